What follows belongs to an exercise in optimizing a design on an open flow for small area and a short achievable clock period; a production flow would make more cautious choices.
At most, simulation tests tie the RTL to the original design; equivalence was not proved.
The runs stand in the order in which they began. Some may have run side by side, so a run need not build on the results above it, and the first need not be the original design.
Some runs may be left out. An edit can pass the tests and still lose a function that they never use.
No functional check of the RTL was part of runs 1, 3, 4, 9, 10, 15 to 18, 29 and 30.
No activity file was given, so power comes from the tool's default toggle rates.

==> flow/design.v <==
`timescale 1ns/10ps
module CannyEdge(dAddrRegRow, dAddrRegCol, bWE, bCE, InData, OutData,
	OPMode, bOPEnable, dReadReg, dWriteReg,	clk, rst_b);
input 	[2:0]			dAddrRegRow, dAddrRegCol;
input				bWE, bCE;
input 	[8-1:0] 	InData;
output 	[8-1:0] 	OutData;
reg     [8-1:0] 	OutData;
input 	[2:0]			OPMode;
input 				bOPEnable;
input 	[3:0]			dReadReg, dWriteReg;
input				clk, rst_b;
reg 	[8-1:0]	regX[0:24];	 
reg 	[8-1:0]	regY[0:24];	 
reg 	[8-1:0]	regZ[0:24];	 
reg 	[8-1:0]	Out_gf, Out_gradient, Out_direction, Out_bThres;
reg 	[8-1:0]	Out_nms;
parameter 			dThresHigh = 15;
parameter			dThresLow = 10;
reg 		[31:0]		tpSum;
integer tempX;
integer	tempY;
integer tempGx;
integer	tempGy;
reg		[1:0]		IntSignal;
reg signed 	[31:0] 		Gx, Gy, fGx, fGy;
reg signed	[1:0]		dx, dy;
integer i,k,j,l;
function integer gf;
	input integer idx;
	begin
		case (idx)
			0, 4, 20, 24:		gf = 1;
			1, 3, 5, 9, 15, 19, 21, 23:	gf = 3;
			2, 10, 14, 22:		gf = 4;
			6, 8, 16, 18:		gf = 7;
			7, 11, 13, 17:		gf = 10;
			default:		gf = 16;	 
		endcase
	end
endfunction
function integer sobelx;
	input integer idx;
	begin
		case (idx)
			0, 6:		sobelx = -1;
			2, 8:		sobelx = 1;
			3:		sobelx = -2;
			5:		sobelx = 2;
			default:	sobelx = 0;
		endcase
	end
endfunction
function integer sobely;
	input integer idx;
	begin
		case (idx)
			0, 2:		sobely = 1;
			1:		sobely = 2;
			6, 8:		sobely = -1;
			7:		sobely = -2;
			default:	sobely = 0;
		endcase
	end
endfunction
always @(posedge clk or negedge rst_b)
begin
	if(!rst_b) begin
		IntSignal <= 2'b00;
	end
	else if(bCE==1'b0 && bWE==1'b0) 
	begin
		if(dWriteReg == 0)
			regX[dAddrRegRow*5+dAddrRegCol] <= InData;
        else if(dWriteReg == 1)
            regY[dAddrRegRow*5+dAddrRegCol] <= InData;
        else if(dWriteReg == 2)
            regZ[dAddrRegRow*5+dAddrRegCol] <= InData;
	end
	else if(bCE==1'b0 && bWE==1'b1)
	begin
		if(dReadReg == 0)
			OutData <= Out_gf;
        else if (dReadReg == 1)
            OutData <= Out_gradient;
        else if (dReadReg == 2)
            OutData <= Out_direction; 
        else if (dReadReg == 3)
            OutData <= Out_nms;
        else if (dReadReg == 4)
            OutData <= Out_bThres;
        else OutData <= 0;
	end
	else
	begin
	if(bOPEnable==1'b0)
	begin
		if(OPMode == 0)
		begin
			if(IntSignal == 2'b00)	begin
                tpSum=0;
                for (i =0; i< 5 ; i = i+1) 
                    for  (j =0; j< 5 ; j = j+1) begin
                         tpSum = tpSum + regX[i*5+j]*gf(i*5+j);
                    end
				IntSignal <= 2'b01;
			end
			else if(IntSignal == 2'b01) begin
                 Out_gf <= tpSum/128;
                 IntSignal <= 2'b10;
			end
			else begin
				Out_gf <= Out_gf;
				IntSignal <= IntSignal;
			end
		end
		else if(OPMode == 1)
		begin
			if(IntSignal == 2'b00)	begin
                tempX =0;
                tempY =0;
                for (i =0; i< 3 ; i = i+1) 
        		for  (j =0; j< 3 ; j = j+1) begin 
                         tempX = tempX+regX[i*5+j]*sobelx(i*3+j);
                         tempY = tempY+regX[i*5+j]*sobely(i*3+j);
                    end
				Gx <= tempX;
				Gy <= tempY;
				IntSignal <= 2'b01;
			end
			else if(IntSignal == 2'b01) begin
				if (Gx[31] == 1) tempGx =-Gx; else tempGx = Gx;
				if (Gy[31] == 1 ) tempGy =-Gy; else tempGy = Gy;
                		Out_gradient <= (tempGx + tempGy) >> 3;
				IntSignal <= 2'b10;
			end	
			else if(IntSignal == 2'b10) begin
				if(Gy < 0)
				begin
					fGx <= -Gx;
					fGy <= -Gy;
				end
				else
				begin
					fGx <= Gx;
					fGy <= Gy;
				end
				IntSignal <= 2'b11;
			end
			else if(IntSignal == 2'b11) begin
				if(fGx >=0)
				begin
                    if (5*fGy <= 2*fGx) Out_direction <= 0;
                    else if (5*fGy > 2*fGx && 5*fGy <= 12*fGx) Out_direction <= 45; 
                    else 
			    Out_direction <= 90;
				    end
				else  
				begin
                    if (5*fGy <= -2*fGx) Out_direction <= 0;
                    else if (5*fGy > -2*fGx && 5*fGy <= -12*fGx) Out_direction <= 135; 
                    else 
			    Out_direction <= 90;
				    end
				IntSignal <= IntSignal;
			end
		end
		else if(OPMode == 2)
		begin
			if(IntSignal == 2'b00) begin
                    if (regY[6] == 0) 
                        begin 
                            dx<=1;
                            dy<=0;
                        end
                    else if (regY[6] == 90) 
                        begin 
                            dx<=0;
                            dy<=-1;
                        end    
                    else if (regY[6] == 45) 
                        begin 
                            dx<=1;
                            dy<=-1;
                        end
					else if (regY[6] ==135) begin
						dx <=-1;
						dy<=-1;
					end	
				IntSignal <= 2'b01;
			end
			else if(IntSignal == 2'b01) begin
				if (regX[6] >= regX[6+dx+(5*dy)] &&  regX[6] >= regX[6-dx-5*dy]) begin 
						regX[6+dx+(5*dy)] <=0;
						regX[6-dx-(5*dy)] <=0;
					Out_nms <= regX[dAddrRegRow*5+dAddrRegCol];
					end
				else  
					Out_nms <= 0 ;  
				IntSignal = 2'b00;
			end
		end
		else if(OPMode == 3)
		begin
			if(IntSignal == 2'b00) begin
                    if (regY[6] == 0) 
                        begin 
                            dx<=0;
                            dy<=1;
                        end
                    else if (regY[6] == 90) 
                        begin 
                            dx<=1;
                            dy<=0;
                        end    
                    else if (regY[6] == 45) 
                        begin 
                            dx<=-1;
                            dy<=-1;
                        end
					else if (regY[6] ==135) begin
						dx <=1;
						dy<=-1;
					end	
				IntSignal <= 2'b01;
			end	
			else if(IntSignal == 2'b01) begin
				if(regX[6] >= dThresHigh)		 
					Out_bThres <= 1;
				else if(regX[6] <= dThresLow)		 
					Out_bThres <= 0;
				else					 
				begin
					if(regX[6-5*dy-dx] >= dThresHigh || regX[6+5*dy+dx] >= dThresHigh)
						Out_bThres <= 1;
					else if(regZ[6-5*dy-dx] == 1 || regZ[6+5*dy+dx] == 1)
						Out_bThres <= 1;
					else
						Out_bThres <= 0;
				end
				IntSignal <= IntSignal;
			end
		end
	end	
	else
		IntSignal <= 2'b00;
	end  
end
endmodule
==> flow/run.sh <==
#!/bin/bash
# synth_recipe.tcl (not shown) runs the flow's synth.tcl, then flattens the netlist and writes it again
# the make line also repeats each setting of config.mk as NAME=value (left out here)
make -C /OpenROAD-flow-scripts/flow DESIGN_CONFIG=/design/flow/config.mk WORK_HOME=/design/flow/orfs CLKGATE_MAP_FILE= SYNTH_SCRIPT=/design/flow/synth_recipe.tcl finish
==> flow/config.mk <==
export PLATFORM = sky130hd
export DESIGN_NAME = CannyEdge
export DESIGN_NICKNAME = CannyEdge
export VERILOG_FILES = /design/flow/design.v
export SDC_FILE = /design/flow/constraint.sdc
export NUM_CORES = 4
export LEC_CHECK = 0
export CAP_MARGIN = 20
export CORE_MARGIN = 2
export CORE_UTILIZATION = 40
export PLACE_DENSITY = 0.6
export SLEW_MARGIN = 20
==> flow/constraint.sdc <==
create_clock -name core_clock -period 10.0 [get_ports {clk}]
set_input_delay 2.0000 -clock core_clock [delete_from_list [all_inputs] [get_ports {clk}]]
set_output_delay 2.0000 -clock core_clock [all_outputs]
set_load 0.01 [all_outputs]
==> results of run 1 <==
==> through the flow <==
| stage | total power, mW | hold WS, ns | utilization | setup slack, ns |
|---|---|---|---|---|
| 2_1_floorplan | 3.39 | 0.400 | - | 0.300 |
| 3_3_place_gp | 3.79 | 0.403 | 0.432 | 0.340 |
| 3_5_place_dp | 3.79 | 0.405 | 0.432 | 0.203 |
| 4_1_cts | 6.54 | 0.414 | 0.448 | 0.194 |
| 5_1_grt | 6.73 | 0.416 | 0.448 | 0.00483 |
| 6_report | 6.54 | 0.412 | 0.448 | 0.453 |
==> layer usage <==
layer | global-route usage | share of wire | vias up
met5 | 0 | 0.00070 | -
met4 | 0.128 | 0.049 | 10
met3 | 0.109 | 0.12 | 635
met2 | 0.443 | 0.40 | 2619
met1 | 0.452 | 0.43 | 24400
li1 | - | - | 20400
==> final cells by class <==
class                      instances  area [um^2]
fill                           14400        85000
multi-input combinational       3945        40300
sequential                       589        17700
inverter                        1118         4200
tap                             2044         2560
timing repair buffer             243         1920
clock buffer                      76         1770
clock inverter                    52          678
antenna                            5         12.5
==> where the power goes <==
part	internal (mW)	switching (mW)	total [mW]
Combinational	0.351	0.682	1.03
Sequential	2.74	0.00560	2.75
Clock	1.58	1.18	2.76
==> state kept, by name (all words and copies together), names as in the netlist <==
register,count
fGx,32
dy,2
regX,200
Gy,32
Gx,32
dx,2
Out_gf,8
Out_bThres,1
Out_nms,8
IntSignal,2
Out_direction,6
Out_gradient,8
fGy,32
tpSum,8
regY,8
OutData,8
regZ,200
==> cells by family (layout without fill, tap and decap cells) <==
family                     Yosys count  after routing  synth area share
AOI/OAI and AO/OA                 1113           1113             0.123
xor gates and xnor gates           307            307            0.0433
adders and majority gates         1441           1441             0.378
buffers and inverters             1237           1489            0.0749
DFF                                589            589             0.285
muxes                               52             52            0.0103
other                                0              5                 0
and+or+nand+nor                   1032           1032            0.0854
==> worst paths after layout <==
kind                                                  to  slack (ns)
worst max-delay path                    Gx[29]$_DFFE_PP_        0.45
worst min-delay path                 Out_gf[2]$_DFFE_PP_        0.41
worst min register to register       Out_gf[2]$_DFFE_PP_        0.41
min in group asynchronous       IntSignal[1]$_DFFE_PN0P_        1.52
worst max register to register          Gx[29]$_DFFE_PP_        0.45
max in group asynchronous       IntSignal[0]$_DFFE_PN0P_        8.30
==> what timing repair did <==
item,in CTS,in global routing
endpoints found under the setup margin,0,11
hold buffers,0,0
gates resized for setup,0,20
setup buffers,0,2
==> placed cells by master (no fill, tap or decap), types with 31 or more instances in the layout <==
cell             Yosys  layout
a21o_1             115     115
a22oi_1            124     123
xnor2_1            242     236
nor3_1              83      69
ha_1               716     712
xor2_1              65      63
a221oi_1            46      46
a31oi_1             42      38
and3_1              33      31
o21a_1              57      57
o31ai_1             32      31
nand2b_1            40      40
nor2_1             223     213
nor2b_1             50      50
o21ai_0            182     179
or4_1               31      31
buf_4                0     206
nand2_1            227     227
fa_1               725     722
o21bai_1            37      37
nand3_1            110     110
a21oi_1            219     212
inv_1             1118    1117
clkbuf_16            0      70
clkdlybuf4s50_1      0      37
mux2i_1             36      35
nand4_1             61      61
edfxtp_1           587     587
a222oi_1            35      35
==> results.toml, run 1 <==
[cells_and_area]
drive_gt1_frac = 0.0767
instances_no_fill = 8072
design_area_mm2 = 0.0691
syn_to_final_growth_pct = 11.3
final_nets = 7438

[sta]
skew_ns = 0.0841
max_slew.worst_pin.slew_ns = 1.27
finalHoldViolations = 0
finalCriticalPeriod_ns = 9.55
fmax_ghz = 0.105
setup_viol = 0
rsz0062_at_grt = "false"
slew_headroom = 0.154
finalCritPeriodShare = 0.955
fin_setup_tns_ns = 0
finalMaxSlewViolations = 0

[placement]
portBuffers = 37
dp.cells = 7936
dp_hpwl_um = 202000
placedInstanceArea_mm2 = 0.0665
routabilityCongestion = 1.11

[setup_path]
reg2reg_depth = 36
path_common_cell = "fa_1"
critPathBufInv = 7
cpMaxStageDelayCell = "fa_1"
setup.worst_path.class = "flop to flop"
timing.rr.start = "regX[5][2]$_DFFE_PP_"
crit_cells = 36
critPathTopFamily = "adder cells"
cp-startpoint = "regX[5][2]$_DFFE_PP_"
max_stage_delay_ns = 0.57
cp_max_fo = 6
crit_path_end_kind = "flop"
required_ns = 10.46
critical_path_arrival_ns = 10.01
crit_path_start_kind = "flop"

[synth]
synthArstFlopShare = 0.00340
yosysMostFrequentCell = "inv_1"
synth_top_area_cell = "edfxtp_1"
yosys-top-cells-count = "1118 x inv_1, 725 x fa_1, 716 x ha_1, 587 x edfxtp_1, 242 x xnor2_1"
ys_ff_latch = 589
synth.avg_cell_area_um2 = 10.8
synth_area_leaders = "edfxtp_1 28%, fa_1 23%, ha_1 14%, inv_1 6.8%, xnor2_1 3.4%"
synth_top_area_frac = 0.284
syn_inst = 5771
seq_area_frac_synth = 0.285
synth_cell_types = 81
synth_area_mm2 = 0.0621
ys_warn_count = 4
synthFlopType = "edfxtp_1"
synth_nets = 7242
synth_edf_count = 587

[clock_network]
cts_buffers = 70
htreeDepth = 3
cts_max_path_buffers = 3
clkTransAtPathRegs_ns = 0.06
cts-root-buf = "clkbuf_16"
cts.sink_count = 589
cts_tree = "done"
clock_latency_ns = 0.73

[worst_hold_path]
hold_class = "flop to flop"
hold_start = "tpSum[9]$_DFFE_PP_"
min_delay_path_depth = 0

[die]
num_rows = 144
initial_core_util = 0.403
die_area_mm2 = 0.158
ios = 38
die_w_um = 398
die_h_um = 398
coreArea_mm2 = 0.154

[drt]
drtAntennaViolNets = 0
drtIter0Drc = 6118
vias = 48100
via_per_inst = 5.95
route.detailed.drc = 0
firstDrtPassIters = 9
drt_wl_total_um = 254000
wl_per_cell_um = 31.4

[power_and_ir_drop]
p_per_area_mw_per_mm2 = 94.6
p_leak_nw = 29.9
vdd_drop_max_v = 0.000136

[grt]
track_usage = 0.319
grt_pass1_wl_um = 356000
gr-total-overflow = 0
grt_max_degree = 65
antenna_found_initial = 18
grt_pass1_vias = 48000

[run_status]
status = "timing/DRC/antenna clean"

[flow_run]
drv_cap = 0
==> run 2: changes to the inputs <==
==> flow/design.v (replaced) <==
`timescale 1ns/10ps
module CannyEdge(dAddrRegRow, dAddrRegCol, bWE, bCE, InData, OutData,
	OPMode, bOPEnable, dReadReg, dWriteReg, clk, rst_b);
input  [2:0] dAddrRegRow, dAddrRegCol;
input        bWE, bCE;
input  [7:0] InData;
output [7:0] OutData;
reg    [7:0] OutData;
input  [2:0] OPMode;
input        bOPEnable;
input  [3:0] dReadReg, dWriteReg;
input        clk, rst_b;
reg [7:0] x [0:24];
reg [1:0] S;
reg       y6v;           
reg [1:0] y6c;           
reg [1:0] pd;            
reg [7:0] z1;            
reg [7:0] gsum;          
reg [7:0] out_gf, out_grad, gpre, out_nms;
reg [1:0] dpre, out_dir;  
reg       out_bt;
wire wr = !bCE && !bWE;
wire rd = !bCE && bWE;
wire op = bCE && !bOPEnable;
wire op0 = op && S == 2'd0;
wire op1 = op && S == 2'd1;
wire op3 = op && S == 2'd3;
wire [4:0] rdec, cdec;
genvar gi;
generate for (gi = 0; gi < 5; gi = gi + 1) begin : g_dec
	assign rdec[gi] = dAddrRegRow == gi;
	assign cdec[gi] = dAddrRegCol == gi;
end endgenerate
wire [24:0] sel;
generate for (gi = 0; gi < 25; gi = gi + 1) begin : g_sel
	assign sel[gi] = rdec[gi/5] & cdec[gi%5];
end endgenerate
wire [14:0] gs =
	  {7'd0, x[0]} + x[4] + x[20] + x[24]
	+ 3 * ({7'd0, x[1]} + x[3] + x[5] + x[9] + x[15] + x[19] + x[21] + x[23])
	+ 4 * ({7'd0, x[2]} + x[10] + x[14] + x[22])
	+ 7 * ({7'd0, x[6]} + x[8] + x[16] + x[18])
	+ 10 * ({7'd0, x[7]} + x[11] + x[13] + x[17])
	+ 16 * {7'd0, x[12]};
wire [11:0] gx = {4'd0, x[2]} - {4'd0, x[0]} + {3'd0, x[7], 1'b0} - {3'd0, x[5], 1'b0}
	+ {4'd0, x[12]} - {4'd0, x[10]};
wire [11:0] gy = {4'd0, x[0]} + {3'd0, x[1], 1'b0} + {4'd0, x[2]}
	- {4'd0, x[10]} - {3'd0, x[11], 1'b0} - {4'd0, x[12]};
wire [10:0] ax = gx[11] ? -gx : gx;
wire [10:0] ay = gy[11] ? -gy : gy;
wire [10:0] gsumxy = ax + ay;
wire [13:0] b5 = ay * 5;
wire [13:0] a2 = ax * 2;
wire [13:0] a12 = ax * 12;
wire [1:0] dcls = (b5 <= a2) ? 2'd0 :
	(b5 <= a12) ? ((gx[11] == gy[11]) ? 2'd1 : 2'd3) : 2'd2;
reg [7:0] xa, xb;
reg       za, zb;
always @* begin
	case (pd)
	2'd0: begin xa = x[5];  xb = x[7];  za = z1[3]; zb = z1[4]; end
	2'd1: begin xa = x[1];  xb = x[11]; za = z1[1]; zb = z1[6]; end
	2'd2: begin xa = x[2];  xb = x[10]; za = z1[2]; zb = z1[5]; end
	default: begin xa = x[0]; xb = x[12]; za = z1[0]; zb = z1[7]; end
	endcase
end
wire nms_max = x[6] >= xa && x[6] >= xb;
wire nms_zero = op1 && OPMode == 3'd2 && nms_max;
wire [3:0] pdz;    
assign pdz[0] = nms_zero && pd == 2'd0;
assign pdz[1] = nms_zero && pd == 2'd1;
assign pdz[2] = nms_zero && pd == 2'd2;
assign pdz[3] = nms_zero && pd == 2'd3;
reg [7:0] xsel;
integer k;
always @* begin
	xsel = 8'd0;
	for (k = 0; k < 25; k = k + 1)
		xsel = xsel | ({8{sel[k]}} & x[k]);
end
wire hi6 = x[6] >= 8'd15;
wire lo6 = x[6] <= 8'd10;
wire bt = hi6 || (!lo6 && (xa >= 8'd15 || xb >= 8'd15 || za || zb));
always @(posedge clk or negedge rst_b) begin
	if (!rst_b)
		S <= 2'd0;
	else if (bCE) begin
		if (bOPEnable)
			S <= 2'd0;
		else case (OPMode)
			3'd0: if (S[1] == 1'b0) S <= S + 2'd1;
			3'd1: if (S != 2'd3) S <= S + 2'd1;
			3'd2: if (S == 2'd0) S <= 2'd1; else if (S == 2'd1) S <= 2'd0;
			3'd3: if (S == 2'd0) S <= 2'd1;
			default: ;
		endcase
	end
end
wire xw = rst_b && wr && dWriteReg == 4'd0;
wire yw = rst_b && wr && dWriteReg == 4'd1;
wire zw = rst_b && wr && dWriteReg == 4'd2;
generate for (gi = 0; gi < 25; gi = gi + 1) begin : g_x
	wire clr;
	if (gi == 5 || gi == 7) assign clr = pdz[0];
	else if (gi == 1 || gi == 11) assign clr = pdz[1];
	else if (gi == 2 || gi == 10) assign clr = pdz[2];
	else if (gi == 0 || gi == 12) assign clr = pdz[3];
	else assign clr = 1'b0;
	always @(posedge clk)
		if (xw && sel[gi])
			x[gi] <= InData;
		else if (rst_b && clr)
			x[gi] <= 8'd0;
end endgenerate
wire in_is1 = InData == 8'd1;
always @(posedge clk) begin
	if (yw && sel[6]) begin
		y6v <= InData == 8'd0 || InData == 8'd90 || InData == 8'd45 || InData == 8'd135;
		y6c <= {InData == 8'd45 || InData == 8'd135, InData == 8'd90 || InData == 8'd135};
	end
	if (zw && sel[0])  z1[0] <= in_is1;
	if (zw && sel[1])  z1[1] <= in_is1;
	if (zw && sel[2])  z1[2] <= in_is1;
	if (zw && sel[5])  z1[3] <= in_is1;
	if (zw && sel[7])  z1[4] <= in_is1;
	if (zw && sel[10]) z1[5] <= in_is1;
	if (zw && sel[11]) z1[6] <= in_is1;
	if (zw && sel[12]) z1[7] <= in_is1;
end
reg [7:0] dir8;
always @* case (out_dir)
	2'd0: dir8 = 8'd0;
	2'd1: dir8 = 8'd45;
	2'd2: dir8 = 8'd90;
	default: dir8 = 8'd135;
endcase
always @(posedge clk) begin
	if (rst_b) begin
		if (rd) case (dReadReg)
			4'd0: OutData <= out_gf;
			4'd1: OutData <= out_grad;
			4'd2: OutData <= dir8;
			4'd3: OutData <= out_nms;
			4'd4: OutData <= {7'd0, out_bt};
			default: OutData <= 8'd0;
		endcase
		if (op0 && OPMode == 3'd0) gsum <= gs[14:7];
		if (op1 && OPMode == 3'd0) out_gf <= gsum;
		if (op0 && OPMode == 3'd1) begin gpre <= gsumxy[10:3]; dpre <= dcls; end
		if (op1 && OPMode == 3'd1) out_grad <= gpre;
		if (op3 && OPMode == 3'd1) out_dir <= dpre;
		if (op0 && OPMode == 3'd2 && y6v) pd <= y6c;
		if (op0 && OPMode == 3'd3 && y6v) pd <= y6c ^ 2'd1;
		if (op1 && OPMode == 3'd2) out_nms <= nms_max ? xsel : 8'd0;
		if (op1 && OPMode == 3'd3) out_bt <= bt;
	end
end
endmodule
==> results.toml, run 2 <==
[synth]
synth_top_area_cell = "edfxtp_1"
syn_inst = 2031
synth_area_leaders = "edfxtp_1 35%, fa_1 21%, ha_1 11%, inv_1 6.8%, a22oi_1 2.3%"
synth_nets = 2507
ys_ff_latch = 268
synthFlopType = "edfxtp_1"
synth_area_mm2 = 0.0229
synth.avg_cell_area_um2 = 11.3
ys_warn_count = 2
yosys-top-cells-count = "418 x inv_1, 266 x edfxtp_1, 240 x fa_1, 206 x ha_1, 106 x nor2_1"
synth_edf_count = 266
synthArstFlopShare = 0.00746
synth_top_area_frac = 0.348
synth_cell_types = 72
seq_area_frac_synth = 0.350
yosysMostFrequentCell = "inv_1"

[clock_network]
cts_max_path_buffers = 3
cts_buffers = 30
postCtsHoldBufs = 0
clkTransAtPathRegs_ns = 0.07
clock_latency_ns = 0.58
cts.sink_count = 268
htreeDepth = 1
cts-root-buf = "clkbuf_16"
cts_tree = "done"
post_cts_resized = 0
post_cts_buffers = 0

[setup_path]
reg2reg_depth = 31
crit_path_start_kind = "flop"
timing.rr.start = "x[1][3]$_SDFFCE_PN0P_"
path_common_cell = "fa_1"
required_ns = 10.32
cp_max_fo = 5
ff2ff_setup_slack_ns = 1.15
max_stage_delay_ns = 0.56
r2r_end = "gsum[6]$_DFFE_PP_"
cp-startpoint = "x[1][3]$_SDFFCE_PN0P_"
critical_path_arrival_ns = 9.17
crit_path_end_kind = "flop"
crit_end = "gsum[6]$_DFFE_PP_"
cpMaxStageDelayCell = "fa_1"
setup.worst_path.class = "flop to flop"

[worst_hold_path]
hold_class = "flop to flop"

[grt]
antenna_found_initial = 1
grt_max_degree = 86
track_usage = 0.238
grt_pass1_vias = 16800
grt_pass1_wl_um = 105000
gr-total-overflow = 0

[drt]
route.detailed.drc = 0
wl_per_cell_um = 24.4
drtAntennaViolNets = 0
drtIter0Drc = 1657
via_per_inst = 5.61
firstDrtPassIters = 5
drt_wl_total_um = 70100
vias = 16100

[run_status]
status = "timing/DRC/antenna clean"

[cells_and_area]
nFillCells = 5284
final_nets = 2574
largest_reg_flops = 200
mostFrequentLayoutCells = "418 x inv_1, 266 x edfxtp_1, 240 x fa_1, 206 x ha_1, 98 x nor2_1"
final_common_cell = "inv_1"
top_register = "x"
syn_to_final_growth_pct = 11.1
drive_gt1_frac = 0.0646
num_antenna_cells = 0

[sta]
finalMaxSlewViolations = 0
finalHoldViolations = 0
finalCritPeriodShare = 0.885
slew_headroom = 0.177
finalCriticalPeriod_ns = 8.85
rsz0062_at_grt = "false"
skew_ns = 0.0135
max_slew.worst_pin.slew_ns = 1.23
fmax_ghz = 0.113
fin_setup_tns_ns = 0
hold_slack_ns = 0.421
setup_viol = 0

[power_and_ir_drop]
switchingPower_mw = 0.620
comb_power_share = 0.088
vdd_drop_max_v = 0.000124
pwr-share-clk = 0.438
p_int_mw = 2.00
p_per_area_mw_per_mm2 = 103
p_leak_nw = 11.1
seq_power_share = 0.474
switching_share = 0.237

[die]
coreArea_mm2 = 0.0566
die_h_um = 244
die_area_mm2 = 0.0593
die_w_um = 244
num_rows = 87
ios = 38
initial_core_util = 0.405

[flow_run]
drv_cap = 0

[placement]
dp_hpwl_um = 55400
routabilityCongestion = 0.947
portBuffers = 37
[run 2: cell count changes in the layout (fill, tap and decap cells not counted), sizes merged, moves of 138 or more]
cell    change
nand2     -188
edfxtp    -321
a21oi     -158
o21ai     -138
ha        -510
inv       -706
buf       -166
xnor2     -181
fa        -485
[run 2: cells by family (layout without fill, tap and decap cells)]
logic type | count (synthesis) | count (layout) | synth area share
buffers and inverters | 460 | 551 | 0.0753
adders and majority gates | 446 | 446 | 0.322
and+or+nand+nor | 390 | 390 | 0.0904
AOI/OAI and AO/OA | 359 | 359 | 0.109
DFF | 268 | 268 | 0.350
xor gates and xnor gates | 87 | 87 | 0.0341
muxes | 21 | 21 | 0.0196
[run 2: worst min-delay path by stage]
stage          slack, ns  cells past startpoint                     to                   from
2_1_floorplan       0.40                      0   out_dir[0]$_DFFE_PP_  dpre[0]$_SDFFCE_PP0P_
3_3_place_gp        0.40                      0        pd[1]$_DFFE_PP_       y6c[1]$_DFFE_PP_
3_5_place_dp        0.41                      0  out_grad[1]$_DFFE_PP_      gpre[1]$_DFFE_PP_
4_1_cts             0.42                      0  out_grad[1]$_DFFE_PP_      gpre[1]$_DFFE_PP_
5_1_grt             0.43                      0  out_grad[3]$_DFFE_PP_      gpre[3]$_DFFE_PP_
6_report            0.42                      0  out_grad[1]$_DFFE_PP_      gpre[1]$_DFFE_PP_
[run 2: area by class of cell]
type                       instances  area [um^2]  share of cell area
multi-input combinational       1303        13300               0.520
sequential                       268         8040               0.315
inverter                         418         1570              0.0616
tap                              756          946              0.0371
clock buffer                      34          787              0.0309
timing repair buffer              77          674              0.0265
clock inverter                    22          219             0.00859
[run 2: critical path: cells and delay by family (launching register included)]
| family | cells | cell delay [ns] |
|---|---|---|
| XOR/XNOR | 1 | 0.22 |
| AO/OA/AOI/OAI | 8 | 1.57 |
| flip-flops | 1 | 0.40 |
| buffers and inverters | 8 | 0.57 |
| adder cells (fa/ha/maj) | 11 | 5.43 |
| AND/OR/NAND/NOR | 3 | 0.39 |
[run 2: power by group through the flow]
stage          clock [mW]  combinational (mW)  sequential, mW
6_report             1.15               0.230            1.24
5_1_grt              1.20               0.256            1.24
4_1_cts              1.16               0.229            1.24
3_5_place_dp            0               0.227            1.26
3_3_place_gp            0               0.219            1.26
2_1_floorplan           0               0.146            1.26
[run 2: routing by layer]
metal / part of all wire / GRT usage / up-vias
met4: 0.040 / 0.0827 / 0
met3: 0.077 / 0.0361 / 143
met1: 0.43 / 0.332 / 8112
li1: - / - / 7154
met5: 0 / 0 / -
met2: 0.46 / 0.378 / 725
[run 2: per-stage QoR]
| stage | util | area, um^2 | setup slack [ns] | cells | total power, mW |
|---|---|---|---|---|---|
| floorplan | - | 22900 | 1.84 | 2031 | 1.41 |
| global placement | 0.432 | 24400 | 1.31 | 2819 | 1.48 |
| detailed placement | 0.432 | 24500 | 1.17 | 2819 | 1.49 |
| CTS | 0.450 | 25500 | 1.16 | 2875 | 2.62 |
| global route | 0.450 | 25500 | 0.757 | 2878 | 2.70 |
| finish | 0.450 | 25500 | 1.15 | 2878 | 2.62 |
==> run 3: changes to the inputs <==
--- a/flow/design.v
+++ b/flow/design.v
@@ -16,9 +16,8 @@
 reg [1:0] y6c;           
 reg [1:0] pd;            
 reg [7:0] z1;            
-reg [7:0] gsum;          
-reg [7:0] out_gf, out_grad, gpre, out_nms;
-reg [1:0] dpre, out_dir;  
+reg [7:0] out_gf, out_grad, out_nms;
+reg [1:0] out_dir;       
 reg       out_bt;
 wire wr = !bCE && !bWE;
 wire rd = !bCE && bWE;
@@ -36,25 +35,650 @@
 generate for (gi = 0; gi < 25; gi = gi + 1) begin : g_sel
 	assign sel[gi] = rdec[gi/5] & cdec[gi%5];
 end endgenerate
-wire [14:0] gs =
-	  {7'd0, x[0]} + x[4] + x[20] + x[24]
-	+ 3 * ({7'd0, x[1]} + x[3] + x[5] + x[9] + x[15] + x[19] + x[21] + x[23])
-	+ 4 * ({7'd0, x[2]} + x[10] + x[14] + x[22])
-	+ 7 * ({7'd0, x[6]} + x[8] + x[16] + x[18])
-	+ 10 * ({7'd0, x[7]} + x[11] + x[13] + x[17])
-	+ 16 * {7'd0, x[12]};
-wire [11:0] gx = {4'd0, x[2]} - {4'd0, x[0]} + {3'd0, x[7], 1'b0} - {3'd0, x[5], 1'b0}
-	+ {4'd0, x[12]} - {4'd0, x[10]};
-wire [11:0] gy = {4'd0, x[0]} + {3'd0, x[1], 1'b0} + {4'd0, x[2]}
-	- {4'd0, x[10]} - {3'd0, x[11], 1'b0} - {4'd0, x[12]};
-wire [10:0] ax = gx[11] ? -gx : gx;
-wire [10:0] ay = gy[11] ? -gy : gy;
-wire [10:0] gsumxy = ax + ay;
+wire g1_1 = x[0][0] ^ x[1][0] ^ x[3][0];
+wire g1_2 = (x[0][0] & x[1][0]) | (x[0][0] & x[3][0]) | (x[1][0] & x[3][0]);
+wire g1_3 = x[4][0] ^ x[5][0] ^ ~x[6][0];
+wire g1_4 = (x[4][0] & x[5][0]) | (x[4][0] & ~x[6][0]) | (x[5][0] & ~x[6][0]);
+wire g1_5 = ~x[8][0] ^ x[9][0] ^ x[15][0];
+wire g1_6 = (~x[8][0] & x[9][0]) | (~x[8][0] & x[15][0]) | (x[9][0] & x[15][0]);
+wire g1_7 = ~x[16][0] ^ ~x[18][0] ^ x[19][0];
+wire g1_8 = (~x[16][0] & ~x[18][0]) | (~x[16][0] & x[19][0]) | (~x[18][0] & x[19][0]);
+wire g1_9 = x[20][0] ^ x[21][0] ^ x[23][0];
+wire g1_10 = (x[20][0] & x[21][0]) | (x[20][0] & x[23][0]) | (x[21][0] & x[23][0]);
+wire g1_11 = x[0][1] ^ x[1][1] ^ x[1][0];
+wire g1_12 = (x[0][1] & x[1][1]) | (x[0][1] & x[1][0]) | (x[1][1] & x[1][0]);
+wire g1_13 = x[3][1] ^ x[3][0] ^ x[4][1];
+wire g1_14 = (x[3][1] & x[3][0]) | (x[3][1] & x[4][1]) | (x[3][0] & x[4][1]);
+wire g1_15 = x[5][1] ^ x[5][0] ^ ~x[6][1];
+wire g1_16 = (x[5][1] & x[5][0]) | (x[5][1] & ~x[6][1]) | (x[5][0] & ~x[6][1]);
+wire g1_17 = x[7][0] ^ ~x[8][1] ^ x[9][1];
+wire g1_18 = (x[7][0] & ~x[8][1]) | (x[7][0] & x[9][1]) | (~x[8][1] & x[9][1]);
+wire g1_19 = x[9][0] ^ x[11][0] ^ x[13][0];
+wire g1_20 = (x[9][0] & x[11][0]) | (x[9][0] & x[13][0]) | (x[11][0] & x[13][0]);
+wire g1_21 = x[15][1] ^ x[15][0] ^ ~x[16][1];
+wire g1_22 = (x[15][1] & x[15][0]) | (x[15][1] & ~x[16][1]) | (x[15][0] & ~x[16][1]);
+wire g1_23 = x[17][0] ^ ~x[18][1] ^ x[19][1];
+wire g1_24 = (x[17][0] & ~x[18][1]) | (x[17][0] & x[19][1]) | (~x[18][1] & x[19][1]);
+wire g1_25 = x[19][0] ^ x[20][1] ^ x[21][1];
+wire g1_26 = (x[19][0] & x[20][1]) | (x[19][0] & x[21][1]) | (x[20][1] & x[21][1]);
+wire g1_27 = x[21][0] ^ x[23][1] ^ x[23][0];
+wire g1_28 = (x[21][0] & x[23][1]) | (x[21][0] & x[23][0]) | (x[23][1] & x[23][0]);
+wire g1_29 = x[0][2] ^ x[1][2] ^ x[1][1];
+wire g1_30 = (x[0][2] & x[1][2]) | (x[0][2] & x[1][1]) | (x[1][2] & x[1][1]);
+wire g1_31 = x[2][0] ^ x[3][2] ^ x[3][1];
+wire g1_32 = (x[2][0] & x[3][2]) | (x[2][0] & x[3][1]) | (x[3][2] & x[3][1]);
+wire g1_33 = x[4][2] ^ x[5][2] ^ x[5][1];
+wire g1_34 = (x[4][2] & x[5][2]) | (x[4][2] & x[5][1]) | (x[5][2] & x[5][1]);
+wire g1_35 = ~x[6][2] ^ x[7][1] ^ ~x[8][2];
+wire g1_36 = (~x[6][2] & x[7][1]) | (~x[6][2] & ~x[8][2]) | (x[7][1] & ~x[8][2]);
+wire g1_37 = x[9][2] ^ x[9][1] ^ x[10][0];
+wire g1_38 = (x[9][2] & x[9][1]) | (x[9][2] & x[10][0]) | (x[9][1] & x[10][0]);
+wire g1_39 = x[11][1] ^ x[13][1] ^ x[14][0];
+wire g1_40 = (x[11][1] & x[13][1]) | (x[11][1] & x[14][0]) | (x[13][1] & x[14][0]);
+wire g1_41 = x[15][2] ^ x[15][1] ^ ~x[16][2];
+wire g1_42 = (x[15][2] & x[15][1]) | (x[15][2] & ~x[16][2]) | (x[15][1] & ~x[16][2]);
+wire g1_43 = x[17][1] ^ ~x[18][2] ^ x[19][2];
+wire g1_44 = (x[17][1] & ~x[18][2]) | (x[17][1] & x[19][2]) | (~x[18][2] & x[19][2]);
+wire g1_45 = x[19][1] ^ x[20][2] ^ x[21][2];
+wire g1_46 = (x[19][1] & x[20][2]) | (x[19][1] & x[21][2]) | (x[20][2] & x[21][2]);
+wire g1_47 = x[21][1] ^ x[22][0] ^ x[23][2];
+wire g1_48 = (x[21][1] & x[22][0]) | (x[21][1] & x[23][2]) | (x[22][0] & x[23][2]);
+wire g1_49 = x[0][3] ^ x[1][3] ^ x[1][2];
+wire g1_50 = (x[0][3] & x[1][3]) | (x[0][3] & x[1][2]) | (x[1][3] & x[1][2]);
+wire g1_51 = x[2][1] ^ x[3][3] ^ x[3][2];
+wire g1_52 = (x[2][1] & x[3][3]) | (x[2][1] & x[3][2]) | (x[3][3] & x[3][2]);
+wire g1_53 = x[4][3] ^ x[5][3] ^ x[5][2];
+wire g1_54 = (x[4][3] & x[5][3]) | (x[4][3] & x[5][2]) | (x[5][3] & x[5][2]);
+wire g1_55 = x[6][0] ^ ~x[6][3] ^ x[7][2];
+wire g1_56 = (x[6][0] & ~x[6][3]) | (x[6][0] & x[7][2]) | (~x[6][3] & x[7][2]);
+wire g1_57 = x[7][0] ^ x[8][0] ^ ~x[8][3];
+wire g1_58 = (x[7][0] & x[8][0]) | (x[7][0] & ~x[8][3]) | (x[8][0] & ~x[8][3]);
+wire g1_59 = x[9][3] ^ x[9][2] ^ x[10][1];
+wire g1_60 = (x[9][3] & x[9][2]) | (x[9][3] & x[10][1]) | (x[9][2] & x[10][1]);
+wire g1_61 = x[11][2] ^ x[11][0] ^ x[13][2];
+wire g1_62 = (x[11][2] & x[11][0]) | (x[11][2] & x[13][2]) | (x[11][0] & x[13][2]);
+wire g1_63 = x[13][0] ^ x[14][1] ^ x[15][3];
+wire g1_64 = (x[13][0] & x[14][1]) | (x[13][0] & x[15][3]) | (x[14][1] & x[15][3]);
+wire g1_65 = x[15][2] ^ x[16][0] ^ ~x[16][3];
+wire g1_66 = (x[15][2] & x[16][0]) | (x[15][2] & ~x[16][3]) | (x[16][0] & ~x[16][3]);
+wire g1_67 = x[17][2] ^ x[17][0] ^ x[18][0];
+wire g1_68 = (x[17][2] & x[17][0]) | (x[17][2] & x[18][0]) | (x[17][0] & x[18][0]);
+wire g1_69 = ~x[18][3] ^ x[19][3] ^ x[19][2];
+wire g1_70 = (~x[18][3] & x[19][3]) | (~x[18][3] & x[19][2]) | (x[19][3] & x[19][2]);
+wire g1_71 = x[20][3] ^ x[21][3] ^ x[21][2];
+wire g1_72 = (x[20][3] & x[21][3]) | (x[20][3] & x[21][2]) | (x[21][3] & x[21][2]);
+wire g1_73 = x[22][1] ^ x[23][3] ^ x[23][2];
+wire g1_74 = (x[22][1] & x[23][3]) | (x[22][1] & x[23][2]) | (x[23][3] & x[23][2]);
+wire g1_75 = x[0][4] ^ x[1][4] ^ x[1][3];
+wire g1_76 = (x[0][4] & x[1][4]) | (x[0][4] & x[1][3]) | (x[1][4] & x[1][3]);
+wire g1_77 = x[2][2] ^ x[3][4] ^ x[3][3];
+wire g1_78 = (x[2][2] & x[3][4]) | (x[2][2] & x[3][3]) | (x[3][4] & x[3][3]);
+wire g1_79 = x[4][4] ^ x[5][4] ^ x[5][3];
+wire g1_80 = (x[4][4] & x[5][4]) | (x[4][4] & x[5][3]) | (x[5][4] & x[5][3]);
+wire g1_81 = x[6][1] ^ ~x[6][4] ^ x[7][3];
+wire g1_82 = (x[6][1] & ~x[6][4]) | (x[6][1] & x[7][3]) | (~x[6][4] & x[7][3]);
+wire g1_83 = x[7][1] ^ x[8][1] ^ ~x[8][4];
+wire g1_84 = (x[7][1] & x[8][1]) | (x[7][1] & ~x[8][4]) | (x[8][1] & ~x[8][4]);
+wire g1_85 = x[9][4] ^ x[9][3] ^ x[10][2];
+wire g1_86 = (x[9][4] & x[9][3]) | (x[9][4] & x[10][2]) | (x[9][3] & x[10][2]);
+wire g1_87 = x[11][3] ^ x[11][1] ^ x[12][0];
+wire g1_88 = (x[11][3] & x[11][1]) | (x[11][3] & x[12][0]) | (x[11][1] & x[12][0]);
+wire g1_89 = x[13][3] ^ x[13][1] ^ x[14][2];
+wire g1_90 = (x[13][3] & x[13][1]) | (x[13][3] & x[14][2]) | (x[13][1] & x[14][2]);
+wire g1_91 = x[15][4] ^ x[15][3] ^ x[16][1];
+wire g1_92 = (x[15][4] & x[15][3]) | (x[15][4] & x[16][1]) | (x[15][3] & x[16][1]);
+wire g1_93 = ~x[16][4] ^ x[17][3] ^ x[17][1];
+wire g1_94 = (~x[16][4] & x[17][3]) | (~x[16][4] & x[17][1]) | (x[17][3] & x[17][1]);
+wire g1_95 = x[18][1] ^ ~x[18][4] ^ x[19][4];
+wire g1_96 = (x[18][1] & ~x[18][4]) | (x[18][1] & x[19][4]) | (~x[18][4] & x[19][4]);
+wire g1_97 = x[19][3] ^ x[20][4] ^ x[21][4];
+wire g1_98 = (x[19][3] & x[20][4]) | (x[19][3] & x[21][4]) | (x[20][4] & x[21][4]);
+wire g1_99 = x[21][3] ^ x[22][2] ^ x[23][4];
+wire g1_100 = (x[21][3] & x[22][2]) | (x[21][3] & x[23][4]) | (x[22][2] & x[23][4]);
+wire g1_101 = x[0][5] ^ x[1][5] ^ x[1][4];
+wire g1_102 = (x[0][5] & x[1][5]) | (x[0][5] & x[1][4]) | (x[1][5] & x[1][4]);
+wire g1_103 = x[2][3] ^ x[3][5] ^ x[3][4];
+wire g1_104 = (x[2][3] & x[3][5]) | (x[2][3] & x[3][4]) | (x[3][5] & x[3][4]);
+wire g1_105 = x[4][5] ^ x[5][5] ^ x[5][4];
+wire g1_106 = (x[4][5] & x[5][5]) | (x[4][5] & x[5][4]) | (x[5][5] & x[5][4]);
+wire g1_107 = x[6][2] ^ ~x[6][5] ^ x[7][4];
+wire g1_108 = (x[6][2] & ~x[6][5]) | (x[6][2] & x[7][4]) | (~x[6][5] & x[7][4]);
+wire g1_109 = x[7][2] ^ x[8][2] ^ ~x[8][5];
+wire g1_110 = (x[7][2] & x[8][2]) | (x[7][2] & ~x[8][5]) | (x[8][2] & ~x[8][5]);
+wire g1_111 = x[9][5] ^ x[9][4] ^ x[10][3];
+wire g1_112 = (x[9][5] & x[9][4]) | (x[9][5] & x[10][3]) | (x[9][4] & x[10][3]);
+wire g1_113 = x[11][4] ^ x[11][2] ^ x[12][1];
+wire g1_114 = (x[11][4] & x[11][2]) | (x[11][4] & x[12][1]) | (x[11][2] & x[12][1]);
+wire g1_115 = x[13][4] ^ x[13][2] ^ x[14][3];
+wire g1_116 = (x[13][4] & x[13][2]) | (x[13][4] & x[14][3]) | (x[13][2] & x[14][3]);
+wire g1_117 = x[15][5] ^ x[15][4] ^ x[16][2];
+wire g1_118 = (x[15][5] & x[15][4]) | (x[15][5] & x[16][2]) | (x[15][4] & x[16][2]);
+wire g1_119 = ~x[16][5] ^ x[17][4] ^ x[17][2];
+wire g1_120 = (~x[16][5] & x[17][4]) | (~x[16][5] & x[17][2]) | (x[17][4] & x[17][2]);
+wire g1_121 = x[18][2] ^ ~x[18][5] ^ x[19][5];
+wire g1_122 = (x[18][2] & ~x[18][5]) | (x[18][2] & x[19][5]) | (~x[18][5] & x[19][5]);
+wire g1_123 = x[19][4] ^ x[20][5] ^ x[21][5];
+wire g1_124 = (x[19][4] & x[20][5]) | (x[19][4] & x[21][5]) | (x[20][5] & x[21][5]);
+wire g1_125 = x[21][4] ^ x[22][3] ^ x[23][5];
+wire g1_126 = (x[21][4] & x[22][3]) | (x[21][4] & x[23][5]) | (x[22][3] & x[23][5]);
+wire g1_127 = x[0][6] ^ x[1][6] ^ x[1][5];
+wire g1_128 = (x[0][6] & x[1][6]) | (x[0][6] & x[1][5]) | (x[1][6] & x[1][5]);
+wire g1_129 = x[2][4] ^ x[3][6] ^ x[3][5];
+wire g1_130 = (x[2][4] & x[3][6]) | (x[2][4] & x[3][5]) | (x[3][6] & x[3][5]);
+wire g1_131 = x[4][6] ^ x[5][6] ^ x[5][5];
+wire g1_132 = (x[4][6] & x[5][6]) | (x[4][6] & x[5][5]) | (x[5][6] & x[5][5]);
+wire g1_133 = x[6][3] ^ ~x[6][6] ^ x[7][5];
+wire g1_134 = (x[6][3] & ~x[6][6]) | (x[6][3] & x[7][5]) | (~x[6][6] & x[7][5]);
+wire g1_135 = x[7][3] ^ x[8][3] ^ ~x[8][6];
+wire g1_136 = (x[7][3] & x[8][3]) | (x[7][3] & ~x[8][6]) | (x[8][3] & ~x[8][6]);
+wire g1_137 = x[9][6] ^ x[9][5] ^ x[10][4];
+wire g1_138 = (x[9][6] & x[9][5]) | (x[9][6] & x[10][4]) | (x[9][5] & x[10][4]);
+wire g1_139 = x[11][5] ^ x[11][3] ^ x[12][2];
+wire g1_140 = (x[11][5] & x[11][3]) | (x[11][5] & x[12][2]) | (x[11][3] & x[12][2]);
+wire g1_141 = x[13][5] ^ x[13][3] ^ x[14][4];
+wire g1_142 = (x[13][5] & x[13][3]) | (x[13][5] & x[14][4]) | (x[13][3] & x[14][4]);
+wire g1_143 = x[15][6] ^ x[15][5] ^ x[16][3];
+wire g1_144 = (x[15][6] & x[15][5]) | (x[15][6] & x[16][3]) | (x[15][5] & x[16][3]);
+wire g1_145 = ~x[16][6] ^ x[17][5] ^ x[17][3];
+wire g1_146 = (~x[16][6] & x[17][5]) | (~x[16][6] & x[17][3]) | (x[17][5] & x[17][3]);
+wire g1_147 = x[18][3] ^ ~x[18][6] ^ x[19][6];
+wire g1_148 = (x[18][3] & ~x[18][6]) | (x[18][3] & x[19][6]) | (~x[18][6] & x[19][6]);
+wire g1_149 = x[19][5] ^ x[20][6] ^ x[21][6];
+wire g1_150 = (x[19][5] & x[20][6]) | (x[19][5] & x[21][6]) | (x[20][6] & x[21][6]);
+wire g1_151 = x[21][5] ^ x[22][4] ^ x[23][6];
+wire g1_152 = (x[21][5] & x[22][4]) | (x[21][5] & x[23][6]) | (x[22][4] & x[23][6]);
+wire g1_153 = x[0][7] ^ x[1][7] ^ x[1][6];
+wire g1_154 = (x[0][7] & x[1][7]) | (x[0][7] & x[1][6]) | (x[1][7] & x[1][6]);
+wire g1_155 = x[2][5] ^ x[3][7] ^ x[3][6];
+wire g1_156 = (x[2][5] & x[3][7]) | (x[2][5] & x[3][6]) | (x[3][7] & x[3][6]);
+wire g1_157 = x[4][7] ^ x[5][7] ^ x[5][6];
+wire g1_158 = (x[4][7] & x[5][7]) | (x[4][7] & x[5][6]) | (x[5][7] & x[5][6]);
+wire g1_159 = x[6][4] ^ ~x[6][7] ^ x[7][6];
+wire g1_160 = (x[6][4] & ~x[6][7]) | (x[6][4] & x[7][6]) | (~x[6][7] & x[7][6]);
+wire g1_161 = x[7][4] ^ x[8][4] ^ ~x[8][7];
+wire g1_162 = (x[7][4] & x[8][4]) | (x[7][4] & ~x[8][7]) | (x[8][4] & ~x[8][7]);
+wire g1_163 = x[9][7] ^ x[9][6] ^ x[10][5];
+wire g1_164 = (x[9][7] & x[9][6]) | (x[9][7] & x[10][5]) | (x[9][6] & x[10][5]);
+wire g1_165 = x[11][6] ^ x[11][4] ^ x[12][3];
+wire g1_166 = (x[11][6] & x[11][4]) | (x[11][6] & x[12][3]) | (x[11][4] & x[12][3]);
+wire g1_167 = x[13][6] ^ x[13][4] ^ x[14][5];
+wire g1_168 = (x[13][6] & x[13][4]) | (x[13][6] & x[14][5]) | (x[13][4] & x[14][5]);
+wire g1_169 = x[15][7] ^ x[15][6] ^ x[16][4];
+wire g1_170 = (x[15][7] & x[15][6]) | (x[15][7] & x[16][4]) | (x[15][6] & x[16][4]);
+wire g1_171 = ~x[16][7] ^ x[17][6] ^ x[17][4];
+wire g1_172 = (~x[16][7] & x[17][6]) | (~x[16][7] & x[17][4]) | (x[17][6] & x[17][4]);
+wire g1_173 = x[18][4] ^ ~x[18][7] ^ x[19][7];
+wire g1_174 = (x[18][4] & ~x[18][7]) | (x[18][4] & x[19][7]) | (~x[18][7] & x[19][7]);
+wire g1_175 = x[19][6] ^ x[20][7] ^ x[21][7];
+wire g1_176 = (x[19][6] & x[20][7]) | (x[19][6] & x[21][7]) | (x[20][7] & x[21][7]);
+wire g1_177 = x[21][6] ^ x[22][5] ^ x[23][7];
+wire g1_178 = (x[21][6] & x[22][5]) | (x[21][6] & x[23][7]) | (x[22][5] & x[23][7]);
+wire g1_179 = x[1][7] ^ x[2][6] ^ x[3][7];
+wire g1_180 = (x[1][7] & x[2][6]) | (x[1][7] & x[3][7]) | (x[2][6] & x[3][7]);
+wire g1_181 = x[5][7] ^ x[6][5] ^ x[7][7];
+wire g1_182 = (x[5][7] & x[6][5]) | (x[5][7] & x[7][7]) | (x[6][5] & x[7][7]);
+wire g1_183 = x[7][5] ^ x[8][5] ^ x[9][7];
+wire g1_184 = (x[7][5] & x[8][5]) | (x[7][5] & x[9][7]) | (x[8][5] & x[9][7]);
+wire g1_185 = x[10][6] ^ x[11][7] ^ x[11][5];
+wire g1_186 = (x[10][6] & x[11][7]) | (x[10][6] & x[11][5]) | (x[11][7] & x[11][5]);
+wire g1_187 = x[12][4] ^ x[13][7] ^ x[13][5];
+wire g1_188 = (x[12][4] & x[13][7]) | (x[12][4] & x[13][5]) | (x[13][7] & x[13][5]);
+wire g1_189 = x[14][6] ^ x[15][7] ^ x[16][5];
+wire g1_190 = (x[14][6] & x[15][7]) | (x[14][6] & x[16][5]) | (x[15][7] & x[16][5]);
+wire g1_191 = x[17][7] ^ x[17][5] ^ x[18][5];
+wire g1_192 = (x[17][7] & x[17][5]) | (x[17][7] & x[18][5]) | (x[17][5] & x[18][5]);
+wire g1_193 = x[19][7] ^ x[21][7] ^ x[22][6];
+wire g1_194 = (x[19][7] & x[21][7]) | (x[19][7] & x[22][6]) | (x[21][7] & x[22][6]);
+wire g1_195 = x[2][7] ^ x[6][6] ^ x[7][6];
+wire g1_196 = (x[2][7] & x[6][6]) | (x[2][7] & x[7][6]) | (x[6][6] & x[7][6]);
+wire g1_197 = x[8][6] ^ x[10][7] ^ x[11][6];
+wire g1_198 = (x[8][6] & x[10][7]) | (x[8][6] & x[11][6]) | (x[10][7] & x[11][6]);
+wire g1_199 = x[12][5] ^ x[13][6] ^ x[14][7];
+wire g1_200 = (x[12][5] & x[13][6]) | (x[12][5] & x[14][7]) | (x[13][6] & x[14][7]);
+wire g1_201 = x[16][6] ^ x[17][6] ^ x[18][6];
+wire g1_202 = (x[16][6] & x[17][6]) | (x[16][6] & x[18][6]) | (x[17][6] & x[18][6]);
+wire g1_203 = x[6][7] ^ x[7][7] ^ x[8][7];
+wire g1_204 = (x[6][7] & x[7][7]) | (x[6][7] & x[8][7]) | (x[7][7] & x[8][7]);
+wire g1_205 = x[11][7] ^ x[12][6] ^ x[13][7];
+wire g1_206 = (x[11][7] & x[12][6]) | (x[11][7] & x[13][7]) | (x[12][6] & x[13][7]);
+wire g1_207 = x[16][7] ^ x[17][7] ^ x[18][7];
+wire g1_208 = (x[16][7] & x[17][7]) | (x[16][7] & x[18][7]) | (x[17][7] & x[18][7]);
+wire g1_209 = g1_1 ^ g1_3 ^ g1_5;
+wire g1_210 = (g1_1 & g1_3) | (g1_1 & g1_5) | (g1_3 & g1_5);
+wire g1_211 = g1_7 ^ g1_9 ^ x[24][0];
+wire g1_212 = (g1_7 & g1_9) | (g1_7 & x[24][0]) | (g1_9 & x[24][0]);
+wire g1_213 = g1_11 ^ g1_13 ^ g1_15;
+wire g1_214 = (g1_11 & g1_13) | (g1_11 & g1_15) | (g1_13 & g1_15);
+wire g1_215 = g1_17 ^ g1_19 ^ g1_21;
+wire g1_216 = (g1_17 & g1_19) | (g1_17 & g1_21) | (g1_19 & g1_21);
+wire g1_217 = g1_23 ^ g1_25 ^ g1_27;
+wire g1_218 = (g1_23 & g1_25) | (g1_23 & g1_27) | (g1_25 & g1_27);
+wire g1_219 = x[24][1] ^ g1_2 ^ g1_4;
+wire g1_220 = (x[24][1] & g1_2) | (x[24][1] & g1_4) | (g1_2 & g1_4);
+wire g1_221 = g1_6 ^ g1_8 ^ g1_10;
+wire g1_222 = (g1_6 & g1_8) | (g1_6 & g1_10) | (g1_8 & g1_10);
+wire g1_223 = g1_29 ^ g1_31 ^ g1_33;
+wire g1_224 = (g1_29 & g1_31) | (g1_29 & g1_33) | (g1_31 & g1_33);
+wire g1_225 = g1_35 ^ g1_37 ^ g1_39;
+wire g1_226 = (g1_35 & g1_37) | (g1_35 & g1_39) | (g1_37 & g1_39);
+wire g1_227 = g1_41 ^ g1_43 ^ g1_45;
+wire g1_228 = (g1_41 & g1_43) | (g1_41 & g1_45) | (g1_43 & g1_45);
+wire g1_229 = g1_47 ^ x[23][1] ^ x[24][2];
+wire g1_230 = (g1_47 & x[23][1]) | (g1_47 & x[24][2]) | (x[23][1] & x[24][2]);
+wire g1_231 = g1_12 ^ g1_14 ^ g1_16;
+wire g1_232 = (g1_12 & g1_14) | (g1_12 & g1_16) | (g1_14 & g1_16);
+wire g1_233 = g1_18 ^ g1_20 ^ g1_22;
+wire g1_234 = (g1_18 & g1_20) | (g1_18 & g1_22) | (g1_20 & g1_22);
+wire g1_235 = g1_24 ^ g1_26 ^ g1_28;
+wire g1_236 = (g1_24 & g1_26) | (g1_24 & g1_28) | (g1_26 & g1_28);
+wire g1_237 = g1_49 ^ g1_51 ^ g1_53;
+wire g1_238 = (g1_49 & g1_51) | (g1_49 & g1_53) | (g1_51 & g1_53);
+wire g1_239 = g1_55 ^ g1_57 ^ g1_59;
+wire g1_240 = (g1_55 & g1_57) | (g1_55 & g1_59) | (g1_57 & g1_59);
+wire g1_241 = g1_61 ^ g1_63 ^ g1_65;
+wire g1_242 = (g1_61 & g1_63) | (g1_61 & g1_65) | (g1_63 & g1_65);
+wire g1_243 = g1_67 ^ g1_69 ^ g1_71;
+wire g1_244 = (g1_67 & g1_69) | (g1_67 & g1_71) | (g1_69 & g1_71);
+wire g1_245 = g1_73 ^ x[24][3] ^ g1_30;
+wire g1_246 = (g1_73 & x[24][3]) | (g1_73 & g1_30) | (x[24][3] & g1_30);
+wire g1_247 = g1_32 ^ g1_34 ^ g1_36;
+wire g1_248 = (g1_32 & g1_34) | (g1_32 & g1_36) | (g1_34 & g1_36);
+wire g1_249 = g1_38 ^ g1_40 ^ g1_42;
+wire g1_250 = (g1_38 & g1_40) | (g1_38 & g1_42) | (g1_40 & g1_42);
+wire g1_251 = g1_44 ^ g1_46 ^ g1_48;
+wire g1_252 = (g1_44 & g1_46) | (g1_44 & g1_48) | (g1_46 & g1_48);
+wire g1_253 = g1_75 ^ g1_77 ^ g1_79;
+wire g1_254 = (g1_75 & g1_77) | (g1_75 & g1_79) | (g1_77 & g1_79);
+wire g1_255 = g1_81 ^ g1_83 ^ g1_85;
+wire g1_256 = (g1_81 & g1_83) | (g1_81 & g1_85) | (g1_83 & g1_85);
+wire g1_257 = g1_87 ^ g1_89 ^ g1_91;
+wire g1_258 = (g1_87 & g1_89) | (g1_87 & g1_91) | (g1_89 & g1_91);
+wire g1_259 = g1_93 ^ g1_95 ^ g1_97;
+wire g1_260 = (g1_93 & g1_95) | (g1_93 & g1_97) | (g1_95 & g1_97);
+wire g1_261 = g1_99 ^ x[23][3] ^ x[24][4];
+wire g1_262 = (g1_99 & x[23][3]) | (g1_99 & x[24][4]) | (x[23][3] & x[24][4]);
+wire g1_263 = g1_50 ^ g1_52 ^ g1_54;
+wire g1_264 = (g1_50 & g1_52) | (g1_50 & g1_54) | (g1_52 & g1_54);
+wire g1_265 = g1_56 ^ g1_58 ^ g1_60;
+wire g1_266 = (g1_56 & g1_58) | (g1_56 & g1_60) | (g1_58 & g1_60);
+wire g1_267 = g1_62 ^ g1_64 ^ g1_66;
+wire g1_268 = (g1_62 & g1_64) | (g1_62 & g1_66) | (g1_64 & g1_66);
+wire g1_269 = g1_68 ^ g1_70 ^ g1_72;
+wire g1_270 = (g1_68 & g1_70) | (g1_68 & g1_72) | (g1_70 & g1_72);
+wire g1_271 = g1_101 ^ g1_103 ^ g1_105;
+wire g1_272 = (g1_101 & g1_103) | (g1_101 & g1_105) | (g1_103 & g1_105);
+wire g1_273 = g1_107 ^ g1_109 ^ g1_111;
+wire g1_274 = (g1_107 & g1_109) | (g1_107 & g1_111) | (g1_109 & g1_111);
+wire g1_275 = g1_113 ^ g1_115 ^ g1_117;
+wire g1_276 = (g1_113 & g1_115) | (g1_113 & g1_117) | (g1_115 & g1_117);
+wire g1_277 = g1_119 ^ g1_121 ^ g1_123;
+wire g1_278 = (g1_119 & g1_121) | (g1_119 & g1_123) | (g1_121 & g1_123);
+wire g1_279 = g1_125 ^ x[23][4] ^ x[24][5];
+wire g1_280 = (g1_125 & x[23][4]) | (g1_125 & x[24][5]) | (x[23][4] & x[24][5]);
+wire g1_281 = g1_76 ^ g1_78 ^ g1_80;
+wire g1_282 = (g1_76 & g1_78) | (g1_76 & g1_80) | (g1_78 & g1_80);
+wire g1_283 = g1_82 ^ g1_84 ^ g1_86;
+wire g1_284 = (g1_82 & g1_84) | (g1_82 & g1_86) | (g1_84 & g1_86);
+wire g1_285 = g1_88 ^ g1_90 ^ g1_92;
+wire g1_286 = (g1_88 & g1_90) | (g1_88 & g1_92) | (g1_90 & g1_92);
+wire g1_287 = g1_94 ^ g1_96 ^ g1_98;
+wire g1_288 = (g1_94 & g1_96) | (g1_94 & g1_98) | (g1_96 & g1_98);
+wire g1_289 = g1_127 ^ g1_129 ^ g1_131;
+wire g1_290 = (g1_127 & g1_129) | (g1_127 & g1_131) | (g1_129 & g1_131);
+wire g1_291 = g1_133 ^ g1_135 ^ g1_137;
+wire g1_292 = (g1_133 & g1_135) | (g1_133 & g1_137) | (g1_135 & g1_137);
+wire g1_293 = g1_139 ^ g1_141 ^ g1_143;
+wire g1_294 = (g1_139 & g1_141) | (g1_139 & g1_143) | (g1_141 & g1_143);
+wire g1_295 = g1_145 ^ g1_147 ^ g1_149;
+wire g1_296 = (g1_145 & g1_147) | (g1_145 & g1_149) | (g1_147 & g1_149);
+wire g1_297 = g1_151 ^ x[23][5] ^ x[24][6];
+wire g1_298 = (g1_151 & x[23][5]) | (g1_151 & x[24][6]) | (x[23][5] & x[24][6]);
+wire g1_299 = g1_102 ^ g1_104 ^ g1_106;
+wire g1_300 = (g1_102 & g1_104) | (g1_102 & g1_106) | (g1_104 & g1_106);
+wire g1_301 = g1_108 ^ g1_110 ^ g1_112;
+wire g1_302 = (g1_108 & g1_110) | (g1_108 & g1_112) | (g1_110 & g1_112);
+wire g1_303 = g1_114 ^ g1_116 ^ g1_118;
+wire g1_304 = (g1_114 & g1_116) | (g1_114 & g1_118) | (g1_116 & g1_118);
+wire g1_305 = g1_120 ^ g1_122 ^ g1_124;
+wire g1_306 = (g1_120 & g1_122) | (g1_120 & g1_124) | (g1_122 & g1_124);
+wire g1_307 = g1_153 ^ g1_155 ^ g1_157;
+wire g1_308 = (g1_153 & g1_155) | (g1_153 & g1_157) | (g1_155 & g1_157);
+wire g1_309 = g1_159 ^ g1_161 ^ g1_163;
+wire g1_310 = (g1_159 & g1_161) | (g1_159 & g1_163) | (g1_161 & g1_163);
+wire g1_311 = g1_165 ^ g1_167 ^ g1_169;
+wire g1_312 = (g1_165 & g1_167) | (g1_165 & g1_169) | (g1_167 & g1_169);
+wire g1_313 = g1_171 ^ g1_173 ^ g1_175;
+wire g1_314 = (g1_171 & g1_173) | (g1_171 & g1_175) | (g1_173 & g1_175);
+wire g1_315 = g1_177 ^ x[23][6] ^ x[24][7];
+wire g1_316 = (g1_177 & x[23][6]) | (g1_177 & x[24][7]) | (x[23][6] & x[24][7]);
+wire g1_317 = g1_128 ^ g1_130 ^ g1_132;
+wire g1_318 = (g1_128 & g1_130) | (g1_128 & g1_132) | (g1_130 & g1_132);
+wire g1_319 = g1_134 ^ g1_136 ^ g1_138;
+wire g1_320 = (g1_134 & g1_136) | (g1_134 & g1_138) | (g1_136 & g1_138);
+wire g1_321 = g1_140 ^ g1_142 ^ g1_144;
+wire g1_322 = (g1_140 & g1_142) | (g1_140 & g1_144) | (g1_142 & g1_144);
+wire g1_323 = g1_146 ^ g1_148 ^ g1_150;
+wire g1_324 = (g1_146 & g1_148) | (g1_146 & g1_150) | (g1_148 & g1_150);
+wire g1_325 = g1_179 ^ g1_181 ^ g1_183;
+wire g1_326 = (g1_179 & g1_181) | (g1_179 & g1_183) | (g1_181 & g1_183);
+wire g1_327 = g1_185 ^ g1_187 ^ g1_189;
+wire g1_328 = (g1_185 & g1_187) | (g1_185 & g1_189) | (g1_187 & g1_189);
+wire g1_329 = g1_191 ^ g1_193 ^ x[23][7];
+wire g1_330 = (g1_191 & g1_193) | (g1_191 & x[23][7]) | (g1_193 & x[23][7]);
+wire g1_331 = g1_154 ^ g1_156 ^ g1_158;
+wire g1_332 = (g1_154 & g1_156) | (g1_154 & g1_158) | (g1_156 & g1_158);
+wire g1_333 = g1_160 ^ g1_162 ^ g1_164;
+wire g1_334 = (g1_160 & g1_162) | (g1_160 & g1_164) | (g1_162 & g1_164);
+wire g1_335 = g1_166 ^ g1_168 ^ g1_170;
+wire g1_336 = (g1_166 & g1_168) | (g1_166 & g1_170) | (g1_168 & g1_170);
+wire g1_337 = g1_172 ^ g1_174 ^ g1_176;
+wire g1_338 = (g1_172 & g1_174) | (g1_172 & g1_176) | (g1_174 & g1_176);
+wire g1_339 = g1_195 ^ g1_197 ^ g1_199;
+wire g1_340 = (g1_195 & g1_197) | (g1_195 & g1_199) | (g1_197 & g1_199);
+wire g1_341 = g1_201 ^ x[22][7] ^ g1_180;
+wire g1_342 = (g1_201 & x[22][7]) | (g1_201 & g1_180) | (x[22][7] & g1_180);
+wire g1_343 = g1_182 ^ g1_184 ^ g1_186;
+wire g1_344 = (g1_182 & g1_184) | (g1_182 & g1_186) | (g1_184 & g1_186);
+wire g1_345 = g1_188 ^ g1_190 ^ g1_192;
+wire g1_346 = (g1_188 & g1_190) | (g1_188 & g1_192) | (g1_190 & g1_192);
+wire g1_347 = g1_203 ^ g1_205 ^ g1_207;
+wire g1_348 = (g1_203 & g1_205) | (g1_203 & g1_207) | (g1_205 & g1_207);
+wire g1_349 = g1_196 ^ g1_198 ^ g1_200;
+wire g1_350 = (g1_196 & g1_198) | (g1_196 & g1_200) | (g1_198 & g1_200);
+wire g1_351 = x[12][7] ^ g1_204 ^ g1_206;
+wire g1_352 = (x[12][7] & g1_204) | (x[12][7] & g1_206) | (g1_204 & g1_206);
+wire g1_353 = g1_213 ^ g1_215 ^ g1_217;
+wire g1_354 = (g1_213 & g1_215) | (g1_213 & g1_217) | (g1_215 & g1_217);
+wire g1_355 = g1_219 ^ g1_221 ^ g1_210;
+wire g1_356 = (g1_219 & g1_221) | (g1_219 & g1_210) | (g1_221 & g1_210);
+wire g1_357 = g1_223 ^ g1_225 ^ g1_227;
+wire g1_358 = (g1_223 & g1_225) | (g1_223 & g1_227) | (g1_225 & g1_227);
+wire g1_359 = g1_229 ^ g1_231 ^ g1_233;
+wire g1_360 = (g1_229 & g1_231) | (g1_229 & g1_233) | (g1_231 & g1_233);
+wire g1_361 = g1_235 ^ g1_214 ^ g1_216;
+wire g1_362 = (g1_235 & g1_214) | (g1_235 & g1_216) | (g1_214 & g1_216);
+wire g1_363 = g1_218 ^ g1_220 ^ g1_222;
+wire g1_364 = (g1_218 & g1_220) | (g1_218 & g1_222) | (g1_220 & g1_222);
+wire g1_365 = g1_237 ^ g1_239 ^ g1_241;
+wire g1_366 = (g1_237 & g1_239) | (g1_237 & g1_241) | (g1_239 & g1_241);
+wire g1_367 = g1_243 ^ g1_245 ^ g1_247;
+wire g1_368 = (g1_243 & g1_245) | (g1_243 & g1_247) | (g1_245 & g1_247);
+wire g1_369 = g1_249 ^ g1_251 ^ g1_224;
+wire g1_370 = (g1_249 & g1_251) | (g1_249 & g1_224) | (g1_251 & g1_224);
+wire g1_371 = g1_226 ^ g1_228 ^ g1_230;
+wire g1_372 = (g1_226 & g1_228) | (g1_226 & g1_230) | (g1_228 & g1_230);
+wire g1_373 = g1_232 ^ g1_234 ^ g1_236;
+wire g1_374 = (g1_232 & g1_234) | (g1_232 & g1_236) | (g1_234 & g1_236);
+wire g1_375 = g1_253 ^ g1_255 ^ g1_257;
+wire g1_376 = (g1_253 & g1_255) | (g1_253 & g1_257) | (g1_255 & g1_257);
+wire g1_377 = g1_259 ^ g1_261 ^ g1_263;
+wire g1_378 = (g1_259 & g1_261) | (g1_259 & g1_263) | (g1_261 & g1_263);
+wire g1_379 = g1_265 ^ g1_267 ^ g1_269;
+wire g1_380 = (g1_265 & g1_267) | (g1_265 & g1_269) | (g1_267 & g1_269);
+wire g1_381 = g1_74 ^ g1_238 ^ g1_240;
+wire g1_382 = (g1_74 & g1_238) | (g1_74 & g1_240) | (g1_238 & g1_240);
+wire g1_383 = g1_242 ^ g1_244 ^ g1_246;
+wire g1_384 = (g1_242 & g1_244) | (g1_242 & g1_246) | (g1_244 & g1_246);
+wire g1_385 = g1_248 ^ g1_250 ^ g1_252;
+wire g1_386 = (g1_248 & g1_250) | (g1_248 & g1_252) | (g1_250 & g1_252);
+wire g1_387 = g1_271 ^ g1_273 ^ g1_275;
+wire g1_388 = (g1_271 & g1_273) | (g1_271 & g1_275) | (g1_273 & g1_275);
+wire g1_389 = g1_277 ^ g1_279 ^ g1_281;
+wire g1_390 = (g1_277 & g1_279) | (g1_277 & g1_281) | (g1_279 & g1_281);
+wire g1_391 = g1_283 ^ g1_285 ^ g1_287;
+wire g1_392 = (g1_283 & g1_285) | (g1_283 & g1_287) | (g1_285 & g1_287);
+wire g1_393 = g1_100 ^ g1_254 ^ g1_256;
+wire g1_394 = (g1_100 & g1_254) | (g1_100 & g1_256) | (g1_254 & g1_256);
+wire g1_395 = g1_258 ^ g1_260 ^ g1_262;
+wire g1_396 = (g1_258 & g1_260) | (g1_258 & g1_262) | (g1_260 & g1_262);
+wire g1_397 = g1_264 ^ g1_266 ^ g1_268;
+wire g1_398 = (g1_264 & g1_266) | (g1_264 & g1_268) | (g1_266 & g1_268);
+wire g1_399 = g1_289 ^ g1_291 ^ g1_293;
+wire g1_400 = (g1_289 & g1_291) | (g1_289 & g1_293) | (g1_291 & g1_293);
+wire g1_401 = g1_295 ^ g1_297 ^ g1_299;
+wire g1_402 = (g1_295 & g1_297) | (g1_295 & g1_299) | (g1_297 & g1_299);
+wire g1_403 = g1_301 ^ g1_303 ^ g1_305;
+wire g1_404 = (g1_301 & g1_303) | (g1_301 & g1_305) | (g1_303 & g1_305);
+wire g1_405 = g1_126 ^ g1_272 ^ g1_274;
+wire g1_406 = (g1_126 & g1_272) | (g1_126 & g1_274) | (g1_272 & g1_274);
+wire g1_407 = g1_276 ^ g1_278 ^ g1_280;
+wire g1_408 = (g1_276 & g1_278) | (g1_276 & g1_280) | (g1_278 & g1_280);
+wire g1_409 = g1_282 ^ g1_284 ^ g1_286;
+wire g1_410 = (g1_282 & g1_284) | (g1_282 & g1_286) | (g1_284 & g1_286);
+wire g1_411 = g1_307 ^ g1_309 ^ g1_311;
+wire g1_412 = (g1_307 & g1_309) | (g1_307 & g1_311) | (g1_309 & g1_311);
+wire g1_413 = g1_313 ^ g1_315 ^ g1_317;
+wire g1_414 = (g1_313 & g1_315) | (g1_313 & g1_317) | (g1_315 & g1_317);
+wire g1_415 = g1_319 ^ g1_321 ^ g1_323;
+wire g1_416 = (g1_319 & g1_321) | (g1_319 & g1_323) | (g1_321 & g1_323);
+wire g1_417 = g1_152 ^ g1_290 ^ g1_292;
+wire g1_418 = (g1_152 & g1_290) | (g1_152 & g1_292) | (g1_290 & g1_292);
+wire g1_419 = g1_294 ^ g1_296 ^ g1_298;
+wire g1_420 = (g1_294 & g1_296) | (g1_294 & g1_298) | (g1_296 & g1_298);
+wire g1_421 = g1_300 ^ g1_302 ^ g1_304;
+wire g1_422 = (g1_300 & g1_302) | (g1_300 & g1_304) | (g1_302 & g1_304);
+wire g1_423 = g1_325 ^ g1_327 ^ g1_329;
+wire g1_424 = (g1_325 & g1_327) | (g1_325 & g1_329) | (g1_327 & g1_329);
+wire g1_425 = g1_331 ^ g1_333 ^ g1_335;
+wire g1_426 = (g1_331 & g1_333) | (g1_331 & g1_335) | (g1_333 & g1_335);
+wire g1_427 = g1_337 ^ g1_178 ^ g1_308;
+wire g1_428 = (g1_337 & g1_178) | (g1_337 & g1_308) | (g1_178 & g1_308);
+wire g1_429 = g1_310 ^ g1_312 ^ g1_314;
+wire g1_430 = (g1_310 & g1_312) | (g1_310 & g1_314) | (g1_312 & g1_314);
+wire g1_431 = g1_316 ^ g1_318 ^ g1_320;
+wire g1_432 = (g1_316 & g1_318) | (g1_316 & g1_320) | (g1_318 & g1_320);
+wire g1_433 = g1_339 ^ g1_341 ^ g1_343;
+wire g1_434 = (g1_339 & g1_341) | (g1_339 & g1_343) | (g1_341 & g1_343);
+wire g1_435 = g1_345 ^ g1_194 ^ g1_326;
+wire g1_436 = (g1_345 & g1_194) | (g1_345 & g1_326) | (g1_194 & g1_326);
+wire g1_437 = g1_328 ^ g1_330 ^ g1_332;
+wire g1_438 = (g1_328 & g1_330) | (g1_328 & g1_332) | (g1_330 & g1_332);
+wire g1_439 = g1_334 ^ g1_336 ^ g1_338;
+wire g1_440 = (g1_334 & g1_336) | (g1_334 & g1_338) | (g1_336 & g1_338);
+wire g1_441 = g1_347 ^ g1_349 ^ g1_202;
+wire g1_442 = (g1_347 & g1_349) | (g1_347 & g1_202) | (g1_349 & g1_202);
+wire g1_443 = g1_340 ^ g1_342 ^ g1_344;
+wire g1_444 = (g1_340 & g1_342) | (g1_340 & g1_344) | (g1_342 & g1_344);
+wire g1_445 = g1_351 ^ g1_208 ^ g1_348;
+wire g1_446 = (g1_351 & g1_208) | (g1_351 & g1_348) | (g1_208 & g1_348);
+wire g1_447 = g1_353 ^ g1_355 ^ g1_212;
+wire g1_448 = (g1_353 & g1_355) | (g1_353 & g1_212) | (g1_355 & g1_212);
+wire g1_449 = g1_357 ^ g1_359 ^ g1_361;
+wire g1_450 = (g1_357 & g1_359) | (g1_357 & g1_361) | (g1_359 & g1_361);
+wire g1_451 = g1_363 ^ g1_354 ^ g1_356;
+wire g1_452 = (g1_363 & g1_354) | (g1_363 & g1_356) | (g1_354 & g1_356);
+wire g1_453 = g1_365 ^ g1_367 ^ g1_369;
+wire g1_454 = (g1_365 & g1_367) | (g1_365 & g1_369) | (g1_367 & g1_369);
+wire g1_455 = g1_371 ^ g1_373 ^ g1_358;
+wire g1_456 = (g1_371 & g1_373) | (g1_371 & g1_358) | (g1_373 & g1_358);
+wire g1_457 = g1_360 ^ g1_362 ^ g1_364;
+wire g1_458 = (g1_360 & g1_362) | (g1_360 & g1_364) | (g1_362 & g1_364);
+wire g1_459 = g1_375 ^ g1_377 ^ g1_379;
+wire g1_460 = (g1_375 & g1_377) | (g1_375 & g1_379) | (g1_377 & g1_379);
+wire g1_461 = g1_381 ^ g1_383 ^ g1_385;
+wire g1_462 = (g1_381 & g1_383) | (g1_381 & g1_385) | (g1_383 & g1_385);
+wire g1_463 = g1_366 ^ g1_368 ^ g1_370;
+wire g1_464 = (g1_366 & g1_368) | (g1_366 & g1_370) | (g1_368 & g1_370);
+wire g1_465 = g1_387 ^ g1_389 ^ g1_391;
+wire g1_466 = (g1_387 & g1_389) | (g1_387 & g1_391) | (g1_389 & g1_391);
+wire g1_467 = g1_393 ^ g1_395 ^ g1_397;
+wire g1_468 = (g1_393 & g1_395) | (g1_393 & g1_397) | (g1_395 & g1_397);
+wire g1_469 = g1_270 ^ g1_376 ^ g1_378;
+wire g1_470 = (g1_270 & g1_376) | (g1_270 & g1_378) | (g1_376 & g1_378);
+wire g1_471 = g1_380 ^ g1_382 ^ g1_384;
+wire g1_472 = (g1_380 & g1_382) | (g1_380 & g1_384) | (g1_382 & g1_384);
+wire g1_473 = g1_399 ^ g1_401 ^ g1_403;
+wire g1_474 = (g1_399 & g1_401) | (g1_399 & g1_403) | (g1_401 & g1_403);
+wire g1_475 = g1_405 ^ g1_407 ^ g1_409;
+wire g1_476 = (g1_405 & g1_407) | (g1_405 & g1_409) | (g1_407 & g1_409);
+wire g1_477 = g1_288 ^ g1_388 ^ g1_390;
+wire g1_478 = (g1_288 & g1_388) | (g1_288 & g1_390) | (g1_388 & g1_390);
+wire g1_479 = g1_392 ^ g1_394 ^ g1_396;
+wire g1_480 = (g1_392 & g1_394) | (g1_392 & g1_396) | (g1_394 & g1_396);
+wire g1_481 = g1_411 ^ g1_413 ^ g1_415;
+wire g1_482 = (g1_411 & g1_413) | (g1_411 & g1_415) | (g1_413 & g1_415);
+wire g1_483 = g1_417 ^ g1_419 ^ g1_421;
+wire g1_484 = (g1_417 & g1_419) | (g1_417 & g1_421) | (g1_419 & g1_421);
+wire g1_485 = g1_306 ^ g1_400 ^ g1_402;
+wire g1_486 = (g1_306 & g1_400) | (g1_306 & g1_402) | (g1_400 & g1_402);
+wire g1_487 = g1_404 ^ g1_406 ^ g1_408;
+wire g1_488 = (g1_404 & g1_406) | (g1_404 & g1_408) | (g1_406 & g1_408);
+wire g1_489 = g1_423 ^ g1_425 ^ g1_427;
+wire g1_490 = (g1_423 & g1_425) | (g1_423 & g1_427) | (g1_425 & g1_427);
+wire g1_491 = g1_429 ^ g1_431 ^ g1_322;
+wire g1_492 = (g1_429 & g1_431) | (g1_429 & g1_322) | (g1_431 & g1_322);
+wire g1_493 = g1_324 ^ g1_412 ^ g1_414;
+wire g1_494 = (g1_324 & g1_412) | (g1_324 & g1_414) | (g1_412 & g1_414);
+wire g1_495 = g1_416 ^ g1_418 ^ g1_420;
+wire g1_496 = (g1_416 & g1_418) | (g1_416 & g1_420) | (g1_418 & g1_420);
+wire g1_497 = g1_433 ^ g1_435 ^ g1_437;
+wire g1_498 = (g1_433 & g1_435) | (g1_433 & g1_437) | (g1_435 & g1_437);
+wire g1_499 = g1_439 ^ g1_424 ^ g1_426;
+wire g1_500 = (g1_439 & g1_424) | (g1_439 & g1_426) | (g1_424 & g1_426);
+wire g1_501 = g1_428 ^ g1_430 ^ g1_432;
+wire g1_502 = (g1_428 & g1_430) | (g1_428 & g1_432) | (g1_430 & g1_432);
+wire g1_503 = g1_441 ^ g1_443 ^ g1_346;
+wire g1_504 = (g1_441 & g1_443) | (g1_441 & g1_346) | (g1_443 & g1_346);
+wire g1_505 = g1_434 ^ g1_436 ^ g1_438;
+wire g1_506 = (g1_434 & g1_436) | (g1_434 & g1_438) | (g1_436 & g1_438);
+wire g1_507 = g1_445 ^ g1_350 ^ g1_442;
+wire g1_508 = (g1_445 & g1_350) | (g1_445 & g1_442) | (g1_350 & g1_442);
+wire g1_509 = g1_449 ^ g1_451 ^ g1_448;
+wire g1_510 = (g1_449 & g1_451) | (g1_449 & g1_448) | (g1_451 & g1_448);
+wire g1_511 = g1_453 ^ g1_455 ^ g1_457;
+wire g1_512 = (g1_453 & g1_455) | (g1_453 & g1_457) | (g1_455 & g1_457);
+wire g1_513 = g1_459 ^ g1_461 ^ g1_463;
+wire g1_514 = (g1_459 & g1_461) | (g1_459 & g1_463) | (g1_461 & g1_463);
+wire g1_515 = g1_372 ^ g1_374 ^ g1_454;
+wire g1_516 = (g1_372 & g1_374) | (g1_372 & g1_454) | (g1_374 & g1_454);
+wire g1_517 = g1_465 ^ g1_467 ^ g1_469;
+wire g1_518 = (g1_465 & g1_467) | (g1_465 & g1_469) | (g1_467 & g1_469);
+wire g1_519 = g1_471 ^ g1_386 ^ g1_460;
+wire g1_520 = (g1_471 & g1_386) | (g1_471 & g1_460) | (g1_386 & g1_460);
+wire g1_521 = g1_473 ^ g1_475 ^ g1_477;
+wire g1_522 = (g1_473 & g1_475) | (g1_473 & g1_477) | (g1_475 & g1_477);
+wire g1_523 = g1_479 ^ g1_398 ^ g1_466;
+wire g1_524 = (g1_479 & g1_398) | (g1_479 & g1_466) | (g1_398 & g1_466);
+wire g1_525 = g1_468 ^ g1_470 ^ g1_472;
+wire g1_526 = (g1_468 & g1_470) | (g1_468 & g1_472) | (g1_470 & g1_472);
+wire g1_527 = g1_481 ^ g1_483 ^ g1_485;
+wire g1_528 = (g1_481 & g1_483) | (g1_481 & g1_485) | (g1_483 & g1_485);
+wire g1_529 = g1_487 ^ g1_410 ^ g1_474;
+wire g1_530 = (g1_487 & g1_410) | (g1_487 & g1_474) | (g1_410 & g1_474);
+wire g1_531 = g1_476 ^ g1_478 ^ g1_480;
+wire g1_532 = (g1_476 & g1_478) | (g1_476 & g1_480) | (g1_478 & g1_480);
+wire g1_533 = g1_489 ^ g1_491 ^ g1_493;
+wire g1_534 = (g1_489 & g1_491) | (g1_489 & g1_493) | (g1_491 & g1_493);
+wire g1_535 = g1_495 ^ g1_422 ^ g1_482;
+wire g1_536 = (g1_495 & g1_422) | (g1_495 & g1_482) | (g1_422 & g1_482);
+wire g1_537 = g1_484 ^ g1_486 ^ g1_488;
+wire g1_538 = (g1_484 & g1_486) | (g1_484 & g1_488) | (g1_486 & g1_488);
+wire g1_539 = g1_497 ^ g1_499 ^ g1_501;
+wire g1_540 = (g1_497 & g1_499) | (g1_497 & g1_501) | (g1_499 & g1_501);
+wire g1_541 = g1_490 ^ g1_492 ^ g1_494;
+wire g1_542 = (g1_490 & g1_492) | (g1_490 & g1_494) | (g1_492 & g1_494);
+wire g1_543 = g1_503 ^ g1_505 ^ g1_440;
+wire g1_544 = (g1_503 & g1_505) | (g1_503 & g1_440) | (g1_505 & g1_440);
+wire g1_545 = g1_498 ^ g1_500 ^ g1_502;
+wire g1_546 = (g1_498 & g1_500) | (g1_498 & g1_502) | (g1_500 & g1_502);
+wire g1_547 = g1_507 ^ g1_444 ^ g1_504;
+wire g1_548 = (g1_507 & g1_444) | (g1_507 & g1_504) | (g1_444 & g1_504);
+wire g1_549 = g1_352 ^ g1_446 ^ g1_508;
+wire g1_550 = (g1_352 & g1_446) | (g1_352 & g1_508) | (g1_446 & g1_508);
+reg [52:0] gq;
+wire [52:0] gq_d = {g1_550, g1_548, g1_549, g1_546, g1_544, g1_506, g1_547, g1_542, g1_540, g1_545, g1_543, g1_538, g1_536, g1_534, g1_496, g1_541, g1_539, g1_532, g1_530, g1_528, g1_537, g1_535, g1_533, g1_526, g1_524, g1_522, g1_531, g1_529, g1_527, g1_520, g1_518, g1_525, g1_523, g1_521, g1_516, g1_514, g1_464, g1_462, g1_519, g1_517, g1_512, g1_458, g1_456, g1_515, g1_513, g1_510, g1_452, g1_450, g1_511, g1_509, g1_447, g1_211, g1_209};
+wire g2_1 = gq[8] ^ gq[9];
+wire g2_2 = gq[8] & gq[9];
+wire g2_3 = gq[13] ^ gq[14] ^ gq[15];
+wire g2_4 = (gq[13] & gq[14]) | (gq[13] & gq[15]) | (gq[14] & gq[15]);
+wire g2_5 = gq[16] ^ gq[17];
+wire g2_6 = gq[16] & gq[17];
+wire g2_7 = gq[19] ^ gq[20] ^ gq[21];
+wire g2_8 = (gq[19] & gq[20]) | (gq[19] & gq[21]) | (gq[20] & gq[21]);
+wire g2_9 = gq[22] ^ gq[23];
+wire g2_10 = gq[22] & gq[23];
+wire g2_11 = gq[24] ^ gq[25] ^ gq[26];
+wire g2_12 = (gq[24] & gq[25]) | (gq[24] & gq[26]) | (gq[25] & gq[26]);
+wire g2_13 = gq[27] ^ gq[28] ^ gq[29];
+wire g2_14 = (gq[27] & gq[28]) | (gq[27] & gq[29]) | (gq[28] & gq[29]);
+wire g2_15 = gq[30] ^ gq[31] ^ gq[32];
+wire g2_16 = (gq[30] & gq[31]) | (gq[30] & gq[32]) | (gq[31] & gq[32]);
+wire g2_17 = gq[33] ^ gq[34] ^ gq[35];
+wire g2_18 = (gq[33] & gq[34]) | (gq[33] & gq[35]) | (gq[34] & gq[35]);
+wire g2_19 = gq[36] ^ gq[37] ^ gq[38];
+wire g2_20 = (gq[36] & gq[37]) | (gq[36] & gq[38]) | (gq[37] & gq[38]);
+wire g2_21 = gq[39] ^ gq[40] ^ gq[41];
+wire g2_22 = (gq[39] & gq[40]) | (gq[39] & gq[41]) | (gq[40] & gq[41]);
+wire g2_23 = gq[42] ^ gq[43] ^ gq[44];
+wire g2_24 = (gq[42] & gq[43]) | (gq[42] & gq[44]) | (gq[43] & gq[44]);
+wire g2_25 = gq[45] ^ 1'b1;
+wire g2_26 = gq[45] & 1'b1;
+wire g2_27 = gq[46] ^ gq[47] ^ gq[48];
+wire g2_28 = (gq[46] & gq[47]) | (gq[46] & gq[48]) | (gq[47] & gq[48]);
+wire g2_29 = gq[49] ^ 1'b1;
+wire g2_30 = gq[49] & 1'b1;
+wire g2_31 = gq[50] ^ gq[51];
+wire g2_32 = gq[50] & gq[51];
+wire g2_33 = gq[4] ^ gq[5];
+wire g2_34 = gq[4] & gq[5];
+wire g2_35 = g2_1 ^ gq[10] ^ gq[11];
+wire g2_36 = (g2_1 & gq[10]) | (g2_1 & gq[11]) | (gq[10] & gq[11]);
+wire g2_37 = g2_2 ^ g2_3 ^ g2_5;
+wire g2_38 = (g2_2 & g2_3) | (g2_2 & g2_5) | (g2_3 & g2_5);
+wire g2_39 = g2_4 ^ g2_6 ^ g2_7;
+wire g2_40 = (g2_4 & g2_6) | (g2_4 & g2_7) | (g2_6 & g2_7);
+wire g2_41 = g2_8 ^ g2_10 ^ g2_11;
+wire g2_42 = (g2_8 & g2_10) | (g2_8 & g2_11) | (g2_10 & g2_11);
+wire g2_43 = g2_12 ^ g2_14 ^ g2_15;
+wire g2_44 = (g2_12 & g2_14) | (g2_12 & g2_15) | (g2_14 & g2_15);
+wire g2_45 = g2_16 ^ g2_18 ^ g2_19;
+wire g2_46 = (g2_16 & g2_18) | (g2_16 & g2_19) | (g2_18 & g2_19);
+wire g2_47 = g2_20 ^ g2_22 ^ g2_23;
+wire g2_48 = (g2_20 & g2_22) | (g2_20 & g2_23) | (g2_22 & g2_23);
+wire g2_49 = g2_24 ^ g2_26 ^ g2_27;
+wire g2_50 = (g2_24 & g2_26) | (g2_24 & g2_27) | (g2_26 & g2_27);
+wire g2_51 = g2_28 ^ g2_30 ^ g2_31;
+wire g2_52 = (g2_28 & g2_30) | (g2_28 & g2_31) | (g2_30 & g2_31);
+wire g2_53 = g2_32 ^ gq[52];
+wire g2_54 = g2_32 & gq[52];
+wire g2_55 = g2_33 ^ gq[6];
+wire g2_56 = g2_33 & gq[6];
+wire g2_57 = g2_34 ^ g2_35 ^ gq[12];
+wire g2_58 = (g2_34 & g2_35) | (g2_34 & gq[12]) | (g2_35 & gq[12]);
+wire g2_59 = g2_36 ^ g2_37 ^ gq[18];
+wire g2_60 = (g2_36 & g2_37) | (g2_36 & gq[18]) | (g2_37 & gq[18]);
+wire g2_61 = g2_38 ^ g2_39 ^ g2_9;
+wire g2_62 = (g2_38 & g2_39) | (g2_38 & g2_9) | (g2_39 & g2_9);
+wire g2_63 = g2_40 ^ g2_41 ^ g2_13;
+wire g2_64 = (g2_40 & g2_41) | (g2_40 & g2_13) | (g2_41 & g2_13);
+wire g2_65 = g2_42 ^ g2_43 ^ g2_17;
+wire g2_66 = (g2_42 & g2_43) | (g2_42 & g2_17) | (g2_43 & g2_17);
+wire g2_67 = g2_44 ^ g2_45 ^ g2_21;
+wire g2_68 = (g2_44 & g2_45) | (g2_44 & g2_21) | (g2_45 & g2_21);
+wire g2_69 = g2_46 ^ g2_47 ^ g2_25;
+wire g2_70 = (g2_46 & g2_47) | (g2_46 & g2_25) | (g2_47 & g2_25);
+wire g2_71 = g2_48 ^ g2_49 ^ g2_29;
+wire g2_72 = (g2_48 & g2_49) | (g2_48 & g2_29) | (g2_49 & g2_29);
+wire g2_73 = g2_50 ^ g2_51 ^ 1'b1;
+wire g2_74 = (g2_50 & g2_51) | (g2_50 & 1'b1) | (g2_51 & 1'b1);
+wire g2_75 = g2_52 ^ g2_53 ^ 1'b1;
+wire g2_76 = (g2_52 & g2_53) | (g2_52 & 1'b1) | (g2_53 & 1'b1);
+wire g2_77 = g2_54 ^ 1'b1;
+wire g2_78 = g2_54 & 1'b1;
+wire [14:0] gfsum = {g2_76, g2_74, g2_72, g2_70, g2_68, g2_66, g2_64, g2_62, g2_60, g2_58, g2_56, g2_55, gq[3], gq[2], gq[0]} + {g2_77, g2_75, g2_73, g2_71, g2_69, g2_67, g2_65, g2_63, g2_61, g2_59, g2_57, gq[7], 1'b1, 1'b0, gq[1]};
+wire [10:0] gx = {3'd0, x[2]} - {3'd0, x[0]} + {2'd0, x[7], 1'b0} - {2'd0, x[5], 1'b0}
+	+ {3'd0, x[12]} - {3'd0, x[10]};
+wire [10:0] gy = {3'd0, x[0]} + {2'd0, x[1], 1'b0} + {3'd0, x[2]}
+	- {3'd0, x[10]} - {2'd0, x[11], 1'b0} - {3'd0, x[12]};
+reg [10:0] Gx, Gy;
+wire sx = Gx[10], sy = Gy[10];
+wire [9:0] ax = (Gx[9:0] ^ {10{sx}}) + sx;    
+wire [9:0] ay = (Gy[9:0] ^ {10{sy}}) + sy;    
+wire [10:0] gsumxy = {1'b0, Gx[9:0] ^ {10{sx}}} + {1'b0, Gy[9:0] ^ {10{sy}}} + sx + sy;
 wire [13:0] b5 = ay * 5;
 wire [13:0] a2 = ax * 2;
 wire [13:0] a12 = ax * 12;
-wire [1:0] dcls = (b5 <= a2) ? 2'd0 :
-	(b5 <= a12) ? ((gx[11] == gy[11]) ? 2'd1 : 2'd3) : 2'd2;
+wire [1:0] dcls = (b5 <= a2) ? 2'd0 : (b5 <= a12) ? ((sx == sy) ? 2'd1 : 2'd3) : 2'd2;
 reg [7:0] xa, xb;
 reg       za, zb;
 always @* begin
@@ -145,11 +769,11 @@
 			4'd4: OutData <= {7'd0, out_bt};
 			default: OutData <= 8'd0;
 		endcase
-		if (op0 && OPMode == 3'd0) gsum <= gs[14:7];
-		if (op1 && OPMode == 3'd0) out_gf <= gsum;
-		if (op0 && OPMode == 3'd1) begin gpre <= gsumxy[10:3]; dpre <= dcls; end
-		if (op1 && OPMode == 3'd1) out_grad <= gpre;
-		if (op3 && OPMode == 3'd1) out_dir <= dpre;
+		if (op0 && OPMode == 3'd0) gq <= gq_d;
+		if (op1 && OPMode == 3'd0) out_gf <= gfsum[14:7];
+		if (op0 && OPMode == 3'd1) begin Gx <= gx; Gy <= gy; end
+		if (op1 && OPMode == 3'd1) out_grad <= gsumxy[10:3];
+		if (op3 && OPMode == 3'd1) out_dir <= dcls;
 		if (op0 && OPMode == 3'd2 && y6v) pd <= y6c;
 		if (op0 && OPMode == 3'd3 && y6v) pd <= y6c ^ 2'd1;
 		if (op1 && OPMode == 3'd2) out_nms <= nms_max ? xsel : 8'd0;
--- a/flow/config.mk
+++ b/flow/config.mk
@@ -7,6 +7,7 @@
 export LEC_CHECK = 0
 export CAP_MARGIN = 20
 export CORE_MARGIN = 2
-export CORE_UTILIZATION = 40
-export PLACE_DENSITY = 0.6
+export CORE_UTILIZATION = 55
+export PLACE_DENSITY = 0.7
+export SETUP_SLACK_MARGIN = 5
 export SLEW_MARGIN = 20
==> results.toml, run 3 <==
[sta]
setup_viol = 0
fmax_ghz = 0.210
slew_headroom = 0.316
finalCritPeriodShare = 0.475
finalCriticalPeriod_ns = 4.75
finalHoldViolations = 0
max_slew.worst_pin.slew_ns = 1.02
fin_setup_tns_ns = 0
skew_ns = 0.0333
finalMaxSlewViolations = 0
rsz0062_at_grt = "false"

[setup_path]
cp-startpoint = "x[5][1]$_SDFFCE_PN0P_"
critPathTopFamily = "adder cells"
reg2reg_depth = 14
crit_path_end_kind = "flop"
crit_cells = 14
critPathBufInv = 3
cp_max_fo = 4
required_ns = 10.32
max_stage_delay_ns = 0.71
cpMaxStageDelayCell = "edfxtp_1"
path_cells = "inv_1 -> fa_1 -> fa_1 -> inv_1 -> fa_1 -> inv_1 -> ha_1 -> a21o_1 -> a21oi_1 -> o21ai_1 -> or4_1 -> a31o_1 -> a21oi_1 -> xnor2_1"
r2r_end = "Gx[10]$_DFFE_PP_"
crit_end = "Gx[10]$_DFFE_PP_"
setup.worst_path.class = "flop to flop"
timing.rr.start = "x[5][1]$_SDFFCE_PN0P_"
crit_path_start_kind = "flop"
ff2ff_setup_slack_ns = 5.25
critical_path_arrival_ns = 5.07

[synth]
synth_top_area_cell = "edfxtp_1"
ys_warn_count = 2
yosysMostFrequentCell = "inv_1"
syn_inst = 2139
synth-xor-area-share = 0.0310
synth.avg_cell_area_um2 = 12.2
synth-compound-area-share = 0.0702
synth_top_area_frac = 0.372
synth_area_leaders = "edfxtp_1 37%, fa_1 28%, inv_1 7.7%, ha_1 7.1%, and3_1 1.9%"
synth_cell_types = 75
ys_ff_latch = 325
synth_nets = 2676
yosys.area_share.simple = 0.0762
synthArstFlopShare = 0.00615
synth_edf_count = 323
synth_mux_area_frac = 0.0180
synthFlopType = "edfxtp_1"
synth_top_family_by_area = "adder cells"
yosys-top-cells-count = "536 x inv_1, 359 x fa_1, 323 x edfxtp_1, 148 x ha_1, 81 x and3_1"
yosys.area_share.adder = 0.347
synth_area_mm2 = 0.0261
seq_area_frac_synth = 0.373

[cells_and_area]
post-route-util = 0.613
syn_to_final_growth_pct = 9.61
top_register = "x"
drive_gt1_frac = 0.0710
instances_no_fill = 2849
final_nets = 2751
largest_reg_flops = 200
mostFrequentLayoutCells = "536 x inv_1, 359 x fa_1, 323 x edfxtp_1, 148 x ha_1, 81 x and3_1"
reg.largest.list = "x (200), gq (53)"
design_area_mm2 = 0.0286
final_common_cell = "inv_1"

[grt]
antenna_found_initial = 3
grt_max_degree = 87
track_usage = 0.377
grt_pass1_wl_um = 128000
gr-total-overflow = 0
grt_pass1_vias = 17800

[power_and_ir_drop]
p_int_mw = 2.31
switchingPower_mw = 0.676
seq_power_share = 0.501
p_per_area_mw_per_mm2 = 104
comb_power_share = 0.046
vdd_drop_max_v = 0.000151
switching_share = 0.226
pwr-share-clk = 0.453
p_leak_nw = 12.5

[die]
coreArea_mm2 = 0.0467
die_area_mm2 = 0.0492
ios = 38
initial_core_util = 0.560
die_w_um = 222
die_h_um = 222
num_rows = 79

[drt]
vias = 17600
drt_wl_total_um = 90600
wl_per_cell_um = 31.8
via_per_inst = 6.17
firstDrtPassIters = 8
route.detailed.drc = 0
drtAntennaViolNets = 0
drtIter0Drc = 2157

[clock_network]
cts-root-buf = "clkbuf_16"
cts.sink_count = 325
cts_buffers = 38
postCtsHoldBufs = 0
clock_latency_ns = 0.57
clkTransAtPathRegs_ns = 0.06
cts_max_path_buffers = 3
htreeDepth = 2
cts_tree = "done"

[worst_hold_path]
hold_class = "flop to flop"
min_delay_path_depth = 0

[placement]
routabilityCongestion = 1.06
dp_hpwl_um = 70100
placedInstanceArea_mm2 = 0.0273
dp.cells = 2774
portBuffers = 37

[flow_run]
drv_cap = 0

[run_status]
status = "timing/DRC/antenna clean"
[run 3: cell count changes after synthesis, moves of 16 or more]
cell / change
a21o_1: -16
ha_1: -58
nand3_1: -18
a221oi_1: +21
a21oi_1: -21
nor2_1: -34
edfxtp_1: +57
inv_1: +118
fa_1: +119
a22oi_1: -36
o21bai_1: -21
[run 3: metrics by stage]
step / hold WS (ns) / setup slack [ns] / total power [mW]
global placement: 0.404 / 4.95 / 1.66
finish: 0.420 / 5.25 / 2.99
floorplan: 0.400 / 5.52 / 1.60
CTS: 0.421 / 5.25 / 2.99
global route: 0.438 / 5.05 / 3.06
detailed placement: 0.421 / 4.80 / 1.66
[run 3: how the worst min path moves through the flow]
stage,from,endpoint,slack (ns)
2_1_floorplan,y6c[1]$_DFFE_PP_,pd[1]$_DFFE_PP_,0.40
3_3_place_gp,y6c[1]$_DFFE_PP_,pd[1]$_DFFE_PP_,0.40
3_5_place_dp,y6c[1]$_DFFE_PP_,pd[1]$_DFFE_PP_,0.42
4_1_cts,y6c[1]$_DFFE_PP_,pd[1]$_DFFE_PP_,0.42
5_1_grt,y6c[1]$_DFFE_PP_,pd[1]$_DFFE_PP_,0.44
6_report,y6c[1]$_DFFE_PP_,pd[1]$_DFFE_PP_,0.42
[run 3: cell type report]
cell class	count	area, um^2
well taps	607	759
multi-input cells	1233	14200
clock inverters	23	188
repair buffers	80	681
diodes	1	2.50
inverters	536	2010
flip-flops and latches	325	9750
clock buffers	44	995
fillers	3784	18000
[run 3: repair_timing]
item	CTS	global route
setup buffers	4	3
resized for setup	0	4
setup endpoints to repair	2	2
[run 3: power by group through the flow]
stage,Sequential [mW],Clock [mW],Combinational [mW]
3_5_place_dp,1.53,0,0.135
3_3_place_gp,1.53,0,0.135
6_report,1.50,1.35,0.138
4_1_cts,1.50,1.36,0.136
5_1_grt,1.50,1.41,0.150
2_1_floorplan,1.52,0,0.0753
[run 3: cells by family after synthesis]
kind of cell / count (synthesis)
buffers and inverters: 581
adder cells (fa/ha/maj): 508
AND/OR/NAND/NOR: 359
flip-flops: 325
AO/OA/AOI/OAI: 255
XOR/XNOR: 88
multiplexers: 23
[run 3: layer usage]
layer | up-vias | global-route usage | part of all wire
li1 | 7245 | - | -
met1 | 8876 | 0.507 | 0.38
met2 | 1208 | 0.534 | 0.41
met3 | 241 | 0.140 | 0.14
met4 | 2 | 0.204 | 0.066
met5 | - | 0 | 0.00014
==> run 4: changes to the inputs <==
--- a/flow/config.mk
+++ b/flow/config.mk
@@ -7,7 +7,6 @@
 export LEC_CHECK = 0
 export CAP_MARGIN = 20
 export CORE_MARGIN = 2
-export CORE_UTILIZATION = 55
-export PLACE_DENSITY = 0.7
-export SETUP_SLACK_MARGIN = 5
+export CORE_UTILIZATION = 40
+export PLACE_DENSITY = 0.6
 export SLEW_MARGIN = 20
==> results.toml, run 4 <==
[clock_network]
cts-root-buf = "clkbuf_16"
cts_max_path_buffers = 3
clock_latency_ns = 0.58
cts.sink_count = 325
clkTransAtPathRegs_ns = 0.06
post_cts_buffers = 0
cts_buffers = 38
cts_tree = "done"
post_cts_resized = 0
htreeDepth = 2
postCtsHoldBufs = 0

[die]
ios = 38
die_h_um = 259
initial_core_util = 0.405
num_rows = 93
coreArea_mm2 = 0.0645
die_w_um = 259
die_area_mm2 = 0.0673

[placement]
dp.cells = 3014
dp_hpwl_um = 69500
portBuffers = 37
placedInstanceArea_mm2 = 0.0276
routabilityCongestion = 1.03

[power_and_ir_drop]
totalPowerFinal_mw = 3.02
p_leak_nw = 12.5
p_per_area_mw_per_mm2 = 105
vdd_drop_max_v = 0.0000877

[sta]
fin_setup_tns_ns = 0
setup_viol = 0
fmax_ghz = 0.195
slew_headroom = 0.246
finalCriticalPeriod_ns = 5.14
rsz0062_at_grt = "false"
finalHoldViolations = 0
finalMaxSlewViolations = 0
finalCritPeriodShare = 0.514
max_slew.worst_pin.slew_ns = 1.13
skew_ns = 0.0313

[cells_and_area]
nFillCells = 5971
design_area_mm2 = 0.0288
largest_reg_flops = 200
syn_to_final_growth_pct = 10.3
final_nets = 2736
mostFrequentLayoutCells = "536 x inv_1, 359 x fa_1, 323 x edfxtp_1, 148 x ha_1, 81 x and3_1"
reg.largest.list = "x (200), gq (53)"
top_register = "x"
final_common_cell = "inv_1"
num_antenna_cells = 0
instances_no_fill = 3081
drive_gt1_frac = 0.0615
post-route-util = 0.447

[synth]
yosysMostFrequentCell = "inv_1"
synth_area_mm2 = 0.0261
ys_warn_count = 2
synthArstFlopShare = 0.00615
synth_top_area_frac = 0.372
seq_area_frac_synth = 0.373
synth_nets = 2676
synth.avg_cell_area_um2 = 12.2
synthFlopType = "edfxtp_1"
ys_ff_latch = 325
yosys-top-cells-count = "536 x inv_1, 359 x fa_1, 323 x edfxtp_1, 148 x ha_1, 81 x and3_1"
synth_top_area_cell = "edfxtp_1"
synth_edf_count = 323
synth_area_leaders = "edfxtp_1 37%, fa_1 28%, inv_1 7.7%, ha_1 7.1%, and3_1 1.9%"
synth_cell_types = 75
syn_inst = 2139

[drt]
drt_wl_total_um = 88900
via_per_inst = 5.62
vias = 17300
route.detailed.drc = 0
drtAntennaViolNets = 0
wl_per_cell_um = 28.8
firstDrtPassIters = 5
drtIter0Drc = 2267

[setup_path]
cp_max_fo = 18
required_ns = 10.29
crit_path_start_kind = "flop"
setup.worst_path.class = "flop to flop"
critical_path_arrival_ns = 5.43
crit_path_end_kind = "flop"

[grt]
grt_pass1_wl_um = 127000
gr-total-overflow = 0
track_usage = 0.269
antenna_found_initial = 4
grt_max_degree = 87
grt_pass1_vias = 18000

[worst_hold_path]
hold_class = "flop to flop"

[run_status]
status = "timing/DRC/antenna clean"

[flow_run]
drv_cap = 0
[run 4: worst paths after layout]
check / start / to / slack [ns] / depth (start not counted)
min in group asynchronous: rst_b / S[0]$_DFFE_PN0P_ / 1.65 / 1
hold / removal: y6c[1]$_DFFE_PP_ / pd[1]$_DFFE_PP_ / 0.43 / 0
setup reg to reg: Gy[10]$_DFFE_PP_ / out_dir[1]$_SDFFCE_PP0P_ / 4.86 / 17
setup / recovery: Gy[10]$_DFFE_PP_ / out_dir[1]$_SDFFCE_PP0P_ / 4.86 / 17
hold reg to reg: y6c[1]$_DFFE_PP_ / pd[1]$_DFFE_PP_ / 0.43 / 0
max in group asynchronous: rst_b / S[1]$_DFFE_PN0P_ / 8.17 / 1
[run 4: per-layer routing]
layer / share of wire / routed length, um / track usage
met5: 0.00017 / 15 / 0
met1: 0.41 / 36300 / 0.365
met3: 0.11 / 9830 / 0.0766
met2: 0.43 / 37900 / 0.401
met4: 0.055 / 4870 / 0.122
[run 4: cell type report]
| type | count | area (um^2) | area share |
|---|---|---|---|
| Clock buffer | 44 | 973 | 0.0338 |
| Clock inverter | 23 | 245 | 0.00851 |
| Inverter | 536 | 2010 | 0.0698 |
| Multi-Input combinational cell | 1233 | 14200 | 0.493 |
| Sequential cell | 325 | 9750 | 0.338 |
| Tap cell | 855 | 1070 | 0.0371 |
| Timing Repair Buffer | 65 | 564 | 0.0196 |
[run 4: power by group]
group / switching (mW) / total (mW) / internal [mW]
registers: 0.00417 / 1.50 / 1.49
logic: 0.0849 / 0.136 / 0.0513
clock network: 0.577 / 1.38 / 0.806
[run 4: through the flow]
step | setup slack [ns] | hold slack, ns
2_1_floorplan | 2.09 | 0.400
3_3_place_gp | 5.02 | 0.401
3_5_place_dp | 4.78 | 0.406
4_1_cts | 4.84 | 0.423
5_1_grt | 4.30 | 0.426
6_report | 4.86 | 0.427
[run 4: critical path, cell delays in order (launching register included)]
cell and delay (ns):
edfxtp_1 0.80, xor2_1 0.33, ha_1 0.25, nand3_1 0.11, nor3b_1 0.35, xnor2_1 0.20
ha_1 0.28, ha_1 0.35, a21oi_1 0.16, nor2b_1 0.06, a311oi_1 0.46, xnor2_1 0.19
ha_1 0.34, a21o_1 0.18, a211oi_1 0.31, nand3b_1 0.13, a31oi_1 0.24, a22oi_1 0.13
[run 4: cells by family after synthesis]
| kind of cell | Yosys count | synth area share |
|---|---|---|
| multiplexers | 23 | 0.0180 |
| adder cells (fa/ha/maj) | 508 | 0.347 |
| AO/OA/AOI/OAI | 255 | 0.0702 |
| flip-flops | 325 | 0.373 |
| AND/OR/NAND/NOR | 359 | 0.0762 |
| XOR/XNOR | 88 | 0.0310 |
| buffers and inverters | 581 | 0.0846 |
## Run 5: large edit since run 4, in outline
flow/design.v: 783 -> 1067 lines; modules unchanged: 0
  CannyEdge: edited, 782 -> 1066 lines, shown in part
==> module CannyEdge as of run 5, first 48 of 1066 lines <==
module CannyEdge(dAddrRegRow, dAddrRegCol, bWE, bCE, InData, OutData,
	OPMode, bOPEnable, dReadReg, dWriteReg, clk, rst_b);
input  [2:0] dAddrRegRow, dAddrRegCol;
input        bWE, bCE;
input  [7:0] InData;
output [7:0] OutData;
reg    [7:0] OutData;
input  [2:0] OPMode;
input        bOPEnable;
input  [3:0] dReadReg, dWriteReg;
input        clk, rst_b;
reg [7:0] x [0:24];
reg [1:0] S;
reg       y6v;           
reg [1:0] y6c;           
reg [1:0] pd;            
reg [7:0] z1;            
reg [7:0] out_gf, out_grad, out_nms;
reg [1:0] out_dir;       
reg       out_bt;
wire wr = !bCE && !bWE;
wire rd = !bCE && bWE;
wire op = bCE && !bOPEnable;
wire op0 = op && S == 2'd0;
wire op1 = op && S == 2'd1;
wire op3 = op && S == 2'd3;
wire [4:0] rdec, cdec;
genvar gi;
generate for (gi = 0; gi < 5; gi = gi + 1) begin : g_dec
	assign rdec[gi] = dAddrRegRow == gi;
	assign cdec[gi] = dAddrRegCol == gi;
end endgenerate
wire [24:0] sel;
generate for (gi = 0; gi < 25; gi = gi + 1) begin : g_sel
	assign sel[gi] = rdec[gi/5] & cdec[gi%5];
end endgenerate
wire g1_1 = ~(~x[0][0] ^ x[1][0] ^ x[3][0]);
wire g1_2 = ~((~x[0][0] & ~x[1][0]) | (~x[3][0] & (~x[0][0] | ~x[1][0])));
wire g1_3 = ~(~x[4][0] ^ x[5][0] ^ ~x[6][0]);
wire g1_4 = ~((~x[4][0] & ~x[5][0]) | (x[6][0] & (~x[4][0] | ~x[5][0])));
wire g1_5 = ~(x[8][0] ^ x[9][0] ^ x[15][0]);
wire g1_6 = ~((x[8][0] & ~x[9][0]) | (~x[15][0] & (x[8][0] | ~x[9][0])));
wire g1_7 = ~(x[16][0] ^ ~x[18][0] ^ x[19][0]);
wire g1_8 = ~((x[16][0] & x[18][0]) | (~x[19][0] & (x[16][0] | x[18][0])));
wire g1_9 = ~(~x[20][0] ^ x[21][0] ^ x[23][0]);
wire g1_10 = ~((~x[20][0] & ~x[21][0]) | (~x[23][0] & (~x[20][0] | ~x[21][0])));
wire g1_11 = ~(~x[0][1] ^ x[1][1] ^ x[1][0]);
wire g1_12 = ~((~x[0][1] & ~x[1][1]) | (~x[1][0] & (~x[0][1] | ~x[1][1])));
--- a/flow/config.mk
+++ b/flow/config.mk
@@ -7,6 +7,7 @@
 export LEC_CHECK = 0
 export CAP_MARGIN = 20
 export CORE_MARGIN = 2
-export CORE_UTILIZATION = 40
-export PLACE_DENSITY = 0.6
+export CORE_UTILIZATION = 55
+export PLACE_DENSITY = 0.7
+export SETUP_SLACK_MARGIN = 5
 export SLEW_MARGIN = 20
==> results.toml, run 5 <==
[clock_network]
cts-root-buf = "clkbuf_16"
clkTransAtPathRegs_ns = 0.06
post_cts_resized = 0
clock_latency_ns = 0.55
cts_max_path_buffers = 3
cts_tree = "done"
htreeDepth = 2
postCtsHoldBufs = 0
post_cts_buffers = 0
cts.sink_count = 325
cts_buffers = 36

[flow_run]
drv_cap = 0

[sta]
worst_slack_ns = 5.38
finalCriticalPeriod_ns = 4.62
finalHoldViolations = 0
fin_setup_tns_ns = 0
skew_ns = 0.0154
fmax_ghz = 0.217
hold_slack_ns = 0.425
setup_viol = 0
finalCritPeriodShare = 0.462
max_slew.worst_pin.slew_ns = 1.02
finalMaxSlewViolations = 0
slew_headroom = 0.320
rsz0062_at_grt = "false"

[worst_hold_path]
hold_start = "y6c[1]$_DFFE_PP_"
holdPathEnd = "pd[1]$_DFFE_PP_"
hold_class = "flop to flop"
min_delay_path_depth = 0

[placement]
routabilityCongestion = 1.05
portBuffers = 37
dp.cells = 2663
dp_hpwl_um = 55800
placedInstanceArea_mm2 = 0.0273
dpl_worst_slack_ns = 4.91

[power_and_ir_drop]
totalPowerFinal_mw = 3.02
p_leak_nw = 12.1
p_per_area_mw_per_mm2 = 106
vdd_drop_max_v = 0.000102

[grt]
antenna_found_initial = 2
track_usage = 0.300
grt_pass1_wl_um = 107000
grt_max_degree = 54
gr-total-overflow = 0
grt_pass1_vias = 17300

[cells_and_area]
final_common_cell = "inv_1"
largest_reg_flops = 200
drive_gt1_frac = 0.0746
instances_no_fill = 2725
post-route-util = 0.608
design_area_mm2 = 0.0284
mostFrequentLayoutCells = "527 x inv_1, 382 x fa_1, 323 x edfxtp_1, 150 x ha_1, 106 x nor2_1"
reg.largest.list = "x (200), gq (53)"
syn_to_final_growth_pct = 8.65
top_register = "x"
final_nets = 2656
num_antenna_cells = 0

[synth]
synth.avg_cell_area_um2 = 12.8
synth_nets = 2608
yosys-top-cells-count = "527 x inv_1, 382 x fa_1, 323 x edfxtp_1, 150 x ha_1, 106 x nor2_1"
synth_top_area_frac = 0.371
synthArstFlopShare = 0.00615
synth_area_leaders = "edfxtp_1 37%, fa_1 29%, inv_1 7.6%, ha_1 7.2%, mux4_2 4.6%"
synth_edf_count = 323
seq_area_frac_synth = 0.372
synth_area_mm2 = 0.0262
synthFlopType = "edfxtp_1"
synth_cell_types = 66
ys_warn_count = 3
syn_inst = 2046
synth_top_area_cell = "edfxtp_1"
ys_ff_latch = 325
yosysMostFrequentCell = "inv_1"

[drt]
route.detailed.drc = 0
vias = 16100
drt_wl_total_um = 70800
drtIter0Drc = 1879
via_per_inst = 5.92
wl_per_cell_um = 26.0
drtAntennaViolNets = 0
firstDrtPassIters = 5

[die]
die_h_um = 222
die_area_mm2 = 0.0494
ios = 38
initial_core_util = 0.560
die_w_um = 222
num_rows = 79
coreArea_mm2 = 0.0468

[setup_path]
r2r_end = "Gx[10]$_DFFE_PP_"
required_ns = 10.17
critical_path_arrival_ns = 4.79
cpMaxStageDelayCell = "nor3b_2"
cp_max_fo = 9
path_cells = "clkdlybuf4s50_1 -> nor3b_2 -> nand3_1 -> nor2_1 -> inv_1 -> o31ai_2"
reg2reg_depth = 13
setup.worst_path.class = "input pin to flop"
crit_path_end_kind = "flop"
ff2ff_setup_slack_ns = 5.51
timing.rr.start = "x[12][4]$_SDFFCE_PN0P_"
crit_path_start_kind = "input pin"
max_stage_delay_ns = 0.86

[run_status]
status = "timing/DRC/antenna clean"
run 5: cell count changes after synthesis, sizes merged, moves of 12 or more:
cell    change
a21oi      -15
a221oi     -12
a22o       -21
a22oi      -14
and2       +48
and3       -79
fa         +23
mux4       +40
nor2       +29
nor2b      -16
o21ai      -12
xnor2      -22
run 5: critical path: cells and delay by family:
| family | cells | cell delay (ns) |
|---|---|---|
| AOI/OAI and AO/OA | 1 | 0.21 |
| buffers and inverters | 2 | 0.69 |
| and+or+nand+nor | 3 | 1.88 |
run 5: worst max path at each step:
stage	start	endpoint	slack [ns]
after global placement	bCE	x[12][7]$_SDFFCE_PN0P_	5.03
after floorplan	bCE	gq[0]$_DFFE_PP_	5.27
after global routing	rst_b	x[12][7]$_SDFFCE_PN0P_	5.21
after detailed placement	bCE	x[2][3]$_SDFFCE_PN0P_	4.91
after CTS	bCE	x[0][4]$_SDFFCE_PN0P_	5.46
final	rst_b	x[12][7]$_SDFFCE_PN0P_	5.38
run 5: kinds of logic (layout without fill, tap and decap cells):
family,after synthesis,after routing,synth area share
mux,60,60,0.0519
xor+xnor,61,61,0.0204
buf+inv,589,661,0.0858
compound gates,170,170,0.0458
simple gates,308,308,0.0595
fa+ha+maj,533,533,0.364
flops,325,325,0.372
run 5: where the power goes:
part           internal (mW)  switching (mW)
Combinational         0.0732           0.118
Sequential              1.49         0.00391
Clock                  0.780           0.547
run 5: final cells by class:
type                    instances  area, um^2
fillers                      3609       18300
multi-input cells            1132       14200
flip-flops and latches        325        9750
inverters                     545        2050
clock buffers                  44         952
well taps                     607         759
repair buffers                 54         488
clock inverters                18         198
run 5: per-layer routing:
metal / vias to the layer above / track usage / share of wire
li1: 6765 / - / -
met5: - / 0 / 0.00037
met2: 972 / 0.447 / 0.44
met3: 240 / 0.102 / 0.12
met1: 8143 / 0.394 / 0.37
met4: 4 / 0.154 / 0.061
==> run 6: changes to the inputs <==
==> flow/flow/run.sh (new file) <==
#!/bin/bash
# Standard layout with two changes:
#  - after the standard synthesis, flow/polarity.py removes inverters between
#    full adders (a full adder is self-dual, so an adder can be implemented in
#    its inverted form); registers and all other cells are untouched;
#  - timing repair aims at a setup slack margin of MARGIN ns, and the port
#    buffers are plain buffers instead of the delay cell buffer_ports picks.
set -euo pipefail
MARGIN=5
R=orfs/results/sky130hd/CannyEdge/base
bash standard.sh synth > log_synth.txt 2>&1
cp $R/1_2_yosys.v $R/1_2_yosys_std.v
python3 flow/polarity.py $R/1_2_yosys_std.v $R/1_2_yosys.v > log_polarity.txt 2>&1
rm -f $R/1_synth.odb $R/1_synth.sdc
bash standard.sh SETUP_SLACK_MARGIN=$MARGIN "BUFFER_PORTS_ARGS=-buffer_cell sky130_fd_sc_hd__buf_2" finish > log_finish.txt 2>&1
==> flow/flow/polarity.py (new file) <==
#!/usr/bin/env python3
# Full-adder polarity clean-up on a Yosys netlist of sky130 cells.
# A full adder is self-dual: FA(~a,~b,~c) = (~cout, ~sum). Yosys's extract_fa
# picks input/output inversions freely, which leaves many inverters between
# adders. This pass chooses, for each fa cell, whether to implement it in the
# inverted form, so that as few signals as possible need an inverter, and then
# rebuilds the inverters (one per signal that needs the inverted polarity).
# Registers and all other cells are left as they are.
# usage: polarity.py in.v out.v
import re, sys, random

OUTPINS = {"X", "Y", "Q", "Q_N", "SUM", "COUT", "HI", "LO"}
src = open(sys.argv[1]).read()
cell_re = re.compile(r"^  (sky130_fd_sc_hd__\w+) (\S+)\s+\((.*?)\n  \);\n", re.S | re.M)
pin_re = re.compile(r"\.(\w+)\(([^()]*)\)")

cells = []
for m in cell_re.finditer(src):
    pins = [(p, n.strip()) for p, n in pin_re.findall(m.group(3))]
    cells.append([m.group(1), m.group(2), pins, m.start(), m.end()])

def is_inv(t):
    return t in ("sky130_fd_sc_hd__inv_1", "sky130_fd_sc_hd__clkinv_1")
def is_fa(t):
    return t.startswith("sky130_fd_sc_hd__fa_")

inv_of = {}       # inverter output net -> input net
for c in cells:
    if is_inv(c[0]):
        d = dict(c[2])
        inv_of[d["Y"]] = d["A"]
drv = {}          # net -> cell index (non-inverter drivers)
for i, c in enumerate(cells):
    if is_inv(c[0]):
        continue
    for p, n in c[2]:
        if p in OUTPINS:
            drv[n] = i

def root(n):
    par = 0
    seen = 0
    while n in inv_of:
        n = inv_of[n]; par ^= 1; seen += 1
        if seen > 100:
            raise SystemExit("inverter loop")
    return n, par

# consumers of each root: list of (cell index, pin, parity)
cons = {}
ext_inv_roots = set()
for i, c in enumerate(cells):
    if is_inv(c[0]):
        continue
    for p, n in c[2]:
        if p in OUTPINS:
            continue
        r, par = root(n)
        cons.setdefault(r, []).append((i, p, par))
# inverter outputs that are not consumed by any cell (e.g. ports) keep their inverters
consumed = set()
for c in cells:
    for p, n in c[2]:
        if p not in OUTPINS:
            consumed.add(n)
port_nets = set()
for m in re.finditer(r"^\s*output\s+(?:\[(\d+):(\d+)\]\s+)?(\S+);", src, re.M):
    if m.group(1):
        for b in range(int(m.group(2)), int(m.group(1)) + 1):
            port_nets.add("%s[%d]" % (m.group(3), b))
    else:
        port_nets.add(m.group(3))
for n in inv_of:
    if n in port_nets:
        raise SystemExit("inverter drives a port; not handled")

fa_idx = [i for i, c in enumerate(cells) if is_fa(c[0])]
f = {i: 0 for i in fa_idx}
def fl(i):
    return f.get(i, 0)
def root_cost(r):
    fd = fl(drv[r]) if r in drv else 0
    return 1 if any(par ^ fl(ci) ^ fd for ci, p, par in cons.get(r, [])) else 0

# roots touched by each fa: its outputs and its inputs
touch = {}
for i in fa_idx:
    rs = set()
    for p, n in cells[i][2]:
        if p in OUTPINS:
            rs.add(n)
        else:
            rs.add(root(n)[0])
    touch[i] = rs
before = sum(root_cost(r) for r in cons)
improved = True
it = 0
while improved and it < 50:
    improved = False
    it += 1
    order = fa_idx[:]
    random.Random(it).shuffle(order)
    for i in order:
        rs = touch[i]
        c0 = sum(root_cost(r) for r in rs)
        f[i] ^= 1
        c1 = sum(root_cost(r) for r in rs)
        if c1 < c0:
            improved = True
        else:
            f[i] ^= 1
after = sum(root_cost(r) for r in cons)
sys.stderr.write("polarity: %d fa cells, %d flipped, inverted signals %d -> %d, old inverter cells %d\n"
                 % (len(fa_idx), sum(f.values()), before, after, len(inv_of)))

# rebuild connections
newconn = {}   # (cell index, pin) -> net
newinv = []
k = 0
for r, lst in cons.items():
    fd = fl(drv[r]) if r in drv else 0
    need = [(ci, p) for ci, p, par in lst if par ^ fl(ci) ^ fd]
    keep = [(ci, p) for ci, p, par in lst if not (par ^ fl(ci) ^ fd)]
    for ci, p in keep:
        newconn[(ci, p)] = r
    if need:
        k += 1
        nn = "_pol%d_" % k
        newinv.append((nn, r))
        for ci, p in need:
            newconn[(ci, p)] = nn

out = []
pos = 0
wire_decl = "".join("  wire %s;\n" % nn for nn, r in newinv)
for i, c in enumerate(cells):
    out.append(src[pos:c[3]])
    pos = c[4]
    if is_inv(c[0]):
        continue
    pins = []
    for p, n in c[2]:
        if p not in OUTPINS:
            n = newconn[(i, p)]
        pins.append("    .%s(%s)" % (p, n if not n.startswith("\\") else n + " "))
    nm = c[1] + " " if c[1].startswith("\\") else c[1]
    out.append("  %s %s (\n%s\n  );\n" % (c[0], nm, ",\n".join(pins)))
tail = src[pos:]
for j, (nn, r) in enumerate(newinv):
    tail_cell = "  sky130_fd_sc_hd__inv_1 _polinv%d_ (\n    .A(%s),\n    .Y(%s)\n  );\n" % (
        j + 1, r if not r.startswith("\\") else r + " ", nn)
    out.append(tail_cell)
out.append(tail)
res = "".join(out)
# declare the new wires after the module header
mh = re.search(r"^module [^;]*;\n", res, re.M | re.S)
res = res[:mh.end()] + wire_decl + res[mh.end():]
n_in = len(re.findall(r"^  sky130_fd_sc_hd__", src, re.M))
if n_in != len(cells):
    raise SystemExit("parsed %d of %d cells" % (len(cells), n_in))
open(sys.argv[2], "w").write(res)
==> flow/standard.sh (new file) <==
#!/bin/bash
# synth_recipe.tcl (not shown) runs the flow's synth.tcl, then flattens the netlist and writes it again
# the make line also repeats each setting of config.mk as NAME=value (left out here)
make -C /OpenROAD-flow-scripts/flow DESIGN_CONFIG=/design/flow/config.mk WORK_HOME=/design/flow/orfs CLKGATE_MAP_FILE= SYNTH_SCRIPT=/design/flow/synth_recipe.tcl "${@:-finish}"
--- a/flow/config.mk
+++ b/flow/config.mk
@@ -9,5 +9,4 @@
 export CORE_MARGIN = 2
 export CORE_UTILIZATION = 55
 export PLACE_DENSITY = 0.7
-export SETUP_SLACK_MARGIN = 5
 export SLEW_MARGIN = 20
removed: flow/run.sh
==> results.toml, run 6 <==
[power_and_ir_drop]
p_leak_nw = 9.90
p_per_area_mw_per_mm2 = 115
totalPowerFinal_mw = 3.10
vdd_drop_max_v = 0.000127

[cells_and_area]
post-route-util = 0.607
drive_gt1_frac = 0.113
largest_reg_flops = 200
final_nets = 2276
syn_to_final_growth_pct = 8.65
nFillCells = 3343
final_common_cell = "fa_1"
design_area_mm2 = 0.0269
mostFrequentLayoutCells = "382 x fa_1, 323 x edfxtp_1, 150 x ha_1, 149 x inv_1, 106 x nor2_1"
reg.largest.list = "x (200), gq (53)"
top_register = "x"

[clock_network]
htreeDepth = 2
clock_latency_ns = 0.57
post_cts_resized = 0
postCtsHoldBufs = 0
cts_buffers = 37
cts_max_path_buffers = 3
cts.sink_count = 325
cts_tree = "done"
post_cts_buffers = 0
cts-root-buf = "clkbuf_16"
clkTransAtPathRegs_ns = 0.07

[setup_path]
critical_path_arrival_ns = 4.52
required_ns = 10.18
critPathTopFamily = "compound AO/OA/AOI/OAI gates"
path_cells = "buf_4 -> mux4_1 -> ha_1 -> nand2b_1 -> a21o_1 -> a21o_1 -> a21oi_1 -> o21ai_1 -> nand2_1 -> o41ai_2"
max_stage_delay_ns = 0.99
path_common_cell = "a21o_1"
cpMaxStageDelayCell = "o41ai_2"
crit_path_end_kind = "flop"
crit_path_start_kind = "flop"
critPathBufInv = 1
setup.worst_path.class = "flop to flop"
cp_max_fo = 24

[die]
coreArea_mm2 = 0.0443
die_w_um = 216
initial_core_util = 0.559
ios = 38
die_area_mm2 = 0.0467
num_rows = 77
die_h_um = 216

[drt]
firstDrtPassIters = 5
drtIter0Drc = 1428
route.detailed.drc = 0
wl_per_cell_um = 29.3
via_per_inst = 6.29
drtAntennaViolNets = 0
vias = 14700
drt_wl_total_um = 68500

[flow_run]
drv_cap = 0

[placement]
routabilityCongestion = 0.987
portBuffers = 37
dp_hpwl_um = 53500
placedInstanceArea_mm2 = 0.0256

[run_status]
status = "timing/DRC/antenna clean"

[sta]
rsz0062_at_grt = "false"
fin_setup_tns_ns = 0
finalCriticalPeriod_ns = 4.34
slew_headroom = 0.250
max_slew.worst_pin.slew_ns = 1.12
setup_viol = 0
finalCritPeriodShare = 0.434
finalHoldViolations = 0
skew_ns = 0.0187
finalMaxSlewViolations = 0
fmax_ghz = 0.230

[worst_hold_path]
hold_class = "flop to flop"

[grt]
track_usage = 0.309
gr-total-overflow = 0
grt_pass1_wl_um = 103000
grt_max_degree = 54
grt_pass1_vias = 15900
antenna_found_initial = 1

[synth]
syn_inst = 1668
ys_warn_count = 3
synth_nets = 2230
synth.avg_cell_area_um2 = 14.8
synth_area_mm2 = 0.0248
## run 6: changes by cell type in the layout (fill, tap and decap cells not counted), moves of 3 or more
cell and change:
clkinv_2 +4, buf_4 -4, clkbuf_1 -3, clkinvlp_4 -3, clkdlybuf4s50_1 -35, inv_1 -378, buf_2 +35
## run 6: through the flow
stage | instances | hold WS [ns] | setup WS (ns)
after floorplan | 1668 | 0.400 | 5.27
after global placement | 2266 | 0.431 | 5.41
after detailed placement | 2266 | 0.428 | 5.34
after CTS | 2333 | 0.452 | 5.58
after global routing | 2334 | 0.459 | 5.46
final | 2336 | 0.455 | 5.66
## run 6: area by class of cell
| cell class | count | area (um^2) | share of cell area |
|---|---|---|---|
| multi-input cells | 1132 | 14200 | 0.529 |
| flip-flops and latches | 325 | 9750 | 0.362 |
| clock buffers | 41 | 941 | 0.0350 |
| well taps | 592 | 741 | 0.0275 |
| inverters | 167 | 627 | 0.0233 |
| clock inverters | 26 | 314 | 0.0117 |
| repair buffers | 51 | 288 | 0.0107 |
| diodes | 2 | 5.00 | 0.000186 |
## run 6: power by group
group          switching [mW]  internal, mW
combinational           0.115        0.0658
clock                   0.578         0.840
sequential            0.00411          1.49
## run 6: per-layer routing
| metal | GRT usage | part of all wire | up-vias | routed length [um] |
|---|---|---|---|---|
| li1 | - | - | 6001 | - |
| met1 | 0.427 | 0.38 | 7601 | 26000 |
| met2 | 0.466 | 0.45 | 926 | 31100 |
| met3 | 0.0874 | 0.12 | 166 | 8010 |
| met4 | 0.129 | 0.049 | 0 | 3350 |
| met5 | 0 | 0 | - | 0 |
## run 6: path summary, 6_finish.rpt
path | from | to | slack (ns) | cells after the start
worst max-delay path | pd[1]$_DFFE_PP_ | x[11][7]$_SDFFCE_PN0P_ | 5.66 | 10
worst min-delay path | y6c[1]$_DFFE_PP_ | pd[1]$_DFFE_PP_ | 0.46 | 0
worst max register to register | pd[1]$_DFFE_PP_ | x[11][7]$_SDFFCE_PN0P_ | 5.66 | 10
worst min register to register | y6c[1]$_DFFE_PP_ | pd[1]$_DFFE_PP_ | 0.46 | 0
max in group asynchronous | rst_b | S[1]$_DFFE_PN0P_ | 8.66 | 1
min in group asynchronous | rst_b | S[0]$_DFFE_PN0P_ | 1.23 | 1
==> run 7: changes to the inputs <==
--- a/flow/flow/run.sh
+++ b/flow/flow/run.sh
@@ -6,7 +6,7 @@
 #  - timing repair aims at a setup slack margin of MARGIN ns, and the port
 #    buffers are plain buffers instead of the delay cell buffer_ports picks.
 set -euo pipefail
-MARGIN=5
+MARGIN=6
 R=orfs/results/sky130hd/CannyEdge/base
 bash standard.sh synth > log_synth.txt 2>&1
 cp $R/1_2_yosys.v $R/1_2_yosys_std.v
==> results.toml, run 7 <==
[run_status]
status = "timing/DRC/antenna clean"

[drt]
drtIter0Drc = 1645
drt_wl_total_um = 70500
firstDrtPassIters = 5
route.detailed.drc = 0
vias = 14900
wl_per_cell_um = 29.6
drtAntennaViolNets = 0
via_per_inst = 6.24

[die]
die_area_mm2 = 0.0467
die_h_um = 216
num_rows = 77
die_w_um = 216
coreArea_mm2 = 0.0443
initial_core_util = 0.559
ios = 38

[grt]
grt_pass1_vias = 15700
grt_max_degree = 54
gr-total-overflow = 0
grt_pass1_wl_um = 104000
track_usage = 0.316
antenna_found_initial = 0

[cells_and_area]
nFillCells = 3349
regArea_mm2 = 0.00975
drive_gt1_frac = 0.159
largest_reg_flops = 200
final_common_cell = "fa_1"
syn_to_final_growth_pct = 11.6
design_area_mm2 = 0.0276
post-route-util = 0.623
instances_no_fill = 2379
multiInputGateArea_mm2 = 0.0145
final_nets = 2319
top_register = "x"
mostFrequentLayoutCells = "379 x fa_1, 323 x edfxtp_1, 149 x inv_1, 147 x ha_1, 100 x nor2_1"
reg.largest.list = "x (200), gq (53)"

[setup_path]
timing.rr.start = "x[0][1]$_SDFFCE_PN0P_"
critPathBufInv = 0
cpMaxStageDelayCell = "fa_1"
setup.worst_path.class = "flop to flop"
cp_max_fo = 2
crit_path_start_kind = "flop"
r2r_end = "Gy[9]$_DFFE_PP_"
path_cells = "fa_1 -> fa_1 -> fa_1 -> ha_1 -> a21o_1 -> a21oi_2 -> o21ai_1 -> or4_1 -> a31oi_2 -> o21ai_1 -> xor2_1"
crit_path_end_kind = "flop"
ff2ff_setup_slack_ns = 5.99
critPathTopFamily = "adder cells"
critical_path_arrival_ns = 4.30
path_common_cell = "fa_1"
required_ns = 10.30
max_stage_delay_ns = 0.59
reg2reg_depth = 11

[clock_network]
postCtsHoldBufs = 0
clkTransAtPathRegs_ns = 0.06
cts_tree = "done"
htreeDepth = 2
cts_buffers = 37
clock_latency_ns = 0.57
cts-root-buf = "clkbuf_16"
cts_max_path_buffers = 3
cts.sink_count = 325

[sta]
worst_slack_ns = 5.99
skew_ns = 0.0287
fmax_ghz = 0.250
finalHoldViolations = 0
finalCritPeriodShare = 0.401
finalMaxSlewViolations = 0
setup_viol = 0
hold_slack_ns = 0.424
slew_headroom = 0.260
fin_setup_tns_ns = 0
rsz0062_at_grt = "true"
finalCriticalPeriod_ns = 4.01
max_slew.worst_pin.slew_ns = 1.10

[placement]
dp_hpwl_um = 54200
portBuffers = 37
placedInstanceArea_mm2 = 0.0257
routabilityCongestion = 1.01
dpl_worst_slack_ns = 5.43
dp.cells = 2267

[worst_hold_path]
min_delay_path_depth = 0
hold_class = "flop to flop"
hold_start = "y6c[1]$_DFFE_PP_"
holdPathEnd = "pd[1]$_DFFE_PP_"

[power_and_ir_drop]
p_per_area_mw_per_mm2 = 116
vdd_drop_max_v = 0.000124
totalPowerFinal_mw = 3.20
p_leak_nw = 10.2

[synth]
ys_warn_count = 3
syn_inst = 1668
synth_nets = 2230
synth_area_mm2 = 0.0248
synth.avg_cell_area_um2 = 14.8

[flow_run]
drv_cap = 0
run 7: worst max-delay path by stage:
stage | endpoint | startpoint | depth (start not counted) | slack, ns
global route | out_dir[1]$_SDFFCE_PP0P_ | Gx[10]$_DFFE_PP_ | 14 | 5.90
detailed placement | out_nms[4]$_SDFFCE_PN0P_ | dAddrRegCol[1] | 8 | 5.43
floorplan | gq[0]$_DFFE_PP_ | bCE | 5 | 5.38
global placement | out_nms[4]$_SDFFCE_PN0P_ | dAddrRegCol[1] | 8 | 5.52
CTS | x[11][4]$_SDFFCE_PN0P_ | pd[1]$_DFFE_PP_ | 10 | 5.91
finish | Gy[9]$_DFFE_PP_ | x[0][1]$_SDFFCE_PN0P_ | 11 | 5.99
run 7: report_power, final:
group          total, mW  switching [mW]  internal (mW)  leakage (nW)
Combinational      0.188           0.120         0.0680          6.80
Sequential          1.50         0.00381           1.49          2.79
Clock               1.51           0.588          0.925         0.654
Total               3.20           0.712           2.49          10.2
run 7: layout make-up:
cell class / instances / share of cell area
clock buffers: 42 / 0.0357
inverters: 167 / 0.0227
well taps: 592 / 0.0268
clock inverters: 25 / 0.0130
flip-flops and latches: 325 / 0.353
diodes: 2 / 0.000181
repair buffers: 94 / 0.0223
multi-input cells: 1132 / 0.526
run 7: repair_timing:
action	4_1_cts	5_1_grt
pin swaps	0	12
resized for setup	5	38
setup buffers	23	20
endpoints found under the setup margin	31	179
run 7: routing by layer:
| layer | share of wire | vias up | wire [um] | GRT usage |
|---|---|---|---|---|
| met1 | 0.37 | 7608 | 26300 | 0.430 |
| met4 | 0.044 | 0 | 3100 | 0.126 |
| met3 | 0.13 | 178 | 9300 | 0.107 |
| met5 | 0 | - | 0 | 0 |
| li1 | - | 6089 | - | - |
| met2 | 0.45 | 979 | 31800 | 0.473 |
==> run 8: changes to the inputs <==
--- a/flow/flow/run.sh
+++ b/flow/flow/run.sh
@@ -6,7 +6,7 @@
 #  - timing repair aims at a setup slack margin of MARGIN ns, and the port
 #    buffers are plain buffers instead of the delay cell buffer_ports picks.
 set -euo pipefail
-MARGIN=6
+MARGIN=7
 R=orfs/results/sky130hd/CannyEdge/base
 bash standard.sh synth > log_synth.txt 2>&1
 cp $R/1_2_yosys.v $R/1_2_yosys_std.v
==> results.toml, run 8 <==
[run_status]
status = "timing/DRC/antenna clean"

[placement]
dp_hpwl_um = 53800
dpl_worst_slack_ns = 5.34
routabilityCongestion = 0.964
portBuffers = 37

[sta]
finalCritPeriodShare = 0.394
worst_slack_ns = 6.06
fmax_ghz = 0.254
finalHoldViolations = 0
max_slew.worst_pin.slew_ns = 0.816
rsz0062_at_grt = "true"
setup_viol = 0
slew_headroom = 0.454
hold_slack_ns = 0.438
fin_setup_tns_ns = 0
finalMaxSlewViolations = 0
finalCriticalPeriod_ns = 3.94
skew_ns = 0.0195

[grt]
grt_max_degree = 54
antenna_found_initial = 1
grt_pass1_vias = 17300
gr-total-overflow = 0
track_usage = 0.340
grt_pass1_wl_um = 113000

[setup_path]
required_ns = 10.29
critPathBufInv = 0
cp_max_fo = 2
max_stage_delay_ns = 0.64
critPathTopFamily = "adder cells"
setup.worst_path.class = "flop to flop"
cpMaxStageDelayCell = "fa_2"
path_cells = "fa_1 -> fa_1 -> fa_2 -> ha_4 -> a21o_1 -> a21oi_2 -> o21ai_2 -> or4_4 -> a31oi_1 -> o21ai_1 -> xor2_1"
crit_path_start_kind = "flop"
critical_path_arrival_ns = 4.23
path_common_cell = "fa_1"
crit_path_end_kind = "flop"

[die]
die_w_um = 216
ios = 38
coreArea_mm2 = 0.0443
die_h_um = 216
die_area_mm2 = 0.0467
initial_core_util = 0.559
num_rows = 77

[drt]
wl_per_cell_um = 30.0
drt_wl_total_um = 77000
drtAntennaViolNets = 0
via_per_inst = 6.28
drtIter0Drc = 2085
vias = 16100
route.detailed.drc = 0
firstDrtPassIters = 7

[power_and_ir_drop]
p_leak_nw = 11.7
vdd_drop_max_v = 0.000105
p_per_area_mw_per_mm2 = 100
totalPowerFinal_mw = 3.17

[cells_and_area]
num_antenna_cells = 0
mostFrequentLayoutCells = "323 x edfxtp_1, 255 x fa_1, 136 x inv_1, 134 x buf_4, 127 x fa_2"
syn_to_final_growth_pct = 27.6
reg.largest.list = "x (200), gq (53)"
largest_reg_flops = 200
final_nets = 2511
drive_gt1_frac = 0.388
top_register = "x"
final_common_cell = "edfxtp_1"

[clock_network]
cts-root-buf = "clkbuf_16"
cts_tree = "done"
cts_max_path_buffers = 3
postCtsHoldBufs = 0
clkTransAtPathRegs_ns = 0.06
clock_latency_ns = 0.56
cts.sink_count = 325
cts_buffers = 39
htreeDepth = 2

[synth]
syn_inst = 1668
synth_nets = 2230
synth.avg_cell_area_um2 = 14.8
ys_warn_count = 3
synth_area_mm2 = 0.0248

[worst_hold_path]
hold_class = "flop to flop"

[flow_run]
drv_cap = 0
run 8: changes by cell type in the layout (fill, tap and decap cells not counted), sizes merged:
cell / previous run / this run
diode: 2 / 0
clkbuf: 42 / 53
inv: 170 / 168
bufinv: 8 / 2
buf: 94 / 278
bufbuf: 0 / 4
clkinvlp: 2 / 4
clkinv: 12 / 13
run 8: path summary, 6_finish.rpt:
path                            slack, ns  cells after the start                to             startpoint
worst max-delay path                 6.06                     11   Gy[9]$_DFFE_PP_  x[0][1]$_SDFFCE_PN0P_
worst min-delay path                 0.44                      0   pd[1]$_DFFE_PP_       y6c[1]$_DFFE_PP_
worst max register to register       6.06                     11   Gy[9]$_DFFE_PP_  x[0][1]$_SDFFCE_PN0P_
worst min register to register       0.44                      0   pd[1]$_DFFE_PP_       y6c[1]$_DFFE_PP_
max in group asynchronous            8.59                      2  S[1]$_DFFE_PN0P_                  rst_b
min in group asynchronous            1.32                      2  S[0]$_DFFE_PN0P_                  rst_b
run 8: layout make-up:
cell class | instances | area, um^2
multi-input cells | 1132 | 16200
fillers | 2762 | 12700
flip-flops and latches | 325 | 9750
repair buffers | 284 | 3020
clock buffers | 51 | 1080
well taps | 592 | 741
inverters | 167 | 644
clock inverters | 20 | 164
run 8: report_power, final:
group,leakage [nW],total (mW),switching (mW),internal (mW)
combinational,8.26,0.263,0.150,0.113
sequential,2.79,1.50,0.00380,1.50
clock,0.600,1.41,0.588,0.818
total,11.7,3.17,0.742,2.43
run 8: through the flow:
| step | area (um^2) | utilization | std cells |
|---|---|---|---|
| floorplan | 26000 | - | 1668 |
| global placement | 26600 | 0.600 | 2262 |
| detailed placement | 26600 | 0.600 | 2262 |
| CTS | 30900 | 0.697 | 2540 |
| global route | 31600 | 0.713 | 2571 |
| finish | 31600 | 0.713 | 2571 |
run 8: repair_timing:
item,CTS,global route
pin swaps,131,59
setup endpoints to repair,434,354
resized for setup,245,99
cloned,13,0
endpoints found under the hold margin,0,0
setup buffers,194,31
run 8: per-layer routing:
layer / up-vias / part of all wire / GRT usage / wire, um
li1: 6494 / - / - / -
met2: 1073 / 0.47 / 0.529 / 35900
met3: 245 / 0.11 / 0.0860 / 8720
met5: - / 0 / 0 / 0
met4: 0 / 0.053 / 0.149 / 4100
met1: 8332 / 0.37 / 0.459 / 28400
==> run 9: changes to the inputs <==
--- a/flow/design.v
+++ b/flow/design.v
@@ -587,375 +587,329 @@
 wire g1_550 = ~((~g1_352 & ~g1_446) | (~g1_508 & (~g1_352 | ~g1_446)));
 reg [52:0] gq;
 wire [52:0] gq_d = {g1_550, g1_548, g1_549, g1_546, g1_544, g1_506, g1_547, g1_542, g1_540, g1_545, g1_543, g1_538, g1_536, g1_534, g1_496, g1_541, g1_539, g1_532, g1_530, g1_528, g1_537, g1_535, g1_533, g1_526, g1_524, g1_522, g1_531, g1_529, g1_527, g1_520, g1_518, g1_525, g1_523, g1_521, g1_516, g1_514, g1_464, g1_462, g1_519, g1_517, g1_512, g1_458, g1_456, g1_515, g1_513, g1_510, g1_452, g1_450, g1_511, g1_509, g1_447, g1_211, g1_209};
-wire g2_1 = gq[8] ^ gq[9];
-wire g2_2 = gq[8] & gq[9];
-wire g2_3 = ~(~gq[13] ^ gq[14] ^ gq[15]);
-wire g2_4 = ~((~gq[13] & ~gq[14]) | (~gq[15] & (~gq[13] | ~gq[14])));
-wire g2_5 = gq[16] ^ gq[17];
-wire g2_6 = gq[16] & gq[17];
-wire g2_7 = ~(~gq[19] ^ gq[20] ^ gq[21]);
-wire g2_8 = ~((~gq[19] & ~gq[20]) | (~gq[21] & (~gq[19] | ~gq[20])));
-wire g2_9 = gq[22] ^ gq[23];
-wire g2_10 = gq[22] & gq[23];
-wire g2_11 = ~(~gq[24] ^ gq[25] ^ gq[26]);
-wire g2_12 = ~((~gq[24] & ~gq[25]) | (~gq[26] & (~gq[24] | ~gq[25])));
-wire g2_13 = ~(~gq[27] ^ gq[28] ^ gq[29]);
-wire g2_14 = ~((~gq[27] & ~gq[28]) | (~gq[29] & (~gq[27] | ~gq[28])));
-wire g2_15 = ~(~gq[30] ^ gq[31] ^ gq[32]);
-wire g2_16 = ~((~gq[30] & ~gq[31]) | (~gq[32] & (~gq[30] | ~gq[31])));
-wire g2_17 = ~(~gq[33] ^ gq[34] ^ gq[35]);
-wire g2_18 = ~((~gq[33] & ~gq[34]) | (~gq[35] & (~gq[33] | ~gq[34])));
-wire g2_19 = ~(~gq[36] ^ gq[37] ^ gq[38]);
-wire g2_20 = ~((~gq[36] & ~gq[37]) | (~gq[38] & (~gq[36] | ~gq[37])));
-wire g2_21 = ~(~gq[39] ^ gq[40] ^ gq[41]);
-wire g2_22 = ~((~gq[39] & ~gq[40]) | (~gq[41] & (~gq[39] | ~gq[40])));
-wire g2_23 = ~(~gq[42] ^ gq[43] ^ gq[44]);
-wire g2_24 = ~((~gq[42] & ~gq[43]) | (~gq[44] & (~gq[42] | ~gq[43])));
-wire g2_25 = gq[45] ^ 1'b1;
-wire g2_26 = gq[45] & 1'b1;
-wire g2_27 = ~(~gq[46] ^ gq[47] ^ gq[48]);
-wire g2_28 = ~((~gq[46] & ~gq[47]) | (~gq[48] & (~gq[46] | ~gq[47])));
-wire g2_29 = gq[49] ^ 1'b1;
-wire g2_30 = gq[49] & 1'b1;
-wire g2_31 = gq[50] ^ gq[51];
-wire g2_32 = gq[50] & gq[51];
-wire g2_33 = gq[4] ^ gq[5];
-wire g2_34 = gq[4] & gq[5];
-wire g2_35 = ~(~g2_1 ^ gq[10] ^ gq[11]);
-wire g2_36 = ~((~g2_1 & ~gq[10]) | (~gq[11] & (~g2_1 | ~gq[10])));
-wire g2_37 = ~(~g2_2 ^ g2_3 ^ g2_5);
-wire g2_38 = ~((~g2_2 & ~g2_3) | (~g2_5 & (~g2_2 | ~g2_3)));
-wire g2_39 = ~(~g2_4 ^ g2_6 ^ g2_7);
-wire g2_40 = ~((~g2_4 & ~g2_6) | (~g2_7 & (~g2_4 | ~g2_6)));
-wire g2_41 = ~(~g2_8 ^ g2_10 ^ g2_11);
-wire g2_42 = ~((~g2_8 & ~g2_10) | (~g2_11 & (~g2_8 | ~g2_10)));
-wire g2_43 = ~(~g2_12 ^ g2_14 ^ g2_15);
-wire g2_44 = ~((~g2_12 & ~g2_14) | (~g2_15 & (~g2_12 | ~g2_14)));
-wire g2_45 = ~(~g2_16 ^ g2_18 ^ g2_19);
-wire g2_46 = ~((~g2_16 & ~g2_18) | (~g2_19 & (~g2_16 | ~g2_18)));
-wire g2_47 = ~(~g2_20 ^ g2_22 ^ g2_23);
-wire g2_48 = ~((~g2_20 & ~g2_22) | (~g2_23 & (~g2_20 | ~g2_22)));
-wire g2_49 = ~(~g2_24 ^ g2_26 ^ g2_27);
-wire g2_50 = ~((~g2_24 & ~g2_26) | (~g2_27 & (~g2_24 | ~g2_26)));
-wire g2_51 = ~(~g2_28 ^ g2_30 ^ g2_31);
-wire g2_52 = ~((~g2_28 & ~g2_30) | (~g2_31 & (~g2_28 | ~g2_30)));
-wire g2_53 = g2_32 ^ gq[52];
-wire g2_54 = g2_32 & gq[52];
-wire g2_55 = g2_33 ^ gq[6];
-wire g2_56 = g2_33 & gq[6];
-wire g2_57 = ~(~g2_34 ^ g2_35 ^ gq[12]);
-wire g2_58 = ~((~g2_34 & ~g2_35) | (~gq[12] & (~g2_34 | ~g2_35)));
-wire g2_59 = ~(~g2_36 ^ g2_37 ^ gq[18]);
-wire g2_60 = ~((~g2_36 & ~g2_37) | (~gq[18] & (~g2_36 | ~g2_37)));
-wire g2_61 = ~(~g2_38 ^ g2_39 ^ g2_9);
-wire g2_62 = ~((~g2_38 & ~g2_39) | (~g2_9 & (~g2_38 | ~g2_39)));
-wire g2_63 = ~(~g2_40 ^ g2_41 ^ g2_13);
-wire g2_64 = ~((~g2_40 & ~g2_41) | (~g2_13 & (~g2_40 | ~g2_41)));
-wire g2_65 = ~(~g2_42 ^ g2_43 ^ g2_17);
-wire g2_66 = ~((~g2_42 & ~g2_43) | (~g2_17 & (~g2_42 | ~g2_43)));
-wire g2_67 = ~(~g2_44 ^ g2_45 ^ g2_21);
-wire g2_68 = ~((~g2_44 & ~g2_45) | (~g2_21 & (~g2_44 | ~g2_45)));
-wire g2_69 = ~(~g2_46 ^ g2_47 ^ g2_25);
-wire g2_70 = ~((~g2_46 & ~g2_47) | (~g2_25 & (~g2_46 | ~g2_47)));
-wire g2_71 = ~(~g2_48 ^ g2_49 ^ g2_29);
-wire g2_72 = ~((~g2_48 & ~g2_49) | (~g2_29 & (~g2_48 | ~g2_49)));
-wire g2_73 = ~(~g2_50 ^ g2_51 ^ 1'b1);
-wire g2_74 = ~((~g2_50 & ~g2_51) | (~1'b1 & (~g2_50 | ~g2_51)));
-wire g2_75 = ~(~g2_52 ^ g2_53 ^ 1'b1);
-wire g2_76 = ~((~g2_52 & ~g2_53) | (~1'b1 & (~g2_52 | ~g2_53)));
-wire g2_77 = g2_54 ^ 1'b1;
-wire g2_78 = g2_54 & 1'b1;
-wire [14:0] gfsum = {g2_76, g2_74, g2_72, g2_70, g2_68, g2_66, g2_64, g2_62, g2_60, g2_58, g2_56, g2_55, gq[3], gq[2], gq[0]} + {g2_77, g2_75, g2_73, g2_71, g2_69, g2_67, g2_65, g2_63, g2_61, g2_59, g2_57, gq[7], 1'b1, 1'b0, gq[1]};
-wire sx_1 = x[2][2] ^ x[12][2];
-wire sx_2 = x[2][2] & x[12][2];
-wire sx_3 = x[2][3] ^ x[12][3];
-wire sx_4 = x[2][3] & x[12][3];
-wire sx_5 = x[2][4] ^ x[12][4];
-wire sx_6 = x[2][4] & x[12][4];
-wire sx_7 = x[2][5] ^ x[12][5];
-wire sx_8 = x[2][5] & x[12][5];
-wire sx_9 = x[2][6] ^ x[12][6];
-wire sx_10 = x[2][6] & x[12][6];
-wire sx_11 = x[2][7] ^ x[12][7];
-wire sx_12 = x[2][7] & x[12][7];
-wire sx_13 = ~(~x[2][1] ^ x[12][1] ^ x[7][0]);
-wire sx_14 = ~((~x[2][1] & ~x[12][1]) | (~x[7][0] & (~x[2][1] | ~x[12][1])));
-wire sx_15 = ~(~sx_1 ^ x[7][1] ^ ~x[0][2]);
-wire sx_16 = ~((~sx_1 & ~x[7][1]) | (x[0][2] & (~sx_1 | ~x[7][1])));
-wire sx_17 = ~x[10][2] ^ ~x[5][1];
-wire sx_18 = ~x[10][2] & ~x[5][1];
-wire sx_19 = ~(~sx_2 ^ sx_3 ^ x[7][2]);
-wire sx_20 = ~((~sx_2 & ~sx_3) | (~x[7][2] & (~sx_2 | ~sx_3)));
-wire sx_21 = ~(x[0][3] ^ ~x[10][3] ^ ~x[5][2]);
-wire sx_22 = ~((x[0][3] & x[10][3]) | (x[5][2] & (x[0][3] | x[10][3])));
-wire sx_23 = ~(~sx_4 ^ sx_5 ^ x[7][3]);
-wire sx_24 = ~((~sx_4 & ~sx_5) | (~x[7][3] & (~sx_4 | ~sx_5)));
-wire sx_25 = ~(x[0][4] ^ ~x[10][4] ^ ~x[5][3]);
-wire sx_26 = ~((x[0][4] & x[10][4]) | (x[5][3] & (x[0][4] | x[10][4])));
-wire sx_27 = ~(~sx_6 ^ sx_7 ^ x[7][4]);
-wire sx_28 = ~((~sx_6 & ~sx_7) | (~x[7][4] & (~sx_6 | ~sx_7)));
-wire sx_29 = ~(x[0][5] ^ ~x[10][5] ^ ~x[5][4]);
-wire sx_30 = ~((x[0][5] & x[10][5]) | (x[5][4] & (x[0][5] | x[10][5])));
-wire sx_31 = ~(~sx_8 ^ sx_9 ^ x[7][5]);
-wire sx_32 = ~((~sx_8 & ~sx_9) | (~x[7][5] & (~sx_8 | ~sx_9)));
-wire sx_33 = ~(x[0][6] ^ ~x[10][6] ^ ~x[5][5]);
-wire sx_34 = ~((x[0][6] & x[10][6]) | (x[5][5] & (x[0][6] | x[10][6])));
-wire sx_35 = ~(~sx_10 ^ sx_11 ^ x[7][6]);
-wire sx_36 = ~((~sx_10 & ~sx_11) | (~x[7][6] & (~sx_10 | ~sx_11)));
-wire sx_37 = ~(x[0][7] ^ ~x[10][7] ^ ~x[5][6]);
-wire sx_38 = ~((x[0][7] & x[10][7]) | (x[5][6] & (x[0][7] | x[10][7])));
-wire sx_39 = sx_12 ^ x[7][7];
-wire sx_40 = sx_12 & x[7][7];
-wire sx_41 = x[2][0] ^ x[12][0];
-wire sx_42 = x[2][0] & x[12][0];
-wire sx_43 = ~(~sx_13 ^ ~x[0][1] ^ ~x[10][1]);
-wire sx_44 = ~((~sx_13 & x[0][1]) | (x[10][1] & (~sx_13 | x[0][1])));
-wire sx_45 = ~(~sx_14 ^ sx_15 ^ sx_17);
-wire sx_46 = ~((~sx_14 & ~sx_15) | (~sx_17 & (~sx_14 | ~sx_15)));
-wire sx_47 = ~(~sx_16 ^ sx_18 ^ sx_19);
-wire sx_48 = ~((~sx_16 & ~sx_18) | (~sx_19 & (~sx_16 | ~sx_18)));
-wire sx_49 = ~(~sx_20 ^ sx_22 ^ sx_23);
-wire sx_50 = ~((~sx_20 & ~sx_22) | (~sx_23 & (~sx_20 | ~sx_22)));
-wire sx_51 = ~(~sx_24 ^ sx_26 ^ sx_27);
-wire sx_52 = ~((~sx_24 & ~sx_26) | (~sx_27 & (~sx_24 | ~sx_26)));
-wire sx_53 = ~(~sx_28 ^ sx_30 ^ sx_31);
-wire sx_54 = ~((~sx_28 & ~sx_30) | (~sx_31 & (~sx_28 | ~sx_30)));
-wire sx_55 = ~(~sx_32 ^ sx_34 ^ sx_35);
-wire sx_56 = ~((~sx_32 & ~sx_34) | (~sx_35 & (~sx_32 | ~sx_34)));
-wire sx_57 = ~(~sx_36 ^ sx_38 ^ sx_39);
-wire sx_58 = ~((~sx_36 & ~sx_38) | (~sx_39 & (~sx_36 | ~sx_38)));
-wire sx_59 = sx_41 ^ ~x[0][0];
-wire sx_60 = sx_41 & ~x[0][0];
-wire sx_61 = ~(~sx_42 ^ sx_43 ^ ~x[5][0]);
-wire sx_62 = ~((~sx_42 & ~sx_43) | (x[5][0] & (~sx_42 | ~sx_43)));
-wire sx_63 = ~(~sx_44 ^ sx_45 ^ 1'b1);
-wire sx_64 = ~((~sx_44 & ~sx_45) | (~1'b1 & (~sx_44 | ~sx_45)));
-wire sx_65 = ~(~sx_46 ^ sx_47 ^ sx_21);
-wire sx_66 = ~((~sx_46 & ~sx_47) | (~sx_21 & (~sx_46 | ~sx_47)));
-wire sx_67 = ~(~sx_48 ^ sx_49 ^ sx_25);
-wire sx_68 = ~((~sx_48 & ~sx_49) | (~sx_25 & (~sx_48 | ~sx_49)));
-wire sx_69 = ~(~sx_50 ^ sx_51 ^ sx_29);
-wire sx_70 = ~((~sx_50 & ~sx_51) | (~sx_29 & (~sx_50 | ~sx_51)));
-wire sx_71 = ~(~sx_52 ^ sx_53 ^ sx_33);
-wire sx_72 = ~((~sx_52 & ~sx_53) | (~sx_33 & (~sx_52 | ~sx_53)));
-wire sx_73 = ~(~sx_54 ^ sx_55 ^ sx_37);
-wire sx_74 = ~((~sx_54 & ~sx_55) | (~sx_37 & (~sx_54 | ~sx_55)));
-wire sx_75 = ~(~sx_56 ^ sx_57 ^ ~x[5][7]);
-wire sx_76 = ~((~sx_56 & ~sx_57) | (x[5][7] & (~sx_56 | ~sx_57)));
-wire sx_77 = sx_58 ^ sx_40;
-wire sx_78 = sx_58 & sx_40;
-wire [10:0] gx = {sx_78, sx_76, sx_74, sx_72, sx_70, sx_68, sx_66, sx_64, sx_62, sx_60, sx_59} + {1'b1, sx_77, sx_75, sx_73, sx_71, sx_69, sx_67, sx_65, sx_63, sx_61, ~x[10][0]};
-wire sy_1 = x[0][2] ^ x[1][1];
-wire sy_2 = x[0][2] & x[1][1];
-wire sy_3 = x[0][3] ^ x[1][2];
-wire sy_4 = x[0][3] & x[1][2];
-wire sy_5 = x[0][4] ^ x[1][3];
-wire sy_6 = x[0][4] & x[1][3];
-wire sy_7 = x[0][5] ^ x[1][4];
-wire sy_8 = x[0][5] & x[1][4];
-wire sy_9 = x[0][6] ^ x[1][5];
-wire sy_10 = x[0][6] & x[1][5];
-wire sy_11 = x[0][7] ^ x[1][6];
-wire sy_12 = x[0][7] & x[1][6];
-wire sy_13 = ~(~x[0][1] ^ x[1][0] ^ x[2][1]);
-wire sy_14 = ~((~x[0][1] & ~x[1][0]) | (~x[2][1] & (~x[0][1] | ~x[1][0])));
-wire sy_15 = ~(~sy_1 ^ x[2][2] ^ ~x[10][2]);
-wire sy_16 = ~((~sy_1 & ~x[2][2]) | (x[10][2] & (~sy_1 | ~x[2][2])));
-wire sy_17 = ~x[11][1] ^ ~x[12][2];
-wire sy_18 = ~x[11][1] & ~x[12][2];
-wire sy_19 = ~(~sy_2 ^ sy_3 ^ x[2][3]);
-wire sy_20 = ~((~sy_2 & ~sy_3) | (~x[2][3] & (~sy_2 | ~sy_3)));
-wire sy_21 = ~(x[10][3] ^ ~x[11][2] ^ ~x[12][3]);
-wire sy_22 = ~((x[10][3] & x[11][2]) | (x[12][3] & (x[10][3] | x[11][2])));
-wire sy_23 = ~(~sy_4 ^ sy_5 ^ x[2][4]);
-wire sy_24 = ~((~sy_4 & ~sy_5) | (~x[2][4] & (~sy_4 | ~sy_5)));
-wire sy_25 = ~(x[10][4] ^ ~x[11][3] ^ ~x[12][4]);
-wire sy_26 = ~((x[10][4] & x[11][3]) | (x[12][4] & (x[10][4] | x[11][3])));
-wire sy_27 = ~(~sy_6 ^ sy_7 ^ x[2][5]);
-wire sy_28 = ~((~sy_6 & ~sy_7) | (~x[2][5] & (~sy_6 | ~sy_7)));
-wire sy_29 = ~(x[10][5] ^ ~x[11][4] ^ ~x[12][5]);
-wire sy_30 = ~((x[10][5] & x[11][4]) | (x[12][5] & (x[10][5] | x[11][4])));
-wire sy_31 = ~(~sy_8 ^ sy_9 ^ x[2][6]);
-wire sy_32 = ~((~sy_8 & ~sy_9) | (~x[2][6] & (~sy_8 | ~sy_9)));
-wire sy_33 = ~(x[10][6] ^ ~x[11][5] ^ ~x[12][6]);
-wire sy_34 = ~((x[10][6] & x[11][5]) | (x[12][6] & (x[10][6] | x[11][5])));
-wire sy_35 = ~(~sy_10 ^ sy_11 ^ x[2][7]);
-wire sy_36 = ~((~sy_10 & ~sy_11) | (~x[2][7] & (~sy_10 | ~sy_11)));
-wire sy_37 = ~(x[10][7] ^ ~x[11][6] ^ ~x[12][7]);
-wire sy_38 = ~((x[10][7] & x[11][6]) | (x[12][7] & (x[10][7] | x[11][6])));
-wire sy_39 = sy_12 ^ x[1][7];
-wire sy_40 = sy_12 & x[1][7];
-wire sy_41 = x[0][0] ^ x[2][0];
-wire sy_42 = x[0][0] & x[2][0];
-wire sy_43 = ~(~sy_13 ^ ~x[10][1] ^ ~x[11][0]);
-wire sy_44 = ~((~sy_13 & x[10][1]) | (x[11][0] & (~sy_13 | x[10][1])));
-wire sy_45 = ~(~sy_14 ^ sy_15 ^ sy_17);
-wire sy_46 = ~((~sy_14 & ~sy_15) | (~sy_17 & (~sy_14 | ~sy_15)));
-wire sy_47 = ~(~sy_16 ^ sy_18 ^ sy_19);
-wire sy_48 = ~((~sy_16 & ~sy_18) | (~sy_19 & (~sy_16 | ~sy_18)));
-wire sy_49 = ~(~sy_20 ^ sy_22 ^ sy_23);
-wire sy_50 = ~((~sy_20 & ~sy_22) | (~sy_23 & (~sy_20 | ~sy_22)));
-wire sy_51 = ~(~sy_24 ^ sy_26 ^ sy_27);
-wire sy_52 = ~((~sy_24 & ~sy_26) | (~sy_27 & (~sy_24 | ~sy_26)));
-wire sy_53 = ~(~sy_28 ^ sy_30 ^ sy_31);
-wire sy_54 = ~((~sy_28 & ~sy_30) | (~sy_31 & (~sy_28 | ~sy_30)));
-wire sy_55 = ~(~sy_32 ^ sy_34 ^ sy_35);
-wire sy_56 = ~((~sy_32 & ~sy_34) | (~sy_35 & (~sy_32 | ~sy_34)));
-wire sy_57 = ~(~sy_36 ^ sy_38 ^ sy_39);
-wire sy_58 = ~((~sy_36 & ~sy_38) | (~sy_39 & (~sy_36 | ~sy_38)));
-wire sy_59 = sy_41 ^ ~x[10][0];
-wire sy_60 = sy_41 & ~x[10][0];
-wire sy_61 = ~(~sy_42 ^ sy_43 ^ ~x[12][1]);
-wire sy_62 = ~((~sy_42 & ~sy_43) | (x[12][1] & (~sy_42 | ~sy_43)));
-wire sy_63 = ~(~sy_44 ^ sy_45 ^ 1'b1);
-wire sy_64 = ~((~sy_44 & ~sy_45) | (~1'b1 & (~sy_44 | ~sy_45)));
-wire sy_65 = ~(~sy_46 ^ sy_47 ^ sy_21);
-wire sy_66 = ~((~sy_46 & ~sy_47) | (~sy_21 & (~sy_46 | ~sy_47)));
-wire sy_67 = ~(~sy_48 ^ sy_49 ^ sy_25);
-wire sy_68 = ~((~sy_48 & ~sy_49) | (~sy_25 & (~sy_48 | ~sy_49)));
-wire sy_69 = ~(~sy_50 ^ sy_51 ^ sy_29);
-wire sy_70 = ~((~sy_50 & ~sy_51) | (~sy_29 & (~sy_50 | ~sy_51)));
-wire sy_71 = ~(~sy_52 ^ sy_53 ^ sy_33);
-wire sy_72 = ~((~sy_52 & ~sy_53) | (~sy_33 & (~sy_52 | ~sy_53)));
-wire sy_73 = ~(~sy_54 ^ sy_55 ^ sy_37);
-wire sy_74 = ~((~sy_54 & ~sy_55) | (~sy_37 & (~sy_54 | ~sy_55)));
-wire sy_75 = ~(~sy_56 ^ sy_57 ^ ~x[11][7]);
-wire sy_76 = ~((~sy_56 & ~sy_57) | (x[11][7] & (~sy_56 | ~sy_57)));
-wire sy_77 = sy_58 ^ sy_40;
-wire sy_78 = sy_58 & sy_40;
-wire [10:0] gy = {sy_78, sy_76, sy_74, sy_72, sy_70, sy_68, sy_66, sy_64, sy_62, sy_60, sy_59} + {1'b1, sy_77, sy_75, sy_73, sy_71, sy_69, sy_67, sy_65, sy_63, sy_61, ~x[12][0]};
+wire g2_1 = ~(~gq[4] ^ gq[5] ^ gq[6]);
+wire g2_2 = ~((~gq[4] & ~gq[5]) | (~gq[6] & (~gq[4] | ~gq[5])));
+wire g2_3 = ~(~gq[8] ^ gq[9] ^ gq[10]);
+wire g2_4 = ~((~gq[8] & ~gq[9]) | (~gq[10] & (~gq[8] | ~gq[9])));
+wire g2_5 = ~(~gq[11] ^ gq[12] ^ g2_2);
+wire g2_6 = ~((~gq[11] & ~gq[12]) | (~g2_2 & (~gq[11] | ~gq[12])));
+wire g2_7 = ~(~gq[13] ^ gq[14] ^ gq[15]);
+wire g2_8 = ~((~gq[13] & ~gq[14]) | (~gq[15] & (~gq[13] | ~gq[14])));
+wire g2_9 = ~(~gq[16] ^ gq[17] ^ gq[18]);
+wire g2_10 = ~((~gq[16] & ~gq[17]) | (~gq[18] & (~gq[16] | ~gq[17])));
+wire g2_11 = ~(~g2_4 ^ g2_7 ^ g2_9);
+wire g2_12 = ~((~g2_4 & ~g2_7) | (~g2_9 & (~g2_4 | ~g2_7)));
+wire g2_13 = ~(~gq[19] ^ gq[20] ^ gq[21]);
+wire g2_14 = ~((~gq[19] & ~gq[20]) | (~gq[21] & (~gq[19] | ~gq[20])));
+wire g2_15 = ~(~gq[22] ^ gq[23] ^ g2_8);
+wire g2_16 = ~((~gq[22] & ~gq[23]) | (~g2_8 & (~gq[22] | ~gq[23])));
+wire g2_17 = ~(~g2_10 ^ g2_13 ^ g2_12);
+wire g2_18 = ~((~g2_10 & ~g2_13) | (~g2_12 & (~g2_10 | ~g2_13)));
+wire g2_19 = ~(~gq[24] ^ gq[25] ^ gq[26]);
+wire g2_20 = ~((~gq[24] & ~gq[25]) | (~gq[26] & (~gq[24] | ~gq[25])));
+wire g2_21 = ~(~gq[27] ^ gq[28] ^ gq[29]);
+wire g2_22 = ~((~gq[27] & ~gq[28]) | (~gq[29] & (~gq[27] | ~gq[28])));
+wire g2_23 = ~(~g2_14 ^ g2_19 ^ g2_21);
+wire g2_24 = ~((~g2_14 & ~g2_19) | (~g2_21 & (~g2_14 | ~g2_19)));
+wire g2_25 = g2_16 ^ g2_23;
+wire g2_26 = g2_16 & g2_23;
+wire g2_27 = ~(~gq[30] ^ gq[31] ^ gq[32]);
+wire g2_28 = ~((~gq[30] & ~gq[31]) | (~gq[32] & (~gq[30] | ~gq[31])));
+wire g2_29 = ~(~gq[33] ^ gq[34] ^ gq[35]);
+wire g2_30 = ~((~gq[33] & ~gq[34]) | (~gq[35] & (~gq[33] | ~gq[34])));
+wire g2_31 = ~(~g2_20 ^ g2_22 ^ g2_27);
+wire g2_32 = ~((~g2_20 & ~g2_22) | (~g2_27 & (~g2_20 | ~g2_22)));
+wire g2_33 = ~(~g2_29 ^ g2_24 ^ g2_31);
+wire g2_34 = ~((~g2_29 & ~g2_24) | (~g2_31 & (~g2_29 | ~g2_24)));
+wire g2_35 = ~(~gq[36] ^ gq[37] ^ gq[38]);
+wire g2_36 = ~((~gq[36] & ~gq[37]) | (~gq[38] & (~gq[36] | ~gq[37])));
+wire g2_37 = ~(~gq[39] ^ gq[40] ^ gq[41]);
+wire g2_38 = ~((~gq[39] & ~gq[40]) | (~gq[41] & (~gq[39] | ~gq[40])));
+wire g2_39 = ~(~g2_28 ^ g2_30 ^ g2_35);
+wire g2_40 = ~((~g2_28 & ~g2_30) | (~g2_35 & (~g2_28 | ~g2_30)));
+wire g2_41 = ~(~g2_37 ^ g2_32 ^ g2_39);
+wire g2_42 = ~((~g2_37 & ~g2_32) | (~g2_39 & (~g2_37 | ~g2_32)));
+wire g2_43 = ~(~1'b1 ^ gq[42] ^ gq[43]);
+wire g2_44 = ~((~1'b1 & ~gq[42]) | (~gq[43] & (~1'b1 | ~gq[42])));
+wire g2_45 = ~(~gq[44] ^ gq[45] ^ g2_36);
+wire g2_46 = ~((~gq[44] & ~gq[45]) | (~g2_36 & (~gq[44] | ~gq[45])));
+wire g2_47 = ~(~g2_38 ^ g2_43 ^ g2_40);
+wire g2_48 = ~((~g2_38 & ~g2_43) | (~g2_40 & (~g2_38 | ~g2_43)));
+wire g2_49 = g2_45 ^ g2_42;
+wire g2_50 = g2_45 & g2_42;
+wire g2_51 = ~(~1'b1 ^ gq[46] ^ gq[47]);
+wire g2_52 = ~((~1'b1 & ~gq[46]) | (~gq[47] & (~1'b1 | ~gq[46])));
+wire g2_53 = ~(~gq[48] ^ gq[49] ^ g2_44);
+wire g2_54 = ~((~gq[48] & ~gq[49]) | (~g2_44 & (~gq[48] | ~gq[49])));
+wire g2_55 = ~(~g2_51 ^ g2_46 ^ g2_53);
+wire g2_56 = ~((~g2_51 & ~g2_46) | (~g2_53 & (~g2_51 | ~g2_46)));
+wire g2_57 = g2_48 ^ g2_55;
+wire g2_58 = g2_48 & g2_55;
+wire g2_59 = ~(~1'b1 ^ gq[50] ^ gq[51]);
+wire g2_60 = ~((~1'b1 & ~gq[50]) | (~gq[51] & (~1'b1 | ~gq[50])));
+wire g2_61 = ~(~g2_52 ^ g2_59 ^ g2_54);
+wire g2_62 = ~((~g2_52 & ~g2_59) | (~g2_54 & (~g2_52 | ~g2_59)));
+wire g2_63 = g2_56 ^ g2_61;
+wire g2_64 = g2_56 & g2_61;
+wire g2_65 = ~(~1'b1 ^ gq[52] ^ g2_60);
+wire g2_66 = ~((~1'b1 & ~gq[52]) | (~g2_60 & (~1'b1 | ~gq[52])));
+wire g2_67 = g2_65 ^ g2_62;
+wire g2_68 = g2_65 & g2_62;
+wire g2_69 = 1'b1 ^ g2_66;
+wire g2_70 = 1'b1 & g2_66;
+wire [14:0] gfsum = {g2_68, g2_64, g2_58, g2_50, g2_47, g2_34, g2_26, g2_18, g2_15, g2_6, g2_3, gq[7], gq[3], gq[2], gq[0]} + {g2_69, g2_67, g2_63, g2_57, g2_49, g2_41, g2_33, g2_25, g2_17, g2_11, g2_5, g2_1, 1'b1, 1'b0, gq[1]};
+wire sx_1 = ~(~x[2][0] ^ x[12][0] ^ ~x[0][0]);
+wire sx_2 = ~((~x[2][0] & ~x[12][0]) | (x[0][0] & (~x[2][0] | ~x[12][0])));
+wire sx_3 = ~(~x[2][1] ^ x[12][1] ^ x[7][0]);
+wire sx_4 = ~((~x[2][1] & ~x[12][1]) | (~x[7][0] & (~x[2][1] | ~x[12][1])));
+wire sx_5 = ~(x[0][1] ^ ~x[10][1] ^ ~x[5][0]);
+wire sx_6 = ~((x[0][1] & x[10][1]) | (x[5][0] & (x[0][1] | x[10][1])));
+wire sx_7 = sx_2 ^ sx_3;
+wire sx_8 = sx_2 & sx_3;
+wire sx_9 = ~(~1'b1 ^ x[2][2] ^ x[12][2]);
+wire sx_10 = ~((~1'b1 & ~x[2][2]) | (~x[12][2] & (~1'b1 | ~x[2][2])));
+wire sx_11 = ~(~x[7][1] ^ ~x[0][2] ^ ~x[10][2]);
+wire sx_12 = ~((~x[7][1] & x[0][2]) | (x[10][2] & (~x[7][1] | x[0][2])));
+wire sx_13 = ~(x[5][1] ^ sx_4 ^ sx_6);
+wire sx_14 = ~((x[5][1] & ~sx_4) | (~sx_6 & (x[5][1] | ~sx_4)));
+wire sx_15 = ~(~sx_9 ^ sx_11 ^ sx_8);
+wire sx_16 = ~((~sx_9 & ~sx_11) | (~sx_8 & (~sx_9 | ~sx_11)));
+wire sx_17 = ~(~x[2][3] ^ x[12][3] ^ x[7][2]);
+wire sx_18 = ~((~x[2][3] & ~x[12][3]) | (~x[7][2] & (~x[2][3] | ~x[12][3])));
+wire sx_19 = ~(x[0][3] ^ ~x[10][3] ^ ~x[5][2]);
+wire sx_20 = ~((x[0][3] & x[10][3]) | (x[5][2] & (x[0][3] | x[10][3])));
+wire sx_21 = ~(~sx_10 ^ sx_12 ^ sx_17);
+wire sx_22 = ~((~sx_10 & ~sx_12) | (~sx_17 & (~sx_10 | ~sx_12)));
+wire sx_23 = ~(~sx_19 ^ sx_14 ^ sx_21);
+wire sx_24 = ~((~sx_19 & ~sx_14) | (~sx_21 & (~sx_19 | ~sx_14)));
+wire sx_25 = ~(~x[2][4] ^ x[12][4] ^ x[7][3]);
+wire sx_26 = ~((~x[2][4] & ~x[12][4]) | (~x[7][3] & (~x[2][4] | ~x[12][4])));
+wire sx_27 = ~(x[0][4] ^ ~x[10][4] ^ ~x[5][3]);
+wire sx_28 = ~((x[0][4] & x[10][4]) | (x[5][3] & (x[0][4] | x[10][4])));
+wire sx_29 = ~(~sx_18 ^ sx_20 ^ sx_25);
+wire sx_30 = ~((~sx_18 & ~sx_20) | (~sx_25 & (~sx_18 | ~sx_20)));
+wire sx_31 = ~(~sx_27 ^ sx_22 ^ sx_29);
+wire sx_32 = ~((~sx_27 & ~sx_22) | (~sx_29 & (~sx_27 | ~sx_22)));
+wire sx_33 = ~(~x[2][5] ^ x[12][5] ^ x[7][4]);
+wire sx_34 = ~((~x[2][5] & ~x[12][5]) | (~x[7][4] & (~x[2][5] | ~x[12][5])));
+wire sx_35 = ~(x[0][5] ^ ~x[10][5] ^ ~x[5][4]);
+wire sx_36 = ~((x[0][5] & x[10][5]) | (x[5][4] & (x[0][5] | x[10][5])));
+wire sx_37 = ~(~sx_26 ^ sx_28 ^ sx_33);
+wire sx_38 = ~((~sx_26 & ~sx_28) | (~sx_33 & (~sx_26 | ~sx_28)));
+wire sx_39 = ~(~sx_35 ^ sx_30 ^ sx_37);
+wire sx_40 = ~((~sx_35 & ~sx_30) | (~sx_37 & (~sx_35 | ~sx_30)));
+wire sx_41 = ~(~x[2][6] ^ x[12][6] ^ x[7][5]);
+wire sx_42 = ~((~x[2][6] & ~x[12][6]) | (~x[7][5] & (~x[2][6] | ~x[12][6])));
+wire sx_43 = ~(x[0][6] ^ ~x[10][6] ^ ~x[5][5]);
+wire sx_44 = ~((x[0][6] & x[10][6]) | (x[5][5] & (x[0][6] | x[10][6])));
+wire sx_45 = ~(~sx_34 ^ sx_36 ^ sx_41);
+wire sx_46 = ~((~sx_34 & ~sx_36) | (~sx_41 & (~sx_34 | ~sx_36)));
+wire sx_47 = ~(~sx_43 ^ sx_38 ^ sx_45);
+wire sx_48 = ~((~sx_43 & ~sx_38) | (~sx_45 & (~sx_43 | ~sx_38)));
+wire sx_49 = ~(~x[2][7] ^ x[12][7] ^ x[7][6]);
+wire sx_50 = ~((~x[2][7] & ~x[12][7]) | (~x[7][6] & (~x[2][7] | ~x[12][7])));
+wire sx_51 = ~(x[0][7] ^ ~x[10][7] ^ ~x[5][6]);
+wire sx_52 = ~((x[0][7] & x[10][7]) | (x[5][6] & (x[0][7] | x[10][7])));
+wire sx_53 = ~(~sx_42 ^ sx_44 ^ sx_49);
+wire sx_54 = ~((~sx_42 & ~sx_44) | (~sx_49 & (~sx_42 | ~sx_44)));
+wire sx_55 = ~(~sx_51 ^ sx_46 ^ sx_53);
+wire sx_56 = ~((~sx_51 & ~sx_46) | (~sx_53 & (~sx_51 | ~sx_46)));
+wire sx_57 = ~(~x[7][7] ^ ~x[5][7] ^ sx_50);
+wire sx_58 = ~((~x[7][7] & x[5][7]) | (~sx_50 & (~x[7][7] | x[5][7])));
+wire sx_59 = ~(~sx_52 ^ sx_54 ^ sx_57);
+wire sx_60 = ~((~sx_52 & ~sx_54) | (~sx_57 & (~sx_52 | ~sx_54)));
+wire [10:0] gx = {1'b1, sx_58, sx_56, sx_48, sx_40, sx_32, sx_24, sx_16, sx_13, sx_5, ~x[10][0]} + {1'b0, sx_60, sx_59, sx_55, sx_47, sx_39, sx_31, sx_23, sx_15, sx_7, sx_1};
+wire sy_1 = ~(~x[0][0] ^ x[2][0] ^ ~x[10][0]);
+wire sy_2 = ~((~x[0][0] & ~x[2][0]) | (x[10][0] & (~x[0][0] | ~x[2][0])));
+wire sy_3 = ~(~x[0][1] ^ x[1][0] ^ x[2][1]);
+wire sy_4 = ~((~x[0][1] & ~x[1][0]) | (~x[2][1] & (~x[0][1] | ~x[1][0])));
+wire sy_5 = ~(x[10][1] ^ ~x[11][0] ^ ~x[12][1]);
+wire sy_6 = ~((x[10][1] & x[11][0]) | (x[12][1] & (x[10][1] | x[11][0])));
+wire sy_7 = sy_2 ^ sy_3;
+wire sy_8 = sy_2 & sy_3;
+wire sy_9 = ~(~1'b1 ^ x[0][2] ^ x[1][1]);
+wire sy_10 = ~((~1'b1 & ~x[0][2]) | (~x[1][1] & (~1'b1 | ~x[0][2])));
+wire sy_11 = ~(~x[2][2] ^ ~x[10][2] ^ ~x[11][1]);
+wire sy_12 = ~((~x[2][2] & x[10][2]) | (x[11][1] & (~x[2][2] | x[10][2])));
+wire sy_13 = ~(x[12][2] ^ sy_4 ^ sy_6);
+wire sy_14 = ~((x[12][2] & ~sy_4) | (~sy_6 & (x[12][2] | ~sy_4)));
+wire sy_15 = ~(~sy_9 ^ sy_11 ^ sy_8);
+wire sy_16 = ~((~sy_9 & ~sy_11) | (~sy_8 & (~sy_9 | ~sy_11)));
+wire sy_17 = ~(~x[0][3] ^ x[1][2] ^ x[2][3]);
+wire sy_18 = ~((~x[0][3] & ~x[1][2]) | (~x[2][3] & (~x[0][3] | ~x[1][2])));
+wire sy_19 = ~(x[10][3] ^ ~x[11][2] ^ ~x[12][3]);
+wire sy_20 = ~((x[10][3] & x[11][2]) | (x[12][3] & (x[10][3] | x[11][2])));
+wire sy_21 = ~(~sy_10 ^ sy_12 ^ sy_17);
+wire sy_22 = ~((~sy_10 & ~sy_12) | (~sy_17 & (~sy_10 | ~sy_12)));
+wire sy_23 = ~(~sy_19 ^ sy_14 ^ sy_21);
+wire sy_24 = ~((~sy_19 & ~sy_14) | (~sy_21 & (~sy_19 | ~sy_14)));
+wire sy_25 = ~(~x[0][4] ^ x[1][3] ^ x[2][4]);
+wire sy_26 = ~((~x[0][4] & ~x[1][3]) | (~x[2][4] & (~x[0][4] | ~x[1][3])));
+wire sy_27 = ~(x[10][4] ^ ~x[11][3] ^ ~x[12][4]);
+wire sy_28 = ~((x[10][4] & x[11][3]) | (x[12][4] & (x[10][4] | x[11][3])));
+wire sy_29 = ~(~sy_18 ^ sy_20 ^ sy_25);
+wire sy_30 = ~((~sy_18 & ~sy_20) | (~sy_25 & (~sy_18 | ~sy_20)));
+wire sy_31 = ~(~sy_27 ^ sy_22 ^ sy_29);
+wire sy_32 = ~((~sy_27 & ~sy_22) | (~sy_29 & (~sy_27 | ~sy_22)));
+wire sy_33 = ~(~x[0][5] ^ x[1][4] ^ x[2][5]);
+wire sy_34 = ~((~x[0][5] & ~x[1][4]) | (~x[2][5] & (~x[0][5] | ~x[1][4])));
+wire sy_35 = ~(x[10][5] ^ ~x[11][4] ^ ~x[12][5]);
+wire sy_36 = ~((x[10][5] & x[11][4]) | (x[12][5] & (x[10][5] | x[11][4])));
+wire sy_37 = ~(~sy_26 ^ sy_28 ^ sy_33);
+wire sy_38 = ~((~sy_26 & ~sy_28) | (~sy_33 & (~sy_26 | ~sy_28)));
+wire sy_39 = ~(~sy_35 ^ sy_30 ^ sy_37);
+wire sy_40 = ~((~sy_35 & ~sy_30) | (~sy_37 & (~sy_35 | ~sy_30)));
+wire sy_41 = ~(~x[0][6] ^ x[1][5] ^ x[2][6]);
+wire sy_42 = ~((~x[0][6] & ~x[1][5]) | (~x[2][6] & (~x[0][6] | ~x[1][5])));
+wire sy_43 = ~(x[10][6] ^ ~x[11][5] ^ ~x[12][6]);
+wire sy_44 = ~((x[10][6] & x[11][5]) | (x[12][6] & (x[10][6] | x[11][5])));
+wire sy_45 = ~(~sy_34 ^ sy_36 ^ sy_41);
+wire sy_46 = ~((~sy_34 & ~sy_36) | (~sy_41 & (~sy_34 | ~sy_36)));
+wire sy_47 = ~(~sy_43 ^ sy_38 ^ sy_45);
+wire sy_48 = ~((~sy_43 & ~sy_38) | (~sy_45 & (~sy_43 | ~sy_38)));
+wire sy_49 = ~(~x[0][7] ^ x[1][6] ^ x[2][7]);
+wire sy_50 = ~((~x[0][7] & ~x[1][6]) | (~x[2][7] & (~x[0][7] | ~x[1][6])));
+wire sy_51 = ~(x[10][7] ^ ~x[11][6] ^ ~x[12][7]);
+wire sy_52 = ~((x[10][7] & x[11][6]) | (x[12][7] & (x[10][7] | x[11][6])));
+wire sy_53 = ~(~sy_42 ^ sy_44 ^ sy_49);
+wire sy_54 = ~((~sy_42 & ~sy_44) | (~sy_49 & (~sy_42 | ~sy_44)));
+wire sy_55 = ~(~sy_51 ^ sy_46 ^ sy_53);
+wire sy_56 = ~((~sy_51 & ~sy_46) | (~sy_53 & (~sy_51 | ~sy_46)));
+wire sy_57 = ~(~x[1][7] ^ ~x[11][7] ^ sy_50);
+wire sy_58 = ~((~x[1][7] & x[11][7]) | (~sy_50 & (~x[1][7] | x[11][7])));
+wire sy_59 = ~(~sy_52 ^ sy_54 ^ sy_57);
+wire sy_60 = ~((~sy_52 & ~sy_54) | (~sy_57 & (~sy_52 | ~sy_54)));
+wire [10:0] gy = {1'b1, sy_58, sy_56, sy_48, sy_40, sy_32, sy_24, sy_16, sy_13, sy_5, ~x[12][0]} + {1'b0, sy_60, sy_59, sy_55, sy_47, sy_39, sy_31, sy_23, sy_15, sy_7, sy_1};
 reg [10:0] Gx, Gy;
 wire sx = Gx[10], sy = Gy[10];
 wire [9:0] ga = Gx[9:0] ^ {10{sx}};    
 wire [9:0] gb = Gy[9:0] ^ {10{sy}};    
-wire sm_1 = ga[0] ^ gb[0];
-wire sm_2 = ga[0] & gb[0];
-wire sm_3 = sm_1 ^ sx;
-wire sm_4 = sm_1 & sx;
-wire sm_5 = ~(~sm_2 ^ ga[1] ^ gb[1]);
-wire sm_6 = ~((~sm_2 & ~ga[1]) | (~gb[1] & (~sm_2 | ~ga[1])));
-wire sm_7 = ga[2] ^ gb[2];
-wire sm_8 = ga[2] & gb[2];
-wire sm_9 = ga[3] ^ gb[3];
-wire sm_10 = ga[3] & gb[3];
-wire sm_11 = ga[4] ^ gb[4];
-wire sm_12 = ga[4] & gb[4];
-wire sm_13 = ga[5] ^ gb[5];
-wire sm_14 = ga[5] & gb[5];
-wire sm_15 = ga[6] ^ gb[6];
-wire sm_16 = ga[6] & gb[6];
-wire sm_17 = ga[7] ^ gb[7];
-wire sm_18 = ga[7] & gb[7];
-wire sm_19 = ga[8] ^ gb[8];
-wire sm_20 = ga[8] & gb[8];
-wire sm_21 = ga[9] ^ gb[9];
-wire sm_22 = ga[9] & gb[9];
-wire [10:0] gsumxy = {sm_22, sm_20, sm_18, sm_16, sm_14, sm_12, sm_10, sm_8, sm_6, sm_4, sm_3} + {1'b0, sm_21, sm_19, sm_17, sm_15, sm_13, sm_11, sm_9, sm_7, sm_5, sy};
-wire d1_1 = ga[1] ^ ~gb[0];
-wire d1_2 = ga[1] & ~gb[0];
-wire d1_3 = ga[2] ^ ~gb[1];
-wire d1_4 = ga[2] & ~gb[1];
-wire d1_5 = ga[3] ^ ~gb[2];
-wire d1_6 = ga[3] & ~gb[2];
-wire d1_7 = ga[4] ^ ~gb[3];
-wire d1_8 = ga[4] & ~gb[3];
-wire d1_9 = ga[5] ^ ~gb[4];
-wire d1_10 = ga[5] & ~gb[4];
-wire d1_11 = ga[6] ^ ~gb[5];
-wire d1_12 = ga[6] & ~gb[5];
-wire d1_13 = ga[7] ^ ~gb[6];
-wire d1_14 = ga[7] & ~gb[6];
-wire d1_15 = ga[8] ^ ~gb[7];
-wire d1_16 = ga[8] & ~gb[7];
-wire d1_17 = ga[9] ^ ~gb[8];
-wire d1_18 = ga[9] & ~gb[8];
-wire d1_19 = ga[0] ^ sx;
-wire d1_20 = ga[0] & sx;
-wire d1_21 = ~(~d1_1 ^ ~gb[2] ^ ~sy);
-wire d1_22 = ~((~d1_1 & gb[2]) | (sy & (~d1_1 | gb[2])));
-wire d1_23 = ~(~d1_2 ^ d1_3 ^ ~gb[3]);
-wire d1_24 = ~((~d1_2 & ~d1_3) | (gb[3] & (~d1_2 | ~d1_3)));
-wire d1_25 = ~(~d1_4 ^ d1_5 ^ ~gb[4]);
-wire d1_26 = ~((~d1_4 & ~d1_5) | (gb[4] & (~d1_4 | ~d1_5)));
-wire d1_27 = ~(~d1_6 ^ d1_7 ^ ~gb[5]);
-wire d1_28 = ~((~d1_6 & ~d1_7) | (gb[5] & (~d1_6 | ~d1_7)));
-wire d1_29 = ~(~d1_8 ^ d1_9 ^ ~gb[6]);
-wire d1_30 = ~((~d1_8 & ~d1_9) | (gb[6] & (~d1_8 | ~d1_9)));
-wire d1_31 = ~(~d1_10 ^ d1_11 ^ ~gb[7]);
-wire d1_32 = ~((~d1_10 & ~d1_11) | (gb[7] & (~d1_10 | ~d1_11)));
-wire d1_33 = ~(~d1_12 ^ d1_13 ^ ~gb[8]);
-wire d1_34 = ~((~d1_12 & ~d1_13) | (gb[8] & (~d1_12 | ~d1_13)));
-wire d1_35 = ~(~d1_14 ^ d1_15 ^ ~gb[9]);
-wire d1_36 = ~((~d1_14 & ~d1_15) | (gb[9] & (~d1_14 | ~d1_15)));
-wire d1_37 = ~(~d1_16 ^ d1_17 ^ 1'b1);
-wire d1_38 = ~((~d1_16 & ~d1_17) | (~1'b1 & (~d1_16 | ~d1_17)));
-wire d1_39 = ~(~d1_18 ^ ~gb[9] ^ 1'b1);
-wire d1_40 = ~((~d1_18 & gb[9]) | (~1'b1 & (~d1_18 | gb[9])));
-wire [13:0] d1 = {1'b1, d1_40, d1_38, d1_36, d1_34, d1_32, d1_30, d1_28, d1_26, d1_24, d1_22, d1_20, d1_19, ~gb[0]} + {1'b0, 1'b0, d1_39, d1_37, d1_35, d1_33, d1_31, d1_29, d1_27, d1_25, d1_23, d1_21, ~gb[1], ~sy};
-wire d2_1 = ga[0] ^ sx;
-wire d2_2 = ga[0] & sx;
-wire d2_3 = ~(~ga[0] ^ ga[1] ^ sx);
-wire d2_4 = ~((~ga[0] & ~ga[1]) | (~sx & (~ga[0] | ~ga[1])));
-wire d2_5 = ga[1] ^ ga[2];
-wire d2_6 = ga[1] & ga[2];
-wire d2_7 = ga[2] ^ ga[3];
-wire d2_8 = ga[2] & ga[3];
-wire d2_9 = ga[3] ^ ga[4];
-wire d2_10 = ga[3] & ga[4];
-wire d2_11 = ga[4] ^ ga[5];
-wire d2_12 = ga[4] & ga[5];
-wire d2_13 = ga[5] ^ ga[6];
-wire d2_14 = ga[5] & ga[6];
-wire d2_15 = ga[6] ^ ga[7];
-wire d2_16 = ga[6] & ga[7];
-wire d2_17 = ga[7] ^ ga[8];
-wire d2_18 = ga[7] & ga[8];
-wire d2_19 = ga[8] ^ ga[9];
-wire d2_20 = ga[8] & ga[9];
-wire d2_21 = d2_1 ^ ~gb[0];
-wire d2_22 = d2_1 & ~gb[0];
-wire d2_23 = ~(~d2_2 ^ d2_3 ^ ~gb[1]);
-wire d2_24 = ~((~d2_2 & ~d2_3) | (gb[1] & (~d2_2 | ~d2_3)));
-wire d2_25 = ~(~d2_4 ^ d2_5 ^ ~gb[2]);
-wire d2_26 = ~((~d2_4 & ~d2_5) | (gb[2] & (~d2_4 | ~d2_5)));
-wire d2_27 = ~(~d2_6 ^ d2_7 ^ ~gb[3]);
-wire d2_28 = ~((~d2_6 & ~d2_7) | (gb[3] & (~d2_6 | ~d2_7)));
-wire d2_29 = ~(~d2_8 ^ d2_9 ^ ~gb[4]);
-wire d2_30 = ~((~d2_8 & ~d2_9) | (gb[4] & (~d2_8 | ~d2_9)));
-wire d2_31 = ~(~d2_10 ^ d2_11 ^ ~gb[5]);
-wire d2_32 = ~((~d2_10 & ~d2_11) | (gb[5] & (~d2_10 | ~d2_11)));
-wire d2_33 = ~(~d2_12 ^ d2_13 ^ ~gb[6]);
-wire d2_34 = ~((~d2_12 & ~d2_13) | (gb[6] & (~d2_12 | ~d2_13)));
-wire d2_35 = ~(~d2_14 ^ d2_15 ^ ~gb[7]);
-wire d2_36 = ~((~d2_14 & ~d2_15) | (gb[7] & (~d2_14 | ~d2_15)));
-wire d2_37 = ~(~d2_16 ^ d2_17 ^ ~gb[8]);
-wire d2_38 = ~((~d2_16 & ~d2_17) | (gb[8] & (~d2_16 | ~d2_17)));
-wire d2_39 = ~(~d2_18 ^ d2_19 ^ ~gb[9]);
-wire d2_40 = ~((~d2_18 & ~d2_19) | (gb[9] & (~d2_18 | ~d2_19)));
-wire d2_41 = d2_21 ^ ~gb[2];
-wire d2_42 = d2_21 & ~gb[2];
-wire d2_43 = ~(~d2_22 ^ d2_23 ^ ~gb[3]);
-wire d2_44 = ~((~d2_22 & ~d2_23) | (gb[3] & (~d2_22 | ~d2_23)));
-wire d2_45 = ~(~d2_24 ^ d2_25 ^ ~gb[4]);
-wire d2_46 = ~((~d2_24 & ~d2_25) | (gb[4] & (~d2_24 | ~d2_25)));
-wire d2_47 = ~(~d2_26 ^ d2_27 ^ ~gb[5]);
-wire d2_48 = ~((~d2_26 & ~d2_27) | (gb[5] & (~d2_26 | ~d2_27)));
-wire d2_49 = ~(~d2_28 ^ d2_29 ^ ~gb[6]);
-wire d2_50 = ~((~d2_28 & ~d2_29) | (gb[6] & (~d2_28 | ~d2_29)));
-wire d2_51 = ~(~d2_30 ^ d2_31 ^ ~gb[7]);
-wire d2_52 = ~((~d2_30 & ~d2_31) | (gb[7] & (~d2_30 | ~d2_31)));
-wire d2_53 = ~(~d2_32 ^ d2_33 ^ ~gb[8]);
-wire d2_54 = ~((~d2_32 & ~d2_33) | (gb[8] & (~d2_32 | ~d2_33)));
-wire d2_55 = ~(~d2_34 ^ d2_35 ^ ~gb[9]);
-wire d2_56 = ~((~d2_34 & ~d2_35) | (gb[9] & (~d2_34 | ~d2_35)));
-wire d2_57 = ~(~d2_36 ^ d2_37 ^ 1'b1);
-wire d2_58 = ~((~d2_36 & ~d2_37) | (~1'b1 & (~d2_36 | ~d2_37)));
-wire d2_59 = ~(~d2_38 ^ d2_39 ^ 1'b1);
-wire d2_60 = ~((~d2_38 & ~d2_39) | (~1'b1 & (~d2_38 | ~d2_39)));
-wire d2_61 = ~(~d2_40 ^ d2_20 ^ ga[9]);
-wire d2_62 = ~((~d2_40 & ~d2_20) | (~ga[9] & (~d2_40 | ~d2_20)));
-wire [14:0] d2 = {1'b1, d2_62, d2_60, d2_58, d2_56, d2_54, d2_52, d2_50, d2_48, d2_46, d2_44, d2_42, d2_41, ~gb[1], ~gb[0]} + {1'b0, 1'b1, d2_61, d2_59, d2_57, d2_55, d2_53, d2_51, d2_49, d2_47, d2_45, d2_43, ~sy, 1'b0, ~sy};
+wire sm_1 = ~(~ga[0] ^ gb[0] ^ sx);
+wire sm_2 = ~((~ga[0] & ~gb[0]) | (~sx & (~ga[0] | ~gb[0])));
+wire sm_3 = ga[1] ^ gb[1];
+wire sm_4 = ga[1] & gb[1];
+wire sm_5 = ga[2] ^ gb[2];
+wire sm_6 = ga[2] & gb[2];
+wire sm_7 = ga[3] ^ gb[3];
+wire sm_8 = ga[3] & gb[3];
+wire sm_9 = ga[4] ^ gb[4];
+wire sm_10 = ga[4] & gb[4];
+wire sm_11 = ga[5] ^ gb[5];
+wire sm_12 = ga[5] & gb[5];
+wire sm_13 = ga[6] ^ gb[6];
+wire sm_14 = ga[6] & gb[6];
+wire sm_15 = ga[7] ^ gb[7];
+wire sm_16 = ga[7] & gb[7];
+wire sm_17 = ga[8] ^ gb[8];
+wire sm_18 = ga[8] & gb[8];
+wire sm_19 = ga[9] ^ gb[9];
+wire sm_20 = ga[9] & gb[9];
+wire [10:0] gsumxy = {sm_20, sm_18, sm_16, sm_14, sm_12, sm_10, sm_8, sm_6, sm_4, sm_2, sy} + {1'b0, sm_19, sm_17, sm_15, sm_13, sm_11, sm_9, sm_7, sm_5, sm_3, sm_1};
+wire d1_1 = ga[0] ^ sx;
+wire d1_2 = ga[0] & sx;
+wire d1_3 = ~(~ga[1] ^ ~gb[0] ^ ~gb[2]);
+wire d1_4 = ~((~ga[1] & gb[0]) | (gb[2] & (~ga[1] | gb[0])));
+wire d1_5 = ~sy ^ d1_2;
+wire d1_6 = ~sy & d1_2;
+wire d1_7 = ~(~ga[2] ^ ~gb[1] ^ ~gb[3]);
+wire d1_8 = ~((~ga[2] & gb[1]) | (gb[3] & (~ga[2] | gb[1])));
+wire d1_9 = d1_4 ^ d1_7;
+wire d1_10 = d1_4 & d1_7;
+wire d1_11 = ~(~ga[3] ^ ~gb[2] ^ ~gb[4]);
+wire d1_12 = ~((~ga[3] & gb[2]) | (gb[4] & (~ga[3] | gb[2])));
+wire d1_13 = d1_8 ^ d1_11;
+wire d1_14 = d1_8 & d1_11;
+wire d1_15 = ~(~ga[4] ^ ~gb[3] ^ ~gb[5]);
+wire d1_16 = ~((~ga[4] & gb[3]) | (gb[5] & (~ga[4] | gb[3])));
+wire d1_17 = d1_12 ^ d1_15;
+wire d1_18 = d1_12 & d1_15;
+wire d1_19 = ~(~ga[5] ^ ~gb[4] ^ ~gb[6]);
+wire d1_20 = ~((~ga[5] & gb[4]) | (gb[6] & (~ga[5] | gb[4])));
+wire d1_21 = d1_16 ^ d1_19;
+wire d1_22 = d1_16 & d1_19;
+wire d1_23 = ~(~ga[6] ^ ~gb[5] ^ ~gb[7]);
+wire d1_24 = ~((~ga[6] & gb[5]) | (gb[7] & (~ga[6] | gb[5])));
+wire d1_25 = d1_20 ^ d1_23;
+wire d1_26 = d1_20 & d1_23;
+wire d1_27 = ~(~ga[7] ^ ~gb[6] ^ ~gb[8]);
+wire d1_28 = ~((~ga[7] & gb[6]) | (gb[8] & (~ga[7] | gb[6])));
+wire d1_29 = d1_24 ^ d1_27;
+wire d1_30 = d1_24 & d1_27;
+wire d1_31 = ~(~ga[8] ^ ~gb[7] ^ ~gb[9]);
+wire d1_32 = ~((~ga[8] & gb[7]) | (gb[9] & (~ga[8] | gb[7])));
+wire d1_33 = d1_28 ^ d1_31;
+wire d1_34 = d1_28 & d1_31;
+wire d1_35 = ~(~1'b1 ^ ga[9] ^ ~gb[8]);
+wire d1_36 = ~((~1'b1 & ~ga[9]) | (gb[8] & (~1'b1 | ~ga[9])));
+wire d1_37 = d1_32 ^ d1_35;
+wire d1_38 = d1_32 & d1_35;
+wire d1_39 = ~(~1'b1 ^ ~gb[9] ^ d1_36);
+wire d1_40 = ~((~1'b1 & gb[9]) | (~d1_36 & (~1'b1 | gb[9])));
+wire [13:0] d1 = {1'b1, d1_40, d1_38, d1_34, d1_30, d1_26, d1_22, d1_18, d1_14, d1_10, d1_6, d1_3, ~gb[1], ~gb[0]} + {1'b0, 1'b0, d1_39, d1_37, d1_33, d1_29, d1_25, d1_21, d1_17, d1_13, d1_9, d1_5, d1_1, ~sy};
+wire d2_1 = ~(~ga[0] ^ sx ^ ~gb[0]);
+wire d2_2 = ~((~ga[0] & ~sx) | (gb[0] & (~ga[0] | ~sx)));
+wire d2_3 = ~gb[2] ^ ~sy;
+wire d2_4 = ~gb[2] & ~sy;
+wire d2_5 = ~(~ga[0] ^ ga[1] ^ sx);
+wire d2_6 = ~((~ga[0] & ~ga[1]) | (~sx & (~ga[0] | ~ga[1])));
+wire d2_7 = ~(gb[1] ^ ~gb[3] ^ d2_2);
+wire d2_8 = ~((gb[1] & gb[3]) | (~d2_2 & (gb[1] | gb[3])));
+wire d2_9 = d2_4 ^ d2_5;
+wire d2_10 = d2_4 & d2_5;
+wire d2_11 = ~(~ga[1] ^ ga[2] ^ ~gb[2]);
+wire d2_12 = ~((~ga[1] & ~ga[2]) | (gb[2] & (~ga[1] | ~ga[2])));
+wire d2_13 = ~(gb[4] ^ d2_6 ^ d2_11);
+wire d2_14 = ~((gb[4] & ~d2_6) | (~d2_11 & (gb[4] | ~d2_6)));
+wire d2_15 = d2_8 ^ d2_10;
+wire d2_16 = d2_8 & d2_10;
+wire d2_17 = ~(~ga[2] ^ ga[3] ^ ~gb[3]);
+wire d2_18 = ~((~ga[2] & ~ga[3]) | (gb[3] & (~ga[2] | ~ga[3])));
+wire d2_19 = ~(gb[5] ^ d2_12 ^ d2_17);
+wire d2_20 = ~((gb[5] & ~d2_12) | (~d2_17 & (gb[5] | ~d2_12)));
+wire d2_21 = d2_14 ^ d2_19;
+wire d2_22 = d2_14 & d2_19;
+wire d2_23 = ~(~ga[3] ^ ga[4] ^ ~gb[4]);
+wire d2_24 = ~((~ga[3] & ~ga[4]) | (gb[4] & (~ga[3] | ~ga[4])));
+wire d2_25 = ~(gb[6] ^ d2_18 ^ d2_23);
+wire d2_26 = ~((gb[6] & ~d2_18) | (~d2_23 & (gb[6] | ~d2_18)));
+wire d2_27 = d2_20 ^ d2_25;
+wire d2_28 = d2_20 & d2_25;
+wire d2_29 = ~(~ga[4] ^ ga[5] ^ ~gb[5]);
+wire d2_30 = ~((~ga[4] & ~ga[5]) | (gb[5] & (~ga[4] | ~ga[5])));
+wire d2_31 = ~(gb[7] ^ d2_24 ^ d2_29);
+wire d2_32 = ~((gb[7] & ~d2_24) | (~d2_29 & (gb[7] | ~d2_24)));
+wire d2_33 = d2_26 ^ d2_31;
+wire d2_34 = d2_26 & d2_31;
+wire d2_35 = ~(~ga[5] ^ ga[6] ^ ~gb[6]);
+wire d2_36 = ~((~ga[5] & ~ga[6]) | (gb[6] & (~ga[5] | ~ga[6])));
+wire d2_37 = ~(gb[8] ^ d2_30 ^ d2_35);
+wire d2_38 = ~((gb[8] & ~d2_30) | (~d2_35 & (gb[8] | ~d2_30)));
+wire d2_39 = d2_32 ^ d2_37;
+wire d2_40 = d2_32 & d2_37;
+wire d2_41 = ~(~ga[6] ^ ga[7] ^ ~gb[7]);
+wire d2_42 = ~((~ga[6] & ~ga[7]) | (gb[7] & (~ga[6] | ~ga[7])));
+wire d2_43 = ~(gb[9] ^ d2_36 ^ d2_41);
+wire d2_44 = ~((gb[9] & ~d2_36) | (~d2_41 & (gb[9] | ~d2_36)));
+wire d2_45 = d2_38 ^ d2_43;
+wire d2_46 = d2_38 & d2_43;
+wire d2_47 = ~(~1'b1 ^ ga[7] ^ ga[8]);
+wire d2_48 = ~((~1'b1 & ~ga[7]) | (~ga[8] & (~1'b1 | ~ga[7])));
+wire d2_49 = ~(gb[8] ^ d2_42 ^ d2_47);
+wire d2_50 = ~((gb[8] & ~d2_42) | (~d2_47 & (gb[8] | ~d2_42)));
+wire d2_51 = d2_44 ^ d2_49;
+wire d2_52 = d2_44 & d2_49;
+wire d2_53 = ~(~1'b1 ^ ga[8] ^ ga[9]);
+wire d2_54 = ~((~1'b1 & ~ga[8]) | (~ga[9] & (~1'b1 | ~ga[8])));
+wire d2_55 = ~(gb[9] ^ d2_48 ^ d2_53);
+wire d2_56 = ~((gb[9] & ~d2_48) | (~d2_53 & (gb[9] | ~d2_48)));
+wire d2_57 = d2_50 ^ d2_55;
+wire d2_58 = d2_50 & d2_55;
+wire d2_59 = ~(~ga[9] ^ d2_54 ^ d2_56);
+wire d2_60 = ~((~ga[9] & ~d2_54) | (~d2_56 & (~ga[9] | ~d2_54)));
+wire [14:0] d2 = {1'b1, 1'b1, d2_58, d2_52, d2_46, d2_40, d2_34, d2_28, d2_22, d2_16, d2_13, d2_7, d2_1, ~gb[1], ~gb[0]} + {1'b0, d2_60, d2_59, d2_57, d2_51, d2_45, d2_39, d2_33, d2_27, d2_21, d2_15, d2_9, d2_3, 1'b0, ~sy};
 wire [1:0] dcls = !d1[13] ? 2'd0 : !d2[14] ? ((sx == sy) ? 2'd1 : 2'd3) : 2'd2;
+reg [1:0] dpre;
+always @(posedge clk) dpre <= dcls;
 reg [7:0] xa, xb;
 reg       za, zb;
 always @* begin
@@ -1057,7 +1011,7 @@
 		if (op1 && OPMode == 3'd0) out_gf <= gfsum[14:7];
 		if (op0 && OPMode == 3'd1) begin Gx <= gx; Gy <= gy; end
 		if (op1 && OPMode == 3'd1) out_grad <= gsumxy[10:3];
-		if (op3 && OPMode == 3'd1) out_dir <= dcls;
+		if (op3 && OPMode == 3'd1) out_dir <= dpre;
 		if (op0 && OPMode == 3'd2 && y6v) pd <= y6c;
 		if (op0 && OPMode == 3'd3 && y6v) pd <= y6c ^ 2'd1;
 		if (op1 && OPMode == 3'd2) out_nms <= nms_max ? xsel : 8'd0;
--- a/flow/flow/run.sh
+++ b/flow/flow/run.sh
@@ -6,7 +6,7 @@
 #  - timing repair aims at a setup slack margin of MARGIN ns, and the port
 #    buffers are plain buffers instead of the delay cell buffer_ports picks.
 set -euo pipefail
-MARGIN=7
+MARGIN=6.5
 R=orfs/results/sky130hd/CannyEdge/base
 bash standard.sh synth > log_synth.txt 2>&1
 cp $R/1_2_yosys.v $R/1_2_yosys_std.v
--- a/flow/flow/polarity.py
+++ b/flow/flow/polarity.py
@@ -93,22 +93,37 @@
             rs.add(root(n)[0])
     touch[i] = rs
 before = sum(root_cost(r) for r in cons)
-improved = True
-it = 0
-while improved and it < 50:
-    improved = False
-    it += 1
-    order = fa_idx[:]
-    random.Random(it).shuffle(order)
-    for i in order:
-        rs = touch[i]
-        c0 = sum(root_cost(r) for r in rs)
+def local_search(seed):
+    improved = True
+    it = 0
+    while improved and it < 50:
+        improved = False
+        it += 1
+        order = fa_idx[:]
+        random.Random(seed * 1000 + it).shuffle(order)
+        for i in order:
+            rs = touch[i]
+            c0 = sum(root_cost(r) for r in rs)
+            f[i] ^= 1
+            c1 = sum(root_cost(r) for r in rs)
+            if c1 < c0 or (c1 == c0 and random.Random(seed * 7 + i + it).random() < 0.3):
+                improved = improved or c1 < c0
+            else:
+                f[i] ^= 1
+local_search(0)
+best = dict(f); bestc = sum(root_cost(r) for r in cons)
+# perturb and re-optimise a few times; keep the best assignment
+rng = random.Random(12345)
+for rnd in range(1, 200):
+    for i in rng.sample(fa_idx, max(1, len(fa_idx) // 20)):
         f[i] ^= 1
-        c1 = sum(root_cost(r) for r in rs)
-        if c1 < c0:
-            improved = True
-        else:
-            f[i] ^= 1
+    local_search(rnd)
+    c = sum(root_cost(r) for r in cons)
+    if c < bestc:
+        best = dict(f); bestc = c
+    else:
+        f.clear(); f.update(best)
+f.clear(); f.update(best)
 after = sum(root_cost(r) for r in cons)
 sys.stderr.write("polarity: %d fa cells, %d flipped, inverted signals %d -> %d, old inverter cells %d\n"
                  % (len(fa_idx), sum(f.values()), before, after, len(inv_of)))
==> results.toml, run 9 <==
[run_status]
status = "timing/DRC/antenna clean"

[sta]
fin_setup_tns_ns = 0
skew_ns = 0.0217
max_slew.worst_pin.slew_ns = 0.893
hold_slack_ns = 0.411
finalCritPeriodShare = 0.378
setup_viol = 0
fmax_ghz = 0.264
finalHoldViolations = 0
finalMaxSlewViolations = 0
rsz0062_at_grt = "true"
finalCriticalPeriod_ns = 3.78
slew_headroom = 0.400

[power_and_ir_drop]
p_per_area_mw_per_mm2 = 108
p_leak_nw = 10.5
vdd_drop_max_v = 0.000143

[grt]
gr-total-overflow = 0
grt_max_degree = 54
track_usage = 0.320
grt_pass1_wl_um = 106000
grt_pass1_vias = 16200
antenna_found_initial = 0

[drt]
drt_wl_total_um = 72000
drtIter0Drc = 1895
firstDrtPassIters = 5
route.detailed.drc = 0
wl_per_cell_um = 29.7
via_per_inst = 6.25
vias = 15200
drtAntennaViolNets = 0

[die]
ios = 38
die_h_um = 215
die_w_um = 215
coreArea_mm2 = 0.0441
initial_core_util = 0.555
num_rows = 77
die_area_mm2 = 0.0462

[placement]
routabilityCongestion = 0.954
portBuffers = 37
dp_hpwl_um = 53800

[cells_and_area]
drive_gt1_frac = 0.241
syn_to_final_growth_pct = 18.1
reg.largest.list = "x (200), gq (53)"
top_register = "x"
largest_reg_flops = 200
mostFrequentLayoutCells = "345 x fa_1, 323 x edfxtp_1, 142 x inv_1, 123 x ha_1, 101 x buf_4"
num_antenna_cells = 0
final_nets = 2348
nFillCells = 3120
final_common_cell = "fa_1"

[setup_path]
critical_path_arrival_ns = 4.05
setup.worst_path.class = "flop to flop"
required_ns = 10.27
crit_path_end_kind = "flop"
cp_max_fo = 3
crit_path_start_kind = "flop"

[synth]
syn_inst = 1635
synth_nets = 2175
synth_area_mm2 = 0.0245
synth.avg_cell_area_um2 = 15.0
ys_warn_count = 3

[worst_hold_path]
hold_class = "flop to flop"

[clock_network]
postCtsHoldBufs = 0
clock_latency_ns = 0.56
cts_buffers = 37
clkTransAtPathRegs_ns = 0.06
cts_max_path_buffers = 3
cts-root-buf = "clkbuf_16"
htreeDepth = 2
cts.sink_count = 327
cts_tree = "done"

[flow_run]
drv_cap = 0
==> run 9: power breakdown <==
group	leakage, nW	switching [mW]	total (mW)	internal (mW)
clock	0.577	0.572	1.38	0.810
combinational	7.23	0.150	0.247	0.0973
sequential	2.74	0.00557	1.51	1.50
total	10.5	0.727	3.14	2.41
==> run 9: per-stage QoR <==
stage	total power, mW	setup slack (ns)	area (um^2)	cells	utilization
after detailed placement	1.75	5.28	25500	2229	0.579
final	3.14	6.22	28900	2426	0.656
after floorplan	1.67	6.11	24800	1635	-
after CTS	3.12	6.24	28200	2395	0.640
after global placement	1.74	5.36	25500	2229	0.579
after global routing	3.22	6.10	28900	2426	0.656
==> run 9: worst max-delay path, cell delays in order (launching register included) <==
cell,delay (ns)
edfxtp_1,0.40
fa_1,0.61
fa_1,0.45
fa_2,0.37
ha_1,0.29
ha_2,0.35
o21ai_1,0.19
nand2b_1,0.16
a21oi_2,0.24
a21oi_4,0.06
a21oi_4,0.21
xnor2_4,0.16
==> run 9: layout make-up <==
type | instances | area, um^2 | share of cell area
Tap cell | 592 | 741 | 0.0256
Multi-Input combinational cell | 1112 | 15100 | 0.522
Clock buffer | 44 | 952 | 0.0329
Clock inverter | 21 | 238 | 0.00821
Timing Repair Buffer | 178 | 1540 | 0.0533
Sequential cell | 327 | 9790 | 0.338
Inverter | 152 | 577 | 0.0199
==> run 9: worst paths after layout <==
kind | from | end | slack (ns) | cells past startpoint
worst max-delay path | gq[37]$_DFFE_PP_ | out_gf[7]$_DFFE_PP_ | 6.22 | 11
worst min register to register | dpre[0]$_SDFF_PP0_ | out_dir[0]$_DFFE_PP_ | 0.41 | 0
worst max register to register | gq[37]$_DFFE_PP_ | out_gf[7]$_DFFE_PP_ | 6.22 | 11
worst min-delay path | dpre[0]$_SDFF_PP0_ | out_dir[0]$_DFFE_PP_ | 0.41 | 0
max in group asynchronous | rst_b | S[1]$_DFFE_PN0P_ | 8.62 | 1
min in group asynchronous | rst_b | S[0]$_DFFE_PN0P_ | 1.25 | 1
==> run 9: repair_timing <==
item | 4_1_cts | 5_1_grt
gates cloned | 0 | 4
endpoints found under the setup margin | 209 | 184
setup buffers | 101 | 27
pin swaps | 76 | 66
resized for setup | 140 | 71
endpoints found under the hold margin | 0 | 0
==> run 9: routing by layer <==
| metal | wire [um] | GRT usage | vias up |
|---|---|---|---|
| li1 | - | - | 6170 |
| met1 | 28000 | 0.449 | 7951 |
| met2 | 33800 | 0.504 | 887 |
| met3 | 7190 | 0.0672 | 161 |
| met4 | 3000 | 0.110 | 0 |
| met5 | 0 | 0 | - |
==> run 10: changes to the inputs <==
--- a/flow/flow/run.sh
+++ b/flow/flow/run.sh
@@ -6,7 +6,7 @@
 #  - timing repair aims at a setup slack margin of MARGIN ns, and the port
 #    buffers are plain buffers instead of the delay cell buffer_ports picks.
 set -euo pipefail
-MARGIN=6.5
+MARGIN=6
 R=orfs/results/sky130hd/CannyEdge/base
 bash standard.sh synth > log_synth.txt 2>&1
 cp $R/1_2_yosys.v $R/1_2_yosys_std.v
--- a/flow/config.mk
+++ b/flow/config.mk
@@ -8,5 +8,8 @@
 export CAP_MARGIN = 20
 export CORE_MARGIN = 2
 export CORE_UTILIZATION = 55
+export CTS_BUF_LIST = sky130_fd_sc_hd__clkbuf_8
+export CTS_CLUSTER_DIAMETER = 60
+export CTS_CLUSTER_SIZE = 12
 export PLACE_DENSITY = 0.7
 export SLEW_MARGIN = 20
==> results.toml, run 10 <==
[drt]
drt_wl_total_um = 68500
routed.top_layer = "met5"
route.detailed.drc = 0
via_per_inst = 6.22
wl_per_cell_um = 29.6
wl_met1_um = 27200
firstDrtPassIters = 7
drtAntennaViolNets = 0
wl_met2_um = 31500
vias = 14400
met3WireLength_um = 7180
drtIter0Drc = 1905

[setup_path]
critical_path_arrival_ns = 4.29
required_ns = 10.25
crit_path_start_kind = "input pin"
setup.worst_path.class = "input pin to flop"
crit_path_end_kind = "flop"
cp_max_fo = 9

[synth]
syn_inst = 1635
synth_area_mm2 = 0.0245
ys_warn_count = 3
synth.avg_cell_area_um2 = 15.0
synth_nets = 2175

[cells_and_area]
mostFrequentLayoutCells = "378 x fa_1, 323 x edfxtp_1, 150 x inv_1, 132 x ha_1, 97 x nor2_1"
instances_no_fill = 2316
largest_reg_flops = 200
post-route-util = 0.598
syn_to_final_growth_pct = 7.64
top_register = "x"
final_nets = 2242
reg.largest.list = "x (200), gq (53)"
drive_gt1_frac = 0.118
final_common_cell = "fa_1"

[die]
num_rows = 77
die_w_um = 215
coreArea_mm2 = 0.0441
die_area_mm2 = 0.0462
die_h_um = 215
initial_core_util = 0.555
ios = 38

[clock_network]
htreeDepth = 2
cts_max_path_buffers = 3
cts.sink_count = 327
cts_tree = "done"
clock_latency_ns = 0.67
clkTransAtPathRegs_ns = 0.08
postCtsHoldBufs = 0
cts_buffers = 40
cts-root-buf = "clkbuf_8"

[power_and_ir_drop]
p_leak_nw = 9.54
totalPowerFinal_mw = 2.74
vdd_drop_max_v = 0.000111
p_per_area_mw_per_mm2 = 104

[placement]
dp_hpwl_um = 53900
routabilityCongestion = 0.959
portBuffers = 37
dp.cells = 2227

[sta]
finalCritPeriodShare = 0.404
slew_headroom = 0.315
finalCriticalPeriod_ns = 4.04
hold_slack_ns = 0.419
fmax_ghz = 0.247
finalHoldViolations = 0
skew_ns = 0.0589
fin_setup_tns_ns = 0
rsz0062_at_grt = "true"
max_slew.worst_pin.slew_ns = 1.02
setup_viol = 0
finalMaxSlewViolations = 0

[grt]
grt_pass1_vias = 15400
track_usage = 0.311
grt_pass1_wl_um = 103000
antenna_found_initial = 3
gr-total-overflow = 0
grt_max_degree = 54

[worst_hold_path]
hold_class = "flop to flop"

[flow_run]
drv_cap = 0

[run_status]
status = "timing/DRC/antenna clean"
==> run 10: worst paths after layout <==
path | start | end | slack (ns) | cells after the start
setup / recovery | bOPEnable | x[1][2]$_SDFFCE_PN0P_ | 5.96 | 4
hold / removal | dpre[0]$_SDFF_PP0_ | out_dir[0]$_DFFE_PP_ | 0.42 | 0
setup reg to reg | x[10][2]$_SDFFCE_PN0P_ | Gx[10]$_DFFE_PP_ | 6.09 | 11
hold reg to reg | dpre[0]$_SDFF_PP0_ | out_dir[0]$_DFFE_PP_ | 0.42 | 0
max in group asynchronous | rst_b | S[1]$_DFFE_PN0P_ | 8.70 | 1
min in group asynchronous | rst_b | S[0]$_DFFE_PN0P_ | 1.18 | 1
==> run 10: timing repair <==
| item | 4_1_cts | 5_1_grt |
|---|---|---|
| resized for setup | 1 | 5 |
| gates cloned | 0 | 0 |
| setup buffers | 9 | 16 |
| endpoints found under the setup margin | 2 | 54 |
==> run 10: final cells by class <==
class	instances	area (um^2)
diodes	1	2.50
clock buffers	41	564
clock inverters	22	230
fillers	3563	17800
inverters	152	571
multi-input cells	1112	14000
flip-flops and latches	327	9790
well taps	592	741
repair buffers	69	438
==> run 10: critical path, cell delays in order <==
cell and delay, ns:
buf_2 0.12, and3b_1 0.32, nand4b_1 0.75, o41ai_2 1.09
==> run 10: layer usage <==
layer / up-vias / GRT usage
li1: 5946 / -
met1: 7503 / 0.443
met2: 808 / 0.475
met3: 136 / 0.0745
met4: 2 / 0.107
met5: - / 0
==> run 10: power by group <==
part	leakage, nW	switching (mW)	internal [mW]
clock network	0.412	0.558	0.475
registers	2.74	0.00512	1.50
logic	6.38	0.127	0.0778
==> run 10: per-stage QoR <==
step	worst slack, ns	cell area [um^2]
floorplan	5.90	24500
global placement	5.45	25300
detailed placement	5.39	25300
CTS	6.02	26200
global route	5.86	26400
finish	5.96	26400
## Run 11: large edit since run 10, in outline
flow/design.v: 1021 -> 1191 lines; modules unchanged: 0
  CannyEdge: edited, 1020 -> 1190 lines, shown in part
==> module CannyEdge as of run 11, first 48 of 1190 lines <==
module CannyEdge(dAddrRegRow, dAddrRegCol, bWE, bCE, InData, OutData,
	OPMode, bOPEnable, dReadReg, dWriteReg, clk, rst_b);
input  [2:0] dAddrRegRow, dAddrRegCol;
input        bWE, bCE;
input  [7:0] InData;
output [7:0] OutData;
reg    [7:0] OutData;
input  [2:0] OPMode;
input        bOPEnable;
input  [3:0] dReadReg, dWriteReg;
input        clk, rst_b;
reg [7:0] x [0:24];
reg [1:0] S;
reg       y6v;           
reg [1:0] y6c;           
reg [1:0] pd;            
reg [7:0] z1;            
reg [7:0] out_gf, out_grad, out_nms;
reg [1:0] out_dir;       
reg       out_bt;
wire wr = !bCE && !bWE;
wire rd = !bCE && bWE;
wire op = bCE && !bOPEnable;
wire op0 = op && S == 2'd0;
wire op1 = op && S == 2'd1;
wire op3 = op && S == 2'd3;
wire [4:0] rdec, cdec;
genvar gi;
generate for (gi = 0; gi < 5; gi = gi + 1) begin : g_dec
	assign rdec[gi] = dAddrRegRow == gi;
	assign cdec[gi] = dAddrRegCol == gi;
end endgenerate
wire [24:0] sel;
generate for (gi = 0; gi < 25; gi = gi + 1) begin : g_sel
	assign sel[gi] = rdec[gi/5] & cdec[gi%5];
end endgenerate
wire g1_1 = ~(~x[0][0] ^ x[1][0] ^ x[3][0]);
wire g1_2 = ~((~x[0][0] & ~x[1][0]) | (~x[3][0] & (~x[0][0] | ~x[1][0])));
wire g1_3 = ~(~x[4][0] ^ x[5][0] ^ ~x[6][0]);
wire g1_4 = ~((~x[4][0] & ~x[5][0]) | (x[6][0] & (~x[4][0] | ~x[5][0])));
wire g1_5 = ~(x[8][0] ^ x[9][0] ^ x[15][0]);
wire g1_6 = ~((x[8][0] & ~x[9][0]) | (~x[15][0] & (x[8][0] | ~x[9][0])));
wire g1_7 = ~(x[16][0] ^ ~x[18][0] ^ x[19][0]);
wire g1_8 = ~((x[16][0] & x[18][0]) | (~x[19][0] & (x[16][0] | x[18][0])));
wire g1_9 = ~(~x[20][0] ^ x[21][0] ^ x[23][0]);
wire g1_10 = ~((~x[20][0] & ~x[21][0]) | (~x[23][0] & (~x[20][0] | ~x[21][0])));
wire g1_11 = ~(~x[0][1] ^ x[1][1] ^ x[1][0]);
wire g1_12 = ~((~x[0][1] & ~x[1][1]) | (~x[1][0] & (~x[0][1] | ~x[1][1])));
--- a/flow/flow/run.sh
+++ b/flow/flow/run.sh
@@ -6,7 +6,7 @@
 #  - timing repair aims at a setup slack margin of MARGIN ns, and the port
 #    buffers are plain buffers instead of the delay cell buffer_ports picks.
 set -euo pipefail
-MARGIN=6
+MARGIN=7
 R=orfs/results/sky130hd/CannyEdge/base
 bash standard.sh synth > log_synth.txt 2>&1
 cp $R/1_2_yosys.v $R/1_2_yosys_std.v
==> results.toml, run 11 <==
[sta]
finalMaxSlewViolations = 0
max_slew.worst_pin.slew_ns = 0.807
finalHoldViolations = 0
setup_viol = 0
finalCritPeriodShare = 0.334
finalCriticalPeriod_ns = 3.34
fin_setup_tns_ns = 0
slew_headroom = 0.460
rsz0062_at_grt = "true"
fmax_ghz = 0.300
worst_slack_ns = 6.66
skew_ns = 0.0245
hold_slack_ns = 0.409

[placement]
dp_hpwl_um = 62000
dp.cells = 2745
placedInstanceArea_mm2 = 0.0274
routabilityCongestion = 1.04
dpl_worst_slack_ns = 5.45
portBuffers = 37

[synth]
synth_area_mm2 = 0.0262
synth.avg_cell_area_um2 = 12.2
syn_inst = 2154
ys_warn_count = 3
synth_nets = 2540

[power_and_ir_drop]
seq_power_share = 0.560
switchingPower_mw = 0.690
totalPowerFinal_mw = 2.69
p_int_mw = 2.00
vdd_drop_max_v = 0.000108
comb_power_share = 0.108
switching_share = 0.256
pwr-share-clk = 0.333
p_per_area_mw_per_mm2 = 78.8
p_leak_nw = 12.8

[clock_network]
cts.sink_count = 327
cts_max_path_buffers = 3
htreeDepth = 2
cts_buffers = 38
postCtsHoldBufs = 0
cts_tree = "done"
clock_latency_ns = 0.64
clkTransAtPathRegs_ns = 0.08
cts-root-buf = "clkbuf_8"

[grt]
grt_pass1_vias = 19500
gr-total-overflow = 0
track_usage = 0.366
grt_pass1_wl_um = 129000
grt_max_degree = 54
antenna_found_initial = 5

[setup_path]
setup.worst_path.class = "flop to flop"
crit_path_start_kind = "flop"
cp_max_fo = 4
path_cells = "buf_4 -> buf_6 -> buf_8 -> fa_2 -> fa_2 -> fa_2 -> inv_2 -> xor2_1 -> xnor2_1 -> o21ai_1"
max_stage_delay_ns = 0.55
cp-startpoint = "x[1][2]$_SDFFCE_PN0P_"
required_ns = 10.37
critPathBufInv = 4
critical_path_arrival_ns = 3.71
crit_path_end_kind = "flop"
critPathTopFamily = "adder cells"
path_common_cell = "fa_2"
timing.rr.start = "x[1][2]$_SDFFCE_PN0P_"
cpMaxStageDelayCell = "fa_2"

[die]
die_area_mm2 = 0.0494
die_w_um = 222
initial_core_util = 0.560
num_rows = 79
die_h_um = 222
ios = 38
coreArea_mm2 = 0.0468

[drt]
wl_per_cell_um = 29.2
route.detailed.drc = 0
via_per_inst = 6.27
drtIter0Drc = 2337
drtAntennaViolNets = 0
drt_wl_total_um = 93100
firstDrtPassIters = 8
vias = 20000

[cells_and_area]
reg.largest.list = "x (200), gq (53)"
instances_no_fill = 3191
drive_gt1_frac = 0.396
top_register = "x"
final_nets = 2954
syn_to_final_growth_pct = 30.5
largest_reg_flops = 200
post-route-util = 0.731
final_common_cell = "edfxtp_1"
nFillCells = 2997
design_area_mm2 = 0.0342
mostFrequentLayoutCells = "323 x edfxtp_1, 261 x buf_4, 205 x xnor2_1, 149 x fa_1, 134 x inv_1"

[flow_run]
drv_cap = 0

[worst_hold_path]
hold_class = "flop to flop"
hold_start = "dpre[0]$_SDFF_PP0_"

[run_status]
status = "timing/DRC/antenna clean"
==> run 11: what timing repair did <==
| item | 4_1_cts | 5_1_grt |
|---|---|---|
| hold endpoints to repair | 0 | 0 |
| endpoints found under the setup margin | 419 | 422 |
| setup buffers | 296 | 78 |
| gates cloned | 12 | 4 |
| pin swaps | 205 | 208 |
| gates resized for setup | 350 | 308 |
==> run 11: area by class of cell <==
type	instances	area (um^2)	area share
Clock inverter	16	118	0.00344
Inverter	182	721	0.0211
Sequential cell	327	9790	0.286
Antenna cell	1	2.50	0.0000732
Timing Repair Buffer	430	4270	0.125
Multi-Input combinational cell	1587	18000	0.526
Clock buffer	39	537	0.0157
Tap cell	607	759	0.0222
Timing Repair inverter	2	17.5	0.000513
==> run 11: path summary, 6_finish.rpt <==
kind / depth (start not counted) / slack, ns / to
min in group asynchronous: 1 / 1.13 / S[1]$_DFFE_PN0P_
hold reg to reg: 0 / 0.41 / out_dir[0]$_DFFE_PP_
hold / removal: 0 / 0.41 / out_dir[0]$_DFFE_PP_
setup reg to reg: 10 / 6.66 / gq[12]$_DFFE_PP_
max in group asynchronous: 1 / 8.78 / S[0]$_DFFE_PN0P_
setup / recovery: 10 / 6.66 / gq[12]$_DFFE_PP_
==> run 11: power groups by stage <==
stage,registers [mW],clock network [mW],logic [mW]
3_3_place_gp,1.54,0,0.195
5_1_grt,1.51,0.947,0.309
4_1_cts,1.51,0.895,0.245
3_5_place_dp,1.54,0,0.201
6_report,1.51,0.896,0.290
2_1_floorplan,1.54,0,0.149
==> run 11: metal layers <==
layer  wire (um)  share of wire  track usage
met1       34700           0.37        0.500
met2       39600           0.43        0.524
met3       13200           0.14        0.126
met4        5680          0.061        0.180
met5           0              0            0
==> run 12: changes to the inputs <==
--- a/flow/flow/run.sh
+++ b/flow/flow/run.sh
@@ -6,7 +6,7 @@
 #  - timing repair aims at a setup slack margin of MARGIN ns, and the port
 #    buffers are plain buffers instead of the delay cell buffer_ports picks.
 set -euo pipefail
-MARGIN=7
+MARGIN=6.5
 R=orfs/results/sky130hd/CannyEdge/base
 bash standard.sh synth > log_synth.txt 2>&1
 cp $R/1_2_yosys.v $R/1_2_yosys_std.v
==> results.toml, run 12 <==
[run_status]
status = "timing/DRC/antenna clean"

[flow_run]
drv_cap = 0

[drt]
drt_wl_total_um = 79000
via_per_inst = 6.20
vias = 18000
firstDrtPassIters = 6
drtAntennaViolNets = 0
wl_per_cell_um = 27.2
drtIter0Drc = 2181
route.detailed.drc = 0

[die]
ios = 38
die_area_mm2 = 0.0494
die_h_um = 222
coreArea_mm2 = 0.0468
initial_core_util = 0.560
die_w_um = 222
num_rows = 79

[sta]
slew_headroom = 0.389
finalMaxSlewViolations = 0
worst_slack_ns = 6.55
fmax_ghz = 0.290
setup_viol = 0
fin_setup_tns_ns = 0
skew_ns = 0.0520
finalHoldViolations = 0
finalCritPeriodShare = 0.345
rsz0062_at_grt = "false"
max_slew.worst_pin.slew_ns = 0.913
finalCriticalPeriod_ns = 3.45

[setup_path]
crit_path_start_kind = "flop"
required_ns = 10.35
setup.worst_path.class = "flop to flop"
cp_max_fo = 6
crit_path_end_kind = "flop"
critical_path_arrival_ns = 3.80

[clock_network]
cts_buffers = 40
clkTransAtPathRegs_ns = 0.09
cts-root-buf = "clkbuf_8"
cts.sink_count = 327
cts_max_path_buffers = 3
htreeDepth = 2
clock_latency_ns = 0.64
cts_tree = "done"
postCtsHoldBufs = 0

[grt]
grt_pass1_vias = 18000
grt_pass1_wl_um = 115000
antenna_found_initial = 6
grt_max_degree = 54
track_usage = 0.321
gr-total-overflow = 0

[cells_and_area]
top_register = "x"
largest_reg_flops = 200
final_common_cell = "edfxtp_1"
final_nets = 2661
drive_gt1_frac = 0.159
post-route-util = 0.625
mostFrequentLayoutCells = "323 x edfxtp_1, 256 x xnor2_1, 225 x fa_1, 177 x inv_1, 130 x ha_1"
reg.largest.list = "x (200), gq (53)"
nFillCells = 3608
syn_to_final_growth_pct = 11.5

[synth]
synth_nets = 2540
synth.avg_cell_area_um2 = 12.2
syn_inst = 2154
ys_warn_count = 3
synth_area_mm2 = 0.0262

[power_and_ir_drop]
vdd_drop_max_v = 0.000106
totalPowerFinal_mw = 2.68
p_leak_nw = 10.7
p_per_area_mw_per_mm2 = 91.9

[placement]
dpl_worst_slack_ns = 5.56
dp_hpwl_um = 59900
portBuffers = 37
routabilityCongestion = 1.03

[worst_hold_path]
hold_class = "flop to flop"
==> run 12: worst paths after layout <==
path                                        startpoint                    to  slack, ns  cells after the start
max in group asynchronous                        rst_b      S[0]$_DFFE_PN0P_       8.70                      1
worst min register to register      dpre[1]$_SDFF_PP0_  out_dir[1]$_DFFE_PP_       0.49                      0
worst min-delay path                dpre[1]$_SDFF_PP0_  out_dir[1]$_DFFE_PP_       0.49                      0
min in group asynchronous                        rst_b      S[1]$_DFFE_PN0P_       1.19                      1
worst max-delay path            x[11][6]$_SDFFCE_PN0P_      gq[45]$_DFFE_PP_       6.55                      5
worst max register to register  x[11][6]$_SDFFCE_PN0P_      gq[45]$_DFFE_PP_       6.55                      5
==> run 12: where the power goes <==
| part | switching [mW] | total (mW) | internal (mW) |
|---|---|---|---|
| clock network | 0.529 | 0.969 | 0.440 |
| registers | 0.00602 | 1.51 | 1.50 |
| logic | 0.123 | 0.206 | 0.0827 |
| total | 0.658 | 2.68 | 2.02 |
==> run 12: per-stage QoR <==
stage	area (um^2)	hold slack, ns	std cells
3_3_place_gp	27100	0.499	2746
4_1_cts	28400	0.502	2854
2_1_floorplan	26400	0.386	2154
3_5_place_dp	27100	0.463	2746
6_report	29200	0.486	2902
5_1_grt	29200	0.487	2899
==> run 12: cell type report <==
cell class                      count  area [um^2]  area share
Antenna cell                        3         7.51    0.000257
Clock buffer                       40          551      0.0189
Clock inverter                     19          204     0.00698
Inverter                          182          686      0.0235
Multi-Input combinational cell   1584        16100       0.552
Sequential cell                   327         9790       0.335
Tap cell                          607          759      0.0260
Timing Repair Buffer              140         1090      0.0372
==> run 12: critical path: stages, from the launching register on <==
cell and delay [ns]:
edfxtp_1 0.80, fa_1 0.56, fa_1 0.49, fa_1 0.52
maj3_1 0.41, maj3_1 0.38
==> run 12: timing repair <==
action,in CTS,in global routing
pin swaps,1,18
setup buffers,49,45
resized for setup,23,73
endpoints found under the setup margin,116,103
==> run 12: routing by layer <==
layer  up-vias  wire length [um]  GRT usage
li1       7775                 -          -
met1      8875             30600      0.440
met2      1101             34000      0.468
met3       225             10300      0.106
met4         4              3960      0.140
met5         -                57          0
==> run 13: changes to the inputs <==
--- a/flow/config.mk
+++ b/flow/config.mk
@@ -7,9 +7,9 @@
 export LEC_CHECK = 0
 export CAP_MARGIN = 20
 export CORE_MARGIN = 2
-export CORE_UTILIZATION = 55
+export CORE_UTILIZATION = 70
 export CTS_BUF_LIST = sky130_fd_sc_hd__clkbuf_8
 export CTS_CLUSTER_DIAMETER = 60
 export CTS_CLUSTER_SIZE = 12
-export PLACE_DENSITY = 0.7
+export PLACE_DENSITY = 0.8
 export SLEW_MARGIN = 20
==> results.toml, run 13 <==
[cells_and_area]
top_register = "x"
largest_reg_flops = 200
drive_gt1_frac = 0.160
final_nets = 2680
syn_to_final_growth_pct = 11.0
reg.largest.list = "x (200), gq (53)"
final_common_cell = "edfxtp_1"
design_area_mm2 = 0.0291
num_antenna_cells = 0
nFillCells = 2104
mostFrequentLayoutCells = "323 x edfxtp_1, 258 x xnor2_1, 225 x fa_1, 179 x inv_1, 129 x ha_1"
post-route-util = 0.792

[run_status]
status = "timing/DRC/antenna clean"

[setup_path]
path_cells = "buf_2 -> nor2_1 -> and2_1 -> nand2_2 -> nor2_4 -> inv_1 -> o41ai_4 -> buf_4"
cp_max_fo = 15
crit_cells = 8
setup.worst_path.class = "input pin to flop"
crit_path_end_kind = "flop"
cpMaxStageDelayCell = "and2_1"
required_ns = 10.31
critPathTopFamily = "simple AND/OR/NAND/NOR gates"
crit_path_start_kind = "input pin"
critical_path_arrival_ns = 3.84
critPathBufInv = 3
reg2reg_depth = 6
max_stage_delay_ns = 0.48

[sta]
rsz0062_at_grt = "true"
slew_headroom = 0.321
setup_viol = 0
skew_ns = 0.0240
finalMaxSlewViolations = 0
finalCritPeriodShare = 0.353
fin_setup_tns_ns = 0
finalHoldViolations = 0
finalCriticalPeriod_ns = 3.53
max_slew.worst_pin.slew_ns = 1.01
fmax_ghz = 0.284
hold_slack_ns = 0.453

[grt]
track_usage = 0.413
gr-total-overflow = 0
grt_pass1_wl_um = 114000
grt-busiest-layer = "met2"
grt_util_met1 = 0.532
grt_pass1_vias = 18300
grt_max_degree = 54
met2_usage = 0.595
grt_use_met3 = 0.182
antenna_found_initial = 3

[placement]
routabilityCongestion = 1.08
placedInstanceArea_mm2 = 0.0269
portBuffers = 37
dp_hpwl_um = 59800

[clock_network]
clock_latency_ns = 0.61
cts_tree = "done"
cts_max_path_buffers = 3
cts_buffers = 37
cts-root-buf = "clkbuf_8"
cts.sink_count = 327
htreeDepth = 2
postCtsHoldBufs = 0
clkTransAtPathRegs_ns = 0.07

[flow_run]
drv_cap = 0

[power_and_ir_drop]
comb_power_share = 0.080
pwr-share-clk = 0.340
p_int_mw = 1.99
seq_power_share = 0.580
switching_share = 0.236
switchingPower_mw = 0.613
vdd_drop_max_v = 0.000142
p_per_area_mw_per_mm2 = 89.4
p_leak_nw = 10.8

[drt]
via_per_inst = 6.72
drtAntennaViolNets = 0
drt_wl_total_um = 80300
wl_per_cell_um = 28.9
drtIter0Drc = 2552
route.detailed.drc = 0
vias = 18700
firstDrtPassIters = 15

[worst_hold_path]
hold_class = "flop to flop"
min_delay_path_depth = 0

[synth]
synth_nets = 2540
syn_inst = 2154
synth_area_mm2 = 0.0262
ys_warn_count = 3
synth.avg_cell_area_um2 = 12.2

[die]
die_w_um = 197
initial_core_util = 0.714
die_area_mm2 = 0.0390
ios = 38
coreArea_mm2 = 0.0367
num_rows = 70
die_h_um = 197
[run 13: cell types whose count changed in the layout (fill, tap and decap cells not counted), sizes merged]
cell,before,now
buf,140,160
clkbuf,40,39
clkinv,5,6
clkinvlp,3,2
diode,3,0
inv,191,187
[run 13: path summary, 6_finish.rpt]
check,from,endpoint,slack [ns]
worst max-delay path,dAddrRegRow[2],x[5][7]$_SDFFCE_PN0P_,6.47
worst min-delay path,dpre[1]$_SDFF_PP0_,out_dir[1]$_DFFE_PP_,0.45
worst max register to register,x[1][3]$_SDFFCE_PN0P_,gq[17]$_DFFE_PP_,6.48
worst min register to register,dpre[1]$_SDFF_PP0_,out_dir[1]$_DFFE_PP_,0.45
max in group asynchronous,rst_b,S[0]$_DFFE_PN0P_,8.70
min in group asynchronous,rst_b,S[1]$_DFFE_PN0P_,1.18
[run 13: layout make-up]
cell class	instances	area (um^2)	share of cell area
clock inverter	15	148	0.00508
timing repair buffer	162	1280	0.0441
sequential	327	9790	0.337
tap	468	586	0.0201
clock buffer	37	509	0.0175
multi-input combinational	1584	16100	0.553
inverter	182	686	0.0236
[run 13: routing by layer]
layer  up-vias  wire length, um
met1      9064            28100
met5         -              125
li1       7800                -
met3       362            12800
met4         6             5540
met2      1429            33700
[run 13: power by group through the flow]
stage                     logic (mW)  clock network, mW  registers [mW]
final                          0.207              0.883            1.51
after global routing           0.225              0.933            1.51
after CTS                      0.197              0.886            1.51
after detailed placement       0.193                  0            1.54
after global placement         0.186                  0            1.54
after floorplan                0.140                  0            1.54
[run 13: through the flow]
stage | total power [mW] | setup WS (ns) | cells
2_1_floorplan | 1.68 | 6.13 | 2154
3_3_place_gp | 1.72 | 5.64 | 2607
3_5_place_dp | 1.73 | 5.56 | 2607
4_1_cts | 2.59 | 6.33 | 2682
5_1_grt | 2.67 | 6.41 | 2775
6_report | 2.60 | 6.47 | 2775
[run 13: what timing repair did]
action                                  4_1_cts  5_1_grt
endpoints found under the setup margin      111      153
pin swaps                                     1       12
buffers inserted                             23       93
gates resized for setup                      17       59
==> run 14: changes to the inputs <==
--- a/flow/flow/run.sh
+++ b/flow/flow/run.sh
@@ -6,7 +6,7 @@
 #  - timing repair aims at a setup slack margin of MARGIN ns, and the port
 #    buffers are plain buffers instead of the delay cell buffer_ports picks.
 set -euo pipefail
-MARGIN=6.5
+MARGIN=6.7
 R=orfs/results/sky130hd/CannyEdge/base
 bash standard.sh synth > log_synth.txt 2>&1
 cp $R/1_2_yosys.v $R/1_2_yosys_std.v
--- a/flow/config.mk
+++ b/flow/config.mk
@@ -7,9 +7,9 @@
 export LEC_CHECK = 0
 export CAP_MARGIN = 20
 export CORE_MARGIN = 2
-export CORE_UTILIZATION = 70
+export CORE_UTILIZATION = 55
 export CTS_BUF_LIST = sky130_fd_sc_hd__clkbuf_8
 export CTS_CLUSTER_DIAMETER = 60
 export CTS_CLUSTER_SIZE = 12
-export PLACE_DENSITY = 0.8
+export PLACE_DENSITY = 0.7
 export SLEW_MARGIN = 20
==> results.toml, run 14 <==
[run_status]
status = "timing/DRC/antenna clean"

[sta]
finalCritPeriodShare = 0.339
fmax_ghz = 0.295
slew_headroom = 0.464
finalMaxSlewViolations = 0
fin_setup_tns_ns = 0
skew_ns = 0.0305
finalCriticalPeriod_ns = 3.39
rsz0062_at_grt = "true"
setup_viol = 0
max_slew.worst_pin.slew_ns = 0.794
finalHoldViolations = 0

[setup_path]
critical_path_arrival_ns = 3.76
cpMaxStageDelayCell = "edfxtp_1"
max_stage_delay_ns = 0.55
required_ns = 10.37
r2r_end = "Gy[9]$_DFFE_PP_"
path_cells = "buf_4 -> buf_6 -> a21oi_1 -> a21oi_1 -> nor2_1 -> o21ai_0 -> maj3_1 -> ha_4 -> nand2_1 -> o21ai_2 -> or4_4 -> a31o_4 -> a21oi_4 -> xnor2_2"
reg2reg_depth = 14
timing.rr.start = "x[1][0]$_SDFFCE_PN0P_"
setup.worst_path.class = "flop to flop"
crit_path_end_kind = "flop"
path_common_cell = "a21oi_1"
crit_path_start_kind = "flop"
ff2ff_setup_slack_ns = 6.61
cp_max_fo = 4

[cells_and_area]
syn_to_final_growth_pct = 19.7
regArea_mm2 = 0.00979
nFillCells = 3326
design_area_mm2 = 0.0314
final_common_cell = "edfxtp_1"
final_nets = 2833
top_register = "x"
largest_reg_flops = 200
reg.largest.list = "x (200), gq (53)"
drive_gt1_frac = 0.245
multiInputGateArea_mm2 = 0.0165
mostFrequentLayoutCells = "323 x edfxtp_1, 244 x xnor2_1, 220 x buf_4, 210 x fa_1, 174 x inv_1"

[clock_network]
clkTransAtPathRegs_ns = 0.08
cts_buffers = 39
cts-root-buf = "clkbuf_8"
clock_latency_ns = 0.64
htreeDepth = 2
cts.sink_count = 327
postCtsHoldBufs = 0
cts_tree = "done"
cts_max_path_buffers = 3

[die]
die_w_um = 222
coreArea_mm2 = 0.0468
die_area_mm2 = 0.0494
die_h_um = 222
num_rows = 79
ios = 38
initial_core_util = 0.560

[drt]
vias = 19100
met3WireLength_um = 11700
via_per_inst = 6.21
route.detailed.drc = 0
firstDrtPassIters = 6
wl_met2_um = 37000
drtAntennaViolNets = 0
wl_per_cell_um = 28.7
wl_met1_um = 34700
drtIter0Drc = 2533
routed.top_layer = "met5"
drt_wl_total_um = 88300

[synth]
synth_area_mm2 = 0.0262
synth.avg_cell_area_um2 = 12.2
syn_inst = 2154
ys_warn_count = 3
synth_nets = 2540

[grt]
grt_max_degree = 54
grt_pass1_vias = 18200
antenna_found_initial = 1
gr-total-overflow = 0
grt_pass1_wl_um = 121000
track_usage = 0.346

[placement]
portBuffers = 37
placedInstanceArea_mm2 = 0.0272
dp_hpwl_um = 63100
routabilityCongestion = 1.02

[power_and_ir_drop]
p_leak_nw = 11.7
p_per_area_mw_per_mm2 = 84.9
vdd_drop_max_v = 0.000109

[worst_hold_path]
hold_start = "dpre[1]$_SDFF_PP0_"
min_delay_path_depth = 0
hold_class = "flop to flop"
holdPathEnd = "out_dir[1]$_DFFE_PP_"

[flow_run]
drv_cap = 0
==> run 14: power by group <==
group	internal, mW	switching (mW)	leakage (nW)	total (mW)
Sequential	1.50	0.00570	2.74	1.51
Clock	0.409	0.517	0.365	0.926
Combinational	0.0961	0.132	8.64	0.229
Total	2.01	0.656	11.7	2.66
==> run 14: worst max path at each step <==
stage | end | cells past startpoint | startpoint
after floorplan | x[11][0]$_SDFFCE_PN0P_ | 5 | bOPEnable
after global placement | x[15][0]$_DFFE_PP_ | 5 | bCE
after detailed placement | x[15][2]$_DFFE_PP_ | 5 | rst_b
after CTS | Gx[9]$_DFFE_PP_ | 14 | x[7][1]$_SDFFCE_PN0P_
after global routing | Gx[9]$_DFFE_PP_ | 14 | x[7][1]$_SDFFCE_PN0P_
final | Gy[9]$_DFFE_PP_ | 14 | x[1][0]$_SDFFCE_PN0P_
==> run 14: critical path: cells and delay by family, from the launching register on <==
kind | cells | cell delay [ns]
compound gates | 6 | 0.84
simple gates | 3 | 0.61
buf+inv | 2 | 0.34
flops | 1 | 0.55
xor+xnor | 1 | 0.10
fa+ha+maj | 2 | 0.68
==> run 14: layout make-up <==
cell class | instances | share of cell area
Multi-Input combinational cell | 1585 | 0.528
Sequential cell | 327 | 0.312
Timing Repair Buffer | 312 | 0.0910
Tap cell | 607 | 0.0242
Inverter | 182 | 0.0222
Clock buffer | 40 | 0.0176
Clock inverter | 18 | 0.00499
Antenna cell | 2 | 0.000160
==> run 14: through the flow <==
step	utilization	total power [mW]	hold WS, ns	setup slack (ns)	instances
finish	0.671	2.66	0.424	6.61	3073
detailed placement	0.583	1.74	0.410	5.42	2745
floorplan	-	1.68	0.386	6.32	2154
global route	0.671	2.74	0.435	6.50	3071
CTS	0.634	2.65	0.429	6.64	2943
global placement	0.583	1.73	0.401	5.60	2745
==> run 14: per-layer routing <==
| layer | vias to the layer above | global-route usage |
|---|---|---|
| li1 | 8144 | - |
| met1 | 9425 | 0.492 |
| met2 | 1250 | 0.505 |
| met3 | 275 | 0.0951 |
| met4 | 2 | 0.144 |
| met5 | - | 0 |
==> run 14: repair_timing <==
action,4_1_cts,5_1_grt
gates cloned,0,7
setup endpoints to repair,317,238
pin swaps,25,111
setup buffers,140,121
resized for setup,69,139
==> run 15: changes to the inputs <==
--- a/flow/design.v
+++ b/flow/design.v
@@ -923,9 +923,8 @@
 wire sx = Gx[10], sy = Gy[10];
 wire [9:0] ga = Gx[9:0] ^ {10{sx}};    
 wire [9:0] gb = Gy[9:0] ^ {10{sy}};    
-wire sm_1_x = ga[0] ^ gb[0];
-wire sm_1 = sm_1_x ^ sx;
-wire sm_2 = sm_1_x ? sx : ga[0];
+wire sm_1 = ~(~ga[0] ^ gb[0] ^ sx);
+wire sm_2 = ~((~ga[0] & ~gb[0]) | (~sx & (~ga[0] | ~gb[0])));
 wire sm_3 = ga[1] ^ gb[1];
 wire sm_4 = ga[1] & gb[1];
 wire sm_5 = ga[2] ^ gb[2];
@@ -1097,18 +1096,12 @@
 assign pdz[1] = nms_zero && pd == 2'd1;
 assign pdz[2] = nms_zero && pd == 2'd2;
 assign pdz[3] = nms_zero && pd == 2'd3;
-reg [7:0] xrow [0:4];
 reg [7:0] xsel;
-integer k, r;
+integer k;
 always @* begin
-	for (r = 0; r < 5; r = r + 1) begin
-		xrow[r] = 8'd0;
-		for (k = 0; k < 5; k = k + 1)
-			xrow[r] = xrow[r] | ({8{cdec[k]}} & x[r*5+k]);
-	end
 	xsel = 8'd0;
-	for (r = 0; r < 5; r = r + 1)
-		xsel = xsel | ({8{rdec[r]}} & xrow[r]);
+	for (k = 0; k < 25; k = k + 1)
+		xsel = xsel | ({8{sel[k]}} & x[k]);
 end
 wire hi6 = x[6] >= 8'd15;
 wire lo6 = x[6] <= 8'd10;
--- a/flow/flow/run.sh
+++ b/flow/flow/run.sh
@@ -6,7 +6,7 @@
 #  - timing repair aims at a setup slack margin of MARGIN ns, and the port
 #    buffers are plain buffers instead of the delay cell buffer_ports picks.
 set -euo pipefail
-MARGIN=6.7
+MARGIN=6.5
 R=orfs/results/sky130hd/CannyEdge/base
 bash standard.sh synth > log_synth.txt 2>&1
 cp $R/1_2_yosys.v $R/1_2_yosys_std.v
==> results.toml, run 15 <==
[placement]
portBuffers = 37
dp_hpwl_um = 67900
routabilityCongestion = 1.07

[worst_hold_path]
min_delay_path_depth = 0
hold_class = "flop to flop"

[cells_and_area]
post-route-util = 0.634
reg.largest.list = "x (200), gq (53)"
drive_gt1_frac = 0.177
final_common_cell = "edfxtp_1"
final_nets = 2717
syn_to_final_growth_pct = 14.3
mostFrequentLayoutCells = "323 x edfxtp_1, 248 x xnor2_1, 225 x fa_1, 167 x inv_1, 143 x buf_4"
largest_reg_flops = 200
top_register = "x"
nFillCells = 3584

[power_and_ir_drop]
totalPowerFinal_mw = 2.62
p_int_mw = 2.00
p_per_area_mw_per_mm2 = 89.2
switchingPower_mw = 0.617
p_leak_nw = 11.1
pwr-share-clk = 0.368
seq_power_share = 0.574
vdd_drop_max_v = 0.000115
switching_share = 0.235
comb_power_share = 0.058

[die]
num_rows = 79
initial_core_util = 0.554
die_w_um = 220
die_h_um = 220
coreArea_mm2 = 0.0464
die_area_mm2 = 0.0485
ios = 38

[sta]
finalMaxSlewViolations = 0
max_slew.worst_pin.slew_ns = 1.04
setup_viol = 0
finalCriticalPeriod_ns = 3.49
fin_setup_tns_ns = 0
slew_headroom = 0.298
finalCritPeriodShare = 0.349
fmax_ghz = 0.286
skew_ns = 0.0527
rsz0062_at_grt = "true"
finalHoldViolations = 0

[drt]
drtIter0Drc = 2228
firstDrtPassIters = 7
via_per_inst = 6.36
drt_wl_total_um = 91900
route.detailed.drc = 0
wl_per_cell_um = 31.1
drtAntennaViolNets = 0
vias = 18800

[setup_path]
crit_path_start_kind = "flop"
reg2reg_depth = 14
required_ns = 10.35
crit_path_end_kind = "flop"
critical_path_arrival_ns = 3.85
setup.worst_path.class = "flop to flop"
cp_max_fo = 5

[grt]
antenna_found_initial = 2
grt_max_degree = 54
gr-total-overflow = 0
grt_pass1_vias = 17800
grt_pass1_wl_um = 126000
track_usage = 0.379

[clock_network]
cts_tree = "done"
clkTransAtPathRegs_ns = 0.08
cts.sink_count = 327
htreeDepth = 2
cts_max_path_buffers = 3
cts-root-buf = "clkbuf_8"
clock_latency_ns = 0.64
cts_buffers = 38

[synth]
syn_inst = 2152
synth_area_mm2 = 0.0257
ys_warn_count = 2
synth_nets = 2538
synth.avg_cell_area_um2 = 11.9

[run_status]
status = "timing/DRC/antenna clean"

[flow_run]
drv_cap = 0
==> run 15: per-layer routing <==
| metal | global-route usage | vias up | part of all wire |
|---|---|---|---|
| met5 | 0.00606 | - | 0.00042 |
| met4 | 0.219 | 2 | 0.063 |
| met3 | 0.140 | 250 | 0.14 |
| met2 | 0.537 | 1269 | 0.42 |
| met1 | 0.502 | 9261 | 0.38 |
| li1 | - | 8006 | - |
==> run 15: timing repair <==
action                                 in CTS  in global routing
buffers inserted                           84                 72
resized for setup                          22                 83
setup endpoints to repair                 226                116
pin swaps                                   7                 52
hold buffers                                0                  0
gates cloned                                2                  1
endpoints found under the hold margin       0                  0
==> run 15: worst max-delay path, cell delays in order, from the launching register on <==
cell      delay [ns]
edfxtp_1        0.41
buf_6           0.17
xnor2_2         0.16
xnor2_1         0.14
ha_2            0.20
nand2b_1        0.07
nor2b_1         0.14
xnor2_1         0.24
ha_1            0.32
a21oi_2         0.21
o21ai_2         0.10
or4_4           0.54
a41o_1          0.25
a21oi_2         0.14
xnor2_1         0.10
==> run 15: power groups by stage <==
stage | clock network (mW) | registers [mW] | logic (mW)
final | 0.964 | 1.51 | 0.152
after detailed placement | 0 | 1.54 | 0.141
after global routing | 1.02 | 1.51 | 0.164
after global placement | 0 | 1.54 | 0.138
after CTS | 0.973 | 1.51 | 0.145
after floorplan | 0 | 1.54 | 0.0914
==> run 15: layout make-up <==
cell class | instances | area, um^2 | share of cell area
multi-input cells | 1588 | 15800 | 0.536
clock buffers | 39 | 537 | 0.0183
repair buffers | 207 | 1710 | 0.0583
flip-flops and latches | 327 | 9790 | 0.333
diodes | 1 | 2.50 | 0.0000851
clock inverters | 17 | 193 | 0.00656
well taps | 607 | 759 | 0.0258
inverters | 169 | 634 | 0.0216
==> run 15: final timing paths <==
kind / startpoint / to / slack, ns
max in group asynchronous: rst_b / S[0]$_DFFE_PN0P_ / 8.68
worst max register to register: x[2][1]$_SDFFCE_PN0P_ / Gx[9]$_DFFE_PP_ / 6.51
worst min register to register: dpre[0]$_SDFF_PP0_ / out_dir[0]$_DFFE_PP_ / 0.41
min in group asynchronous: rst_b / S[1]$_DFFE_PN0P_ / 1.19
worst max-delay path: x[2][1]$_SDFFCE_PN0P_ / Gx[9]$_DFFE_PP_ / 6.51
worst min-delay path: dpre[0]$_SDFF_PP0_ / out_dir[0]$_DFFE_PP_ / 0.41
==> run 15: through the flow <==
stage                     area [um^2]  cells  hold slack [ns]  setup slack, ns
after global placement          26700   2737            0.388             5.51
after global routing            29400   2954            0.413             6.37
after CTS                       28300   2879            0.411             6.50
after detailed placement        26700   2737            0.389             5.46
after floorplan                 26100   2152            0.386             5.64
final                           29400   2955            0.410             6.51
==> run 16: changes to the inputs <==
--- a/flow/flow/run.sh
+++ b/flow/flow/run.sh
@@ -12,4 +12,4 @@
 cp $R/1_2_yosys.v $R/1_2_yosys_std.v
 python3 flow/polarity.py $R/1_2_yosys_std.v $R/1_2_yosys.v > log_polarity.txt 2>&1
 rm -f $R/1_synth.odb $R/1_synth.sdc
-bash standard.sh SETUP_SLACK_MARGIN=$MARGIN "BUFFER_PORTS_ARGS=-buffer_cell sky130_fd_sc_hd__buf_2" finish > log_finish.txt 2>&1
+bash standard.sh SETUP_SLACK_MARGIN=$MARGIN RECOVER_POWER=100 "BUFFER_PORTS_ARGS=-buffer_cell sky130_fd_sc_hd__buf_2" finish > log_finish.txt 2>&1
==> results.toml, run 16 <==
[setup_path]
crit_path_start_kind = "input pin"
setup.worst_path.class = "input pin to flop"
crit_path_end_kind = "flop"
critical_path_arrival_ns = 5.52
cp_max_fo = 22
required_ns = 10.28

[synth]
synth_nets = 2538
syn_inst = 2152
synth_area_mm2 = 0.0257
ys_warn_count = 2
synth.avg_cell_area_um2 = 11.9

[clock_network]
postCtsHoldBufs = 0
cts-root-buf = "clkbuf_8"
clkTransAtPathRegs_ns = 0.08
cts.sink_count = 327
cts_max_path_buffers = 3
cts_buffers = 38
cts_tree = "done"
htreeDepth = 2
clock_latency_ns = 0.65

[sta]
fin_setup_tns_ns = 0
slew_headroom = -0.748
finalCriticalPeriod_ns = 5.24
setup_viol = 0
worst_slack_ns = 4.76
skew_ns = 0.0570
finalMaxSlewViolations = 367
finalHoldViolations = 0
rsz0062_at_grt = "true"
hold_slack_ns = 0.409
finalCritPeriodShare = 0.524
max_slew.worst_pin.slew_ns = 2.62
fmax_ghz = 0.191

[drt]
via_per_inst = 6.37
firstDrtPassIters = 8
drtAntennaViolNets = 0
drt_wl_total_um = 91900
vias = 18800
wl_per_cell_um = 31.1
drtIter0Drc = 2319
route.detailed.drc = 0

[die]
num_rows = 79
coreArea_mm2 = 0.0464
initial_core_util = 0.554
die_h_um = 220
die_w_um = 220
ios = 38
die_area_mm2 = 0.0485

[cells_and_area]
num_antenna_cells = 0
drive_gt1_frac = 0.137
design_area_mm2 = 0.0290
mostFrequentLayoutCells = "323 x edfxtp_1, 252 x xnor2_1, 225 x fa_1, 167 x inv_1, 128 x ha_1"
final_nets = 2717
final_common_cell = "edfxtp_1"
top_register = "x"
largest_reg_flops = 200
instances_no_fill = 2954
nFillCells = 3671
reg.largest.list = "x (200), gq (53)"
syn_to_final_growth_pct = 12.7

[worst_hold_path]
hold_class = "flop to flop"

[power_and_ir_drop]
switching_share = 0.234
p_per_area_mw_per_mm2 = 90.3
comb_power_share = 0.056
switchingPower_mw = 0.613
p_leak_nw = 10.7
seq_power_share = 0.576
vdd_drop_max_v = 0.000114
pwr-share-clk = 0.368
p_int_mw = 2.00

[grt]
track_usage = 0.379
grt_max_degree = 54
grt_pass1_wl_um = 126000
gr-total-overflow = 0
grt_pass1_vias = 17800
antenna_found_initial = 4

[placement]
dp.cells = 2737
portBuffers = 37
dpl_worst_slack_ns = 5.46
routabilityCongestion = 1.07
dp_hpwl_um = 67900
placedInstanceArea_mm2 = 0.0267

[run_status]
status = "complete, but fails checks"
failed_checks = "capacitance limit, slew limit"

[flow_run]
drv_cap = 12
-- run 16: path summary, 6_finish.rpt --
kind / from / endpoint / slack [ns] / cells after the start
max reg2reg: Gx[10]$_DFFE_PP_ / out_grad[7]$_DFFE_PP_ / 5.75 / 12
max in group asynchronous: rst_b / S[0]$_DFFE_PN0P_ / 8.57 / 1
min: dpre[0]$_SDFF_PP0_ / out_dir[0]$_DFFE_PP_ / 0.41 / 0
min in group asynchronous: rst_b / S[1]$_DFFE_PN0P_ / 1.23 / 1
max: rst_b / x[12][0]$_SDFFCE_PN0P_ / 4.76 / 8
min reg2reg: dpre[0]$_SDFF_PP0_ / out_dir[0]$_DFFE_PP_ / 0.41 / 0
-- run 16: critical path, cell delays in order --
cell      delay [ns]
clkbuf_1        0.22
nand2b_1        0.14
nor3_1          0.25
clkbuf_1        0.60
and2_0          1.49
nand2_1         0.28
o31ai_4         0.14
clkbuf_1        0.39
-- run 16: through the flow --
stage               power, mW   util
global placement         1.67  0.577
detailed placement       1.68  0.577
floorplan                1.63      -
finish                   2.62  0.625
global route             2.69  0.625
CTS                      2.62  0.610
-- run 16: routing by layer --
metal | up-vias | global-route usage | wire (um)
met5 | - | 0.00606 | 34
met4 | 2 | 0.219 | 6080
met3 | 263 | 0.140 | 12600
met2 | 1251 | 0.537 | 38300
met1 | 9298 | 0.502 | 34900
li1 | 8007 | - | -
-- run 16: area by class of cell --
type / count / area, um^2 / share of cell area
Clock inverter: 17 / 193 / 0.00665
Tap cell: 607 / 759 / 0.0262
Inverter: 169 / 634 / 0.0219
Sequential cell: 327 / 9790 / 0.338
Multi-Input combinational cell: 1588 / 15500 / 0.535
Clock buffer: 39 / 537 / 0.0185
Timing Repair Buffer: 207 / 1560 / 0.0539
-- run 16: power by group through the flow --
| stage | logic [mW] | clock network, mW | registers, mW |
|---|---|---|---|
| 2_1_floorplan | 0.0914 | 0 | 1.54 |
| 3_3_place_gp | 0.138 | 0 | 1.54 |
| 3_5_place_dp | 0.141 | 0 | 1.54 |
| 4_1_cts | 0.145 | 0.973 | 1.51 |
| 5_1_grt | 0.159 | 1.02 | 1.51 |
| 6_report | 0.147 | 0.963 | 1.51 |
-- run 16: timing repair --
| action | CTS | global route |
|---|---|---|
| setup buffers | 84 | 72 |
| pin swaps | 7 | 52 |
| cloned | 2 | 1 |
| endpoints found under the setup margin | 226 | 116 |
| resized for setup | 22 | 83 |
==> run 17: too many edits to list; what changed since run 16 <==
flow/design.v: 1184 -> 1015 lines; modules unchanged: 0
  CannyEdge: edited, 1183 -> 1014 lines, shown in part
==> module CannyEdge as of run 17, first 48 of 1014 lines <==
module CannyEdge(dAddrRegRow, dAddrRegCol, bWE, bCE, InData, OutData,
	OPMode, bOPEnable, dReadReg, dWriteReg, clk, rst_b);
input  [2:0] dAddrRegRow, dAddrRegCol;
input        bWE, bCE;
input  [7:0] InData;
output [7:0] OutData;
reg    [7:0] OutData;
input  [2:0] OPMode;
input        bOPEnable;
input  [3:0] dReadReg, dWriteReg;
input        clk, rst_b;
reg [7:0] x [0:24];
reg [1:0] S;
reg       y6v;           
reg [1:0] y6c;           
reg [1:0] pd;            
reg [7:0] z1;            
reg [7:0] out_gf, out_grad, out_nms;
reg [1:0] out_dir;       
reg       out_bt;
wire wr = !bCE && !bWE;
wire rd = !bCE && bWE;
wire op = bCE && !bOPEnable;
wire op0 = op && S == 2'd0;
wire op1 = op && S == 2'd1;
wire op3 = op && S == 2'd3;
wire [4:0] rdec, cdec;
genvar gi;
generate for (gi = 0; gi < 5; gi = gi + 1) begin : g_dec
	assign rdec[gi] = dAddrRegRow == gi;
	assign cdec[gi] = dAddrRegCol == gi;
end endgenerate
wire [24:0] sel;
generate for (gi = 0; gi < 25; gi = gi + 1) begin : g_sel
	assign sel[gi] = rdec[gi/5] & cdec[gi%5];
end endgenerate
wire g1_1 = ~(~x[0][0] ^ x[1][0] ^ x[3][0]);
wire g1_2 = ~((~x[0][0] & ~x[1][0]) | (~x[3][0] & (~x[0][0] | ~x[1][0])));
wire g1_3 = ~(~x[4][0] ^ x[5][0] ^ ~x[6][0]);
wire g1_4 = ~((~x[4][0] & ~x[5][0]) | (x[6][0] & (~x[4][0] | ~x[5][0])));
wire g1_5 = ~(x[8][0] ^ x[9][0] ^ x[15][0]);
wire g1_6 = ~((x[8][0] & ~x[9][0]) | (~x[15][0] & (x[8][0] | ~x[9][0])));
wire g1_7 = ~(x[16][0] ^ ~x[18][0] ^ x[19][0]);
wire g1_8 = ~((x[16][0] & x[18][0]) | (~x[19][0] & (x[16][0] | x[18][0])));
wire g1_9 = ~(~x[20][0] ^ x[21][0] ^ x[23][0]);
wire g1_10 = ~((~x[20][0] & ~x[21][0]) | (~x[23][0] & (~x[20][0] | ~x[21][0])));
wire g1_11 = ~(~x[0][1] ^ x[1][1] ^ x[1][0]);
wire g1_12 = ~((~x[0][1] & ~x[1][1]) | (~x[1][0] & (~x[0][1] | ~x[1][1])));
--- a/flow/flow/run.sh
+++ b/flow/flow/run.sh
@@ -12,4 +12,4 @@
 cp $R/1_2_yosys.v $R/1_2_yosys_std.v
 python3 flow/polarity.py $R/1_2_yosys_std.v $R/1_2_yosys.v > log_polarity.txt 2>&1
 rm -f $R/1_synth.odb $R/1_synth.sdc
-bash standard.sh SETUP_SLACK_MARGIN=$MARGIN RECOVER_POWER=100 "BUFFER_PORTS_ARGS=-buffer_cell sky130_fd_sc_hd__buf_2" finish > log_finish.txt 2>&1
+bash standard.sh SETUP_SLACK_MARGIN=$MARGIN "BUFFER_PORTS_ARGS=-buffer_cell sky130_fd_sc_hd__buf_2" finish > log_finish.txt 2>&1
==> results.toml, run 17 <==
[cells_and_area]
mostFrequentLayoutCells = "347 x fa_1, 323 x edfxtp_1, 142 x buf_4, 134 x inv_1, 125 x ha_1"
top_register = "x"
final_common_cell = "fa_1"
reg.largest.list = "x (200), gq (53)"
largest_reg_flops = 200
nFillCells = 3044
final_nets = 2405
drive_gt1_frac = 0.253
syn_to_final_growth_pct = 17.5

[clock_network]
cts.sink_count = 327
postCtsHoldBufs = 0
htreeDepth = 2
clock_latency_ns = 0.63
cts_tree = "done"
clkTransAtPathRegs_ns = 0.08
cts_buffers = 39
cts_max_path_buffers = 3
cts-root-buf = "clkbuf_8"

[synth]
ys_warn_count = 2
synth_area_mm2 = 0.0243
synth.avg_cell_area_um2 = 14.8
syn_inst = 1637
synth_nets = 2180

[grt]
grt_pass1_vias = 16800
track_usage = 0.398
antenna_found_initial = 4
gr-total-overflow = 0
grt_pass1_wl_um = 125000
grt_max_degree = 66

[die]
num_rows = 76
die_area_mm2 = 0.0458
coreArea_mm2 = 0.0433
initial_core_util = 0.561
ios = 38
die_h_um = 214
die_w_um = 214

[sta]
finalHoldViolations = 0
slew_headroom = 0.392
fin_setup_tns_ns = 0
rsz0062_at_grt = "true"
finalCriticalPeriod_ns = 3.77
finalCritPeriodShare = 0.377
max_slew.worst_pin.slew_ns = 0.889
setup_viol = 0
finalMaxSlewViolations = 0
fmax_ghz = 0.265
skew_ns = 0.0507

[setup_path]
timing.rr.start = "x[0][6]$_SDFFCE_PN0P_"
r2r_end = "Gy[9]$_DFFE_PP_"
critical_path_arrival_ns = 4.12
max_stage_delay_ns = 0.66
path_common_cell = "fa_1"
crit_path_start_kind = "flop"
crit_path_end_kind = "flop"
cpMaxStageDelayCell = "edfxtp_1"
setup.worst_path.class = "flop to flop"
reg2reg_depth = 8
required_ns = 10.34
path_cells = "fa_1 -> fa_1 -> fa_1 -> ha_1 -> or4_1 -> a31o_1 -> a21oi_2 -> xnor2_1"
ff2ff_setup_slack_ns = 6.23
cp_max_fo = 5

[drt]
firstDrtPassIters = 7
drtAntennaViolNets = 0
drt_wl_total_um = 90000
wl_per_cell_um = 36.5
route.detailed.drc = 0
vias = 16300
via_per_inst = 6.63
drtIter0Drc = 2336

[power_and_ir_drop]
vdd_drop_max_v = 0.0000923
p_per_area_mw_per_mm2 = 91.7
totalPowerFinal_mw = 2.61
p_leak_nw = 10.8

[worst_hold_path]
hold_class = "flop to flop"
min_delay_path_depth = 0
hold_start = "y6c[1]$_DFFE_PP_"
holdPathEnd = "pd[1]$_DFFE_PP_"

[placement]
dp_hpwl_um = 66900
portBuffers = 37
routabilityCongestion = 1.12

[flow_run]
drv_cap = 0

[run_status]
status = "timing/DRC/antenna clean"
==> run 17: cell count changes in the layout (fill, tap and decap cells not counted), moves of 33 or more <==
cell / change
xnor2_1: -227
fa_1: +122
o21ai_0: -76
maj3_1: -74
xor2_1: -49
a21oi_1: -47
nand2_1: -44
clkbuf_1: -43
nor2_1: -36
fa_2: +34
inv_1: -33
==> run 17: power by group <==
group	internal (mW)	switching (mW)	total (mW)
registers	1.50	0.00447	1.51
clock network	0.425	0.526	0.951
logic	0.0565	0.101	0.157
total	1.98	0.632	2.61
==> run 17: through the flow <==
| stage | hold WS (ns) | cells | setup WS (ns) | cell area, um^2 | utilization |
|---|---|---|---|---|---|
| floorplan | 0.386 | 1637 | 5.64 | 24700 | - |
| detailed placement | 0.409 | 2222 | 5.45 | 25400 | 0.586 |
| finish | 0.425 | 2463 | 6.23 | 28500 | 0.659 |
| global placement | 0.407 | 2222 | 5.57 | 25400 | 0.586 |
| CTS | 0.409 | 2418 | 6.31 | 27800 | 0.643 |
| global route | 0.406 | 2460 | 6.17 | 28500 | 0.658 |
==> run 17: what timing repair did <==
item                                    4_1_cts  5_1_grt
endpoints found under the setup margin      225      121
setup buffers                               142       42
gates resized for setup                     118       73
pin swaps                                    77       53
hold endpoints to repair                      0        0
==> run 17: worst max-delay path, delay by kind of cell, from the launching register on <==
family | cells | cell delay [ns]
xor gates and xnor gates | 1 | 0.10
and+or+nand+nor | 1 | 0.51
DFF | 1 | 0.66
adders and majority gates | 4 | 1.83
AOI/OAI and AO/OA | 2 | 0.39
==> run 17: area by class of cell <==
cell class / instances / area, um^2 / area share
diodes: 3 / 7.51 / 0.000263
clock inverters: 15 / 165 / 0.00580
inverters: 141 / 546 / 0.0191
clock buffers: 39 / 537 / 0.0188
multi-input cells: 1123 / 14700 / 0.517
well taps: 585 / 732 / 0.0257
repair buffers: 230 / 1990 / 0.0699
flip-flops and latches: 327 / 9790 / 0.344
==> run 17: worst max-delay path by stage <==
stage	cells past startpoint	slack, ns	to	from
after floorplan	2	5.64	gq[0]$_DFFE_PP_	OPMode[0]
after global placement	7	5.57	out_nms[7]$_SDFFCE_PN0P_	dAddrRegRow[1]
after detailed placement	7	5.45	out_nms[7]$_SDFFCE_PN0P_	dAddrRegRow[1]
after CTS	10	6.31	Gy[9]$_DFFE_PP_	x[2][3]$_SDFFCE_PN0P_
after global routing	11	6.17	Gy[9]$_DFFE_PP_	x[0][0]$_SDFFCE_PN0P_
final	8	6.23	Gy[9]$_DFFE_PP_	x[0][6]$_SDFFCE_PN0P_
==> run 17: routing by layer <==
layer / wire length (um) / GRT usage
met1: 32800 / 0.526
met2: 37800 / 0.566
met3: 13000 / 0.152
met4: 6430 / 0.234
met5: 75 / 0
## Run 18: large edit since run 17, in outline
flow/design.v: 1015 -> 1231 lines; modules unchanged: 0
  CannyEdge: edited, 1014 -> 1230 lines, shown in part
==> module CannyEdge as of run 18, first 48 of 1230 lines <==
module CannyEdge(dAddrRegRow, dAddrRegCol, bWE, bCE, InData, OutData,
	OPMode, bOPEnable, dReadReg, dWriteReg, clk, rst_b);
input  [2:0] dAddrRegRow, dAddrRegCol;
input        bWE, bCE;
input  [7:0] InData;
output [7:0] OutData;
reg    [7:0] OutData;
input  [2:0] OPMode;
input        bOPEnable;
input  [3:0] dReadReg, dWriteReg;
input        clk, rst_b;
reg [7:0] x [0:24];
reg [1:0] S;
reg       y6v;           
reg [1:0] y6c;           
reg [1:0] pd;            
reg [7:0] z1;            
reg [7:0] out_gf, out_grad, out_nms;
reg [1:0] out_dir;       
reg       out_bt;
wire wr = !bCE && !bWE;
wire rd = !bCE && bWE;
wire op = bCE && !bOPEnable;
wire op0 = op && S == 2'd0;
wire op1 = op && S == 2'd1;
wire op3 = op && S == 2'd3;
wire [4:0] rdec, cdec;
genvar gi;
generate for (gi = 0; gi < 5; gi = gi + 1) begin : g_dec
	assign rdec[gi] = dAddrRegRow == gi;
	assign cdec[gi] = dAddrRegCol == gi;
end endgenerate
wire [24:0] sel;
generate for (gi = 0; gi < 25; gi = gi + 1) begin : g_sel
	assign sel[gi] = rdec[gi/5] & cdec[gi%5];
end endgenerate
wire g1_1 = ~(~x[0][0] ^ x[1][0] ^ x[3][0]);
wire g1_2 = ~((~x[0][0] & ~x[1][0]) | (~x[3][0] & (~x[0][0] | ~x[1][0])));
wire g1_3 = ~(~x[4][0] ^ x[5][0] ^ ~x[6][0]);
wire g1_4 = ~((~x[4][0] & ~x[5][0]) | (x[6][0] & (~x[4][0] | ~x[5][0])));
wire g1_5 = ~(x[8][0] ^ x[9][0] ^ x[15][0]);
wire g1_6 = ~((x[8][0] & ~x[9][0]) | (~x[15][0] & (x[8][0] | ~x[9][0])));
wire g1_7 = ~(x[16][0] ^ ~x[18][0] ^ x[19][0]);
wire g1_8 = ~((x[16][0] & x[18][0]) | (~x[19][0] & (x[16][0] | x[18][0])));
wire g1_9 = ~(~x[20][0] ^ x[21][0] ^ x[23][0]);
wire g1_10 = ~((~x[20][0] & ~x[21][0]) | (~x[23][0] & (~x[20][0] | ~x[21][0])));
wire g1_11 = ~(~x[0][1] ^ x[1][1] ^ x[1][0]);
wire g1_12 = ~((~x[0][1] & ~x[1][1]) | (~x[1][0] & (~x[0][1] | ~x[1][1])));
==> results.toml, run 18 <==
[run_status]
status = "timing/DRC/antenna clean"

[sta]
setup_viol = 0
finalHoldViolations = 0
fmax_ghz = 0.282
rsz0062_at_grt = "true"
skew_ns = 0.0569
worst_slack_ns = 6.45
finalCritPeriodShare = 0.355
finalMaxSlewViolations = 0
fin_setup_tns_ns = 0
finalCriticalPeriod_ns = 3.55
max_slew.worst_pin.slew_ns = 1.14
slew_headroom = 0.238

[clock_network]
clock_latency_ns = 0.66
postCtsHoldBufs = 0
cts_tree = "done"
cts_buffers = 38
cts-root-buf = "clkbuf_8"
cts_max_path_buffers = 3
cts.sink_count = 327
htreeDepth = 2
clkTransAtPathRegs_ns = 0.08

[setup_path]
crit_path_end_kind = "flop"
critical_path_arrival_ns = 4.04
required_ns = 10.49
cp_max_fo = 5
crit_path_start_kind = "flop"
setup.worst_path.class = "flop to flop"

[die]
initial_core_util = 0.554
die_h_um = 223
ios = 38
coreArea_mm2 = 0.0474
die_w_um = 223
die_area_mm2 = 0.0495
num_rows = 80

[drt]
vias = 19600
firstDrtPassIters = 8
drt_wl_total_um = 91100
wl_per_cell_um = 29.5
via_per_inst = 6.36
drtAntennaViolNets = 0
drtIter0Drc = 2797
route.detailed.drc = 0

[placement]
routabilityCongestion = 1.03
dpl_worst_slack_ns = 5.61
dp.cells = 2892
dp_hpwl_um = 69100
portBuffers = 37

[power_and_ir_drop]
totalPowerFinal_mw = 2.64
p_per_area_mw_per_mm2 = 88.6
vdd_drop_max_v = 0.0000962
p_leak_nw = 11.3

[cells_and_area]
largest_reg_flops = 200
final_common_cell = "edfxtp_1"
drive_gt1_frac = 0.158
instances_no_fill = 3087
top_register = "x"
mostFrequentLayoutCells = "323 x edfxtp_1, 320 x xnor2_1, 201 x inv_1, 178 x fa_1, 134 x buf_4"
final_nets = 2789
reg.largest.list = "x (200), gq (53)"
syn_to_final_growth_pct = 13.4

[synth]
synth_area_mm2 = 0.0263
synth_nets = 2627
syn_inst = 2288
synth.avg_cell_area_um2 = 11.5
ys_warn_count = 2

[grt]
gr-total-overflow = 0
grt_pass1_vias = 19100
antenna_found_initial = 6
track_usage = 0.370
grt_pass1_wl_um = 131000
grt_max_degree = 80

[worst_hold_path]
hold_class = "flop to flop"

[flow_run]
drv_cap = 0
run 18: path summary, 6_finish.rpt:
kind | startpoint | end | slack [ns] | depth (start not counted)
setup / recovery | Gy[10]$_DFFE_PP_ | dpre[0]$_SDFF_PP0_ | 6.45 | 16
hold / removal | dpre[0]$_SDFF_PP0_ | out_dir[0]$_DFFE_PP_ | 0.42 | 0
setup reg to reg | Gy[10]$_DFFE_PP_ | dpre[0]$_SDFF_PP0_ | 6.45 | 16
hold reg to reg | dpre[0]$_SDFF_PP0_ | out_dir[0]$_DFFE_PP_ | 0.42 | 0
max in group asynchronous | rst_b | S[1]$_DFFE_PN0P_ | 8.71 | 1
min in group asynchronous | rst_b | S[0]$_DFFE_PN0P_ | 1.18 | 1
run 18: area by class of cell:
type                       count  area [um^2]
fill                        3689        17700
clock buffer                  38          523
clock inverter                23          251
tap                          615          769
sequential                   327         9790
multi-input combinational   1696        16300
inverter                     203          764
timing repair buffer         184         1420
antenna                        1         2.50
run 18: where the power goes:
| group | switching [mW] | internal [mW] | leakage [nW] |
|---|---|---|---|
| combinational | 0.0888 | 0.0489 | 8.10 |
| clock | 0.527 | 0.472 | 0.408 |
| sequential | 0.00391 | 1.50 | 2.81 |
| total | 0.620 | 2.02 | 11.3 |
run 18: routing by layer:
| metal | up-vias | global-route usage | wire length [um] |
|---|---|---|---|
| met5 | - | 0 | 64 |
| met1 | 9607 | 0.491 | 34900 |
| met3 | 297 | 0.109 | 11200 |
| met4 | 6 | 0.166 | 4860 |
| li1 | 8467 | - | - |
| met2 | 1260 | 0.565 | 40100 |
run 18: worst max-delay path, stage by stage, from the launching register on:
cell	delay [ns]
edfxtp_1	0.44
buf_6	0.19
buf_6	0.13
xnor2_4	0.28
xnor2_2	0.19
a21oi_2	0.08
o21ai_1	0.17
o311ai_2	0.13
ha_1	0.36
ha_4	0.25
a21o_1	0.16
a21o_1	0.15
a221o_1	0.33
a211oi_2	0.19
o21a_1	0.18
o21ai_2	0.06
nor2b_2	0.16
run 18: timing repair:
item                       CTS  global route
setup endpoints to repair  222           209
buffers inserted            54            79
resized for setup           53            59
pin swaps                   14            34
run 18: stage by stage:
stage | utilization | instance area (um^2) | hold slack [ns]
floorplan | - | 26600 | 0.386
global placement | 0.577 | 27400 | 0.408
detailed placement | 0.577 | 27400 | 0.390
CTS | 0.609 | 28900 | 0.418
global route | 0.628 | 29800 | 0.421
finish | 0.628 | 29800 | 0.415
==> run 19: changes to the inputs <==
==> flow/design.v: back to that of run 11 <==
--- a/flow/config.mk
+++ b/flow/config.mk
@@ -9,7 +9,7 @@
 export CORE_MARGIN = 2
 export CORE_UTILIZATION = 55
 export CTS_BUF_LIST = sky130_fd_sc_hd__clkbuf_8
-export CTS_CLUSTER_DIAMETER = 60
-export CTS_CLUSTER_SIZE = 12
+export CTS_CLUSTER_DIAMETER = 70
+export CTS_CLUSTER_SIZE = 14
 export PLACE_DENSITY = 0.7
 export SLEW_MARGIN = 20
==> results.toml, run 19 <==
[die]
die_area_mm2 = 0.0494
die_h_um = 222
num_rows = 79
coreArea_mm2 = 0.0468
ios = 38
die_w_um = 222
initial_core_util = 0.560

[cells_and_area]
syn_to_final_growth_pct = 11.0
post-route-util = 0.622
drive_gt1_frac = 0.154
largest_reg_flops = 200
final_common_cell = "edfxtp_1"
top_register = "x"
reg.largest.list = "x (200), gq (53)"
final_nets = 2655
mostFrequentLayoutCells = "323 x edfxtp_1, 256 x xnor2_1, 225 x fa_1, 177 x inv_1, 130 x ha_1"

[power_and_ir_drop]
switchingPower_mw = 0.632
seq_power_share = 0.585
comb_power_share = 0.080
p_per_area_mw_per_mm2 = 88.6
switching_share = 0.245
pwr-share-clk = 0.335
vdd_drop_max_v = 0.0000961
p_leak_nw = 10.7
p_int_mw = 1.94

[synth]
ys_warn_count = 3
syn_inst = 2154
synth.avg_cell_area_um2 = 12.2
synth_area_mm2 = 0.0262
synth_nets = 2540

[drt]
firstDrtPassIters = 8
wl_per_cell_um = 27.3
drt_wl_total_um = 78800
vias = 17900
via_per_inst = 6.20
drtAntennaViolNets = 0
drtIter0Drc = 2114
route.detailed.drc = 0

[sta]
finalCriticalPeriod_ns = 3.50
slew_headroom = 0.366
max_slew.worst_pin.slew_ns = 0.947
finalCritPeriodShare = 0.350
hold_slack_ns = 0.483
finalMaxSlewViolations = 0
setup_viol = 0
fmax_ghz = 0.285
skew_ns = 0.0591
fin_setup_tns_ns = 0
finalHoldViolations = 0
rsz0062_at_grt = "true"

[grt]
antenna_found_initial = 4
grt_pass1_wl_um = 114000
track_usage = 0.320
grt_pass1_vias = 17900
grt_max_degree = 54
gr-total-overflow = 0

[worst_hold_path]
hold_class = "flop to flop"
holdPathEnd = "out_dir[1]$_DFFE_PP_"
hold_start = "dpre[1]$_SDFF_PP0_"
min_delay_path_depth = 0

[clock_network]
cts_tree = "done"
clkTransAtPathRegs_ns = 0.09
cts_buffers = 34
cts.sink_count = 327
htreeDepth = 2
cts_max_path_buffers = 3
clock_latency_ns = 0.63
cts-root-buf = "clkbuf_8"

[setup_path]
setup.worst_path.class = "flop to flop"
reg2reg_depth = 6
path_common_cell = "fa_1"
cpMaxStageDelayCell = "edfxtp_1"
cp_max_fo = 6
timing.rr.start = "x[6][4]$_DFFE_PP_"
path_cells = "inv_1 -> fa_1 -> fa_1 -> fa_1 -> maj3_1 -> maj3_1"
crit_path_start_kind = "flop"
required_ns = 10.32
critPathTopFamily = "adder cells"
max_stage_delay_ns = 0.69
critPathBufInv = 1
crit_path_end_kind = "flop"
r2r_end = "gq[23]$_DFFE_PP_"
ff2ff_setup_slack_ns = 6.50
critical_path_arrival_ns = 3.83

[placement]
dp_hpwl_um = 59900
routabilityCongestion = 1.03
portBuffers = 37

[flow_run]
drv_cap = 0

[run_status]
status = "timing/DRC/antenna clean"
[run 19: metrics by stage]
| stage | power, mW | std cells | instance area, um^2 | setup slack (ns) |
|---|---|---|---|---|
| 4_1_cts | 2.58 | 2842 | 28300 | 6.37 |
| 3_5_place_dp | 1.73 | 2746 | 27100 | 5.56 |
| 6_report | 2.58 | 2891 | 29100 | 6.50 |
| 5_1_grt | 2.66 | 2887 | 29000 | 6.43 |
| 2_1_floorplan | 1.68 | 2154 | 26400 | 6.13 |
| 3_3_place_gp | 1.73 | 2746 | 27100 | 5.60 |
[run 19: worst max path at each step]
stage	startpoint	endpoint	slack [ns]	depth (start not counted)
2_1_floorplan	bOPEnable	x[0][0]$_SDFFCE_PN0P_	6.13	5
3_3_place_gp	bOPEnable	x[10][1]$_SDFFCE_PN0P_	5.60	6
3_5_place_dp	bOPEnable	x[10][4]$_SDFFCE_PN0P_	5.56	6
4_1_cts	pd[1]$_DFFE_PP_	x[7][5]$_SDFFCE_PN0P_	6.37	11
5_1_grt	rst_b	x[1][4]$_SDFFCE_PN0P_	6.43	9
6_report	x[6][4]$_DFFE_PP_	gq[23]$_DFFE_PP_	6.50	6
[run 19: repair_timing]
item / 4_1_cts / 5_1_grt
resized for setup: 26 / 69
setup buffers: 49 / 45
hold buffers: 0 / 0
pin swaps: 1 / 19
setup endpoints to repair: 118 / 94
[run 19: power by group through the flow]
stage	registers [mW]	clock network [mW]	logic [mW]
2_1_floorplan	1.54	0	0.140
3_3_place_gp	1.54	0	0.189
3_5_place_dp	1.54	0	0.195
4_1_cts	1.51	0.871	0.199
5_1_grt	1.51	0.923	0.226
6_report	1.51	0.862	0.206
[run 19: worst register-to-register path, cell delays in order (launching register included)]
cell	delay, ns
edfxtp_1	0.69
inv_1	0.13
fa_1	0.51
fa_1	0.62
fa_1	0.48
maj3_1	0.39
maj3_1	0.39
[run 19: per-layer routing]
layer,GRT usage,wire [um]
met1,0.438,30600
met2,0.467,33900
met3,0.105,10400
met4,0.142,3870
met5,0,0
[run 19: final cells by class]
class | count | area, um^2
fillers | 3636 | 17700
diodes | 4 | 10.0
repair buffers | 140 | 1080
multi-input cells | 1584 | 16100
flip-flops and latches | 327 | 9790
clock buffers | 34 | 468
inverters | 182 | 686
clock inverters | 13 | 156
well taps | 607 | 759
==> run 20: changes to the inputs <==
--- a/flow/flow/run.sh
+++ b/flow/flow/run.sh
@@ -6,7 +6,7 @@
 #  - timing repair aims at a setup slack margin of MARGIN ns, and the port
 #    buffers are plain buffers instead of the delay cell buffer_ports picks.
 set -euo pipefail
-MARGIN=6.5
+MARGIN=6.35
 R=orfs/results/sky130hd/CannyEdge/base
 bash standard.sh synth > log_synth.txt 2>&1
 cp $R/1_2_yosys.v $R/1_2_yosys_std.v
==> results.toml, run 20 <==
[run_status]
status = "timing/DRC/antenna clean"

[die]
num_rows = 79
die_h_um = 222
die_w_um = 222
ios = 38
initial_core_util = 0.560
coreArea_mm2 = 0.0468
die_area_mm2 = 0.0494

[clock_network]
postCtsHoldBufs = 0
htreeDepth = 2
cts.sink_count = 327
cts-root-buf = "clkbuf_8"
clock_latency_ns = 0.62
cts_buffers = 34
cts_max_path_buffers = 3
clkTransAtPathRegs_ns = 0.09
cts_tree = "done"

[synth]
ys_warn_count = 3
synth.avg_cell_area_um2 = 12.2
synth_area_mm2 = 0.0262
synth_nets = 2540
syn_inst = 2154

[power_and_ir_drop]
pwr-share-clk = 0.333
switchingPower_mw = 0.621
p_per_area_mw_per_mm2 = 89.9
totalPowerFinal_mw = 2.56
seq_power_share = 0.588
p_leak_nw = 10.4
p_int_mw = 1.94
vdd_drop_max_v = 0.000110
comb_power_share = 0.079
switching_share = 0.242

[sta]
skew_ns = 0.0566
finalCriticalPeriod_ns = 3.64
finalCritPeriodShare = 0.364
finalHoldViolations = 0
rsz0062_at_grt = "true"
fmax_ghz = 0.275
fin_setup_tns_ns = 0
finalMaxSlewViolations = 0
max_slew.worst_pin.slew_ns = 0.996
slew_headroom = 0.330
setup_viol = 0

[drt]
vias = 17800
wl_per_cell_um = 27.9
drtIter0Drc = 1997
drt_wl_total_um = 79900
route.detailed.drc = 0
via_per_inst = 6.20
firstDrtPassIters = 5
drtAntennaViolNets = 0

[cells_and_area]
top_register = "x"
multiInputGateArea_mm2 = 0.0158
final_nets = 2632
syn_to_final_growth_pct = 8.87
reg.largest.list = "x (200), gq (53)"
final_common_cell = "edfxtp_1"
regArea_mm2 = 0.00979
drive_gt1_frac = 0.130
nFillCells = 3738
mostFrequentLayoutCells = "323 x edfxtp_1, 265 x xnor2_1, 225 x fa_1, 179 x inv_1, 130 x ha_1"
largest_reg_flops = 200

[grt]
antenna_found_initial = 5
grt_pass1_wl_um = 115000
grt_pass1_vias = 17700
grt_max_degree = 54
gr-total-overflow = 0
track_usage = 0.326

[setup_path]
setup.worst_path.class = "input pin to flop"
required_ns = 10.48
crit_path_start_kind = "input pin"
cp_max_fo = 43
critical_path_arrival_ns = 4.12
ff2ff_setup_slack_ns = 6.41
crit_path_end_kind = "flop"

[flow_run]
drv_cap = 0

[placement]
routabilityCongestion = 1.03
dp_hpwl_um = 61900
portBuffers = 37

[worst_hold_path]
hold_class = "flop to flop"
run 20: cell types whose count changed in the layout (fill, tap and decap cells not counted), moves of 5 or more:
cell / change
a21oi_1: +6
a21oi_2: -6
buf_4: -20
nor2_1: +5
nor2_2: +8
nor2_4: -13
o21ai_0: +8
o21ai_1: -7
xnor2_1: +9
xnor2_4: -8
run 20: worst paths after layout:
path,to,cells after the start,startpoint
worst min register to register,out_dir[1]$_DFFE_PP_,0,dpre[1]$_SDFF_PP0_
min in group asynchronous,S[0]$_DFFE_PN0P_,1,rst_b
worst min-delay path,out_dir[1]$_DFFE_PP_,0,dpre[1]$_SDFF_PP0_
max in group asynchronous,S[1]$_DFFE_PN0P_,1,rst_b
worst max-delay path,out_nms[6]$_SDFFCE_PN0P_,7,dAddrRegCol[2]
worst max register to register,Gy[9]$_DFFE_PP_,10,x[11][4]$_SDFFCE_PN0P_
run 20: area by class of cell:
type                            count  share of cell area
Multi-Input combinational cell   1584               0.553
Sequential cell                   327               0.343
Timing Repair Buffer              117              0.0304
Tap cell                          607              0.0266
Inverter                          182              0.0240
Clock buffer                       34              0.0164
Clock inverter                     14             0.00540
Antenna cell                        3            0.000263
run 20: critical path, stage by stage:
cell and delay (ns):
buf_2 0.13, clkinv_2 0.47, or3_4 0.64, o21ai_0 0.35
a21oi_1 0.12, o221a_2 0.30, nor2_1 0.08
run 20: layer usage:
metal  share of wire  global-route usage  routed length [um]
met1            0.40               0.447               32100
met2            0.43               0.482               34200
met3            0.13               0.109               10000
met4           0.044               0.129                3520
met5         0.00015                   0                  12
run 20: power groups by stage:
stage / Sequential, mW / Clock (mW) / Combinational [mW]
after floorplan: 1.54 / 0 / 0.136
after global placement: 1.54 / 0 / 0.188
after detailed placement: 1.54 / 0 / 0.194
after CTS: 1.51 / 0.864 / 0.196
after global routing: 1.51 / 0.917 / 0.222
final: 1.51 / 0.852 / 0.202
run 20: timing repair:
action	in CTS	in global routing
endpoints found under the hold margin	0	0
gates resized for setup	14	42
pin swaps	0	5
buffers inserted	20	48
setup endpoints to repair	77	203
gates cloned	0	0
run 20: metrics by stage:
step                      instance area (um^2)  hold WS, ns  cells  utilization  setup slack, ns
after floorplan                          26200        0.386   2154            -             6.13
after global placement                   27000        0.471   2748        0.577             5.42
after detailed placement                 27000        0.462   2749        0.577             5.46
after CTS                                27900        0.504   2817        0.596             6.31
after global routing                     28500        0.497   2866        0.610             6.32
final                                    28500        0.495   2868        0.610             6.36
==> run 21: changes to the inputs <==
--- a/flow/flow/run.sh
+++ b/flow/flow/run.sh
@@ -6,7 +6,7 @@
 #  - timing repair aims at a setup slack margin of MARGIN ns, and the port
 #    buffers are plain buffers instead of the delay cell buffer_ports picks.
 set -euo pipefail
-MARGIN=6.35
+MARGIN=6.5
 R=orfs/results/sky130hd/CannyEdge/base
 bash standard.sh synth > log_synth.txt 2>&1
 cp $R/1_2_yosys.v $R/1_2_yosys_std.v
--- a/flow/config.mk
+++ b/flow/config.mk
@@ -9,7 +9,7 @@
 export CORE_MARGIN = 2
 export CORE_UTILIZATION = 55
 export CTS_BUF_LIST = sky130_fd_sc_hd__clkbuf_8
-export CTS_CLUSTER_DIAMETER = 70
-export CTS_CLUSTER_SIZE = 14
+export CTS_CLUSTER_DIAMETER = 80
+export CTS_CLUSTER_SIZE = 16
 export PLACE_DENSITY = 0.7
 export SLEW_MARGIN = 20
==> results.toml, run 21 <==
[run_status]
status = "timing/DRC/antenna clean"

[setup_path]
required_ns = 10.29
max_stage_delay_ns = 0.46
setup.worst_path.class = "input pin to flop"
cp_max_fo = 8
critPathTopFamily = "simple AND/OR/NAND/NOR gates"
crit_path_end_kind = "flop"
critPathBufInv = 3
path_common_cell = "buf_4"
cpMaxStageDelayCell = "or3_1"
crit_path_start_kind = "input pin"
path_cells = "buf_2 -> or3_1 -> nor3b_4 -> buf_4 -> buf_4 -> nand3_4 -> nor2_4"
critical_path_arrival_ns = 3.74

[worst_hold_path]
hold_class = "flop to flop"

[die]
coreArea_mm2 = 0.0468
die_w_um = 222
initial_core_util = 0.560
ios = 38
die_h_um = 222
num_rows = 79
die_area_mm2 = 0.0494

[clock_network]
postCtsHoldBufs = 0
clock_latency_ns = 0.65
cts_max_path_buffers = 3
cts-root-buf = "clkbuf_8"
clkTransAtPathRegs_ns = 0.09
htreeDepth = 1
cts_buffers = 27
cts_tree = "done"
cts.sink_count = 327

[placement]
placedInstanceArea_mm2 = 0.0271
dp_hpwl_um = 59900
portBuffers = 37
dp.cells = 2746
routabilityCongestion = 1.03
dpl_worst_slack_ns = 5.56

[sta]
max_slew.worst_pin.slew_ns = 0.952
finalCritPeriodShare = 0.345
hold_slack_ns = 0.488
fmax_ghz = 0.290
fin_setup_tns_ns = 0
rsz0062_at_grt = "true"
setup_viol = 0
slew_headroom = 0.363
worst_slack_ns = 6.55
skew_ns = 0.0355
finalMaxSlewViolations = 0
finalCriticalPeriod_ns = 3.45
finalHoldViolations = 0

[cells_and_area]
reg.largest.list = "x (200), gq (53)"
mostFrequentLayoutCells = "323 x edfxtp_1, 257 x xnor2_1, 225 x fa_1, 177 x inv_1, 130 x ha_1"
post-route-util = 0.617
design_area_mm2 = 0.0288
final_nets = 2646
final_common_cell = "edfxtp_1"
instances_no_fill = 2880
syn_to_final_growth_pct = 10.2
drive_gt1_frac = 0.147
largest_reg_flops = 200
top_register = "x"

[synth]
synth_nets = 2540
syn_inst = 2154
ys_warn_count = 3
synth.avg_cell_area_um2 = 12.2
synth_area_mm2 = 0.0262

[grt]
grt_pass1_wl_um = 115000
grt_pass1_vias = 17800
track_usage = 0.318
gr-total-overflow = 0
grt_max_degree = 54
antenna_found_initial = 5

[drt]
drt_wl_total_um = 78600
firstDrtPassIters = 5
via_per_inst = 6.23
vias = 17900
drtIter0Drc = 2238
route.detailed.drc = 0
wl_per_cell_um = 27.3
drtAntennaViolNets = 0

[power_and_ir_drop]
totalPowerFinal_mw = 2.44
vdd_drop_max_v = 0.000116
p_per_area_mw_per_mm2 = 84.6
p_leak_nw = 10.5

[flow_run]
drv_cap = 0
-- run 21: final timing paths --
path,start,to,slack [ns],depth (start not counted)
setup / recovery,dWriteReg[0],x[20][0]$_DFFE_PP_,6.55,7
hold / removal,dpre[1]$_SDFF_PP0_,out_dir[1]$_DFFE_PP_,0.49,0
hold reg to reg,dpre[1]$_SDFF_PP0_,out_dir[1]$_DFFE_PP_,0.49,0
min in group asynchronous,rst_b,S[1]$_DFFE_PN0P_,1.14,1
setup reg to reg,x[6][6]$_DFFE_PP_,gq[34]$_DFFE_PP_,6.55,6
max in group asynchronous,rst_b,S[0]$_DFFE_PN0P_,8.74,1
-- run 21: per-layer routing --
metal,wire (um),vias up,GRT usage
li1,-,7747,-
met1,30600,8873,0.439
met2,33900,1118,0.465
met3,10400,193,0.104
met4,3620,2,0.131
met5,17,-,0
-- run 21: what timing repair did --
item,in CTS,in global routing
resized for setup,27,63
setup endpoints to repair,115,105
pin swaps,2,12
setup buffers,47,45
-- run 21: final cells by class --
type | count | area [um^2]
Sequential cell | 327 | 9790
Tap cell | 607 | 759
Timing Repair Buffer | 138 | 1050
Inverter | 182 | 686
Antenna cell | 6 | 15.0
Clock buffer | 27 | 372
Clock inverter | 9 | 88.8
Multi-Input combinational cell | 1584 | 16100
Fill cell | 3651 | 17900
-- run 21: report_power, final --
group	total, mW	switching [mW]	internal (mW)	leakage [nW]
clock network	0.728	0.468	0.260	0.237
registers	1.51	0.00622	1.50	2.74
logic	0.206	0.123	0.0830	7.57
total	2.44	0.596	1.84	10.5
==> run 22: changes to the inputs <==
--- a/flow/config.mk
+++ b/flow/config.mk
@@ -7,9 +7,9 @@
 export LEC_CHECK = 0
 export CAP_MARGIN = 20
 export CORE_MARGIN = 2
-export CORE_UTILIZATION = 55
+export CORE_UTILIZATION = 62
 export CTS_BUF_LIST = sky130_fd_sc_hd__clkbuf_8
 export CTS_CLUSTER_DIAMETER = 80
 export CTS_CLUSTER_SIZE = 16
-export PLACE_DENSITY = 0.7
+export PLACE_DENSITY = 0.75
 export SLEW_MARGIN = 20
==> results.toml, run 22 <==
[power_and_ir_drop]
p_per_area_mw_per_mm2 = 83.6
vdd_drop_max_v = 0.000145
p_leak_nw = 10.6

[sta]
slew_headroom = 0.333
worst_slack_ns = 6.48
fin_setup_tns_ns = 0
finalCritPeriodShare = 0.352
finalHoldViolations = 0
hold_slack_ns = 0.427
finalCriticalPeriod_ns = 3.52
finalMaxSlewViolations = 0
fmax_ghz = 0.284
setup_viol = 0
rsz0062_at_grt = "true"
max_slew.worst_pin.slew_ns = 0.999
skew_ns = 0.0513

[die]
ios = 38
die_area_mm2 = 0.0439
num_rows = 75
die_h_um = 210
initial_core_util = 0.626
coreArea_mm2 = 0.0419
die_w_um = 210

[drt]
drt_wl_total_um = 78700
drtAntennaViolNets = 0
route.detailed.drc = 0
wl_per_cell_um = 27.9
drtIter0Drc = 2186
firstDrtPassIters = 6
via_per_inst = 6.44
vias = 18200

[cells_and_area]
final_nets = 2664
mostFrequentLayoutCells = "323 x edfxtp_1, 262 x xnor2_1, 225 x fa_1, 178 x inv_1, 129 x ha_1"
num_antenna_cells = 0
drive_gt1_frac = 0.152
nFillCells = 2981
reg.largest.list = "x (200), gq (53)"
top_register = "x"
syn_to_final_growth_pct = 10.2
final_common_cell = "edfxtp_1"
largest_reg_flops = 200

[clock_network]
postCtsHoldBufs = 0
clock_latency_ns = 0.64
cts-root-buf = "clkbuf_8"
clkTransAtPathRegs_ns = 0.10
cts_tree = "done"
cts.sink_count = 327
cts_max_path_buffers = 3
htreeDepth = 1
cts_buffers = 27

[synth]
synth_nets = 2540
synth.avg_cell_area_um2 = 12.2
ys_warn_count = 3
syn_inst = 2154
synth_area_mm2 = 0.0262

[flow_run]
drv_cap = 0

[grt]
grt_max_degree = 54
grt_pass1_vias = 17600
track_usage = 0.361
gr-total-overflow = 0
antenna_found_initial = 4
grt_pass1_wl_um = 113000

[setup_path]
cp-startpoint = "bOPEnable"
required_ns = 10.27
setup.worst_path.class = "input pin to flop"
critPathBufInv = 1
timing.rr.start = "x[0][6]$_SDFFCE_PN0P_"
critPathTopFamily = "simple AND/OR/NAND/NOR gates"
crit_path_start_kind = "input pin"
crit_path_end_kind = "flop"
path_cells = "buf_2 -> and3b_2 -> nand2_2 -> nor3b_2 -> nand2_2 -> o31ai_2"
cpMaxStageDelayCell = "o31ai_2"
max_stage_delay_ns = 0.76
path_common_cell = "nand2_2"
cp_max_fo = 9
critical_path_arrival_ns = 3.80

[placement]
portBuffers = 37
routabilityCongestion = 1.08
dp_hpwl_um = 59900
dpl_worst_slack_ns = 5.51

[worst_hold_path]
hold_start = "y6c[1]$_DFFE_PP_"
hold_class = "flop to flop"

[run_status]
status = "timing/DRC/antenna clean"
## run 22: cell count changes in the layout (fill, tap and decap cells not counted), moves of 2 or more
cell / previous run / this run
clkbuf_8: 27 / 29
xnor2_1: 257 / 262
o31ai_4: 2 / 0
nand2_1: 105 / 103
nand2_2: 3 / 6
diode_2: 6 / 0
buf_4: 90 / 104
o31ai_2: 0 / 2
clkinv_1: 1 / 3
xnor2_4: 9 / 7
xnor2_2: 8 / 5
## run 22: path summary, 6_finish.rpt
path	cells after the start	to	slack, ns
worst max-delay path	6	x[2][5]$_SDFFCE_PN0P_	6.48
worst min-delay path	0	pd[1]$_DFFE_PP_	0.43
worst max register to register	5	gq[34]$_DFFE_PP_	6.52
worst min register to register	0	pd[1]$_DFFE_PP_	0.43
max in group asynchronous	1	S[1]$_DFFE_PN0P_	8.73
min in group asynchronous	1	S[0]$_DFFE_PN0P_	1.16
## run 22: metrics by stage
stage	power (mW)	std cells	utilization	instance area [um^2]
after floorplan	1.68	2154	-	26400
after global placement	1.73	2679	0.646	27000
after detailed placement	1.73	2679	0.646	27000
after CTS	2.41	2757	0.669	28000
after global routing	2.49	2824	0.690	28900
final	2.41	2824	0.690	28900
## run 22: layout make-up
| type | instances | area (um^2) | area share |
|---|---|---|---|
| flip-flops and latches | 327 | 9790 | 0.339 |
| multi-input cells | 1584 | 16000 | 0.555 |
| inverters | 182 | 686 | 0.0238 |
| clock buffers | 27 | 372 | 0.0129 |
| clock inverters | 9 | 83.8 | 0.00290 |
| repair buffers | 156 | 1240 | 0.0428 |
| well taps | 539 | 674 | 0.0234 |
## run 22: layer usage
layer,GRT usage,wire length (um),part of all wire,vias to the layer above
li1,-,-,-,7770
met1,0.493,29900,0.38,8992
met2,0.535,33800,0.43,1167
met3,0.113,10300,0.13,242
met4,0.164,4630,0.059,2
met5,0,13,0.00017,-
## run 22: power by group
group	internal, mW	switching, mW	total, mW
clock	0.257	0.443	0.701
combinational	0.0824	0.122	0.204
sequential	1.50	0.00578	1.51
## run 22: timing repair
| action | 4_1_cts | 5_1_grt |
|---|---|---|
| setup endpoints to repair | 97 | 120 |
| setup buffers | 42 | 66 |
| gates cloned | 0 | 1 |
| pin swaps | 4 | 8 |
| gates resized for setup | 30 | 58 |
==> run 23: changes to the inputs <==
==> flow/config.mk (replaced) <==
export PLATFORM = sky130hd
export DESIGN_NAME = CannyEdge
export DESIGN_NICKNAME = CannyEdge
export VERILOG_FILES = /design/flow/design.v
export SDC_FILE = /design/flow/constraint.sdc
export NUM_CORES = 4
export LEC_CHECK = 0
export CAP_MARGIN = 5
export CORE_MARGIN = 2
export CORE_UTILIZATION = 55
export CTS_BUF_LIST = sky130_fd_sc_hd__clkbuf_8
export CTS_CLUSTER_DIAMETER = 80
export CTS_CLUSTER_SIZE = 16
export PLACE_DENSITY = 0.7
export SLEW_MARGIN = 5
==> results.toml, run 23 <==
[setup_path]
r2r_end = "gq[23]$_DFFE_PP_"
required_ns = 10.35
crit_path_end_kind = "flop"
crit_path_start_kind = "input pin"
timing.rr.start = "x[6][4]$_DFFE_PP_"
ff2ff_setup_slack_ns = 6.56
crit_end = "x[11][1]$_SDFFCE_PN0P_"
cp-startpoint = "bOPEnable"
cp_max_fo = 9
path_common_cell = "nand2_2"
path_cells = "buf_2 -> and3b_2 -> nand2_2 -> nor3b_2 -> nand2_2 -> o41ai_4 -> buf_4"
cpMaxStageDelayCell = "o41ai_4"
critical_path_arrival_ns = 3.81
reg2reg_depth = 6
setup.worst_path.class = "input pin to flop"
max_stage_delay_ns = 0.47

[sta]
fmax_ghz = 0.289
max_slew.worst_pin.slew_ns = 1.16
worst_slack_ns = 6.54
slew_headroom = 0.228
finalHoldViolations = 0
rsz0062_at_grt = "true"
setup_viol = 0
finalCriticalPeriod_ns = 3.46
fin_setup_tns_ns = 0
finalCritPeriodShare = 0.346
finalMaxSlewViolations = 0
skew_ns = 0.0353

[die]
die_w_um = 222
die_area_mm2 = 0.0494
initial_core_util = 0.560
die_h_um = 222
coreArea_mm2 = 0.0468
ios = 38
num_rows = 79

[grt]
antenna_found_initial = 5
grt_pass1_vias = 17800
grt_pass1_wl_um = 115000
grt_max_degree = 54
gr-total-overflow = 0
track_usage = 0.318

[clock_network]
cts.sink_count = 327
htreeDepth = 1
postCtsHoldBufs = 0
clock_latency_ns = 0.65
clkTransAtPathRegs_ns = 0.09
cts_max_path_buffers = 3
cts_buffers = 27
cts-root-buf = "clkbuf_8"
cts_tree = "done"

[cells_and_area]
syn_to_final_growth_pct = 10.1
top_register = "x"
design_area_mm2 = 0.0288
reg.largest.list = "x (200), gq (53)"
drive_gt1_frac = 0.147
largest_reg_flops = 200
final_common_cell = "edfxtp_1"
final_nets = 2646
mostFrequentLayoutCells = "323 x edfxtp_1, 257 x xnor2_1, 225 x fa_1, 177 x inv_1, 130 x ha_1"
nFillCells = 3657

[drt]
drt_wl_total_um = 78600
drtIter0Drc = 2103
via_per_inst = 6.22
firstDrtPassIters = 8
drtAntennaViolNets = 0
wl_per_cell_um = 27.3
route.detailed.drc = 0
vias = 17900

[worst_hold_path]
hold_class = "flop to flop"

[placement]
placedInstanceArea_mm2 = 0.0271
dpl_worst_slack_ns = 5.56
routabilityCongestion = 1.03
portBuffers = 37
dp_hpwl_um = 59900

[synth]
syn_inst = 2154
synth.avg_cell_area_um2 = 12.2
synth_nets = 2540
synth_area_mm2 = 0.0262
ys_warn_count = 3

[run_status]
status = "timing/DRC/antenna clean"

[flow_run]
drv_cap = 0

[power_and_ir_drop]
vdd_drop_max_v = 0.000117
p_leak_nw = 10.5
p_per_area_mw_per_mm2 = 84.7
[run 23: power breakdown]
group          total [mW]  switching (mW)  internal (mW)
sequential           1.51         0.00612           1.50
clock               0.728           0.467          0.260
combinational       0.205           0.122         0.0829
total                2.44           0.596           1.84
[run 23: cell type report]
cell class / instances / area [um^2] / area share
multi-input combinational: 1584 / 16100 / 0.557
sequential: 327 / 9790 / 0.340
timing repair buffer: 138 / 1050 / 0.0366
tap: 607 / 759 / 0.0263
inverter: 182 / 686 / 0.0238
clock buffer: 27 / 372 / 0.0129
clock inverter: 9 / 88.8 / 0.00308
antenna: 3 / 7.51 / 0.000260
[run 23: worst min path at each step]
stage                  startpoint                    to  cells after the start
2_1_floorplan  dpre[0]$_SDFF_PP0_  out_dir[0]$_DFFE_PP_                      0
3_3_place_gp   dpre[1]$_SDFF_PP0_  out_dir[1]$_DFFE_PP_                      0
3_5_place_dp   dpre[0]$_SDFF_PP0_  out_dir[0]$_DFFE_PP_                      0
4_1_cts        dpre[0]$_SDFF_PP0_  out_dir[0]$_DFFE_PP_                      0
5_1_grt        dpre[0]$_SDFF_PP0_  out_dir[0]$_DFFE_PP_                      0
6_report       dpre[1]$_SDFF_PP0_  out_dir[1]$_DFFE_PP_                      0
[run 23: critical path: cells and delay by family]
family	cells	cell delay [ns]
and+or+nand+nor	4	0.96
AOI/OAI and AO/OA	1	0.47
buffers and inverters	2	0.35
[run 23: metal layers]
metal,up-vias,GRT usage,part of all wire
met4,2,0.131,0.048
met3,197,0.104,0.13
met2,1055,0.465,0.43
li1,7737,-,-
met1,8891,0.439,0.39
met5,-,0,0.00022
[run 23: metrics by stage]
step / utilization / std cells / total power [mW] / hold slack, ns
6_report: 0.617 / 2877 / 2.44 / 0.489
5_1_grt: 0.616 / 2874 / 2.52 / 0.503
4_1_cts: 0.601 / 2829 / 2.44 / 0.509
3_5_place_dp: 0.579 / 2746 / 1.73 / 0.463
3_3_place_gp: 0.579 / 2746 / 1.73 / 0.499
2_1_floorplan: - / 2154 / 1.68 / 0.386
[run 23: what timing repair did]
item | 4_1_cts | 5_1_grt
endpoints found under the setup margin | 115 | 113
hold endpoints to repair | 0 | 0
pin swaps | 2 | 12
resized for setup | 27 | 63
buffers inserted | 47 | 45
==> run 24: changes to the inputs <==
==> flow/config.mk (replaced) <==
export PLATFORM = sky130hd
export DESIGN_NAME = CannyEdge
export DESIGN_NICKNAME = CannyEdge
export VERILOG_FILES = /design/flow/design.v
export SDC_FILE = /design/flow/constraint.sdc
export NUM_CORES = 4
export LEC_CHECK = 0
export CAP_MARGIN = 20
export CORE_MARGIN = 2
export CORE_UTILIZATION = 55
export CTS_BUF_LIST = sky130_fd_sc_hd__clkbuf_4 sky130_fd_sc_hd__clkbuf_8
export CTS_CLUSTER_DIAMETER = 80
export CTS_CLUSTER_SIZE = 16
export PLACE_DENSITY = 0.7
export SLEW_MARGIN = 20
==> results.toml, run 24 <==
[run_status]
status = "timing/DRC/antenna clean"

[setup_path]
critical_path_arrival_ns = 3.74
setup.worst_path.class = "input pin to flop"
required_ns = 10.29
cp_max_fo = 8
crit_path_start_kind = "input pin"
crit_path_end_kind = "flop"

[drt]
via_per_inst = 6.23
drt_wl_total_um = 78600
vias = 17900
route.detailed.drc = 0
drtAntennaViolNets = 0
firstDrtPassIters = 5
drtIter0Drc = 2238
wl_per_cell_um = 27.3

[sta]
fmax_ghz = 0.290
finalCritPeriodShare = 0.345
finalCriticalPeriod_ns = 3.45
worst_slack_ns = 6.55
finalHoldViolations = 0
rsz0062_at_grt = "true"
setup_viol = 0
max_slew.worst_pin.slew_ns = 0.952
finalMaxSlewViolations = 0
slew_headroom = 0.363
fin_setup_tns_ns = 0
skew_ns = 0.0355

[power_and_ir_drop]
pwr-share-clk = 0.299
p_leak_nw = 10.5
switching_share = 0.244
p_per_area_mw_per_mm2 = 84.7
vdd_drop_max_v = 0.000116
totalPowerFinal_mw = 2.44
seq_power_share = 0.617
switchingPower_mw = 0.596
p_int_mw = 1.85
comb_power_share = 0.084

[die]
die_w_um = 222
num_rows = 79
die_area_mm2 = 0.0494
die_h_um = 222
ios = 38
coreArea_mm2 = 0.0468
initial_core_util = 0.560

[placement]
dpl_worst_slack_ns = 5.56
routabilityCongestion = 1.03
dp_hpwl_um = 59900
portBuffers = 37

[cells_and_area]
final_common_cell = "edfxtp_1"
syn_to_final_growth_pct = 10.2
drive_gt1_frac = 0.147
final_nets = 2646
top_register = "x"
mostFrequentLayoutCells = "323 x edfxtp_1, 257 x xnor2_1, 225 x fa_1, 176 x inv_1, 130 x ha_1"
largest_reg_flops = 200
reg.largest.list = "x (200), gq (53)"

[clock_network]
clkTransAtPathRegs_ns = 0.09
cts-root-buf = "clkbuf_8"
clock_latency_ns = 0.65
cts_buffers = 27
cts_max_path_buffers = 3
cts.sink_count = 327
cts_tree = "done"
htreeDepth = 1

[grt]
gr-total-overflow = 0
grt_pass1_wl_um = 115000
antenna_found_initial = 5
track_usage = 0.318
grt_max_degree = 54
grt_pass1_vias = 17800

[flow_run]
drv_cap = 0

[synth]
synth_area_mm2 = 0.0262
syn_inst = 2154
ys_warn_count = 3
synth_nets = 2540
synth.avg_cell_area_um2 = 12.2

[worst_hold_path]
hold_class = "flop to flop"
## run 24: changes by cell type in the layout (fill, tap and decap cells not counted)
cell | before | now
diode_2 | 3 | 6
and3_2 | 1 | 0
and3_4 | 0 | 1
clkbuf_4 | 0 | 1
inv_1 | 177 | 176
nand2_2 | 4 | 3
nand2_4 | 0 | 1
nor2_2 | 8 | 7
nor2_4 | 16 | 17
## run 24: area by class of cell
cell class	instances	area [um^2]
clock buffer	28	379
fill	3650	17900
timing repair buffer	138	1050
inverter	182	686
multi-input combinational	1584	16100
clock inverter	8	85.1
tap	607	759
sequential	327	9790
antenna	6	15.0
## run 24: final timing paths
path	start	endpoint	slack, ns	cells after the start
hold / removal	dpre[1]$_SDFF_PP0_	out_dir[1]$_DFFE_PP_	0.49	0
setup / recovery	dWriteReg[0]	x[20][0]$_DFFE_PP_	6.55	7
max in group asynchronous	rst_b	S[0]$_DFFE_PN0P_	8.74	1
min in group asynchronous	rst_b	S[1]$_DFFE_PN0P_	1.14	1
hold reg to reg	dpre[1]$_SDFF_PP0_	out_dir[1]$_DFFE_PP_	0.49	0
setup reg to reg	x[6][6]$_DFFE_PP_	gq[34]$_DFFE_PP_	6.55	6
## run 24: worst max-delay path, cell delays in order
cell and delay [ns]:
buf_2 0.11, or3_1 0.46, nor3b_4 0.31, buf_4 0.17, buf_4 0.11, nand3_4 0.15, nor2_4 0.42
## run 24: what timing repair did
action	4_1_cts	5_1_grt
setup endpoints to repair	115	105
pin swaps	2	12
hold buffers	0	0
buffers inserted	47	45
resized for setup	27	63
## run 24: routing by layer
layer / vias up / track usage / part of all wire
li1: 7746 / - / -
met2: 1113 / 0.465 / 0.43
met5: - / 0 / 0.00022
met1: 8876 / 0.439 / 0.39
met3: 193 / 0.104 / 0.13
met4: 2 / 0.131 / 0.046
## run 24: power groups by stage
stage / logic [mW] / clock network [mW] / registers, mW
floorplan: 0.140 / 0 / 1.54
global placement: 0.189 / 0 / 1.54
detailed placement: 0.195 / 0 / 1.54
CTS: 0.199 / 0.739 / 1.51
global route: 0.226 / 0.792 / 1.51
finish: 0.206 / 0.731 / 1.51
## run 24: stage by stage
step,hold WS (ns),utilization,area (um^2),instances
2_1_floorplan,0.386,-,26400,2154
3_3_place_gp,0.499,0.579,27100,2746
3_5_place_dp,0.463,0.579,27100,2746
4_1_cts,0.509,0.601,28100,2829
5_1_grt,0.503,0.617,28800,2874
6_report,0.488,0.617,28900,2880
==> run 25: changes to the inputs <==
--- a/flow/flow/run.sh
+++ b/flow/flow/run.sh
@@ -6,7 +6,7 @@
 #  - timing repair aims at a setup slack margin of MARGIN ns, and the port
 #    buffers are plain buffers instead of the delay cell buffer_ports picks.
 set -euo pipefail
-MARGIN=6.5
+MARGIN=6.8
 R=orfs/results/sky130hd/CannyEdge/base
 bash standard.sh synth > log_synth.txt 2>&1
 cp $R/1_2_yosys.v $R/1_2_yosys_std.v
--- a/flow/config.mk
+++ b/flow/config.mk
@@ -5,10 +5,11 @@
 export SDC_FILE = /design/flow/constraint.sdc
 export NUM_CORES = 4
 export LEC_CHECK = 0
+export ABC_AREA = 1
 export CAP_MARGIN = 20
 export CORE_MARGIN = 2
 export CORE_UTILIZATION = 55
-export CTS_BUF_LIST = sky130_fd_sc_hd__clkbuf_4 sky130_fd_sc_hd__clkbuf_8
+export CTS_BUF_LIST = sky130_fd_sc_hd__clkbuf_8
 export CTS_CLUSTER_DIAMETER = 80
 export CTS_CLUSTER_SIZE = 16
 export PLACE_DENSITY = 0.7
==> results.toml, run 25 <==
[run_status]
status = "timing/DRC/antenna clean"

[worst_hold_path]
hold_start = "dpre[1]$_SDFF_PP0_"
min_delay_path_depth = 0
hold_class = "flop to flop"
holdPathEnd = "out_dir[1]$_DFFE_PP_"

[power_and_ir_drop]
vdd_drop_max_v = 0.000132
p_per_area_mw_per_mm2 = 78.8
totalPowerFinal_mw = 2.55
p_leak_nw = 14.1

[synth]
synth_area_mm2 = 0.0266
syn_inst = 2837
ys_warn_count = 3
synth_nets = 3223
synth.avg_cell_area_um2 = 9.36

[clock_network]
cts.sink_count = 327
cts_buffers = 28
clkTransAtPathRegs_ns = 0.09
cts-root-buf = "clkbuf_8"
clock_latency_ns = 0.67
htreeDepth = 1
cts_tree = "done"
cts_max_path_buffers = 3

[setup_path]
r2r_end = "gq[24]$_DFFE_PP_"
crit_path_end_kind = "flop"
reg2reg_depth = 10
critical_path_arrival_ns = 3.86
crit_path_start_kind = "flop"
cp_max_fo = 4
setup.worst_path.class = "flop to flop"
timing.rr.start = "x[1][6]$_SDFFCE_PN0P_"
required_ns = 10.41
ff2ff_setup_slack_ns = 6.55

[placement]
placedInstanceArea_mm2 = 0.0277
dp_hpwl_um = 66400
portBuffers = 37
routabilityCongestion = 1.03

[cells_and_area]
reg.largest.list = "x (200), gq (53)"
multiInputGateArea_mm2 = 0.0172
syn_to_final_growth_pct = 21.7
mostFrequentLayoutCells = "562 x nand2_1, 353 x inv_1, 323 x edfxtp_1, 218 x nor2_1, 215 x buf_4"
nFillCells = 3651
regArea_mm2 = 0.00979
final_nets = 3520
largest_reg_flops = 200
design_area_mm2 = 0.0323
top_register = "x"
final_common_cell = "nand2_1"
drive_gt1_frac = 0.251

[die]
coreArea_mm2 = 0.0477
die_area_mm2 = 0.0501
initial_core_util = 0.556
die_w_um = 224
num_rows = 80
die_h_um = 224
ios = 38

[drt]
drtAntennaViolNets = 0
via_per_inst = 5.92
vias = 22300
route.detailed.drc = 0
firstDrtPassIters = 6
drtIter0Drc = 2458
drt_wl_total_um = 90400
wl_per_cell_um = 24.0

[sta]
finalCritPeriodShare = 0.345
setup_viol = 0
rsz0062_at_grt = "true"
slew_headroom = 0.402
skew_ns = 0.0462
fin_setup_tns_ns = 0
fmax_ghz = 0.290
finalCriticalPeriod_ns = 3.45
finalHoldViolations = 0
max_slew.worst_pin.slew_ns = 0.891
finalMaxSlewViolations = 0

[grt]
grt_pass1_wl_um = 130000
grt_pass1_vias = 22000
track_usage = 0.352
gr-total-overflow = 0
antenna_found_initial = 1
grt_max_degree = 54

[flow_run]
drv_cap = 0
-- run 25: final cells by class --
cell class	instances	area share
multi-input cells	2074	0.531
flip-flops and latches	327	0.303
well taps	615	0.0238
clock inverters	13	0.00460
inverters	408	0.0488
clock buffers	29	0.0123
diodes	1	0.0000774
repair buffers	295	0.0765
-- run 25: through the flow --
step	hold WS, ns	setup slack (ns)	cells	utilization
5_1_grt	0.423	6.53	3761	0.677
2_1_floorplan	0.386	6.00	2837	-
3_3_place_gp	0.396	5.51	3469	0.580
3_5_place_dp	0.392	5.38	3469	0.580
6_report	0.414	6.55	3762	0.677
4_1_cts	0.416	6.58	3671	0.636
-- run 25: repair_timing --
item,4_1_cts,5_1_grt
hold buffers,0,0
gates cloned,1,4
pin swaps,108,171
setup buffers,159,86
resized for setup,207,317
setup endpoints to repair,316,235
-- run 25: how the worst max path moves through the flow --
| stage | startpoint | endpoint | slack (ns) | depth (start not counted) |
|---|---|---|---|---|
| after CTS | x[1][6]$_SDFFCE_PN0P_ | gq[24]$_DFFE_PP_ | 6.58 | 11 |
| after global routing | x[1][6]$_SDFFCE_PN0P_ | gq[24]$_DFFE_PP_ | 6.53 | 10 |
| after detailed placement | pd[1]$_DFFE_PP_ | x[1][6]$_SDFFCE_PN0P_ | 5.38 | 9 |
| after global placement | pd[1]$_DFFE_PP_ | x[1][5]$_SDFFCE_PN0P_ | 5.51 | 9 |
| after floorplan | bCE | gq[0]$_DFFE_PP_ | 6.00 | 6 |
| final | x[1][6]$_SDFFCE_PN0P_ | gq[24]$_DFFE_PP_ | 6.55 | 10 |
-- run 25: worst max-delay path, stage by stage (launching register included) --
cell and delay [ns]:
edfxtp_1 0.57, buf_6 0.20, fa_1 0.48, fa_1 0.52
fa_2 0.61, inv_2 0.06, xor2_2 0.19, xnor2_2 0.20
or2_4 0.18, nand2_4 0.05, xnor2_2 0.13
-- run 25: per-layer routing --
metal  track usage  vias up  routed length, um
li1              -     9873                  -
met1         0.450    10700              33100
met2         0.574     1315              41700
met3        0.0735      346               9590
met4         0.174        2               5890
met5             0        -                 83
-- run 25: report_power, final --
part	switching, mW	total (mW)	internal (mW)
sequential	0.00351	1.50	1.50
combinational	0.143	0.217	0.0736
clock	0.500	0.829	0.329
==> run 26: changes to the inputs <==
--- a/flow/flow/run.sh
+++ b/flow/flow/run.sh
@@ -6,7 +6,7 @@
 #  - timing repair aims at a setup slack margin of MARGIN ns, and the port
 #    buffers are plain buffers instead of the delay cell buffer_ports picks.
 set -euo pipefail
-MARGIN=6.8
+MARGIN=6.5
 R=orfs/results/sky130hd/CannyEdge/base
 bash standard.sh synth > log_synth.txt 2>&1
 cp $R/1_2_yosys.v $R/1_2_yosys_std.v
==> results.toml, run 26 <==
[grt]
grt-busiest-layer = "met2"
grt_util_met1 = 0.451
grt_pass1_wl_um = 126000
antenna_found_initial = 1
met2_usage = 0.553
grt_use_met3 = 0.0644
track_usage = 0.345
gr-total-overflow = 0
grt_pass1_vias = 20900
grt_max_degree = 54

[placement]
dpl_worst_slack_ns = 5.37
portBuffers = 37
dp_hpwl_um = 67700
placedInstanceArea_mm2 = 0.0275
routabilityCongestion = 1.04

[die]
num_rows = 80
die_w_um = 224
die_area_mm2 = 0.0501
ios = 38
die_h_um = 224
coreArea_mm2 = 0.0477
initial_core_util = 0.556

[setup_path]
crit_path_start_kind = "flop"
setup.worst_path.class = "flop to flop"
max_stage_delay_ns = 0.67
cp-startpoint = "x[2][4]$_SDFFCE_PN0P_"
path_cells = "buf_6 -> fa_1 -> fa_2 -> fa_2 -> nand2_2 -> o21a_1 -> a21oi_2 -> xor2_1 -> xor2_1"
required_ns = 10.46
crit_path_end_kind = "flop"
timing.rr.start = "x[2][4]$_SDFFCE_PN0P_"
cpMaxStageDelayCell = "fa_2"
critical_path_arrival_ns = 3.98
cp_max_fo = 2

[drt]
wl_per_cell_um = 23.5
drt_wl_total_um = 85400
firstDrtPassIters = 6
drtIter0Drc = 2198
via_per_inst = 5.82
drtAntennaViolNets = 0
vias = 21200
route.detailed.drc = 0

[cells_and_area]
mostFrequentLayoutCells = "624 x nand2_1, 395 x inv_1, 323 x edfxtp_1, 238 x nor2_1, 208 x fa_1"
final_nets = 3398
nFillCells = 3969
drive_gt1_frac = 0.129
top_register = "x"
syn_to_final_growth_pct = 11.7
design_area_mm2 = 0.0297
num_antenna_cells = 0
final_common_cell = "nand2_1"
reg.largest.list = "x (200), gq (53)"
largest_reg_flops = 200

[power_and_ir_drop]
seq_power_share = 0.600
vdd_drop_max_v = 0.000131
p_per_area_mw_per_mm2 = 84.4
p_int_mw = 1.88
switching_share = 0.248
switchingPower_mw = 0.622
pwr-share-clk = 0.325
totalPowerFinal_mw = 2.50
p_leak_nw = 13.2
comb_power_share = 0.074

[clock_network]
clock_latency_ns = 0.69
cts-root-buf = "clkbuf_8"
postCtsHoldBufs = 0
cts.sink_count = 327
cts_max_path_buffers = 3
clkTransAtPathRegs_ns = 0.10
htreeDepth = 1
cts_buffers = 28
cts_tree = "done"

[sta]
fmax_ghz = 0.284
finalHoldViolations = 0
finalCriticalPeriod_ns = 3.53
rsz0062_at_grt = "true"
finalCritPeriodShare = 0.353
slew_headroom = 0.299
skew_ns = 0.0689
worst_slack_ns = 6.47
hold_slack_ns = 0.426
finalMaxSlewViolations = 0
max_slew.worst_pin.slew_ns = 1.05
setup_viol = 0
fin_setup_tns_ns = 0

[synth]
synth.avg_cell_area_um2 = 9.36
syn_inst = 2837
ys_warn_count = 3
synth_nets = 3223
synth_area_mm2 = 0.0266

[worst_hold_path]
hold_class = "flop to flop"
hold_start = "dpre[1]$_SDFF_PP0_"

[flow_run]
drv_cap = 0

[run_status]
status = "timing/DRC/antenna clean"
-- run 26: worst paths after layout --
check                                        to  slack [ns]  cells after the start
max                            gq[19]$_DFFE_PP_        6.47                      9
min                        out_dir[1]$_DFFE_PP_        0.43                      0
max reg2reg                    gq[19]$_DFFE_PP_        6.47                      9
min reg2reg                out_dir[1]$_DFFE_PP_        0.43                      0
max in group asynchronous      S[0]$_DFFE_PN0P_        8.75                      1
min in group asynchronous      S[1]$_DFFE_PN0P_        1.15                      1
-- run 26: area by class of cell --
type | count | area [um^2] | area share
clock inverter | 12 | 161 | 0.00544
inverter | 408 | 1550 | 0.0523
tap | 615 | 769 | 0.0259
clock buffer | 28 | 385 | 0.0130
multi-input combinational | 2073 | 15700 | 0.528
sequential | 327 | 9790 | 0.330
timing repair buffer | 174 | 1340 | 0.0450
-- run 26: power groups by stage --
stage,Sequential (mW),Clock [mW],Combinational (mW)
after floorplan,1.53,0,0.106
after global placement,1.54,0,0.170
after CTS,1.50,0.821,0.178
final,1.50,0.815,0.187
after global routing,1.50,0.861,0.204
after detailed placement,1.54,0,0.173
-- run 26: per-stage QoR --
step | util | cells
after detailed placement | 0.576 | 3470
after global placement | 0.576 | 3470
after CTS | 0.602 | 3578
after global routing | 0.621 | 3637
final | 0.621 | 3637
after floorplan | - | 2837
-- run 26: timing repair --
item,in CTS,in global routing
gates resized for setup,36,111
pin swaps,3,48
endpoints found under the setup margin,242,195
setup buffers,68,59
-- run 26: critical path, delay by kind of cell, from the launching register on --
kind / cells / cell delay (ns)
buffers and inverters: 1 / 0.18
XOR/XNOR: 2 / 0.47
AO/OA/AOI/OAI: 2 / 0.36
flip-flops: 1 / 0.50
AND/OR/NAND/NOR: 1 / 0.11
adder cells (fa/ha/maj): 3 / 1.67
-- run 26: metal layers --
metal	routed length, um	share of wire
met2	38900	0.46
met5	16	0.00019
met1	33300	0.39
met4	5320	0.062
met3	7870	0.092
==> run 27: changes to the inputs <==
--- a/flow/flow/run.sh
+++ b/flow/flow/run.sh
@@ -6,7 +6,7 @@
 #  - timing repair aims at a setup slack margin of MARGIN ns, and the port
 #    buffers are plain buffers instead of the delay cell buffer_ports picks.
 set -euo pipefail
-MARGIN=6.5
+MARGIN=6.6
 R=orfs/results/sky130hd/CannyEdge/base
 bash standard.sh synth > log_synth.txt 2>&1
 cp $R/1_2_yosys.v $R/1_2_yosys_std.v
--- a/flow/config.mk
+++ b/flow/config.mk
@@ -5,7 +5,6 @@
 export SDC_FILE = /design/flow/constraint.sdc
 export NUM_CORES = 4
 export LEC_CHECK = 0
-export ABC_AREA = 1
 export CAP_MARGIN = 20
 export CORE_MARGIN = 2
 export CORE_UTILIZATION = 55
==> results.toml, run 27 <==
[run_status]
status = "timing/DRC/antenna clean"

[power_and_ir_drop]
pwr-share-clk = 0.303
switchingPower_mw = 0.593
totalPowerFinal_mw = 2.47
p_leak_nw = 11.1
vdd_drop_max_v = 0.000135
p_int_mw = 1.87
p_per_area_mw_per_mm2 = 82.7
comb_power_share = 0.086
switching_share = 0.240
seq_power_share = 0.611

[sta]
fmax_ghz = 0.297
finalHoldViolations = 0
worst_slack_ns = 6.64
skew_ns = 0.0385
fin_setup_tns_ns = 0
finalCriticalPeriod_ns = 3.36
setup_viol = 0
rsz0062_at_grt = "true"
finalCritPeriodShare = 0.336
slew_headroom = 0.456
max_slew.worst_pin.slew_ns = 0.815
finalMaxSlewViolations = 0

[drt]
vias = 18200
drt_wl_total_um = 83600
drtAntennaViolNets = 0
firstDrtPassIters = 5
drtIter0Drc = 2096
route.detailed.drc = 0
via_per_inst = 6.15
wl_per_cell_um = 28.3

[setup_path]
crit_end = "Gy[9]$_DFFE_PP_"
max_stage_delay_ns = 0.56
cp_max_fo = 5
setup.worst_path.class = "flop to flop"
crit_cells = 10
critPathBufInv = 1
cpMaxStageDelayCell = "or4_4"
ff2ff_setup_slack_ns = 6.64
critical_path_arrival_ns = 3.75
required_ns = 10.39
crit_path_end_kind = "flop"
timing.rr.start = "x[11][3]$_SDFFCE_PN0P_"
r2r_end = "Gy[9]$_DFFE_PP_"
crit_path_start_kind = "flop"
path_cells = "buf_4 -> maj3_1 -> xnor2_1 -> xnor2_1 -> maj3_1 -> ha_1 -> or4_4 -> a31o_4 -> a21oi_4 -> xnor2_2"
cp-startpoint = "x[11][3]$_SDFFCE_PN0P_"
reg2reg_depth = 10
critPathTopFamily = "adder cells"

[grt]
gr-total-overflow = 0
grt_max_degree = 54
grt_pass1_wl_um = 119000
grt_pass1_vias = 17600
track_usage = 0.337
antenna_found_initial = 5

[die]
initial_core_util = 0.560
num_rows = 79
ios = 38
die_w_um = 222
die_area_mm2 = 0.0494
coreArea_mm2 = 0.0468
die_h_um = 222

[synth]
synth_nets = 2540
ys_warn_count = 3
synth.avg_cell_area_um2 = 12.2
synth_area_mm2 = 0.0262
syn_inst = 2154

[cells_and_area]
mostFrequentLayoutCells = "323 x edfxtp_1, 255 x xnor2_1, 218 x fa_1, 182 x inv_1, 146 x buf_4"
largest_reg_flops = 200
syn_to_final_growth_pct = 13.9
regArea_mm2 = 0.00979
post-route-util = 0.638
multiInputGateArea_mm2 = 0.0162
final_common_cell = "edfxtp_1"
instances_no_fill = 2958
drive_gt1_frac = 0.187
top_register = "x"
nFillCells = 3561
reg.largest.list = "x (200), gq (53)"
final_nets = 2723

[clock_network]
postCtsHoldBufs = 0
cts_tree = "done"
cts-root-buf = "clkbuf_8"
cts_buffers = 27
cts.sink_count = 327
clkTransAtPathRegs_ns = 0.10
clock_latency_ns = 0.65
cts_max_path_buffers = 3
htreeDepth = 1

[flow_run]
drv_cap = 0

[placement]
dp_hpwl_um = 63900
routabilityCongestion = 1.01
dp.cells = 2747
dpl_worst_slack_ns = 5.46
portBuffers = 37

[worst_hold_path]
hold_class = "flop to flop"
==> run 27: how the worst min path moves through the flow <==
stage,from,to,depth (start not counted)
floorplan,dpre[0]$_SDFF_PP0_,out_dir[0]$_DFFE_PP_,0
global placement,dpre[1]$_SDFF_PP0_,out_dir[1]$_DFFE_PP_,0
detailed placement,dpre[1]$_SDFF_PP0_,out_dir[1]$_DFFE_PP_,0
CTS,dpre[1]$_SDFF_PP0_,out_dir[1]$_DFFE_PP_,0
global route,dpre[1]$_SDFF_PP0_,out_dir[1]$_DFFE_PP_,0
finish,dpre[0]$_SDFF_PP0_,out_dir[0]$_DFFE_PP_,0
==> run 27: worst reg2reg max path: cells and delay by family, from the launching register on <==
family | cells | cell delay (ns)
xor gates and xnor gates | 3 | 0.42
adders and majority gates | 3 | 1.04
buffers and inverters | 1 | 0.19
DFF | 1 | 0.50
and+or+nand+nor | 1 | 0.56
AOI/OAI and AO/OA | 2 | 0.38
==> run 27: power by group through the flow <==
stage	Combinational, mW	Clock [mW]	Sequential, mW
2_1_floorplan	0.143	0	1.54
3_3_place_gp	0.195	0	1.54
3_5_place_dp	0.199	0	1.54
4_1_cts	0.205	0.753	1.51
5_1_grt	0.233	0.809	1.51
6_report	0.212	0.747	1.51
==> run 27: through the flow <==
stage,hold WS [ns],area [um^2]
detailed placement,0.423,27200
floorplan,0.386,26600
finish,0.449,29800
CTS,0.449,28800
global placement,0.423,27200
global route,0.453,29800
==> run 27: cell type report <==
class / instances / share of cell area
clock inverter: 14 / 0.00424
inverter: 182 / 0.0230
multi-input combinational: 1584 / 0.544
sequential: 327 / 0.328
tap: 607 / 0.0255
antenna: 2 / 0.000168
timing repair buffer: 215 / 0.0625
clock buffer: 27 / 0.0125
==> run 27: metal layers <==
layer / track usage / up-vias / wire length [um]
met5: 0 / - / 13
met4: 0.122 / 2 / 3480
met3: 0.0856 / 177 / 10300
met2: 0.493 / 1028 / 35900
met1: 0.489 / 9096 / 34000
li1: - / 7899 / -
==> run 27: timing repair <==
action | CTS | global route
pin swaps | 7 | 36
resized for setup | 36 | 85
setup endpoints to repair | 289 | 118
cloned | 0 | 0
setup buffers | 92 | 76
==> run 28: changes to the inputs <==
--- a/flow/flow/run.sh
+++ b/flow/flow/run.sh
@@ -6,7 +6,7 @@
 #  - timing repair aims at a setup slack margin of MARGIN ns, and the port
 #    buffers are plain buffers instead of the delay cell buffer_ports picks.
 set -euo pipefail
-MARGIN=6.6
+MARGIN=6.5
 R=orfs/results/sky130hd/CannyEdge/base
 bash standard.sh synth > log_synth.txt 2>&1
 cp $R/1_2_yosys.v $R/1_2_yosys_std.v
--- a/flow/config.mk
+++ b/flow/config.mk
@@ -7,9 +7,9 @@
 export LEC_CHECK = 0
 export CAP_MARGIN = 20
 export CORE_MARGIN = 2
-export CORE_UTILIZATION = 55
+export CORE_UTILIZATION = 50
 export CTS_BUF_LIST = sky130_fd_sc_hd__clkbuf_8
 export CTS_CLUSTER_DIAMETER = 80
 export CTS_CLUSTER_SIZE = 16
-export PLACE_DENSITY = 0.7
+export PLACE_DENSITY = 0.65
 export SLEW_MARGIN = 20
==> results.toml, run 28 <==
[cells_and_area]
drive_gt1_frac = 0.159
reg.largest.list = "x (200), gq (53)"
final_nets = 2671
largest_reg_flops = 200
post-route-util = 0.569
mostFrequentLayoutCells = "323 x edfxtp_1, 259 x xnor2_1, 225 x fa_1, 184 x inv_1, 130 x ha_1"
final_common_cell = "edfxtp_1"
top_register = "x"
syn_to_final_growth_pct = 11.8

[grt]
grt_max_degree = 54
antenna_found_initial = 3
gr-total-overflow = 0
track_usage = 0.301
grt_pass1_wl_um = 116000
grt_pass1_vias = 17600

[power_and_ir_drop]
pwr-share-clk = 0.313
p_leak_nw = 10.8
seq_power_share = 0.604
vdd_drop_max_v = 0.0000893
p_int_mw = 1.89
comb_power_share = 0.083
switching_share = 0.241
p_per_area_mw_per_mm2 = 85.1
switchingPower_mw = 0.600

[clock_network]
cts_tree = "done"
clock_latency_ns = 0.65
cts_max_path_buffers = 3
cts-root-buf = "clkbuf_8"
htreeDepth = 1
clkTransAtPathRegs_ns = 0.10
cts.sink_count = 327
postCtsHoldBufs = 0
cts_buffers = 28

[die]
die_h_um = 233
die_w_um = 233
num_rows = 83
initial_core_util = 0.508
die_area_mm2 = 0.0542
ios = 38
coreArea_mm2 = 0.0515

[synth]
ys_warn_count = 3
synth_area_mm2 = 0.0262
syn_inst = 2154
synth_nets = 2540
synth.avg_cell_area_um2 = 12.2

[flow_run]
drv_cap = 0

[setup_path]
crit_path_end_kind = "flop"
required_ns = 10.38
cp_max_fo = 6
setup.worst_path.class = "flop to flop"
crit_path_start_kind = "flop"
critical_path_arrival_ns = 3.85

[sta]
rsz0062_at_grt = "true"
finalCritPeriodShare = 0.347
slew_headroom = 0.378
fmax_ghz = 0.288
finalHoldViolations = 0
skew_ns = 0.0268
fin_setup_tns_ns = 0
finalMaxSlewViolations = 0
max_slew.worst_pin.slew_ns = 0.927
setup_viol = 0
finalCriticalPeriod_ns = 3.47

[placement]
dp_hpwl_um = 62500
portBuffers = 37
routabilityCongestion = 1.07

[drt]
drt_wl_total_um = 80800
route.detailed.drc = 0
drtAntennaViolNets = 0
drtIter0Drc = 2046
wl_per_cell_um = 27.1
via_per_inst = 6.01
vias = 17900
firstDrtPassIters = 6

[worst_hold_path]
hold_class = "flop to flop"

[run_status]
status = "timing/DRC/antenna clean"
## run 28: cell count changes in the layout (fill, tap and decap cells not counted), sizes merged
cell / before / now
buf: 215 / 161
clkbuf: 27 / 30
clkinv: 4 / 3
inv: 191 / 193
## run 28: worst max-delay path: stages, from the launching register on
cell and delay, ns:
edfxtp_1 0.73, fa_1 0.56, fa_1 0.59, fa_1 0.50, maj3_1 0.41, maj3_1 0.42
## run 28: final timing paths
path,startpoint,cells after the start,end,slack (ns)
setup / recovery,x[1][5]$_SDFFCE_PN0P_,5,gq[35]$_DFFE_PP_,6.53
hold / removal,y6c[1]$_DFFE_PP_,0,pd[1]$_DFFE_PP_,0.44
setup reg to reg,x[1][5]$_SDFFCE_PN0P_,5,gq[35]$_DFFE_PP_,6.53
hold reg to reg,y6c[1]$_DFFE_PP_,0,pd[1]$_DFFE_PP_,0.44
max in group asynchronous,rst_b,1,S[0]$_DFFE_PN0P_,8.74
min in group asynchronous,rst_b,1,S[1]$_DFFE_PN0P_,1.14
## run 28: timing repair
action,4_1_cts,5_1_grt
gates resized for setup,36,58
endpoints found under the setup margin,90,128
setup buffers,42,71
pin swaps,4,17
## run 28: through the flow
| step | setup slack [ns] | total power [mW] | cells | instance area [um^2] | hold WS (ns) |
|---|---|---|---|---|---|
| after floorplan | 6.13 | 1.68 | 2154 | 26400 | 0.386 |
| after global placement | 5.55 | 1.73 | 2821 | 27200 | 0.407 |
| after detailed placement | 5.56 | 1.73 | 2822 | 27200 | 0.410 |
| after CTS | 6.49 | 2.50 | 2908 | 28300 | 0.432 |
| after global routing | 6.46 | 2.58 | 2980 | 29300 | 0.453 |
| final | 6.53 | 2.49 | 2981 | 29300 | 0.444 |
## run 28: power groups by stage
stage	combinational (mW)	clock [mW]	sequential, mW
final	0.206	0.780	1.51
after global routing	0.228	0.846	1.51
after CTS	0.199	0.796	1.51
after detailed placement	0.195	0	1.54
after global placement	0.190	0	1.54
after floorplan	0.140	0	1.54
## run 28: area by class of cell
cell class	count	area, um^2
diodes	2	5.00
clock buffers	29	399
clock inverters	15	145
fillers	4272	22200
inverters	182	686
multi-input cells	1584	16100
flip-flops and latches	327	9790
well taps	680	851
repair buffers	162	1310
## run 28: routing by layer
layer / vias to the layer above / track usage / share of wire
met3: 195 / 0.0723 / 0.11
met2: 978 / 0.446 / 0.43
met5: - / 0 / 0
met4: 0 / 0.116 / 0.046
met1: 8926 / 0.430 / 0.41
li1: 7805 / - / -
==> run 29: changes to the inputs <==
--- a/flow/design.v
+++ b/flow/design.v
@@ -923,9 +923,8 @@
 wire sx = Gx[10], sy = Gy[10];
 wire [9:0] ga = Gx[9:0] ^ {10{sx}};    
 wire [9:0] gb = Gy[9:0] ^ {10{sy}};    
-wire sm_1_x = ga[0] ^ gb[0];
-wire sm_1 = sm_1_x ^ sx;
-wire sm_2 = sm_1_x ? sx : ga[0];
+wire sm_1 = ~(~ga[0] ^ gb[0] ^ sx);
+wire sm_2 = ~((~ga[0] & ~gb[0]) | (~sx & (~ga[0] | ~gb[0])));
 wire sm_3 = ga[1] ^ gb[1];
 wire sm_4 = ga[1] & gb[1];
 wire sm_5 = ga[2] ^ gb[2];
@@ -1097,18 +1096,12 @@
 assign pdz[1] = nms_zero && pd == 2'd1;
 assign pdz[2] = nms_zero && pd == 2'd2;
 assign pdz[3] = nms_zero && pd == 2'd3;
-reg [7:0] xrow [0:4];
 reg [7:0] xsel;
-integer k, r;
+integer k;
 always @* begin
-	for (r = 0; r < 5; r = r + 1) begin
-		xrow[r] = 8'd0;
-		for (k = 0; k < 5; k = k + 1)
-			xrow[r] = xrow[r] | ({8{cdec[k]}} & x[r*5+k]);
-	end
 	xsel = 8'd0;
-	for (r = 0; r < 5; r = r + 1)
-		xsel = xsel | ({8{rdec[r]}} & xrow[r]);
+	for (k = 0; k < 25; k = k + 1)
+		xsel = xsel | ({8{sel[k]}} & x[k]);
 end
 wire hi6 = x[6] >= 8'd15;
 wire lo6 = x[6] <= 8'd10;
--- a/flow/config.mk
+++ b/flow/config.mk
@@ -7,9 +7,9 @@
 export LEC_CHECK = 0
 export CAP_MARGIN = 20
 export CORE_MARGIN = 2
-export CORE_UTILIZATION = 50
+export CORE_UTILIZATION = 55
 export CTS_BUF_LIST = sky130_fd_sc_hd__clkbuf_8
 export CTS_CLUSTER_DIAMETER = 80
 export CTS_CLUSTER_SIZE = 16
-export PLACE_DENSITY = 0.65
+export PLACE_DENSITY = 0.7
 export SLEW_MARGIN = 20
==> results.toml, run 29 <==
[setup_path]
cp_max_fo = 4
path_cells = "maj3_2 -> a21oi_1 -> nor2_2 -> xor2_1 -> xnor2_1 -> xnor2_1 -> ha_4 -> nand2_2 -> o21ai_2 -> or4_4 -> a41o_1 -> a21oi_2 -> xnor2_1"
max_stage_delay_ns = 0.54
crit_path_end_kind = "flop"
crit_path_start_kind = "flop"
reg2reg_depth = 13
crit_cells = 13
setup.worst_path.class = "flop to flop"
cpMaxStageDelayCell = "edfxtp_1"
critPathTopFamily = "XOR/XNOR gates"
path_common_cell = "xnor2_1"
critical_path_arrival_ns = 3.89
critPathBufInv = 0
required_ns = 10.40

[clock_network]
htreeDepth = 1
clkTransAtPathRegs_ns = 0.10
cts_tree = "done"
cts-root-buf = "clkbuf_8"
cts_buffers = 26
clock_latency_ns = 0.66
cts_max_path_buffers = 3
cts.sink_count = 327

[grt]
track_usage = 0.377
gr-total-overflow = 0
grt_pass1_wl_um = 126000
grt_max_degree = 54
antenna_found_initial = 5
grt_pass1_vias = 17600

[cells_and_area]
regArea_mm2 = 0.00979
final_common_cell = "edfxtp_1"
syn_to_final_growth_pct = 12.7
top_register = "x"
mostFrequentLayoutCells = "323 x edfxtp_1, 247 x xnor2_1, 225 x fa_1, 166 x inv_1, 147 x buf_4"
instances_no_fill = 2929
drive_gt1_frac = 0.166
nFillCells = 3629
reg.largest.list = "x (200), gq (53)"
design_area_mm2 = 0.0290
largest_reg_flops = 200
final_nets = 2699
multiInputGateArea_mm2 = 0.0157

[die]
die_w_um = 220
initial_core_util = 0.554
coreArea_mm2 = 0.0464
die_area_mm2 = 0.0485
die_h_um = 220
ios = 38
num_rows = 79

[placement]
placedInstanceArea_mm2 = 0.0267
dp_hpwl_um = 67900
routabilityCongestion = 1.07
portBuffers = 37
dp.cells = 2737

[flow_run]
drv_cap = 0

[synth]
synth_area_mm2 = 0.0257
synth.avg_cell_area_um2 = 11.9
syn_inst = 2152
ys_warn_count = 2
synth_nets = 2538

[drt]
wl_met1_um = 34600
routed.top_layer = "met5"
wl_met2_um = 38100
drtAntennaViolNets = 0
drtIter0Drc = 2322
via_per_inst = 6.36
met3WireLength_um = 12600
wl_per_cell_um = 31.2
route.detailed.drc = 0
drt_wl_total_um = 91400
vias = 18600
firstDrtPassIters = 8

[power_and_ir_drop]
p_int_mw = 1.83
seq_power_share = 0.629
switchingPower_mw = 0.559
p_leak_nw = 10.8
p_per_area_mw_per_mm2 = 82.6
vdd_drop_max_v = 0.000108
pwr-share-clk = 0.307
comb_power_share = 0.064
switching_share = 0.234

[run_status]
status = "timing/DRC/antenna clean"

[sta]
skew_ns = 0.0260
finalCriticalPeriod_ns = 3.49
finalCritPeriodShare = 0.349
rsz0062_at_grt = "true"
max_slew.worst_pin.slew_ns = 1.04
finalHoldViolations = 0
setup_viol = 0
finalMaxSlewViolations = 0
fmax_ghz = 0.287
fin_setup_tns_ns = 0
slew_headroom = 0.302

[worst_hold_path]
min_delay_path_depth = 0
hold_class = "flop to flop"
run 29: through the flow:
stage | util | power, mW | setup WS [ns] | hold slack, ns
after global placement | 0.577 | 1.67 | 5.51 | 0.388
after floorplan | - | 1.63 | 5.64 | 0.386
after global routing | 0.625 | 2.46 | 6.42 | 0.419
after CTS | 0.603 | 2.39 | 6.49 | 0.412
after detailed placement | 0.577 | 1.68 | 5.46 | 0.389
final | 0.625 | 2.39 | 6.51 | 0.411
run 29: routing by layer:
metal / track usage / up-vias
met5: 0.0101 / -
met4: 0.199 / 2
met3: 0.133 / 260
met2: 0.540 / 1209
met1: 0.505 / 9197
li1: - / 7970
run 29: cell type report:
cell class | count | share of cell area
diodes | 1 | 0.0000864
clock buffers | 27 | 0.0128
clock inverters | 9 | 0.00298
inverters | 169 | 0.0219
multi-input cells | 1588 | 0.544
flip-flops and latches | 327 | 0.338
well taps | 607 | 0.0262
repair buffers | 201 | 0.0543
run 29: power by group through the flow:
stage / clock network (mW) / registers (mW) / logic [mW]
final: 0.735 / 1.51 / 0.152
after global routing: 0.786 / 1.51 / 0.164
after floorplan: 0 / 1.54 / 0.0914
after detailed placement: 0 / 1.54 / 0.141
after CTS: 0.739 / 1.50 / 0.144
after global placement: 0 / 1.54 / 0.138
run 29: path summary, 6_finish.rpt:
check	startpoint	to	slack [ns]
max	x[7][2]$_SDFFCE_PN0P_	Gx[9]$_DFFE_PP_	6.51
min	dpre[0]$_SDFF_PP0_	out_dir[0]$_DFFE_PP_	0.41
max reg2reg	x[7][2]$_SDFFCE_PN0P_	Gx[9]$_DFFE_PP_	6.51
min reg2reg	dpre[0]$_SDFF_PP0_	out_dir[0]$_DFFE_PP_	0.41
max in group asynchronous	rst_b	S[0]$_DFFE_PN0P_	8.73
min in group asynchronous	rst_b	S[1]$_DFFE_PN0P_	1.14
run 29: what timing repair did:
item	in CTS	in global routing
resized for setup	22	75
gates cloned	2	0
buffers inserted	83	69
hold buffers	0	0
endpoints found under the setup margin	213	185
pin swaps	6	50
==> run 30: changes to the inputs <==
--- a/flow/design.v
+++ b/flow/design.v
@@ -387,100 +387,147 @@
 wire g1_350 = ~((~g1_196 & ~g1_198) | (~g1_200 & (~g1_196 | ~g1_198)));
 wire g1_351 = ~(~x[12][7] ^ g1_204 ^ g1_206);
 wire g1_352 = ~((~x[12][7] & ~g1_204) | (~g1_206 & (~x[12][7] | ~g1_204)));
-wire g1_353 = ~(~g1_213 ^ g1_215 ^ g1_217);
-wire g1_354 = ~((~g1_213 & ~g1_215) | (~g1_217 & (~g1_213 | ~g1_215)));
-wire g1_355 = ~(~g1_219 ^ g1_221 ^ g1_210);
-wire g1_356 = ~((~g1_219 & ~g1_221) | (~g1_210 & (~g1_219 | ~g1_221)));
-wire g1_357 = ~(~g1_223 ^ g1_225 ^ g1_227);
-wire g1_358 = ~((~g1_223 & ~g1_225) | (~g1_227 & (~g1_223 | ~g1_225)));
-wire g1_359 = ~(~g1_229 ^ g1_231 ^ g1_233);
-wire g1_360 = ~((~g1_229 & ~g1_231) | (~g1_233 & (~g1_229 | ~g1_231)));
-wire g1_361 = ~(~g1_235 ^ g1_214 ^ g1_216);
-wire g1_362 = ~((~g1_235 & ~g1_214) | (~g1_216 & (~g1_235 | ~g1_214)));
-wire g1_363 = ~(~g1_218 ^ g1_220 ^ g1_222);
-wire g1_364 = ~((~g1_218 & ~g1_220) | (~g1_222 & (~g1_218 | ~g1_220)));
-wire g1_365 = ~(~g1_237 ^ g1_239 ^ g1_241);
-wire g1_366 = ~((~g1_237 & ~g1_239) | (~g1_241 & (~g1_237 | ~g1_239)));
-wire g1_367 = ~(~g1_243 ^ g1_245 ^ g1_247);
-wire g1_368 = ~((~g1_243 & ~g1_245) | (~g1_247 & (~g1_243 | ~g1_245)));
-wire g1_369 = ~(~g1_249 ^ g1_251 ^ g1_224);
-wire g1_370 = ~((~g1_249 & ~g1_251) | (~g1_224 & (~g1_249 | ~g1_251)));
-wire g1_371 = ~(~g1_226 ^ g1_228 ^ g1_230);
-wire g1_372 = ~((~g1_226 & ~g1_228) | (~g1_230 & (~g1_226 | ~g1_228)));
-wire g1_373 = ~(~g1_232 ^ g1_234 ^ g1_236);
-wire g1_374 = ~((~g1_232 & ~g1_234) | (~g1_236 & (~g1_232 | ~g1_234)));
-wire g1_375 = ~(~g1_253 ^ g1_255 ^ g1_257);
-wire g1_376 = ~((~g1_253 & ~g1_255) | (~g1_257 & (~g1_253 | ~g1_255)));
-wire g1_377 = ~(~g1_259 ^ g1_261 ^ g1_263);
-wire g1_378 = ~((~g1_259 & ~g1_261) | (~g1_263 & (~g1_259 | ~g1_261)));
-wire g1_379 = ~(~g1_265 ^ g1_267 ^ g1_269);
-wire g1_380 = ~((~g1_265 & ~g1_267) | (~g1_269 & (~g1_265 | ~g1_267)));
-wire g1_381 = ~(~g1_74 ^ g1_238 ^ g1_240);
-wire g1_382 = ~((~g1_74 & ~g1_238) | (~g1_240 & (~g1_74 | ~g1_238)));
-wire g1_383 = ~(~g1_242 ^ g1_244 ^ g1_246);
-wire g1_384 = ~((~g1_242 & ~g1_244) | (~g1_246 & (~g1_242 | ~g1_244)));
-wire g1_385 = ~(~g1_248 ^ g1_250 ^ g1_252);
-wire g1_386 = ~((~g1_248 & ~g1_250) | (~g1_252 & (~g1_248 | ~g1_250)));
-wire g1_387 = ~(~g1_271 ^ g1_273 ^ g1_275);
-wire g1_388 = ~((~g1_271 & ~g1_273) | (~g1_275 & (~g1_271 | ~g1_273)));
-wire g1_389 = ~(~g1_277 ^ g1_279 ^ g1_281);
-wire g1_390 = ~((~g1_277 & ~g1_279) | (~g1_281 & (~g1_277 | ~g1_279)));
-wire g1_391 = ~(~g1_283 ^ g1_285 ^ g1_287);
-wire g1_392 = ~((~g1_283 & ~g1_285) | (~g1_287 & (~g1_283 | ~g1_285)));
-wire g1_393 = ~(~g1_100 ^ g1_254 ^ g1_256);
-wire g1_394 = ~((~g1_100 & ~g1_254) | (~g1_256 & (~g1_100 | ~g1_254)));
-wire g1_395 = ~(~g1_258 ^ g1_260 ^ g1_262);
-wire g1_396 = ~((~g1_258 & ~g1_260) | (~g1_262 & (~g1_258 | ~g1_260)));
-wire g1_397 = ~(~g1_264 ^ g1_266 ^ g1_268);
-wire g1_398 = ~((~g1_264 & ~g1_266) | (~g1_268 & (~g1_264 | ~g1_266)));
-wire g1_399 = ~(~g1_289 ^ g1_291 ^ g1_293);
-wire g1_400 = ~((~g1_289 & ~g1_291) | (~g1_293 & (~g1_289 | ~g1_291)));
-wire g1_401 = ~(~g1_295 ^ g1_297 ^ g1_299);
-wire g1_402 = ~((~g1_295 & ~g1_297) | (~g1_299 & (~g1_295 | ~g1_297)));
-wire g1_403 = ~(~g1_301 ^ g1_303 ^ g1_305);
-wire g1_404 = ~((~g1_301 & ~g1_303) | (~g1_305 & (~g1_301 | ~g1_303)));
-wire g1_405 = ~(~g1_126 ^ g1_272 ^ g1_274);
-wire g1_406 = ~((~g1_126 & ~g1_272) | (~g1_274 & (~g1_126 | ~g1_272)));
-wire g1_407 = ~(~g1_276 ^ g1_278 ^ g1_280);
-wire g1_408 = ~((~g1_276 & ~g1_278) | (~g1_280 & (~g1_276 | ~g1_278)));
-wire g1_409 = ~(~g1_282 ^ g1_284 ^ g1_286);
-wire g1_410 = ~((~g1_282 & ~g1_284) | (~g1_286 & (~g1_282 | ~g1_284)));
-wire g1_411 = ~(~g1_307 ^ g1_309 ^ g1_311);
-wire g1_412 = ~((~g1_307 & ~g1_309) | (~g1_311 & (~g1_307 | ~g1_309)));
-wire g1_413 = ~(~g1_313 ^ g1_315 ^ g1_317);
-wire g1_414 = ~((~g1_313 & ~g1_315) | (~g1_317 & (~g1_313 | ~g1_315)));
-wire g1_415 = ~(~g1_319 ^ g1_321 ^ g1_323);
-wire g1_416 = ~((~g1_319 & ~g1_321) | (~g1_323 & (~g1_319 | ~g1_321)));
-wire g1_417 = ~(~g1_152 ^ g1_290 ^ g1_292);
-wire g1_418 = ~((~g1_152 & ~g1_290) | (~g1_292 & (~g1_152 | ~g1_290)));
-wire g1_419 = ~(~g1_294 ^ g1_296 ^ g1_298);
-wire g1_420 = ~((~g1_294 & ~g1_296) | (~g1_298 & (~g1_294 | ~g1_296)));
-wire g1_421 = ~(~g1_300 ^ g1_302 ^ g1_304);
-wire g1_422 = ~((~g1_300 & ~g1_302) | (~g1_304 & (~g1_300 | ~g1_302)));
-wire g1_423 = ~(~g1_325 ^ g1_327 ^ g1_329);
-wire g1_424 = ~((~g1_325 & ~g1_327) | (~g1_329 & (~g1_325 | ~g1_327)));
-wire g1_425 = ~(~g1_331 ^ g1_333 ^ g1_335);
-wire g1_426 = ~((~g1_331 & ~g1_333) | (~g1_335 & (~g1_331 | ~g1_333)));
-wire g1_427 = ~(~g1_337 ^ g1_178 ^ g1_308);
-wire g1_428 = ~((~g1_337 & ~g1_178) | (~g1_308 & (~g1_337 | ~g1_178)));
-wire g1_429 = ~(~g1_310 ^ g1_312 ^ g1_314);
-wire g1_430 = ~((~g1_310 & ~g1_312) | (~g1_314 & (~g1_310 | ~g1_312)));
-wire g1_431 = ~(~g1_316 ^ g1_318 ^ g1_320);
-wire g1_432 = ~((~g1_316 & ~g1_318) | (~g1_320 & (~g1_316 | ~g1_318)));
-wire g1_433 = ~(~g1_339 ^ g1_341 ^ g1_343);
-wire g1_434 = ~((~g1_339 & ~g1_341) | (~g1_343 & (~g1_339 | ~g1_341)));
-wire g1_435 = ~(~g1_345 ^ g1_194 ^ g1_326);
-wire g1_436 = ~((~g1_345 & ~g1_194) | (~g1_326 & (~g1_345 | ~g1_194)));
-wire g1_437 = ~(~g1_328 ^ g1_330 ^ g1_332);
-wire g1_438 = ~((~g1_328 & ~g1_330) | (~g1_332 & (~g1_328 | ~g1_330)));
-wire g1_439 = ~(~g1_334 ^ g1_336 ^ g1_338);
-wire g1_440 = ~((~g1_334 & ~g1_336) | (~g1_338 & (~g1_334 | ~g1_336)));
-wire g1_441 = ~(~g1_347 ^ g1_349 ^ g1_202);
-wire g1_442 = ~((~g1_347 & ~g1_349) | (~g1_202 & (~g1_347 | ~g1_349)));
-wire g1_443 = ~(~g1_340 ^ g1_342 ^ g1_344);
-wire g1_444 = ~((~g1_340 & ~g1_342) | (~g1_344 & (~g1_340 | ~g1_342)));
-wire g1_445 = ~(~g1_351 ^ g1_208 ^ g1_348);
-wire g1_446 = ~((~g1_351 & ~g1_208) | (~g1_348 & (~g1_351 | ~g1_208)));
+wire g1_353_x = g1_213 ^ g1_215;
+wire g1_353 = g1_353_x ^ g1_217;
+wire g1_354 = g1_353_x ? g1_217 : g1_213;
+wire g1_355_x = g1_219 ^ g1_221;
+wire g1_355 = g1_355_x ^ g1_210;
+wire g1_356 = g1_355_x ? g1_210 : g1_219;
+wire g1_357_x = g1_223 ^ g1_225;
+wire g1_357 = g1_357_x ^ g1_227;
+wire g1_358 = g1_357_x ? g1_227 : g1_223;
+wire g1_359_x = g1_229 ^ g1_231;
+wire g1_359 = g1_359_x ^ g1_233;
+wire g1_360 = g1_359_x ? g1_233 : g1_229;
+wire g1_361_x = g1_235 ^ g1_214;
+wire g1_361 = g1_361_x ^ g1_216;
+wire g1_362 = g1_361_x ? g1_216 : g1_235;
+wire g1_363_x = g1_218 ^ g1_220;
+wire g1_363 = g1_363_x ^ g1_222;
+wire g1_364 = g1_363_x ? g1_222 : g1_218;
+wire g1_365_x = g1_237 ^ g1_239;
+wire g1_365 = g1_365_x ^ g1_241;
+wire g1_366 = g1_365_x ? g1_241 : g1_237;
+wire g1_367_x = g1_243 ^ g1_245;
+wire g1_367 = g1_367_x ^ g1_247;
+wire g1_368 = g1_367_x ? g1_247 : g1_243;
+wire g1_369_x = g1_249 ^ g1_251;
+wire g1_369 = g1_369_x ^ g1_224;
+wire g1_370 = g1_369_x ? g1_224 : g1_249;
+wire g1_371_x = g1_226 ^ g1_228;
+wire g1_371 = g1_371_x ^ g1_230;
+wire g1_372 = g1_371_x ? g1_230 : g1_226;
+wire g1_373_x = g1_232 ^ g1_234;
+wire g1_373 = g1_373_x ^ g1_236;
+wire g1_374 = g1_373_x ? g1_236 : g1_232;
+wire g1_375_x = g1_253 ^ g1_255;
+wire g1_375 = g1_375_x ^ g1_257;
+wire g1_376 = g1_375_x ? g1_257 : g1_253;
+wire g1_377_x = g1_259 ^ g1_261;
+wire g1_377 = g1_377_x ^ g1_263;
+wire g1_378 = g1_377_x ? g1_263 : g1_259;
+wire g1_379_x = g1_265 ^ g1_267;
+wire g1_379 = g1_379_x ^ g1_269;
+wire g1_380 = g1_379_x ? g1_269 : g1_265;
+wire g1_381_x = g1_74 ^ g1_238;
+wire g1_381 = g1_381_x ^ g1_240;
+wire g1_382 = g1_381_x ? g1_240 : g1_74;
+wire g1_383_x = g1_242 ^ g1_244;
+wire g1_383 = g1_383_x ^ g1_246;
+wire g1_384 = g1_383_x ? g1_246 : g1_242;
+wire g1_385_x = g1_248 ^ g1_250;
+wire g1_385 = g1_385_x ^ g1_252;
+wire g1_386 = g1_385_x ? g1_252 : g1_248;
+wire g1_387_x = g1_271 ^ g1_273;
+wire g1_387 = g1_387_x ^ g1_275;
+wire g1_388 = g1_387_x ? g1_275 : g1_271;
+wire g1_389_x = g1_277 ^ g1_279;
+wire g1_389 = g1_389_x ^ g1_281;
+wire g1_390 = g1_389_x ? g1_281 : g1_277;
+wire g1_391_x = g1_283 ^ g1_285;
+wire g1_391 = g1_391_x ^ g1_287;
+wire g1_392 = g1_391_x ? g1_287 : g1_283;
+wire g1_393_x = g1_100 ^ g1_254;
+wire g1_393 = g1_393_x ^ g1_256;
+wire g1_394 = g1_393_x ? g1_256 : g1_100;
+wire g1_395_x = g1_258 ^ g1_260;
+wire g1_395 = g1_395_x ^ g1_262;
+wire g1_396 = g1_395_x ? g1_262 : g1_258;
+wire g1_397_x = g1_264 ^ g1_266;
+wire g1_397 = g1_397_x ^ g1_268;
+wire g1_398 = g1_397_x ? g1_268 : g1_264;
+wire g1_399_x = g1_289 ^ g1_291;
+wire g1_399 = g1_399_x ^ g1_293;
+wire g1_400 = g1_399_x ? g1_293 : g1_289;
+wire g1_401_x = g1_295 ^ g1_297;
+wire g1_401 = g1_401_x ^ g1_299;
+wire g1_402 = g1_401_x ? g1_299 : g1_295;
+wire g1_403_x = g1_301 ^ g1_303;
+wire g1_403 = g1_403_x ^ g1_305;
+wire g1_404 = g1_403_x ? g1_305 : g1_301;
+wire g1_405_x = g1_126 ^ g1_272;
+wire g1_405 = g1_405_x ^ g1_274;
+wire g1_406 = g1_405_x ? g1_274 : g1_126;
+wire g1_407_x = g1_276 ^ g1_278;
+wire g1_407 = g1_407_x ^ g1_280;
+wire g1_408 = g1_407_x ? g1_280 : g1_276;
+wire g1_409_x = g1_282 ^ g1_284;
+wire g1_409 = g1_409_x ^ g1_286;
+wire g1_410 = g1_409_x ? g1_286 : g1_282;
+wire g1_411_x = g1_307 ^ g1_309;
+wire g1_411 = g1_411_x ^ g1_311;
+wire g1_412 = g1_411_x ? g1_311 : g1_307;
+wire g1_413_x = g1_313 ^ g1_315;
+wire g1_413 = g1_413_x ^ g1_317;
+wire g1_414 = g1_413_x ? g1_317 : g1_313;
+wire g1_415_x = g1_319 ^ g1_321;
+wire g1_415 = g1_415_x ^ g1_323;
+wire g1_416 = g1_415_x ? g1_323 : g1_319;
+wire g1_417_x = g1_152 ^ g1_290;
+wire g1_417 = g1_417_x ^ g1_292;
+wire g1_418 = g1_417_x ? g1_292 : g1_152;
+wire g1_419_x = g1_294 ^ g1_296;
+wire g1_419 = g1_419_x ^ g1_298;
+wire g1_420 = g1_419_x ? g1_298 : g1_294;
+wire g1_421_x = g1_300 ^ g1_302;
+wire g1_421 = g1_421_x ^ g1_304;
+wire g1_422 = g1_421_x ? g1_304 : g1_300;
+wire g1_423_x = g1_325 ^ g1_327;
+wire g1_423 = g1_423_x ^ g1_329;
+wire g1_424 = g1_423_x ? g1_329 : g1_325;
+wire g1_425_x = g1_331 ^ g1_333;
+wire g1_425 = g1_425_x ^ g1_335;
+wire g1_426 = g1_425_x ? g1_335 : g1_331;
+wire g1_427_x = g1_337 ^ g1_178;
+wire g1_427 = g1_427_x ^ g1_308;
+wire g1_428 = g1_427_x ? g1_308 : g1_337;
+wire g1_429_x = g1_310 ^ g1_312;
+wire g1_429 = g1_429_x ^ g1_314;
+wire g1_430 = g1_429_x ? g1_314 : g1_310;
+wire g1_431_x = g1_316 ^ g1_318;
+wire g1_431 = g1_431_x ^ g1_320;
+wire g1_432 = g1_431_x ? g1_320 : g1_316;
+wire g1_433_x = g1_339 ^ g1_341;
+wire g1_433 = g1_433_x ^ g1_343;
+wire g1_434 = g1_433_x ? g1_343 : g1_339;
+wire g1_435_x = g1_345 ^ g1_194;
+wire g1_435 = g1_435_x ^ g1_326;
+wire g1_436 = g1_435_x ? g1_326 : g1_345;
+wire g1_437_x = g1_328 ^ g1_330;
+wire g1_437 = g1_437_x ^ g1_332;
+wire g1_438 = g1_437_x ? g1_332 : g1_328;
+wire g1_439_x = g1_334 ^ g1_336;
+wire g1_439 = g1_439_x ^ g1_338;
+wire g1_440 = g1_439_x ? g1_338 : g1_334;
+wire g1_441_x = g1_347 ^ g1_349;
+wire g1_441 = g1_441_x ^ g1_202;
+wire g1_442 = g1_441_x ? g1_202 : g1_347;
+wire g1_443_x = g1_340 ^ g1_342;
+wire g1_443 = g1_443_x ^ g1_344;
+wire g1_444 = g1_443_x ? g1_344 : g1_340;
+wire g1_445_x = g1_351 ^ g1_208;
+wire g1_445 = g1_445_x ^ g1_348;
+wire g1_446 = g1_445_x ? g1_348 : g1_351;
 wire g1_447_x = g1_353 ^ g1_355;
 wire g1_447 = g1_447_x ^ g1_212;
 wire g1_448 = g1_447_x ? g1_212 : g1_353;
@@ -574,171 +621,171 @@
 wire g1_507_x = g1_445 ^ g1_350;
 wire g1_507 = g1_507_x ^ g1_442;
 wire g1_508 = g1_507_x ? g1_442 : g1_445;
-wire g1_509_x = g1_449 ^ g1_451;
-wire g1_509 = g1_509_x ^ g1_448;
-wire g1_510 = g1_509_x ? g1_448 : g1_449;
-wire g1_511_x = g1_453 ^ g1_455;
-wire g1_511 = g1_511_x ^ g1_457;
-wire g1_512 = g1_511_x ? g1_457 : g1_453;
-wire g1_513_x = g1_459 ^ g1_461;
-wire g1_513 = g1_513_x ^ g1_463;
-wire g1_514 = g1_513_x ? g1_463 : g1_459;
-wire g1_515_x = g1_372 ^ g1_374;
-wire g1_515 = g1_515_x ^ g1_454;
-wire g1_516 = g1_515_x ? g1_454 : g1_372;
-wire g1_517_x = g1_465 ^ g1_467;
-wire g1_517 = g1_517_x ^ g1_469;
-wire g1_518 = g1_517_x ? g1_469 : g1_465;
-wire g1_519_x = g1_471 ^ g1_386;
-wire g1_519 = g1_519_x ^ g1_460;
-wire g1_520 = g1_519_x ? g1_460 : g1_471;
-wire g1_521_x = g1_473 ^ g1_475;
-wire g1_521 = g1_521_x ^ g1_477;
-wire g1_522 = g1_521_x ? g1_477 : g1_473;
-wire g1_523_x = g1_479 ^ g1_398;
-wire g1_523 = g1_523_x ^ g1_466;
-wire g1_524 = g1_523_x ? g1_466 : g1_479;
-wire g1_525_x = g1_468 ^ g1_470;
-wire g1_525 = g1_525_x ^ g1_472;
-wire g1_526 = g1_525_x ? g1_472 : g1_468;
-wire g1_527_x = g1_481 ^ g1_483;
-wire g1_527 = g1_527_x ^ g1_485;
-wire g1_528 = g1_527_x ? g1_485 : g1_481;
-wire g1_529_x = g1_487 ^ g1_410;
-wire g1_529 = g1_529_x ^ g1_474;
-wire g1_530 = g1_529_x ? g1_474 : g1_487;
-wire g1_531_x = g1_476 ^ g1_478;
-wire g1_531 = g1_531_x ^ g1_480;
-wire g1_532 = g1_531_x ? g1_480 : g1_476;
-wire g1_533_x = g1_489 ^ g1_491;
-wire g1_533 = g1_533_x ^ g1_493;
-wire g1_534 = g1_533_x ? g1_493 : g1_489;
-wire g1_535_x = g1_495 ^ g1_422;
-wire g1_535 = g1_535_x ^ g1_482;
-wire g1_536 = g1_535_x ? g1_482 : g1_495;
-wire g1_537_x = g1_484 ^ g1_486;
-wire g1_537 = g1_537_x ^ g1_488;
-wire g1_538 = g1_537_x ? g1_488 : g1_484;
-wire g1_539_x = g1_497 ^ g1_499;
-wire g1_539 = g1_539_x ^ g1_501;
-wire g1_540 = g1_539_x ? g1_501 : g1_497;
-wire g1_541_x = g1_490 ^ g1_492;
-wire g1_541 = g1_541_x ^ g1_494;
-wire g1_542 = g1_541_x ? g1_494 : g1_490;
-wire g1_543_x = g1_503 ^ g1_505;
-wire g1_543 = g1_543_x ^ g1_440;
-wire g1_544 = g1_543_x ? g1_440 : g1_503;
-wire g1_545_x = g1_498 ^ g1_500;
-wire g1_545 = g1_545_x ^ g1_502;
-wire g1_546 = g1_545_x ? g1_502 : g1_498;
-wire g1_547_x = g1_507 ^ g1_444;
-wire g1_547 = g1_547_x ^ g1_504;
-wire g1_548 = g1_547_x ? g1_504 : g1_507;
-wire g1_549_x = g1_352 ^ g1_446;
-wire g1_549 = g1_549_x ^ g1_508;
-wire g1_550 = g1_549_x ? g1_508 : g1_352;
-reg [52:0] gq;
-wire [52:0] gq_d = {g1_550, g1_548, g1_549, g1_546, g1_544, g1_506, g1_547, g1_542, g1_540, g1_545, g1_543, g1_538, g1_536, g1_534, g1_496, g1_541, g1_539, g1_532, g1_530, g1_528, g1_537, g1_535, g1_533, g1_526, g1_524, g1_522, g1_531, g1_529, g1_527, g1_520, g1_518, g1_525, g1_523, g1_521, g1_516, g1_514, g1_464, g1_462, g1_519, g1_517, g1_512, g1_458, g1_456, g1_515, g1_513, g1_510, g1_452, g1_450, g1_511, g1_509, g1_447, g1_211, g1_209};
-wire g2_1_x = gq[4] ^ gq[5];
-wire g2_1 = g2_1_x ^ gq[6];
-wire g2_2 = g2_1_x ? gq[6] : gq[4];
-wire g2_3_x = gq[8] ^ gq[9];
-wire g2_3 = g2_3_x ^ gq[10];
-wire g2_4 = g2_3_x ? gq[10] : gq[8];
-wire g2_5_x = gq[11] ^ gq[12];
+reg [73:0] gq;
+wire [73:0] gq_d = {g1_508, g1_446, g1_352, g1_506, g1_504, g1_444, g1_507, g1_502, g1_500, g1_498, g1_440, g1_505, g1_503, g1_496, g1_494, g1_492, g1_490, g1_501, g1_499, g1_497, g1_488, g1_486, g1_484, g1_482, g1_422, g1_495, g1_493, g1_491, g1_489, g1_480, g1_478, g1_476, g1_474, g1_410, g1_487, g1_485, g1_483, g1_481, g1_472, g1_470, g1_468, g1_466, g1_398, g1_479, g1_477, g1_475, g1_473, g1_464, g1_462, g1_460, g1_386, g1_471, g1_469, g1_467, g1_465, g1_458, g1_456, g1_454, g1_374, g1_372, g1_463, g1_461, g1_459, g1_452, g1_450, g1_457, g1_455, g1_453, g1_448, g1_451, g1_449, g1_447, g1_211, g1_209};
+wire g2_1_x = 1'b1 ^ gq[3];
+wire g2_1 = g2_1_x ^ gq[4];
+wire g2_2 = g2_1_x ? gq[4] : 1'b1;
+wire g2_3_x = gq[6] ^ gq[7];
+wire g2_3 = g2_3_x ^ gq[8];
+wire g2_4 = g2_3_x ? gq[8] : gq[6];
+wire g2_5_x = gq[9] ^ gq[10];
 wire g2_5 = g2_5_x ^ g2_2;
-wire g2_6 = g2_5_x ? g2_2 : gq[11];
-wire g2_7_x = gq[13] ^ gq[14];
-wire g2_7 = g2_7_x ^ gq[15];
-wire g2_8 = g2_7_x ? gq[15] : gq[13];
-wire g2_9_x = gq[16] ^ gq[17];
-wire g2_9 = g2_9_x ^ gq[18];
-wire g2_10 = g2_9_x ? gq[18] : gq[16];
-wire g2_11_x = g2_4 ^ g2_7;
-wire g2_11 = g2_11_x ^ g2_9;
-wire g2_12 = g2_11_x ? g2_9 : g2_4;
-wire g2_13_x = gq[19] ^ gq[20];
-wire g2_13 = g2_13_x ^ gq[21];
-wire g2_14 = g2_13_x ? gq[21] : gq[19];
-wire g2_15_x = gq[22] ^ gq[23];
-wire g2_15 = g2_15_x ^ g2_8;
-wire g2_16 = g2_15_x ? g2_8 : gq[22];
-wire g2_17_x = g2_10 ^ g2_13;
-wire g2_17 = g2_17_x ^ g2_12;
-wire g2_18 = g2_17_x ? g2_12 : g2_10;
-wire g2_19_x = gq[24] ^ gq[25];
-wire g2_19 = g2_19_x ^ gq[26];
-wire g2_20 = g2_19_x ? gq[26] : gq[24];
-wire g2_21_x = gq[27] ^ gq[28];
-wire g2_21 = g2_21_x ^ gq[29];
-wire g2_22 = g2_21_x ? gq[29] : gq[27];
-wire g2_23_x = g2_14 ^ g2_19;
+wire g2_6 = g2_5_x ? g2_2 : gq[9];
+wire g2_7_x = gq[11] ^ gq[12];
+wire g2_7 = g2_7_x ^ gq[13];
+wire g2_8 = g2_7_x ? gq[13] : gq[11];
+wire g2_9_x = gq[14] ^ gq[15];
+wire g2_9 = g2_9_x ^ gq[16];
+wire g2_10 = g2_9_x ? gq[16] : gq[14];
+wire g2_11_x = gq[17] ^ gq[18];
+wire g2_11 = g2_11_x ^ g2_4;
+wire g2_12 = g2_11_x ? g2_4 : gq[17];
+wire g2_13_x = g2_7 ^ g2_9;
+wire g2_13 = g2_13_x ^ g2_6;
+wire g2_14 = g2_13_x ? g2_6 : g2_7;
+wire g2_15_x = gq[19] ^ gq[20];
+wire g2_15 = g2_15_x ^ gq[21];
+wire g2_16 = g2_15_x ? gq[21] : gq[19];
+wire g2_17_x = gq[22] ^ gq[23];
+wire g2_17 = g2_17_x ^ gq[24];
+wire g2_18 = g2_17_x ? gq[24] : gq[22];
+wire g2_19_x = gq[25] ^ gq[26];
+wire g2_19 = g2_19_x ^ g2_8;
+wire g2_20 = g2_19_x ? g2_8 : gq[25];
+wire g2_21_x = g2_10 ^ g2_15;
+wire g2_21 = g2_21_x ^ g2_17;
+wire g2_22 = g2_21_x ? g2_17 : g2_10;
+wire g2_23_x = g2_12 ^ g2_19;
 wire g2_23 = g2_23_x ^ g2_21;
-wire g2_24 = g2_23_x ? g2_21 : g2_14;
-wire g2_25 = g2_16 ^ g2_23;
-wire g2_26 = g2_16 & g2_23;
+wire g2_24 = g2_23_x ? g2_21 : g2_12;
+wire g2_25_x = gq[27] ^ gq[28];
+wire g2_25 = g2_25_x ^ gq[29];
+wire g2_26 = g2_25_x ? gq[29] : gq[27];
 wire g2_27_x = gq[30] ^ gq[31];
 wire g2_27 = g2_27_x ^ gq[32];
 wire g2_28 = g2_27_x ? gq[32] : gq[30];
 wire g2_29_x = gq[33] ^ gq[34];
 wire g2_29 = g2_29_x ^ gq[35];
 wire g2_30 = g2_29_x ? gq[35] : gq[33];
-wire g2_31_x = g2_20 ^ g2_22;
-wire g2_31 = g2_31_x ^ g2_27;
-wire g2_32 = g2_31_x ? g2_27 : g2_20;
-wire g2_33_x = g2_29 ^ g2_24;
-wire g2_33 = g2_33_x ^ g2_31;
-wire g2_34 = g2_33_x ? g2_31 : g2_29;
-wire g2_35_x = gq[36] ^ gq[37];
-wire g2_35 = g2_35_x ^ gq[38];
-wire g2_36 = g2_35_x ? gq[38] : gq[36];
-wire g2_37_x = gq[39] ^ gq[40];
-wire g2_37 = g2_37_x ^ gq[41];
-wire g2_38 = g2_37_x ? gq[41] : gq[39];
-wire g2_39_x = g2_28 ^ g2_30;
-wire g2_39 = g2_39_x ^ g2_35;
-wire g2_40 = g2_39_x ? g2_35 : g2_28;
-wire g2_41_x = g2_37 ^ g2_32;
-wire g2_41 = g2_41_x ^ g2_39;
-wire g2_42 = g2_41_x ? g2_39 : g2_37;
-wire g2_43_x = 1'b1 ^ gq[42];
-wire g2_43 = g2_43_x ^ gq[43];
-wire g2_44 = g2_43_x ? gq[43] : 1'b1;
-wire g2_45_x = gq[44] ^ gq[45];
-wire g2_45 = g2_45_x ^ g2_36;
-wire g2_46 = g2_45_x ? g2_36 : gq[44];
-wire g2_47_x = g2_38 ^ g2_43;
-wire g2_47 = g2_47_x ^ g2_40;
-wire g2_48 = g2_47_x ? g2_40 : g2_38;
-wire g2_49 = g2_45 ^ g2_42;
-wire g2_50 = g2_45 & g2_42;
-wire g2_51_x = 1'b1 ^ gq[46];
+wire g2_31_x = g2_16 ^ g2_18;
+wire g2_31 = g2_31_x ^ g2_25;
+wire g2_32 = g2_31_x ? g2_25 : g2_16;
+wire g2_33_x = g2_27 ^ g2_29;
+wire g2_33 = g2_33_x ^ g2_20;
+wire g2_34 = g2_33_x ? g2_20 : g2_27;
+wire g2_35_x = g2_22 ^ g2_31;
+wire g2_35 = g2_35_x ^ g2_24;
+wire g2_36 = g2_35_x ? g2_24 : g2_22;
+wire g2_37_x = gq[36] ^ gq[37];
+wire g2_37 = g2_37_x ^ gq[38];
+wire g2_38 = g2_37_x ? gq[38] : gq[36];
+wire g2_39_x = gq[39] ^ gq[40];
+wire g2_39 = g2_39_x ^ gq[41];
+wire g2_40 = g2_39_x ? gq[41] : gq[39];
+wire g2_41_x = gq[42] ^ gq[43];
+wire g2_41 = g2_41_x ^ gq[44];
+wire g2_42 = g2_41_x ? gq[44] : gq[42];
+wire g2_43_x = g2_26 ^ g2_28;
+wire g2_43 = g2_43_x ^ g2_30;
+wire g2_44 = g2_43_x ? g2_30 : g2_26;
+wire g2_45_x = g2_37 ^ g2_39;
+wire g2_45 = g2_45_x ^ g2_41;
+wire g2_46 = g2_45_x ? g2_41 : g2_37;
+wire g2_47_x = g2_32 ^ g2_43;
+wire g2_47 = g2_47_x ^ g2_45;
+wire g2_48 = g2_47_x ? g2_45 : g2_32;
+wire g2_49 = g2_34 ^ g2_47;
+wire g2_50 = g2_34 & g2_47;
+wire g2_51_x = gq[45] ^ gq[46];
 wire g2_51 = g2_51_x ^ gq[47];
-wire g2_52 = g2_51_x ? gq[47] : 1'b1;
+wire g2_52 = g2_51_x ? gq[47] : gq[45];
 wire g2_53_x = gq[48] ^ gq[49];
-wire g2_53 = g2_53_x ^ g2_44;
-wire g2_54 = g2_53_x ? g2_44 : gq[48];
-wire g2_55_x = g2_51 ^ g2_46;
-wire g2_55 = g2_55_x ^ g2_53;
-wire g2_56 = g2_55_x ? g2_53 : g2_51;
-wire g2_57 = g2_48 ^ g2_55;
-wire g2_58 = g2_48 & g2_55;
-wire g2_59_x = 1'b1 ^ gq[50];
-wire g2_59 = g2_59_x ^ gq[51];
-wire g2_60 = g2_59_x ? gq[51] : 1'b1;
-wire g2_61_x = g2_52 ^ g2_59;
-wire g2_61 = g2_61_x ^ g2_54;
-wire g2_62 = g2_61_x ? g2_54 : g2_52;
-wire g2_63 = g2_56 ^ g2_61;
-wire g2_64 = g2_56 & g2_61;
-wire g2_65_x = 1'b1 ^ gq[52];
-wire g2_65 = g2_65_x ^ g2_60;
-wire g2_66 = g2_65_x ? g2_60 : 1'b1;
-wire g2_67 = g2_65 ^ g2_62;
-wire g2_68 = g2_65 & g2_62;
-wire g2_69 = 1'b1 ^ g2_66;
-wire g2_70 = 1'b1 & g2_66;
-wire [14:0] gfsum = {g2_68, g2_64, g2_58, g2_50, g2_47, g2_34, g2_26, g2_18, g2_15, g2_6, g2_3, gq[7], gq[3], gq[2], gq[0]} + {g2_69, g2_67, g2_63, g2_57, g2_49, g2_41, g2_33, g2_25, g2_17, g2_11, g2_5, g2_1, 1'b1, 1'b0, gq[1]};
+wire g2_53 = g2_53_x ^ gq[50];
+wire g2_54 = g2_53_x ? gq[50] : gq[48];
+wire g2_55_x = gq[51] ^ gq[52];
+wire g2_55 = g2_55_x ^ gq[53];
+wire g2_56 = g2_55_x ? gq[53] : gq[51];
+wire g2_57_x = g2_38 ^ g2_40;
+wire g2_57 = g2_57_x ^ g2_42;
+wire g2_58 = g2_57_x ? g2_42 : g2_38;
+wire g2_59_x = g2_51 ^ g2_53;
+wire g2_59 = g2_59_x ^ g2_55;
+wire g2_60 = g2_59_x ? g2_55 : g2_51;
+wire g2_61_x = g2_44 ^ g2_46;
+wire g2_61 = g2_61_x ^ g2_57;
+wire g2_62 = g2_61_x ? g2_57 : g2_44;
+wire g2_63_x = g2_59 ^ g2_48;
+wire g2_63 = g2_63_x ^ g2_61;
+wire g2_64 = g2_63_x ? g2_61 : g2_59;
+wire g2_65_x = gq[54] ^ gq[55];
+wire g2_65 = g2_65_x ^ gq[56];
+wire g2_66 = g2_65_x ? gq[56] : gq[54];
+wire g2_67_x = gq[57] ^ gq[58];
+wire g2_67 = g2_67_x ^ gq[59];
+wire g2_68 = g2_67_x ? gq[59] : gq[57];
+wire g2_69_x = gq[60] ^ g2_52;
+wire g2_69 = g2_69_x ^ g2_54;
+wire g2_70 = g2_69_x ? g2_54 : gq[60];
+wire g2_71_x = g2_56 ^ g2_65;
+wire g2_71 = g2_71_x ^ g2_67;
+wire g2_72 = g2_71_x ? g2_67 : g2_56;
+wire g2_73_x = g2_58 ^ g2_60;
+wire g2_73 = g2_73_x ^ g2_69;
+wire g2_74 = g2_73_x ? g2_69 : g2_58;
+wire g2_75_x = g2_71 ^ g2_62;
+wire g2_75 = g2_75_x ^ g2_73;
+wire g2_76 = g2_75_x ? g2_73 : g2_71;
+wire g2_77_x = 1'b1 ^ gq[61];
+wire g2_77 = g2_77_x ^ gq[62];
+wire g2_78 = g2_77_x ? gq[62] : 1'b1;
+wire g2_79_x = gq[63] ^ gq[64];
+wire g2_79 = g2_79_x ^ gq[65];
+wire g2_80 = g2_79_x ? gq[65] : gq[63];
+wire g2_81_x = gq[66] ^ g2_66;
+wire g2_81 = g2_81_x ^ g2_68;
+wire g2_82 = g2_81_x ? g2_68 : gq[66];
+wire g2_83_x = g2_77 ^ g2_79;
+wire g2_83 = g2_83_x ^ g2_70;
+wire g2_84 = g2_83_x ? g2_70 : g2_77;
+wire g2_85_x = g2_72 ^ g2_81;
+wire g2_85 = g2_85_x ^ g2_74;
+wire g2_86 = g2_85_x ? g2_74 : g2_72;
+wire g2_87 = g2_83 ^ g2_76;
+wire g2_88 = g2_83 & g2_76;
+wire g2_89_x = 1'b1 ^ gq[67];
+wire g2_89 = g2_89_x ^ gq[68];
+wire g2_90 = g2_89_x ? gq[68] : 1'b1;
+wire g2_91_x = gq[69] ^ gq[70];
+wire g2_91 = g2_91_x ^ g2_78;
+wire g2_92 = g2_91_x ? g2_78 : gq[69];
+wire g2_93_x = g2_80 ^ g2_89;
+wire g2_93 = g2_93_x ^ g2_82;
+wire g2_94 = g2_93_x ? g2_82 : g2_80;
+wire g2_95_x = g2_91 ^ g2_84;
+wire g2_95 = g2_95_x ^ g2_93;
+wire g2_96 = g2_95_x ? g2_93 : g2_91;
+wire g2_97 = g2_86 ^ g2_95;
+wire g2_98 = g2_86 & g2_95;
+wire g2_99_x = 1'b1 ^ gq[71];
+wire g2_99 = g2_99_x ^ gq[72];
+wire g2_100 = g2_99_x ? gq[72] : 1'b1;
+wire g2_101_x = gq[73] ^ g2_90;
+wire g2_101 = g2_101_x ^ g2_99;
+wire g2_102 = g2_101_x ? g2_99 : gq[73];
+wire g2_103_x = g2_92 ^ g2_101;
+wire g2_103 = g2_103_x ^ g2_94;
+wire g2_104 = g2_103_x ? g2_94 : g2_92;
+wire g2_105 = g2_96 ^ g2_103;
+wire g2_106 = g2_96 & g2_103;
+wire g2_107_x = 1'b1 ^ g2_100;
+wire g2_107 = g2_107_x ^ g2_102;
+wire g2_108 = g2_107_x ? g2_102 : 1'b1;
+wire g2_109 = g2_107 ^ g2_104;
+wire g2_110 = g2_107 & g2_104;
+wire g2_111 = 1'b1 ^ g2_108;
+wire g2_112 = 1'b1 & g2_108;
+wire [14:0] gfsum = {g2_110, g2_106, g2_98, g2_88, g2_85, g2_64, g2_50, g2_36, g2_33, g2_14, g2_11, g2_3, gq[5], gq[2], gq[0]} + {g2_111, g2_109, g2_105, g2_97, g2_87, g2_75, g2_63, g2_49, g2_35, g2_23, g2_13, g2_5, g2_1, 1'b0, gq[1]};
 wire sx_1_x = x[2][0] ^ x[12][0];
 wire sx_1 = sx_1_x ^ ~x[0][0];
 wire sx_2 = sx_1_x ? ~x[0][0] : x[2][0];
@@ -923,8 +970,9 @@
 wire sx = Gx[10], sy = Gy[10];
 wire [9:0] ga = Gx[9:0] ^ {10{sx}};    
 wire [9:0] gb = Gy[9:0] ^ {10{sy}};    
-wire sm_1 = ~(~ga[0] ^ gb[0] ^ sx);
-wire sm_2 = ~((~ga[0] & ~gb[0]) | (~sx & (~ga[0] | ~gb[0])));
+wire sm_1_x = ga[0] ^ gb[0];
+wire sm_1 = sm_1_x ^ sx;
+wire sm_2 = sm_1_x ? sx : ga[0];
 wire sm_3 = ga[1] ^ gb[1];
 wire sm_4 = ga[1] & gb[1];
 wire sm_5 = ga[2] ^ gb[2];
@@ -1096,12 +1144,18 @@
 assign pdz[1] = nms_zero && pd == 2'd1;
 assign pdz[2] = nms_zero && pd == 2'd2;
 assign pdz[3] = nms_zero && pd == 2'd3;
+reg [7:0] xrow [0:4];
 reg [7:0] xsel;
-integer k;
+integer k, r;
 always @* begin
+	for (r = 0; r < 5; r = r + 1) begin
+		xrow[r] = 8'd0;
+		for (k = 0; k < 5; k = k + 1)
+			xrow[r] = xrow[r] | ({8{cdec[k]}} & x[r*5+k]);
+	end
 	xsel = 8'd0;
-	for (k = 0; k < 25; k = k + 1)
-		xsel = xsel | ({8{sel[k]}} & x[k]);
+	for (r = 0; r < 5; r = r + 1)
+		xsel = xsel | ({8{rdec[r]}} & xrow[r]);
 end
 wire hi6 = x[6] >= 8'd15;
 wire lo6 = x[6] <= 8'd10;
==> results.toml, run 30 <==
[sta]
rsz0062_at_grt = "true"
fin_setup_tns_ns = 0
setup_viol = 0
slew_headroom = 0.110
finalCriticalPeriod_ns = 4.02
finalHoldViolations = 0
skew_ns = 0.0241
max_slew.worst_pin.slew_ns = 1.30
fmax_ghz = 0.249
finalMaxSlewViolations = 0
hold_slack_ns = 0.403
finalCritPeriodShare = 0.402

[setup_path]
max_stage_delay_ns = 0.41
cpMaxStageDelayCell = "edfxtp_1"
crit_path_end_kind = "flop"
required_ns = 10.40
critical_path_arrival_ns = 4.42
crit_path_start_kind = "flop"
setup.worst_path.class = "flop to flop"
cp_max_fo = 3
path_cells = "maj3_2 -> maj3_2 -> or2_4 -> a21o_1 -> a22oi_2 -> o211ai_1 -> a21o_1 -> xor2_1 -> ha_1 -> a21o_1 -> a21oi_2 -> o31ai_2 -> o311a_1 -> a311o_1 -> a21oi_2 -> xnor2_1"
path_common_cell = "a21o_1"

[drt]
route.detailed.drc = 0
firstDrtPassIters = 6
wl_per_cell_um = 25.0
drt_wl_total_um = 76400
via_per_inst = 6.01
drtAntennaViolNets = 0
vias = 18400
drtIter0Drc = 2199

[die]
initial_core_util = 0.556
die_area_mm2 = 0.0511
num_rows = 81
die_w_um = 226
ios = 38
die_h_um = 226
coreArea_mm2 = 0.0488

[power_and_ir_drop]
switchingPower_mw = 0.675
vdd_drop_max_v = 0.0000899
seq_power_share = 0.599
switching_share = 0.252
p_leak_nw = 11.1
p_per_area_mw_per_mm2 = 89.8
comb_power_share = 0.089
p_int_mw = 2.00
pwr-share-clk = 0.312

[synth]
synth_nets = 2626
synth_area_mm2 = 0.0271
synth.avg_cell_area_um2 = 11.9
syn_inst = 2284
ys_warn_count = 3

[cells_and_area]
final_nets = 2718
drive_gt1_frac = 0.133
num_antenna_cells = 0
top_register = "x"
syn_to_final_growth_pct = 9.84
final_common_cell = "edfxtp_1"
mostFrequentLayoutCells = "344 x edfxtp_1, 326 x xnor2_1, 223 x inv_1, 179 x fa_1, 131 x ha_1"
reg.largest.list = "x (200), gq (74)"
largest_reg_flops = 200

[grt]
grt_max_degree = 62
gr-total-overflow = 0
track_usage = 0.305
antenna_found_initial = 2
grt_pass1_wl_um = 113000
grt_pass1_vias = 18300

[clock_network]
cts.sink_count = 348
cts_tree = "done"
htreeDepth = 1
cts_max_path_buffers = 3
clock_latency_ns = 0.68
cts-root-buf = "clkbuf_8"
clkTransAtPathRegs_ns = 0.10
cts_buffers = 29

[placement]
portBuffers = 37
routabilityCongestion = 0.958
dp_hpwl_um = 59500

[flow_run]
drv_cap = 0

[worst_hold_path]
hold_class = "flop to flop"

[run_status]
status = "timing/DRC/antenna clean"
-- run 30: cell type report --
cell class,instances,area (um^2)
Clock buffer,29,399
Inverter,222,840
Timing Repair Buffer,114,815
Fill cell,3851,19000
Sequential cell,348,10400
Tap cell,664,831
Multi-Input combinational cell,1661,16400
Clock inverter,18,146
-- run 30: power by group through the flow --
stage	combinational (mW)	clock [mW]	sequential [mW]
finish	0.239	0.834	1.60
global route	0.259	0.881	1.60
CTS	0.229	0.839	1.60
detailed placement	0.219	0	1.64
global placement	0.212	0	1.64
floorplan	0.152	0	1.64
-- run 30: final timing paths --
kind	start	endpoint	slack (ns)	cells past startpoint
worst max-delay path	gq[6]$_DFFE_PP_	out_gf[7]$_DFFE_PP_	5.98	16
worst min-delay path	dpre[0]$_SDFF_PP0_	out_dir[0]$_DFFE_PP_	0.40	0
worst max register to register	gq[6]$_DFFE_PP_	out_gf[7]$_DFFE_PP_	5.98	16
worst min register to register	dpre[0]$_SDFF_PP0_	out_dir[0]$_DFFE_PP_	0.40	0
max in group asynchronous	rst_b	S[0]$_DFFE_PN0P_	8.81	1
min in group asynchronous	rst_b	S[1]$_DFFE_PN0P_	1.10	1
-- run 30: repair_timing --
item | 4_1_cts | 5_1_grt
endpoints found under the setup margin | 163 | 159
hold buffers | 0 | 0
buffers inserted | 31 | 35
gates resized for setup | 42 | 49
pin swaps | 5 | 14
-- run 30: critical path, delay by kind of cell, from the launching register on --
family / cells / cell delay [ns]
flip-flops: 1 / 0.41
adder cells (fa/ha/maj): 3 / 0.99
AO/OA/AOI/OAI: 10 / 1.84
XOR/XNOR: 2 / 0.24
AND/OR/NAND/NOR: 1 / 0.27
-- run 30: layer usage --
layer	vias up	wire length, um	track usage
li1	8148	-	-
met1	9071	30400	0.419
met2	987	35000	0.478
met3	151	8380	0.0799
met4	0	2670	0.0913
met5	-	0	0
-- run 30: per-stage QoR --
| step | util | std cells | power (mW) | worst slack (ns) | area [um^2] |
|---|---|---|---|---|---|
| global route | 0.610 | 3056 | 2.75 | 5.79 | 29800 |
| global placement | 0.579 | 2943 | 1.85 | 5.54 | 28300 |
| CTS | 0.600 | 3021 | 2.67 | 5.96 | 29300 |
| finish | 0.610 | 3056 | 2.68 | 5.98 | 29800 |
| detailed placement | 0.579 | 2943 | 1.86 | 5.48 | 28300 |
| floorplan | - | 2284 | 1.79 | 6.19 | 27400 |

==> re-timing with driven ports <==
The flow's constraints put no driver on any port. The routed layouts listed below were extracted and timed again, unchanged, in two steps.
Step 1 assumes that a clkbuf_16 drives the clock port and a buf_2 every other input.
Step 2 also shifts input and output timing later by t, the mid clock arrival at the registers, as if the neighbouring blocks saw the same clock.
Three values: ideal, step 1, step 2; two values: the first two.
run | t, ns | setup slack, ns | slew at the worst register clock pin (ns) | worst slew at a driven data input, ns
run 1 | 0.764 | 0.453 / 0.453 / 0.453 | 0.07 / 0.07 | 0.16
run 2 | 0.632 | 1.154 / 1.154 / 1.154 | 0.07 / 0.07 | 0.03
run 3 | 0.616 | 5.247 / 5.247 / 4.697 | 0.07 / 0.07 | 0.08
run 4 | 0.620 | 4.863 / 4.863 / 4.835 | 0.07 / 0.07 | 0.04
run 5 | 0.596 | 5.384 / 5.390 / 4.794 | 0.07 / 0.07 | 0.11
run 6 | 0.618 | 5.662 / 5.662 / 5.192 | 0.07 / 0.07 | 0.09
run 7 | 0.613 | 5.994 / 5.994 / 5.503 | 0.07 / 0.07 | 0.08
run 8 | 0.607 | 6.060 / 6.060 / 6.060 | 0.07 / 0.07 | 0.08
run 9 | 0.607 | 6.217 / 6.217 / 5.894 | 0.07 / 0.07 | 0.08
run 10 | 0.681 | 5.957 / 5.989 / 5.307 | 0.09 / 0.09 | 0.10
run 11 | 0.682 | 6.664 / 6.664 / 6.133 | 0.09 / 0.09 | 0.06
run 12 | 0.667 | 6.547 / 6.547 / 5.935 | 0.09 / 0.09 | 0.14
run 13 | 0.655 | 6.473 / 6.477 / 5.837 | 0.08 / 0.08 | 0.10
run 14 | 0.680 | 6.612 / 6.612 / 6.002 | 0.09 / 0.09 | 0.05
run 15 | 0.678 | 6.507 / 6.507 / 5.914 | 0.09 / 0.09 | 0.11
run 16 | 0.679 | 4.757 / 4.794 / 4.115 | 0.10 / 0.10 | 0.11
run 17 | 0.661 | 6.227 / 6.227 / 5.868 | 0.09 / 0.09 | 0.09
run 18 | 0.688 | 6.450 / 6.450 / 5.830 | 0.08 / 0.08 | 0.03
run 19 | 0.650 | 6.496 / 6.496 / 5.911 | 0.11 / 0.11 | 0.14
run 20 | 0.659 | 6.365 / 6.403 / 5.744 | 0.09 / 0.09 | 0.14
run 21 | 0.695 | 6.549 / 6.553 / 5.888 | 0.12 / 0.12 | 0.16
run 22 | 0.665 | 6.476 / 6.509 / 5.844 | 0.11 / 0.11 | 0.09
run 23 | 0.694 | 6.541 / 6.561 / 5.882 | 0.12 / 0.12 | 0.14
run 24 | 0.696 | 6.550 / 6.553 / 5.889 | 0.12 / 0.12 | 0.16
run 25 | 0.710 | 6.551 / 6.551 / 6.114 | 0.11 / 0.11 | 0.04
run 26 | 0.710 | 6.474 / 6.474 / 5.812 | 0.11 / 0.11 | 0.03
run 27 | 0.680 | 6.635 / 6.635 / 5.997 | 0.11 / 0.11 | 0.04
run 28 | 0.694 | 6.533 / 6.533 / 5.877 | 0.11 / 0.11 | 0.08
run 29 | 0.706 | 6.511 / 6.511 / 5.889 | 0.11 / 0.11 | 0.09
run 30 | 0.720 | 5.982 / 5.982 / 5.867 | 0.11 / 0.11 | 0.05
The setup slack of run 26, which loses most, moves by 0.000 ns with the drivers and by -0.662 ns with both steps.
